Context: an optimization exercise on an open-source flow, tuned for small area. The choices shown serve that exercise and are no tape-out recipe.
Where RTL was checked, it was by simulation tests only, not by an equivalence proof against the original.
Order is by start time. A run may have started before the one above it ended, and the first run may already hold edits.
The series may have gaps, and a smaller design here may also do less where the tests do not look.
Only the layout flow was run in run 4; the RTL was not checked for function there.
No activity file was given, so power comes from the tool's default toggle rates.

--- design.v ---
module Processing_Element #(
    parameter integer DATA_WIDTH=8,
    parameter integer ACCUMULATOR_DATA_WIDTH=32
) (
    input  wire                                     CLK,
    input  wire                                     ASYNC_RST,
    input  wire                                     SYNC_RST,
    input  wire                                     EN,
    input  wire                                     LOAD,
    input  wire signed [DATA_WIDTH-1:0]             Input,
    input  wire signed [ACCUMULATOR_DATA_WIDTH-1:0] PsumIn,
    output reg  signed [DATA_WIDTH-1:0]             ToRight,
    output reg  signed [ACCUMULATOR_DATA_WIDTH-1:0] PsumOut
);
    reg signed [DATA_WIDTH-1:0] registered_weight;
    reg signed [DATA_WIDTH-1:0] WeightToRight;
    reg signed [DATA_WIDTH-1:0] InputToRight;
    always @(*) begin
        if (LOAD) begin
            ToRight = WeightToRight;
        end
        else begin
            ToRight = InputToRight;
        end
    end
    always @(posedge CLK or negedge ASYNC_RST) begin
        if (~ASYNC_RST) begin
            registered_weight <= 'd0;
            WeightToRight     <= 'd0;
            InputToRight      <= 'd0;
            PsumOut           <= 'd0;
        end
        else if (EN) begin
            if (SYNC_RST) begin
                registered_weight <= 'd0;
                WeightToRight     <= 'd0;
                InputToRight      <= 'd0;
                PsumOut           <= 'd0;
            end
            else if (LOAD) begin
                registered_weight <= Input;
                WeightToRight     <= Input;
            end
            else begin
                PsumOut      <= (Input * registered_weight) + PsumIn;
                InputToRight <= Input;
            end
        end
    end
endmodule
module Matrix_Multiply_Unit #(
    parameter integer DATA_WIDTH=8,
    parameter integer ACCUMULATOR_DATA_WIDTH=19,
    parameter integer SA_LENGTH=6
) (
    input  wire                                               CLK,
    input  wire                                               ASYNC_RST,
    input  wire                                               SYNC_RST,
    input  wire                                               EN,
    input  wire                                               LOAD,
    input  wire [SA_LENGTH*DATA_WIDTH-1:0]                    Inputs,
    output wire [SA_LENGTH*ACCUMULATOR_DATA_WIDTH-1:0]        Result
);
    genvar row;
    genvar col;
    wire [SA_LENGTH*SA_LENGTH*DATA_WIDTH-1:0]             ToRight;
    wire [SA_LENGTH*SA_LENGTH*ACCUMULATOR_DATA_WIDTH-1:0] Psum;
    generate
        for (col = 0; col < SA_LENGTH; col = col + 1) begin : gen_result
            assign Result[col*ACCUMULATOR_DATA_WIDTH+:ACCUMULATOR_DATA_WIDTH] =
                Psum[((SA_LENGTH-1)*SA_LENGTH+col)*ACCUMULATOR_DATA_WIDTH+:ACCUMULATOR_DATA_WIDTH];
        end
    endgenerate
    generate
        for (row = 0; row < SA_LENGTH; row = row + 1) begin : gen_row
            for (col = 0; col < SA_LENGTH; col = col + 1) begin : gen_col
                wire signed [DATA_WIDTH-1:0]             pe_input;
                wire signed [ACCUMULATOR_DATA_WIDTH-1:0] pe_psum_in;
                if (col == 0) begin : gen_first_col
                    assign pe_input = Inputs[row*DATA_WIDTH+:DATA_WIDTH];
                end
                else begin : gen_other_col
                    assign pe_input = ToRight[(row*SA_LENGTH+col-1)*DATA_WIDTH+:DATA_WIDTH];
                end
                if (row == 0) begin : gen_first_row
                    assign pe_psum_in = {ACCUMULATOR_DATA_WIDTH{1'b0}};
                end
                else begin : gen_other_row
                    assign pe_psum_in = Psum[((row-1)*SA_LENGTH+col)*ACCUMULATOR_DATA_WIDTH+:ACCUMULATOR_DATA_WIDTH];
                end
                Processing_Element #(
                    .DATA_WIDTH(DATA_WIDTH),
                    .ACCUMULATOR_DATA_WIDTH(ACCUMULATOR_DATA_WIDTH)
                ) PE (
                    .CLK(CLK),
                    .ASYNC_RST(ASYNC_RST),
                    .SYNC_RST(SYNC_RST),
                    .EN(EN),
                    .LOAD(LOAD),
                    .Input(pe_input),
                    .PsumIn(pe_psum_in),
                    .ToRight(ToRight[(row*SA_LENGTH+col)*DATA_WIDTH+:DATA_WIDTH]),
                    .PsumOut(Psum[(row*SA_LENGTH+col)*ACCUMULATOR_DATA_WIDTH+:ACCUMULATOR_DATA_WIDTH])
                );
            end
        end
    endgenerate
endmodule
module Shift_Register #(
    parameter integer LENGTH=1,
    parameter integer DATA_WIDTH=32
) (
    input  wire                         CLK,
    input  wire                         ASYNC_RST,
    input  wire                         SYNC_RST,
    input  wire                         EN,
    input  wire signed [DATA_WIDTH-1:0] In,
    output wire signed [DATA_WIDTH-1:0] Out
);
    reg [LENGTH*DATA_WIDTH-1:0] regs;
    genvar i;
    always @(posedge CLK or negedge ASYNC_RST) begin
        if (~ASYNC_RST) begin
            regs[0+:DATA_WIDTH] <= 'd0;
        end
        else if (EN) begin
            if (SYNC_RST) begin
                regs[0+:DATA_WIDTH] <= 'd0;
            end
            else begin
                regs[0+:DATA_WIDTH] <= In;
            end
        end
    end
    generate
        for (i = 1; i < LENGTH; i = i + 1) begin : gen_reg
            always @(posedge CLK or negedge ASYNC_RST) begin
                if (~ASYNC_RST) begin
                    regs[i*DATA_WIDTH+:DATA_WIDTH] <= 'd0;
                end
                else if (EN) begin
                    if (SYNC_RST) begin
                        regs[i*DATA_WIDTH+:DATA_WIDTH] <= 'd0;
                    end
                    else begin
                        regs[i*DATA_WIDTH+:DATA_WIDTH] <= regs[(i-1)*DATA_WIDTH+:DATA_WIDTH];
                    end
                end
            end
        end
    endgenerate
    assign Out = regs[(LENGTH-1)*DATA_WIDTH+:DATA_WIDTH];
endmodule
module Systolic_Data_Setup #(
    parameter integer DATA_WIDTH=8,
    parameter integer SA_LENGTH=6,
    parameter integer REVERSE=0
) (
    input  wire                              CLK,
    input  wire                              ASYNC_RST,
    input  wire                              SYNC_RST,
    input  wire                              EN,
    input  wire [SA_LENGTH*DATA_WIDTH-1:0]   Inputs,
    output wire [SA_LENGTH*DATA_WIDTH-1:0]   Outputs
);
    genvar i;
    generate
        for (i = 0; i < SA_LENGTH; i = i + 1) begin : gen_shift_register
            localparam integer Lane = REVERSE ? SA_LENGTH - 1 - i : i;
            Shift_Register #(
                .LENGTH(i + 1),
                .DATA_WIDTH(DATA_WIDTH)
            ) shift_reg (
                .CLK(CLK),
                .SYNC_RST(SYNC_RST),
                .ASYNC_RST(ASYNC_RST),
                .EN(EN),
                .In(Inputs[Lane*DATA_WIDTH+:DATA_WIDTH]),
                .Out(Outputs[Lane*DATA_WIDTH+:DATA_WIDTH])
            );
        end
    endgenerate
endmodule
module Normalization #(
    parameter integer IN_WIDTH=19,
    parameter integer OUT_WIDTH=8,
    parameter integer SA_LENGTH=6
) (
    input  wire signed [7:0]                ShiftAmmount,
    input  wire signed [7:0]                Z,
    input  wire [SA_LENGTH*IN_WIDTH-1:0]    In,
    output reg  [SA_LENGTH*OUT_WIDTH-1:0]   Out
);
    localparam signed [IN_WIDTH-1:0] MAX_VALUE = (1 <<< (OUT_WIDTH-1)) - 1;
    localparam signed [IN_WIDTH-1:0] MIN_VALUE = -(1 <<< (OUT_WIDTH-1));
    integer i;
    reg signed [IN_WIDTH-1:0] in_value;
    reg signed [IN_WIDTH-1:0] shifted_value;
    always @(*) begin
        for (i = 0; i < SA_LENGTH; i = i + 1) begin
            in_value = In[i*IN_WIDTH+:IN_WIDTH];
            if (ShiftAmmount > 0) begin
                shifted_value = in_value <<< ShiftAmmount;
            end
            else begin
                shifted_value = in_value >>> (-ShiftAmmount);
            end
            shifted_value = shifted_value + Z;
            if (shifted_value > MAX_VALUE) begin
                Out[i*OUT_WIDTH+:OUT_WIDTH] = MAX_VALUE[OUT_WIDTH-1:0];
            end
            else if (shifted_value < MIN_VALUE) begin
                Out[i*OUT_WIDTH+:OUT_WIDTH] = MIN_VALUE[OUT_WIDTH-1:0];
            end
            else begin
                Out[i*OUT_WIDTH+:OUT_WIDTH] = shifted_value[OUT_WIDTH-1:0];
            end
        end
    end
endmodule
module Systolic_MMU_Top #(
    parameter  integer SA_LENGTH=6,
    parameter  integer DATA_WIDTH=8,
    localparam integer AccumulatorDataWidth=16+$clog2(SA_LENGTH)
) (
    input  wire                             CLK,
    input  wire                             ASYNC_RST,
    input  wire                             SYNC_RST,
    input  wire                             EN,
    input  wire                             LOAD,
    input  wire [SA_LENGTH*DATA_WIDTH-1:0]  Inputs,
    input  wire [7:0]                       ShiftAmmount,
    input  wire [7:0]                       Z,
    output wire [SA_LENGTH*DATA_WIDTH-1:0]  Out
);
    wire [SA_LENGTH*DATA_WIDTH-1:0]           data_setup_outputs;
    wire [SA_LENGTH*DATA_WIDTH-1:0]           mmu_inputs;
    wire [SA_LENGTH*AccumulatorDataWidth-1:0] mmu_outputs;
    wire [SA_LENGTH*AccumulatorDataWidth-1:0] deskew_outputs;
    assign mmu_inputs = LOAD ? Inputs : data_setup_outputs;
    Systolic_Data_Setup #(
        .DATA_WIDTH(DATA_WIDTH),
        .SA_LENGTH(SA_LENGTH),
        .REVERSE(0)
    ) data_setup (
        .CLK(CLK),
        .ASYNC_RST(ASYNC_RST),
        .SYNC_RST(SYNC_RST),
        .EN(EN),
        .Inputs(Inputs),
        .Outputs(data_setup_outputs)
    );
    Matrix_Multiply_Unit #(
        .DATA_WIDTH(DATA_WIDTH),
        .ACCUMULATOR_DATA_WIDTH(AccumulatorDataWidth),
        .SA_LENGTH(SA_LENGTH)
    ) mmu (
        .CLK(CLK),
        .ASYNC_RST(ASYNC_RST),
        .SYNC_RST(SYNC_RST),
        .EN(EN),
        .LOAD(LOAD),
        .Inputs(mmu_inputs),
        .Result(mmu_outputs)
    );
    Systolic_Data_Setup #(
        .DATA_WIDTH(AccumulatorDataWidth),
        .SA_LENGTH(SA_LENGTH),
        .REVERSE(1)
    ) data_deskew (
        .CLK(CLK),
        .ASYNC_RST(ASYNC_RST),
        .SYNC_RST(SYNC_RST),
        .EN(EN),
        .Inputs(mmu_outputs),
        .Outputs(deskew_outputs)
    );
    Normalization #(
        .IN_WIDTH(AccumulatorDataWidth),
        .OUT_WIDTH(DATA_WIDTH),
        .SA_LENGTH(SA_LENGTH)
    ) norm (
        .ShiftAmmount(ShiftAmmount),
        .Z(Z),
        .In(deskew_outputs),
        .Out(Out)
    );
endmodule
--- run.sh ---
#!/bin/bash
# synth_recipe.tcl (not shown) runs the flow's synth.tcl, then flattens the netlist and writes it again
# the make line also repeats each setting of config.mk as NAME=value (left out here)
make -C /OpenROAD-flow-scripts/flow DESIGN_CONFIG=/design/flow/config.mk WORK_HOME=/design/flow/orfs CLKGATE_MAP_FILE= SYNTH_SCRIPT=/design/flow/synth_recipe.tcl finish
--- config.mk ---
export PLATFORM = sky130hd
export DESIGN_NAME = Systolic_MMU_Top
export DESIGN_NICKNAME = Systolic_MMU_Top
export VERILOG_FILES = /design/flow/design.v
export SDC_FILE = /design/flow/constraint.sdc
export NUM_CORES = 4
export LEC_CHECK = 0
export CAP_MARGIN = 20
export CORE_MARGIN = 2
export CORE_UTILIZATION = 40
export SLEW_MARGIN = 20
--- constraint.sdc ---
create_clock -name core_clock -period 12.0 [get_ports {CLK}]
set_input_delay 2.4000 -clock core_clock [delete_from_list [all_inputs] [get_ports {CLK}]]
set_output_delay 2.4000 -clock core_clock [all_outputs]
set_load 0.01 [all_outputs]
==> flow_metrics.tcl, run 1 <==
set metrics [dict create \
    io_pins 117 \
    grt_pass1_vias 147400 \
    pwr-share-comb 0.222 \
    track_usage 0.2141 \
    synth_area_um2 200800 \
    synth_cells 21210 \
    placed_cell_area_um2 209600 \
    fmax_mhz 85.47 \
    dp_hpwl_um 426500 \
    cts_tree "built" \
    tns_ns 0 \
    place_congestion 0.9228 \
    period_needed_ns 11.70 \
    drtAntennaViolNets 0 \
    crit_fanout 22 \
    grt_pass1_wl_um 866500 \
    nets 25400 \
    num_rows 260 \
    max_stage_delay_ns 0.60 \
    hold-worst-slack_ns 0.4600 \
    setup_ws_ns 0.2997 \
    synth-compound-area-share 0.1198 \
    pwr-share-clk 0.406 \
    core_area_um2 500700 \
    final_hold_viol_count 0 \
    start_util 0.4010 \
    powerDensity_nw_per_um2 78.40 \
    nFillCells 48760 \
    synth-simple-area-share 0.1215 \
    stdcell_area_um2 217100 \
    synth_ff_type "dfrtp_1" \
    final_util 0.4337 \
    criticalPathCategory "primary input to output port" \
    seq_area_frac_synth 0.2195 \
    synth_fa_ha_area_frac 0.3815 \
    cpMaxStageDelayCell "clkdlybuf4s50_1" \
    antenna_found_initial 11 \
    cp_top_family "compound AO/OA/AOI/OAI gates" \
    intPower_mw 11.65 \
    cts_root_buf "clkbuf_16" \
    stdcell_count 27760 \
    initialDrtViolationCount 8421 \
    tightestPinTransition_ns 1.125 \
    async_reset_ff_frac 1.000 \
    cap_violations 0 \
    area_delta_synth_final_pct 8.135 \
    first_pass_iters 6 \
    worstPathArrival_ns 9.30 \
    vias 141800 \
    setup-violations-final 0 \
    rsz0062_at_grt "false" \
    max-vdd-ir-drop_mv 0.1255 \
    finalMaxSlewViolations 0 \
    die_w_um 712.5 \
    htreeDepth 4 \
    cpMostUsedCell "buf_4" \
    routed_via_density 5.109 \
    switchingPower_mw 5.369 \
    cts_sinks 1761 \
    seq_power_share 0.372 \
    drive_above_1_share 0.05954 \
    pre_cts_slack_ns 0.2121 \
    overflow 0 \
    end_kind "output port" \
    dpl.cell_count 27370 \
    p_leak_nw 103.8 \
    clock_path_buffers 4 \
    skew_ns 0.09946 \
    syn_area_per_cell_um2 9.468 \
    slew_headroom 0.2502 \
    min_period_over_period 0.9750 \
    path_clk_slew_ns 0.07 \
    drc 0 \
    numCtsBuffers 216 \
    critPathBufInv 8 \
    synth_edf_count 0 \
    die_y_um 712.5 \
    start_kind "primary input" \
    wl_per_cell_um 19.55 \
    status "finished clean" \
    p_total_mw 17.02 \
    cts_hold_buffers 0 \
    synth-xor-area-share 0.03157 \
    yosysWarnings 14 \
    die_area_um2 507600 \
    clk_latency_ns 0.97 \
    swShare 0.3154 \
    wirelength_um 542700 \
    io_buffers 116 \
    cp.required_ns 9.60 \
    grt_start_max_net_pins 263 \
    synth_top_family_by_area "adder cells" \
    ys_seq_elements 1761 \
    min_path_type "register to register" \
    synthesis.nets 25700 \
    synthDistinctLibCells 91 \
    synth_mux_area_frac 0.02723 \
]
## final cells by class
cell class                      count  area, µm²  area share
Clock inverter                     97       1289    0.005936
Antenna cell                        2      5.005  0.00002305
Multi-Input combinational cell  14190     137000      0.6311
Inverter                         4297      16130     0.07429
Clock buffer                      295       6136     0.02826
Timing Repair Buffer              442       4096     0.01887
Sequential cell                  1761      44070      0.2030
Tap cell                         6681       8359     0.03850
## placed cells by master (no fill, tap or decap), types with 499 or more instances in the layout
master and n:
ha_1 1590, a21oi_1 499, fa_1 2832, and2_1 747, dfrtp_1 1761, nand2_1 2114, inv_1 4293, nand3b_1 522
o21ai_0 1440, xnor2_1 499, a22o_1 662
## synth_stat cells, types with 50 or more instances
master       n  area (µm²)
xor2_1     218        1909
nor2b_1    334        2090
and2_1     750        4692
nor3_1     150       750.7
xnor2_1    502        4397
a21o_1     164        1231
nand2_1   2117        7946
o211ai_1    99       743.2
o31ai_1     62       465.5
a21boi_0    50       375.4
a31oi_1    129       807.0
o21ai_0   1440        7207
o21ai_1    142       710.7
a22o_1     662        5798
a21oi_1    500        2502
mux2_2     206        2320
dfrtp_1   1761       44070
a211oi_1    59       442.9
ha_1      1591       19910
or2_2      223        1395
mux4_2      66        1486
nand3b_1   522        3919
nand2b_1    94       588.1
nor2_1     410        1539
mux2i_1    166        1662
fa_1      2832       56690
clkbuf_1   836        3138
nand3_1    135       675.7
inv_1     4293       16110
buf_1       67       251.5
o21bai_1    50       375.4
o22ai_1     67       419.2
## worst register-to-register path, cell delays in order, from the launching register on
cell and delay [ns]:
dfrtp_1 0.32, inv_1 0.06, o21ai_1 0.64, nand2_1 0.64, inv_1 0.27, fa_1 0.46
fa_1 0.51, fa_1 0.56, fa_1 0.42, fa_1 0.44, ha_1 0.30, inv_1 0.09
o21ai_0 0.10, a21oi_1 0.27, o21ai_1 0.19, a211o_1 0.33, or4_1 0.43, a31oi_1 0.22
xor2_1 0.17, o21ai_1 0.07
## power groups by stage
stage	logic, mW	clock network (mW)	registers (mW)
after floorplan	2.67	0	6.33
after global placement	3.77	0	6.43
after detailed placement	3.81	0	6.44
after CTS	3.84	7.12	6.33
after global routing	4.31	7.35	6.35
final	3.78	6.92	6.33
## registers in the layout, summed over array words and instances, names as in the netlist
name                                           count
data_setup.gen_shift_register.shift_reg.regs     168
mmu.gen_row.gen_col.PE.InputToRight              240
mmu.gen_row.gen_col.PE.PsumOut                   666
mmu.gen_row.gen_col.PE.WeightToRight              24
data_deskew.gen_shift_register.shift_reg.regs    399
mmu.gen_row.gen_col.PE.registered_weight         264
## worst paths after layout
check                           startpoint                                            to  slack [ns]  cells past startpoint
setup / recovery           ShiftAmmount[5]                                       Out[12]        0.30                     26
hold / removal                    register                                      register        0.46                      2
setup reg to reg                  register      mmu.gen_row[3].gen_col[0].PE.PsumOut[17]        5.35                     19
hold reg to reg                   register                                      register        0.46                      2
max in group asynchronous        ASYNC_RST                                     async pin        8.22                      3
min in group asynchronous        ASYNC_RST  mmu.gen_row[1].gen_col[2].PE.InputToRight[2]        1.43                      1
## logic make-up after synthesis
family / count (synthesis)
buffers and inverters: 5259
AND/OR/NAND/NOR: 4858
adder cells (fa/ha/maj): 4423
AO/OA/AOI/OAI: 3745
flip-flops: 1761
XOR/XNOR: 722
multiplexers: 438
## per-layer routing
layer | wire (µm) | up-vias | global-route usage
met3 | 15770 | 599 | 0.01624
met5 | 16 | - | 0
met1 | 247300 | 72010 | 0.2935
li1 | - | 67030 | -
met4 | 14340 | 2 | 0.05170
met2 | 265200 | 2184 | 0.3688
## timing repair
action	CTS	global route
setup endpoints to repair	0	32
buffers inserted	0	0
gates resized for setup	0	8
==> run 2: too many edits to list; what changed since run 1 <==
design.v: 288 -> 1953 lines; modules unchanged: 0
  Processing_Element_R0: new, 132 lines
  Processing_Element_R1: new, 150 lines
  Processing_Element_R2: new, 151 lines, not shown
  Processing_Element_R3: new, 153 lines, not shown
  Processing_Element_R4: new, 154 lines, not shown
  Processing_Element_R5: new, 154 lines, not shown
  FA: new, 4 lines
  HA: new, 4 lines
  Gate_AND2: new, 3 lines
  Gate_NAND2: new, 3 lines
  Gate_INV: new, 3 lines
  Gate_XOR2: new, 3 lines
  Gate_XOR3: new, 3 lines
  Hold_Mux: new, 3 lines
  Normalization: edited, 37 -> 25 lines
  Shift_Decode: new, 10 lines
  Systolic_MMU_Top: edited, 68 -> 998 lines, shown in part
  removed: Processing_Element, Matrix_Multiply_Unit, Shift_Register, Systolic_Data_Setup
==> module Processing_Element_R0 as of run 2 <==
module Processing_Element_R0 (input wire [7:0] x, input wire [7:0] w, output wire [15:0] y);
    wire n2, n3, n4, n5, n6, n7, n8, n9, n10, n11, n12, n13, n14, n15, n16, n17, n18, n19, n20, n21, n22, n23, n24, n25, n26, n27, n28, n29, n30, n31, n32, n33, n34, n35, n36, n37, n38, n39, n40, n41, n42, n43, n44, n45, n46, n47, n48, n49, n50, n51, n52, n53, n54, n55, n56, n57, n58, n59, n60, n61, n62, n63, n64, n66, n67, n68, n70, n71, n72, n73, n74, n76, n77, n78, n79, n80, n81, n82, n84, n85, n86, n87, n88, n89, n90, n91, n92, n94, n95, n96, n97, n98, n99, n100, n101, n102, n103, n104, n106, n107, n108, n109, n110, n111, n112, n113, n114, n115, n116, n117, n118, n120, n121, n122, n123, n124, n125, n126, n127, n128, n129, n130, n131, n132, n133, n135, n136, n137, n138, n139, n140, n141, n142, n143, n144, n145, n146, n147, n149, n150, n151, n152, n153, n154, n155, n156, n157, n158, n159, n161, n162, n163, n164, n165, n166, n167, n168, n169, n171, n172, n173, n174, n175, n176, n177, n179, n180, n181, n182, n183, n185, n186, n187, n189, n190;
    Gate_AND2 gn1 (.a(x[0]), .b(w[0]), .y(y[0]));
    Gate_AND2 gn2 (.a(x[0]), .b(w[1]), .y(n2));
    Gate_AND2 gn3 (.a(x[0]), .b(w[2]), .y(n3));
    Gate_AND2 gn4 (.a(x[0]), .b(w[3]), .y(n4));
    Gate_AND2 gn5 (.a(x[0]), .b(w[4]), .y(n5));
    Gate_AND2 gn6 (.a(x[0]), .b(w[5]), .y(n6));
    Gate_AND2 gn7 (.a(x[0]), .b(w[6]), .y(n7));
    Gate_NAND2 gn8 (.a(x[0]), .b(w[7]), .y(n8));
    Gate_AND2 gn9 (.a(x[1]), .b(w[0]), .y(n9));
    Gate_AND2 gn10 (.a(x[1]), .b(w[1]), .y(n10));
    Gate_AND2 gn11 (.a(x[1]), .b(w[2]), .y(n11));
    Gate_AND2 gn12 (.a(x[1]), .b(w[3]), .y(n12));
    Gate_AND2 gn13 (.a(x[1]), .b(w[4]), .y(n13));
    Gate_AND2 gn14 (.a(x[1]), .b(w[5]), .y(n14));
    Gate_AND2 gn15 (.a(x[1]), .b(w[6]), .y(n15));
    Gate_NAND2 gn16 (.a(x[1]), .b(w[7]), .y(n16));
    Gate_AND2 gn17 (.a(x[2]), .b(w[0]), .y(n17));
    Gate_AND2 gn18 (.a(x[2]), .b(w[1]), .y(n18));
    Gate_AND2 gn19 (.a(x[2]), .b(w[2]), .y(n19));
    Gate_AND2 gn20 (.a(x[2]), .b(w[3]), .y(n20));
    Gate_AND2 gn21 (.a(x[2]), .b(w[4]), .y(n21));
    Gate_AND2 gn22 (.a(x[2]), .b(w[5]), .y(n22));
    Gate_AND2 gn23 (.a(x[2]), .b(w[6]), .y(n23));
    Gate_NAND2 gn24 (.a(x[2]), .b(w[7]), .y(n24));
    Gate_AND2 gn25 (.a(x[3]), .b(w[0]), .y(n25));
    Gate_AND2 gn26 (.a(x[3]), .b(w[1]), .y(n26));
    Gate_AND2 gn27 (.a(x[3]), .b(w[2]), .y(n27));
    Gate_AND2 gn28 (.a(x[3]), .b(w[3]), .y(n28));
    Gate_AND2 gn29 (.a(x[3]), .b(w[4]), .y(n29));
    Gate_AND2 gn30 (.a(x[3]), .b(w[5]), .y(n30));
    Gate_AND2 gn31 (.a(x[3]), .b(w[6]), .y(n31));
    Gate_NAND2 gn32 (.a(x[3]), .b(w[7]), .y(n32));
    Gate_AND2 gn33 (.a(x[4]), .b(w[0]), .y(n33));
    Gate_AND2 gn34 (.a(x[4]), .b(w[1]), .y(n34));
    Gate_AND2 gn35 (.a(x[4]), .b(w[2]), .y(n35));
    Gate_AND2 gn36 (.a(x[4]), .b(w[3]), .y(n36));
    Gate_AND2 gn37 (.a(x[4]), .b(w[4]), .y(n37));
    Gate_AND2 gn38 (.a(x[4]), .b(w[5]), .y(n38));
    Gate_AND2 gn39 (.a(x[4]), .b(w[6]), .y(n39));
    Gate_NAND2 gn40 (.a(x[4]), .b(w[7]), .y(n40));
    Gate_AND2 gn41 (.a(x[5]), .b(w[0]), .y(n41));
    Gate_AND2 gn42 (.a(x[5]), .b(w[1]), .y(n42));
    Gate_AND2 gn43 (.a(x[5]), .b(w[2]), .y(n43));
    Gate_AND2 gn44 (.a(x[5]), .b(w[3]), .y(n44));
    Gate_AND2 gn45 (.a(x[5]), .b(w[4]), .y(n45));
    Gate_AND2 gn46 (.a(x[5]), .b(w[5]), .y(n46));
    Gate_AND2 gn47 (.a(x[5]), .b(w[6]), .y(n47));
    Gate_NAND2 gn48 (.a(x[5]), .b(w[7]), .y(n48));
    Gate_AND2 gn49 (.a(x[6]), .b(w[0]), .y(n49));
    Gate_AND2 gn50 (.a(x[6]), .b(w[1]), .y(n50));
    Gate_AND2 gn51 (.a(x[6]), .b(w[2]), .y(n51));
    Gate_AND2 gn52 (.a(x[6]), .b(w[3]), .y(n52));
    Gate_AND2 gn53 (.a(x[6]), .b(w[4]), .y(n53));
    Gate_AND2 gn54 (.a(x[6]), .b(w[5]), .y(n54));
    Gate_AND2 gn55 (.a(x[6]), .b(w[6]), .y(n55));
    Gate_NAND2 gn56 (.a(x[6]), .b(w[7]), .y(n56));
    Gate_NAND2 gn57 (.a(x[7]), .b(w[0]), .y(n57));
    Gate_NAND2 gn58 (.a(x[7]), .b(w[1]), .y(n58));
    Gate_NAND2 gn59 (.a(x[7]), .b(w[2]), .y(n59));
    Gate_NAND2 gn60 (.a(x[7]), .b(w[3]), .y(n60));
    Gate_NAND2 gn61 (.a(x[7]), .b(w[4]), .y(n61));
    Gate_NAND2 gn62 (.a(x[7]), .b(w[5]), .y(n62));
    Gate_NAND2 gn63 (.a(x[7]), .b(w[6]), .y(n63));
    Gate_AND2 gn64 (.a(x[7]), .b(w[7]), .y(n64));
    HA gn65 (.a(n2), .b(n9), .s(y[1]), .co(n66));
    FA gn67 (.a(n3), .b(n10), .c(n17), .s(n67), .co(n68));
    HA gn69 (.a(n66), .b(n67), .s(y[2]), .co(n70));
    FA gn71 (.a(n4), .b(n11), .c(n18), .s(n71), .co(n72));
    FA gn73 (.a(n25), .b(n68), .c(n71), .s(n73), .co(n74));
    HA gn75 (.a(n70), .b(n73), .s(y[3]), .co(n76));
    FA gn77 (.a(n5), .b(n12), .c(n19), .s(n77), .co(n78));
    FA gn79 (.a(n26), .b(n33), .c(n72), .s(n79), .co(n80));
    FA gn81 (.a(n77), .b(n74), .c(n79), .s(n81), .co(n82));
    HA gn83 (.a(n76), .b(n81), .s(y[4]), .co(n84));
    FA gn85 (.a(n6), .b(n13), .c(n20), .s(n85), .co(n86));
    FA gn87 (.a(n27), .b(n34), .c(n41), .s(n87), .co(n88));
    FA gn89 (.a(n78), .b(n85), .c(n87), .s(n89), .co(n90));
    FA gn91 (.a(n80), .b(n89), .c(n82), .s(n91), .co(n92));
    HA gn93 (.a(n84), .b(n91), .s(y[5]), .co(n94));
    FA gn95 (.a(n7), .b(n14), .c(n21), .s(n95), .co(n96));
    FA gn97 (.a(n28), .b(n35), .c(n42), .s(n97), .co(n98));
    FA gn99 (.a(n49), .b(n86), .c(n88), .s(n99), .co(n100));
    FA gn101 (.a(n95), .b(n97), .c(n90), .s(n101), .co(n102));
    FA gn103 (.a(n99), .b(n101), .c(n92), .s(n103), .co(n104));
    HA gn105 (.a(n94), .b(n103), .s(y[6]), .co(n106));
    FA gn107 (.a(n8), .b(n15), .c(n22), .s(n107), .co(n108));
    FA gn109 (.a(n29), .b(n36), .c(n43), .s(n109), .co(n110));
    FA gn111 (.a(n50), .b(n57), .c(n96), .s(n111), .co(n112));
    FA gn113 (.a(n98), .b(n107), .c(n109), .s(n113), .co(n114));
    FA gn115 (.a(n100), .b(n111), .c(n113), .s(n115), .co(n116));
    FA gn117 (.a(n102), .b(n115), .c(n104), .s(n117), .co(n118));
    HA gn119 (.a(n106), .b(n117), .s(y[7]), .co(n120));
    Gate_INV gn121 (.a(n16), .y(n121));
    FA gn122 (.a(n23), .b(n30), .c(n37), .s(n122), .co(n123));
    FA gn124 (.a(n44), .b(n51), .c(n58), .s(n124), .co(n125));
    FA gn126 (.a(n121), .b(n108), .c(n110), .s(n126), .co(n127));
    FA gn128 (.a(n122), .b(n124), .c(n112), .s(n128), .co(n129));
    FA gn130 (.a(n114), .b(n126), .c(n128), .s(n130), .co(n131));
    FA gn132 (.a(n116), .b(n130), .c(n118), .s(n132), .co(n133));
    HA gn134 (.a(n120), .b(n132), .s(y[8]), .co(n135));
    FA gn136 (.a(n24), .b(n31), .c(n38), .s(n136), .co(n137));
    FA gn138 (.a(n45), .b(n52), .c(n59), .s(n138), .co(n139));
    FA gn140 (.a(n16), .b(n123), .c(n125), .s(n140), .co(n141));
    FA gn142 (.a(n136), .b(n138), .c(n127), .s(n142), .co(n143));
    FA gn144 (.a(n140), .b(n129), .c(n142), .s(n144), .co(n145));
    FA gn146 (.a(n131), .b(n144), .c(n133), .s(n146), .co(n147));
    HA gn148 (.a(n135), .b(n146), .s(y[9]), .co(n149));
    FA gn150 (.a(n32), .b(n39), .c(n46), .s(n150), .co(n151));
    FA gn152 (.a(n53), .b(n60), .c(n137), .s(n152), .co(n153));
    FA gn154 (.a(n139), .b(n150), .c(n141), .s(n154), .co(n155));
    FA gn156 (.a(n152), .b(n143), .c(n154), .s(n156), .co(n157));
    FA gn158 (.a(n145), .b(n156), .c(n147), .s(n158), .co(n159));
    HA gn160 (.a(n149), .b(n158), .s(y[10]), .co(n161));
    FA gn162 (.a(n40), .b(n47), .c(n54), .s(n162), .co(n163));
    FA gn164 (.a(n61), .b(n151), .c(n162), .s(n164), .co(n165));
    FA gn166 (.a(n153), .b(n164), .c(n155), .s(n166), .co(n167));
    FA gn168 (.a(n157), .b(n166), .c(n159), .s(n168), .co(n169));
    HA gn170 (.a(n161), .b(n168), .s(y[11]), .co(n171));
    FA gn172 (.a(n48), .b(n55), .c(n62), .s(n172), .co(n173));
    FA gn174 (.a(n163), .b(n172), .c(n165), .s(n174), .co(n175));
    FA gn176 (.a(n174), .b(n167), .c(n169), .s(n176), .co(n177));
    HA gn178 (.a(n171), .b(n176), .s(y[12]), .co(n179));
    FA gn180 (.a(n56), .b(n63), .c(n173), .s(n180), .co(n181));
    FA gn182 (.a(n180), .b(n175), .c(n177), .s(n182), .co(n183));
    HA gn184 (.a(n179), .b(n182), .s(y[13]), .co(n185));
    FA gn186 (.a(n64), .b(n181), .c(n183), .s(n186), .co(n187));
    HA gn188 (.a(n185), .b(n186), .s(y[14]), .co(n189));
    Gate_INV gn190 (.a(n187), .y(n190));
    Gate_XOR2 gn191 (.a(n190), .b(n189), .y(y[15]));
endmodule
==> module Processing_Element_R1 as of run 2 <==
module Processing_Element_R1 (input wire [7:0] x, input wire [7:0] w, input wire [15:0] pin, output wire [16:0] y);
    wire n1, n2, n3, n4, n5, n6, n7, n8, n9, n10, n11, n12, n13, n14, n15, n16, n17, n18, n19, n20, n21, n22, n23, n24, n25, n26, n27, n28, n29, n30, n31, n32, n33, n34, n35, n36, n37, n38, n39, n40, n41, n42, n43, n44, n45, n46, n47, n48, n49, n50, n51, n52, n53, n54, n55, n56, n57, n58, n59, n60, n61, n62, n63, n64, n65, n67, n68, n69, n71, n72, n73, n74, n75, n77, n78, n79, n80, n81, n82, n83, n85, n86, n87, n88, n89, n90, n91, n92, n93, n95, n96, n97, n98, n99, n100, n101, n102, n103, n104, n105, n107, n108, n109, n110, n111, n112, n113, n114, n115, n116, n117, n118, n119, n121, n122, n123, n124, n125, n126, n127, n128, n129, n130, n131, n132, n133, n134, n135, n137, n138, n139, n140, n141, n142, n143, n144, n145, n146, n147, n148, n149, n150, n151, n152, n154, n155, n156, n157, n158, n159, n160, n161, n162, n163, n164, n165, n166, n167, n168, n170, n171, n172, n173, n174, n175, n176, n177, n178, n179, n180, n181, n182, n184, n185, n186, n187, n188, n189, n190, n191, n192, n193, n194, n196, n197, n198, n199, n200, n201, n202, n203, n204, n206, n207, n208, n209, n210, n211, n212, n214, n215, n216, n217, n218, n220, n221, n222, n224, n225;
    Gate_AND2 gn1 (.a(x[0]), .b(w[0]), .y(n1));
    Gate_AND2 gn2 (.a(x[0]), .b(w[1]), .y(n2));
    Gate_AND2 gn3 (.a(x[0]), .b(w[2]), .y(n3));
    Gate_AND2 gn4 (.a(x[0]), .b(w[3]), .y(n4));
    Gate_AND2 gn5 (.a(x[0]), .b(w[4]), .y(n5));
    Gate_AND2 gn6 (.a(x[0]), .b(w[5]), .y(n6));
    Gate_AND2 gn7 (.a(x[0]), .b(w[6]), .y(n7));
    Gate_NAND2 gn8 (.a(x[0]), .b(w[7]), .y(n8));
    Gate_AND2 gn9 (.a(x[1]), .b(w[0]), .y(n9));
    Gate_AND2 gn10 (.a(x[1]), .b(w[1]), .y(n10));
    Gate_AND2 gn11 (.a(x[1]), .b(w[2]), .y(n11));
    Gate_AND2 gn12 (.a(x[1]), .b(w[3]), .y(n12));
    Gate_AND2 gn13 (.a(x[1]), .b(w[4]), .y(n13));
    Gate_AND2 gn14 (.a(x[1]), .b(w[5]), .y(n14));
    Gate_AND2 gn15 (.a(x[1]), .b(w[6]), .y(n15));
    Gate_NAND2 gn16 (.a(x[1]), .b(w[7]), .y(n16));
    Gate_AND2 gn17 (.a(x[2]), .b(w[0]), .y(n17));
    Gate_AND2 gn18 (.a(x[2]), .b(w[1]), .y(n18));
    Gate_AND2 gn19 (.a(x[2]), .b(w[2]), .y(n19));
    Gate_AND2 gn20 (.a(x[2]), .b(w[3]), .y(n20));
    Gate_AND2 gn21 (.a(x[2]), .b(w[4]), .y(n21));
    Gate_AND2 gn22 (.a(x[2]), .b(w[5]), .y(n22));
    Gate_AND2 gn23 (.a(x[2]), .b(w[6]), .y(n23));
    Gate_NAND2 gn24 (.a(x[2]), .b(w[7]), .y(n24));
    Gate_AND2 gn25 (.a(x[3]), .b(w[0]), .y(n25));
    Gate_AND2 gn26 (.a(x[3]), .b(w[1]), .y(n26));
    Gate_AND2 gn27 (.a(x[3]), .b(w[2]), .y(n27));
    Gate_AND2 gn28 (.a(x[3]), .b(w[3]), .y(n28));
    Gate_AND2 gn29 (.a(x[3]), .b(w[4]), .y(n29));
    Gate_AND2 gn30 (.a(x[3]), .b(w[5]), .y(n30));
    Gate_AND2 gn31 (.a(x[3]), .b(w[6]), .y(n31));
    Gate_NAND2 gn32 (.a(x[3]), .b(w[7]), .y(n32));
    Gate_AND2 gn33 (.a(x[4]), .b(w[0]), .y(n33));
    Gate_AND2 gn34 (.a(x[4]), .b(w[1]), .y(n34));
    Gate_AND2 gn35 (.a(x[4]), .b(w[2]), .y(n35));
    Gate_AND2 gn36 (.a(x[4]), .b(w[3]), .y(n36));
    Gate_AND2 gn37 (.a(x[4]), .b(w[4]), .y(n37));
    Gate_AND2 gn38 (.a(x[4]), .b(w[5]), .y(n38));
    Gate_AND2 gn39 (.a(x[4]), .b(w[6]), .y(n39));
    Gate_NAND2 gn40 (.a(x[4]), .b(w[7]), .y(n40));
    Gate_AND2 gn41 (.a(x[5]), .b(w[0]), .y(n41));
    Gate_AND2 gn42 (.a(x[5]), .b(w[1]), .y(n42));
    Gate_AND2 gn43 (.a(x[5]), .b(w[2]), .y(n43));
    Gate_AND2 gn44 (.a(x[5]), .b(w[3]), .y(n44));
    Gate_AND2 gn45 (.a(x[5]), .b(w[4]), .y(n45));
    Gate_AND2 gn46 (.a(x[5]), .b(w[5]), .y(n46));
    Gate_AND2 gn47 (.a(x[5]), .b(w[6]), .y(n47));
    Gate_NAND2 gn48 (.a(x[5]), .b(w[7]), .y(n48));
    Gate_AND2 gn49 (.a(x[6]), .b(w[0]), .y(n49));
    Gate_AND2 gn50 (.a(x[6]), .b(w[1]), .y(n50));
    Gate_AND2 gn51 (.a(x[6]), .b(w[2]), .y(n51));
    Gate_AND2 gn52 (.a(x[6]), .b(w[3]), .y(n52));
    Gate_AND2 gn53 (.a(x[6]), .b(w[4]), .y(n53));
    Gate_AND2 gn54 (.a(x[6]), .b(w[5]), .y(n54));
    Gate_AND2 gn55 (.a(x[6]), .b(w[6]), .y(n55));
    Gate_NAND2 gn56 (.a(x[6]), .b(w[7]), .y(n56));
    Gate_NAND2 gn57 (.a(x[7]), .b(w[0]), .y(n57));
    Gate_NAND2 gn58 (.a(x[7]), .b(w[1]), .y(n58));
    Gate_NAND2 gn59 (.a(x[7]), .b(w[2]), .y(n59));
    Gate_NAND2 gn60 (.a(x[7]), .b(w[3]), .y(n60));
    Gate_NAND2 gn61 (.a(x[7]), .b(w[4]), .y(n61));
    Gate_NAND2 gn62 (.a(x[7]), .b(w[5]), .y(n62));
    Gate_NAND2 gn63 (.a(x[7]), .b(w[6]), .y(n63));
    Gate_AND2 gn64 (.a(x[7]), .b(w[7]), .y(n64));
    Gate_INV gn65 (.a(pin[15]), .y(n65));
    HA gn66 (.a(pin[0]), .b(n1), .s(y[0]), .co(n67));
    FA gn68 (.a(pin[1]), .b(n2), .c(n9), .s(n68), .co(n69));
    HA gn70 (.a(n67), .b(n68), .s(y[1]), .co(n71));
    FA gn72 (.a(pin[2]), .b(n3), .c(n10), .s(n72), .co(n73));
    FA gn74 (.a(n17), .b(n69), .c(n72), .s(n74), .co(n75));
    HA gn76 (.a(n71), .b(n74), .s(y[2]), .co(n77));
    FA gn78 (.a(pin[3]), .b(n4), .c(n11), .s(n78), .co(n79));
    FA gn80 (.a(n18), .b(n25), .c(n73), .s(n80), .co(n81));
    FA gn82 (.a(n78), .b(n75), .c(n80), .s(n82), .co(n83));
    HA gn84 (.a(n77), .b(n82), .s(y[3]), .co(n85));
    FA gn86 (.a(pin[4]), .b(n5), .c(n12), .s(n86), .co(n87));
    FA gn88 (.a(n19), .b(n26), .c(n33), .s(n88), .co(n89));
    FA gn90 (.a(n79), .b(n86), .c(n88), .s(n90), .co(n91));
    FA gn92 (.a(n81), .b(n90), .c(n83), .s(n92), .co(n93));
    HA gn94 (.a(n85), .b(n92), .s(y[4]), .co(n95));
    FA gn96 (.a(pin[5]), .b(n6), .c(n13), .s(n96), .co(n97));
    FA gn98 (.a(n20), .b(n27), .c(n34), .s(n98), .co(n99));
    FA gn100 (.a(n41), .b(n87), .c(n89), .s(n100), .co(n101));
    FA gn102 (.a(n96), .b(n98), .c(n91), .s(n102), .co(n103));
    FA gn104 (.a(n100), .b(n102), .c(n93), .s(n104), .co(n105));
    HA gn106 (.a(n95), .b(n104), .s(y[5]), .co(n107));
    FA gn108 (.a(pin[6]), .b(n7), .c(n14), .s(n108), .co(n109));
    FA gn110 (.a(n21), .b(n28), .c(n35), .s(n110), .co(n111));
    FA gn112 (.a(n42), .b(n49), .c(n97), .s(n112), .co(n113));
    FA gn114 (.a(n99), .b(n108), .c(n110), .s(n114), .co(n115));
    FA gn116 (.a(n101), .b(n112), .c(n114), .s(n116), .co(n117));
    FA gn118 (.a(n103), .b(n116), .c(n105), .s(n118), .co(n119));
    HA gn120 (.a(n107), .b(n118), .s(y[6]), .co(n121));
    FA gn122 (.a(pin[7]), .b(n8), .c(n15), .s(n122), .co(n123));
    FA gn124 (.a(n22), .b(n29), .c(n36), .s(n124), .co(n125));
    FA gn126 (.a(n43), .b(n50), .c(n57), .s(n126), .co(n127));
    FA gn128 (.a(n109), .b(n111), .c(n122), .s(n128), .co(n129));
    FA gn130 (.a(n124), .b(n126), .c(n113), .s(n130), .co(n131));
    FA gn132 (.a(n115), .b(n128), .c(n130), .s(n132), .co(n133));
    FA gn134 (.a(n117), .b(n132), .c(n119), .s(n134), .co(n135));
    HA gn136 (.a(n121), .b(n134), .s(y[7]), .co(n137));
    Gate_INV gn138 (.a(pin[8]), .y(n138));
    FA gn139 (.a(n138), .b(n16), .c(n23), .s(n139), .co(n140));
    FA gn141 (.a(n30), .b(n37), .c(n44), .s(n141), .co(n142));
    FA gn143 (.a(n51), .b(n58), .c(n123), .s(n143), .co(n144));
    FA gn145 (.a(n125), .b(n127), .c(n139), .s(n145), .co(n146));
    FA gn147 (.a(n141), .b(n129), .c(n143), .s(n147), .co(n148));
    FA gn149 (.a(n145), .b(n131), .c(n147), .s(n149), .co(n150));
    FA gn151 (.a(n133), .b(n149), .c(n135), .s(n151), .co(n152));
    HA gn153 (.a(n137), .b(n151), .s(y[8]), .co(n154));
    FA gn155 (.a(pin[9]), .b(pin[8]), .c(n24), .s(n155), .co(n156));
    FA gn157 (.a(n31), .b(n38), .c(n45), .s(n157), .co(n158));
    FA gn159 (.a(n52), .b(n59), .c(n140), .s(n159), .co(n160));
    FA gn161 (.a(n142), .b(n155), .c(n157), .s(n161), .co(n162));
    FA gn163 (.a(n144), .b(n146), .c(n159), .s(n163), .co(n164));
    FA gn165 (.a(n161), .b(n148), .c(n163), .s(n165), .co(n166));
    FA gn167 (.a(n150), .b(n165), .c(n152), .s(n167), .co(n168));
    HA gn169 (.a(n154), .b(n167), .s(y[9]), .co(n170));
    FA gn171 (.a(pin[10]), .b(n32), .c(n39), .s(n171), .co(n172));
    FA gn173 (.a(n46), .b(n53), .c(n60), .s(n173), .co(n174));
    FA gn175 (.a(n156), .b(n158), .c(n171), .s(n175), .co(n176));
    FA gn177 (.a(n173), .b(n160), .c(n162), .s(n177), .co(n178));
    FA gn179 (.a(n175), .b(n164), .c(n177), .s(n179), .co(n180));
    FA gn181 (.a(n166), .b(n179), .c(n168), .s(n181), .co(n182));
    HA gn183 (.a(n170), .b(n181), .s(y[10]), .co(n184));
    FA gn185 (.a(pin[11]), .b(n40), .c(n47), .s(n185), .co(n186));
    FA gn187 (.a(n54), .b(n61), .c(n172), .s(n187), .co(n188));
    FA gn189 (.a(n174), .b(n185), .c(n176), .s(n189), .co(n190));
    FA gn191 (.a(n187), .b(n178), .c(n189), .s(n191), .co(n192));
    FA gn193 (.a(n180), .b(n191), .c(n182), .s(n193), .co(n194));
    HA gn195 (.a(n184), .b(n193), .s(y[11]), .co(n196));
    FA gn197 (.a(pin[12]), .b(n48), .c(n55), .s(n197), .co(n198));
    FA gn199 (.a(n62), .b(n186), .c(n197), .s(n199), .co(n200));
    FA gn201 (.a(n188), .b(n199), .c(n190), .s(n201), .co(n202));
    FA gn203 (.a(n192), .b(n201), .c(n194), .s(n203), .co(n204));
    HA gn205 (.a(n196), .b(n203), .s(y[12]), .co(n206));
    FA gn207 (.a(pin[13]), .b(n56), .c(n63), .s(n207), .co(n208));
    FA gn209 (.a(n198), .b(n207), .c(n200), .s(n209), .co(n210));
    FA gn211 (.a(n209), .b(n202), .c(n204), .s(n211), .co(n212));
    HA gn213 (.a(n206), .b(n211), .s(y[13]), .co(n214));
    FA gn215 (.a(pin[14]), .b(n64), .c(n208), .s(n215), .co(n216));
    FA gn217 (.a(n215), .b(n210), .c(n212), .s(n217), .co(n218));
    HA gn219 (.a(n214), .b(n217), .s(y[14]), .co(n220));
    FA gn221 (.a(n65), .b(n216), .c(n218), .s(n221), .co(n222));
    HA gn223 (.a(n220), .b(n221), .s(y[15]), .co(n224));
    Gate_INV gn225 (.a(n222), .y(n225));
    Gate_XOR2 gn226 (.a(n225), .b(n224), .y(y[16]));
endmodule
==> module FA as of run 2 <==
module FA (input wire a, input wire b, input wire c, output wire s, output wire co);
    assign s  = a ^ b ^ c;
    assign co = (a & b) | (a & c) | (b & c);
endmodule
==> module HA as of run 2 <==
module HA (input wire a, input wire b, output wire s, output wire co);
    assign s  = a ^ b;
    assign co = a & b;
endmodule
==> module Gate_AND2 as of run 2 <==
module Gate_AND2 (input wire a, input wire b, output wire y);
    assign y = a & b;
endmodule
==> module Gate_NAND2 as of run 2 <==
module Gate_NAND2 (input wire a, input wire b, output wire y);
    assign y = ~(a & b);
endmodule
==> module Gate_INV as of run 2 <==
module Gate_INV (input wire a, output wire y);
    assign y = ~a;
endmodule
==> module Gate_XOR2 as of run 2 <==
module Gate_XOR2 (input wire a, input wire b, output wire y);
    assign y = a ^ b;
endmodule
==> module Gate_XOR3 as of run 2 <==
module Gate_XOR3 (input wire a, input wire b, input wire c, output wire y);
    assign y = a ^ b ^ c;
endmodule
==> module Hold_Mux as of run 2 <==
module Hold_Mux (input wire q, input wire d, input wire h, input wire l, output wire y);
    assign y = (q & h) | (d & l);
endmodule
==> module Normalization as of run 2 <==
module Normalization (
    input  wire [17:0] In,       
    input  wire [5:0]  K,        
    input  wire [7:0]  Z,
    output wire [7:0]  Out
);
    wire [55:0] v = {{19{In[17]}}, In, 19'd0};
    wire [18:0] t = v >> K;
    wire z10 = ~|t[17:8];
    wire o10 = &t[17:8];
    wire t18 = t[18];
    wire t7  = t[7];
    wire [7:0] lo = {1'b0, t[6:0]} + {1'b0, Z[6:0]};
    wire c7  = lo[7];
    wire u7  = t7 ^ Z[7] ^ c7;
    wire d_zero = (Z[7] == c7);
    wire d_plus = c7 & ~Z[7];
    wire d_minus = Z[7] & ~c7;
    wire in_range = (d_zero  & ((z10 & ~t18 & ~t7) | (o10 & t18 & t7))) |
                    (d_plus  & o10 & t18) |
                    (d_minus & z10 & ~t18);
    wire wrap = (d_plus & ~t18 & o10 & t7) | (d_minus & t18 & z10 & ~t7);
    wire neg = t18 ^ wrap;
    assign Out = in_range ? {u7, lo[6:0]} : (neg ? 8'h80 : 8'h7f);
endmodule
==> module Shift_Decode as of run 2 <==
module Shift_Decode (
    input  wire [7:0] ShiftAmmount,
    output wire [5:0] K
);
    wire       left = ~ShiftAmmount[7] & (|ShiftAmmount[6:0]);
    wire [7:0] n    = -ShiftAmmount;                      
    wire [5:0] kl   = (ShiftAmmount[6:0] >= 7'd19) ? 6'd0 : 6'd19 - {1'b0, ShiftAmmount[4:0]};
    wire [5:0] kr   = (n >= 8'd18) ? 6'd37 : 6'd19 + {1'b0, n[4:0]};
    assign K = left ? kl : kr;
endmodule
==> module Systolic_MMU_Top, changes in run 2, first 49 of 1065 lines <==
@@ -1,68 +1,998 @@
-module Systolic_MMU_Top #(
-    parameter  integer SA_LENGTH=6,
-    parameter  integer DATA_WIDTH=8,
-    localparam integer AccumulatorDataWidth=16+$clog2(SA_LENGTH)
-) (
-    input  wire                             CLK,
-    input  wire                             ASYNC_RST,
-    input  wire                             SYNC_RST,
-    input  wire                             EN,
-    input  wire                             LOAD,
-    input  wire [SA_LENGTH*DATA_WIDTH-1:0]  Inputs,
-    input  wire [7:0]                       ShiftAmmount,
-    input  wire [7:0]                       Z,
-    output wire [SA_LENGTH*DATA_WIDTH-1:0]  Out
+module Systolic_MMU_Top (
+    input  wire        CLK,
+    input  wire        ASYNC_RST,
+    input  wire        SYNC_RST,
+    input  wire        EN,
+    input  wire        LOAD,
+    input  wire [47:0] Inputs,
+    input  wire [7:0]  ShiftAmmount,
+    input  wire [7:0]  Z,
+    output wire [47:0] Out
 );
-    wire [SA_LENGTH*DATA_WIDTH-1:0]           data_setup_outputs;
-    wire [SA_LENGTH*DATA_WIDTH-1:0]           mmu_inputs;
-    wire [SA_LENGTH*AccumulatorDataWidth-1:0] mmu_outputs;
-    wire [SA_LENGTH*AccumulatorDataWidth-1:0] deskew_outputs;
-    assign mmu_inputs = LOAD ? Inputs : data_setup_outputs;
-    Systolic_Data_Setup #(
-        .DATA_WIDTH(DATA_WIDTH),
-        .SA_LENGTH(SA_LENGTH),
-        .REVERSE(0)
-    ) data_setup (
-        .CLK(CLK),
-        .ASYNC_RST(ASYNC_RST),
-        .SYNC_RST(SYNC_RST),
-        .EN(EN),
-        .Inputs(Inputs),
-        .Outputs(data_setup_outputs)
-    );
-    Matrix_Multiply_Unit #(
-        .DATA_WIDTH(DATA_WIDTH),
-        .ACCUMULATOR_DATA_WIDTH(AccumulatorDataWidth),
-        .SA_LENGTH(SA_LENGTH)
-    ) mmu (
-        .CLK(CLK),
--- a/config.mk
+++ b/config.mk
@@ -9,3 +9,4 @@
 export CORE_MARGIN = 2
 export CORE_UTILIZATION = 40
 export SLEW_MARGIN = 20
+export SYNTH_HIERARCHICAL = 1
==> flow_metrics.tcl, run 2 <==
set metrics [dict create \
    status "finished clean" \
    die_y_um 591.1 \
    powerDensity_nw_per_um2 110.9 \
    critPathBufInv 6 \
    antenna_found_initial 1 \
    cp.required_ns 9.60 \
    synth_ff_type "dfrtp_1" \
    synthesis.nets 13560 \
    synth_area_leaders "fa_1, dfrtp_1, a22o_1, and2_1, ha_1" \
    setup_ws_ns 0.4823 \
    tns_ns 0 \
    grt_start_max_net_pins 185 \
    die_area_um2 349400 \
    cpMaxStageDelayCell "clkdlybuf4s50_1" \
    syn_area_per_cell_um2 12.95 \
    dp_hpwl_um 251000 \
    synth_edf_count 0 \
    synth_common_cells "fa_1, and2_1, a22o_1, dfrtp_1, nand2_1" \
    whs_path_depth 1 \
    num_rows 215 \
    place_congestion 0.8514 \
    initialDrtViolationCount 5531 \
    die_w_um 591.1 \
    min_to "sk_2_2[6]" \
    drc 0 \
    cpMostUsedCell "a21oi_1" \
    synth_top_cell_by_area "fa_1" \
    overflow 0 \
    ys_seq_elements 1698 \
    seq_area_frac_synth 0.3082 \
    period_needed_ns 11.52 \
    synth_cells 10650 \
    wirelength_um 342600 \
    p_leak_nw 72.22 \
    wl_per_cell_um 21.83 \
    yosysMostFrequentCell "fa_1" \
    synth_top_area_share 0.3197 \
    finalMaxSlewViolations 0 \
    min_path_type "register to register" \
    worstReg2RegStart "a_5_2[0]" \
    grt_pass1_wl_um 564100 \
    io_pins 117 \
    vias 88080 \
    cap_violations 0 \
    crit_fanout 24 \
    async_reset_ff_frac 1.000 \
    final_hold_viol_count 0 \
    area_delta_synth_final_pct 10.74 \
    setup-violations-final 0 \
    track_usage 0.1985 \
    io_buffers 116 \
    end_kind "output port" \
    r2r_cells 20 \
    yosysWarnings 7 \
    min_from "sk_2_1[6]" \
    criticalPathCategory "primary input to output port" \
    r2r_end "p_5_3[17]" \
    final_common_cell "fa_1" \
    cts_root_buf "clkbuf_16" \
    numCtsBuffers 194 \
    drtAntennaViolNets 0 \
    layout_common_cells "fa_1, and2_1, a22o_1, dfrtp_1, nand2_1" \
    max_stage_delay_ns 0.53 \
    worstPathArrival_ns 9.12 \
    start_util 0.4020 \
    grt_pass1_vias 97380 \
    htreeDepth 4 \
    start_kind "primary input" \
    synthDistinctLibCells 84 \
    slew_headroom 0.2913 \
    rsz0062_at_grt "false" \
    max-vdd-ir-drop_mv 0.1143 \
    clock_path_buffers 4 \
    path_clk_slew_ns 0.07 \
    pre_cts_slack_ns 0.2084 \
    cts_tree "built" \
    synth_area_um2 137900 \
    cts_hold_buffers 0 \
    first_pass_iters 8 \
    routed_via_density 5.612 \
    r2r_slack_ns 3.96 \
    cp_top_family "compound AO/OA/AOI/OAI gates" \
    skew_ns 0.06794 \
    fmax_mhz 86.82 \
    drive_above_1_share 0.06833 \
    min_period_over_period 0.9598 \
    nets 13900 \
    tightestPinTransition_ns 1.061 \
    cts_sinks 1698 \
    clk_latency_ns 0.89 \
    core_area_um2 343000 \
]
-- run 2: cell types whose count changed after synthesis, moves of 516 or more --
cell,delta
fa_1,-630
inv_1,-4121
a22o_1,+1036
o21ai_0,-1318
nand3b_1,-516
nand2_1,-1455
ha_1,-951
and2_1,+1068
clkbuf_1,-764
-- run 2: logic make-up (layout without fill, tap and decap cells) --
group	after synthesis	count (layout)	share of synthesized area
buffers and inverters	375	866	0.01231
adder cells (fa/ha/maj)	2842	2842	0.3778
other	0	1	0
multiplexers	260	260	0.02617
AND/OR/NAND/NOR	2908	2908	0.1191
AO/OA/AOI/OAI	2461	2461	0.1480
XOR/XNOR	102	102	0.008439
flip-flops	1698	1698	0.3082
-- run 2: through the flow --
step | instance area [µm²] | hold WS, ns | std cells | power (mW) | util
after floorplan | 137900 | 0.4671 | 10650 | 9.107 | -
after global placement | 146000 | 0.4783 | 15340 | 10.83 | 0.4256
after detailed placement | 146000 | 0.4787 | 15340 | 10.89 | 0.4256
after CTS | 152600 | 0.4579 | 15690 | 17.17 | 0.4449
after global routing | 152700 | 0.4796 | 15700 | 17.90 | 0.4452
final | 152700 | 0.4643 | 15700 | 16.93 | 0.4452
-- run 2: layer usage --
metal,GRT usage,routed length [µm],part of all wire,vias to the layer above
li1,-,-,-,38980
met3,0.01606,10920,0.032,387
met4,0.04210,6290,0.018,0
met1,0.2811,158700,0.46,47050
met2,0.3348,166700,0.49,1652
met5,0,0,0,-
-- run 2: worst register-to-register path, cell delays in order (launching register included) --
cell and delay (ns):
dfrtp_1 0.53, and2_1 0.26, fa_1 0.44, fa_1 0.44, fa_1 0.43, fa_1 0.39, fa_1 0.40, fa_1 0.41
fa_1 0.40, fa_1 0.39, fa_1 0.39, fa_1 0.39, fa_1 0.40, fa_1 0.39, fa_1 0.39, fa_1 0.40
fa_1 0.39, fa_1 0.51, ha_1 0.22, xor2_1 0.14, a22o_1 0.19
-- run 2: worst max path at each step --
stage	startpoint	endpoint	slack (ns)	cells after the start
3_3_place_gp	ShiftAmmount[1]	Out[12]	0.25	26
2_1_floorplan	LOAD	a_0_0[0]	-36.85	2
3_5_place_dp	ShiftAmmount[1]	Out[26]	0.21	27
4_1_cts	ShiftAmmount[1]	Out[26]	0.19	27
6_report	ShiftAmmount[0]	Out[26]	0.48	27
5_1_grt	ShiftAmmount[0]	Out[20]	0.04	28
-- run 2: layout make-up --
type	instances	area (µm²)
Fill cell	31080	190300
Multi-Input combinational cell	8573	93790
Sequential cell	1698	42490
Tap cell	4557	5702
Clock buffer	267	5451
Timing Repair Buffer	342	3381
Clock inverter	77	1167
Inverter	180	701.9
Antenna cell	1	2.502
-- run 2: per-module statistics from Yosys (local to each module, per instance), excerpt --
module            cells  flip-flops and latches  cell area (µm²)  times used
FA                    1                       0            20.02        2196
Gate_NAND2            1                       0            3.754         504
Gate_XOR2             1                       0            8.758          36
HA                    1                       0            12.51         582
Hold_Mux              1                       0            8.758        1698
Normalization       321                       0             2412           6
Systolic_MMU_Top   1705                    1698            42520           1
-- run 2: where the power goes --
| group | internal (mW) | switching [mW] | total (mW) |
|---|---|---|---|
| Sequential | 5.98 | 0.312 | 6.30 |
| Clock | 3.74 | 2.43 | 6.17 |
| Combinational | 2.05 | 2.42 | 4.47 |
-- run 2: what timing repair did --
action / CTS / global route
setup endpoints to repair: 0 / 48
buffers inserted: 0 / 6
gates resized for setup: 0 / 2
endpoints found under the hold margin: 0 / 0
==> inputs of run 3 (changes only) <==
--- a/design.v
+++ b/design.v
@@ -919,22 +919,27 @@
     assign y = (q & h) | (d & l);
 endmodule
 module Normalization (
-    input  wire [17:0] In,       
-    input  wire [5:0]  K,        
+    input  wire [17:0] In,        
+    input  wire [4:0]  J,         
+    input  wire        T_zero,    
+    input  wire [17:0] M,         
+    input  wire        M_full,    
+    input  wire [17:0] H,         
     input  wire [7:0]  Z,
     output wire [7:0]  Out
 );
-    wire [55:0] v = {{19{In[17]}}, In, 19'd0};
-    wire [18:0] t = v >> K;
-    wire z10 = ~|t[17:8];
-    wire o10 = &t[17:8];
-    wire t18 = t[18];
-    wire t7  = t[7];
-    wire [7:0] lo = {1'b0, t[6:0]} + {1'b0, Z[6:0]};
+    wire [32:0] u   = {{8{In[17]}}, In, 7'd0};
+    wire [32:0] us  = u >> J;
+    wire [7:0]  tl  = T_zero ? 8'd0 : us[7:0];
+    wire z10 = ~|(In & M);
+    wire o10 = M_full & (&(In | ~M));
+    wire t18 = |(In & H);
+    wire t7  = tl[7];
+    wire [7:0] lo = {1'b0, tl[6:0]} + {1'b0, Z[6:0]};
     wire c7  = lo[7];
     wire u7  = t7 ^ Z[7] ^ c7;
-    wire d_zero = (Z[7] == c7);
-    wire d_plus = c7 & ~Z[7];
+    wire d_zero  = (Z[7] == c7);
+    wire d_plus  = c7 & ~Z[7];
     wire d_minus = Z[7] & ~c7;
     wire in_range = (d_zero  & ((z10 & ~t18 & ~t7) | (o10 & t18 & t7))) |
                     (d_plus  & o10 & t18) |
@@ -944,14 +949,27 @@
     assign Out = in_range ? {u7, lo[6:0]} : (neg ? 8'h80 : 8'h7f);
 endmodule
 module Shift_Decode (
-    input  wire [7:0] ShiftAmmount,
-    output wire [5:0] K
+    input  wire [7:0]  ShiftAmmount,
+    output wire [4:0]  J,
+    output wire        T_zero,
+    output wire [17:0] M,
+    output wire        M_full,
+    output wire [17:0] H
 );
-    wire       left = ~ShiftAmmount[7] & (|ShiftAmmount[6:0]);
-    wire [7:0] n    = -ShiftAmmount;                      
-    wire [5:0] kl   = (ShiftAmmount[6:0] >= 7'd19) ? 6'd0 : 6'd19 - {1'b0, ShiftAmmount[4:0]};
-    wire [5:0] kr   = (n >= 8'd18) ? 6'd37 : 6'd19 + {1'b0, n[4:0]};
-    assign K = left ? kl : kr;
+    wire signed [7:0] s = ShiftAmmount;
+    wire [7:0] j7 = 8'd7 - ShiftAmmount;
+    assign T_zero = (s >= 8'sd8);
+    assign J      = (s <= -8'sd18) ? 5'd25 : j7[4:0];
+    assign M_full = (s <= 8'sd8);
+    genvar m;
+    generate
+        for (m = 0; m < 17; m = m + 1) begin : g_mask
+            assign M[m] = (s <= 17 - m) && (s >= 8 - m);
+            assign H[m] = (s == 18 - m);
+        end
+    endgenerate
+    assign M[17] = (s <= 8'sd0);
+    assign H[17] = (s <= 8'sd1);
 endmodule
 module Systolic_MMU_Top (
     input  wire        CLK,
@@ -970,8 +988,10 @@
     wire load_w = EN & ~SYNC_RST & LOAD;
     wire hold_c = ~(EN & (SYNC_RST | ~LOAD));        
     wire load_c = EN & ~SYNC_RST & ~LOAD;
-    wire [5:0] shift_k;
-    Shift_Decode shift_decode (.ShiftAmmount(ShiftAmmount), .K(shift_k));
+    wire [4:0]  nj;
+    wire        nt_zero, nm_full;
+    wire [17:0] nm, nh;
+    Shift_Decode shift_decode (.ShiftAmmount(ShiftAmmount), .J(nj), .T_zero(nt_zero), .M(nm), .M_full(nm_full), .H(nh));
     reg  [7:0] sk_0_0;
     wire [7:0] sk_0_0_d;
     Hold_Mux sk_0_0_m [7:0] (.q(sk_0_0), .d(Inputs[7:0]), .h(hold_s), .l(load_s), .y(sk_0_0_d));
@@ -1854,7 +1874,7 @@
     always @(posedge CLK or negedge ASYNC_RST)
         if (~ASYNC_RST) d_0_5 <= 18'd0;
         else d_0_5 <= d_0_5_d;
-    Normalization norm_0 (.In(d_0_5), .K(shift_k), .Z(Z), .Out(Out[7:0]));
+    Normalization norm_0 (.In(d_0_5), .J(nj), .T_zero(nt_zero), .M(nm), .M_full(nm_full), .H(nh), .Z(Z), .Out(Out[7:0]));
     reg  [17:0] d_1_0;
     wire [17:0] d_1_0_d;
     Hold_Mux d_1_0_m [17:0] (.q(d_1_0), .d(p_5_1), .h(hold_s), .l(load_s), .y(d_1_0_d));
@@ -1885,7 +1905,7 @@
     always @(posedge CLK or negedge ASYNC_RST)
         if (~ASYNC_RST) d_1_4 <= 18'd0;
         else d_1_4 <= d_1_4_d;
-    Normalization norm_1 (.In(d_1_4), .K(shift_k), .Z(Z), .Out(Out[15:8]));
+    Normalization norm_1 (.In(d_1_4), .J(nj), .T_zero(nt_zero), .M(nm), .M_full(nm_full), .H(nh), .Z(Z), .Out(Out[15:8]));
     reg  [17:0] d_2_0;
     wire [17:0] d_2_0_d;
     Hold_Mux d_2_0_m [17:0] (.q(d_2_0), .d(p_5_2), .h(hold_s), .l(load_s), .y(d_2_0_d));
@@ -1910,7 +1930,7 @@
     always @(posedge CLK or negedge ASYNC_RST)
         if (~ASYNC_RST) d_2_3 <= 18'd0;
         else d_2_3 <= d_2_3_d;
-    Normalization norm_2 (.In(d_2_3), .K(shift_k), .Z(Z), .Out(Out[23:16]));
+    Normalization norm_2 (.In(d_2_3), .J(nj), .T_zero(nt_zero), .M(nm), .M_full(nm_full), .H(nh), .Z(Z), .Out(Out[23:16]));
     reg  [17:0] d_3_0;
     wire [17:0] d_3_0_d;
     Hold_Mux d_3_0_m [17:0] (.q(d_3_0), .d(p_5_3), .h(hold_s), .l(load_s), .y(d_3_0_d));
@@ -1929,7 +1949,7 @@
     always @(posedge CLK or negedge ASYNC_RST)
         if (~ASYNC_RST) d_3_2 <= 18'd0;
         else d_3_2 <= d_3_2_d;
-    Normalization norm_3 (.In(d_3_2), .K(shift_k), .Z(Z), .Out(Out[31:24]));
+    Normalization norm_3 (.In(d_3_2), .J(nj), .T_zero(nt_zero), .M(nm), .M_full(nm_full), .H(nh), .Z(Z), .Out(Out[31:24]));
     reg  [17:0] d_4_0;
     wire [17:0] d_4_0_d;
     Hold_Mux d_4_0_m [17:0] (.q(d_4_0), .d(p_5_4), .h(hold_s), .l(load_s), .y(d_4_0_d));
@@ -1942,12 +1962,12 @@
     always @(posedge CLK or negedge ASYNC_RST)
         if (~ASYNC_RST) d_4_1 <= 18'd0;
         else d_4_1 <= d_4_1_d;
-    Normalization norm_4 (.In(d_4_1), .K(shift_k), .Z(Z), .Out(Out[39:32]));
+    Normalization norm_4 (.In(d_4_1), .J(nj), .T_zero(nt_zero), .M(nm), .M_full(nm_full), .H(nh), .Z(Z), .Out(Out[39:32]));
     reg  [17:0] d_5_0;
     wire [17:0] d_5_0_d;
     Hold_Mux d_5_0_m [17:0] (.q(d_5_0), .d(p_5_5), .h(hold_s), .l(load_s), .y(d_5_0_d));
     always @(posedge CLK or negedge ASYNC_RST)
         if (~ASYNC_RST) d_5_0 <= 18'd0;
         else d_5_0 <= d_5_0_d;
-    Normalization norm_5 (.In(d_5_0), .K(shift_k), .Z(Z), .Out(Out[47:40]));
+    Normalization norm_5 (.In(d_5_0), .J(nj), .T_zero(nt_zero), .M(nm), .M_full(nm_full), .H(nh), .Z(Z), .Out(Out[47:40]));
 endmodule
--- a/config.mk
+++ b/config.mk
@@ -7,6 +7,7 @@
 export LEC_CHECK = 0
 export CAP_MARGIN = 20
 export CORE_MARGIN = 2
-export CORE_UTILIZATION = 40
+export CORE_UTILIZATION = 55
+export CTS_BUF_LIST = sky130_fd_sc_hd__clkbuf_4
 export SLEW_MARGIN = 20
 export SYNTH_HIERARCHICAL = 1
==> flow_metrics.tcl, run 3 <==
set metrics [dict create \
    io_buffers 116 \
    ys_seq_elements 1698 \
    cpMaxStageDelayCell "clkdlybuf4s50_1" \
    synthDistinctLibCells 71 \
    synth_cells 10200 \
    fmax_mhz 86.91 \
    end_kind "output port" \
    synth_edf_count 0 \
    rsz0062_at_grt "false" \
    yosysMostFrequentCell "fa_1" \
    nets 13700 \
    powerDensity_nw_per_um2 105.6 \
    start_util 0.5523 \
    worstPathArrival_ns 9.11 \
    vias 86740 \
    cpMostUsedCell "ha_1" \
    worstPathCellList "clkdlybuf4s50_1 > inv_1 > ha_1 > nand4b_1 > a41o_1 > nand2_4 > buf_4 > mux2_2 > inv_1 > mux4_2 > nor2_1 > nor3_1 > a211oi_1 > ha_1 > a21oi_1 > o21bai_1 > a2111oi_0 > nor2_1 > ha_1 > nor3b_1 > o2111ai_2 > mux2i_4 > a21o_1 > clkdlybuf4s50_1" \
    grt_pass1_wl_um 555500 \
    synth_common_cells "fa_1, and2_1, a22o_1" \
    min_period_over_period 0.9588 \
    min_path_type "register to register" \
    antenna_found_initial 3 \
    cts_root_buf "clkbuf_4" \
    intPower_mw 10.48 \
    final_common_cell "fa_1" \
    die_w_um 497.8 \
    grt_start_max_net_pins 202 \
    status "finished clean" \
    synthesis.nets 13110 \
    wirelength_um 340200 \
    io_pins 117 \
    tightestPinTransition_ns 1.141 \
    clk_latency_ns 1.45 \
    area_delta_synth_final_pct 8.677 \
    criticalPathCategory "primary input to output port" \
    nFillCells 19560 \
    crit_fanout 32 \
    pwr-share-clk 0.328 \
    max_stage_delay_ns 0.54 \
    initialDrtViolationCount 5441 \
    synth_top_area_share 0.3287 \
    cts_tree "built" \
    ctsResizeCount 0 \
    cts_hold_buffers 0 \
    switchingPower_mw 4.914 \
    pwr-share-comb 0.262 \
    seq_power_share 0.410 \
    start_kind "primary input" \
    grt_pass1_vias 97040 \
    die_y_um 497.8 \
    seq_area_frac_synth 0.3169 \
    syn_area_per_cell_um2 13.15 \
    numCtsBuffers 469 \
    place_congestion 0.8817 \
    die_area_um2 247800 \
    hold-worst-slack_ns 0.4254 \
    core_area_um2 242800 \
    finalMaxSlewViolations 0 \
    synth_area_um2 134100 \
    post_cts_buffers 0 \
    drc 0 \
    routed_via_density 6.062 \
    period_needed_ns 11.51 \
    path_clk_slew_ns 0.06 \
    cp.required_ns 9.60 \
    stdcell_area_um2 145700 \
    setup-violations-final 0 \
    drtAntennaViolNets 0 \
    slew_headroom 0.2363 \
    synth_top_cell_by_area "fa_1" \
    cap_violations 0 \
    num_rows 181 \
    htreeDepth 5 \
    max-vdd-ir-drop_mv 0.1354 \
    tns_ns 0 \
    synth_ff_type "dfrtp_1" \
    placed_cell_area_um2 140100 \
    dp_hpwl_um 245100 \
    synth_area_leaders "fa_1, dfrtp_1, a22o_1, and2_1, ha_1" \
    yosysWarnings 7 \
    skew_ns 0.1317 \
    first_pass_iters 6 \
    p_leak_nw 70.96 \
    async_reset_ff_frac 1.000 \
    layout_common_cells "fa_1, and2_1, a22o_1" \
    final_hold_viol_count 0 \
    cts_sinks 1698 \
    drive_above_1_share 0.08580 \
    clock_path_buffers 4 \
    wl_per_cell_um 23.77 \
    swShare 0.3192 \
    track_usage 0.2816 \
    overflow 0 \
]
==> run 3: path summary, 6_finish.rpt <==
check / start / end / slack [ns] / depth (start not counted)
max reg2reg: sk_5_5[1] / p_5_0[17] / 3.88 / 20
min reg2reg: sk_5_2[1] / sk_5_3[1] / 0.43 / 1
max: ShiftAmmount[4] / Out[44] / 0.49 / 24
min in group asynchronous: ASYNC_RST / d_0_5[13] / 0.99 / 1
min: sk_5_2[1] / sk_5_3[1] / 0.43 / 1
max in group asynchronous: ASYNC_RST / p_0_1[10] / 8.50 / 3
==> run 3: power groups by stage <==
stage / combinational, mW / sequential, mW / clock (mW)
final: 4.04 / 6.31 / 5.04
after CTS: 4.12 / 6.31 / 5.23
after floorplan: 2.75 / 6.28 / 0
after global routing: 4.55 / 6.35 / 5.53
after global placement: 4.00 / 6.41 / 0
after detailed placement: 4.09 / 6.42 / 0
==> run 3: kinds of logic after synthesis <==
family,after synthesis,share of synthesized area
buffers and inverters,301,0.009051
AND/OR/NAND/NOR,2831,0.1191
AO/OA/AOI/OAI,2271,0.1414
XOR/XNOR,96,0.008286
flip-flops,1698,0.3169
adder cells (fa/ha/maj),2842,0.3885
multiplexers,162,0.01691
==> run 3: layout make-up <==
type	instances	area (µm²)	share of cell area
clock inverters	117	635.6	0.004362
repair buffers	222	2326	0.01596
clock buffers	658	4940	0.03390
well taps	3202	4006	0.02749
diodes	12	30.03	0.0002061
multi-input cells	8202	90530	0.6212
inverters	199	773.2	0.005306
flip-flops and latches	1698	42490	0.2916
==> run 3: per-stage QoR <==
| step | power (mW) | instances | utilization | setup slack (ns) |
|---|---|---|---|---|
| CTS | 15.66 | 14300 | 0.5999 | 0.5352 |
| finish | 15.39 | 14310 | 0.6003 | 0.4938 |
| global placement | 10.41 | 13520 | 0.5769 | 0.6319 |
| detailed placement | 10.51 | 13520 | 0.5769 | 0.5801 |
| floorplan | 9.033 | 10200 | - | -36.85 |
| global route | 16.43 | 14310 | 0.6003 | 0.02176 |
==> run 3: worst max-delay path: cells and delay by family <==
kind / cells / cell delay [ns]
compound gates: 7 / 1.83
fa+ha+maj: 3 / 1.03
mux: 3 / 0.97
buf+inv: 5 / 1.50
simple gates: 6 / 1.28
==> run 3: Yosys stat by module (local to each module, per instance), a selection <==
| module | times used | flops+latches | area (µm²) | cells |
|---|---|---|---|---|
| Gate_INV | 120 | 0 | 3.754 | 1 |
| Gate_XOR2 | 36 | 0 | 8.758 | 1 |
| Normalization | 6 | 0 | 1727 | 237 |
| Gate_XOR3 | 18 | 0 | 23.77 | 1 |
| Gate_AND2 | 1800 | 0 | 6.256 | 1 |
| FA | 2196 | 0 | 20.02 | 1 |
| Gate_NAND2 | 504 | 0 | 3.754 | 1 |
| Shift_Decode | 1 | 0 | 750.7 | 120 |
| Hold_Mux | 1698 | 0 | 8.758 | 1 |
| HA | 582 | 0 | 12.51 | 1 |
| Systolic_MMU_Top | 1 | 1698 | 42520 | 1705 |
==> run 3: layer usage <==
| metal | track usage | vias to the layer above | wire length (µm) |
|---|---|---|---|
| met5 | 0 | - | 0 |
| met4 | 0.08275 | 0 | 9078 |
| met3 | 0.03879 | 605 | 14930 |
| met2 | 0.4557 | 2125 | 164900 |
| met1 | 0.4005 | 46160 | 151200 |
| li1 | - | 37850 | - |
--- run 4: outline of the changes from run 3 ---
design.v: 1973 -> 1968 lines; modules unchanged: 10
  Processing_Element_R0: edited, 132 -> 131 lines
  Processing_Element_R1: edited, 150 -> 149 lines
  Processing_Element_R2: edited, 151 -> 149 lines, not shown
  Processing_Element_R3: edited, 153 -> 150 lines, not shown
  Processing_Element_R4: edited, 154 -> 151 lines, not shown
  Processing_Element_R5: edited, 154 -> 151 lines, not shown
  Hold_Mux_N: new, 3 lines
  Hold_Mux_I: new, 3 lines
  Systolic_MMU_Top: edited, 1000 -> 1002 lines, shown in part
==> module Processing_Element_R0 as of run 4 <==
module Processing_Element_R0 (input wire [7:0] x, input wire [7:0] w, output wire [14:0] y_n);
    wire n1, n2, n3, n4, n5, n6, n7, n8, n9, n10, n11, n12, n13, n14, n15, n16, n17, n18, n19, n20, n21, n22, n23, n24, n25, n26, n27, n28, n29, n30, n31, n32, n33, n34, n35, n36, n37, n38, n39, n40, n41, n42, n43, n44, n45, n46, n47, n48, n49, n50, n51, n52, n53, n54, n55, n56, n57, n58, n59, n60, n61, n62, n63, n64, n66, n68, n69, n70, n71, n73, n74, n75, n76, n77, n78, n80, n81, n82, n83, n84, n85, n86, n87, n89, n90, n91, n92, n93, n94, n95, n96, n97, n98, n100, n101, n102, n103, n104, n105, n106, n107, n108, n109, n110, n111, n113, n114, n115, n116, n117, n118, n119, n120, n121, n122, n123, n124, n125, n126, n128, n129, n130, n131, n132, n133, n134, n135, n136, n137, n138, n139, n140, n142, n143, n144, n145, n146, n147, n148, n149, n150, n151, n152, n154, n155, n156, n157, n158, n159, n160, n161, n162, n164, n165, n166, n167, n168, n169, n170, n172, n173, n174, n175, n176, n178, n179, n180, n182, n184;
    Gate_NAND2 gn1 (.a(x[0]), .b(w[0]), .y(n1));
    Gate_NAND2 gn2 (.a(x[0]), .b(w[1]), .y(n2));
    Gate_NAND2 gn3 (.a(x[0]), .b(w[2]), .y(n3));
    Gate_NAND2 gn4 (.a(x[0]), .b(w[3]), .y(n4));
    Gate_NAND2 gn5 (.a(x[0]), .b(w[4]), .y(n5));
    Gate_NAND2 gn6 (.a(x[0]), .b(w[5]), .y(n6));
    Gate_NAND2 gn7 (.a(x[0]), .b(w[6]), .y(n7));
    Gate_AND2 gn8 (.a(x[0]), .b(w[7]), .y(n8));
    Gate_NAND2 gn9 (.a(x[1]), .b(w[0]), .y(n9));
    Gate_NAND2 gn10 (.a(x[1]), .b(w[1]), .y(n10));
    Gate_NAND2 gn11 (.a(x[1]), .b(w[2]), .y(n11));
    Gate_NAND2 gn12 (.a(x[1]), .b(w[3]), .y(n12));
    Gate_NAND2 gn13 (.a(x[1]), .b(w[4]), .y(n13));
    Gate_NAND2 gn14 (.a(x[1]), .b(w[5]), .y(n14));
    Gate_NAND2 gn15 (.a(x[1]), .b(w[6]), .y(n15));
    Gate_AND2 gn16 (.a(x[1]), .b(w[7]), .y(n16));
    Gate_NAND2 gn17 (.a(x[2]), .b(w[0]), .y(n17));
    Gate_NAND2 gn18 (.a(x[2]), .b(w[1]), .y(n18));
    Gate_NAND2 gn19 (.a(x[2]), .b(w[2]), .y(n19));
    Gate_NAND2 gn20 (.a(x[2]), .b(w[3]), .y(n20));
    Gate_NAND2 gn21 (.a(x[2]), .b(w[4]), .y(n21));
    Gate_NAND2 gn22 (.a(x[2]), .b(w[5]), .y(n22));
    Gate_NAND2 gn23 (.a(x[2]), .b(w[6]), .y(n23));
    Gate_AND2 gn24 (.a(x[2]), .b(w[7]), .y(n24));
    Gate_NAND2 gn25 (.a(x[3]), .b(w[0]), .y(n25));
    Gate_NAND2 gn26 (.a(x[3]), .b(w[1]), .y(n26));
    Gate_NAND2 gn27 (.a(x[3]), .b(w[2]), .y(n27));
    Gate_NAND2 gn28 (.a(x[3]), .b(w[3]), .y(n28));
    Gate_NAND2 gn29 (.a(x[3]), .b(w[4]), .y(n29));
    Gate_NAND2 gn30 (.a(x[3]), .b(w[5]), .y(n30));
    Gate_NAND2 gn31 (.a(x[3]), .b(w[6]), .y(n31));
    Gate_AND2 gn32 (.a(x[3]), .b(w[7]), .y(n32));
    Gate_NAND2 gn33 (.a(x[4]), .b(w[0]), .y(n33));
    Gate_NAND2 gn34 (.a(x[4]), .b(w[1]), .y(n34));
    Gate_NAND2 gn35 (.a(x[4]), .b(w[2]), .y(n35));
    Gate_NAND2 gn36 (.a(x[4]), .b(w[3]), .y(n36));
    Gate_NAND2 gn37 (.a(x[4]), .b(w[4]), .y(n37));
    Gate_NAND2 gn38 (.a(x[4]), .b(w[5]), .y(n38));
    Gate_NAND2 gn39 (.a(x[4]), .b(w[6]), .y(n39));
    Gate_AND2 gn40 (.a(x[4]), .b(w[7]), .y(n40));
    Gate_NAND2 gn41 (.a(x[5]), .b(w[0]), .y(n41));
    Gate_NAND2 gn42 (.a(x[5]), .b(w[1]), .y(n42));
    Gate_NAND2 gn43 (.a(x[5]), .b(w[2]), .y(n43));
    Gate_NAND2 gn44 (.a(x[5]), .b(w[3]), .y(n44));
    Gate_NAND2 gn45 (.a(x[5]), .b(w[4]), .y(n45));
    Gate_NAND2 gn46 (.a(x[5]), .b(w[5]), .y(n46));
    Gate_NAND2 gn47 (.a(x[5]), .b(w[6]), .y(n47));
    Gate_AND2 gn48 (.a(x[5]), .b(w[7]), .y(n48));
    Gate_NAND2 gn49 (.a(x[6]), .b(w[0]), .y(n49));
    Gate_NAND2 gn50 (.a(x[6]), .b(w[1]), .y(n50));
    Gate_NAND2 gn51 (.a(x[6]), .b(w[2]), .y(n51));
    Gate_NAND2 gn52 (.a(x[6]), .b(w[3]), .y(n52));
    Gate_NAND2 gn53 (.a(x[6]), .b(w[4]), .y(n53));
    Gate_NAND2 gn54 (.a(x[6]), .b(w[5]), .y(n54));
    Gate_NAND2 gn55 (.a(x[6]), .b(w[6]), .y(n55));
    Gate_AND2 gn56 (.a(x[6]), .b(w[7]), .y(n56));
    Gate_AND2 gn57 (.a(x[7]), .b(w[0]), .y(n57));
    Gate_AND2 gn58 (.a(x[7]), .b(w[1]), .y(n58));
    Gate_AND2 gn59 (.a(x[7]), .b(w[2]), .y(n59));
    Gate_AND2 gn60 (.a(x[7]), .b(w[3]), .y(n60));
    Gate_AND2 gn61 (.a(x[7]), .b(w[4]), .y(n61));
    Gate_AND2 gn62 (.a(x[7]), .b(w[5]), .y(n62));
    Gate_AND2 gn63 (.a(x[7]), .b(w[6]), .y(n63));
    Gate_NAND2 gn64 (.a(x[7]), .b(w[7]), .y(n64));
    Gate_INV gn65 (.a(n1), .y(y_n[0]));
    Gate_INV gn66 (.a(n2), .y(n66));
    FA gn67 (.a(n9), .b(n1), .c(n66), .s(y_n[1]), .co(n68));
    Gate_INV gn69 (.a(n3), .y(n69));
    FA gn70 (.a(n10), .b(n17), .c(n2), .s(n70), .co(n71));
    FA gn72 (.a(n69), .b(n68), .c(n70), .s(y_n[2]), .co(n73));
    Gate_INV gn74 (.a(n4), .y(n74));
    FA gn75 (.a(n11), .b(n18), .c(n25), .s(n75), .co(n76));
    FA gn77 (.a(n3), .b(n74), .c(n71), .s(n77), .co(n78));
    FA gn79 (.a(n75), .b(n73), .c(n77), .s(y_n[3]), .co(n80));
    Gate_INV gn81 (.a(n5), .y(n81));
    FA gn82 (.a(n12), .b(n19), .c(n26), .s(n82), .co(n83));
    FA gn84 (.a(n33), .b(n4), .c(n81), .s(n84), .co(n85));
    FA gn86 (.a(n76), .b(n82), .c(n84), .s(n86), .co(n87));
    FA gn88 (.a(n78), .b(n86), .c(n80), .s(y_n[4]), .co(n89));
    Gate_INV gn90 (.a(n6), .y(n90));
    FA gn91 (.a(n13), .b(n20), .c(n27), .s(n91), .co(n92));
    FA gn93 (.a(n34), .b(n41), .c(n5), .s(n93), .co(n94));
    FA gn95 (.a(n90), .b(n83), .c(n85), .s(n95), .co(n96));
    FA gn97 (.a(n91), .b(n93), .c(n87), .s(n97), .co(n98));
    FA gn99 (.a(n95), .b(n97), .c(n89), .s(y_n[5]), .co(n100));
    Gate_INV gn101 (.a(n7), .y(n101));
    FA gn102 (.a(n14), .b(n21), .c(n28), .s(n102), .co(n103));
    FA gn104 (.a(n35), .b(n42), .c(n49), .s(n104), .co(n105));
    FA gn106 (.a(n6), .b(n101), .c(n92), .s(n106), .co(n107));
    FA gn108 (.a(n94), .b(n102), .c(n104), .s(n108), .co(n109));
    FA gn110 (.a(n96), .b(n106), .c(n108), .s(n110), .co(n111));
    FA gn112 (.a(n98), .b(n110), .c(n100), .s(y_n[6]), .co(n113));
    Gate_INV gn114 (.a(n8), .y(n114));
    FA gn115 (.a(n15), .b(n22), .c(n29), .s(n115), .co(n116));
    FA gn117 (.a(n36), .b(n43), .c(n50), .s(n117), .co(n118));
    FA gn119 (.a(n57), .b(n7), .c(n114), .s(n119), .co(n120));
    FA gn121 (.a(n103), .b(n105), .c(n115), .s(n121), .co(n122));
    FA gn123 (.a(n117), .b(n119), .c(n107), .s(n123), .co(n124));
    FA gn125 (.a(n109), .b(n121), .c(n123), .s(n125), .co(n126));
    FA gn127 (.a(n111), .b(n125), .c(n113), .s(y_n[7]), .co(n128));
    FA gn129 (.a(n16), .b(n23), .c(n30), .s(n129), .co(n130));
    FA gn131 (.a(n37), .b(n44), .c(n51), .s(n131), .co(n132));
    FA gn133 (.a(n58), .b(n8), .c(n116), .s(n133), .co(n134));
    FA gn135 (.a(n118), .b(n120), .c(n129), .s(n135), .co(n136));
    FA gn137 (.a(n131), .b(n122), .c(n133), .s(n137), .co(n138));
    FA gn139 (.a(n135), .b(n124), .c(n137), .s(n139), .co(n140));
    FA gn141 (.a(n126), .b(n139), .c(n128), .s(y_n[8]), .co(n142));
    FA gn143 (.a(n24), .b(n31), .c(n38), .s(n143), .co(n144));
    FA gn145 (.a(n45), .b(n52), .c(n59), .s(n145), .co(n146));
    FA gn147 (.a(n130), .b(n132), .c(n143), .s(n147), .co(n148));
    FA gn149 (.a(n145), .b(n134), .c(n136), .s(n149), .co(n150));
    FA gn151 (.a(n147), .b(n138), .c(n149), .s(n151), .co(n152));
    FA gn153 (.a(n140), .b(n151), .c(n142), .s(y_n[9]), .co(n154));
    FA gn155 (.a(n32), .b(n39), .c(n46), .s(n155), .co(n156));
    FA gn157 (.a(n53), .b(n60), .c(n144), .s(n157), .co(n158));
    FA gn159 (.a(n146), .b(n155), .c(n148), .s(n159), .co(n160));
    FA gn161 (.a(n157), .b(n150), .c(n159), .s(n161), .co(n162));
    FA gn163 (.a(n152), .b(n161), .c(n154), .s(y_n[10]), .co(n164));
    FA gn165 (.a(n40), .b(n47), .c(n54), .s(n165), .co(n166));
    FA gn167 (.a(n61), .b(n156), .c(n165), .s(n167), .co(n168));
    FA gn169 (.a(n158), .b(n167), .c(n160), .s(n169), .co(n170));
    FA gn171 (.a(n162), .b(n169), .c(n164), .s(y_n[11]), .co(n172));
    FA gn173 (.a(n48), .b(n55), .c(n62), .s(n173), .co(n174));
    FA gn175 (.a(n166), .b(n173), .c(n168), .s(n175), .co(n176));
    FA gn177 (.a(n175), .b(n170), .c(n172), .s(y_n[12]), .co(n178));
    FA gn179 (.a(n56), .b(n63), .c(n174), .s(n179), .co(n180));
    FA gn181 (.a(n179), .b(n176), .c(n178), .s(y_n[13]), .co(n182));
    FA gn183 (.a(n64), .b(n180), .c(n182), .s(y_n[14]), .co(n184));
endmodule
==> module Processing_Element_R1 as of run 4 <==
module Processing_Element_R1 (input wire [7:0] x, input wire [7:0] w, input wire [14:0] pin_n, output wire [15:0] y_n);
    wire n1, n2, n3, n4, n5, n6, n7, n8, n9, n10, n11, n12, n13, n14, n15, n16, n17, n18, n19, n20, n21, n22, n23, n24, n25, n26, n27, n28, n29, n30, n31, n32, n33, n34, n35, n36, n37, n38, n39, n40, n41, n42, n43, n44, n45, n46, n47, n48, n49, n50, n51, n52, n53, n54, n55, n56, n57, n58, n59, n60, n61, n62, n63, n64, n65, n66, n68, n69, n70, n71, n73, n74, n75, n76, n77, n78, n80, n81, n82, n83, n84, n85, n86, n87, n89, n90, n91, n92, n93, n94, n95, n96, n97, n98, n100, n101, n102, n103, n104, n105, n106, n107, n108, n109, n110, n111, n113, n114, n115, n116, n117, n118, n119, n120, n121, n122, n123, n124, n125, n126, n128, n129, n130, n131, n132, n133, n134, n135, n136, n137, n138, n139, n140, n141, n142, n143, n145, n146, n147, n148, n149, n150, n151, n152, n153, n154, n155, n156, n157, n158, n159, n161, n162, n163, n164, n165, n166, n167, n168, n169, n170, n171, n172, n173, n175, n176, n177, n178, n179, n180, n181, n182, n183, n184, n185, n187, n188, n189, n190, n191, n192, n193, n194, n195, n197, n198, n199, n200, n201, n202, n203, n205, n206, n207, n208, n209, n211, n212, n213, n214, n216, n218;
    Gate_NAND2 gn1 (.a(x[0]), .b(w[0]), .y(n1));
    Gate_NAND2 gn2 (.a(x[0]), .b(w[1]), .y(n2));
    Gate_NAND2 gn3 (.a(x[0]), .b(w[2]), .y(n3));
    Gate_NAND2 gn4 (.a(x[0]), .b(w[3]), .y(n4));
    Gate_NAND2 gn5 (.a(x[0]), .b(w[4]), .y(n5));
    Gate_NAND2 gn6 (.a(x[0]), .b(w[5]), .y(n6));
    Gate_NAND2 gn7 (.a(x[0]), .b(w[6]), .y(n7));
    Gate_AND2 gn8 (.a(x[0]), .b(w[7]), .y(n8));
    Gate_NAND2 gn9 (.a(x[1]), .b(w[0]), .y(n9));
    Gate_NAND2 gn10 (.a(x[1]), .b(w[1]), .y(n10));
    Gate_NAND2 gn11 (.a(x[1]), .b(w[2]), .y(n11));
    Gate_NAND2 gn12 (.a(x[1]), .b(w[3]), .y(n12));
    Gate_NAND2 gn13 (.a(x[1]), .b(w[4]), .y(n13));
    Gate_NAND2 gn14 (.a(x[1]), .b(w[5]), .y(n14));
    Gate_NAND2 gn15 (.a(x[1]), .b(w[6]), .y(n15));
    Gate_AND2 gn16 (.a(x[1]), .b(w[7]), .y(n16));
    Gate_NAND2 gn17 (.a(x[2]), .b(w[0]), .y(n17));
    Gate_NAND2 gn18 (.a(x[2]), .b(w[1]), .y(n18));
    Gate_NAND2 gn19 (.a(x[2]), .b(w[2]), .y(n19));
    Gate_NAND2 gn20 (.a(x[2]), .b(w[3]), .y(n20));
    Gate_NAND2 gn21 (.a(x[2]), .b(w[4]), .y(n21));
    Gate_NAND2 gn22 (.a(x[2]), .b(w[5]), .y(n22));
    Gate_NAND2 gn23 (.a(x[2]), .b(w[6]), .y(n23));
    Gate_AND2 gn24 (.a(x[2]), .b(w[7]), .y(n24));
    Gate_NAND2 gn25 (.a(x[3]), .b(w[0]), .y(n25));
    Gate_NAND2 gn26 (.a(x[3]), .b(w[1]), .y(n26));
    Gate_NAND2 gn27 (.a(x[3]), .b(w[2]), .y(n27));
    Gate_NAND2 gn28 (.a(x[3]), .b(w[3]), .y(n28));
    Gate_NAND2 gn29 (.a(x[3]), .b(w[4]), .y(n29));
    Gate_NAND2 gn30 (.a(x[3]), .b(w[5]), .y(n30));
    Gate_NAND2 gn31 (.a(x[3]), .b(w[6]), .y(n31));
    Gate_AND2 gn32 (.a(x[3]), .b(w[7]), .y(n32));
    Gate_NAND2 gn33 (.a(x[4]), .b(w[0]), .y(n33));
    Gate_NAND2 gn34 (.a(x[4]), .b(w[1]), .y(n34));
    Gate_NAND2 gn35 (.a(x[4]), .b(w[2]), .y(n35));
    Gate_NAND2 gn36 (.a(x[4]), .b(w[3]), .y(n36));
    Gate_NAND2 gn37 (.a(x[4]), .b(w[4]), .y(n37));
    Gate_NAND2 gn38 (.a(x[4]), .b(w[5]), .y(n38));
    Gate_NAND2 gn39 (.a(x[4]), .b(w[6]), .y(n39));
    Gate_AND2 gn40 (.a(x[4]), .b(w[7]), .y(n40));
    Gate_NAND2 gn41 (.a(x[5]), .b(w[0]), .y(n41));
    Gate_NAND2 gn42 (.a(x[5]), .b(w[1]), .y(n42));
    Gate_NAND2 gn43 (.a(x[5]), .b(w[2]), .y(n43));
    Gate_NAND2 gn44 (.a(x[5]), .b(w[3]), .y(n44));
    Gate_NAND2 gn45 (.a(x[5]), .b(w[4]), .y(n45));
    Gate_NAND2 gn46 (.a(x[5]), .b(w[5]), .y(n46));
    Gate_NAND2 gn47 (.a(x[5]), .b(w[6]), .y(n47));
    Gate_AND2 gn48 (.a(x[5]), .b(w[7]), .y(n48));
    Gate_NAND2 gn49 (.a(x[6]), .b(w[0]), .y(n49));
    Gate_NAND2 gn50 (.a(x[6]), .b(w[1]), .y(n50));
    Gate_NAND2 gn51 (.a(x[6]), .b(w[2]), .y(n51));
    Gate_NAND2 gn52 (.a(x[6]), .b(w[3]), .y(n52));
    Gate_NAND2 gn53 (.a(x[6]), .b(w[4]), .y(n53));
    Gate_NAND2 gn54 (.a(x[6]), .b(w[5]), .y(n54));
    Gate_NAND2 gn55 (.a(x[6]), .b(w[6]), .y(n55));
    Gate_AND2 gn56 (.a(x[6]), .b(w[7]), .y(n56));
    Gate_AND2 gn57 (.a(x[7]), .b(w[0]), .y(n57));
    Gate_AND2 gn58 (.a(x[7]), .b(w[1]), .y(n58));
    Gate_AND2 gn59 (.a(x[7]), .b(w[2]), .y(n59));
    Gate_AND2 gn60 (.a(x[7]), .b(w[3]), .y(n60));
    Gate_AND2 gn61 (.a(x[7]), .b(w[4]), .y(n61));
    Gate_AND2 gn62 (.a(x[7]), .b(w[5]), .y(n62));
    Gate_AND2 gn63 (.a(x[7]), .b(w[6]), .y(n63));
    Gate_NAND2 gn64 (.a(x[7]), .b(w[7]), .y(n64));
    Gate_INV gn65 (.a(pin_n[14]), .y(n65));
    Gate_INV gn66 (.a(pin_n[0]), .y(n66));
    HA gn67 (.a(n66), .b(n1), .s(y_n[0]), .co(n68));
    Gate_INV gn69 (.a(pin_n[1]), .y(n69));
    FA gn70 (.a(pin_n[0]), .b(n69), .c(n2), .s(n70), .co(n71));
    FA gn72 (.a(n9), .b(n68), .c(n70), .s(y_n[1]), .co(n73));
    Gate_INV gn74 (.a(pin_n[2]), .y(n74));
    FA gn75 (.a(pin_n[1]), .b(n74), .c(n3), .s(n75), .co(n76));
    FA gn77 (.a(n10), .b(n17), .c(n71), .s(n77), .co(n78));
    FA gn79 (.a(n75), .b(n73), .c(n77), .s(y_n[2]), .co(n80));
    Gate_INV gn81 (.a(pin_n[3]), .y(n81));
    FA gn82 (.a(pin_n[2]), .b(n81), .c(n4), .s(n82), .co(n83));
    FA gn84 (.a(n11), .b(n18), .c(n25), .s(n84), .co(n85));
    FA gn86 (.a(n76), .b(n82), .c(n84), .s(n86), .co(n87));
    FA gn88 (.a(n78), .b(n86), .c(n80), .s(y_n[3]), .co(n89));
    Gate_INV gn90 (.a(pin_n[4]), .y(n90));
    FA gn91 (.a(pin_n[3]), .b(n90), .c(n5), .s(n91), .co(n92));
    FA gn93 (.a(n12), .b(n19), .c(n26), .s(n93), .co(n94));
    FA gn95 (.a(n33), .b(n83), .c(n85), .s(n95), .co(n96));
    FA gn97 (.a(n91), .b(n93), .c(n87), .s(n97), .co(n98));
    FA gn99 (.a(n95), .b(n97), .c(n89), .s(y_n[4]), .co(n100));
    Gate_INV gn101 (.a(pin_n[5]), .y(n101));
    FA gn102 (.a(pin_n[4]), .b(n101), .c(n6), .s(n102), .co(n103));
    FA gn104 (.a(n13), .b(n20), .c(n27), .s(n104), .co(n105));
    FA gn106 (.a(n34), .b(n41), .c(n92), .s(n106), .co(n107));
    FA gn108 (.a(n94), .b(n102), .c(n104), .s(n108), .co(n109));
    FA gn110 (.a(n96), .b(n106), .c(n108), .s(n110), .co(n111));
    FA gn112 (.a(n98), .b(n110), .c(n100), .s(y_n[5]), .co(n113));
    Gate_INV gn114 (.a(pin_n[6]), .y(n114));
    FA gn115 (.a(pin_n[5]), .b(n114), .c(n7), .s(n115), .co(n116));
    FA gn117 (.a(n14), .b(n21), .c(n28), .s(n117), .co(n118));
    FA gn119 (.a(n35), .b(n42), .c(n49), .s(n119), .co(n120));
    FA gn121 (.a(n103), .b(n105), .c(n115), .s(n121), .co(n122));
    FA gn123 (.a(n117), .b(n119), .c(n107), .s(n123), .co(n124));
    FA gn125 (.a(n109), .b(n121), .c(n123), .s(n125), .co(n126));
    FA gn127 (.a(n111), .b(n125), .c(n113), .s(y_n[6]), .co(n128));
    Gate_INV gn129 (.a(pin_n[7]), .y(n129));
    FA gn130 (.a(pin_n[6]), .b(n129), .c(n8), .s(n130), .co(n131));
    FA gn132 (.a(n15), .b(n22), .c(n29), .s(n132), .co(n133));
    FA gn134 (.a(n36), .b(n43), .c(n50), .s(n134), .co(n135));
    FA gn136 (.a(n57), .b(n116), .c(n118), .s(n136), .co(n137));
    FA gn138 (.a(n120), .b(n130), .c(n132), .s(n138), .co(n139));
    FA gn140 (.a(n134), .b(n122), .c(n136), .s(n140), .co(n141));
    FA gn142 (.a(n138), .b(n124), .c(n140), .s(n142), .co(n143));
    FA gn144 (.a(n126), .b(n142), .c(n128), .s(y_n[7]), .co(n145));
    FA gn146 (.a(pin_n[8]), .b(pin_n[7]), .c(n16), .s(n146), .co(n147));
    FA gn148 (.a(n23), .b(n30), .c(n37), .s(n148), .co(n149));
    FA gn150 (.a(n44), .b(n51), .c(n58), .s(n150), .co(n151));
    FA gn152 (.a(n131), .b(n133), .c(n135), .s(n152), .co(n153));
    FA gn154 (.a(n146), .b(n148), .c(n150), .s(n154), .co(n155));
    FA gn156 (.a(n137), .b(n139), .c(n152), .s(n156), .co(n157));
    FA gn158 (.a(n154), .b(n141), .c(n156), .s(n158), .co(n159));
    FA gn160 (.a(n143), .b(n158), .c(n145), .s(y_n[8]), .co(n161));
    FA gn162 (.a(pin_n[9]), .b(n24), .c(n31), .s(n162), .co(n163));
    FA gn164 (.a(n38), .b(n45), .c(n52), .s(n164), .co(n165));
    FA gn166 (.a(n59), .b(n147), .c(n149), .s(n166), .co(n167));
    FA gn168 (.a(n151), .b(n162), .c(n164), .s(n168), .co(n169));
    FA gn170 (.a(n153), .b(n155), .c(n166), .s(n170), .co(n171));
    FA gn172 (.a(n168), .b(n157), .c(n170), .s(n172), .co(n173));
    FA gn174 (.a(n159), .b(n172), .c(n161), .s(y_n[9]), .co(n175));
    FA gn176 (.a(pin_n[10]), .b(n32), .c(n39), .s(n176), .co(n177));
    FA gn178 (.a(n46), .b(n53), .c(n60), .s(n178), .co(n179));
    FA gn180 (.a(n163), .b(n165), .c(n176), .s(n180), .co(n181));
    FA gn182 (.a(n178), .b(n167), .c(n169), .s(n182), .co(n183));
    FA gn184 (.a(n180), .b(n171), .c(n182), .s(n184), .co(n185));
    FA gn186 (.a(n173), .b(n184), .c(n175), .s(y_n[10]), .co(n187));
    FA gn188 (.a(pin_n[11]), .b(n40), .c(n47), .s(n188), .co(n189));
    FA gn190 (.a(n54), .b(n61), .c(n177), .s(n190), .co(n191));
    FA gn192 (.a(n179), .b(n188), .c(n181), .s(n192), .co(n193));
    FA gn194 (.a(n190), .b(n183), .c(n192), .s(n194), .co(n195));
    FA gn196 (.a(n185), .b(n194), .c(n187), .s(y_n[11]), .co(n197));
    FA gn198 (.a(pin_n[12]), .b(n48), .c(n55), .s(n198), .co(n199));
    FA gn200 (.a(n62), .b(n189), .c(n198), .s(n200), .co(n201));
    FA gn202 (.a(n191), .b(n200), .c(n193), .s(n202), .co(n203));
    FA gn204 (.a(n195), .b(n202), .c(n197), .s(y_n[12]), .co(n205));
    FA gn206 (.a(pin_n[13]), .b(n56), .c(n63), .s(n206), .co(n207));
    FA gn208 (.a(n199), .b(n206), .c(n201), .s(n208), .co(n209));
    FA gn210 (.a(n208), .b(n203), .c(n205), .s(y_n[13]), .co(n211));
    Gate_INV gn212 (.a(n65), .y(n212));
    FA gn213 (.a(n212), .b(n64), .c(n207), .s(n213), .co(n214));
    FA gn215 (.a(n213), .b(n209), .c(n211), .s(y_n[14]), .co(n216));
    FA gn217 (.a(n65), .b(n214), .c(n216), .s(y_n[15]), .co(n218));
endmodule
==> module Hold_Mux_N as of run 4 <==
module Hold_Mux_N (input wire q, input wire d, input wire h_n, input wire l_n, output wire y);
    assign y = (q | h_n) & (d | l_n);
endmodule
==> module Hold_Mux_I as of run 4 <==
module Hold_Mux_I (input wire q, input wire d_n, input wire h, input wire l, output wire y);
    assign y = (q & h) | (~d_n & l);
endmodule
==> module Systolic_MMU_Top, changes in run 4, first 43 of 640 lines <==
@@ -15,6 +15,8 @@
     wire load_w = EN & ~SYNC_RST & LOAD;
     wire hold_c = ~(EN & (SYNC_RST | ~LOAD));        
     wire load_c = EN & ~SYNC_RST & ~LOAD;
+    wire hold_c_n = ~hold_c;
+    wire load_c_n = ~load_c;
     wire [4:0]  nj;
     wire        nt_zero, nm_full;
     wire [17:0] nm, nh;
@@ -577,297 +579,297 @@
         if (~ASYNC_RST) a_5_4 <= 8'd0;
         else a_5_4 <= a_5_4_d;
     wire [7:0] x_5_5 = a_5_4;
-    wire [15:0] m_0_0;
-    Processing_Element_R0 mac_0_0 (.x(x_0_0), .w(w_0_0), .y(m_0_0));
-    reg  [15:0] p_0_0;
-    wire [15:0] p_0_0_d;
-    Hold_Mux p_0_0_m [15:0] (.q(p_0_0), .d(m_0_0), .h(hold_c), .l(load_c), .y(p_0_0_d));
-    always @(posedge CLK or negedge ASYNC_RST)
-        if (~ASYNC_RST) p_0_0 <= 16'd0;
-        else p_0_0 <= p_0_0_d;
-    wire [15:0] m_0_1;
-    Processing_Element_R0 mac_0_1 (.x(x_0_1), .w(w_0_1), .y(m_0_1));
-    reg  [15:0] p_0_1;
-    wire [15:0] p_0_1_d;
-    Hold_Mux p_0_1_m [15:0] (.q(p_0_1), .d(m_0_1), .h(hold_c), .l(load_c), .y(p_0_1_d));
-    always @(posedge CLK or negedge ASYNC_RST)
-        if (~ASYNC_RST) p_0_1 <= 16'd0;
-        else p_0_1 <= p_0_1_d;
-    wire [15:0] m_0_2;
-    Processing_Element_R0 mac_0_2 (.x(x_0_2), .w(w_0_2), .y(m_0_2));
-    reg  [15:0] p_0_2;
-    wire [15:0] p_0_2_d;
-    Hold_Mux p_0_2_m [15:0] (.q(p_0_2), .d(m_0_2), .h(hold_c), .l(load_c), .y(p_0_2_d));
-    always @(posedge CLK or negedge ASYNC_RST)
-        if (~ASYNC_RST) p_0_2 <= 16'd0;
-        else p_0_2 <= p_0_2_d;
-    wire [15:0] m_0_3;
-    Processing_Element_R0 mac_0_3 (.x(x_0_3), .w(w_0_3), .y(m_0_3));
-    reg  [15:0] p_0_3;
-    wire [15:0] p_0_3_d;
-    Hold_Mux p_0_3_m [15:0] (.q(p_0_3), .d(m_0_3), .h(hold_c), .l(load_c), .y(p_0_3_d));
-    always @(posedge CLK or negedge ASYNC_RST)
--- a/config.mk
+++ b/config.mk
@@ -8,6 +8,8 @@
 export CAP_MARGIN = 20
 export CORE_MARGIN = 2
 export CORE_UTILIZATION = 55
-export CTS_BUF_LIST = sky130_fd_sc_hd__clkbuf_4
+export CTS_BUF_LIST = sky130_fd_sc_hd__clkbuf_16
+export CTS_CLUSTER_DIAMETER = 100
+export CTS_CLUSTER_SIZE = 30
 export SLEW_MARGIN = 20
 export SYNTH_HIERARCHICAL = 1
==> flow_metrics.tcl, run 4 <==
set metrics [dict create \
    grt_start_max_net_pins 237 \
    worstPathCellList "clkdlybuf4s50_1 > inv_1 > ha_1 > nand4b_1 > a41o_1 > nand2_4 > buf_4 > mux2i_1 > o31ai_1 > a221oi_1 > a211oi_1 > ha_1 > a21o_1 > a21oi_1 > o21bai_1 > a2111oi_0 > nor2_1 > ha_1 > nor3b_1 > o2111ai_2 > mux2i_4 > a21o_1 > clkdlybuf4s50_1" \
    synthesis.nets 12960 \
    wirelength_um 312700 \
    synth_top_cell_by_area "fa_1" \
    cts_tree "built" \
    synth_common_cells "fa_1, nand2_1, dfrtp_1" \
    seq_area_frac_synth 0.3237 \
    cpMostUsedCell "ha_1" \
    synth_cells 10310 \
    min_path_type "register to register" \
    fmax_mhz 87.51 \
    io_buffers 116 \
    die_y_um 490.7 \
    overflow 0 \
    p_leak_nw 53.19 \
    max_stage_delay_ns 0.54 \
    clk_latency_ns 0.77 \
    synth_area_um2 130300 \
    synth_top_area_share 0.3826 \
    grt_pass1_vias 90210 \
    tightestPinTransition_ns 1.255 \
    use_met1 0.3749 \
    final_hold_viol_count 0 \
    htreeDepth 3 \
    worstPathArrival_ns 9.03 \
    area_delta_synth_final_pct 6.646 \
    wl_per_cell_um 22.83 \
    max-vdd-ir-drop_mv 0.1600 \
    io_pins 117 \
    drtAntennaViolNets 0 \
    cpMaxStageDelayCell "clkdlybuf4s50_1" \
    final_common_cell "fa_1" \
    period_needed_ns 11.43 \
    track_usage 0.2651 \
    async_reset_ff_frac 1.000 \
    clock_path_buffers 3 \
    rsz0062_at_grt "false" \
    layout_common_cells "fa_1, nand2_1, dfrtp_1" \
    routed_via_density 6.039 \
    cap_violations 0 \
    numCtsBuffers 81 \
    grtUsageMet2 0.4433 \
    grt_busiest_layer "met2" \
    place_congestion 0.8954 \
    cts_root_buf "clkbuf_16" \
    vias 82740 \
    synth_edf_count 0 \
    skew_ns 0.03624 \
    synth_ff_type "dfrtp_1" \
    met3_usage 0.02642 \
    finalMaxSlewViolations 0 \
    slew_headroom 0.1602 \
    dp_hpwl_um 232400 \
    setup-violations-final 0 \
    syn_area_per_cell_um2 12.64 \
    start_kind "primary input" \
    grt_pass1_wl_um 516000 \
    synthDistinctLibCells 73 \
    post_cts_buffers 0 \
    criticalPathCategory "primary input to output port" \
    tns_ns 0 \
    die_area_um2 240800 \
    die_w_um 490.7 \
    end_kind "output port" \
    pre_cts_slack_ns 0.5680 \
    start_util 0.5534 \
    initialDrtViolationCount 5507 \
    min_period_over_period 0.9522 \
    core_area_um2 235400 \
    crit_fanout 32 \
    num_rows 178 \
    yosysMostFrequentCell "fa_1" \
    nets 13150 \
    powerDensity_nw_per_um2 108.1 \
    p_total_mw 15.02 \
    synth_area_leaders "fa_1, dfrtp_1, a22o_1, nand2_1, and2_1" \
    drc 0 \
    ctsResizeCount 0 \
    cts_hold_buffers 0 \
    ys_seq_elements 1680 \
    setup_ws_ns 0.5731 \
    yosysWarnings 7 \
    first_pass_iters 8 \
    path_clk_slew_ns 0.10 \
    status "finished clean" \
    antenna_found_initial 1 \
    nFillCells 19010 \
    cp.required_ns 9.60 \
    cts_sinks 1680 \
    drive_above_1_share 0.05583 \
]
==> run 4: changes by cell type after synthesis, sizes merged, moves of 18 or more <==
cell / delta
a22o: -234
and2: -1296
dfrtp: -126
dfstp: +108
fa: +288
ha: -546
inv: +342
nand2: +1405
o21ai: +108
o22a: +108
xor2: -36
xor3: -18
==> run 4: metal layers <==
layer	wire length [µm]	part of all wire
met1	138100	0.44
met2	154400	0.49
met3	11690	0.037
met4	8530	0.027
met5	0	0
==> run 4: layout make-up <==
cell class / instances / area (µm²) / share of cell area
clock buffers: 84 / 2102 / 0.01513
inverters: 541 / 2034 / 0.01464
flip-flops and latches: 1680 / 42180 / 0.3036
multi-input cells: 7982 / 85770 / 0.6174
clock inverters: 56 / 700.7 / 0.005043
repair buffers: 206 / 2205 / 0.01587
well taps: 3150 / 3941 / 0.02837
diodes: 1 / 2.502 / 0.00001801
==> run 4: cell families after synthesis <==
kind of cell    Yosys count  share of synthesized area
compound gates         2254                     0.1443
simple gates           2940                     0.1009
xor+xnor                 42                   0.002824
flops                  1680                     0.3237
buf+inv                 643                    0.01917
mux                     162                    0.01740
fa+ha+maj              2584                     0.3917
==> run 4: worst max-delay path: cells and delay by family <==
family	cells	cell delay, ns
adders and majority gates	3	0.99
buffers and inverters	4	1.48
muxes	2	0.46
AOI/OAI and AO/OA	10	2.58
and+or+nand+nor	4	1.07
==> run 4: where the power goes <==
group | internal [mW] | switching (mW)
combinational | 2.38 | 2.73
sequential | 6.03 | 0.414
clock | 1.42 | 2.04
total | 9.84 | 5.18
==> run 4: worst paths after layout <==
path | start | end | slack [ns] | cells past startpoint
worst min-delay path | pn_5_1[1] | d_1_0[1] | 0.48 | 1
max in group asynchronous | ASYNC_RST | d_0_2[10] | 8.35 | 3
min in group asynchronous | ASYNC_RST | pn_0_5[11] | 1.56 | 1
worst max-delay path | ShiftAmmount[4] | Out[18] | 0.57 | 23
worst min register to register | pn_5_1[1] | d_1_0[1] | 0.48 | 1
worst max register to register | sk_5_5[0] | pn_5_0[17] | 3.50 | 20
==> run 4: metrics by stage <==
step           cells    util  cell area (µm²)  hold slack (ns)
2_1_floorplan  10310       -           130300           0.4559
3_3_place_gp   13560  0.5783           136100           0.4681
3_5_place_dp   13560  0.5783           136100           0.4698
4_1_cts        13700  0.5902           138900           0.4695
5_1_grt        13700  0.5902           138900           0.4778
6_report       13700  0.5902           138900           0.4810
==> run 4: modules after synthesis, one instance, submodules excluded, a selection <==
module / cell area (µm²) / cells inside
Systolic_MMU_Top: 42220 / 1689
Normalization: 1727 / 237
Hold_Mux_I: 16.27 / 3
HA: 12.51 / 1
Hold_Mux: 8.758 / 1
Gate_NAND2: 3.754 / 1
==> inputs of run 5 (changes only) <==
--- a/design.v
+++ b/design.v
@@ -130,7 +130,7 @@
     FA gn183 (.a(n64), .b(n180), .c(n182), .s(y_n[14]), .co(n184));
 endmodule
 module Processing_Element_R1 (input wire [7:0] x, input wire [7:0] w, input wire [14:0] pin_n, output wire [15:0] y_n);
-    wire n1, n2, n3, n4, n5, n6, n7, n8, n9, n10, n11, n12, n13, n14, n15, n16, n17, n18, n19, n20, n21, n22, n23, n24, n25, n26, n27, n28, n29, n30, n31, n32, n33, n34, n35, n36, n37, n38, n39, n40, n41, n42, n43, n44, n45, n46, n47, n48, n49, n50, n51, n52, n53, n54, n55, n56, n57, n58, n59, n60, n61, n62, n63, n64, n65, n66, n68, n69, n70, n71, n73, n74, n75, n76, n77, n78, n80, n81, n82, n83, n84, n85, n86, n87, n89, n90, n91, n92, n93, n94, n95, n96, n97, n98, n100, n101, n102, n103, n104, n105, n106, n107, n108, n109, n110, n111, n113, n114, n115, n116, n117, n118, n119, n120, n121, n122, n123, n124, n125, n126, n128, n129, n130, n131, n132, n133, n134, n135, n136, n137, n138, n139, n140, n141, n142, n143, n145, n146, n147, n148, n149, n150, n151, n152, n153, n154, n155, n156, n157, n158, n159, n161, n162, n163, n164, n165, n166, n167, n168, n169, n170, n171, n172, n173, n175, n176, n177, n178, n179, n180, n181, n182, n183, n184, n185, n187, n188, n189, n190, n191, n192, n193, n194, n195, n197, n198, n199, n200, n201, n202, n203, n205, n206, n207, n208, n209, n211, n212, n213, n214, n216, n218;
+    wire n1, n2, n3, n4, n5, n6, n7, n8, n9, n10, n11, n12, n13, n14, n15, n16, n17, n18, n19, n20, n21, n22, n23, n24, n25, n26, n27, n28, n29, n30, n31, n32, n33, n34, n35, n36, n37, n38, n39, n40, n41, n42, n43, n44, n45, n46, n47, n48, n49, n50, n51, n52, n53, n54, n55, n56, n57, n58, n59, n60, n61, n62, n63, n64, n65, n67, n68, n69, n71, n72, n73, n74, n75, n77, n78, n79, n80, n81, n82, n83, n85, n86, n87, n88, n89, n90, n91, n92, n93, n95, n96, n97, n98, n99, n100, n101, n102, n103, n104, n105, n107, n108, n109, n110, n111, n112, n113, n114, n115, n116, n117, n118, n119, n121, n122, n123, n124, n125, n126, n127, n128, n129, n130, n131, n132, n133, n134, n135, n137, n138, n139, n140, n141, n142, n143, n144, n145, n146, n147, n148, n149, n150, n151, n153, n154, n155, n156, n157, n158, n159, n160, n161, n162, n163, n164, n165, n167, n168, n169, n170, n171, n172, n173, n174, n175, n176, n177, n179, n180, n181, n182, n183, n184, n185, n186, n187, n189, n190, n191, n192, n193, n194, n195, n197, n198, n199, n200, n201, n203, n204, n205, n206, n208, n210;
     Gate_NAND2 gn1 (.a(x[0]), .b(w[0]), .y(n1));
     Gate_NAND2 gn2 (.a(x[0]), .b(w[1]), .y(n2));
     Gate_NAND2 gn3 (.a(x[0]), .b(w[2]), .y(n3));
@@ -196,90 +196,82 @@
     Gate_AND2 gn63 (.a(x[7]), .b(w[6]), .y(n63));
     Gate_NAND2 gn64 (.a(x[7]), .b(w[7]), .y(n64));
     Gate_INV gn65 (.a(pin_n[14]), .y(n65));
-    Gate_INV gn66 (.a(pin_n[0]), .y(n66));
-    HA gn67 (.a(n66), .b(n1), .s(y_n[0]), .co(n68));
-    Gate_INV gn69 (.a(pin_n[1]), .y(n69));
-    FA gn70 (.a(pin_n[0]), .b(n69), .c(n2), .s(n70), .co(n71));
-    FA gn72 (.a(n9), .b(n68), .c(n70), .s(y_n[1]), .co(n73));
-    Gate_INV gn74 (.a(pin_n[2]), .y(n74));
-    FA gn75 (.a(pin_n[1]), .b(n74), .c(n3), .s(n75), .co(n76));
-    FA gn77 (.a(n10), .b(n17), .c(n71), .s(n77), .co(n78));
-    FA gn79 (.a(n75), .b(n73), .c(n77), .s(y_n[2]), .co(n80));
-    Gate_INV gn81 (.a(pin_n[3]), .y(n81));
-    FA gn82 (.a(pin_n[2]), .b(n81), .c(n4), .s(n82), .co(n83));
-    FA gn84 (.a(n11), .b(n18), .c(n25), .s(n84), .co(n85));
-    FA gn86 (.a(n76), .b(n82), .c(n84), .s(n86), .co(n87));
-    FA gn88 (.a(n78), .b(n86), .c(n80), .s(y_n[3]), .co(n89));
-    Gate_INV gn90 (.a(pin_n[4]), .y(n90));
-    FA gn91 (.a(pin_n[3]), .b(n90), .c(n5), .s(n91), .co(n92));
-    FA gn93 (.a(n12), .b(n19), .c(n26), .s(n93), .co(n94));
-    FA gn95 (.a(n33), .b(n83), .c(n85), .s(n95), .co(n96));
-    FA gn97 (.a(n91), .b(n93), .c(n87), .s(n97), .co(n98));
-    FA gn99 (.a(n95), .b(n97), .c(n89), .s(y_n[4]), .co(n100));
-    Gate_INV gn101 (.a(pin_n[5]), .y(n101));
-    FA gn102 (.a(pin_n[4]), .b(n101), .c(n6), .s(n102), .co(n103));
-    FA gn104 (.a(n13), .b(n20), .c(n27), .s(n104), .co(n105));
-    FA gn106 (.a(n34), .b(n41), .c(n92), .s(n106), .co(n107));
-    FA gn108 (.a(n94), .b(n102), .c(n104), .s(n108), .co(n109));
-    FA gn110 (.a(n96), .b(n106), .c(n108), .s(n110), .co(n111));
-    FA gn112 (.a(n98), .b(n110), .c(n100), .s(y_n[5]), .co(n113));
-    Gate_INV gn114 (.a(pin_n[6]), .y(n114));
-    FA gn115 (.a(pin_n[5]), .b(n114), .c(n7), .s(n115), .co(n116));
-    FA gn117 (.a(n14), .b(n21), .c(n28), .s(n117), .co(n118));
-    FA gn119 (.a(n35), .b(n42), .c(n49), .s(n119), .co(n120));
-    FA gn121 (.a(n103), .b(n105), .c(n115), .s(n121), .co(n122));
-    FA gn123 (.a(n117), .b(n119), .c(n107), .s(n123), .co(n124));
-    FA gn125 (.a(n109), .b(n121), .c(n123), .s(n125), .co(n126));
-    FA gn127 (.a(n111), .b(n125), .c(n113), .s(y_n[6]), .co(n128));
-    Gate_INV gn129 (.a(pin_n[7]), .y(n129));
-    FA gn130 (.a(pin_n[6]), .b(n129), .c(n8), .s(n130), .co(n131));
-    FA gn132 (.a(n15), .b(n22), .c(n29), .s(n132), .co(n133));
-    FA gn134 (.a(n36), .b(n43), .c(n50), .s(n134), .co(n135));
-    FA gn136 (.a(n57), .b(n116), .c(n118), .s(n136), .co(n137));
-    FA gn138 (.a(n120), .b(n130), .c(n132), .s(n138), .co(n139));
-    FA gn140 (.a(n134), .b(n122), .c(n136), .s(n140), .co(n141));
-    FA gn142 (.a(n138), .b(n124), .c(n140), .s(n142), .co(n143));
-    FA gn144 (.a(n126), .b(n142), .c(n128), .s(y_n[7]), .co(n145));
-    FA gn146 (.a(pin_n[8]), .b(pin_n[7]), .c(n16), .s(n146), .co(n147));
-    FA gn148 (.a(n23), .b(n30), .c(n37), .s(n148), .co(n149));
-    FA gn150 (.a(n44), .b(n51), .c(n58), .s(n150), .co(n151));
-    FA gn152 (.a(n131), .b(n133), .c(n135), .s(n152), .co(n153));
-    FA gn154 (.a(n146), .b(n148), .c(n150), .s(n154), .co(n155));
-    FA gn156 (.a(n137), .b(n139), .c(n152), .s(n156), .co(n157));
-    FA gn158 (.a(n154), .b(n141), .c(n156), .s(n158), .co(n159));
-    FA gn160 (.a(n143), .b(n158), .c(n145), .s(y_n[8]), .co(n161));
-    FA gn162 (.a(pin_n[9]), .b(n24), .c(n31), .s(n162), .co(n163));
-    FA gn164 (.a(n38), .b(n45), .c(n52), .s(n164), .co(n165));
-    FA gn166 (.a(n59), .b(n147), .c(n149), .s(n166), .co(n167));
-    FA gn168 (.a(n151), .b(n162), .c(n164), .s(n168), .co(n169));
-    FA gn170 (.a(n153), .b(n155), .c(n166), .s(n170), .co(n171));
-    FA gn172 (.a(n168), .b(n157), .c(n170), .s(n172), .co(n173));
-    FA gn174 (.a(n159), .b(n172), .c(n161), .s(y_n[9]), .co(n175));
-    FA gn176 (.a(pin_n[10]), .b(n32), .c(n39), .s(n176), .co(n177));
-    FA gn178 (.a(n46), .b(n53), .c(n60), .s(n178), .co(n179));
-    FA gn180 (.a(n163), .b(n165), .c(n176), .s(n180), .co(n181));
-    FA gn182 (.a(n178), .b(n167), .c(n169), .s(n182), .co(n183));
-    FA gn184 (.a(n180), .b(n171), .c(n182), .s(n184), .co(n185));
-    FA gn186 (.a(n173), .b(n184), .c(n175), .s(y_n[10]), .co(n187));
-    FA gn188 (.a(pin_n[11]), .b(n40), .c(n47), .s(n188), .co(n189));
-    FA gn190 (.a(n54), .b(n61), .c(n177), .s(n190), .co(n191));
-    FA gn192 (.a(n179), .b(n188), .c(n181), .s(n192), .co(n193));
-    FA gn194 (.a(n190), .b(n183), .c(n192), .s(n194), .co(n195));
-    FA gn196 (.a(n185), .b(n194), .c(n187), .s(y_n[11]), .co(n197));
-    FA gn198 (.a(pin_n[12]), .b(n48), .c(n55), .s(n198), .co(n199));
-    FA gn200 (.a(n62), .b(n189), .c(n198), .s(n200), .co(n201));
-    FA gn202 (.a(n191), .b(n200), .c(n193), .s(n202), .co(n203));
-    FA gn204 (.a(n195), .b(n202), .c(n197), .s(y_n[12]), .co(n205));
-    FA gn206 (.a(pin_n[13]), .b(n56), .c(n63), .s(n206), .co(n207));
-    FA gn208 (.a(n199), .b(n206), .c(n201), .s(n208), .co(n209));
-    FA gn210 (.a(n208), .b(n203), .c(n205), .s(y_n[13]), .co(n211));
-    Gate_INV gn212 (.a(n65), .y(n212));
-    FA gn213 (.a(n212), .b(n64), .c(n207), .s(n213), .co(n214));
-    FA gn215 (.a(n213), .b(n209), .c(n211), .s(y_n[14]), .co(n216));
-    FA gn217 (.a(n65), .b(n214), .c(n216), .s(y_n[15]), .co(n218));
+    FA1 gn66 (.a(pin_n[0]), .b(n1), .s(y_n[0]), .co(n67));
+    FA1 gn68 (.a(pin_n[1]), .b(n2), .s(n68), .co(n69));
+    FA gn70 (.a(n9), .b(n67), .c(n68), .s(y_n[1]), .co(n71));
+    FA1 gn72 (.a(pin_n[2]), .b(n3), .s(n72), .co(n73));
+    FA gn74 (.a(n10), .b(n17), .c(n69), .s(n74), .co(n75));
+    FA gn76 (.a(n72), .b(n71), .c(n74), .s(y_n[2]), .co(n77));
+    FA1 gn78 (.a(pin_n[3]), .b(n4), .s(n78), .co(n79));
+    FA gn80 (.a(n11), .b(n18), .c(n25), .s(n80), .co(n81));
+    FA gn82 (.a(n73), .b(n78), .c(n80), .s(n82), .co(n83));
+    FA gn84 (.a(n75), .b(n82), .c(n77), .s(y_n[3]), .co(n85));
+    FA1 gn86 (.a(pin_n[4]), .b(n5), .s(n86), .co(n87));
+    FA gn88 (.a(n12), .b(n19), .c(n26), .s(n88), .co(n89));
+    FA gn90 (.a(n33), .b(n79), .c(n81), .s(n90), .co(n91));
+    FA gn92 (.a(n86), .b(n88), .c(n83), .s(n92), .co(n93));
+    FA gn94 (.a(n90), .b(n92), .c(n85), .s(y_n[4]), .co(n95));
+    FA1 gn96 (.a(pin_n[5]), .b(n6), .s(n96), .co(n97));
+    FA gn98 (.a(n13), .b(n20), .c(n27), .s(n98), .co(n99));
+    FA gn100 (.a(n34), .b(n41), .c(n87), .s(n100), .co(n101));
+    FA gn102 (.a(n89), .b(n96), .c(n98), .s(n102), .co(n103));
+    FA gn104 (.a(n91), .b(n100), .c(n102), .s(n104), .co(n105));
+    FA gn106 (.a(n93), .b(n104), .c(n95), .s(y_n[5]), .co(n107));
+    FA1 gn108 (.a(pin_n[6]), .b(n7), .s(n108), .co(n109));
+    FA gn110 (.a(n14), .b(n21), .c(n28), .s(n110), .co(n111));
+    FA gn112 (.a(n35), .b(n42), .c(n49), .s(n112), .co(n113));
+    FA gn114 (.a(n97), .b(n99), .c(n108), .s(n114), .co(n115));
+    FA gn116 (.a(n110), .b(n112), .c(n101), .s(n116), .co(n117));
+    FA gn118 (.a(n103), .b(n114), .c(n116), .s(n118), .co(n119));
+    FA gn120 (.a(n105), .b(n118), .c(n107), .s(y_n[6]), .co(n121));
+    FA1 gn122 (.a(pin_n[7]), .b(n8), .s(n122), .co(n123));
+    FA gn124 (.a(n15), .b(n22), .c(n29), .s(n124), .co(n125));
+    FA gn126 (.a(n36), .b(n43), .c(n50), .s(n126), .co(n127));
+    FA gn128 (.a(n57), .b(n109), .c(n111), .s(n128), .co(n129));
+    FA gn130 (.a(n113), .b(n122), .c(n124), .s(n130), .co(n131));
+    FA gn132 (.a(n126), .b(n115), .c(n128), .s(n132), .co(n133));
+    FA gn134 (.a(n130), .b(n117), .c(n132), .s(n134), .co(n135));
+    FA gn136 (.a(n119), .b(n134), .c(n121), .s(y_n[7]), .co(n137));
+    FA gn138 (.a(pin_n[8]), .b(n16), .c(n23), .s(n138), .co(n139));
+    FA gn140 (.a(n30), .b(n37), .c(n44), .s(n140), .co(n141));
+    FA gn142 (.a(n51), .b(n58), .c(n123), .s(n142), .co(n143));
+    FA gn144 (.a(n125), .b(n127), .c(n138), .s(n144), .co(n145));
+    FA gn146 (.a(n140), .b(n129), .c(n142), .s(n146), .co(n147));
+    FA gn148 (.a(n131), .b(n144), .c(n133), .s(n148), .co(n149));
+    FA gn150 (.a(n146), .b(n135), .c(n148), .s(n150), .co(n151));
+    HA gn152 (.a(n150), .b(n137), .s(y_n[8]), .co(n153));
+    FA gn154 (.a(pin_n[9]), .b(n24), .c(n31), .s(n154), .co(n155));
+    FA gn156 (.a(n38), .b(n45), .c(n52), .s(n156), .co(n157));
+    FA gn158 (.a(n59), .b(n139), .c(n141), .s(n158), .co(n159));
+    FA gn160 (.a(n154), .b(n156), .c(n143), .s(n160), .co(n161));
+    FA gn162 (.a(n145), .b(n158), .c(n147), .s(n162), .co(n163));
+    FA gn164 (.a(n160), .b(n149), .c(n162), .s(n164), .co(n165));
+    FA gn166 (.a(n151), .b(n164), .c(n153), .s(y_n[9]), .co(n167));
+    FA gn168 (.a(pin_n[10]), .b(n32), .c(n39), .s(n168), .co(n169));
+    FA gn170 (.a(n46), .b(n53), .c(n60), .s(n170), .co(n171));
+    FA gn172 (.a(n155), .b(n157), .c(n168), .s(n172), .co(n173));
+    FA gn174 (.a(n170), .b(n159), .c(n172), .s(n174), .co(n175));
+    FA gn176 (.a(n161), .b(n174), .c(n163), .s(n176), .co(n177));
+    FA gn178 (.a(n165), .b(n176), .c(n167), .s(y_n[10]), .co(n179));
+    FA gn180 (.a(pin_n[11]), .b(n40), .c(n47), .s(n180), .co(n181));
+    FA gn182 (.a(n54), .b(n61), .c(n169), .s(n182), .co(n183));
+    FA gn184 (.a(n171), .b(n180), .c(n173), .s(n184), .co(n185));
+    FA gn186 (.a(n182), .b(n175), .c(n184), .s(n186), .co(n187));
+    FA gn188 (.a(n186), .b(n177), .c(n179), .s(y_n[11]), .co(n189));
+    FA gn190 (.a(pin_n[12]), .b(n48), .c(n55), .s(n190), .co(n191));
+    FA gn192 (.a(n62), .b(n181), .c(n190), .s(n192), .co(n193));
+    FA gn194 (.a(n183), .b(n192), .c(n185), .s(n194), .co(n195));
+    FA gn196 (.a(n187), .b(n194), .c(n189), .s(y_n[12]), .co(n197));
+    FA gn198 (.a(pin_n[13]), .b(n56), .c(n63), .s(n198), .co(n199));
+    FA gn200 (.a(n191), .b(n198), .c(n193), .s(n200), .co(n201));
+    FA gn202 (.a(n200), .b(n195), .c(n197), .s(y_n[13]), .co(n203));
+    Gate_INV gn204 (.a(n65), .y(n204));
+    FA gn205 (.a(n204), .b(n64), .c(n199), .s(n205), .co(n206));
+    FA gn207 (.a(n205), .b(n201), .c(n203), .s(y_n[14]), .co(n208));
+    FA gn209 (.a(n65), .b(n206), .c(n208), .s(y_n[15]), .co(n210));
 endmodule
 module Processing_Element_R2 (input wire [7:0] x, input wire [7:0] w, input wire [15:0] pin_n, output wire [16:0] y_n);
-    wire n1, n2, n3, n4, n5, n6, n7, n8, n9, n10, n11, n12, n13, n14, n15, n16, n17, n18, n19, n20, n21, n22, n23, n24, n25, n26, n27, n28, n29, n30, n31, n32, n33, n34, n35, n36, n37, n38, n39, n40, n41, n42, n43, n44, n45, n46, n47, n48, n49, n50, n51, n52, n53, n54, n55, n56, n57, n58, n59, n60, n61, n62, n63, n64, n65, n66, n68, n69, n70, n71, n73, n74, n75, n76, n77, n78, n80, n81, n82, n83, n84, n85, n86, n87, n89, n90, n91, n92, n93, n94, n95, n96, n97, n98, n100, n101, n102, n103, n104, n105, n106, n107, n108, n109, n110, n111, n113, n114, n115, n116, n117, n118, n119, n120, n121, n122, n123, n124, n125, n126, n128, n129, n130, n131, n132, n133, n134, n135, n136, n137, n138, n139, n140, n141, n142, n143, n145, n146, n147, n148, n149, n150, n151, n152, n153, n154, n155, n156, n157, n158, n159, n161, n162, n163, n164, n165, n166, n167, n168, n169, n170, n171, n172, n173, n175, n176, n177, n178, n179, n180, n181, n182, n183, n184, n185, n187, n188, n189, n190, n191, n192, n193, n194, n195, n197, n198, n199, n200, n201, n202, n203, n205, n206, n207, n208, n209, n211, n212, n213, n215, n217;
+    wire n1, n2, n3, n4, n5, n6, n7, n8, n9, n10, n11, n12, n13, n14, n15, n16, n17, n18, n19, n20, n21, n22, n23, n24, n25, n26, n27, n28, n29, n30, n31, n32, n33, n34, n35, n36, n37, n38, n39, n40, n41, n42, n43, n44, n45, n46, n47, n48, n49, n50, n51, n52, n53, n54, n55, n56, n57, n58, n59, n60, n61, n62, n63, n64, n65, n67, n68, n69, n71, n72, n73, n74, n75, n77, n78, n79, n80, n81, n82, n83, n85, n86, n87, n88, n89, n90, n91, n92, n93, n95, n96, n97, n98, n99, n100, n101, n102, n103, n104, n105, n107, n108, n109, n110, n111, n112, n113, n114, n115, n116, n117, n118, n119, n121, n122, n123, n124, n125, n126, n127, n128, n129, n130, n131, n132, n133, n134, n135, n137, n138, n139, n140, n141, n142, n143, n144, n145, n146, n147, n148, n149, n150, n151, n153, n154, n155, n156, n157, n158, n159, n160, n161, n162, n163, n164, n165, n167, n168, n169, n170, n171, n172, n173, n174, n175, n176, n177, n179, n180, n181, n182, n183, n184, n185, n186, n187, n189, n190, n191, n192, n193, n194, n195, n197, n198, n199, n200, n201, n203, n204, n205, n207, n209;
     Gate_NAND2 gn1 (.a(x[0]), .b(w[0]), .y(n1));
     Gate_NAND2 gn2 (.a(x[0]), .b(w[1]), .y(n2));
     Gate_NAND2 gn3 (.a(x[0]), .b(w[2]), .y(n3));
@@ -345,90 +337,82 @@
     Gate_AND2 gn63 (.a(x[7]), .b(w[6]), .y(n63));
     Gate_NAND2 gn64 (.a(x[7]), .b(w[7]), .y(n64));
     Gate_INV gn65 (.a(pin_n[15]), .y(n65));
-    Gate_INV gn66 (.a(pin_n[0]), .y(n66));
-    HA gn67 (.a(n66), .b(n1), .s(y_n[0]), .co(n68));
-    Gate_INV gn69 (.a(pin_n[1]), .y(n69));
-    FA gn70 (.a(pin_n[0]), .b(n69), .c(n2), .s(n70), .co(n71));
-    FA gn72 (.a(n9), .b(n68), .c(n70), .s(y_n[1]), .co(n73));
-    Gate_INV gn74 (.a(pin_n[2]), .y(n74));
-    FA gn75 (.a(pin_n[1]), .b(n74), .c(n3), .s(n75), .co(n76));
-    FA gn77 (.a(n10), .b(n17), .c(n71), .s(n77), .co(n78));
-    FA gn79 (.a(n75), .b(n73), .c(n77), .s(y_n[2]), .co(n80));
-    Gate_INV gn81 (.a(pin_n[3]), .y(n81));
-    FA gn82 (.a(pin_n[2]), .b(n81), .c(n4), .s(n82), .co(n83));
-    FA gn84 (.a(n11), .b(n18), .c(n25), .s(n84), .co(n85));
-    FA gn86 (.a(n76), .b(n82), .c(n84), .s(n86), .co(n87));
-    FA gn88 (.a(n78), .b(n86), .c(n80), .s(y_n[3]), .co(n89));
-    Gate_INV gn90 (.a(pin_n[4]), .y(n90));
-    FA gn91 (.a(pin_n[3]), .b(n90), .c(n5), .s(n91), .co(n92));
-    FA gn93 (.a(n12), .b(n19), .c(n26), .s(n93), .co(n94));
-    FA gn95 (.a(n33), .b(n83), .c(n85), .s(n95), .co(n96));
-    FA gn97 (.a(n91), .b(n93), .c(n87), .s(n97), .co(n98));
-    FA gn99 (.a(n95), .b(n97), .c(n89), .s(y_n[4]), .co(n100));
-    Gate_INV gn101 (.a(pin_n[5]), .y(n101));
-    FA gn102 (.a(pin_n[4]), .b(n101), .c(n6), .s(n102), .co(n103));
-    FA gn104 (.a(n13), .b(n20), .c(n27), .s(n104), .co(n105));
-    FA gn106 (.a(n34), .b(n41), .c(n92), .s(n106), .co(n107));
-    FA gn108 (.a(n94), .b(n102), .c(n104), .s(n108), .co(n109));
-    FA gn110 (.a(n96), .b(n106), .c(n108), .s(n110), .co(n111));
-    FA gn112 (.a(n98), .b(n110), .c(n100), .s(y_n[5]), .co(n113));
-    Gate_INV gn114 (.a(pin_n[6]), .y(n114));
-    FA gn115 (.a(pin_n[5]), .b(n114), .c(n7), .s(n115), .co(n116));
-    FA gn117 (.a(n14), .b(n21), .c(n28), .s(n117), .co(n118));
-    FA gn119 (.a(n35), .b(n42), .c(n49), .s(n119), .co(n120));
-    FA gn121 (.a(n103), .b(n105), .c(n115), .s(n121), .co(n122));
-    FA gn123 (.a(n117), .b(n119), .c(n107), .s(n123), .co(n124));
-    FA gn125 (.a(n109), .b(n121), .c(n123), .s(n125), .co(n126));
-    FA gn127 (.a(n111), .b(n125), .c(n113), .s(y_n[6]), .co(n128));
-    Gate_INV gn129 (.a(pin_n[7]), .y(n129));
-    FA gn130 (.a(pin_n[6]), .b(n129), .c(n8), .s(n130), .co(n131));
-    FA gn132 (.a(n15), .b(n22), .c(n29), .s(n132), .co(n133));
-    FA gn134 (.a(n36), .b(n43), .c(n50), .s(n134), .co(n135));
-    FA gn136 (.a(n57), .b(n116), .c(n118), .s(n136), .co(n137));
-    FA gn138 (.a(n120), .b(n130), .c(n132), .s(n138), .co(n139));
-    FA gn140 (.a(n134), .b(n122), .c(n136), .s(n140), .co(n141));
-    FA gn142 (.a(n138), .b(n124), .c(n140), .s(n142), .co(n143));
-    FA gn144 (.a(n126), .b(n142), .c(n128), .s(y_n[7]), .co(n145));
-    FA gn146 (.a(pin_n[8]), .b(pin_n[7]), .c(n16), .s(n146), .co(n147));
-    FA gn148 (.a(n23), .b(n30), .c(n37), .s(n148), .co(n149));
-    FA gn150 (.a(n44), .b(n51), .c(n58), .s(n150), .co(n151));
-    FA gn152 (.a(n131), .b(n133), .c(n135), .s(n152), .co(n153));
-    FA gn154 (.a(n146), .b(n148), .c(n150), .s(n154), .co(n155));
-    FA gn156 (.a(n137), .b(n139), .c(n152), .s(n156), .co(n157));
-    FA gn158 (.a(n154), .b(n141), .c(n156), .s(n158), .co(n159));
-    FA gn160 (.a(n143), .b(n158), .c(n145), .s(y_n[8]), .co(n161));
-    FA gn162 (.a(pin_n[9]), .b(n24), .c(n31), .s(n162), .co(n163));
-    FA gn164 (.a(n38), .b(n45), .c(n52), .s(n164), .co(n165));
-    FA gn166 (.a(n59), .b(n147), .c(n149), .s(n166), .co(n167));
-    FA gn168 (.a(n151), .b(n162), .c(n164), .s(n168), .co(n169));
-    FA gn170 (.a(n153), .b(n155), .c(n166), .s(n170), .co(n171));
-    FA gn172 (.a(n168), .b(n157), .c(n170), .s(n172), .co(n173));
-    FA gn174 (.a(n159), .b(n172), .c(n161), .s(y_n[9]), .co(n175));
-    FA gn176 (.a(pin_n[10]), .b(n32), .c(n39), .s(n176), .co(n177));
-    FA gn178 (.a(n46), .b(n53), .c(n60), .s(n178), .co(n179));
-    FA gn180 (.a(n163), .b(n165), .c(n176), .s(n180), .co(n181));
-    FA gn182 (.a(n178), .b(n167), .c(n169), .s(n182), .co(n183));
-    FA gn184 (.a(n180), .b(n171), .c(n182), .s(n184), .co(n185));
-    FA gn186 (.a(n173), .b(n184), .c(n175), .s(y_n[10]), .co(n187));
-    FA gn188 (.a(pin_n[11]), .b(n40), .c(n47), .s(n188), .co(n189));
-    FA gn190 (.a(n54), .b(n61), .c(n177), .s(n190), .co(n191));
-    FA gn192 (.a(n179), .b(n188), .c(n181), .s(n192), .co(n193));
-    FA gn194 (.a(n190), .b(n183), .c(n192), .s(n194), .co(n195));
-    FA gn196 (.a(n185), .b(n194), .c(n187), .s(y_n[11]), .co(n197));
-    FA gn198 (.a(pin_n[12]), .b(n48), .c(n55), .s(n198), .co(n199));
-    FA gn200 (.a(n62), .b(n189), .c(n198), .s(n200), .co(n201));
-    FA gn202 (.a(n191), .b(n200), .c(n193), .s(n202), .co(n203));
-    FA gn204 (.a(n195), .b(n202), .c(n197), .s(y_n[12]), .co(n205));
-    FA gn206 (.a(pin_n[13]), .b(n56), .c(n63), .s(n206), .co(n207));
-    FA gn208 (.a(n199), .b(n206), .c(n201), .s(n208), .co(n209));
-    FA gn210 (.a(n208), .b(n203), .c(n205), .s(y_n[13]), .co(n211));
-    FA gn212 (.a(pin_n[14]), .b(n64), .c(n207), .s(n212), .co(n213));
-    FA gn214 (.a(n212), .b(n209), .c(n211), .s(y_n[14]), .co(n215));
-    FA gn216 (.a(n65), .b(n213), .c(n215), .s(y_n[15]), .co(n217));
-    Gate_INV gn218 (.a(n217), .y(y_n[16]));
+    FA1 gn66 (.a(pin_n[0]), .b(n1), .s(y_n[0]), .co(n67));
+    FA1 gn68 (.a(pin_n[1]), .b(n2), .s(n68), .co(n69));
+    FA gn70 (.a(n9), .b(n67), .c(n68), .s(y_n[1]), .co(n71));
+    FA1 gn72 (.a(pin_n[2]), .b(n3), .s(n72), .co(n73));
+    FA gn74 (.a(n10), .b(n17), .c(n69), .s(n74), .co(n75));
+    FA gn76 (.a(n72), .b(n71), .c(n74), .s(y_n[2]), .co(n77));
+    FA1 gn78 (.a(pin_n[3]), .b(n4), .s(n78), .co(n79));
+    FA gn80 (.a(n11), .b(n18), .c(n25), .s(n80), .co(n81));
+    FA gn82 (.a(n73), .b(n78), .c(n80), .s(n82), .co(n83));
+    FA gn84 (.a(n75), .b(n82), .c(n77), .s(y_n[3]), .co(n85));
+    FA1 gn86 (.a(pin_n[4]), .b(n5), .s(n86), .co(n87));
+    FA gn88 (.a(n12), .b(n19), .c(n26), .s(n88), .co(n89));
+    FA gn90 (.a(n33), .b(n79), .c(n81), .s(n90), .co(n91));
+    FA gn92 (.a(n86), .b(n88), .c(n83), .s(n92), .co(n93));
+    FA gn94 (.a(n90), .b(n92), .c(n85), .s(y_n[4]), .co(n95));
+    FA1 gn96 (.a(pin_n[5]), .b(n6), .s(n96), .co(n97));
+    FA gn98 (.a(n13), .b(n20), .c(n27), .s(n98), .co(n99));
+    FA gn100 (.a(n34), .b(n41), .c(n87), .s(n100), .co(n101));
+    FA gn102 (.a(n89), .b(n96), .c(n98), .s(n102), .co(n103));
+    FA gn104 (.a(n91), .b(n100), .c(n102), .s(n104), .co(n105));
+    FA gn106 (.a(n93), .b(n104), .c(n95), .s(y_n[5]), .co(n107));
+    FA1 gn108 (.a(pin_n[6]), .b(n7), .s(n108), .co(n109));
+    FA gn110 (.a(n14), .b(n21), .c(n28), .s(n110), .co(n111));
+    FA gn112 (.a(n35), .b(n42), .c(n49), .s(n112), .co(n113));
+    FA gn114 (.a(n97), .b(n99), .c(n108), .s(n114), .co(n115));
+    FA gn116 (.a(n110), .b(n112), .c(n101), .s(n116), .co(n117));
+    FA gn118 (.a(n103), .b(n114), .c(n116), .s(n118), .co(n119));
+    FA gn120 (.a(n105), .b(n118), .c(n107), .s(y_n[6]), .co(n121));
+    FA1 gn122 (.a(pin_n[7]), .b(n8), .s(n122), .co(n123));
+    FA gn124 (.a(n15), .b(n22), .c(n29), .s(n124), .co(n125));
+    FA gn126 (.a(n36), .b(n43), .c(n50), .s(n126), .co(n127));
+    FA gn128 (.a(n57), .b(n109), .c(n111), .s(n128), .co(n129));
+    FA gn130 (.a(n113), .b(n122), .c(n124), .s(n130), .co(n131));
+    FA gn132 (.a(n126), .b(n115), .c(n128), .s(n132), .co(n133));
+    FA gn134 (.a(n130), .b(n117), .c(n132), .s(n134), .co(n135));
+    FA gn136 (.a(n119), .b(n134), .c(n121), .s(y_n[7]), .co(n137));
+    FA gn138 (.a(pin_n[8]), .b(n16), .c(n23), .s(n138), .co(n139));
+    FA gn140 (.a(n30), .b(n37), .c(n44), .s(n140), .co(n141));
+    FA gn142 (.a(n51), .b(n58), .c(n123), .s(n142), .co(n143));
+    FA gn144 (.a(n125), .b(n127), .c(n138), .s(n144), .co(n145));
+    FA gn146 (.a(n140), .b(n129), .c(n142), .s(n146), .co(n147));
+    FA gn148 (.a(n131), .b(n144), .c(n133), .s(n148), .co(n149));
+    FA gn150 (.a(n146), .b(n135), .c(n148), .s(n150), .co(n151));
+    HA gn152 (.a(n150), .b(n137), .s(y_n[8]), .co(n153));
+    FA gn154 (.a(pin_n[9]), .b(n24), .c(n31), .s(n154), .co(n155));
+    FA gn156 (.a(n38), .b(n45), .c(n52), .s(n156), .co(n157));
+    FA gn158 (.a(n59), .b(n139), .c(n141), .s(n158), .co(n159));
+    FA gn160 (.a(n154), .b(n156), .c(n143), .s(n160), .co(n161));
+    FA gn162 (.a(n145), .b(n158), .c(n147), .s(n162), .co(n163));
+    FA gn164 (.a(n160), .b(n149), .c(n162), .s(n164), .co(n165));
+    FA gn166 (.a(n151), .b(n164), .c(n153), .s(y_n[9]), .co(n167));
+    FA gn168 (.a(pin_n[10]), .b(n32), .c(n39), .s(n168), .co(n169));
+    FA gn170 (.a(n46), .b(n53), .c(n60), .s(n170), .co(n171));
+    FA gn172 (.a(n155), .b(n157), .c(n168), .s(n172), .co(n173));
+    FA gn174 (.a(n170), .b(n159), .c(n172), .s(n174), .co(n175));
+    FA gn176 (.a(n161), .b(n174), .c(n163), .s(n176), .co(n177));
+    FA gn178 (.a(n165), .b(n176), .c(n167), .s(y_n[10]), .co(n179));
+    FA gn180 (.a(pin_n[11]), .b(n40), .c(n47), .s(n180), .co(n181));
+    FA gn182 (.a(n54), .b(n61), .c(n169), .s(n182), .co(n183));
+    FA gn184 (.a(n171), .b(n180), .c(n173), .s(n184), .co(n185));
+    FA gn186 (.a(n182), .b(n175), .c(n184), .s(n186), .co(n187));
+    FA gn188 (.a(n186), .b(n177), .c(n179), .s(y_n[11]), .co(n189));
+    FA gn190 (.a(pin_n[12]), .b(n48), .c(n55), .s(n190), .co(n191));
+    FA gn192 (.a(n62), .b(n181), .c(n190), .s(n192), .co(n193));
+    FA gn194 (.a(n183), .b(n192), .c(n185), .s(n194), .co(n195));
+    FA gn196 (.a(n187), .b(n194), .c(n189), .s(y_n[12]), .co(n197));
+    FA gn198 (.a(pin_n[13]), .b(n56), .c(n63), .s(n198), .co(n199));
+    FA gn200 (.a(n191), .b(n198), .c(n193), .s(n200), .co(n201));
+    FA gn202 (.a(n200), .b(n195), .c(n197), .s(y_n[13]), .co(n203));
+    FA gn204 (.a(pin_n[14]), .b(n64), .c(n199), .s(n204), .co(n205));
+    FA gn206 (.a(n204), .b(n201), .c(n203), .s(y_n[14]), .co(n207));
+    FA gn208 (.a(n65), .b(n205), .c(n207), .s(y_n[15]), .co(n209));
+    Gate_INV gn210 (.a(n209), .y(y_n[16]));
 endmodule
 module Processing_Element_R3 (input wire [7:0] x, input wire [7:0] w, input wire [16:0] pin_n, output wire [16:0] y_n);
-    wire n1, n2, n3, n4, n5, n6, n7, n8, n9, n10, n11, n12, n13, n14, n15, n16, n17, n18, n19, n20, n21, n22, n23, n24, n25, n26, n27, n28, n29, n30, n31, n32, n33, n34, n35, n36, n37, n38, n39, n40, n41, n42, n43, n44, n45, n46, n47, n48, n49, n50, n51, n52, n53, n54, n55, n56, n57, n58, n59, n60, n61, n62, n63, n64, n65, n67, n68, n69, n70, n72, n73, n74, n75, n76, n77, n79, n80, n81, n82, n83, n84, n85, n86, n88, n89, n90, n91, n92, n93, n94, n95, n96, n97, n99, n100, n101, n102, n103, n104, n105, n106, n107, n108, n109, n110, n112, n113, n114, n115, n116, n117, n118, n119, n120, n121, n122, n123, n124, n125, n127, n128, n129, n130, n131, n132, n133, n134, n135, n136, n137, n138, n139, n140, n141, n142, n144, n145, n146, n147, n148, n149, n150, n151, n152, n153, n154, n155, n156, n157, n158, n160, n161, n162, n163, n164, n165, n166, n167, n168, n169, n170, n171, n172, n174, n175, n176, n177, n178, n179, n180, n181, n182, n183, n184, n186, n187, n188, n189, n190, n191, n192, n193, n194, n196, n197, n198, n199, n200, n201, n202, n204, n205, n206, n207, n208, n210, n211, n212, n214, n215, n217, n218, n220;
+    wire n1, n2, n3, n4, n5, n6, n7, n8, n9, n10, n11, n12, n13, n14, n15, n16, n17, n18, n19, n20, n21, n22, n23, n24, n25, n26, n27, n28, n29, n30, n31, n32, n33, n34, n35, n36, n37, n38, n39, n40, n41, n42, n43, n44, n45, n46, n47, n48, n49, n50, n51, n52, n53, n54, n55, n56, n57, n58, n59, n60, n61, n62, n63, n64, n66, n67, n68, n70, n71, n72, n73, n74, n76, n77, n78, n79, n80, n81, n82, n84, n85, n86, n87, n88, n89, n90, n91, n92, n94, n95, n96, n97, n98, n99, n100, n101, n102, n103, n104, n106, n107, n108, n109, n110, n111, n112, n113, n114, n115, n116, n117, n118, n120, n121, n122, n123, n124, n125, n126, n127, n128, n129, n130, n131, n132, n133, n134, n136, n137, n138, n139, n140, n141, n142, n143, n144, n145, n146, n147, n148, n149, n150, n152, n153, n154, n155, n156, n157, n158, n159, n160, n161, n162, n163, n164, n166, n167, n168, n169, n170, n171, n172, n173, n174, n175, n176, n178, n179, n180, n181, n182, n183, n184, n185, n186, n188, n189, n190, n191, n192, n193, n194, n196, n197, n198, n199, n200, n202, n203, n204, n206, n207, n209, n210, n211;
     Gate_NAND2 gn1 (.a(x[0]), .b(w[0]), .y(n1));
     Gate_NAND2 gn2 (.a(x[0]), .b(w[1]), .y(n2));
     Gate_NAND2 gn3 (.a(x[0]), .b(w[2]), .y(n3));
@@ -493,92 +477,84 @@
     Gate_AND2 gn62 (.a(x[7]), .b(w[5]), .y(n62));
     Gate_AND2 gn63 (.a(x[7]), .b(w[6]), .y(n63));
     Gate_NAND2 gn64 (.a(x[7]), .b(w[7]), .y(n64));
-    Gate_INV gn65 (.a(pin_n[0]), .y(n65));
-    HA gn66 (.a(n65), .b(n1), .s(y_n[0]), .co(n67));
-    Gate_INV gn68 (.a(pin_n[1]), .y(n68));
-    FA gn69 (.a(pin_n[0]), .b(n68), .c(n2), .s(n69), .co(n70));
-    FA gn71 (.a(n9), .b(n67), .c(n69), .s(y_n[1]), .co(n72));
-    Gate_INV gn73 (.a(pin_n[2]), .y(n73));
-    FA gn74 (.a(pin_n[1]), .b(n73), .c(n3), .s(n74), .co(n75));
-    FA gn76 (.a(n10), .b(n17), .c(n70), .s(n76), .co(n77));
-    FA gn78 (.a(n74), .b(n72), .c(n76), .s(y_n[2]), .co(n79));
-    Gate_INV gn80 (.a(pin_n[3]), .y(n80));
-    FA gn81 (.a(pin_n[2]), .b(n80), .c(n4), .s(n81), .co(n82));
-    FA gn83 (.a(n11), .b(n18), .c(n25), .s(n83), .co(n84));
-    FA gn85 (.a(n75), .b(n81), .c(n83), .s(n85), .co(n86));
-    FA gn87 (.a(n77), .b(n85), .c(n79), .s(y_n[3]), .co(n88));
-    Gate_INV gn89 (.a(pin_n[4]), .y(n89));
-    FA gn90 (.a(pin_n[3]), .b(n89), .c(n5), .s(n90), .co(n91));
-    FA gn92 (.a(n12), .b(n19), .c(n26), .s(n92), .co(n93));
-    FA gn94 (.a(n33), .b(n82), .c(n84), .s(n94), .co(n95));
-    FA gn96 (.a(n90), .b(n92), .c(n86), .s(n96), .co(n97));
-    FA gn98 (.a(n94), .b(n96), .c(n88), .s(y_n[4]), .co(n99));
-    Gate_INV gn100 (.a(pin_n[5]), .y(n100));
-    FA gn101 (.a(pin_n[4]), .b(n100), .c(n6), .s(n101), .co(n102));
-    FA gn103 (.a(n13), .b(n20), .c(n27), .s(n103), .co(n104));
-    FA gn105 (.a(n34), .b(n41), .c(n91), .s(n105), .co(n106));
-    FA gn107 (.a(n93), .b(n101), .c(n103), .s(n107), .co(n108));
-    FA gn109 (.a(n95), .b(n105), .c(n107), .s(n109), .co(n110));
-    FA gn111 (.a(n97), .b(n109), .c(n99), .s(y_n[5]), .co(n112));
-    Gate_INV gn113 (.a(pin_n[6]), .y(n113));
-    FA gn114 (.a(pin_n[5]), .b(n113), .c(n7), .s(n114), .co(n115));
-    FA gn116 (.a(n14), .b(n21), .c(n28), .s(n116), .co(n117));
-    FA gn118 (.a(n35), .b(n42), .c(n49), .s(n118), .co(n119));
-    FA gn120 (.a(n102), .b(n104), .c(n114), .s(n120), .co(n121));
-    FA gn122 (.a(n116), .b(n118), .c(n106), .s(n122), .co(n123));
-    FA gn124 (.a(n108), .b(n120), .c(n122), .s(n124), .co(n125));
-    FA gn126 (.a(n110), .b(n124), .c(n112), .s(y_n[6]), .co(n127));
-    Gate_INV gn128 (.a(pin_n[7]), .y(n128));
-    FA gn129 (.a(pin_n[6]), .b(n128), .c(n8), .s(n129), .co(n130));
-    FA gn131 (.a(n15), .b(n22), .c(n29), .s(n131), .co(n132));
-    FA gn133 (.a(n36), .b(n43), .c(n50), .s(n133), .co(n134));
-    FA gn135 (.a(n57), .b(n115), .c(n117), .s(n135), .co(n136));
-    FA gn137 (.a(n119), .b(n129), .c(n131), .s(n137), .co(n138));
-    FA gn139 (.a(n133), .b(n121), .c(n135), .s(n139), .co(n140));
-    FA gn141 (.a(n137), .b(n123), .c(n139), .s(n141), .co(n142));
-    FA gn143 (.a(n125), .b(n141), .c(n127), .s(y_n[7]), .co(n144));
-    FA gn145 (.a(pin_n[8]), .b(pin_n[7]), .c(n16), .s(n145), .co(n146));
-    FA gn147 (.a(n23), .b(n30), .c(n37), .s(n147), .co(n148));
-    FA gn149 (.a(n44), .b(n51), .c(n58), .s(n149), .co(n150));
-    FA gn151 (.a(n130), .b(n132), .c(n134), .s(n151), .co(n152));
-    FA gn153 (.a(n145), .b(n147), .c(n149), .s(n153), .co(n154));
-    FA gn155 (.a(n136), .b(n138), .c(n151), .s(n155), .co(n156));
-    FA gn157 (.a(n153), .b(n140), .c(n155), .s(n157), .co(n158));
-    FA gn159 (.a(n142), .b(n157), .c(n144), .s(y_n[8]), .co(n160));
-    FA gn161 (.a(pin_n[9]), .b(n24), .c(n31), .s(n161), .co(n162));
-    FA gn163 (.a(n38), .b(n45), .c(n52), .s(n163), .co(n164));
-    FA gn165 (.a(n59), .b(n146), .c(n148), .s(n165), .co(n166));
-    FA gn167 (.a(n150), .b(n161), .c(n163), .s(n167), .co(n168));
-    FA gn169 (.a(n152), .b(n154), .c(n165), .s(n169), .co(n170));
-    FA gn171 (.a(n167), .b(n156), .c(n169), .s(n171), .co(n172));
-    FA gn173 (.a(n158), .b(n171), .c(n160), .s(y_n[9]), .co(n174));
-    FA gn175 (.a(pin_n[10]), .b(n32), .c(n39), .s(n175), .co(n176));
-    FA gn177 (.a(n46), .b(n53), .c(n60), .s(n177), .co(n178));
-    FA gn179 (.a(n162), .b(n164), .c(n175), .s(n179), .co(n180));
-    FA gn181 (.a(n177), .b(n166), .c(n168), .s(n181), .co(n182));
-    FA gn183 (.a(n179), .b(n170), .c(n181), .s(n183), .co(n184));
-    FA gn185 (.a(n172), .b(n183), .c(n174), .s(y_n[10]), .co(n186));
-    FA gn187 (.a(pin_n[11]), .b(n40), .c(n47), .s(n187), .co(n188));
-    FA gn189 (.a(n54), .b(n61), .c(n176), .s(n189), .co(n190));
-    FA gn191 (.a(n178), .b(n187), .c(n180), .s(n191), .co(n192));
-    FA gn193 (.a(n189), .b(n182), .c(n191), .s(n193), .co(n194));
-    FA gn195 (.a(n184), .b(n193), .c(n186), .s(y_n[11]), .co(n196));
-    FA gn197 (.a(pin_n[12]), .b(n48), .c(n55), .s(n197), .co(n198));
-    FA gn199 (.a(n62), .b(n188), .c(n197), .s(n199), .co(n200));
-    FA gn201 (.a(n190), .b(n199), .c(n192), .s(n201), .co(n202));
-    FA gn203 (.a(n194), .b(n201), .c(n196), .s(y_n[12]), .co(n204));
-    FA gn205 (.a(pin_n[13]), .b(n56), .c(n63), .s(n205), .co(n206));
-    FA gn207 (.a(n198), .b(n205), .c(n200), .s(n207), .co(n208));
-    FA gn209 (.a(n207), .b(n202), .c(n204), .s(y_n[13]), .co(n210));
-    FA gn211 (.a(pin_n[14]), .b(n64), .c(n206), .s(n211), .co(n212));
-    FA gn213 (.a(n211), .b(n208), .c(n210), .s(y_n[14]), .co(n214));
-    Gate_INV gn215 (.a(pin_n[15]), .y(n215));
-    FA gn216 (.a(n215), .b(n212), .c(n214), .s(y_n[15]), .co(n217));
-    Gate_INV gn218 (.a(pin_n[16]), .y(n218));
-    FA gn219 (.a(pin_n[15]), .b(n218), .c(n217), .s(y_n[16]), .co(n220));
+    FA1 gn65 (.a(pin_n[0]), .b(n1), .s(y_n[0]), .co(n66));
+    FA1 gn67 (.a(pin_n[1]), .b(n2), .s(n67), .co(n68));
+    FA gn69 (.a(n9), .b(n66), .c(n67), .s(y_n[1]), .co(n70));
+    FA1 gn71 (.a(pin_n[2]), .b(n3), .s(n71), .co(n72));
+    FA gn73 (.a(n10), .b(n17), .c(n68), .s(n73), .co(n74));
+    FA gn75 (.a(n71), .b(n70), .c(n73), .s(y_n[2]), .co(n76));
+    FA1 gn77 (.a(pin_n[3]), .b(n4), .s(n77), .co(n78));
+    FA gn79 (.a(n11), .b(n18), .c(n25), .s(n79), .co(n80));
+    FA gn81 (.a(n72), .b(n77), .c(n79), .s(n81), .co(n82));
+    FA gn83 (.a(n74), .b(n81), .c(n76), .s(y_n[3]), .co(n84));
+    FA1 gn85 (.a(pin_n[4]), .b(n5), .s(n85), .co(n86));
+    FA gn87 (.a(n12), .b(n19), .c(n26), .s(n87), .co(n88));
+    FA gn89 (.a(n33), .b(n78), .c(n80), .s(n89), .co(n90));
+    FA gn91 (.a(n85), .b(n87), .c(n82), .s(n91), .co(n92));
+    FA gn93 (.a(n89), .b(n91), .c(n84), .s(y_n[4]), .co(n94));
+    FA1 gn95 (.a(pin_n[5]), .b(n6), .s(n95), .co(n96));
+    FA gn97 (.a(n13), .b(n20), .c(n27), .s(n97), .co(n98));
+    FA gn99 (.a(n34), .b(n41), .c(n86), .s(n99), .co(n100));
+    FA gn101 (.a(n88), .b(n95), .c(n97), .s(n101), .co(n102));
+    FA gn103 (.a(n90), .b(n99), .c(n101), .s(n103), .co(n104));
+    FA gn105 (.a(n92), .b(n103), .c(n94), .s(y_n[5]), .co(n106));
+    FA1 gn107 (.a(pin_n[6]), .b(n7), .s(n107), .co(n108));
+    FA gn109 (.a(n14), .b(n21), .c(n28), .s(n109), .co(n110));
+    FA gn111 (.a(n35), .b(n42), .c(n49), .s(n111), .co(n112));
+    FA gn113 (.a(n96), .b(n98), .c(n107), .s(n113), .co(n114));
+    FA gn115 (.a(n109), .b(n111), .c(n100), .s(n115), .co(n116));
+    FA gn117 (.a(n102), .b(n113), .c(n115), .s(n117), .co(n118));
+    FA gn119 (.a(n104), .b(n117), .c(n106), .s(y_n[6]), .co(n120));
+    FA1 gn121 (.a(pin_n[7]), .b(n8), .s(n121), .co(n122));
+    FA gn123 (.a(n15), .b(n22), .c(n29), .s(n123), .co(n124));
+    FA gn125 (.a(n36), .b(n43), .c(n50), .s(n125), .co(n126));
+    FA gn127 (.a(n57), .b(n108), .c(n110), .s(n127), .co(n128));
+    FA gn129 (.a(n112), .b(n121), .c(n123), .s(n129), .co(n130));
+    FA gn131 (.a(n125), .b(n114), .c(n127), .s(n131), .co(n132));
+    FA gn133 (.a(n129), .b(n116), .c(n131), .s(n133), .co(n134));
+    FA gn135 (.a(n118), .b(n133), .c(n120), .s(y_n[7]), .co(n136));
+    FA gn137 (.a(pin_n[8]), .b(n16), .c(n23), .s(n137), .co(n138));
+    FA gn139 (.a(n30), .b(n37), .c(n44), .s(n139), .co(n140));
+    FA gn141 (.a(n51), .b(n58), .c(n122), .s(n141), .co(n142));
+    FA gn143 (.a(n124), .b(n126), .c(n137), .s(n143), .co(n144));
+    FA gn145 (.a(n139), .b(n128), .c(n141), .s(n145), .co(n146));
+    FA gn147 (.a(n130), .b(n143), .c(n132), .s(n147), .co(n148));
+    FA gn149 (.a(n145), .b(n134), .c(n147), .s(n149), .co(n150));
+    HA gn151 (.a(n149), .b(n136), .s(y_n[8]), .co(n152));
+    FA gn153 (.a(pin_n[9]), .b(n24), .c(n31), .s(n153), .co(n154));
+    FA gn155 (.a(n38), .b(n45), .c(n52), .s(n155), .co(n156));
+    FA gn157 (.a(n59), .b(n138), .c(n140), .s(n157), .co(n158));
+    FA gn159 (.a(n153), .b(n155), .c(n142), .s(n159), .co(n160));
+    FA gn161 (.a(n144), .b(n157), .c(n146), .s(n161), .co(n162));
+    FA gn163 (.a(n159), .b(n148), .c(n161), .s(n163), .co(n164));
+    FA gn165 (.a(n150), .b(n163), .c(n152), .s(y_n[9]), .co(n166));
+    FA gn167 (.a(pin_n[10]), .b(n32), .c(n39), .s(n167), .co(n168));
+    FA gn169 (.a(n46), .b(n53), .c(n60), .s(n169), .co(n170));
+    FA gn171 (.a(n154), .b(n156), .c(n167), .s(n171), .co(n172));
+    FA gn173 (.a(n169), .b(n158), .c(n171), .s(n173), .co(n174));
+    FA gn175 (.a(n160), .b(n173), .c(n162), .s(n175), .co(n176));
+    FA gn177 (.a(n164), .b(n175), .c(n166), .s(y_n[10]), .co(n178));
+    FA gn179 (.a(pin_n[11]), .b(n40), .c(n47), .s(n179), .co(n180));
+    FA gn181 (.a(n54), .b(n61), .c(n168), .s(n181), .co(n182));
+    FA gn183 (.a(n170), .b(n179), .c(n172), .s(n183), .co(n184));
+    FA gn185 (.a(n181), .b(n174), .c(n183), .s(n185), .co(n186));
+    FA gn187 (.a(n185), .b(n176), .c(n178), .s(y_n[11]), .co(n188));
+    FA gn189 (.a(pin_n[12]), .b(n48), .c(n55), .s(n189), .co(n190));
+    FA gn191 (.a(n62), .b(n180), .c(n189), .s(n191), .co(n192));
+    FA gn193 (.a(n182), .b(n191), .c(n184), .s(n193), .co(n194));
+    FA gn195 (.a(n186), .b(n193), .c(n188), .s(y_n[12]), .co(n196));
+    FA gn197 (.a(pin_n[13]), .b(n56), .c(n63), .s(n197), .co(n198));
+    FA gn199 (.a(n190), .b(n197), .c(n192), .s(n199), .co(n200));
+    FA gn201 (.a(n199), .b(n194), .c(n196), .s(y_n[13]), .co(n202));
+    FA gn203 (.a(pin_n[14]), .b(n64), .c(n198), .s(n203), .co(n204));
+    FA gn205 (.a(n203), .b(n200), .c(n202), .s(y_n[14]), .co(n206));
+    Gate_INV gn207 (.a(pin_n[15]), .y(n207));
+    FA gn208 (.a(n207), .b(n204), .c(n206), .s(y_n[15]), .co(n209));
+    FA1 gn210 (.a(pin_n[16]), .b(pin_n[15]), .s(n210), .co(n211));
+    Gate_XOR2 gn212 (.a(n210), .b(n209), .y(y_n[16]));
 endmodule
 module Processing_Element_R4 (input wire [7:0] x, input wire [7:0] w, input wire [16:0] pin_n, output wire [17:0] y_n);
-    wire n1, n2, n3, n4, n5, n6, n7, n8, n9, n10, n11, n12, n13, n14, n15, n16, n17, n18, n19, n20, n21, n22, n23, n24, n25, n26, n27, n28, n29, n30, n31, n32, n33, n34, n35, n36, n37, n38, n39, n40, n41, n42, n43, n44, n45, n46, n47, n48, n49, n50, n51, n52, n53, n54, n55, n56, n57, n58, n59, n60, n61, n62, n63, n64, n65, n66, n68, n69, n70, n71, n73, n74, n75, n76, n77, n78, n80, n81, n82, n83, n84, n85, n86, n87, n89, n90, n91, n92, n93, n94, n95, n96, n97, n98, n100, n101, n102, n103, n104, n105, n106, n107, n108, n109, n110, n111, n113, n114, n115, n116, n117, n118, n119, n120, n121, n122, n123, n124, n125, n126, n128, n129, n130, n131, n132, n133, n134, n135, n136, n137, n138, n139, n140, n141, n142, n143, n145, n146, n147, n148, n149, n150, n151, n152, n153, n154, n155, n156, n157, n158, n159, n161, n162, n163, n164, n165, n166, n167, n168, n169, n170, n171, n172, n173, n175, n176, n177, n178, n179, n180, n181, n182, n183, n184, n185, n187, n188, n189, n190, n191, n192, n193, n194, n195, n197, n198, n199, n200, n201, n202, n203, n205, n206, n207, n208, n209, n211, n212, n213, n215, n216, n218, n220;
+    wire n1, n2, n3, n4, n5, n6, n7, n8, n9, n10, n11, n12, n13, n14, n15, n16, n17, n18, n19, n20, n21, n22, n23, n24, n25, n26, n27, n28, n29, n30, n31, n32, n33, n34, n35, n36, n37, n38, n39, n40, n41, n42, n43, n44, n45, n46, n47, n48, n49, n50, n51, n52, n53, n54, n55, n56, n57, n58, n59, n60, n61, n62, n63, n64, n65, n67, n68, n69, n71, n72, n73, n74, n75, n77, n78, n79, n80, n81, n82, n83, n85, n86, n87, n88, n89, n90, n91, n92, n93, n95, n96, n97, n98, n99, n100, n101, n102, n103, n104, n105, n107, n108, n109, n110, n111, n112, n113, n114, n115, n116, n117, n118, n119, n121, n122, n123, n124, n125, n126, n127, n128, n129, n130, n131, n132, n133, n134, n135, n137, n138, n139, n140, n141, n142, n143, n144, n145, n146, n147, n148, n149, n150, n151, n153, n154, n155, n156, n157, n158, n159, n160, n161, n162, n163, n164, n165, n167, n168, n169, n170, n171, n172, n173, n174, n175, n176, n177, n179, n180, n181, n182, n183, n184, n185, n186, n187, n189, n190, n191, n192, n193, n194, n195, n197, n198, n199, n200, n201, n203, n204, n205, n207, n208, n210, n212;
     Gate_NAND2 gn1 (.a(x[0]), .b(w[0]), .y(n1));
     Gate_NAND2 gn2 (.a(x[0]), .b(w[1]), .y(n2));
     Gate_NAND2 gn3 (.a(x[0]), .b(w[2]), .y(n3));
@@ -644,92 +620,84 @@
     Gate_AND2 gn63 (.a(x[7]), .b(w[6]), .y(n63));
     Gate_NAND2 gn64 (.a(x[7]), .b(w[7]), .y(n64));
     Gate_INV gn65 (.a(pin_n[16]), .y(n65));
-    Gate_INV gn66 (.a(pin_n[0]), .y(n66));
-    HA gn67 (.a(n66), .b(n1), .s(y_n[0]), .co(n68));
-    Gate_INV gn69 (.a(pin_n[1]), .y(n69));
-    FA gn70 (.a(pin_n[0]), .b(n69), .c(n2), .s(n70), .co(n71));
-    FA gn72 (.a(n9), .b(n68), .c(n70), .s(y_n[1]), .co(n73));
-    Gate_INV gn74 (.a(pin_n[2]), .y(n74));
-    FA gn75 (.a(pin_n[1]), .b(n74), .c(n3), .s(n75), .co(n76));
-    FA gn77 (.a(n10), .b(n17), .c(n71), .s(n77), .co(n78));
-    FA gn79 (.a(n75), .b(n73), .c(n77), .s(y_n[2]), .co(n80));
-    Gate_INV gn81 (.a(pin_n[3]), .y(n81));
-    FA gn82 (.a(pin_n[2]), .b(n81), .c(n4), .s(n82), .co(n83));
-    FA gn84 (.a(n11), .b(n18), .c(n25), .s(n84), .co(n85));
-    FA gn86 (.a(n76), .b(n82), .c(n84), .s(n86), .co(n87));
-    FA gn88 (.a(n78), .b(n86), .c(n80), .s(y_n[3]), .co(n89));
-    Gate_INV gn90 (.a(pin_n[4]), .y(n90));
-    FA gn91 (.a(pin_n[3]), .b(n90), .c(n5), .s(n91), .co(n92));
-    FA gn93 (.a(n12), .b(n19), .c(n26), .s(n93), .co(n94));
-    FA gn95 (.a(n33), .b(n83), .c(n85), .s(n95), .co(n96));
-    FA gn97 (.a(n91), .b(n93), .c(n87), .s(n97), .co(n98));
-    FA gn99 (.a(n95), .b(n97), .c(n89), .s(y_n[4]), .co(n100));
-    Gate_INV gn101 (.a(pin_n[5]), .y(n101));
-    FA gn102 (.a(pin_n[4]), .b(n101), .c(n6), .s(n102), .co(n103));
-    FA gn104 (.a(n13), .b(n20), .c(n27), .s(n104), .co(n105));
-    FA gn106 (.a(n34), .b(n41), .c(n92), .s(n106), .co(n107));
-    FA gn108 (.a(n94), .b(n102), .c(n104), .s(n108), .co(n109));
-    FA gn110 (.a(n96), .b(n106), .c(n108), .s(n110), .co(n111));
-    FA gn112 (.a(n98), .b(n110), .c(n100), .s(y_n[5]), .co(n113));
-    Gate_INV gn114 (.a(pin_n[6]), .y(n114));
-    FA gn115 (.a(pin_n[5]), .b(n114), .c(n7), .s(n115), .co(n116));
-    FA gn117 (.a(n14), .b(n21), .c(n28), .s(n117), .co(n118));
-    FA gn119 (.a(n35), .b(n42), .c(n49), .s(n119), .co(n120));
-    FA gn121 (.a(n103), .b(n105), .c(n115), .s(n121), .co(n122));
-    FA gn123 (.a(n117), .b(n119), .c(n107), .s(n123), .co(n124));
-    FA gn125 (.a(n109), .b(n121), .c(n123), .s(n125), .co(n126));
-    FA gn127 (.a(n111), .b(n125), .c(n113), .s(y_n[6]), .co(n128));
-    Gate_INV gn129 (.a(pin_n[7]), .y(n129));
-    FA gn130 (.a(pin_n[6]), .b(n129), .c(n8), .s(n130), .co(n131));
-    FA gn132 (.a(n15), .b(n22), .c(n29), .s(n132), .co(n133));
-    FA gn134 (.a(n36), .b(n43), .c(n50), .s(n134), .co(n135));
-    FA gn136 (.a(n57), .b(n116), .c(n118), .s(n136), .co(n137));
-    FA gn138 (.a(n120), .b(n130), .c(n132), .s(n138), .co(n139));
-    FA gn140 (.a(n134), .b(n122), .c(n136), .s(n140), .co(n141));
-    FA gn142 (.a(n138), .b(n124), .c(n140), .s(n142), .co(n143));
-    FA gn144 (.a(n126), .b(n142), .c(n128), .s(y_n[7]), .co(n145));
-    FA gn146 (.a(pin_n[8]), .b(pin_n[7]), .c(n16), .s(n146), .co(n147));
-    FA gn148 (.a(n23), .b(n30), .c(n37), .s(n148), .co(n149));
-    FA gn150 (.a(n44), .b(n51), .c(n58), .s(n150), .co(n151));
-    FA gn152 (.a(n131), .b(n133), .c(n135), .s(n152), .co(n153));
-    FA gn154 (.a(n146), .b(n148), .c(n150), .s(n154), .co(n155));
-    FA gn156 (.a(n137), .b(n139), .c(n152), .s(n156), .co(n157));
-    FA gn158 (.a(n154), .b(n141), .c(n156), .s(n158), .co(n159));
-    FA gn160 (.a(n143), .b(n158), .c(n145), .s(y_n[8]), .co(n161));
-    FA gn162 (.a(pin_n[9]), .b(n24), .c(n31), .s(n162), .co(n163));
-    FA gn164 (.a(n38), .b(n45), .c(n52), .s(n164), .co(n165));
-    FA gn166 (.a(n59), .b(n147), .c(n149), .s(n166), .co(n167));
-    FA gn168 (.a(n151), .b(n162), .c(n164), .s(n168), .co(n169));
-    FA gn170 (.a(n153), .b(n155), .c(n166), .s(n170), .co(n171));
-    FA gn172 (.a(n168), .b(n157), .c(n170), .s(n172), .co(n173));
-    FA gn174 (.a(n159), .b(n172), .c(n161), .s(y_n[9]), .co(n175));
-    FA gn176 (.a(pin_n[10]), .b(n32), .c(n39), .s(n176), .co(n177));
-    FA gn178 (.a(n46), .b(n53), .c(n60), .s(n178), .co(n179));
-    FA gn180 (.a(n163), .b(n165), .c(n176), .s(n180), .co(n181));
-    FA gn182 (.a(n178), .b(n167), .c(n169), .s(n182), .co(n183));
-    FA gn184 (.a(n180), .b(n171), .c(n182), .s(n184), .co(n185));
-    FA gn186 (.a(n173), .b(n184), .c(n175), .s(y_n[10]), .co(n187));
-    FA gn188 (.a(pin_n[11]), .b(n40), .c(n47), .s(n188), .co(n189));
-    FA gn190 (.a(n54), .b(n61), .c(n177), .s(n190), .co(n191));
-    FA gn192 (.a(n179), .b(n188), .c(n181), .s(n192), .co(n193));
-    FA gn194 (.a(n190), .b(n183), .c(n192), .s(n194), .co(n195));
-    FA gn196 (.a(n185), .b(n194), .c(n187), .s(y_n[11]), .co(n197));
-    FA gn198 (.a(pin_n[12]), .b(n48), .c(n55), .s(n198), .co(n199));
-    FA gn200 (.a(n62), .b(n189), .c(n198), .s(n200), .co(n201));
-    FA gn202 (.a(n191), .b(n200), .c(n193), .s(n202), .co(n203));
-    FA gn204 (.a(n195), .b(n202), .c(n197), .s(y_n[12]), .co(n205));
-    FA gn206 (.a(pin_n[13]), .b(n56), .c(n63), .s(n206), .co(n207));
-    FA gn208 (.a(n199), .b(n206), .c(n201), .s(n208), .co(n209));
-    FA gn210 (.a(n208), .b(n203), .c(n205), .s(y_n[13]), .co(n211));
-    FA gn212 (.a(pin_n[14]), .b(n64), .c(n207), .s(n212), .co(n213));
-    FA gn214 (.a(n212), .b(n209), .c(n211), .s(y_n[14]), .co(n215));
-    Gate_INV gn216 (.a(pin_n[15]), .y(n216));
-    FA gn217 (.a(n216), .b(n213), .c(n215), .s(y_n[15]), .co(n218));
-    FA gn219 (.a(pin_n[15]), .b(n65), .c(n218), .s(y_n[16]), .co(n220));
-    Gate_INV gn221 (.a(n220), .y(y_n[17]));
+    FA1 gn66 (.a(pin_n[0]), .b(n1), .s(y_n[0]), .co(n67));
+    FA1 gn68 (.a(pin_n[1]), .b(n2), .s(n68), .co(n69));
+    FA gn70 (.a(n9), .b(n67), .c(n68), .s(y_n[1]), .co(n71));
+    FA1 gn72 (.a(pin_n[2]), .b(n3), .s(n72), .co(n73));
+    FA gn74 (.a(n10), .b(n17), .c(n69), .s(n74), .co(n75));
+    FA gn76 (.a(n72), .b(n71), .c(n74), .s(y_n[2]), .co(n77));
+    FA1 gn78 (.a(pin_n[3]), .b(n4), .s(n78), .co(n79));
+    FA gn80 (.a(n11), .b(n18), .c(n25), .s(n80), .co(n81));
+    FA gn82 (.a(n73), .b(n78), .c(n80), .s(n82), .co(n83));
+    FA gn84 (.a(n75), .b(n82), .c(n77), .s(y_n[3]), .co(n85));
+    FA1 gn86 (.a(pin_n[4]), .b(n5), .s(n86), .co(n87));
+    FA gn88 (.a(n12), .b(n19), .c(n26), .s(n88), .co(n89));
+    FA gn90 (.a(n33), .b(n79), .c(n81), .s(n90), .co(n91));
+    FA gn92 (.a(n86), .b(n88), .c(n83), .s(n92), .co(n93));
+    FA gn94 (.a(n90), .b(n92), .c(n85), .s(y_n[4]), .co(n95));
+    FA1 gn96 (.a(pin_n[5]), .b(n6), .s(n96), .co(n97));
+    FA gn98 (.a(n13), .b(n20), .c(n27), .s(n98), .co(n99));
+    FA gn100 (.a(n34), .b(n41), .c(n87), .s(n100), .co(n101));
+    FA gn102 (.a(n89), .b(n96), .c(n98), .s(n102), .co(n103));
+    FA gn104 (.a(n91), .b(n100), .c(n102), .s(n104), .co(n105));
+    FA gn106 (.a(n93), .b(n104), .c(n95), .s(y_n[5]), .co(n107));
+    FA1 gn108 (.a(pin_n[6]), .b(n7), .s(n108), .co(n109));
+    FA gn110 (.a(n14), .b(n21), .c(n28), .s(n110), .co(n111));
+    FA gn112 (.a(n35), .b(n42), .c(n49), .s(n112), .co(n113));
+    FA gn114 (.a(n97), .b(n99), .c(n108), .s(n114), .co(n115));
+    FA gn116 (.a(n110), .b(n112), .c(n101), .s(n116), .co(n117));
+    FA gn118 (.a(n103), .b(n114), .c(n116), .s(n118), .co(n119));
+    FA gn120 (.a(n105), .b(n118), .c(n107), .s(y_n[6]), .co(n121));
+    FA1 gn122 (.a(pin_n[7]), .b(n8), .s(n122), .co(n123));
+    FA gn124 (.a(n15), .b(n22), .c(n29), .s(n124), .co(n125));
+    FA gn126 (.a(n36), .b(n43), .c(n50), .s(n126), .co(n127));
+    FA gn128 (.a(n57), .b(n109), .c(n111), .s(n128), .co(n129));
+    FA gn130 (.a(n113), .b(n122), .c(n124), .s(n130), .co(n131));
+    FA gn132 (.a(n126), .b(n115), .c(n128), .s(n132), .co(n133));
+    FA gn134 (.a(n130), .b(n117), .c(n132), .s(n134), .co(n135));
+    FA gn136 (.a(n119), .b(n134), .c(n121), .s(y_n[7]), .co(n137));
+    FA gn138 (.a(pin_n[8]), .b(n16), .c(n23), .s(n138), .co(n139));
+    FA gn140 (.a(n30), .b(n37), .c(n44), .s(n140), .co(n141));
+    FA gn142 (.a(n51), .b(n58), .c(n123), .s(n142), .co(n143));
+    FA gn144 (.a(n125), .b(n127), .c(n138), .s(n144), .co(n145));
+    FA gn146 (.a(n140), .b(n129), .c(n142), .s(n146), .co(n147));
+    FA gn148 (.a(n131), .b(n144), .c(n133), .s(n148), .co(n149));
+    FA gn150 (.a(n146), .b(n135), .c(n148), .s(n150), .co(n151));
+    HA gn152 (.a(n150), .b(n137), .s(y_n[8]), .co(n153));
+    FA gn154 (.a(pin_n[9]), .b(n24), .c(n31), .s(n154), .co(n155));
+    FA gn156 (.a(n38), .b(n45), .c(n52), .s(n156), .co(n157));
+    FA gn158 (.a(n59), .b(n139), .c(n141), .s(n158), .co(n159));
+    FA gn160 (.a(n154), .b(n156), .c(n143), .s(n160), .co(n161));
+    FA gn162 (.a(n145), .b(n158), .c(n147), .s(n162), .co(n163));
+    FA gn164 (.a(n160), .b(n149), .c(n162), .s(n164), .co(n165));
+    FA gn166 (.a(n151), .b(n164), .c(n153), .s(y_n[9]), .co(n167));
+    FA gn168 (.a(pin_n[10]), .b(n32), .c(n39), .s(n168), .co(n169));
+    FA gn170 (.a(n46), .b(n53), .c(n60), .s(n170), .co(n171));
+    FA gn172 (.a(n155), .b(n157), .c(n168), .s(n172), .co(n173));
+    FA gn174 (.a(n170), .b(n159), .c(n172), .s(n174), .co(n175));
+    FA gn176 (.a(n161), .b(n174), .c(n163), .s(n176), .co(n177));
+    FA gn178 (.a(n165), .b(n176), .c(n167), .s(y_n[10]), .co(n179));
+    FA gn180 (.a(pin_n[11]), .b(n40), .c(n47), .s(n180), .co(n181));
+    FA gn182 (.a(n54), .b(n61), .c(n169), .s(n182), .co(n183));
+    FA gn184 (.a(n171), .b(n180), .c(n173), .s(n184), .co(n185));
+    FA gn186 (.a(n182), .b(n175), .c(n184), .s(n186), .co(n187));
+    FA gn188 (.a(n186), .b(n177), .c(n179), .s(y_n[11]), .co(n189));
+    FA gn190 (.a(pin_n[12]), .b(n48), .c(n55), .s(n190), .co(n191));
+    FA gn192 (.a(n62), .b(n181), .c(n190), .s(n192), .co(n193));
+    FA gn194 (.a(n183), .b(n192), .c(n185), .s(n194), .co(n195));
+    FA gn196 (.a(n187), .b(n194), .c(n189), .s(y_n[12]), .co(n197));
+    FA gn198 (.a(pin_n[13]), .b(n56), .c(n63), .s(n198), .co(n199));
+    FA gn200 (.a(n191), .b(n198), .c(n193), .s(n200), .co(n201));
+    FA gn202 (.a(n200), .b(n195), .c(n197), .s(y_n[13]), .co(n203));
+    FA gn204 (.a(pin_n[14]), .b(n64), .c(n199), .s(n204), .co(n205));
+    FA gn206 (.a(n204), .b(n201), .c(n203), .s(y_n[14]), .co(n207));
+    Gate_INV gn208 (.a(pin_n[15]), .y(n208));
+    FA gn209 (.a(n208), .b(n205), .c(n207), .s(y_n[15]), .co(n210));
+    FA gn211 (.a(pin_n[15]), .b(n65), .c(n210), .s(y_n[16]), .co(n212));
+    Gate_INV gn213 (.a(n212), .y(y_n[17]));
 endmodule
 module Processing_Element_R5 (input wire [7:0] x, input wire [7:0] w, input wire [17:0] pin_n, output wire [17:0] y_n);
-    wire n1, n2, n3, n4, n5, n6, n7, n8, n9, n10, n11, n12, n13, n14, n15, n16, n17, n18, n19, n20, n21, n22, n23, n24, n25, n26, n27, n28, n29, n30, n31, n32, n33, n34, n35, n36, n37, n38, n39, n40, n41, n42, n43, n44, n45, n46, n47, n48, n49, n50, n51, n52, n53, n54, n55, n56, n57, n58, n59, n60, n61, n62, n63, n64, n66, n67, n68, n69, n71, n72, n73, n74, n75, n76, n78, n79, n80, n81, n82, n83, n84, n85, n87, n88, n89, n90, n91, n92, n93, n94, n95, n96, n98, n99, n100, n101, n102, n103, n104, n105, n106, n107, n108, n109, n111, n112, n113, n114, n115, n116, n117, n118, n119, n120, n121, n122, n123, n124, n126, n127, n128, n129, n130, n131, n132, n133, n134, n135, n136, n137, n138, n139, n140, n141, n143, n144, n145, n146, n147, n148, n149, n150, n151, n152, n153, n154, n155, n156, n157, n159, n160, n161, n162, n163, n164, n165, n166, n167, n168, n169, n170, n171, n173, n174, n175, n176, n177, n178, n179, n180, n181, n182, n183, n185, n186, n187, n188, n189, n190, n191, n192, n193, n195, n196, n197, n198, n199, n200, n201, n203, n204, n205, n206, n207, n209, n210, n211, n213, n214, n216, n217, n219, n220, n222;
+    wire n1, n2, n3, n4, n5, n6, n7, n8, n9, n10, n11, n12, n13, n14, n15, n16, n17, n18, n19, n20, n21, n22, n23, n24, n25, n26, n27, n28, n29, n30, n31, n32, n33, n34, n35, n36, n37, n38, n39, n40, n41, n42, n43, n44, n45, n46, n47, n48, n49, n50, n51, n52, n53, n54, n55, n56, n57, n58, n59, n60, n61, n62, n63, n64, n66, n67, n68, n70, n71, n72, n73, n74, n76, n77, n78, n79, n80, n81, n82, n84, n85, n86, n87, n88, n89, n90, n91, n92, n94, n95, n96, n97, n98, n99, n100, n101, n102, n103, n104, n106, n107, n108, n109, n110, n111, n112, n113, n114, n115, n116, n117, n118, n120, n121, n122, n123, n124, n125, n126, n127, n128, n129, n130, n131, n132, n133, n134, n136, n137, n138, n139, n140, n141, n142, n143, n144, n145, n146, n147, n148, n149, n150, n152, n153, n154, n155, n156, n157, n158, n159, n160, n161, n162, n163, n164, n166, n167, n168, n169, n170, n171, n172, n173, n174, n175, n176, n178, n179, n180, n181, n182, n183, n184, n185, n186, n188, n189, n190, n191, n192, n193, n194, n196, n197, n198, n199, n200, n202, n203, n204, n206, n207, n209, n210, n212, n213, n214;
     Gate_NAND2 gn1 (.a(x[0]), .b(w[0]), .y(n1));
     Gate_NAND2 gn2 (.a(x[0]), .b(w[1]), .y(n2));
     Gate_NAND2 gn3 (.a(x[0]), .b(w[2]), .y(n3));
@@ -795,94 +763,103 @@
     Gate_AND2 gn63 (.a(x[7]), .b(w[6]), .y(n63));
     Gate_NAND2 gn64 (.a(x[7]), .b(w[7]), .y(n64));
     HA gn65 (.a(pin_n[0]), .b(n1), .s(y_n[0]), .co(n66));
-    Gate_INV gn67 (.a(pin_n[1]), .y(n67));
-    FA gn68 (.a(n67), .b(n2), .c(n9), .s(n68), .co(n69));
-    HA gn70 (.a(n66), .b(n68), .s(y_n[1]), .co(n71));
-    Gate_INV gn72 (.a(pin_n[2]), .y(n72));
-    FA gn73 (.a(pin_n[1]), .b(n72), .c(n3), .s(n73), .co(n74));
-    FA gn75 (.a(n10), .b(n17), .c(n69), .s(n75), .co(n76));
-    FA gn77 (.a(n73), .b(n71), .c(n75), .s(y_n[2]), .co(n78));
-    Gate_INV gn79 (.a(pin_n[3]), .y(n79));
-    FA gn80 (.a(pin_n[2]), .b(n79), .c(n4), .s(n80), .co(n81));
-    FA gn82 (.a(n11), .b(n18), .c(n25), .s(n82), .co(n83));
-    FA gn84 (.a(n74), .b(n80), .c(n82), .s(n84), .co(n85));
-    FA gn86 (.a(n76), .b(n84), .c(n78), .s(y_n[3]), .co(n87));
-    Gate_INV gn88 (.a(pin_n[4]), .y(n88));
-    FA gn89 (.a(pin_n[3]), .b(n88), .c(n5), .s(n89), .co(n90));
-    FA gn91 (.a(n12), .b(n19), .c(n26), .s(n91), .co(n92));
-    FA gn93 (.a(n33), .b(n81), .c(n83), .s(n93), .co(n94));
-    FA gn95 (.a(n89), .b(n91), .c(n85), .s(n95), .co(n96));
-    FA gn97 (.a(n93), .b(n95), .c(n87), .s(y_n[4]), .co(n98));
-    Gate_INV gn99 (.a(pin_n[5]), .y(n99));
-    FA gn100 (.a(pin_n[4]), .b(n99), .c(n6), .s(n100), .co(n101));
-    FA gn102 (.a(n13), .b(n20), .c(n27), .s(n102), .co(n103));
-    FA gn104 (.a(n34), .b(n41), .c(n90), .s(n104), .co(n105));
-    FA gn106 (.a(n92), .b(n100), .c(n102), .s(n106), .co(n107));
-    FA gn108 (.a(n94), .b(n104), .c(n106), .s(n108), .co(n109));
-    FA gn110 (.a(n96), .b(n108), .c(n98), .s(y_n[5]), .co(n111));
-    Gate_INV gn112 (.a(pin_n[6]), .y(n112));
-    FA gn113 (.a(pin_n[5]), .b(n112), .c(n7), .s(n113), .co(n114));
-    FA gn115 (.a(n14), .b(n21), .c(n28), .s(n115), .co(n116));
-    FA gn117 (.a(n35), .b(n42), .c(n49), .s(n117), .co(n118));
-    FA gn119 (.a(n101), .b(n103), .c(n113), .s(n119), .co(n120));
-    FA gn121 (.a(n115), .b(n117), .c(n105), .s(n121), .co(n122));
-    FA gn123 (.a(n107), .b(n119), .c(n121), .s(n123), .co(n124));
-    FA gn125 (.a(n109), .b(n123), .c(n111), .s(y_n[6]), .co(n126));
-    Gate_INV gn127 (.a(pin_n[7]), .y(n127));
-    FA gn128 (.a(pin_n[6]), .b(n127), .c(n8), .s(n128), .co(n129));
-    FA gn130 (.a(n15), .b(n22), .c(n29), .s(n130), .co(n131));
-    FA gn132 (.a(n36), .b(n43), .c(n50), .s(n132), .co(n133));
-    FA gn134 (.a(n57), .b(n114), .c(n116), .s(n134), .co(n135));
-    FA gn136 (.a(n118), .b(n128), .c(n130), .s(n136), .co(n137));
-    FA gn138 (.a(n132), .b(n120), .c(n134), .s(n138), .co(n139));
-    FA gn140 (.a(n136), .b(n122), .c(n138), .s(n140), .co(n141));
-    FA gn142 (.a(n124), .b(n140), .c(n126), .s(y_n[7]), .co(n143));
-    FA gn144 (.a(pin_n[8]), .b(pin_n[7]), .c(n16), .s(n144), .co(n145));
-    FA gn146 (.a(n23), .b(n30), .c(n37), .s(n146), .co(n147));
-    FA gn148 (.a(n44), .b(n51), .c(n58), .s(n148), .co(n149));
-    FA gn150 (.a(n129), .b(n131), .c(n133), .s(n150), .co(n151));
-    FA gn152 (.a(n144), .b(n146), .c(n148), .s(n152), .co(n153));
-    FA gn154 (.a(n135), .b(n137), .c(n150), .s(n154), .co(n155));
-    FA gn156 (.a(n152), .b(n139), .c(n154), .s(n156), .co(n157));
-    FA gn158 (.a(n141), .b(n156), .c(n143), .s(y_n[8]), .co(n159));
-    FA gn160 (.a(pin_n[9]), .b(n24), .c(n31), .s(n160), .co(n161));
-    FA gn162 (.a(n38), .b(n45), .c(n52), .s(n162), .co(n163));
-    FA gn164 (.a(n59), .b(n145), .c(n147), .s(n164), .co(n165));
-    FA gn166 (.a(n149), .b(n160), .c(n162), .s(n166), .co(n167));
-    FA gn168 (.a(n151), .b(n153), .c(n164), .s(n168), .co(n169));
-    FA gn170 (.a(n166), .b(n155), .c(n168), .s(n170), .co(n171));
-    FA gn172 (.a(n157), .b(n170), .c(n159), .s(y_n[9]), .co(n173));
-    FA gn174 (.a(pin_n[10]), .b(n32), .c(n39), .s(n174), .co(n175));
-    FA gn176 (.a(n46), .b(n53), .c(n60), .s(n176), .co(n177));
-    FA gn178 (.a(n161), .b(n163), .c(n174), .s(n178), .co(n179));
-    FA gn180 (.a(n176), .b(n165), .c(n167), .s(n180), .co(n181));
-    FA gn182 (.a(n178), .b(n169), .c(n180), .s(n182), .co(n183));
-    FA gn184 (.a(n171), .b(n182), .c(n173), .s(y_n[10]), .co(n185));
-    FA gn186 (.a(pin_n[11]), .b(n40), .c(n47), .s(n186), .co(n187));
-    FA gn188 (.a(n54), .b(n61), .c(n175), .s(n188), .co(n189));
-    FA gn190 (.a(n177), .b(n186), .c(n179), .s(n190), .co(n191));
-    FA gn192 (.a(n188), .b(n181), .c(n190), .s(n192), .co(n193));
-    FA gn194 (.a(n183), .b(n192), .c(n185), .s(y_n[11]), .co(n195));
-    FA gn196 (.a(pin_n[12]), .b(n48), .c(n55), .s(n196), .co(n197));
-    FA gn198 (.a(n62), .b(n187), .c(n196), .s(n198), .co(n199));
-    FA gn200 (.a(n189), .b(n198), .c(n191), .s(n200), .co(n201));
-    FA gn202 (.a(n193), .b(n200), .c(n195), .s(y_n[12]), .co(n203));
-    FA gn204 (.a(pin_n[13]), .b(n56), .c(n63), .s(n204), .co(n205));
-    FA gn206 (.a(n197), .b(n204), .c(n199), .s(n206), .co(n207));
-    FA gn208 (.a(n206), .b(n201), .c(n203), .s(y_n[13]), .co(n209));
-    FA gn210 (.a(pin_n[14]), .b(n64), .c(n205), .s(n210), .co(n211));
-    FA gn212 (.a(n210), .b(n207), .c(n209), .s(y_n[14]), .co(n213));
-    Gate_INV gn214 (.a(pin_n[15]), .y(n214));
-    FA gn215 (.a(n214), .b(n211), .c(n213), .s(y_n[15]), .co(n216));
-    Gate_INV gn217 (.a(pin_n[16]), .y(n217));
-    FA gn218 (.a(pin_n[15]), .b(n217), .c(n216), .s(y_n[16]), .co(n219));
-    Gate_INV gn220 (.a(pin_n[17]), .y(n220));
-    FA gn221 (.a(pin_n[16]), .b(n220), .c(n219), .s(y_n[17]), .co(n222));
+    FA1 gn67 (.a(pin_n[1]), .b(n2), .s(n67), .co(n68));
+    FA gn69 (.a(n9), .b(n66), .c(n67), .s(y_n[1]), .co(n70));
+    FA1 gn71 (.a(pin_n[2]), .b(n3), .s(n71), .co(n72));
+    FA gn73 (.a(n10), .b(n17), .c(n68), .s(n73), .co(n74));
+    FA gn75 (.a(n71), .b(n70), .c(n73), .s(y_n[2]), .co(n76));
+    FA1 gn77 (.a(pin_n[3]), .b(n4), .s(n77), .co(n78));
+    FA gn79 (.a(n11), .b(n18), .c(n25), .s(n79), .co(n80));
+    FA gn81 (.a(n72), .b(n77), .c(n79), .s(n81), .co(n82));
+    FA gn83 (.a(n74), .b(n81), .c(n76), .s(y_n[3]), .co(n84));
+    FA1 gn85 (.a(pin_n[4]), .b(n5), .s(n85), .co(n86));
+    FA gn87 (.a(n12), .b(n19), .c(n26), .s(n87), .co(n88));
+    FA gn89 (.a(n33), .b(n78), .c(n80), .s(n89), .co(n90));
+    FA gn91 (.a(n85), .b(n87), .c(n82), .s(n91), .co(n92));
+    FA gn93 (.a(n89), .b(n91), .c(n84), .s(y_n[4]), .co(n94));
+    FA1 gn95 (.a(pin_n[5]), .b(n6), .s(n95), .co(n96));
+    FA gn97 (.a(n13), .b(n20), .c(n27), .s(n97), .co(n98));
+    FA gn99 (.a(n34), .b(n41), .c(n86), .s(n99), .co(n100));
+    FA gn101 (.a(n88), .b(n95), .c(n97), .s(n101), .co(n102));
+    FA gn103 (.a(n90), .b(n99), .c(n101), .s(n103), .co(n104));
+    FA gn105 (.a(n92), .b(n103), .c(n94), .s(y_n[5]), .co(n106));
+    FA1 gn107 (.a(pin_n[6]), .b(n7), .s(n107), .co(n108));
+    FA gn109 (.a(n14), .b(n21), .c(n28), .s(n109), .co(n110));
+    FA gn111 (.a(n35), .b(n42), .c(n49), .s(n111), .co(n112));
+    FA gn113 (.a(n96), .b(n98), .c(n107), .s(n113), .co(n114));
+    FA gn115 (.a(n109), .b(n111), .c(n100), .s(n115), .co(n116));
+    FA gn117 (.a(n102), .b(n113), .c(n115), .s(n117), .co(n118));
+    FA gn119 (.a(n104), .b(n117), .c(n106), .s(y_n[6]), .co(n120));
+    FA1 gn121 (.a(pin_n[7]), .b(n8), .s(n121), .co(n122));
+    FA gn123 (.a(n15), .b(n22), .c(n29), .s(n123), .co(n124));
+    FA gn125 (.a(n36), .b(n43), .c(n50), .s(n125), .co(n126));
+    FA gn127 (.a(n57), .b(n108), .c(n110), .s(n127), .co(n128));
+    FA gn129 (.a(n112), .b(n121), .c(n123), .s(n129), .co(n130));
+    FA gn131 (.a(n125), .b(n114), .c(n127), .s(n131), .co(n132));
+    FA gn133 (.a(n129), .b(n116), .c(n131), .s(n133), .co(n134));
+    FA gn135 (.a(n118), .b(n133), .c(n120), .s(y_n[7]), .co(n136));
+    FA gn137 (.a(pin_n[8]), .b(n16), .c(n23), .s(n137), .co(n138));
+    FA gn139 (.a(n30), .b(n37), .c(n44), .s(n139), .co(n140));
+    FA gn141 (.a(n51), .b(n58), .c(n122), .s(n141), .co(n142));
+    FA gn143 (.a(n124), .b(n126), .c(n137), .s(n143), .co(n144));
+    FA gn145 (.a(n139), .b(n128), .c(n141), .s(n145), .co(n146));
+    FA gn147 (.a(n130), .b(n143), .c(n132), .s(n147), .co(n148));
+    FA gn149 (.a(n145), .b(n134), .c(n147), .s(n149), .co(n150));
+    HA gn151 (.a(n149), .b(n136), .s(y_n[8]), .co(n152));
+    FA gn153 (.a(pin_n[9]), .b(n24), .c(n31), .s(n153), .co(n154));
+    FA gn155 (.a(n38), .b(n45), .c(n52), .s(n155), .co(n156));
+    FA gn157 (.a(n59), .b(n138), .c(n140), .s(n157), .co(n158));
+    FA gn159 (.a(n153), .b(n155), .c(n142), .s(n159), .co(n160));
+    FA gn161 (.a(n144), .b(n157), .c(n146), .s(n161), .co(n162));
+    FA gn163 (.a(n159), .b(n148), .c(n161), .s(n163), .co(n164));
+    FA gn165 (.a(n150), .b(n163), .c(n152), .s(y_n[9]), .co(n166));
+    FA gn167 (.a(pin_n[10]), .b(n32), .c(n39), .s(n167), .co(n168));
+    FA gn169 (.a(n46), .b(n53), .c(n60), .s(n169), .co(n170));
+    FA gn171 (.a(n154), .b(n156), .c(n167), .s(n171), .co(n172));
+    FA gn173 (.a(n169), .b(n158), .c(n171), .s(n173), .co(n174));
+    FA gn175 (.a(n160), .b(n173), .c(n162), .s(n175), .co(n176));
+    FA gn177 (.a(n164), .b(n175), .c(n166), .s(y_n[10]), .co(n178));
+    FA gn179 (.a(pin_n[11]), .b(n40), .c(n47), .s(n179), .co(n180));
+    FA gn181 (.a(n54), .b(n61), .c(n168), .s(n181), .co(n182));
+    FA gn183 (.a(n170), .b(n179), .c(n172), .s(n183), .co(n184));
+    FA gn185 (.a(n181), .b(n174), .c(n183), .s(n185), .co(n186));
+    FA gn187 (.a(n185), .b(n176), .c(n178), .s(y_n[11]), .co(n188));
+    FA gn189 (.a(pin_n[12]), .b(n48), .c(n55), .s(n189), .co(n190));
+    FA gn191 (.a(n62), .b(n180), .c(n189), .s(n191), .co(n192));
+    FA gn193 (.a(n182), .b(n191), .c(n184), .s(n193), .co(n194));
+    FA gn195 (.a(n186), .b(n193), .c(n188), .s(y_n[12]), .co(n196));
+    FA gn197 (.a(pin_n[13]), .b(n56), .c(n63), .s(n197), .co(n198));
+    FA gn199 (.a(n190), .b(n197), .c(n192), .s(n199), .co(n200));
+    FA gn201 (.a(n199), .b(n194), .c(n196), .s(y_n[13]), .co(n202));
+    FA gn203 (.a(pin_n[14]), .b(n64), .c(n198), .s(n203), .co(n204));
+    FA gn205 (.a(n203), .b(n200), .c(n202), .s(y_n[14]), .co(n206));
+    Gate_INV gn207 (.a(pin_n[15]), .y(n207));
+    FA gn208 (.a(n207), .b(n204), .c(n206), .s(y_n[15]), .co(n209));
+    Gate_INV gn210 (.a(pin_n[16]), .y(n210));
+    FA gn211 (.a(pin_n[15]), .b(n210), .c(n209), .s(y_n[16]), .co(n212));
+    FA1 gn213 (.a(pin_n[17]), .b(pin_n[16]), .s(n213), .co(n214));
+    Gate_XOR2 gn215 (.a(n213), .b(n212), .y(y_n[17]));
 endmodule
 module FA (input wire a, input wire b, input wire c, output wire s, output wire co);
     assign s  = a ^ b ^ c;
     assign co = (a & b) | (a & c) | (b & c);
 endmodule
+module FA1 (input wire a, input wire b, output wire s, output wire co);
+    Gate_XNOR2 gs (.a(a), .b(b), .y(s));
+    Gate_OR2   gc (.a(a), .b(b), .y(co));
+endmodule
+module Gate_XNOR2 (input wire a, input wire b, output wire y);
+    assign y = ~(a ^ b);
+endmodule
+module Gate_OR2 (input wire a, input wire b, output wire y);
+    assign y = a | b;
+endmodule
+module Gate_NOR2 (input wire a, input wire b, output wire y);
+    assign y = ~(a | b);
+endmodule
+module Gate_A21O (input wire a1, input wire a2, input wire b, output wire y);
+    assign y = (a1 & a2) | b;
+endmodule
 module HA (input wire a, input wire b, output wire s, output wire co);
     assign s  = a ^ b;
     assign co = a & b;
@@ -908,8 +885,10 @@
 module Hold_Mux_N (input wire q, input wire d, input wire h_n, input wire l_n, output wire y);
     assign y = (q | h_n) & (d | l_n);
 endmodule
-module Hold_Mux_I (input wire q, input wire d_n, input wire h, input wire l, output wire y);
-    assign y = (q & h) | (~d_n & l);
+module Hold_Mux_I (input wire q, input wire d_n, input wire h, input wire l_n, output wire y);
+    wire t;
+    Gate_NOR2 gt (.a(d_n), .b(l_n), .y(t));
+    Gate_A21O gy (.a1(q), .a2(h), .b(t), .y(y));
 endmodule
 module Normalization (
     input  wire [17:0] In,        
@@ -921,9 +900,82 @@
     input  wire [7:0]  Z,
     output wire [7:0]  Out
 );
-    wire [32:0] u   = {{8{In[17]}}, In, 7'd0};
-    wire [32:0] us  = u >> J;
-    wire [7:0]  tl  = T_zero ? 8'd0 : us[7:0];
+    wire f4_0, f4_1, f4_2, f4_3, f4_4, f4_5, f4_6, f4_7, f4_8, f4_9, f4_10, f4_11, f4_12, f4_13, f4_14, f4_15, f4_16, f4_17, f4_18, f4_19, f4_20, f4_21, f4_22, f3_0, f3_1, f3_2, f3_3, f3_4, f3_5, f3_6, f3_7, f3_8, f3_9, f3_10, f3_11, f3_12, f3_13, f3_14, f2_0, f2_1, f2_2, f2_3, f2_4, f2_5, f2_6, f2_7, f2_8, f2_9, f2_10, f1_0, f1_1, f1_2, f1_3, f1_4, f1_5, f1_6, f1_7, f1_8, f0_0, f0_1, f0_2, f0_3, f0_4, f0_5, f0_6, f0_7, i_0, i_1, i_2, i_3, i_4, i_5, i_6, i_7;
+    Gate_NAND2 gf4_0 (.a(In[9]), .b(J[4]), .y(f4_0));
+    Gate_NAND2 gf4_1 (.a(In[10]), .b(J[4]), .y(f4_1));
+    Gate_NAND2 gf4_2 (.a(In[11]), .b(J[4]), .y(f4_2));
+    Gate_NAND2 gf4_3 (.a(In[12]), .b(J[4]), .y(f4_3));
+    Gate_NAND2 gf4_4 (.a(In[13]), .b(J[4]), .y(f4_4));
+    Gate_NAND2 gf4_5 (.a(In[14]), .b(J[4]), .y(f4_5));
+    Gate_NAND2 gf4_6 (.a(In[15]), .b(J[4]), .y(f4_6));
+    Gate_MUX2I gf4_7 (.a(In[0]), .b(In[16]), .s(J[4]), .y(f4_7));
+    Gate_MUX2I gf4_8 (.a(In[1]), .b(In[17]), .s(J[4]), .y(f4_8));
+    Gate_MUX2I gf4_9 (.a(In[2]), .b(In[17]), .s(J[4]), .y(f4_9));
+    Gate_MUX2I gf4_10 (.a(In[3]), .b(In[17]), .s(J[4]), .y(f4_10));
+    Gate_MUX2I gf4_11 (.a(In[4]), .b(In[17]), .s(J[4]), .y(f4_11));
+    Gate_MUX2I gf4_12 (.a(In[5]), .b(In[17]), .s(J[4]), .y(f4_12));
+    Gate_MUX2I gf4_13 (.a(In[6]), .b(In[17]), .s(J[4]), .y(f4_13));
+    Gate_MUX2I gf4_14 (.a(In[7]), .b(In[17]), .s(J[4]), .y(f4_14));
+    Gate_MUX2I gf4_15 (.a(In[8]), .b(In[17]), .s(J[4]), .y(f4_15));
+    Gate_MUX2I gf4_16 (.a(In[9]), .b(In[17]), .s(J[4]), .y(f4_16));
+    Gate_MUX2I gf4_17 (.a(In[10]), .b(In[17]), .s(J[4]), .y(f4_17));
+    Gate_MUX2I gf4_18 (.a(In[11]), .b(In[17]), .s(J[4]), .y(f4_18));
+    Gate_MUX2I gf4_19 (.a(In[12]), .b(In[17]), .s(J[4]), .y(f4_19));
+    Gate_MUX2I gf4_20 (.a(In[13]), .b(In[17]), .s(J[4]), .y(f4_20));
+    Gate_MUX2I gf4_21 (.a(In[14]), .b(In[17]), .s(J[4]), .y(f4_21));
+    Gate_MUX2I gf4_22 (.a(In[15]), .b(In[17]), .s(J[4]), .y(f4_22));
+    Gate_MUX2I gf3_0 (.a(f4_0), .b(f4_8), .s(J[3]), .y(f3_0));
+    Gate_MUX2I gf3_1 (.a(f4_1), .b(f4_9), .s(J[3]), .y(f3_1));
+    Gate_MUX2I gf3_2 (.a(f4_2), .b(f4_10), .s(J[3]), .y(f3_2));
+    Gate_MUX2I gf3_3 (.a(f4_3), .b(f4_11), .s(J[3]), .y(f3_3));
+    Gate_MUX2I gf3_4 (.a(f4_4), .b(f4_12), .s(J[3]), .y(f3_4));
+    Gate_MUX2I gf3_5 (.a(f4_5), .b(f4_13), .s(J[3]), .y(f3_5));
+    Gate_MUX2I gf3_6 (.a(f4_6), .b(f4_14), .s(J[3]), .y(f3_6));
+    Gate_MUX2I gf3_7 (.a(f4_7), .b(f4_15), .s(J[3]), .y(f3_7));
+    Gate_MUX2I gf3_8 (.a(f4_8), .b(f4_16), .s(J[3]), .y(f3_8));
+    Gate_MUX2I gf3_9 (.a(f4_9), .b(f4_17), .s(J[3]), .y(f3_9));
+    Gate_MUX2I gf3_10 (.a(f4_10), .b(f4_18), .s(J[3]), .y(f3_10));
+    Gate_MUX2I gf3_11 (.a(f4_11), .b(f4_19), .s(J[3]), .y(f3_11));
+    Gate_MUX2I gf3_12 (.a(f4_12), .b(f4_20), .s(J[3]), .y(f3_12));
+    Gate_MUX2I gf3_13 (.a(f4_13), .b(f4_21), .s(J[3]), .y(f3_13));
+    Gate_MUX2I gf3_14 (.a(f4_14), .b(f4_22), .s(J[3]), .y(f3_14));
+    Gate_MUX2I gf2_0 (.a(f3_0), .b(f3_4), .s(J[2]), .y(f2_0));
+    Gate_MUX2I gf2_1 (.a(f3_1), .b(f3_5), .s(J[2]), .y(f2_1));
+    Gate_MUX2I gf2_2 (.a(f3_2), .b(f3_6), .s(J[2]), .y(f2_2));
+    Gate_MUX2I gf2_3 (.a(f3_3), .b(f3_7), .s(J[2]), .y(f2_3));
+    Gate_MUX2I gf2_4 (.a(f3_4), .b(f3_8), .s(J[2]), .y(f2_4));
+    Gate_MUX2I gf2_5 (.a(f3_5), .b(f3_9), .s(J[2]), .y(f2_5));
+    Gate_MUX2I gf2_6 (.a(f3_6), .b(f3_10), .s(J[2]), .y(f2_6));
+    Gate_MUX2I gf2_7 (.a(f3_7), .b(f3_11), .s(J[2]), .y(f2_7));
+    Gate_MUX2I gf2_8 (.a(f3_8), .b(f3_12), .s(J[2]), .y(f2_8));
+    Gate_MUX2I gf2_9 (.a(f3_9), .b(f3_13), .s(J[2]), .y(f2_9));
+    Gate_MUX2I gf2_10 (.a(f3_10), .b(f3_14), .s(J[2]), .y(f2_10));
+    Gate_MUX2I gf1_0 (.a(f2_0), .b(f2_2), .s(J[1]), .y(f1_0));
+    Gate_MUX2I gf1_1 (.a(f2_1), .b(f2_3), .s(J[1]), .y(f1_1));
+    Gate_MUX2I gf1_2 (.a(f2_2), .b(f2_4), .s(J[1]), .y(f1_2));
+    Gate_MUX2I gf1_3 (.a(f2_3), .b(f2_5), .s(J[1]), .y(f1_3));
+    Gate_MUX2I gf1_4 (.a(f2_4), .b(f2_6), .s(J[1]), .y(f1_4));
+    Gate_MUX2I gf1_5 (.a(f2_5), .b(f2_7), .s(J[1]), .y(f1_5));
+    Gate_MUX2I gf1_6 (.a(f2_6), .b(f2_8), .s(J[1]), .y(f1_6));
+    Gate_MUX2I gf1_7 (.a(f2_7), .b(f2_9), .s(J[1]), .y(f1_7));
+    Gate_MUX2I gf1_8 (.a(f2_8), .b(f2_10), .s(J[1]), .y(f1_8));
+    Gate_MUX2I gf0_0 (.a(f1_0), .b(f1_1), .s(J[0]), .y(f0_0));
+    Gate_MUX2I gf0_1 (.a(f1_1), .b(f1_2), .s(J[0]), .y(f0_1));
+    Gate_MUX2I gf0_2 (.a(f1_2), .b(f1_3), .s(J[0]), .y(f0_2));
+    Gate_MUX2I gf0_3 (.a(f1_3), .b(f1_4), .s(J[0]), .y(f0_3));
+    Gate_MUX2I gf0_4 (.a(f1_4), .b(f1_5), .s(J[0]), .y(f0_4));
+    Gate_MUX2I gf0_5 (.a(f1_5), .b(f1_6), .s(J[0]), .y(f0_5));
+    Gate_MUX2I gf0_6 (.a(f1_6), .b(f1_7), .s(J[0]), .y(f0_6));
+    Gate_MUX2I gf0_7 (.a(f1_7), .b(f1_8), .s(J[0]), .y(f0_7));
+    Gate_INV gi_0 (.a(f0_0), .y(i_0));
+    Gate_INV gi_1 (.a(f0_1), .y(i_1));
+    Gate_INV gi_2 (.a(f0_2), .y(i_2));
+    Gate_INV gi_3 (.a(f0_3), .y(i_3));
+    Gate_INV gi_4 (.a(f0_4), .y(i_4));
+    Gate_INV gi_5 (.a(f0_5), .y(i_5));
+    Gate_INV gi_6 (.a(f0_6), .y(i_6));
+    Gate_INV gi_7 (.a(f0_7), .y(i_7));
+    wire [7:0]  tl  = T_zero ? 8'd0 : {i_7, i_6, i_5, i_4, i_3, i_2, i_1, i_0};
     wire z10 = ~|(In & M);
     wire o10 = M_full & (&(In | ~M));
     wire t18 = |(In & H);
@@ -964,6 +1016,15 @@
     assign M[17] = (s <= 8'sd0);
     assign H[17] = (s <= 8'sd1);
 endmodule
+module Gate_MUX2I (input wire a, input wire b, input wire s, output wire y);
+    assign y = ~(s ? b : a);
+endmodule
+module Gate_ANDN (input wire a, input wire b, output wire y);
+    assign y = a & ~b;
+endmodule
+module Gate_ORN (input wire a, input wire b, output wire y);
+    assign y = a | ~b;
+endmodule
 module Systolic_MMU_Top (
     input  wire        CLK,
     input  wire        ASYNC_RST,
@@ -977,6 +1038,7 @@
 );
     wire hold_s = ~EN;                               
     wire load_s = EN & ~SYNC_RST;
+    wire load_s_n = ~load_s;
     wire hold_w = ~(EN & (SYNC_RST | LOAD));         
     wire load_w = EN & ~SYNC_RST & LOAD;
     wire hold_c = ~(EN & (SYNC_RST | ~LOAD));        
@@ -1835,7 +1897,7 @@
         else pn_5_5 <= pn_5_5_d;
     reg  [17:0] d_0_0;
     wire [17:0] d_0_0_d;
-    Hold_Mux_I d_0_0_m [17:0] (.q(d_0_0), .d_n(pn_5_0), .h(hold_s), .l(load_s), .y(d_0_0_d));
+    Hold_Mux_I d_0_0_m [17:0] (.q(d_0_0), .d_n(pn_5_0), .h(hold_s), .l_n(load_s_n), .y(d_0_0_d));
     always @(posedge CLK or negedge ASYNC_RST)
         if (~ASYNC_RST) d_0_0 <= 18'd0;
         else d_0_0 <= d_0_0_d;
@@ -1872,7 +1934,7 @@
     Normalization norm_0 (.In(d_0_5), .J(nj), .T_zero(nt_zero), .M(nm), .M_full(nm_full), .H(nh), .Z(Z), .Out(Out[7:0]));
     reg  [17:0] d_1_0;
     wire [17:0] d_1_0_d;
-    Hold_Mux_I d_1_0_m [17:0] (.q(d_1_0), .d_n(pn_5_1), .h(hold_s), .l(load_s), .y(d_1_0_d));
+    Hold_Mux_I d_1_0_m [17:0] (.q(d_1_0), .d_n(pn_5_1), .h(hold_s), .l_n(load_s_n), .y(d_1_0_d));
     always @(posedge CLK or negedge ASYNC_RST)
         if (~ASYNC_RST) d_1_0 <= 18'd0;
         else d_1_0 <= d_1_0_d;
@@ -1903,7 +1965,7 @@
     Normalization norm_1 (.In(d_1_4), .J(nj), .T_zero(nt_zero), .M(nm), .M_full(nm_full), .H(nh), .Z(Z), .Out(Out[15:8]));
     reg  [17:0] d_2_0;
     wire [17:0] d_2_0_d;
-    Hold_Mux_I d_2_0_m [17:0] (.q(d_2_0), .d_n(pn_5_2), .h(hold_s), .l(load_s), .y(d_2_0_d));
+    Hold_Mux_I d_2_0_m [17:0] (.q(d_2_0), .d_n(pn_5_2), .h(hold_s), .l_n(load_s_n), .y(d_2_0_d));
     always @(posedge CLK or negedge ASYNC_RST)
         if (~ASYNC_RST) d_2_0 <= 18'd0;
         else d_2_0 <= d_2_0_d;
@@ -1928,7 +1990,7 @@
     Normalization norm_2 (.In(d_2_3), .J(nj), .T_zero(nt_zero), .M(nm), .M_full(nm_full), .H(nh), .Z(Z), .Out(Out[23:16]));
     reg  [17:0] d_3_0;
     wire [17:0] d_3_0_d;
-    Hold_Mux_I d_3_0_m [17:0] (.q(d_3_0), .d_n(pn_5_3), .h(hold_s), .l(load_s), .y(d_3_0_d));
+    Hold_Mux_I d_3_0_m [17:0] (.q(d_3_0), .d_n(pn_5_3), .h(hold_s), .l_n(load_s_n), .y(d_3_0_d));
     always @(posedge CLK or negedge ASYNC_RST)
         if (~ASYNC_RST) d_3_0 <= 18'd0;
         else d_3_0 <= d_3_0_d;
@@ -1947,7 +2009,7 @@
     Normalization norm_3 (.In(d_3_2), .J(nj), .T_zero(nt_zero), .M(nm), .M_full(nm_full), .H(nh), .Z(Z), .Out(Out[31:24]));
     reg  [17:0] d_4_0;
     wire [17:0] d_4_0_d;
-    Hold_Mux_I d_4_0_m [17:0] (.q(d_4_0), .d_n(pn_5_4), .h(hold_s), .l(load_s), .y(d_4_0_d));
+    Hold_Mux_I d_4_0_m [17:0] (.q(d_4_0), .d_n(pn_5_4), .h(hold_s), .l_n(load_s_n), .y(d_4_0_d));
     always @(posedge CLK or negedge ASYNC_RST)
         if (~ASYNC_RST) d_4_0 <= 18'd0;
         else d_4_0 <= d_4_0_d;
@@ -1960,7 +2022,7 @@
     Normalization norm_4 (.In(d_4_1), .J(nj), .T_zero(nt_zero), .M(nm), .M_full(nm_full), .H(nh), .Z(Z), .Out(Out[39:32]));
     reg  [17:0] d_5_0;
     wire [17:0] d_5_0_d;
-    Hold_Mux_I d_5_0_m [17:0] (.q(d_5_0), .d_n(pn_5_5), .h(hold_s), .l(load_s), .y(d_5_0_d));
+    Hold_Mux_I d_5_0_m [17:0] (.q(d_5_0), .d_n(pn_5_5), .h(hold_s), .l_n(load_s_n), .y(d_5_0_d));
     always @(posedge CLK or negedge ASYNC_RST)
         if (~ASYNC_RST) d_5_0 <= 18'd0;
         else d_5_0 <= d_5_0_d;
==> flow_metrics.tcl, run 5 <==
set metrics [dict create \
    first_pass_iters 8 \
    layout_common_cells "fa_1, nand2_1, dfrtp_1" \
    die_y_um 483.7 \
    status "finished clean" \
    htreeDepth 3 \
    setup_ws_ns 0.6998 \
    final_hold_viol_count 0 \
    post_cts_buffers 0 \
    grt_start_max_net_pins 213 \
    nets 12620 \
    grt_pass1_wl_um 498400 \
    place_congestion 0.8699 \
    crit_fanout 49 \
    routed_via_density 5.977 \
    slew_headroom 0.2302 \
    critPathBufInv 7 \
    num_rows 176 \
    pre_cts_slack_ns 0.7341 \
    intPower_mw 9.032 \
    cts_tree "built" \
    tns_ns 0 \
    end_kind "output port" \
    wirelength_um 299300 \
    min_path_type "register to register" \
    wl_per_cell_um 22.50 \
    pwr-share-clk 0.260 \
    dp_hpwl_um 221600 \
    setup-violations-final 0 \
    worstPathArrival_ns 8.90 \
    max-vdd-ir-drop_mv 0.1353 \
    cpMostUsedCell "mux2i_1" \
    drc 0 \
    switchingPower_mw 4.356 \
    period_needed_ns 11.30 \
    cp.required_ns 9.60 \
    antenna_found_initial 1 \
    max_stage_delay_ns 0.58 \
    nFillCells 18570 \
    io_pins 117 \
    criticalPathCategory "primary input to output port" \
    start_kind "primary input" \
    rsz0062_at_grt "false" \
    cts_hold_buffers 0 \
    r2r_slack_ns 4.14 \
    tightestPinTransition_ns 1.150 \
    p_total_mw 13.39 \
    overflow 0 \
    io_buffers 116 \
    cts_sinks 1680 \
    track_usage 0.2629 \
    cap_violations 0 \
    numCtsBuffers 82 \
    synthesis.nets 12340 \
    drive_above_1_share 0.04263 \
    finalMaxSlewViolations 0 \
    fmax_mhz 88.49 \
    seq_power_share 0.471 \
    final_common_cell "fa_1" \
    swShare 0.3254 \
    p_leak_nw 53.43 \
    start_util 0.5516 \
    pwr-share-comb 0.269 \
    synth_cells 9928 \
    r2r_end "pn_5_2[17]" \
    endpoint "Out[46]" \
    syn_area_per_cell_um2 12.75 \
    r2r_cells 20 \
    cp-startpoint "ShiftAmmount[4]" \
    die_w_um 483.7 \
    grt_pass1_vias 87180 \
    area_delta_synth_final_pct 7.068 \
    die_area_um2 234000 \
    clk_latency_ns 0.78 \
    vias 79500 \
    cp_top_family "buffers and inverters" \
    synth_area_um2 126600 \
    skew_ns 0.05536 \
    clock_path_buffers 3 \
    initialDrtViolationCount 4925 \
    cp.depth 26 \
    ctsResizeCount 0 \
    drtAntennaViolNets 0 \
    core_area_um2 229500 \
    yosysWarnings 7 \
    powerDensity_nw_per_um2 98.79 \
    cpMaxStageDelayCell "clkdlybuf4s50_1" \
    worstReg2RegStart "a_5_1[0]" \
    min_period_over_period 0.9417 \
    path_clk_slew_ns 0.11 \
    cts_root_buf "clkbuf_16" \
]
-- run 5: power groups by stage --
stage | Sequential, mW | Combinational, mW | Clock (mW)
floorplan | 6.28 | 2.37 | 0
global placement | 6.41 | 3.53 | 0
detailed placement | 6.42 | 3.62 | 0
CTS | 6.31 | 3.63 | 3.63
global route | 6.35 | 4.05 | 3.81
finish | 6.30 | 3.60 | 3.49
-- run 5: metrics by stage --
step / hold WS [ns] / instance area (µm²) / instances / util
5_1_grt: 0.4931 / 135500 / 13300 / 0.5906
3_5_place_dp: 0.4692 / 132700 / 13150 / 0.5782
4_1_cts: 0.4837 / 135500 / 13300 / 0.5906
2_1_floorplan: 0.4541 / 126600 / 9928 / -
6_report: 0.4764 / 135500 / 13300 / 0.5906
3_3_place_gp: 0.4638 / 132700 / 13150 / 0.5782
-- run 5: worst min-delay path by stage --
stage                     cells past startpoint  slack, ns         to       from
after floorplan                               1       0.45   d_0_0[0]   d_0_0[0]
after global placement                        1       0.46   d_0_0[0]   d_0_0[0]
after detailed placement                      1       0.47  d_4_0[11]  d_4_0[11]
after CTS                                     1       0.48   d_4_1[8]   d_4_0[8]
after global routing                          1       0.49   d_4_1[8]   d_4_0[8]
final                                         1       0.48   d_4_1[8]   d_4_0[8]
-- run 5: worst reg2reg max path, cell delays in order, from the launching register on --
cell and delay [ns]:
dfrtp_1 0.64, nand2_1 0.15, or2_1 0.27, fa_1 0.45, fa_1 0.39, fa_1 0.40, fa_1 0.40, fa_1 0.40
fa_1 0.40, fa_1 0.39, ha_1 0.21, fa_1 0.38, fa_1 0.39, fa_1 0.39, fa_1 0.40, fa_1 0.39
fa_1 0.39, fa_1 0.40, fa_1 0.40, xor2_1 0.35, o22a_1 0.18
-- run 5: cell type report --
type / count / area [µm²] / share of cell area
Multi-Input combinational cell: 7946 / 83420 / 0.6155
Sequential cell: 1680 / 42180 / 0.3112
Tap cell: 3026 / 3786 / 0.02794
Timing Repair Buffer: 210 / 2197 / 0.01621
Clock buffer: 84 / 2102 / 0.01551
Inverter: 290 / 1097 / 0.008097
Clock inverter: 64 / 739.5 / 0.005456
Antenna cell: 2 / 5.005 / 0.00003693
-- run 5: layer usage --
metal / global-route usage / up-vias / share of wire
met1: 0.3691 / 42440 / 0.44
met5: 0 / - / 0
li1: - / 34960 / -
met2: 0.4484 / 1725 / 0.50
met4: 0.06047 / 0 / 0.022
met3: 0.02435 / 378 / 0.035
==> inputs of run 6 (changes only) <==
--- a/config.mk
+++ b/config.mk
@@ -8,8 +8,8 @@
 export CAP_MARGIN = 20
 export CORE_MARGIN = 2
 export CORE_UTILIZATION = 55
-export CTS_BUF_LIST = sky130_fd_sc_hd__clkbuf_16
-export CTS_CLUSTER_DIAMETER = 100
-export CTS_CLUSTER_SIZE = 30
+export CTS_BUF_LIST = sky130_fd_sc_hd__clkbuf_8
+export CTS_CLUSTER_DIAMETER = 60
+export CTS_CLUSTER_SIZE = 14
 export SLEW_MARGIN = 20
 export SYNTH_HIERARCHICAL = 1
==> flow_metrics.tcl, run 6 <==
set metrics [dict create \
    status "finished clean" \
    p_leak_nw 54.12 \
    syn_area_per_cell_um2 12.75 \
    slew_headroom 0.2206 \
    area_delta_synth_final_pct 7.895 \
    setup_ws_ns 0.7151 \
    wirelength_um 301500 \
    clk_latency_ns 1.03 \
    post_cts_buffers 0 \
    rsz0062_at_grt "false" \
    min_period_over_period 0.9404 \
    cts_tree "built" \
    switchingPower_mw 4.569 \
    start_util 0.5516 \
    pwr-share-clk 0.292 \
    htreeDepth 4 \
    setup-violations-final 0 \
    ctsResizeCount 0 \
    stdcell_area_um2 136600 \
    hold-worst-slack_ns 0.4615 \
    vias 80340 \
    final_common_cell "fa_1" \
    placed_cell_area_um2 132700 \
    antenna_found_initial 1 \
    synthesis.nets 12340 \
    drive_above_1_share 0.05536 \
    nets 12710 \
    die_area_um2 234000 \
    nFillCells 18560 \
    path_clk_slew_ns 0.10 \
    period_needed_ns 11.28 \
    crit_fanout 49 \
    pre_cts_slack_ns 0.7341 \
    cts_root_buf "clkbuf_8" \
    final_hold_viol_count 0 \
    final_util 0.5952 \
    die_w_um 483.7 \
    dpl.cell_count 13150 \
    drc 0 \
    intPower_mw 9.421 \
    clock_path_buffers 3 \
    tns_ns 0 \
    criticalPathCategory "primary input to output port" \
    place_congestion 0.8699 \
    grt_pass1_vias 88160 \
    dp_hpwl_um 221600 \
    layout_common_cells "fa_1, nand2_1, dfrtp_1" \
    skew_ns 0.05518 \
    end_kind "output port" \
    drtAntennaViolNets 0 \
    max-vdd-ir-drop_mv 0.1406 \
    track_usage 0.2654 \
    cts_sinks 1680 \
    cp.required_ns 9.60 \
    stdcell_count 13470 \
    overflow 0 \
    wl_per_cell_um 22.39 \
    initialDrtViolationCount 4732 \
    synth_cells 9928 \
    finalMaxSlewViolations 0 \
    seq_power_share 0.450 \
    worstPathArrival_ns 8.88 \
    start_kind "primary input" \
    cts_hold_buffers 0 \
    numCtsBuffers 175 \
    tightestPinTransition_ns 1.165 \
    pwr-share-comb 0.258 \
    cap_violations 0 \
    routed_via_density 5.965 \
    fmax_mhz 88.61 \
    core_area_um2 229500 \
    min_path_type "register to register" \
    io_pins 117 \
    first_pass_iters 6 \
    swShare 0.3266 \
    yosysWarnings 7 \
    powerDensity_nw_per_um2 102.4 \
    p_total_mw 13.99 \
    num_rows 176 \
    die_y_um 483.7 \
    io_buffers 116 \
    grt_start_max_net_pins 213 \
    grt_pass1_wl_um 501700 \
    synth_area_um2 126600 \
]
-- run 6: changes by cell type in the layout (fill, tap and decap cells not counted), sizes merged --
cell	previous run	this run
clkinvlp	3	6
bufinv	1	12
clkbuf	84	185
clkinv	22	33
inv	328	368
-- run 6: layer usage --
layer,vias up,part of all wire,routed length (µm),global-route usage
li1,35190,-,-,-
met1,42860,0.44,133100,0.3696
met2,1823,0.50,149800,0.4488
met3,454,0.037,11220,0.02787
met4,0,0.024,7350,0.07110
met5,-,0,0,0
-- run 6: final cells by class --
class                   count  area (µm²)  share of cell area
multi-input cells        7946       83420              0.6108
flip-flops and latches   1680       42180              0.3088
well taps                3026        3786             0.02772
clock buffers             185        2546             0.01864
repair buffers            210        2197             0.01609
clock inverters           129        1343            0.009830
inverters                 290        1097            0.008035
diodes                      2       5.005          0.00003665
-- run 6: final timing paths --
kind                                  from          to  slack (ns)  depth (start not counted)
setup / recovery           ShiftAmmount[3]     Out[46]        0.72                         24
hold / removal                   d_0_0[16]   d_0_1[16]        0.46                          1
setup reg to reg                  w_5_2[1]  pn_5_2[17]        4.21                         20
hold reg to reg                  d_0_0[16]   d_0_1[16]        0.46                          1
max in group asynchronous        ASYNC_RST   sk_5_5[5]        8.21                          4
min in group asynchronous        ASYNC_RST  pn_0_5[14]        1.36                          1
-- run 6: worst max-delay path, stage by stage --
cell             delay, ns
clkdlybuf4s50_1       0.65
buf_4                 0.27
inv_1                 0.20
ha_1                  0.34
nand2b_4              0.39
buf_12                0.33
mux2i_1               0.29
mux2i_1               0.14
mux2i_1               0.22
mux2i_1               0.14
mux2i_1               0.14
inv_1                 0.05
nor2b_1               0.16
ha_1                  0.32
a21o_1                0.18
a21oi_1               0.29
nand2_1               0.09
a21oi_1               0.31
inv_1                 0.08
ha_1                  0.30
a21oi_1               0.09
o31ai_4               0.53
mux2i_1               0.33
clkdlybuf4s50_1       0.58
-- run 6: power groups by stage --
| stage | logic, mW | registers [mW] | clock network (mW) |
|---|---|---|---|
| floorplan | 2.37 | 6.28 | 0 |
| global placement | 3.53 | 6.41 | 0 |
| detailed placement | 3.62 | 6.42 | 0 |
| CTS | 3.63 | 6.31 | 4.23 |
| global route | 4.04 | 6.35 | 4.45 |
| finish | 3.60 | 6.30 | 4.09 |
==> inputs of run 7 (changes only) <==
==> config.mk (replaced) <==
export PLATFORM = sky130hd
export DESIGN_NAME = Systolic_MMU_Top
export DESIGN_NICKNAME = Systolic_MMU_Top
export VERILOG_FILES = /design/flow/design.v
export SDC_FILE = /design/flow/constraint.sdc
export NUM_CORES = 4
export LEC_CHECK = 0
export CAP_MARGIN = 5
export CORE_MARGIN = 2
export CORE_UTILIZATION = 55
export CTS_BUF_LIST = sky130_fd_sc_hd__clkbuf_16
export CTS_CLUSTER_DIAMETER = 100
export CTS_CLUSTER_SIZE = 30
export SLEW_MARGIN = 5
export SYNTH_HIERARCHICAL = 1
==> flow_metrics.tcl, run 7 <==
set metrics [dict create \
    status "finished clean" \
    dp_hpwl_um 221600 \
    cts_hold_buffers 0 \
    synth_area_um2 126600 \
    antenna_found_initial 1 \
    layout_common_cells "fa_1, nand2_1, dfrtp_1" \
    ctsResizeCount 0 \
    first_pass_iters 6 \
    grt_pass1_wl_um 498400 \
    criticalPathCategory "primary input to output port" \
    setup_ws_ns 0.7196 \
    die_y_um 483.7 \
    slew_headroom 0.1354 \
    p_leak_nw 53.43 \
    start_util 0.5516 \
    io_buffers 116 \
    final_hold_viol_count 0 \
    final_common_cell "fa_1" \
    initialDrtViolationCount 4858 \
    intPower_mw 9.032 \
    die_w_um 483.7 \
    start_kind "primary input" \
    grt_pass1_vias 87180 \
    switchingPower_mw 4.355 \
    rsz0062_at_grt "false" \
    area_delta_synth_final_pct 7.062 \
    worstPathArrival_ns 8.88 \
    fmax_mhz 88.65 \
    syn_area_per_cell_um2 12.75 \
    skew_ns 0.05602 \
    powerDensity_nw_per_um2 98.78 \
    post_cts_buffers 0 \
    routed_via_density 5.967 \
    max-vdd-ir-drop_mv 0.1342 \
    cp.required_ns 9.60 \
    period_needed_ns 11.28 \
    place_congestion 0.8699 \
    path_clk_slew_ns 0.11 \
    overflow 0 \
    clock_path_buffers 3 \
    setup-violations-final 0 \
    core_area_um2 229500 \
    pwr-share-comb 0.269 \
    nets 12620 \
    wl_per_cell_um 22.50 \
    grt_start_max_net_pins 213 \
    min_period_over_period 0.9400 \
    tightestPinTransition_ns 1.297 \
    track_usage 0.2629 \
    htreeDepth 3 \
    min_path_type "register to register" \
    pwr-share-clk 0.261 \
    tns_ns 0 \
    yosysWarnings 7 \
    swShare 0.3253 \
    finalMaxSlewViolations 0 \
    crit_fanout 49 \
    cap_violations 0 \
    clk_latency_ns 0.78 \
    numCtsBuffers 82 \
    seq_power_share 0.471 \
    io_pins 117 \
    drive_above_1_share 0.04263 \
    num_rows 176 \
    synthesis.nets 12340 \
    r2r_slack_ns 4.14 \
    die_area_um2 234000 \
    cts_sinks 1680 \
    wirelength_um 299200 \
    vias 79370 \
    pre_cts_slack_ns 0.7341 \
    end_kind "output port" \
    cts_tree "built" \
    drc 0 \
    drtAntennaViolNets 0 \
    synth_cells 9928 \
    cts_root_buf "clkbuf_16" \
]
[run 7: path summary, 6_finish.rpt]
| check | start | to | depth (start not counted) |
|---|---|---|---|
| hold / removal | d_4_0[8] | d_4_1[8] | 1 |
| max in group asynchronous | ASYNC_RST | sk_5_3[0] | 4 |
| setup reg to reg | w_5_2[1] | pn_5_2[17] | 20 |
| min in group asynchronous | ASYNC_RST | pn_0_5[14] | 1 |
| setup / recovery | ShiftAmmount[4] | Out[46] | 26 |
| hold reg to reg | d_4_0[8] | d_4_1[8] | 1 |
[run 7: worst max-delay path, cell delays in order]
cell	delay, ns
clkdlybuf4s50_1	0.41
buf_4	0.19
inv_1	0.12
ha_1	0.31
nand4b_1	0.16
a41o_1	0.31
nand2b_4	0.36
buf_12	0.33
mux2i_1	0.29
mux2i_1	0.14
mux2i_1	0.22
mux2i_1	0.14
mux2i_1	0.14
inv_1	0.05
nor2b_1	0.15
ha_1	0.32
a21o_1	0.18
a21oi_1	0.29
nand2_1	0.09
a21oi_1	0.32
inv_1	0.08
ha_1	0.30
a21oi_1	0.09
o31ai_4	0.52
mux2i_1	0.32
clkdlybuf4s50_1	0.58
[run 7: per-layer routing]
metal | GRT usage | part of all wire
met5 | 0 | 0
met1 | 0.3691 | 0.44
met3 | 0.02435 | 0.034
met4 | 0.06047 | 0.023
met2 | 0.4484 | 0.50
[run 7: per-stage QoR]
stage | utilization | power, mW | hold WS [ns] | instances | cell area, µm²
after floorplan | - | 8.653 | 0.4541 | 9928 | 126600
after global placement | 0.5782 | 9.935 | 0.4638 | 13150 | 132700
after detailed placement | 0.5782 | 10.04 | 0.4692 | 13150 | 132700
after CTS | 0.5906 | 13.56 | 0.4837 | 13300 | 135500
after global routing | 0.5906 | 14.20 | 0.4931 | 13300 | 135500
final | 0.5906 | 13.39 | 0.4762 | 13300 | 135500
[run 7: power groups by stage]
stage          Clock (mW)  Sequential (mW)  Combinational, mW
2_1_floorplan           0             6.28               2.37
3_3_place_gp            0             6.41               3.53
3_5_place_dp            0             6.42               3.62
4_1_cts              3.63             6.31               3.63
5_1_grt              3.81             6.35               4.05
6_report             3.49             6.30               3.60
[run 7: final cells by class]
type                       count  area, µm²
fill                       18570      93940
multi-input combinational   7946      83410
sequential                  1680      42180
tap                         3026       3786
timing repair buffer         210       2197
clock buffer                  84       2102
inverter                     290       1097
clock inverter                64      739.5
antenna                        2      5.005
==> inputs of run 8 (changes only) <==
--- a/design.v
+++ b/design.v
@@ -900,7 +900,7 @@
     input  wire [7:0]  Z,
     output wire [7:0]  Out
 );
-    wire f4_0, f4_1, f4_2, f4_3, f4_4, f4_5, f4_6, f4_7, f4_8, f4_9, f4_10, f4_11, f4_12, f4_13, f4_14, f4_15, f4_16, f4_17, f4_18, f4_19, f4_20, f4_21, f4_22, f3_0, f3_1, f3_2, f3_3, f3_4, f3_5, f3_6, f3_7, f3_8, f3_9, f3_10, f3_11, f3_12, f3_13, f3_14, f2_0, f2_1, f2_2, f2_3, f2_4, f2_5, f2_6, f2_7, f2_8, f2_9, f2_10, f1_0, f1_1, f1_2, f1_3, f1_4, f1_5, f1_6, f1_7, f1_8, f0_0, f0_1, f0_2, f0_3, f0_4, f0_5, f0_6, f0_7, i_0, i_1, i_2, i_3, i_4, i_5, i_6, i_7;
+    wire f4_0, f4_1, f4_2, f4_3, f4_4, f4_5, f4_6, f4_7, f4_8, f4_9, f4_10, f4_11, f4_12, f4_13, f4_14, f4_15, f4_16, f4_17, f4_18, f4_19, f4_20, f4_21, f4_22, f3_0, f3_1, f3_2, f3_3, f3_4, f3_5, f3_6, f3_7, f3_8, f3_9, f3_10, f3_11, f3_12, f3_13, f3_14, f2_0, f2_1, f2_2, f2_3, f2_4, f2_5, f2_6, f2_7, f2_8, f2_9, f2_10, f1_0, f1_1, f1_2, f1_3, f1_4, f1_5, f1_6, f1_7, f1_8, f0_0, f0_1, f0_2, f0_3, f0_4, f0_5, f0_6, f0_7;
     Gate_NAND2 gf4_0 (.a(In[9]), .b(J[4]), .y(f4_0));
     Gate_NAND2 gf4_1 (.a(In[10]), .b(J[4]), .y(f4_1));
     Gate_NAND2 gf4_2 (.a(In[11]), .b(J[4]), .y(f4_2));
@@ -967,31 +967,31 @@
     Gate_MUX2I gf0_5 (.a(f1_5), .b(f1_6), .s(J[0]), .y(f0_5));
     Gate_MUX2I gf0_6 (.a(f1_6), .b(f1_7), .s(J[0]), .y(f0_6));
     Gate_MUX2I gf0_7 (.a(f1_7), .b(f1_8), .s(J[0]), .y(f0_7));
-    Gate_INV gi_0 (.a(f0_0), .y(i_0));
-    Gate_INV gi_1 (.a(f0_1), .y(i_1));
-    Gate_INV gi_2 (.a(f0_2), .y(i_2));
-    Gate_INV gi_3 (.a(f0_3), .y(i_3));
-    Gate_INV gi_4 (.a(f0_4), .y(i_4));
-    Gate_INV gi_5 (.a(f0_5), .y(i_5));
-    Gate_INV gi_6 (.a(f0_6), .y(i_6));
-    Gate_INV gi_7 (.a(f0_7), .y(i_7));
-    wire [7:0]  tl  = T_zero ? 8'd0 : {i_7, i_6, i_5, i_4, i_3, i_2, i_1, i_0};
-    wire z10 = ~|(In & M);
-    wire o10 = M_full & (&(In | ~M));
-    wire t18 = |(In & H);
-    wire t7  = tl[7];
-    wire [7:0] lo = {1'b0, tl[6:0]} + {1'b0, Z[6:0]};
-    wire c7  = lo[7];
-    wire u7  = t7 ^ Z[7] ^ c7;
-    wire d_zero  = (Z[7] == c7);
-    wire d_plus  = c7 & ~Z[7];
-    wire d_minus = Z[7] & ~c7;
-    wire in_range = (d_zero  & ((z10 & ~t18 & ~t7) | (o10 & t18 & t7))) |
-                    (d_plus  & o10 & t18) |
-                    (d_minus & z10 & ~t18);
-    wire wrap = (d_plus & ~t18 & o10 & t7) | (d_minus & t18 & z10 & ~t7);
-    wire neg = t18 ^ wrap;
-    assign Out = in_range ? {u7, lo[6:0]} : (neg ? 8'h80 : 8'h7f);
+    wire [7:0] tl;    
+    Gate_NOR2 gtl0 (.a(f0_0), .b(T_zero), .y(tl[0]));
+    Gate_NOR2 gtl1 (.a(f0_1), .b(T_zero), .y(tl[1]));
+    Gate_NOR2 gtl2 (.a(f0_2), .b(T_zero), .y(tl[2]));
+    Gate_NOR2 gtl3 (.a(f0_3), .b(T_zero), .y(tl[3]));
+    Gate_NOR2 gtl4 (.a(f0_4), .b(T_zero), .y(tl[4]));
+    Gate_NOR2 gtl5 (.a(f0_5), .b(T_zero), .y(tl[5]));
+    Gate_NOR2 gtl6 (.a(f0_6), .b(T_zero), .y(tl[6]));
+    Gate_NOR2 gtl7 (.a(f0_7), .b(T_zero), .y(tl[7]));
+    wire z10, o10, t18;
+    Norm_Flags flags (.In(In), .M(M), .M_full(M_full), .H(H), .z10(z10), .o10(o10), .t18(t18));
+    wire [6:0] lo;
+    wire [7:0] cy;
+    HA ad0 (.a(tl[0]), .b(Z[0]), .s(lo[0]), .co(cy[1]));
+    FA ad [5:0] (.a(tl[6:1]), .b(Z[6:1]), .c(cy[6:1]), .s(lo[6:1]), .co(cy[7:2]));
+    wire c7 = cy[7];
+    wire t7 = tl[7];
+    wire u7x, u7;
+    Gate_XOR2 x7a (.a(t7), .b(Z[7]), .y(u7x));
+    Gate_XOR2 x7b (.a(u7x), .b(c7), .y(u7));
+    wire in_range, sat_lo, sat_hi;
+    Norm_Range range (.z10(z10), .o10(o10), .t18(t18), .t7(t7), .c7(c7), .z7(Z[7]),
+                      .in_range(in_range), .sat_lo(sat_lo), .sat_hi(sat_hi));
+    Gate_A21O go [6:0] (.a1(lo), .a2(in_range), .b(sat_lo), .y(Out[6:0]));
+    Gate_A21O go7 (.a1(u7), .a2(in_range), .b(sat_hi), .y(Out[7]));
 endmodule
 module Shift_Decode (
     input  wire [7:0]  ShiftAmmount,
@@ -1001,20 +1001,63 @@
     output wire        M_full,
     output wire [17:0] H
 );
-    wire signed [7:0] s = ShiftAmmount;
+    wire [27:0] le, gt;
+    Shift_Thermometer therm (.s(ShiftAmmount), .le(le));
+    Gate_INV ginv [27:0] (.a(le), .y(gt));
     wire [7:0] j7 = 8'd7 - ShiftAmmount;
-    assign T_zero = (s >= 8'sd8);
-    assign J      = (s <= -8'sd18) ? 5'd25 : j7[4:0];
-    assign M_full = (s <= 8'sd8);
+    wire signed [7:0] s = ShiftAmmount;
+    wire far_right = (s <= -8'sd18);
+    assign J      = far_right ? 5'd25 : j7[4:0];
+    assign T_zero = gt[16];                   
+    assign M_full = le[17];                   
     genvar m;
     generate
         for (m = 0; m < 17; m = m + 1) begin : g_mask
-            assign M[m] = (s <= 17 - m) && (s >= 8 - m);
-            assign H[m] = (s == 18 - m);
+            Gate_NOR2 gm (.a(gt[26 - m]), .b(le[16 - m]), .y(M[m]));
+            Gate_NOR2 gh (.a(gt[27 - m]), .b(le[26 - m]), .y(H[m]));
+        end
+    endgenerate
+    assign M[17] = le[9];                     
+    assign H[17] = le[10];                    
+endmodule
+module Shift_Thermometer (input wire signed [7:0] s, output wire [27:0] le);
+    genvar i;
+    generate
+        for (i = 0; i < 28; i = i + 1) begin : g_le
+            assign le[i] = (s <= i - 9);
         end
     endgenerate
-    assign M[17] = (s <= 8'sd0);
-    assign H[17] = (s <= 8'sd1);
+endmodule
+module Norm_Flags (
+    input  wire [17:0] In,
+    input  wire [17:0] M,
+    input  wire        M_full,
+    input  wire [17:0] H,
+    output wire        z10,
+    output wire        o10,
+    output wire        t18
+);
+    assign z10 = ~|(In & M);
+    assign o10 = M_full & (&(In | ~M));
+    assign t18 = |(In & H);
+endmodule
+module Norm_Range (
+    input  wire z10, input wire o10, input wire t18, input wire t7,
+    input  wire c7, input wire z7,
+    output wire in_range,
+    output wire sat_lo,      
+    output wire sat_hi       
+);
+    wire d_zero  = (z7 == c7);
+    wire d_plus  = c7 & ~z7;
+    wire d_minus = z7 & ~c7;
+    assign in_range = (d_zero  & ((z10 & ~t18 & ~t7) | (o10 & t18 & t7))) |
+                      (d_plus  & o10 & t18) |
+                      (d_minus & z10 & ~t18);
+    wire wrap = (d_plus & ~t18 & o10 & t7) | (d_minus & t18 & z10 & ~t7);
+    wire neg = t18 ^ wrap;
+    assign sat_lo = ~in_range & ~neg;
+    assign sat_hi = ~in_range & neg;
 endmodule
 module Gate_MUX2I (input wire a, input wire b, input wire s, output wire y);
     assign y = ~(s ? b : a);
--- a/config.mk
+++ b/config.mk
@@ -5,11 +5,11 @@
 export SDC_FILE = /design/flow/constraint.sdc
 export NUM_CORES = 4
 export LEC_CHECK = 0
-export CAP_MARGIN = 5
+export CAP_MARGIN = 20
 export CORE_MARGIN = 2
 export CORE_UTILIZATION = 55
 export CTS_BUF_LIST = sky130_fd_sc_hd__clkbuf_16
 export CTS_CLUSTER_DIAMETER = 100
 export CTS_CLUSTER_SIZE = 30
-export SLEW_MARGIN = 5
+export SLEW_MARGIN = 20
 export SYNTH_HIERARCHICAL = 1
==> flow_metrics.tcl, run 8 <==
set metrics [dict create \
    powerDensity_nw_per_um2 101.7 \
    multiInputGateArea_um2 81870 \
    nFillCells 18120 \
    p_leak_nw 52.31 \
    die_y_um 480.5 \
    place_congestion 0.8714 \
    max-vdd-ir-drop_mv 0.1440 \
    pwr-share-comb 0.275 \
    criticalPathCategory "primary input to output port" \
    finalMaxSlewViolations 0 \
    routed_via_density 6.003 \
    rsz0062_at_grt "true" \
    tightestPinTransition_ns 1.205 \
    slew_headroom 0.1965 \
    numCtsBuffers 84 \
    setup-violations-final 0 \
    num_rows 174 \
    period_needed_ns 11.69 \
    grt_start_max_net_pins 223 \
    final_hold_viol_count 0 \
    io_pins 117 \
    cts_tree "built" \
    cts_sinks 1680 \
    overflow 0 \
    worstPathArrival_ns 9.29 \
    synth_area_um2 124900 \
    die_w_um 480.5 \
    track_usage 0.2624 \
    vias 78630 \
    start_kind "primary input" \
    start_util 0.5543 \
    wl_per_cell_um 22.43 \
    drc 0 \
    crit_fanout 34 \
    antenna_found_initial 1 \
    min_period_over_period 0.9743 \
    switchingPower_mw 4.484 \
    clk_latency_ns 0.79 \
    initialDrtViolationCount 4645 \
    tns_ns 0 \
    intPower_mw 9.145 \
    drive_above_1_share 0.03898 \
    status "finished clean" \
    layout_common_cells "fa_1, nand2_1, dfrtp_1" \
    synthesis.nets 12150 \
    synth_cells 9750 \
    final_util 0.5948 \
    seq_power_share 0.462 \
    seq_area_um2 42180 \
    wirelength_um 293800 \
    drtAntennaViolNets 0 \
    core_area_um2 225300 \
    dp_hpwl_um 214200 \
    cp.required_ns 9.60 \
    skew_ns 0.04735 \
    cts_root_buf "clkbuf_16" \
    r2r_slack_ns 4.07 \
    io_buffers 116 \
    die_area_um2 230900 \
    clock_path_buffers 3 \
    first_pass_iters 6 \
    swShare 0.3290 \
    syn_area_per_cell_um2 12.81 \
    final_common_cell "fa_1" \
    yosysWarnings 7 \
    grt_pass1_vias 85750 \
    whs_path_depth 1 \
    area_delta_synth_final_pct 7.309 \
    r2r_cells 20 \
    pwr-share-clk 0.263 \
    htreeDepth 3 \
    end_kind "output port" \
    cap_violations 0 \
    fmax_mhz 85.53 \
    path_clk_slew_ns 0.11 \
    nets 12440 \
    grt_pass1_wl_um 488500 \
    min_path_type "register to register" \
]
[run 8: critical path, stage by stage]
cell,delay [ns]
clkdlybuf4s50_1,0.49
inv_1,0.06
ha_1,0.18
and4b_1,0.20
o21ai_2,0.21
nand3_4,0.17
buf_16,0.23
mux2i_2,0.24
mux2i_1,0.15
mux2i_1,0.21
mux2i_1,0.13
mux2i_1,0.17
nor2_1,0.06
ha_1,0.23
fa_1,0.38
fa_1,0.40
fa_1,0.39
fa_1,0.40
fa_1,0.39
fa_1,0.44
inv_1,0.10
ha_1,0.24
nor2b_1,0.14
o211a_1,0.24
or2_1,0.33
a21o_1,0.19
clkdlybuf4s50_1,0.47
[run 8: power by group through the flow]
stage	combinational, mW	sequential [mW]	clock [mW]
2_1_floorplan	2.38	6.28	0
3_3_place_gp	3.65	6.40	0
3_5_place_dp	3.77	6.41	0
4_1_cts	3.77	6.30	3.71
5_1_grt	4.19	6.35	3.90
6_report	3.75	6.30	3.58
[run 8: timing repair]
item / CTS / global route
endpoints found under the setup margin: 0 / 48
hold buffers: 0 / 0
buffers inserted: 0 / 6
gates resized for setup: 0 / 25
[run 8: layer usage]
metal  part of all wire  wire (µm)  vias to the layer above  track usage
li1                   -          -                    34320            -
met1               0.44     130400                    42290       0.3740
met2               0.50     146800                     1681       0.4437
met3              0.036      10520                      336      0.02333
met4              0.021       6091                        0      0.05702
met5                  0          0                        -            0
[run 8: area by class of cell]
type                       count  area share
sequential                  1680      0.3147
antenna                        1  0.00001867
timing repair buffer         210     0.01670
tap                         2992     0.02793
multi-input combinational   7800      0.6109
inverter                     265    0.007487
clock buffer                  88     0.01643
clock inverter                64    0.005807
[run 8: through the flow]
stage                     power (mW)  instance area (µm²)  hold WS, ns  cells  worst slack [ns]
after global placement         10.05               130800       0.4623  12940            0.3782
final                          13.63               134000       0.4828  13100            0.3088
after detailed placement       10.18               130800       0.4693  12940            0.2219
after global routing           14.43               134000       0.4902  13100          -0.02549
after CTS                      13.78               133800       0.4783  13090            0.2022
after floorplan                8.657               124900       0.4541   9750            -6.854
[run 8: final timing paths]
| path | from | to |
|---|---|---|
| max in group asynchronous | ASYNC_RST | d_0_5[2] |
| min reg2reg | sk_2_1[0] | sk_2_2[0] |
| min | sk_2_1[0] | sk_2_2[0] |
| max | ShiftAmmount[4] | Out[6] |
| min in group asynchronous | ASYNC_RST | d_4_0[17] |
| max reg2reg | a_5_2[0] | pn_5_3[17] |
--- run 9: outline of the changes from run 8 ---
design.v: 2073 -> 2537 lines; modules unchanged: 23
  Processing_Element_R0: edited, 131 -> 123 lines
  Processing_Element_R1: edited, 141 -> 141 lines
  Processing_Element_R2: edited, 141 -> 141 lines, not shown
  Processing_Element_R3: edited, 142 -> 142 lines, not shown
  Processing_Element_R4: edited, 143 -> 143 lines, not shown
  Processing_Element_R5: edited, 144 -> 144 lines
  Hold_Mux_S: new, 3 lines
  Systolic_MMU_Top: edited, 1003 -> 1472 lines, shown in part
==> module Processing_Element_R0 as of run 9 <==
module Processing_Element_R0 (input wire [7:0] x, input wire [7:0] w, output wire [14:0] y_n);
    wire n2, n3, n4, n5, n6, n7, n8, n9, n10, n11, n12, n13, n14, n15, n16, n17, n18, n19, n20, n21, n22, n23, n24, n25, n26, n27, n28, n29, n30, n31, n32, n33, n34, n35, n36, n37, n38, n39, n40, n41, n42, n43, n44, n45, n46, n47, n48, n49, n50, n51, n52, n53, n54, n55, n56, n57, n58, n59, n60, n61, n62, n63, n64, n66, n67, n68, n70, n71, n72, n73, n74, n76, n77, n78, n79, n80, n81, n82, n84, n85, n86, n87, n88, n89, n90, n91, n92, n94, n95, n96, n97, n98, n99, n100, n101, n102, n103, n104, n106, n107, n108, n109, n110, n111, n112, n113, n114, n115, n116, n117, n118, n120, n121, n122, n123, n124, n125, n126, n127, n128, n129, n130, n131, n132, n134, n135, n136, n137, n138, n139, n140, n141, n142, n143, n144, n146, n147, n148, n149, n150, n151, n152, n153, n154, n156, n157, n158, n159, n160, n161, n162, n164, n165, n166, n167, n168, n170, n171, n172, n174, n176;
    Gate_NAND2 gn1 (.a(x[0]), .b(w[0]), .y(y_n[0]));
    Gate_NAND2 gn2 (.a(x[0]), .b(w[1]), .y(n2));
    Gate_NAND2 gn3 (.a(x[0]), .b(w[2]), .y(n3));
    Gate_NAND2 gn4 (.a(x[0]), .b(w[3]), .y(n4));
    Gate_NAND2 gn5 (.a(x[0]), .b(w[4]), .y(n5));
    Gate_NAND2 gn6 (.a(x[0]), .b(w[5]), .y(n6));
    Gate_NAND2 gn7 (.a(x[0]), .b(w[6]), .y(n7));
    Gate_AND2 gn8 (.a(x[0]), .b(w[7]), .y(n8));
    Gate_NAND2 gn9 (.a(x[1]), .b(w[0]), .y(n9));
    Gate_NAND2 gn10 (.a(x[1]), .b(w[1]), .y(n10));
    Gate_NAND2 gn11 (.a(x[1]), .b(w[2]), .y(n11));
    Gate_NAND2 gn12 (.a(x[1]), .b(w[3]), .y(n12));
    Gate_NAND2 gn13 (.a(x[1]), .b(w[4]), .y(n13));
    Gate_NAND2 gn14 (.a(x[1]), .b(w[5]), .y(n14));
    Gate_NAND2 gn15 (.a(x[1]), .b(w[6]), .y(n15));
    Gate_AND2 gn16 (.a(x[1]), .b(w[7]), .y(n16));
    Gate_NAND2 gn17 (.a(x[2]), .b(w[0]), .y(n17));
    Gate_NAND2 gn18 (.a(x[2]), .b(w[1]), .y(n18));
    Gate_NAND2 gn19 (.a(x[2]), .b(w[2]), .y(n19));
    Gate_NAND2 gn20 (.a(x[2]), .b(w[3]), .y(n20));
    Gate_NAND2 gn21 (.a(x[2]), .b(w[4]), .y(n21));
    Gate_NAND2 gn22 (.a(x[2]), .b(w[5]), .y(n22));
    Gate_NAND2 gn23 (.a(x[2]), .b(w[6]), .y(n23));
    Gate_AND2 gn24 (.a(x[2]), .b(w[7]), .y(n24));
    Gate_NAND2 gn25 (.a(x[3]), .b(w[0]), .y(n25));
    Gate_NAND2 gn26 (.a(x[3]), .b(w[1]), .y(n26));
    Gate_NAND2 gn27 (.a(x[3]), .b(w[2]), .y(n27));
    Gate_NAND2 gn28 (.a(x[3]), .b(w[3]), .y(n28));
    Gate_NAND2 gn29 (.a(x[3]), .b(w[4]), .y(n29));
    Gate_NAND2 gn30 (.a(x[3]), .b(w[5]), .y(n30));
    Gate_NAND2 gn31 (.a(x[3]), .b(w[6]), .y(n31));
    Gate_AND2 gn32 (.a(x[3]), .b(w[7]), .y(n32));
    Gate_NAND2 gn33 (.a(x[4]), .b(w[0]), .y(n33));
    Gate_NAND2 gn34 (.a(x[4]), .b(w[1]), .y(n34));
    Gate_NAND2 gn35 (.a(x[4]), .b(w[2]), .y(n35));
    Gate_NAND2 gn36 (.a(x[4]), .b(w[3]), .y(n36));
    Gate_NAND2 gn37 (.a(x[4]), .b(w[4]), .y(n37));
    Gate_NAND2 gn38 (.a(x[4]), .b(w[5]), .y(n38));
    Gate_NAND2 gn39 (.a(x[4]), .b(w[6]), .y(n39));
    Gate_AND2 gn40 (.a(x[4]), .b(w[7]), .y(n40));
    Gate_NAND2 gn41 (.a(x[5]), .b(w[0]), .y(n41));
    Gate_NAND2 gn42 (.a(x[5]), .b(w[1]), .y(n42));
    Gate_NAND2 gn43 (.a(x[5]), .b(w[2]), .y(n43));
    Gate_NAND2 gn44 (.a(x[5]), .b(w[3]), .y(n44));
    Gate_NAND2 gn45 (.a(x[5]), .b(w[4]), .y(n45));
    Gate_NAND2 gn46 (.a(x[5]), .b(w[5]), .y(n46));
    Gate_NAND2 gn47 (.a(x[5]), .b(w[6]), .y(n47));
    Gate_AND2 gn48 (.a(x[5]), .b(w[7]), .y(n48));
    Gate_NAND2 gn49 (.a(x[6]), .b(w[0]), .y(n49));
    Gate_NAND2 gn50 (.a(x[6]), .b(w[1]), .y(n50));
    Gate_NAND2 gn51 (.a(x[6]), .b(w[2]), .y(n51));
    Gate_NAND2 gn52 (.a(x[6]), .b(w[3]), .y(n52));
    Gate_NAND2 gn53 (.a(x[6]), .b(w[4]), .y(n53));
    Gate_NAND2 gn54 (.a(x[6]), .b(w[5]), .y(n54));
    Gate_NAND2 gn55 (.a(x[6]), .b(w[6]), .y(n55));
    Gate_AND2 gn56 (.a(x[6]), .b(w[7]), .y(n56));
    Gate_AND2 gn57 (.a(x[7]), .b(w[0]), .y(n57));
    Gate_AND2 gn58 (.a(x[7]), .b(w[1]), .y(n58));
    Gate_AND2 gn59 (.a(x[7]), .b(w[2]), .y(n59));
    Gate_AND2 gn60 (.a(x[7]), .b(w[3]), .y(n60));
    Gate_AND2 gn61 (.a(x[7]), .b(w[4]), .y(n61));
    Gate_AND2 gn62 (.a(x[7]), .b(w[5]), .y(n62));
    Gate_AND2 gn63 (.a(x[7]), .b(w[6]), .y(n63));
    Gate_NAND2 gn64 (.a(x[7]), .b(w[7]), .y(n64));
    HA gn65 (.a(n2), .b(n9), .s(y_n[1]), .co(n66));
    FA gn67 (.a(n3), .b(n10), .c(n17), .s(n67), .co(n68));
    HA gn69 (.a(n66), .b(n67), .s(y_n[2]), .co(n70));
    FA gn71 (.a(n4), .b(n11), .c(n18), .s(n71), .co(n72));
    FA gn73 (.a(n25), .b(n68), .c(n71), .s(n73), .co(n74));
    HA gn75 (.a(n70), .b(n73), .s(y_n[3]), .co(n76));
    FA gn77 (.a(n5), .b(n12), .c(n19), .s(n77), .co(n78));
    FA gn79 (.a(n26), .b(n33), .c(n72), .s(n79), .co(n80));
    FA gn81 (.a(n77), .b(n74), .c(n79), .s(n81), .co(n82));
    HA gn83 (.a(n76), .b(n81), .s(y_n[4]), .co(n84));
    FA gn85 (.a(n6), .b(n13), .c(n20), .s(n85), .co(n86));
    FA gn87 (.a(n27), .b(n34), .c(n41), .s(n87), .co(n88));
    FA gn89 (.a(n78), .b(n85), .c(n87), .s(n89), .co(n90));
    FA gn91 (.a(n80), .b(n89), .c(n82), .s(n91), .co(n92));
    HA gn93 (.a(n84), .b(n91), .s(y_n[5]), .co(n94));
    FA gn95 (.a(n7), .b(n14), .c(n21), .s(n95), .co(n96));
    FA gn97 (.a(n28), .b(n35), .c(n42), .s(n97), .co(n98));
    FA gn99 (.a(n49), .b(n86), .c(n88), .s(n99), .co(n100));
    FA gn101 (.a(n95), .b(n97), .c(n90), .s(n101), .co(n102));
    FA gn103 (.a(n99), .b(n101), .c(n92), .s(n103), .co(n104));
    HA gn105 (.a(n94), .b(n103), .s(y_n[6]), .co(n106));
    FA gn107 (.a(n8), .b(n15), .c(n22), .s(n107), .co(n108));
    FA gn109 (.a(n29), .b(n36), .c(n43), .s(n109), .co(n110));
    FA gn111 (.a(n50), .b(n57), .c(n96), .s(n111), .co(n112));
    FA gn113 (.a(n98), .b(n107), .c(n109), .s(n113), .co(n114));
    FA gn115 (.a(n100), .b(n111), .c(n113), .s(n115), .co(n116));
    FA gn117 (.a(n102), .b(n115), .c(n104), .s(n117), .co(n118));
    HA gn119 (.a(n106), .b(n117), .s(y_n[7]), .co(n120));
    FA1 gn121 (.a(n16), .b(n23), .s(n121), .co(n122));
    FA gn123 (.a(n30), .b(n37), .c(n44), .s(n123), .co(n124));
    FA gn125 (.a(n51), .b(n58), .c(n108), .s(n125), .co(n126));
    FA gn127 (.a(n110), .b(n121), .c(n123), .s(n127), .co(n128));
    FA gn129 (.a(n112), .b(n114), .c(n125), .s(n129), .co(n130));
    FA gn131 (.a(n127), .b(n116), .c(n129), .s(n131), .co(n132));
    FA gn133 (.a(n131), .b(n118), .c(n120), .s(y_n[8]), .co(n134));
    FA gn135 (.a(n24), .b(n31), .c(n38), .s(n135), .co(n136));
    FA gn137 (.a(n45), .b(n52), .c(n59), .s(n137), .co(n138));
    FA gn139 (.a(n122), .b(n124), .c(n135), .s(n139), .co(n140));
    FA gn141 (.a(n137), .b(n126), .c(n128), .s(n141), .co(n142));
    FA gn143 (.a(n139), .b(n130), .c(n141), .s(n143), .co(n144));
    FA gn145 (.a(n132), .b(n143), .c(n134), .s(y_n[9]), .co(n146));
    FA gn147 (.a(n32), .b(n39), .c(n46), .s(n147), .co(n148));
    FA gn149 (.a(n53), .b(n60), .c(n136), .s(n149), .co(n150));
    FA gn151 (.a(n138), .b(n147), .c(n140), .s(n151), .co(n152));
    FA gn153 (.a(n149), .b(n142), .c(n151), .s(n153), .co(n154));
    FA gn155 (.a(n144), .b(n153), .c(n146), .s(y_n[10]), .co(n156));
    FA gn157 (.a(n40), .b(n47), .c(n54), .s(n157), .co(n158));
    FA gn159 (.a(n61), .b(n148), .c(n157), .s(n159), .co(n160));
    FA gn161 (.a(n150), .b(n159), .c(n152), .s(n161), .co(n162));
    FA gn163 (.a(n154), .b(n161), .c(n156), .s(y_n[11]), .co(n164));
    FA gn165 (.a(n48), .b(n55), .c(n62), .s(n165), .co(n166));
    FA gn167 (.a(n158), .b(n165), .c(n160), .s(n167), .co(n168));
    FA gn169 (.a(n167), .b(n162), .c(n164), .s(y_n[12]), .co(n170));
    FA gn171 (.a(n56), .b(n63), .c(n166), .s(n171), .co(n172));
    FA gn173 (.a(n171), .b(n168), .c(n170), .s(y_n[13]), .co(n174));
    FA gn175 (.a(n64), .b(n172), .c(n174), .s(y_n[14]), .co(n176));
endmodule
==> module Processing_Element_R1 as of run 9 <==
module Processing_Element_R1 (input wire [7:0] x, input wire [7:0] w, input wire [14:0] pin_n, output wire [15:0] y_n);
    wire n1, n2, n3, n4, n5, n6, n7, n8, n9, n10, n11, n12, n13, n14, n15, n16, n17, n18, n19, n20, n21, n22, n23, n24, n25, n26, n27, n28, n29, n30, n31, n32, n33, n34, n35, n36, n37, n38, n39, n40, n41, n42, n43, n44, n45, n46, n47, n48, n49, n50, n51, n52, n53, n54, n55, n56, n57, n58, n59, n60, n61, n62, n63, n64, n65, n67, n68, n69, n71, n72, n73, n74, n75, n77, n78, n79, n80, n81, n82, n83, n85, n86, n87, n88, n89, n90, n91, n92, n93, n95, n96, n97, n98, n99, n100, n101, n102, n103, n104, n105, n107, n108, n109, n110, n111, n112, n113, n114, n115, n116, n117, n118, n119, n121, n122, n123, n124, n125, n126, n127, n128, n129, n130, n131, n132, n133, n134, n135, n137, n138, n139, n140, n141, n142, n143, n144, n145, n146, n147, n148, n149, n150, n151, n153, n154, n155, n156, n157, n158, n159, n160, n161, n162, n163, n164, n165, n167, n168, n169, n170, n171, n172, n173, n174, n175, n176, n177, n179, n180, n181, n182, n183, n184, n185, n186, n187, n189, n190, n191, n192, n193, n194, n195, n197, n198, n199, n200, n201, n203, n204, n205, n206, n208, n210;
    Gate_NAND2 gn1 (.a(x[0]), .b(w[0]), .y(n1));
    Gate_NAND2 gn2 (.a(x[0]), .b(w[1]), .y(n2));
    Gate_NAND2 gn3 (.a(x[0]), .b(w[2]), .y(n3));
    Gate_NAND2 gn4 (.a(x[0]), .b(w[3]), .y(n4));
    Gate_NAND2 gn5 (.a(x[0]), .b(w[4]), .y(n5));
    Gate_NAND2 gn6 (.a(x[0]), .b(w[5]), .y(n6));
    Gate_NAND2 gn7 (.a(x[0]), .b(w[6]), .y(n7));
    Gate_AND2 gn8 (.a(x[0]), .b(w[7]), .y(n8));
    Gate_NAND2 gn9 (.a(x[1]), .b(w[0]), .y(n9));
    Gate_NAND2 gn10 (.a(x[1]), .b(w[1]), .y(n10));
    Gate_NAND2 gn11 (.a(x[1]), .b(w[2]), .y(n11));
    Gate_NAND2 gn12 (.a(x[1]), .b(w[3]), .y(n12));
    Gate_NAND2 gn13 (.a(x[1]), .b(w[4]), .y(n13));
    Gate_NAND2 gn14 (.a(x[1]), .b(w[5]), .y(n14));
    Gate_NAND2 gn15 (.a(x[1]), .b(w[6]), .y(n15));
    Gate_AND2 gn16 (.a(x[1]), .b(w[7]), .y(n16));
    Gate_NAND2 gn17 (.a(x[2]), .b(w[0]), .y(n17));
    Gate_NAND2 gn18 (.a(x[2]), .b(w[1]), .y(n18));
    Gate_NAND2 gn19 (.a(x[2]), .b(w[2]), .y(n19));
    Gate_NAND2 gn20 (.a(x[2]), .b(w[3]), .y(n20));
    Gate_NAND2 gn21 (.a(x[2]), .b(w[4]), .y(n21));
    Gate_NAND2 gn22 (.a(x[2]), .b(w[5]), .y(n22));
    Gate_NAND2 gn23 (.a(x[2]), .b(w[6]), .y(n23));
    Gate_AND2 gn24 (.a(x[2]), .b(w[7]), .y(n24));
    Gate_NAND2 gn25 (.a(x[3]), .b(w[0]), .y(n25));
    Gate_NAND2 gn26 (.a(x[3]), .b(w[1]), .y(n26));
    Gate_NAND2 gn27 (.a(x[3]), .b(w[2]), .y(n27));
    Gate_NAND2 gn28 (.a(x[3]), .b(w[3]), .y(n28));
    Gate_NAND2 gn29 (.a(x[3]), .b(w[4]), .y(n29));
    Gate_NAND2 gn30 (.a(x[3]), .b(w[5]), .y(n30));
    Gate_NAND2 gn31 (.a(x[3]), .b(w[6]), .y(n31));
    Gate_AND2 gn32 (.a(x[3]), .b(w[7]), .y(n32));
    Gate_NAND2 gn33 (.a(x[4]), .b(w[0]), .y(n33));
    Gate_NAND2 gn34 (.a(x[4]), .b(w[1]), .y(n34));
    Gate_NAND2 gn35 (.a(x[4]), .b(w[2]), .y(n35));
    Gate_NAND2 gn36 (.a(x[4]), .b(w[3]), .y(n36));
    Gate_NAND2 gn37 (.a(x[4]), .b(w[4]), .y(n37));
    Gate_NAND2 gn38 (.a(x[4]), .b(w[5]), .y(n38));
    Gate_NAND2 gn39 (.a(x[4]), .b(w[6]), .y(n39));
    Gate_AND2 gn40 (.a(x[4]), .b(w[7]), .y(n40));
    Gate_NAND2 gn41 (.a(x[5]), .b(w[0]), .y(n41));
    Gate_NAND2 gn42 (.a(x[5]), .b(w[1]), .y(n42));
    Gate_NAND2 gn43 (.a(x[5]), .b(w[2]), .y(n43));
    Gate_NAND2 gn44 (.a(x[5]), .b(w[3]), .y(n44));
    Gate_NAND2 gn45 (.a(x[5]), .b(w[4]), .y(n45));
    Gate_NAND2 gn46 (.a(x[5]), .b(w[5]), .y(n46));
    Gate_NAND2 gn47 (.a(x[5]), .b(w[6]), .y(n47));
    Gate_AND2 gn48 (.a(x[5]), .b(w[7]), .y(n48));
    Gate_NAND2 gn49 (.a(x[6]), .b(w[0]), .y(n49));
    Gate_NAND2 gn50 (.a(x[6]), .b(w[1]), .y(n50));
    Gate_NAND2 gn51 (.a(x[6]), .b(w[2]), .y(n51));
    Gate_NAND2 gn52 (.a(x[6]), .b(w[3]), .y(n52));
    Gate_NAND2 gn53 (.a(x[6]), .b(w[4]), .y(n53));
    Gate_NAND2 gn54 (.a(x[6]), .b(w[5]), .y(n54));
    Gate_NAND2 gn55 (.a(x[6]), .b(w[6]), .y(n55));
    Gate_AND2 gn56 (.a(x[6]), .b(w[7]), .y(n56));
    Gate_AND2 gn57 (.a(x[7]), .b(w[0]), .y(n57));
    Gate_AND2 gn58 (.a(x[7]), .b(w[1]), .y(n58));
    Gate_AND2 gn59 (.a(x[7]), .b(w[2]), .y(n59));
    Gate_AND2 gn60 (.a(x[7]), .b(w[3]), .y(n60));
    Gate_AND2 gn61 (.a(x[7]), .b(w[4]), .y(n61));
    Gate_AND2 gn62 (.a(x[7]), .b(w[5]), .y(n62));
    Gate_AND2 gn63 (.a(x[7]), .b(w[6]), .y(n63));
    Gate_NAND2 gn64 (.a(x[7]), .b(w[7]), .y(n64));
    Gate_INV gn65 (.a(pin_n[14]), .y(n65));
    HA gn66 (.a(pin_n[0]), .b(n1), .s(y_n[0]), .co(n67));
    FA gn68 (.a(pin_n[1]), .b(n2), .c(n9), .s(n68), .co(n69));
    HA gn70 (.a(n67), .b(n68), .s(y_n[1]), .co(n71));
    FA gn72 (.a(pin_n[2]), .b(n3), .c(n10), .s(n72), .co(n73));
    FA gn74 (.a(n17), .b(n69), .c(n72), .s(n74), .co(n75));
    HA gn76 (.a(n71), .b(n74), .s(y_n[2]), .co(n77));
    FA gn78 (.a(pin_n[3]), .b(n4), .c(n11), .s(n78), .co(n79));
    FA gn80 (.a(n18), .b(n25), .c(n73), .s(n80), .co(n81));
    FA gn82 (.a(n78), .b(n75), .c(n80), .s(n82), .co(n83));
    HA gn84 (.a(n77), .b(n82), .s(y_n[3]), .co(n85));
    FA gn86 (.a(pin_n[4]), .b(n5), .c(n12), .s(n86), .co(n87));
    FA gn88 (.a(n19), .b(n26), .c(n33), .s(n88), .co(n89));
    FA gn90 (.a(n79), .b(n86), .c(n88), .s(n90), .co(n91));
    FA gn92 (.a(n81), .b(n90), .c(n83), .s(n92), .co(n93));
    HA gn94 (.a(n85), .b(n92), .s(y_n[4]), .co(n95));
    FA gn96 (.a(pin_n[5]), .b(n6), .c(n13), .s(n96), .co(n97));
    FA gn98 (.a(n20), .b(n27), .c(n34), .s(n98), .co(n99));
    FA gn100 (.a(n41), .b(n87), .c(n89), .s(n100), .co(n101));
    FA gn102 (.a(n96), .b(n98), .c(n91), .s(n102), .co(n103));
    FA gn104 (.a(n100), .b(n102), .c(n93), .s(n104), .co(n105));
    HA gn106 (.a(n95), .b(n104), .s(y_n[5]), .co(n107));
    FA gn108 (.a(pin_n[6]), .b(n7), .c(n14), .s(n108), .co(n109));
    FA gn110 (.a(n21), .b(n28), .c(n35), .s(n110), .co(n111));
    FA gn112 (.a(n42), .b(n49), .c(n97), .s(n112), .co(n113));
    FA gn114 (.a(n99), .b(n108), .c(n110), .s(n114), .co(n115));
    FA gn116 (.a(n101), .b(n112), .c(n114), .s(n116), .co(n117));
    FA gn118 (.a(n103), .b(n116), .c(n105), .s(n118), .co(n119));
    HA gn120 (.a(n107), .b(n118), .s(y_n[6]), .co(n121));
    FA gn122 (.a(pin_n[7]), .b(n8), .c(n15), .s(n122), .co(n123));
    FA gn124 (.a(n22), .b(n29), .c(n36), .s(n124), .co(n125));
    FA gn126 (.a(n43), .b(n50), .c(n57), .s(n126), .co(n127));
    FA gn128 (.a(n109), .b(n111), .c(n122), .s(n128), .co(n129));
    FA gn130 (.a(n124), .b(n126), .c(n113), .s(n130), .co(n131));
    FA gn132 (.a(n115), .b(n128), .c(n130), .s(n132), .co(n133));
    FA gn134 (.a(n117), .b(n132), .c(n119), .s(n134), .co(n135));
    HA gn136 (.a(n121), .b(n134), .s(y_n[7]), .co(n137));
    FA1 gn138 (.a(pin_n[8]), .b(n16), .s(n138), .co(n139));
    FA gn140 (.a(n23), .b(n30), .c(n37), .s(n140), .co(n141));
    FA gn142 (.a(n44), .b(n51), .c(n58), .s(n142), .co(n143));
    FA gn144 (.a(n123), .b(n125), .c(n127), .s(n144), .co(n145));
    FA gn146 (.a(n138), .b(n140), .c(n142), .s(n146), .co(n147));
    FA gn148 (.a(n129), .b(n144), .c(n146), .s(n148), .co(n149));
    FA gn150 (.a(n131), .b(n148), .c(n133), .s(n150), .co(n151));
    FA gn152 (.a(n150), .b(n135), .c(n137), .s(y_n[8]), .co(n153));
    FA gn154 (.a(pin_n[9]), .b(n24), .c(n31), .s(n154), .co(n155));
    FA gn156 (.a(n38), .b(n45), .c(n52), .s(n156), .co(n157));
    FA gn158 (.a(n59), .b(n139), .c(n141), .s(n158), .co(n159));
    FA gn160 (.a(n143), .b(n154), .c(n156), .s(n160), .co(n161));
    FA gn162 (.a(n145), .b(n147), .c(n158), .s(n162), .co(n163));
    FA gn164 (.a(n160), .b(n149), .c(n162), .s(n164), .co(n165));
    FA gn166 (.a(n164), .b(n151), .c(n153), .s(y_n[9]), .co(n167));
    FA gn168 (.a(pin_n[10]), .b(n32), .c(n39), .s(n168), .co(n169));
    FA gn170 (.a(n46), .b(n53), .c(n60), .s(n170), .co(n171));
    FA gn172 (.a(n155), .b(n157), .c(n168), .s(n172), .co(n173));
    FA gn174 (.a(n170), .b(n159), .c(n161), .s(n174), .co(n175));
    FA gn176 (.a(n172), .b(n163), .c(n174), .s(n176), .co(n177));
    FA gn178 (.a(n165), .b(n176), .c(n167), .s(y_n[10]), .co(n179));
    FA gn180 (.a(pin_n[11]), .b(n40), .c(n47), .s(n180), .co(n181));
    FA gn182 (.a(n54), .b(n61), .c(n169), .s(n182), .co(n183));
    FA gn184 (.a(n171), .b(n180), .c(n173), .s(n184), .co(n185));
    FA gn186 (.a(n182), .b(n175), .c(n184), .s(n186), .co(n187));
    FA gn188 (.a(n177), .b(n186), .c(n179), .s(y_n[11]), .co(n189));
    FA gn190 (.a(pin_n[12]), .b(n48), .c(n55), .s(n190), .co(n191));
    FA gn192 (.a(n62), .b(n181), .c(n190), .s(n192), .co(n193));
    FA gn194 (.a(n183), .b(n192), .c(n185), .s(n194), .co(n195));
    FA gn196 (.a(n187), .b(n194), .c(n189), .s(y_n[12]), .co(n197));
    FA gn198 (.a(pin_n[13]), .b(n56), .c(n63), .s(n198), .co(n199));
    FA gn200 (.a(n191), .b(n198), .c(n193), .s(n200), .co(n201));
    FA gn202 (.a(n200), .b(n195), .c(n197), .s(y_n[13]), .co(n203));
    Gate_INV gn204 (.a(n65), .y(n204));
    FA gn205 (.a(n204), .b(n64), .c(n199), .s(n205), .co(n206));
    FA gn207 (.a(n205), .b(n201), .c(n203), .s(y_n[14]), .co(n208));
    FA gn209 (.a(n65), .b(n206), .c(n208), .s(y_n[15]), .co(n210));
endmodule
==> module Processing_Element_R5, changes in run 9 <==
@@ -1,5 +1,5 @@
 module Processing_Element_R5 (input wire [7:0] x, input wire [7:0] w, input wire [17:0] pin_n, output wire [17:0] y_n);
-    wire n1, n2, n3, n4, n5, n6, n7, n8, n9, n10, n11, n12, n13, n14, n15, n16, n17, n18, n19, n20, n21, n22, n23, n24, n25, n26, n27, n28, n29, n30, n31, n32, n33, n34, n35, n36, n37, n38, n39, n40, n41, n42, n43, n44, n45, n46, n47, n48, n49, n50, n51, n52, n53, n54, n55, n56, n57, n58, n59, n60, n61, n62, n63, n64, n66, n67, n68, n70, n71, n72, n73, n74, n76, n77, n78, n79, n80, n81, n82, n84, n85, n86, n87, n88, n89, n90, n91, n92, n94, n95, n96, n97, n98, n99, n100, n101, n102, n103, n104, n106, n107, n108, n109, n110, n111, n112, n113, n114, n115, n116, n117, n118, n120, n121, n122, n123, n124, n125, n126, n127, n128, n129, n130, n131, n132, n133, n134, n136, n137, n138, n139, n140, n141, n142, n143, n144, n145, n146, n147, n148, n149, n150, n152, n153, n154, n155, n156, n157, n158, n159, n160, n161, n162, n163, n164, n166, n167, n168, n169, n170, n171, n172, n173, n174, n175, n176, n178, n179, n180, n181, n182, n183, n184, n185, n186, n188, n189, n190, n191, n192, n193, n194, n196, n197, n198, n199, n200, n202, n203, n204, n206, n207, n209, n210, n212, n213, n214;
+    wire n1, n2, n3, n4, n5, n6, n7, n8, n9, n10, n11, n12, n13, n14, n15, n16, n17, n18, n19, n20, n21, n22, n23, n24, n25, n26, n27, n28, n29, n30, n31, n32, n33, n34, n35, n36, n37, n38, n39, n40, n41, n42, n43, n44, n45, n46, n47, n48, n49, n50, n51, n52, n53, n54, n55, n56, n57, n58, n59, n60, n61, n62, n63, n64, n66, n67, n68, n70, n71, n72, n73, n74, n76, n77, n78, n79, n80, n81, n82, n84, n85, n86, n87, n88, n89, n90, n91, n92, n94, n95, n96, n97, n98, n99, n100, n101, n102, n103, n104, n106, n107, n108, n109, n110, n111, n112, n113, n114, n115, n116, n117, n118, n120, n121, n122, n123, n124, n125, n126, n127, n128, n129, n130, n131, n132, n133, n134, n136, n137, n138, n139, n140, n141, n142, n143, n144, n145, n146, n147, n148, n149, n150, n152, n153, n154, n155, n156, n157, n158, n159, n160, n161, n162, n163, n164, n166, n167, n168, n169, n170, n171, n172, n173, n174, n175, n176, n178, n179, n180, n181, n182, n183, n184, n185, n186, n188, n189, n190, n191, n192, n193, n194, n196, n197, n198, n199, n200, n202, n203, n204, n206, n207, n209, n210, n212, n213, n215;
     Gate_NAND2 gn1 (.a(x[0]), .b(w[0]), .y(n1));
     Gate_NAND2 gn2 (.a(x[0]), .b(w[1]), .y(n2));
     Gate_NAND2 gn3 (.a(x[0]), .b(w[2]), .y(n3));
@@ -64,12 +64,12 @@
     Gate_AND2 gn62 (.a(x[7]), .b(w[5]), .y(n62));
     Gate_AND2 gn63 (.a(x[7]), .b(w[6]), .y(n63));
     Gate_NAND2 gn64 (.a(x[7]), .b(w[7]), .y(n64));
-    HA gn65 (.a(pin_n[0]), .b(n1), .s(y_n[0]), .co(n66));
-    FA1 gn67 (.a(pin_n[1]), .b(n2), .s(n67), .co(n68));
-    FA gn69 (.a(n9), .b(n66), .c(n67), .s(y_n[1]), .co(n70));
-    FA1 gn71 (.a(pin_n[2]), .b(n3), .s(n71), .co(n72));
-    FA gn73 (.a(n10), .b(n17), .c(n68), .s(n73), .co(n74));
-    FA gn75 (.a(n71), .b(n70), .c(n73), .s(y_n[2]), .co(n76));
+    FA1 gn65 (.a(pin_n[0]), .b(n1), .s(y_n[0]), .co(n66));
+    FA gn67 (.a(pin_n[1]), .b(n2), .c(n9), .s(n67), .co(n68));
+    HA gn69 (.a(n66), .b(n67), .s(y_n[1]), .co(n70));
+    FA gn71 (.a(pin_n[2]), .b(n3), .c(n10), .s(n71), .co(n72));
+    FA gn73 (.a(n17), .b(n68), .c(n71), .s(n73), .co(n74));
+    HA gn75 (.a(n70), .b(n73), .s(y_n[2]), .co(n76));
     FA1 gn77 (.a(pin_n[3]), .b(n4), .s(n77), .co(n78));
     FA gn79 (.a(n11), .b(n18), .c(n25), .s(n79), .co(n80));
     FA gn81 (.a(n72), .b(n77), .c(n79), .s(n81), .co(n82));
@@ -139,6 +139,6 @@
     FA gn208 (.a(n207), .b(n204), .c(n206), .s(y_n[15]), .co(n209));
     Gate_INV gn210 (.a(pin_n[16]), .y(n210));
     FA gn211 (.a(pin_n[15]), .b(n210), .c(n209), .s(y_n[16]), .co(n212));
-    FA1 gn213 (.a(pin_n[17]), .b(pin_n[16]), .s(n213), .co(n214));
-    Gate_XOR2 gn215 (.a(n213), .b(n212), .y(y_n[17]));
+    Gate_INV gn213 (.a(pin_n[17]), .y(n213));
+    FA gn214 (.a(pin_n[16]), .b(n213), .c(n212), .s(y_n[17]), .co(n215));
 endmodule
==> module Hold_Mux_S as of run 9 <==
module Hold_Mux_S (input wire q, input wire d, input wire h, input wire l, input wire c, output wire y);
    assign y = (q & h) | (d & l) | c;
endmodule
==> module Systolic_MMU_Top, changes in run 9, first 25 of 778 lines <==
@@ -12,6 +12,7 @@
     wire hold_s = ~EN;                               
     wire load_s = EN & ~SYNC_RST;
     wire load_s_n = ~load_s;
+    wire clr = EN & SYNC_RST;                        
     wire hold_w = ~(EN & (SYNC_RST | LOAD));         
     wire load_w = EN & ~SYNC_RST & LOAD;
     wire hold_c = ~(EN & (SYNC_RST | ~LOAD));        
@@ -584,241 +585,709 @@
     Processing_Element_R0 mac_0_0 (.x(x_0_0), .w(w_0_0), .y_n(mn_0_0));
     reg  [14:0] pn_0_0;
     wire [14:0] pn_0_0_d;
-    Hold_Mux pn_0_0_m [14:0] (.q(pn_0_0), .d(mn_0_0), .h(hold_c), .l(load_c), .y(pn_0_0_d));
+    Hold_Mux_S pn_0_0_m0 (.q(pn_0_0[0]), .d(mn_0_0[0]), .h(hold_c), .l(load_c), .c(clr), .y(pn_0_0_d[0]));
+    Hold_Mux pn_0_0_m1 (.q(pn_0_0[1]), .d(mn_0_0[1]), .h(hold_c), .l(load_c), .y(pn_0_0_d[1]));
+    Hold_Mux pn_0_0_m2 (.q(pn_0_0[2]), .d(mn_0_0[2]), .h(hold_c), .l(load_c), .y(pn_0_0_d[2]));
+    Hold_Mux pn_0_0_m3 (.q(pn_0_0[3]), .d(mn_0_0[3]), .h(hold_c), .l(load_c), .y(pn_0_0_d[3]));
+    Hold_Mux pn_0_0_m4 (.q(pn_0_0[4]), .d(mn_0_0[4]), .h(hold_c), .l(load_c), .y(pn_0_0_d[4]));
+    Hold_Mux pn_0_0_m5 (.q(pn_0_0[5]), .d(mn_0_0[5]), .h(hold_c), .l(load_c), .y(pn_0_0_d[5]));
+    Hold_Mux pn_0_0_m6 (.q(pn_0_0[6]), .d(mn_0_0[6]), .h(hold_c), .l(load_c), .y(pn_0_0_d[6]));
+    Hold_Mux pn_0_0_m7 (.q(pn_0_0[7]), .d(mn_0_0[7]), .h(hold_c), .l(load_c), .y(pn_0_0_d[7]));
+    Hold_Mux pn_0_0_m8 (.q(pn_0_0[8]), .d(mn_0_0[8]), .h(hold_c), .l(load_c), .y(pn_0_0_d[8]));
+    Hold_Mux pn_0_0_m9 (.q(pn_0_0[9]), .d(mn_0_0[9]), .h(hold_c), .l(load_c), .y(pn_0_0_d[9]));
+    Hold_Mux pn_0_0_m10 (.q(pn_0_0[10]), .d(mn_0_0[10]), .h(hold_c), .l(load_c), .y(pn_0_0_d[10]));
+    Hold_Mux pn_0_0_m11 (.q(pn_0_0[11]), .d(mn_0_0[11]), .h(hold_c), .l(load_c), .y(pn_0_0_d[11]));
==> flow_metrics.tcl, run 9 <==
set metrics [dict create \
    final_util 0.5926 \
    swShare 0.3297 \
    setup-violations-final 0 \
    max_stage_delay_ns 0.49 \
    tns_ns 0 \
    pwr-share-clk 0.254 \
    clk_latency_ns 0.80 \
    async_reset_ff_frac 1.000 \
    synthDistinctLibCells 52 \
    synth_edf_count 0 \
    synth_area_um2 124100 \
    start_util 0.5524 \
    end_kind "output port" \
    cts_tree "built" \
    drc 0 \
    first_pass_iters 7 \
    clock_path_buffers 3 \
    cts_hold_buffers 0 \
    met2WireLength_um 143600 \
    intPower_mw 9.292 \
    overflow 0 \
    critPathBufInv 5 \
    nFillCells 18000 \
    wirelength_um 290700 \
    yosysMostFrequentCell "fa_1" \
    skew_ns 0.06966 \
    pwr-share-comb 0.282 \
    die_area_um2 229500 \
    wl_met3_um 10400 \
    core_area_um2 224700 \
    io_buffers 116 \
    nets 12410 \
    cts_root_buf "clkbuf_16" \
    fmax_mhz 85.94 \
    worstPathArrival_ns 9.24 \
    p_total_mw 13.86 \
    syn_area_per_cell_um2 13.02 \
    synth_ff_type "dfrtp_1" \
    drtAntennaViolNets 0 \
    yosysWarnings 7 \
    start_kind "primary input" \
    finalMaxSlewViolations 0 \
    seq_area_um2 42230 \
    place_congestion 0.8720 \
    wl_per_cell_um 22.55 \
    pre_cts_slack_ns 0.2538 \
    cp_top_family "adder cells" \
    path_clk_slew_ns 0.11 \
    cts_sinks 1680 \
    grt_pass1_wl_um 482500 \
    setup_ws_ns 0.3639 \
    cpMaxStageDelayCell "clkdlybuf4s50_1" \
    seq_power_share 0.464 \
    grt_start_max_net_pins 193 \
    p_leak_nw 53.60 \
    io_pins 117 \
    multiInputGateArea_um2 81130 \
    track_usage 0.2601 \
    initialDrtViolationCount 4825 \
    slew_headroom 0.2416 \
    cpMostUsedCell "fa_1" \
    area_delta_synth_final_pct 7.271 \
    rsz0062_at_grt "true" \
    cp.required_ns 9.60 \
    synthesis.nets 12110 \
    switchingPower_mw 4.571 \
    synth_area_leaders "fa_1, dfrtp_1, a22o_1, nand2_1, dfstp_2" \
    cap_violations 0 \
    routed.top_layer "met4" \
    synth_common_cells "fa_1, nand2_1, dfrtp_1" \
    vias 77580 \
    die_y_um 479.0 \
    htreeDepth 3 \
    ys_seq_elements 1680 \
    drive_above_1_share 0.04314 \
    antenna_found_initial 1 \
    num_rows 174 \
    status "finished clean" \
    grt_pass1_vias 84390 \
    min_path_type "register to register" \
    final_common_cell "fa_1" \
    tightestPinTransition_ns 1.138 \
    dp_hpwl_um 210800 \
    min_period_over_period 0.9697 \
    routed_via_density 6.018 \
    crit_fanout 30 \
    layout_common_cells "fa_1, nand2_1, dfrtp_1" \
    die_w_um 479.0 \
    numCtsBuffers 81 \
    synth_top_cell_by_area "fa_1" \
    seq_area_frac_synth 0.3402 \
    criticalPathCategory "primary input to output port" \
    wl_met1_um 130400 \
    period_needed_ns 11.64 \
    synth_top_area_share 0.3610 \
    max-vdd-ir-drop_mv 0.1156 \
    final_hold_viol_count 0 \
    powerDensity_nw_per_um2 104.1 \
    synth_cells 9536 \
]
==> run 9: cell types whose count changed in the layout (fill, tap and decap cells not counted), moves of 8 or more <==
cell and delta:
a221o_1 +42, a22o_1 -42, fa_1 -34, or2_1 -168, xnor2_1 -180, xor2_1 -12
inv_8 -8, dfstp_2 +42, ha_1 +216, buf_4 +8, dfrtp_1 -42, inv_1 -33
==> run 9: cells by family (layout without fill, tap and decap cells) <==
family	Yosys count	after routing	share of synthesized area
simple gates	2744	2744	0.09642
fa+ha+maj	2509	2509	0.3883
compound gates	1936	1936	0.1338
flops	1680	1680	0.3402
mux	354	354	0.02855
buf+inv	235	598	0.007188
xor+xnor	78	78	0.005504
other cells	0	1	0
==> run 9: power groups by stage <==
stage | Sequential [mW] | Combinational, mW | Clock, mW
after floorplan | 6.38 | 2.58 | 0
after global placement | 6.53 | 3.83 | 0
after detailed placement | 6.54 | 3.94 | 0
after CTS | 6.43 | 3.95 | 3.66
after global routing | 6.48 | 4.40 | 3.85
final | 6.43 | 3.91 | 3.52
==> run 9: metrics by stage <==
stage	area, µm²	hold WS (ns)	instances
floorplan	124100	0.4541	9536
global placement	130100	0.4620	12730
detailed placement	130100	0.4692	12730
CTS	133000	0.4628	12880
global route	133100	0.4688	12890
finish	133100	0.4558	12890
==> run 9: per-layer routing <==
metal,vias up,track usage
met2,1663,0.4360
met3,355,0.02334
li1,33930,-
met1,41640,0.3721
met4,0,0.06202
met5,-,0
==> run 9: final timing paths <==
path                                  from    endpoint  slack (ns)  cells past startpoint
max                        ShiftAmmount[4]     Out[15]        0.36                     27
min                              d_1_0[13]   d_1_1[13]        0.46                      1
max reg2reg                       a_5_0[0]  pn_5_1[17]        3.99                     20
min reg2reg                      d_1_0[13]   d_1_1[13]        0.46                      1
max in group asynchronous        ASYNC_RST  pn_3_5[16]        8.27                      3
min in group asynchronous        ASYNC_RST    w_0_0[7]        1.47                      1
==> run 9: worst reg2reg max path, cell delays in order, from the launching register on <==
cell and delay, ns:
dfrtp_1 0.65, nand2_1 0.15, fa_1 0.54, fa_1 0.42, ha_1 0.20, fa_1 0.38
fa_1 0.39, fa_1 0.40, fa_1 0.40, fa_1 0.39, ha_1 0.21, fa_1 0.38
fa_1 0.41, fa_1 0.41, fa_1 0.40, fa_1 0.39, fa_1 0.39, fa_1 0.40
fa_1 0.39, fa_1 0.45, o22a_1 0.17
==> run 9: final cells by class <==
cell class / count / share of cell area
clock buffer: 82 / 0.01541
inverter: 230 / 0.006522
timing repair buffer: 219 / 0.01719
multi-input combinational: 7621 / 0.6094
clock inverter: 67 / 0.006221
antenna: 1 / 0.00001880
tap: 2992 / 0.02812
sequential: 1680 / 0.3172
==> run 9: modules after synthesis, one instance, submodules excluded, a selection <==
module / flops+latches / cells inside / copies in the design
Systolic_MMU_Top: 1680 / 1692 / 1
Hold_Mux_S: 0 / 1 / 42
Hold_Mux: 0 / 1 / 1422
Shift_Decode: 0 / 14 / 1
FA: 0 / 1 / 2238
Shift_Thermometer: 0 / 68 / 1
Gate_INV: 0 / 1 / 90
Gate_MUX2I: 0 / 1 / 354
Gate_A21O: 0 / 1 / 156
Norm_Flags: 0 / 53 / 6
==> run 9: repair_timing <==
item	4_1_cts	5_1_grt
endpoints found under the setup margin	0	48
setup buffers	0	7
gates resized for setup	0	12
==> inputs of run 10 (changes only) <==
--- a/config.mk
+++ b/config.mk
@@ -9,7 +9,7 @@
 export CORE_MARGIN = 2
 export CORE_UTILIZATION = 55
 export CTS_BUF_LIST = sky130_fd_sc_hd__clkbuf_16
-export CTS_CLUSTER_DIAMETER = 100
+export CTS_CLUSTER_DIAMETER = 60
 export CTS_CLUSTER_SIZE = 30
 export SLEW_MARGIN = 20
 export SYNTH_HIERARCHICAL = 1
==> flow_metrics.tcl, run 10 <==
set metrics [dict create \
    layout_common_cells "fa_1, nand2_1, dfrtp_1" \
    initialDrtViolationCount 4772 \
    numCtsBuffers 150 \
    die_area_um2 229500 \
    drive_above_1_share 0.05661 \
    powerDensity_nw_per_um2 115.6 \
    min_period_over_period 0.9699 \
    intPower_mw 10.62 \
    cpMaxStageDelayCell "clkdlybuf4s50_1" \
    skew_ns 0.05700 \
    pwr-share-clk 0.342 \
    end_kind "output port" \
    cts_root_buf "clkbuf_16" \
    grt_pass1_wl_um 484900 \
    wl_per_cell_um 22.39 \
    placed_cell_area_um2 130100 \
    io_pins 117 \
    rsz0062_at_grt "true" \
    max-vdd-ir-drop_mv 0.1292 \
    htreeDepth 4 \
    dp_hpwl_um 210800 \
    cap_violations 0 \
    track_usage 0.2616 \
    setup-violations-final 0 \
    routed_via_density 6.006 \
    drc 0 \
    synth_cells 9536 \
    nFillCells 17770 \
    syn_area_per_cell_um2 13.02 \
    switchingPower_mw 5.099 \
    pwr-share-comb 0.249 \
    swShare 0.3244 \
    final_util 0.6049 \
    antenna_found_initial 1 \
    period_needed_ns 11.64 \
    ys_seq_elements 1680 \
    nets 12480 \
    crit_fanout 30 \
    synth_common_cells "fa_1, nand2_1, dfrtp_1" \
    start_util 0.5524 \
    die_w_um 479.0 \
    wirelength_um 291600 \
    stdcell_area_um2 135900 \
    overflow 0 \
    critPathBufInv 5 \
    worstPathArrival_ns 9.24 \
    seq_power_share 0.409 \
    r2r_slack_ns 4.02 \
    synthDistinctLibCells 52 \
    die_y_um 479.0 \
    fmax_mhz 85.92 \
    seq_area_um2 42230 \
    final_hold_viol_count 0 \
    cp_top_family "adder cells" \
    clk_latency_ns 0.85 \
    grt_start_max_net_pins 193 \
    cp.required_ns 9.60 \
    synth_ff_type "dfrtp_1" \
    cts_tree "built" \
    synth_area_um2 124100 \
    p_leak_nw 54.88 \
    vias 78240 \
    tightestPinTransition_ns 1.156 \
    synthesis.nets 12110 \
    criticalPathCategory "primary input to output port" \
    seq_area_frac_synth 0.3402 \
    area_delta_synth_final_pct 9.505 \
    num_rows 174 \
    final_common_cell "fa_1" \
    synth_top_cell_by_area "fa_1" \
    io_buffers 116 \
    min_path_type "register to register" \
    core_area_um2 224700 \
    max_stage_delay_ns 0.49 \
    clock_path_buffers 3 \
    grt_pass1_vias 85260 \
    synth_edf_count 0 \
    cts_sinks 1680 \
    multiInputGateArea_um2 81130 \
    path_clk_slew_ns 0.08 \
    place_congestion 0.8720 \
    synth_area_leaders "fa_1, dfrtp_1, a22o_1, nand2_1, dfstp_2" \
    async_reset_ff_frac 1.000 \
    drtAntennaViolNets 0 \
    cpMostUsedCell "fa_1" \
    p_total_mw 15.72 \
    start_kind "primary input" \
    synth_top_area_share 0.3610 \
    first_pass_iters 6 \
    status "finished clean" \
    finalMaxSlewViolations 0 \
    yosysMostFrequentCell "fa_1" \
    slew_headroom 0.2296 \
    yosysWarnings 7 \
]
## run 10: cell counts after synthesis
No cell type changed its count.
## run 10: metal layers
layer	wire length [µm]	up-vias	GRT usage
met5	0	-	0
met4	6904	0	0.06513
met3	11530	423	0.03042
met2	143000	1772	0.4357
met1	130200	41860	0.3708
li1	-	34190	-
## run 10: logic make-up after synthesis
group | share of synthesized area
AND/OR/NAND/NOR | 0.09642
AO/OA/AOI/OAI | 0.1338
flip-flops | 0.3402
adder cells (fa/ha/maj) | 0.3883
buffers and inverters | 0.007188
multiplexers | 0.02855
XOR/XNOR | 0.005504
## run 10: layout make-up
class | instances | share of cell area
diodes | 3 | 0.00005524
clock buffers | 151 | 0.02780
clock inverters | 131 | 0.01372
inverters | 230 | 0.006389
multi-input cells | 7621 | 0.5969
flip-flops and latches | 1680 | 0.3107
well taps | 2992 | 0.02754
repair buffers | 220 | 0.01689
## run 10: final timing paths
kind                                 startpoint          to  cells after the start
worst max register to register        sk_5_5[0]  pn_5_0[17]                     20
max in group asynchronous             ASYNC_RST  pn_3_5[12]                      3
worst min-delay path                  sk_2_1[6]   sk_2_2[6]                      1
worst min register to register        sk_2_1[6]   sk_2_2[6]                      1
worst max-delay path            ShiftAmmount[4]     Out[15]                     27
min in group asynchronous             ASYNC_RST    w_0_0[7]                      1
## run 10: per-module statistics from Yosys, one instance, submodules excluded, a selection
module | cells inside | flops+latches | cell area [µm²]
Gate_MUX2I | 1 | 0 | 10.01
FA | 1 | 0 | 20.02
Systolic_MMU_Top | 1692 | 1680 | 42290
HA | 1 | 0 | 12.51
Gate_NAND2 | 1 | 0 | 3.754
Gate_NOR2 | 1 | 0 | 3.754
## run 10: per-stage QoR
step	cells	hold WS, ns	setup TNS (ns)	setup slack (ns)
3_3_place_gp	12730	0.4620	0	0.3148
3_5_place_dp	12730	0.4692	0	0.2538
5_1_grt	13030	0.4698	-0.01132	-0.007433
2_1_floorplan	9536	0.4541	-7151.76	-6.984
6_report	13030	0.4789	0	0.3609
4_1_cts	13020	0.4656	0	0.2286
## run 10: power groups by stage
stage	clock network [mW]	logic, mW	registers, mW
finish	5.37	3.92	6.43
global route	5.75	4.41	6.48
CTS	5.52	3.95	6.43
detailed placement	0	3.94	6.54
global placement	0	3.83	6.53
floorplan	0	2.58	6.38
## run 10: timing repair
action,in CTS,in global routing
hold buffers,0,0
gates resized for setup,0,11
setup endpoints to repair,0,48
buffers inserted,0,8
==> inputs of run 11 (changes only) <==
--- a/config.mk
+++ b/config.mk
@@ -9,7 +9,8 @@
 export CORE_MARGIN = 2
 export CORE_UTILIZATION = 55
 export CTS_BUF_LIST = sky130_fd_sc_hd__clkbuf_16
-export CTS_CLUSTER_DIAMETER = 60
+export CTS_CLUSTER_DIAMETER = 100
 export CTS_CLUSTER_SIZE = 30
+export PLACE_DENSITY = 0.75
 export SLEW_MARGIN = 20
 export SYNTH_HIERARCHICAL = 1
==> flow_metrics.tcl, run 11 <==
set metrics [dict create \
    status "finished clean" \
    cts_hold_buffers 0 \
    cpMaxStageDelayCell "clkdlybuf4s50_1" \
    end_kind "output port" \
    final_common_cell "fa_1" \
    endpoint "Out[32]" \
    seq_area_frac_synth 0.3402 \
    grt_pass1_wl_um 476500 \
    start_kind "primary input" \
    nFillCells 17730 \
    finalMaxSlewViolations 0 \
    pre_cts_slack_ns 0.2727 \
    synth_area_um2 124100 \
    r2r_slack_ns 4.00 \
    worstPathArrival_ns 9.36 \
    drtAntennaViolNets 0 \
    slew_headroom 0.1354 \
    layout_common_cells "fa_1, nand2_1, dfrtp_1" \
    io_buffers 116 \
    worstReg2RegStart "sk_5_5[0]" \
    synth_top_area_share 0.3610 \
    critPathBufInv 7 \
    cp-startpoint "ShiftAmmount[4]" \
    path_clk_slew_ns 0.11 \
    crit_fanout 17 \
    yosysWarnings 7 \
    stdcell_count 12880 \
    max_stage_delay_ns 0.48 \
    cts_sinks 1680 \
    place_congestion 0.8809 \
    cp.required_ns 9.60 \
    antenna_found_initial 3 \
    drc 0 \
    overflow 0 \
    min_path_type "register to register" \
    syn_area_per_cell_um2 13.02 \
    clock_path_buffers 3 \
    p_total_mw 13.71 \
    max-vdd-ir-drop_mv 0.1075 \
    core_area_um2 224700 \
    wirelength_um 287800 \
    first_pass_iters 5 \
    initialDrtViolationCount 6140 \
    synthesis.nets 12110 \
    cp.depth 29 \
    synth_area_leaders "fa_1, dfrtp_1, a22o_1, nand2_1, dfstp_2" \
    cp_top_family "adder cells" \
    die_w_um 479.0 \
    r2r_end "pn_5_0[17]" \
    seq_area_um2 42230 \
    clk_latency_ns 0.78 \
    grt_start_max_net_pins 239 \
    multiInputGateArea_um2 81190 \
    dp_hpwl_um 209500 \
    start_util 0.5524 \
    p_leak_nw 53.56 \
    grt_pass1_vias 86000 \
    wl_per_cell_um 22.34 \
    synth_cells 9536 \
    vias 79350 \
    num_rows 174 \
    ys_seq_elements 1680 \
    area_delta_synth_final_pct 7.266 \
    period_needed_ns 11.76 \
    die_y_um 479.0 \
    r2r_cells 20 \
    drive_above_1_share 0.04338 \
    synth_common_cells "fa_1, nand2_1, dfrtp_1" \
    synth_top_cell_by_area "fa_1" \
    tightestPinTransition_ns 1.292 \
    cts_tree "built" \
    track_usage 0.2547 \
    htreeDepth 3 \
    final_hold_viol_count 0 \
    min_period_over_period 0.9796 \
    synth_ff_type "dfrtp_1" \
    io_pins 117 \
    dpl.cell_count 12730 \
    setup_ws_ns 0.2444 \
    synthDistinctLibCells 52 \
    routed_via_density 6.159 \
    powerDensity_nw_per_um2 103.0 \
    fmax_mhz 85.07 \
    die_area_um2 229500 \
    cpMostUsedCell "fa_1" \
    setup-violations-final 0 \
    numCtsBuffers 76 \
    cts_root_buf "clkbuf_16" \
    cap_violations 0 \
    criticalPathCategory "primary input to output port" \
    yosysMostFrequentCell "fa_1" \
    hold-worst-slack_ns 0.4874 \
    nets 12410 \
    synth_edf_count 0 \
    skew_ns 0.04236 \
    async_reset_ff_frac 1.000 \
]
==> run 11: stage by stage <==
stage,TNS (ns),utilization,cell area (µm²)
2_1_floorplan,-7151.76,-,124100
3_3_place_gp,0,0.5788,130000
3_5_place_dp,0,0.5789,130100
4_1_cts,0,0.5907,132700
5_1_grt,-0.04689,0.5926,133100
6_report,0,0.5926,133100
==> run 11: worst reg2reg max path: cells and delay by family (launching register included) <==
kind / cells / cell delay [ns]
simple gates: 1 / 0.16
compound gates: 1 / 0.17
flops: 1 / 0.66
fa+ha+maj: 18 / 6.94
==> run 11: cells by family (layout without fill, tap and decap cells) <==
family	count (synthesis)	after routing	synth area share
buf+inv	235	589	0.007188
mux	354	354	0.02855
flops	1680	1680	0.3402
xor+xnor	78	78	0.005504
fa+ha+maj	2509	2509	0.3883
other cells	0	1	0
simple gates	2744	2744	0.09642
compound gates	1936	1936	0.1338
==> run 11: how the worst min path moves through the flow <==
stage	end	startpoint	depth (start not counted)	slack [ns]
3_3_place_gp	d_4_0[3]	d_4_0[3]	1	0.46
6_report	d_1_3[3]	d_1_2[3]	1	0.49
2_1_floorplan	d_0_0[0]	d_0_0[0]	1	0.45
3_5_place_dp	d_3_0[8]	d_3_0[8]	1	0.47
4_1_cts	sk_4_4[4]	sk_4_3[4]	1	0.49
5_1_grt	sk_4_4[4]	sk_4_3[4]	1	0.50
==> run 11: layer usage <==
metal  global-route usage  vias up  routed length [µm]
li1                     -    33910                   -
met4              0.05841        4                5606
met5                    0        -                  20
met1               0.3573    42590              123500
met2               0.4346     2425              145000
met3              0.02463      415               13650
==> run 11: cell type report <==
| class | count | share of cell area |
|---|---|---|
| multi-input combinational | 7621 | 0.6098 |
| antenna | 1 | 0.00001880 |
| tap | 2992 | 0.02812 |
| inverter | 230 | 0.006522 |
| timing repair buffer | 221 | 0.01845 |
| clock buffer | 77 | 0.01447 |
| sequential | 1680 | 0.3172 |
| clock inverter | 61 | 0.005404 |
==> run 11: power by group <==
part | total [mW] | switching [mW] | internal (mW)
Sequential | 6.43 | 0.396 | 6.03
Combinational | 3.95 | 2.09 | 1.86
Clock | 3.34 | 2.00 | 1.34
Total | 13.7 | 4.48 | 9.23
==> run 11: Yosys stat by module, one instance, submodules excluded, a selection <==
module            times used  flip-flops and latches  cell area, µm²
HA                       258                       0           12.51
Hold_Mux                1422                       0           8.758
Hold_Mux_S                42                       0           10.01
Gate_NAND2              1842                       0           3.754
Gate_A21O                156                       0           7.507
Gate_MUX2I               354                       0           10.01
Hold_Mux_N               108                       0           8.758
Shift_Decode               1                       0           85.08
Gate_OR2                  66                       0           6.256
Systolic_MMU_Top           1                    1680           42290
Gate_INV                  90                       0           3.754
==> run 11: repair_timing <==
action,in CTS,in global routing
setup buffers,0,11
endpoints found under the setup margin,0,48
gates resized for setup,0,25
==> inputs of run 12 (changes only) <==
--- a/design.v
+++ b/design.v
@@ -1,128 +1,5 @@
-module Processing_Element_R0 (input wire [7:0] x, input wire [7:0] w, output wire [14:0] y_n);
-    wire n2, n3, n4, n5, n6, n7, n8, n9, n10, n11, n12, n13, n14, n15, n16, n17, n18, n19, n20, n21, n22, n23, n24, n25, n26, n27, n28, n29, n30, n31, n32, n33, n34, n35, n36, n37, n38, n39, n40, n41, n42, n43, n44, n45, n46, n47, n48, n49, n50, n51, n52, n53, n54, n55, n56, n57, n58, n59, n60, n61, n62, n63, n64, n66, n67, n68, n70, n71, n72, n73, n74, n76, n77, n78, n79, n80, n81, n82, n84, n85, n86, n87, n88, n89, n90, n91, n92, n94, n95, n96, n97, n98, n99, n100, n101, n102, n103, n104, n106, n107, n108, n109, n110, n111, n112, n113, n114, n115, n116, n117, n118, n120, n121, n122, n123, n124, n125, n126, n127, n128, n129, n130, n131, n132, n134, n135, n136, n137, n138, n139, n140, n141, n142, n143, n144, n146, n147, n148, n149, n150, n151, n152, n153, n154, n156, n157, n158, n159, n160, n161, n162, n164, n165, n166, n167, n168, n170, n171, n172, n174, n176;
-    Gate_NAND2 gn1 (.a(x[0]), .b(w[0]), .y(y_n[0]));
-    Gate_NAND2 gn2 (.a(x[0]), .b(w[1]), .y(n2));
-    Gate_NAND2 gn3 (.a(x[0]), .b(w[2]), .y(n3));
-    Gate_NAND2 gn4 (.a(x[0]), .b(w[3]), .y(n4));
-    Gate_NAND2 gn5 (.a(x[0]), .b(w[4]), .y(n5));
-    Gate_NAND2 gn6 (.a(x[0]), .b(w[5]), .y(n6));
-    Gate_NAND2 gn7 (.a(x[0]), .b(w[6]), .y(n7));
-    Gate_AND2 gn8 (.a(x[0]), .b(w[7]), .y(n8));
-    Gate_NAND2 gn9 (.a(x[1]), .b(w[0]), .y(n9));
-    Gate_NAND2 gn10 (.a(x[1]), .b(w[1]), .y(n10));
-    Gate_NAND2 gn11 (.a(x[1]), .b(w[2]), .y(n11));
-    Gate_NAND2 gn12 (.a(x[1]), .b(w[3]), .y(n12));
-    Gate_NAND2 gn13 (.a(x[1]), .b(w[4]), .y(n13));
-    Gate_NAND2 gn14 (.a(x[1]), .b(w[5]), .y(n14));
-    Gate_NAND2 gn15 (.a(x[1]), .b(w[6]), .y(n15));
-    Gate_AND2 gn16 (.a(x[1]), .b(w[7]), .y(n16));
-    Gate_NAND2 gn17 (.a(x[2]), .b(w[0]), .y(n17));
-    Gate_NAND2 gn18 (.a(x[2]), .b(w[1]), .y(n18));
-    Gate_NAND2 gn19 (.a(x[2]), .b(w[2]), .y(n19));
-    Gate_NAND2 gn20 (.a(x[2]), .b(w[3]), .y(n20));
-    Gate_NAND2 gn21 (.a(x[2]), .b(w[4]), .y(n21));
-    Gate_NAND2 gn22 (.a(x[2]), .b(w[5]), .y(n22));
-    Gate_NAND2 gn23 (.a(x[2]), .b(w[6]), .y(n23));
-    Gate_AND2 gn24 (.a(x[2]), .b(w[7]), .y(n24));
-    Gate_NAND2 gn25 (.a(x[3]), .b(w[0]), .y(n25));
-    Gate_NAND2 gn26 (.a(x[3]), .b(w[1]), .y(n26));
-    Gate_NAND2 gn27 (.a(x[3]), .b(w[2]), .y(n27));
-    Gate_NAND2 gn28 (.a(x[3]), .b(w[3]), .y(n28));
-    Gate_NAND2 gn29 (.a(x[3]), .b(w[4]), .y(n29));
-    Gate_NAND2 gn30 (.a(x[3]), .b(w[5]), .y(n30));
-    Gate_NAND2 gn31 (.a(x[3]), .b(w[6]), .y(n31));
-    Gate_AND2 gn32 (.a(x[3]), .b(w[7]), .y(n32));
-    Gate_NAND2 gn33 (.a(x[4]), .b(w[0]), .y(n33));
-    Gate_NAND2 gn34 (.a(x[4]), .b(w[1]), .y(n34));
-    Gate_NAND2 gn35 (.a(x[4]), .b(w[2]), .y(n35));
-    Gate_NAND2 gn36 (.a(x[4]), .b(w[3]), .y(n36));
-    Gate_NAND2 gn37 (.a(x[4]), .b(w[4]), .y(n37));
-    Gate_NAND2 gn38 (.a(x[4]), .b(w[5]), .y(n38));
-    Gate_NAND2 gn39 (.a(x[4]), .b(w[6]), .y(n39));
-    Gate_AND2 gn40 (.a(x[4]), .b(w[7]), .y(n40));
-    Gate_NAND2 gn41 (.a(x[5]), .b(w[0]), .y(n41));
-    Gate_NAND2 gn42 (.a(x[5]), .b(w[1]), .y(n42));
-    Gate_NAND2 gn43 (.a(x[5]), .b(w[2]), .y(n43));
-    Gate_NAND2 gn44 (.a(x[5]), .b(w[3]), .y(n44));
-    Gate_NAND2 gn45 (.a(x[5]), .b(w[4]), .y(n45));
-    Gate_NAND2 gn46 (.a(x[5]), .b(w[5]), .y(n46));
-    Gate_NAND2 gn47 (.a(x[5]), .b(w[6]), .y(n47));
-    Gate_AND2 gn48 (.a(x[5]), .b(w[7]), .y(n48));
-    Gate_NAND2 gn49 (.a(x[6]), .b(w[0]), .y(n49));
-    Gate_NAND2 gn50 (.a(x[6]), .b(w[1]), .y(n50));
-    Gate_NAND2 gn51 (.a(x[6]), .b(w[2]), .y(n51));
-    Gate_NAND2 gn52 (.a(x[6]), .b(w[3]), .y(n52));
-    Gate_NAND2 gn53 (.a(x[6]), .b(w[4]), .y(n53));
-    Gate_NAND2 gn54 (.a(x[6]), .b(w[5]), .y(n54));
-    Gate_NAND2 gn55 (.a(x[6]), .b(w[6]), .y(n55));
-    Gate_AND2 gn56 (.a(x[6]), .b(w[7]), .y(n56));
-    Gate_AND2 gn57 (.a(x[7]), .b(w[0]), .y(n57));
-    Gate_AND2 gn58 (.a(x[7]), .b(w[1]), .y(n58));
-    Gate_AND2 gn59 (.a(x[7]), .b(w[2]), .y(n59));
-    Gate_AND2 gn60 (.a(x[7]), .b(w[3]), .y(n60));
-    Gate_AND2 gn61 (.a(x[7]), .b(w[4]), .y(n61));
-    Gate_AND2 gn62 (.a(x[7]), .b(w[5]), .y(n62));
-    Gate_AND2 gn63 (.a(x[7]), .b(w[6]), .y(n63));
-    Gate_NAND2 gn64 (.a(x[7]), .b(w[7]), .y(n64));
-    HA gn65 (.a(n2), .b(n9), .s(y_n[1]), .co(n66));
-    FA gn67 (.a(n3), .b(n10), .c(n17), .s(n67), .co(n68));
-    HA gn69 (.a(n66), .b(n67), .s(y_n[2]), .co(n70));
-    FA gn71 (.a(n4), .b(n11), .c(n18), .s(n71), .co(n72));
-    FA gn73 (.a(n25), .b(n68), .c(n71), .s(n73), .co(n74));
-    HA gn75 (.a(n70), .b(n73), .s(y_n[3]), .co(n76));
-    FA gn77 (.a(n5), .b(n12), .c(n19), .s(n77), .co(n78));
-    FA gn79 (.a(n26), .b(n33), .c(n72), .s(n79), .co(n80));
-    FA gn81 (.a(n77), .b(n74), .c(n79), .s(n81), .co(n82));
-    HA gn83 (.a(n76), .b(n81), .s(y_n[4]), .co(n84));
-    FA gn85 (.a(n6), .b(n13), .c(n20), .s(n85), .co(n86));
-    FA gn87 (.a(n27), .b(n34), .c(n41), .s(n87), .co(n88));
-    FA gn89 (.a(n78), .b(n85), .c(n87), .s(n89), .co(n90));
-    FA gn91 (.a(n80), .b(n89), .c(n82), .s(n91), .co(n92));
-    HA gn93 (.a(n84), .b(n91), .s(y_n[5]), .co(n94));
-    FA gn95 (.a(n7), .b(n14), .c(n21), .s(n95), .co(n96));
-    FA gn97 (.a(n28), .b(n35), .c(n42), .s(n97), .co(n98));
-    FA gn99 (.a(n49), .b(n86), .c(n88), .s(n99), .co(n100));
-    FA gn101 (.a(n95), .b(n97), .c(n90), .s(n101), .co(n102));
-    FA gn103 (.a(n99), .b(n101), .c(n92), .s(n103), .co(n104));
-    HA gn105 (.a(n94), .b(n103), .s(y_n[6]), .co(n106));
-    FA gn107 (.a(n8), .b(n15), .c(n22), .s(n107), .co(n108));
-    FA gn109 (.a(n29), .b(n36), .c(n43), .s(n109), .co(n110));
-    FA gn111 (.a(n50), .b(n57), .c(n96), .s(n111), .co(n112));
-    FA gn113 (.a(n98), .b(n107), .c(n109), .s(n113), .co(n114));
-    FA gn115 (.a(n100), .b(n111), .c(n113), .s(n115), .co(n116));
-    FA gn117 (.a(n102), .b(n115), .c(n104), .s(n117), .co(n118));
-    HA gn119 (.a(n106), .b(n117), .s(y_n[7]), .co(n120));
-    FA1 gn121 (.a(n16), .b(n23), .s(n121), .co(n122));
-    FA gn123 (.a(n30), .b(n37), .c(n44), .s(n123), .co(n124));
-    FA gn125 (.a(n51), .b(n58), .c(n108), .s(n125), .co(n126));
-    FA gn127 (.a(n110), .b(n121), .c(n123), .s(n127), .co(n128));
-    FA gn129 (.a(n112), .b(n114), .c(n125), .s(n129), .co(n130));
-    FA gn131 (.a(n127), .b(n116), .c(n129), .s(n131), .co(n132));
-    FA gn133 (.a(n131), .b(n118), .c(n120), .s(y_n[8]), .co(n134));
-    FA gn135 (.a(n24), .b(n31), .c(n38), .s(n135), .co(n136));
-    FA gn137 (.a(n45), .b(n52), .c(n59), .s(n137), .co(n138));
-    FA gn139 (.a(n122), .b(n124), .c(n135), .s(n139), .co(n140));
-    FA gn141 (.a(n137), .b(n126), .c(n128), .s(n141), .co(n142));
-    FA gn143 (.a(n139), .b(n130), .c(n141), .s(n143), .co(n144));
-    FA gn145 (.a(n132), .b(n143), .c(n134), .s(y_n[9]), .co(n146));
-    FA gn147 (.a(n32), .b(n39), .c(n46), .s(n147), .co(n148));
-    FA gn149 (.a(n53), .b(n60), .c(n136), .s(n149), .co(n150));
-    FA gn151 (.a(n138), .b(n147), .c(n140), .s(n151), .co(n152));
-    FA gn153 (.a(n149), .b(n142), .c(n151), .s(n153), .co(n154));
-    FA gn155 (.a(n144), .b(n153), .c(n146), .s(y_n[10]), .co(n156));
-    FA gn157 (.a(n40), .b(n47), .c(n54), .s(n157), .co(n158));
-    FA gn159 (.a(n61), .b(n148), .c(n157), .s(n159), .co(n160));
-    FA gn161 (.a(n150), .b(n159), .c(n152), .s(n161), .co(n162));
-    FA gn163 (.a(n154), .b(n161), .c(n156), .s(y_n[11]), .co(n164));
-    FA gn165 (.a(n48), .b(n55), .c(n62), .s(n165), .co(n166));
-    FA gn167 (.a(n158), .b(n165), .c(n160), .s(n167), .co(n168));
-    FA gn169 (.a(n167), .b(n162), .c(n164), .s(y_n[12]), .co(n170));
-    FA gn171 (.a(n56), .b(n63), .c(n166), .s(n171), .co(n172));
-    FA gn173 (.a(n171), .b(n168), .c(n170), .s(y_n[13]), .co(n174));
-    FA gn175 (.a(n64), .b(n172), .c(n174), .s(y_n[14]), .co(n176));
-endmodule
-module Processing_Element_R1 (input wire [7:0] x, input wire [7:0] w, input wire [14:0] pin_n, output wire [15:0] y_n);
-    wire n1, n2, n3, n4, n5, n6, n7, n8, n9, n10, n11, n12, n13, n14, n15, n16, n17, n18, n19, n20, n21, n22, n23, n24, n25, n26, n27, n28, n29, n30, n31, n32, n33, n34, n35, n36, n37, n38, n39, n40, n41, n42, n43, n44, n45, n46, n47, n48, n49, n50, n51, n52, n53, n54, n55, n56, n57, n58, n59, n60, n61, n62, n63, n64, n65, n67, n68, n69, n71, n72, n73, n74, n75, n77, n78, n79, n80, n81, n82, n83, n85, n86, n87, n88, n89, n90, n91, n92, n93, n95, n96, n97, n98, n99, n100, n101, n102, n103, n104, n105, n107, n108, n109, n110, n111, n112, n113, n114, n115, n116, n117, n118, n119, n121, n122, n123, n124, n125, n126, n127, n128, n129, n130, n131, n132, n133, n134, n135, n137, n138, n139, n140, n141, n142, n143, n144, n145, n146, n147, n148, n149, n150, n151, n153, n154, n155, n156, n157, n158, n159, n160, n161, n162, n163, n164, n165, n167, n168, n169, n170, n171, n172, n173, n174, n175, n176, n177, n179, n180, n181, n182, n183, n184, n185, n186, n187, n189, n190, n191, n192, n193, n194, n195, n197, n198, n199, n200, n201, n203, n204, n205, n206, n208, n210;
+module Processing_Element_R1 (input wire [7:0] x, input wire [7:0] w, input wire [7:0] x2, input wire [7:0] w2, output wire [15:0] y_n);
+    wire n1, n2, n3, n4, n5, n6, n7, n8, n9, n10, n11, n12, n13, n14, n15, n16, n17, n18, n19, n20, n21, n22, n23, n24, n25, n26, n27, n28, n29, n30, n31, n32, n33, n34, n35, n36, n37, n38, n39, n40, n41, n42, n43, n44, n45, n46, n47, n48, n49, n50, n51, n52, n53, n54, n55, n56, n57, n58, n59, n60, n61, n62, n63, n64, n65, n66, n67, n68, n69, n70, n71, n72, n73, n74, n75, n76, n77, n78, n79, n80, n81, n82, n83, n84, n85, n86, n87, n88, n89, n90, n91, n92, n93, n94, n95, n96, n97, n98, n99, n100, n101, n102, n103, n104, n105, n106, n107, n108, n109, n110, n111, n112, n113, n114, n115, n116, n117, n118, n119, n120, n121, n122, n123, n124, n125, n126, n127, n128, n130, n131, n132, n134, n135, n136, n137, n138, n139, n140, n142, n143, n144, n145, n146, n147, n148, n149, n150, n151, n152, n154, n155, n156, n157, n158, n159, n160, n161, n162, n163, n164, n165, n166, n167, n168, n170, n171, n172, n173, n174, n175, n176, n177, n178, n179, n180, n181, n182, n183, n184, n185, n186, n187, n188, n190, n191, n192, n193, n194, n195, n196, n197, n198, n199, n200, n201, n202, n203, n204, n205, n206, n207, n208, n209, n210, n211, n212, n214, n215, n216, n217, n218, n219, n220, n221, n222, n223, n224, n225, n226, n227, n228, n229, n230, n231, n232, n233, n234, n235, n236, n237, n238, n239, n240, n242, n243, n244, n245, n246, n247, n248, n249, n250, n251, n252, n253, n254, n255, n256, n257, n258, n259, n260, n261, n262, n263, n264, n265, n266, n267, n268, n270, n271, n272, n273, n274, n275, n276, n277, n278, n279, n280, n281, n282, n283, n284, n285, n286, n287, n288, n289, n290, n291, n292, n293, n294, n296, n297, n298, n299, n300, n301, n302, n303, n304, n305, n306, n307, n308, n309, n310, n311, n312, n313, n314, n315, n316, n318, n319, n320, n321, n322, n323, n324, n325, n326, n327, n328, n329, n330, n331, n332, n333, n334, n336, n337, n338, n339, n340, n341, n342, n343, n344, n345, n346, n347, n348, n350, n351, n352, n353, n354, n355, n356, n357, n358, n360, n361, n362, n363, n364, n366, n368;
     Gate_NAND2 gn1 (.a(x[0]), .b(w[0]), .y(n1));
     Gate_NAND2 gn2 (.a(x[0]), .b(w[1]), .y(n2));
     Gate_NAND2 gn3 (.a(x[0]), .b(w[2]), .y(n3));
@@ -187,80 +64,190 @@
     Gate_AND2 gn62 (.a(x[7]), .b(w[5]), .y(n62));
     Gate_AND2 gn63 (.a(x[7]), .b(w[6]), .y(n63));
     Gate_NAND2 gn64 (.a(x[7]), .b(w[7]), .y(n64));
-    Gate_INV gn65 (.a(pin_n[14]), .y(n65));
-    HA gn66 (.a(pin_n[0]), .b(n1), .s(y_n[0]), .co(n67));
-    FA gn68 (.a(pin_n[1]), .b(n2), .c(n9), .s(n68), .co(n69));
-    HA gn70 (.a(n67), .b(n68), .s(y_n[1]), .co(n71));
-    FA gn72 (.a(pin_n[2]), .b(n3), .c(n10), .s(n72), .co(n73));
-    FA gn74 (.a(n17), .b(n69), .c(n72), .s(n74), .co(n75));
-    HA gn76 (.a(n71), .b(n74), .s(y_n[2]), .co(n77));
-    FA gn78 (.a(pin_n[3]), .b(n4), .c(n11), .s(n78), .co(n79));
-    FA gn80 (.a(n18), .b(n25), .c(n73), .s(n80), .co(n81));
-    FA gn82 (.a(n78), .b(n75), .c(n80), .s(n82), .co(n83));
-    HA gn84 (.a(n77), .b(n82), .s(y_n[3]), .co(n85));
-    FA gn86 (.a(pin_n[4]), .b(n5), .c(n12), .s(n86), .co(n87));
-    FA gn88 (.a(n19), .b(n26), .c(n33), .s(n88), .co(n89));
-    FA gn90 (.a(n79), .b(n86), .c(n88), .s(n90), .co(n91));
-    FA gn92 (.a(n81), .b(n90), .c(n83), .s(n92), .co(n93));
-    HA gn94 (.a(n85), .b(n92), .s(y_n[4]), .co(n95));
-    FA gn96 (.a(pin_n[5]), .b(n6), .c(n13), .s(n96), .co(n97));
-    FA gn98 (.a(n20), .b(n27), .c(n34), .s(n98), .co(n99));
-    FA gn100 (.a(n41), .b(n87), .c(n89), .s(n100), .co(n101));
-    FA gn102 (.a(n96), .b(n98), .c(n91), .s(n102), .co(n103));
-    FA gn104 (.a(n100), .b(n102), .c(n93), .s(n104), .co(n105));
-    HA gn106 (.a(n95), .b(n104), .s(y_n[5]), .co(n107));
-    FA gn108 (.a(pin_n[6]), .b(n7), .c(n14), .s(n108), .co(n109));
-    FA gn110 (.a(n21), .b(n28), .c(n35), .s(n110), .co(n111));
-    FA gn112 (.a(n42), .b(n49), .c(n97), .s(n112), .co(n113));
-    FA gn114 (.a(n99), .b(n108), .c(n110), .s(n114), .co(n115));
-    FA gn116 (.a(n101), .b(n112), .c(n114), .s(n116), .co(n117));
-    FA gn118 (.a(n103), .b(n116), .c(n105), .s(n118), .co(n119));
-    HA gn120 (.a(n107), .b(n118), .s(y_n[6]), .co(n121));
-    FA gn122 (.a(pin_n[7]), .b(n8), .c(n15), .s(n122), .co(n123));
-    FA gn124 (.a(n22), .b(n29), .c(n36), .s(n124), .co(n125));
-    FA gn126 (.a(n43), .b(n50), .c(n57), .s(n126), .co(n127));
-    FA gn128 (.a(n109), .b(n111), .c(n122), .s(n128), .co(n129));
-    FA gn130 (.a(n124), .b(n126), .c(n113), .s(n130), .co(n131));
-    FA gn132 (.a(n115), .b(n128), .c(n130), .s(n132), .co(n133));
-    FA gn134 (.a(n117), .b(n132), .c(n119), .s(n134), .co(n135));
-    HA gn136 (.a(n121), .b(n134), .s(y_n[7]), .co(n137));
-    FA1 gn138 (.a(pin_n[8]), .b(n16), .s(n138), .co(n139));
-    FA gn140 (.a(n23), .b(n30), .c(n37), .s(n140), .co(n141));
-    FA gn142 (.a(n44), .b(n51), .c(n58), .s(n142), .co(n143));
-    FA gn144 (.a(n123), .b(n125), .c(n127), .s(n144), .co(n145));
-    FA gn146 (.a(n138), .b(n140), .c(n142), .s(n146), .co(n147));
-    FA gn148 (.a(n129), .b(n144), .c(n146), .s(n148), .co(n149));
-    FA gn150 (.a(n131), .b(n148), .c(n133), .s(n150), .co(n151));
-    FA gn152 (.a(n150), .b(n135), .c(n137), .s(y_n[8]), .co(n153));
-    FA gn154 (.a(pin_n[9]), .b(n24), .c(n31), .s(n154), .co(n155));
-    FA gn156 (.a(n38), .b(n45), .c(n52), .s(n156), .co(n157));
-    FA gn158 (.a(n59), .b(n139), .c(n141), .s(n158), .co(n159));
-    FA gn160 (.a(n143), .b(n154), .c(n156), .s(n160), .co(n161));
-    FA gn162 (.a(n145), .b(n147), .c(n158), .s(n162), .co(n163));
-    FA gn164 (.a(n160), .b(n149), .c(n162), .s(n164), .co(n165));
-    FA gn166 (.a(n164), .b(n151), .c(n153), .s(y_n[9]), .co(n167));
-    FA gn168 (.a(pin_n[10]), .b(n32), .c(n39), .s(n168), .co(n169));
-    FA gn170 (.a(n46), .b(n53), .c(n60), .s(n170), .co(n171));
-    FA gn172 (.a(n155), .b(n157), .c(n168), .s(n172), .co(n173));
-    FA gn174 (.a(n170), .b(n159), .c(n161), .s(n174), .co(n175));
-    FA gn176 (.a(n172), .b(n163), .c(n174), .s(n176), .co(n177));
-    FA gn178 (.a(n165), .b(n176), .c(n167), .s(y_n[10]), .co(n179));
-    FA gn180 (.a(pin_n[11]), .b(n40), .c(n47), .s(n180), .co(n181));
-    FA gn182 (.a(n54), .b(n61), .c(n169), .s(n182), .co(n183));
-    FA gn184 (.a(n171), .b(n180), .c(n173), .s(n184), .co(n185));
-    FA gn186 (.a(n182), .b(n175), .c(n184), .s(n186), .co(n187));
-    FA gn188 (.a(n177), .b(n186), .c(n179), .s(y_n[11]), .co(n189));
-    FA gn190 (.a(pin_n[12]), .b(n48), .c(n55), .s(n190), .co(n191));
-    FA gn192 (.a(n62), .b(n181), .c(n190), .s(n192), .co(n193));
-    FA gn194 (.a(n183), .b(n192), .c(n185), .s(n194), .co(n195));
-    FA gn196 (.a(n187), .b(n194), .c(n189), .s(y_n[12]), .co(n197));
-    FA gn198 (.a(pin_n[13]), .b(n56), .c(n63), .s(n198), .co(n199));
-    FA gn200 (.a(n191), .b(n198), .c(n193), .s(n200), .co(n201));
-    FA gn202 (.a(n200), .b(n195), .c(n197), .s(y_n[13]), .co(n203));
-    Gate_INV gn204 (.a(n65), .y(n204));
-    FA gn205 (.a(n204), .b(n64), .c(n199), .s(n205), .co(n206));
-    FA gn207 (.a(n205), .b(n201), .c(n203), .s(y_n[14]), .co(n208));
-    FA gn209 (.a(n65), .b(n206), .c(n208), .s(y_n[15]), .co(n210));
+    Gate_NAND2 gn65 (.a(x2[0]), .b(w2[0]), .y(n65));
+    Gate_NAND2 gn66 (.a(x2[0]), .b(w2[1]), .y(n66));
+    Gate_NAND2 gn67 (.a(x2[0]), .b(w2[2]), .y(n67));
+    Gate_NAND2 gn68 (.a(x2[0]), .b(w2[3]), .y(n68));
+    Gate_NAND2 gn69 (.a(x2[0]), .b(w2[4]), .y(n69));
+    Gate_NAND2 gn70 (.a(x2[0]), .b(w2[5]), .y(n70));
+    Gate_NAND2 gn71 (.a(x2[0]), .b(w2[6]), .y(n71));
+    Gate_AND2 gn72 (.a(x2[0]), .b(w2[7]), .y(n72));
+    Gate_NAND2 gn73 (.a(x2[1]), .b(w2[0]), .y(n73));
+    Gate_NAND2 gn74 (.a(x2[1]), .b(w2[1]), .y(n74));
+    Gate_NAND2 gn75 (.a(x2[1]), .b(w2[2]), .y(n75));
+    Gate_NAND2 gn76 (.a(x2[1]), .b(w2[3]), .y(n76));
+    Gate_NAND2 gn77 (.a(x2[1]), .b(w2[4]), .y(n77));
+    Gate_NAND2 gn78 (.a(x2[1]), .b(w2[5]), .y(n78));
+    Gate_NAND2 gn79 (.a(x2[1]), .b(w2[6]), .y(n79));
+    Gate_AND2 gn80 (.a(x2[1]), .b(w2[7]), .y(n80));
+    Gate_NAND2 gn81 (.a(x2[2]), .b(w2[0]), .y(n81));
+    Gate_NAND2 gn82 (.a(x2[2]), .b(w2[1]), .y(n82));
+    Gate_NAND2 gn83 (.a(x2[2]), .b(w2[2]), .y(n83));
+    Gate_NAND2 gn84 (.a(x2[2]), .b(w2[3]), .y(n84));
+    Gate_NAND2 gn85 (.a(x2[2]), .b(w2[4]), .y(n85));
+    Gate_NAND2 gn86 (.a(x2[2]), .b(w2[5]), .y(n86));
+    Gate_NAND2 gn87 (.a(x2[2]), .b(w2[6]), .y(n87));
+    Gate_AND2 gn88 (.a(x2[2]), .b(w2[7]), .y(n88));
+    Gate_NAND2 gn89 (.a(x2[3]), .b(w2[0]), .y(n89));
+    Gate_NAND2 gn90 (.a(x2[3]), .b(w2[1]), .y(n90));
+    Gate_NAND2 gn91 (.a(x2[3]), .b(w2[2]), .y(n91));
+    Gate_NAND2 gn92 (.a(x2[3]), .b(w2[3]), .y(n92));
+    Gate_NAND2 gn93 (.a(x2[3]), .b(w2[4]), .y(n93));
+    Gate_NAND2 gn94 (.a(x2[3]), .b(w2[5]), .y(n94));
+    Gate_NAND2 gn95 (.a(x2[3]), .b(w2[6]), .y(n95));
+    Gate_AND2 gn96 (.a(x2[3]), .b(w2[7]), .y(n96));
+    Gate_NAND2 gn97 (.a(x2[4]), .b(w2[0]), .y(n97));
+    Gate_NAND2 gn98 (.a(x2[4]), .b(w2[1]), .y(n98));
+    Gate_NAND2 gn99 (.a(x2[4]), .b(w2[2]), .y(n99));
+    Gate_NAND2 gn100 (.a(x2[4]), .b(w2[3]), .y(n100));
+    Gate_NAND2 gn101 (.a(x2[4]), .b(w2[4]), .y(n101));
+    Gate_NAND2 gn102 (.a(x2[4]), .b(w2[5]), .y(n102));
+    Gate_NAND2 gn103 (.a(x2[4]), .b(w2[6]), .y(n103));
+    Gate_AND2 gn104 (.a(x2[4]), .b(w2[7]), .y(n104));
+    Gate_NAND2 gn105 (.a(x2[5]), .b(w2[0]), .y(n105));
+    Gate_NAND2 gn106 (.a(x2[5]), .b(w2[1]), .y(n106));
+    Gate_NAND2 gn107 (.a(x2[5]), .b(w2[2]), .y(n107));
+    Gate_NAND2 gn108 (.a(x2[5]), .b(w2[3]), .y(n108));
+    Gate_NAND2 gn109 (.a(x2[5]), .b(w2[4]), .y(n109));
+    Gate_NAND2 gn110 (.a(x2[5]), .b(w2[5]), .y(n110));
+    Gate_NAND2 gn111 (.a(x2[5]), .b(w2[6]), .y(n111));
+    Gate_AND2 gn112 (.a(x2[5]), .b(w2[7]), .y(n112));
+    Gate_NAND2 gn113 (.a(x2[6]), .b(w2[0]), .y(n113));
+    Gate_NAND2 gn114 (.a(x2[6]), .b(w2[1]), .y(n114));
+    Gate_NAND2 gn115 (.a(x2[6]), .b(w2[2]), .y(n115));
+    Gate_NAND2 gn116 (.a(x2[6]), .b(w2[3]), .y(n116));
+    Gate_NAND2 gn117 (.a(x2[6]), .b(w2[4]), .y(n117));
+    Gate_NAND2 gn118 (.a(x2[6]), .b(w2[5]), .y(n118));
+    Gate_NAND2 gn119 (.a(x2[6]), .b(w2[6]), .y(n119));
+    Gate_AND2 gn120 (.a(x2[6]), .b(w2[7]), .y(n120));
+    Gate_AND2 gn121 (.a(x2[7]), .b(w2[0]), .y(n121));
+    Gate_AND2 gn122 (.a(x2[7]), .b(w2[1]), .y(n122));
+    Gate_AND2 gn123 (.a(x2[7]), .b(w2[2]), .y(n123));
+    Gate_AND2 gn124 (.a(x2[7]), .b(w2[3]), .y(n124));
+    Gate_AND2 gn125 (.a(x2[7]), .b(w2[4]), .y(n125));
+    Gate_AND2 gn126 (.a(x2[7]), .b(w2[5]), .y(n126));
+    Gate_AND2 gn127 (.a(x2[7]), .b(w2[6]), .y(n127));
+    Gate_NAND2 gn128 (.a(x2[7]), .b(w2[7]), .y(n128));
+    HA gn129 (.a(n1), .b(n65), .s(y_n[0]), .co(n130));
+    FA gn131 (.a(n2), .b(n9), .c(n66), .s(n131), .co(n132));
+    FA gn133 (.a(n73), .b(n130), .c(n131), .s(y_n[1]), .co(n134));
+    FA gn135 (.a(n3), .b(n10), .c(n17), .s(n135), .co(n136));
+    FA gn137 (.a(n67), .b(n74), .c(n81), .s(n137), .co(n138));
+    FA gn139 (.a(n132), .b(n135), .c(n137), .s(n139), .co(n140));
+    HA gn141 (.a(n134), .b(n139), .s(y_n[2]), .co(n142));
+    FA gn143 (.a(n4), .b(n11), .c(n18), .s(n143), .co(n144));
+    FA gn145 (.a(n25), .b(n68), .c(n75), .s(n145), .co(n146));
+    FA gn147 (.a(n82), .b(n89), .c(n136), .s(n147), .co(n148));
+    FA gn149 (.a(n138), .b(n143), .c(n145), .s(n149), .co(n150));
+    FA gn151 (.a(n140), .b(n147), .c(n149), .s(n151), .co(n152));
+    HA gn153 (.a(n142), .b(n151), .s(y_n[3]), .co(n154));
+    FA gn155 (.a(n5), .b(n12), .c(n19), .s(n155), .co(n156));
+    FA gn157 (.a(n26), .b(n33), .c(n69), .s(n157), .co(n158));
+    FA gn159 (.a(n76), .b(n83), .c(n90), .s(n159), .co(n160));
+    FA gn161 (.a(n97), .b(n144), .c(n146), .s(n161), .co(n162));
+    FA gn163 (.a(n155), .b(n157), .c(n159), .s(n163), .co(n164));
+    FA gn165 (.a(n148), .b(n150), .c(n161), .s(n165), .co(n166));
+    FA gn167 (.a(n163), .b(n152), .c(n165), .s(n167), .co(n168));
+    HA gn169 (.a(n154), .b(n167), .s(y_n[4]), .co(n170));
+    FA gn171 (.a(n6), .b(n13), .c(n20), .s(n171), .co(n172));
+    FA gn173 (.a(n27), .b(n34), .c(n41), .s(n173), .co(n174));
+    FA gn175 (.a(n70), .b(n77), .c(n84), .s(n175), .co(n176));
+    FA gn177 (.a(n91), .b(n98), .c(n105), .s(n177), .co(n178));
+    FA gn179 (.a(n156), .b(n158), .c(n160), .s(n179), .co(n180));
+    FA gn181 (.a(n171), .b(n173), .c(n175), .s(n181), .co(n182));
+    FA gn183 (.a(n177), .b(n162), .c(n164), .s(n183), .co(n184));
+    FA gn185 (.a(n179), .b(n181), .c(n166), .s(n185), .co(n186));
+    FA gn187 (.a(n183), .b(n168), .c(n185), .s(n187), .co(n188));
+    HA gn189 (.a(n170), .b(n187), .s(y_n[5]), .co(n190));
+    FA gn191 (.a(n7), .b(n14), .c(n21), .s(n191), .co(n192));
+    FA gn193 (.a(n28), .b(n35), .c(n42), .s(n193), .co(n194));
+    FA gn195 (.a(n49), .b(n71), .c(n78), .s(n195), .co(n196));
+    FA gn197 (.a(n85), .b(n92), .c(n99), .s(n197), .co(n198));
+    FA gn199 (.a(n106), .b(n113), .c(n172), .s(n199), .co(n200));
+    FA gn201 (.a(n174), .b(n176), .c(n178), .s(n201), .co(n202));
+    FA gn203 (.a(n191), .b(n193), .c(n195), .s(n203), .co(n204));
+    FA gn205 (.a(n197), .b(n180), .c(n182), .s(n205), .co(n206));
+    FA gn207 (.a(n199), .b(n201), .c(n203), .s(n207), .co(n208));
+    FA gn209 (.a(n184), .b(n205), .c(n207), .s(n209), .co(n210));
+    FA gn211 (.a(n186), .b(n209), .c(n188), .s(n211), .co(n212));
+    HA gn213 (.a(n190), .b(n211), .s(y_n[6]), .co(n214));
+    FA gn215 (.a(n8), .b(n15), .c(n22), .s(n215), .co(n216));
+    FA gn217 (.a(n29), .b(n36), .c(n43), .s(n217), .co(n218));
+    FA gn219 (.a(n50), .b(n57), .c(n72), .s(n219), .co(n220));
+    FA gn221 (.a(n79), .b(n86), .c(n93), .s(n221), .co(n222));
+    FA gn223 (.a(n100), .b(n107), .c(n114), .s(n223), .co(n224));
+    FA gn225 (.a(n121), .b(n192), .c(n194), .s(n225), .co(n226));
+    FA gn227 (.a(n196), .b(n198), .c(n215), .s(n227), .co(n228));
+    FA gn229 (.a(n217), .b(n219), .c(n221), .s(n229), .co(n230));
+    FA gn231 (.a(n223), .b(n200), .c(n202), .s(n231), .co(n232));
+    FA gn233 (.a(n204), .b(n225), .c(n227), .s(n233), .co(n234));
+    FA gn235 (.a(n229), .b(n206), .c(n231), .s(n235), .co(n236));
+    FA gn237 (.a(n208), .b(n233), .c(n235), .s(n237), .co(n238));
+    FA gn239 (.a(n210), .b(n237), .c(n212), .s(n239), .co(n240));
+    HA gn241 (.a(n214), .b(n239), .s(y_n[7]), .co(n242));
+    FA gn243 (.a(n16), .b(n23), .c(n30), .s(n243), .co(n244));
+    FA gn245 (.a(n37), .b(n44), .c(n51), .s(n245), .co(n246));
+    FA gn247 (.a(n58), .b(n80), .c(n87), .s(n247), .co(n248));
+    FA gn249 (.a(n94), .b(n101), .c(n108), .s(n249), .co(n250));
+    FA gn251 (.a(n115), .b(n122), .c(n216), .s(n251), .co(n252));
+    FA gn253 (.a(n218), .b(n220), .c(n222), .s(n253), .co(n254));
+    FA gn255 (.a(n224), .b(n243), .c(n245), .s(n255), .co(n256));
+    FA gn257 (.a(n247), .b(n249), .c(n226), .s(n257), .co(n258));
+    FA gn259 (.a(n228), .b(n230), .c(n251), .s(n259), .co(n260));
+    FA gn261 (.a(n253), .b(n255), .c(n232), .s(n261), .co(n262));
+    FA gn263 (.a(n257), .b(n234), .c(n259), .s(n263), .co(n264));
+    FA gn265 (.a(n236), .b(n261), .c(n263), .s(n265), .co(n266));
+    FA gn267 (.a(n238), .b(n265), .c(n240), .s(n267), .co(n268));
+    HA gn269 (.a(n242), .b(n267), .s(y_n[8]), .co(n270));
+    FA1 gn271 (.a(n24), .b(n31), .s(n271), .co(n272));
+    FA gn273 (.a(n38), .b(n45), .c(n52), .s(n273), .co(n274));
+    FA gn275 (.a(n59), .b(n88), .c(n95), .s(n275), .co(n276));
+    FA gn277 (.a(n102), .b(n109), .c(n116), .s(n277), .co(n278));
+    FA gn279 (.a(n123), .b(n244), .c(n246), .s(n279), .co(n280));
+    FA gn281 (.a(n248), .b(n250), .c(n271), .s(n281), .co(n282));
+    FA gn283 (.a(n273), .b(n275), .c(n277), .s(n283), .co(n284));
+    FA gn285 (.a(n252), .b(n254), .c(n256), .s(n285), .co(n286));
+    FA gn287 (.a(n279), .b(n281), .c(n283), .s(n287), .co(n288));
+    FA gn289 (.a(n258), .b(n260), .c(n285), .s(n289), .co(n290));
+    FA gn291 (.a(n262), .b(n287), .c(n264), .s(n291), .co(n292));
+    FA gn293 (.a(n289), .b(n266), .c(n291), .s(n293), .co(n294));
+    FA gn295 (.a(n293), .b(n268), .c(n270), .s(y_n[9]), .co(n296));
+    FA gn297 (.a(n32), .b(n39), .c(n46), .s(n297), .co(n298));
+    FA gn299 (.a(n53), .b(n60), .c(n96), .s(n299), .co(n300));
+    FA gn301 (.a(n103), .b(n110), .c(n117), .s(n301), .co(n302));
+    FA gn303 (.a(n124), .b(n272), .c(n274), .s(n303), .co(n304));
+    FA gn305 (.a(n276), .b(n278), .c(n297), .s(n305), .co(n306));
+    FA gn307 (.a(n299), .b(n301), .c(n280), .s(n307), .co(n308));
+    FA gn309 (.a(n282), .b(n284), .c(n303), .s(n309), .co(n310));
+    FA gn311 (.a(n305), .b(n286), .c(n307), .s(n311), .co(n312));
+    FA gn313 (.a(n288), .b(n309), .c(n290), .s(n313), .co(n314));
+    FA gn315 (.a(n311), .b(n292), .c(n313), .s(n315), .co(n316));
+    FA gn317 (.a(n294), .b(n315), .c(n296), .s(y_n[10]), .co(n318));
+    FA gn319 (.a(n40), .b(n47), .c(n54), .s(n319), .co(n320));
+    FA gn321 (.a(n61), .b(n104), .c(n111), .s(n321), .co(n322));
+    FA gn323 (.a(n118), .b(n125), .c(n298), .s(n323), .co(n324));
+    FA gn325 (.a(n300), .b(n302), .c(n319), .s(n325), .co(n326));
+    FA gn327 (.a(n321), .b(n304), .c(n306), .s(n327), .co(n328));
+    FA gn329 (.a(n323), .b(n325), .c(n308), .s(n329), .co(n330));
+    FA gn331 (.a(n310), .b(n327), .c(n312), .s(n331), .co(n332));
+    FA gn333 (.a(n329), .b(n314), .c(n331), .s(n333), .co(n334));
+    FA gn335 (.a(n316), .b(n333), .c(n318), .s(y_n[11]), .co(n336));
+    FA gn337 (.a(n48), .b(n55), .c(n62), .s(n337), .co(n338));
+    FA gn339 (.a(n112), .b(n119), .c(n126), .s(n339), .co(n340));
+    FA gn341 (.a(n320), .b(n322), .c(n337), .s(n341), .co(n342));
+    FA gn343 (.a(n339), .b(n324), .c(n326), .s(n343), .co(n344));
+    FA gn345 (.a(n341), .b(n328), .c(n343), .s(n345), .co(n346));
+    FA gn347 (.a(n330), .b(n345), .c(n332), .s(n347), .co(n348));
+    FA gn349 (.a(n334), .b(n347), .c(n336), .s(y_n[12]), .co(n350));
+    FA gn351 (.a(n56), .b(n63), .c(n120), .s(n351), .co(n352));
+    FA gn353 (.a(n127), .b(n338), .c(n340), .s(n353), .co(n354));
+    FA gn355 (.a(n351), .b(n342), .c(n353), .s(n355), .co(n356));
+    FA gn357 (.a(n344), .b(n355), .c(n346), .s(n357), .co(n358));
+    FA gn359 (.a(n357), .b(n348), .c(n350), .s(y_n[13]), .co(n360));
+    FA gn361 (.a(n64), .b(n128), .c(n352), .s(n361), .co(n362));
+    FA gn363 (.a(n354), .b(n361), .c(n356), .s(n363), .co(n364));
+    FA gn365 (.a(n363), .b(n358), .c(n360), .s(y_n[14]), .co(n366));
+    FA gn367 (.a(n362), .b(n364), .c(n366), .s(y_n[15]), .co(n368));
 endmodule
 module Processing_Element_R2 (input wire [7:0] x, input wire [7:0] w, input wire [15:0] pin_n, output wire [16:0] y_n);
     wire n1, n2, n3, n4, n5, n6, n7, n8, n9, n10, n11, n12, n13, n14, n15, n16, n17, n18, n19, n20, n21, n22, n23, n24, n25, n26, n27, n28, n29, n30, n31, n32, n33, n34, n35, n36, n37, n38, n39, n40, n41, n42, n43, n44, n45, n46, n47, n48, n49, n50, n51, n52, n53, n54, n55, n56, n57, n58, n59, n60, n61, n62, n63, n64, n65, n67, n68, n69, n71, n72, n73, n74, n75, n77, n78, n79, n80, n81, n82, n83, n85, n86, n87, n88, n89, n90, n91, n92, n93, n95, n96, n97, n98, n99, n100, n101, n102, n103, n104, n105, n107, n108, n109, n110, n111, n112, n113, n114, n115, n116, n117, n118, n119, n121, n122, n123, n124, n125, n126, n127, n128, n129, n130, n131, n132, n133, n134, n135, n137, n138, n139, n140, n141, n142, n143, n144, n145, n146, n147, n148, n149, n150, n151, n153, n154, n155, n156, n157, n158, n159, n160, n161, n162, n163, n164, n165, n167, n168, n169, n170, n171, n172, n173, n174, n175, n176, n177, n179, n180, n181, n182, n183, n184, n185, n186, n187, n189, n190, n191, n192, n193, n194, n195, n197, n198, n199, n200, n201, n203, n204, n205, n207, n209;
@@ -1466,6 +1453,12 @@
         if (~ASYNC_RST) a_0_4 <= 8'd0;
         else a_0_4 <= a_0_4_d;
     wire [7:0] x_0_5 = a_0_4;
+    reg  [7:0] a_0_5;
+    wire [7:0] a_0_5_d;
+    Hold_Mux a_0_5_m [7:0] (.q(a_0_5), .d(x_0_5), .h(hold_c), .l(load_c), .y(a_0_5_d));
+    always @(posedge CLK or negedge ASYNC_RST)
+        if (~ASYNC_RST) a_0_5 <= 8'd0;
+        else a_0_5 <= a_0_5_d;
     wire [7:0] x_1_0 = sk_1_1;
     reg  [7:0] a_1_0;
     wire [7:0] a_1_0_d;
@@ -1646,140 +1639,44 @@
         if (~ASYNC_RST) a_5_4 <= 8'd0;
         else a_5_4 <= a_5_4_d;
     wire [7:0] x_5_5 = a_5_4;
-    wire [14:0] mn_0_0;
-    Processing_Element_R0 mac_0_0 (.x(x_0_0), .w(w_0_0), .y_n(mn_0_0));
-    reg  [14:0] pn_0_0;
-    wire [14:0] pn_0_0_d;
-    Hold_Mux_S pn_0_0_m0 (.q(pn_0_0[0]), .d(mn_0_0[0]), .h(hold_c), .l(load_c), .c(clr), .y(pn_0_0_d[0]));
-    Hold_Mux pn_0_0_m1 (.q(pn_0_0[1]), .d(mn_0_0[1]), .h(hold_c), .l(load_c), .y(pn_0_0_d[1]));
-    Hold_Mux pn_0_0_m2 (.q(pn_0_0[2]), .d(mn_0_0[2]), .h(hold_c), .l(load_c), .y(pn_0_0_d[2]));
-    Hold_Mux pn_0_0_m3 (.q(pn_0_0[3]), .d(mn_0_0[3]), .h(hold_c), .l(load_c), .y(pn_0_0_d[3]));
-    Hold_Mux pn_0_0_m4 (.q(pn_0_0[4]), .d(mn_0_0[4]), .h(hold_c), .l(load_c), .y(pn_0_0_d[4]));
-    Hold_Mux pn_0_0_m5 (.q(pn_0_0[5]), .d(mn_0_0[5]), .h(hold_c), .l(load_c), .y(pn_0_0_d[5]));
-    Hold_Mux pn_0_0_m6 (.q(pn_0_0[6]), .d(mn_0_0[6]), .h(hold_c), .l(load_c), .y(pn_0_0_d[6]));
-    Hold_Mux pn_0_0_m7 (.q(pn_0_0[7]), .d(mn_0_0[7]), .h(hold_c), .l(load_c), .y(pn_0_0_d[7]));
-    Hold_Mux pn_0_0_m8 (.q(pn_0_0[8]), .d(mn_0_0[8]), .h(hold_c), .l(load_c), .y(pn_0_0_d[8]));
-    Hold_Mux pn_0_0_m9 (.q(pn_0_0[9]), .d(mn_0_0[9]), .h(hold_c), .l(load_c), .y(pn_0_0_d[9]));
-    Hold_Mux pn_0_0_m10 (.q(pn_0_0[10]), .d(mn_0_0[10]), .h(hold_c), .l(load_c), .y(pn_0_0_d[10]));
-    Hold_Mux pn_0_0_m11 (.q(pn_0_0[11]), .d(mn_0_0[11]), .h(hold_c), .l(load_c), .y(pn_0_0_d[11]));
-    Hold_Mux pn_0_0_m12 (.q(pn_0_0[12]), .d(mn_0_0[12]), .h(hold_c), .l(load_c), .y(pn_0_0_d[12]));
-    Hold_Mux pn_0_0_m13 (.q(pn_0_0[13]), .d(mn_0_0[13]), .h(hold_c), .l(load_c), .y(pn_0_0_d[13]));
-    Hold_Mux pn_0_0_m14 (.q(pn_0_0[14]), .d(mn_0_0[14]), .h(hold_c), .l(load_c), .y(pn_0_0_d[14]));
-    always @(posedge CLK or negedge ASYNC_RST)
-        if (~ASYNC_RST) pn_0_0 <= 15'd1;
-        else pn_0_0 <= pn_0_0_d;
-    wire [14:0] mn_0_1;
-    Processing_Element_R0 mac_0_1 (.x(x_0_1), .w(w_0_1), .y_n(mn_0_1));
-    reg  [14:0] pn_0_1;
-    wire [14:0] pn_0_1_d;
-    Hold_Mux_S pn_0_1_m0 (.q(pn_0_1[0]), .d(mn_0_1[0]), .h(hold_c), .l(load_c), .c(clr), .y(pn_0_1_d[0]));
-    Hold_Mux pn_0_1_m1 (.q(pn_0_1[1]), .d(mn_0_1[1]), .h(hold_c), .l(load_c), .y(pn_0_1_d[1]));
-    Hold_Mux pn_0_1_m2 (.q(pn_0_1[2]), .d(mn_0_1[2]), .h(hold_c), .l(load_c), .y(pn_0_1_d[2]));
-    Hold_Mux pn_0_1_m3 (.q(pn_0_1[3]), .d(mn_0_1[3]), .h(hold_c), .l(load_c), .y(pn_0_1_d[3]));
-    Hold_Mux pn_0_1_m4 (.q(pn_0_1[4]), .d(mn_0_1[4]), .h(hold_c), .l(load_c), .y(pn_0_1_d[4]));
-    Hold_Mux pn_0_1_m5 (.q(pn_0_1[5]), .d(mn_0_1[5]), .h(hold_c), .l(load_c), .y(pn_0_1_d[5]));
-    Hold_Mux pn_0_1_m6 (.q(pn_0_1[6]), .d(mn_0_1[6]), .h(hold_c), .l(load_c), .y(pn_0_1_d[6]));
-    Hold_Mux pn_0_1_m7 (.q(pn_0_1[7]), .d(mn_0_1[7]), .h(hold_c), .l(load_c), .y(pn_0_1_d[7]));
-    Hold_Mux pn_0_1_m8 (.q(pn_0_1[8]), .d(mn_0_1[8]), .h(hold_c), .l(load_c), .y(pn_0_1_d[8]));
-    Hold_Mux pn_0_1_m9 (.q(pn_0_1[9]), .d(mn_0_1[9]), .h(hold_c), .l(load_c), .y(pn_0_1_d[9]));
-    Hold_Mux pn_0_1_m10 (.q(pn_0_1[10]), .d(mn_0_1[10]), .h(hold_c), .l(load_c), .y(pn_0_1_d[10]));
-    Hold_Mux pn_0_1_m11 (.q(pn_0_1[11]), .d(mn_0_1[11]), .h(hold_c), .l(load_c), .y(pn_0_1_d[11]));
-    Hold_Mux pn_0_1_m12 (.q(pn_0_1[12]), .d(mn_0_1[12]), .h(hold_c), .l(load_c), .y(pn_0_1_d[12]));
-    Hold_Mux pn_0_1_m13 (.q(pn_0_1[13]), .d(mn_0_1[13]), .h(hold_c), .l(load_c), .y(pn_0_1_d[13]));
-    Hold_Mux pn_0_1_m14 (.q(pn_0_1[14]), .d(mn_0_1[14]), .h(hold_c), .l(load_c), .y(pn_0_1_d[14]));
-    always @(posedge CLK or negedge ASYNC_RST)
-        if (~ASYNC_RST) pn_0_1 <= 15'd1;
-        else pn_0_1 <= pn_0_1_d;
-    wire [14:0] mn_0_2;
-    Processing_Element_R0 mac_0_2 (.x(x_0_2), .w(w_0_2), .y_n(mn_0_2));
-    reg  [14:0] pn_0_2;
-    wire [14:0] pn_0_2_d;
-    Hold_Mux_S pn_0_2_m0 (.q(pn_0_2[0]), .d(mn_0_2[0]), .h(hold_c), .l(load_c), .c(clr), .y(pn_0_2_d[0]));
-    Hold_Mux pn_0_2_m1 (.q(pn_0_2[1]), .d(mn_0_2[1]), .h(hold_c), .l(load_c), .y(pn_0_2_d[1]));
-    Hold_Mux pn_0_2_m2 (.q(pn_0_2[2]), .d(mn_0_2[2]), .h(hold_c), .l(load_c), .y(pn_0_2_d[2]));
-    Hold_Mux pn_0_2_m3 (.q(pn_0_2[3]), .d(mn_0_2[3]), .h(hold_c), .l(load_c), .y(pn_0_2_d[3]));
-    Hold_Mux pn_0_2_m4 (.q(pn_0_2[4]), .d(mn_0_2[4]), .h(hold_c), .l(load_c), .y(pn_0_2_d[4]));
-    Hold_Mux pn_0_2_m5 (.q(pn_0_2[5]), .d(mn_0_2[5]), .h(hold_c), .l(load_c), .y(pn_0_2_d[5]));
-    Hold_Mux pn_0_2_m6 (.q(pn_0_2[6]), .d(mn_0_2[6]), .h(hold_c), .l(load_c), .y(pn_0_2_d[6]));
-    Hold_Mux pn_0_2_m7 (.q(pn_0_2[7]), .d(mn_0_2[7]), .h(hold_c), .l(load_c), .y(pn_0_2_d[7]));
-    Hold_Mux pn_0_2_m8 (.q(pn_0_2[8]), .d(mn_0_2[8]), .h(hold_c), .l(load_c), .y(pn_0_2_d[8]));
-    Hold_Mux pn_0_2_m9 (.q(pn_0_2[9]), .d(mn_0_2[9]), .h(hold_c), .l(load_c), .y(pn_0_2_d[9]));
-    Hold_Mux pn_0_2_m10 (.q(pn_0_2[10]), .d(mn_0_2[10]), .h(hold_c), .l(load_c), .y(pn_0_2_d[10]));
-    Hold_Mux pn_0_2_m11 (.q(pn_0_2[11]), .d(mn_0_2[11]), .h(hold_c), .l(load_c), .y(pn_0_2_d[11]));
-    Hold_Mux pn_0_2_m12 (.q(pn_0_2[12]), .d(mn_0_2[12]), .h(hold_c), .l(load_c), .y(pn_0_2_d[12]));
-    Hold_Mux pn_0_2_m13 (.q(pn_0_2[13]), .d(mn_0_2[13]), .h(hold_c), .l(load_c), .y(pn_0_2_d[13]));
-    Hold_Mux pn_0_2_m14 (.q(pn_0_2[14]), .d(mn_0_2[14]), .h(hold_c), .l(load_c), .y(pn_0_2_d[14]));
-    always @(posedge CLK or negedge ASYNC_RST)
-        if (~ASYNC_RST) pn_0_2 <= 15'd1;
-        else pn_0_2 <= pn_0_2_d;
-    wire [14:0] mn_0_3;
-    Processing_Element_R0 mac_0_3 (.x(x_0_3), .w(w_0_3), .y_n(mn_0_3));
-    reg  [14:0] pn_0_3;
-    wire [14:0] pn_0_3_d;
-    Hold_Mux_S pn_0_3_m0 (.q(pn_0_3[0]), .d(mn_0_3[0]), .h(hold_c), .l(load_c), .c(clr), .y(pn_0_3_d[0]));
-    Hold_Mux pn_0_3_m1 (.q(pn_0_3[1]), .d(mn_0_3[1]), .h(hold_c), .l(load_c), .y(pn_0_3_d[1]));
-    Hold_Mux pn_0_3_m2 (.q(pn_0_3[2]), .d(mn_0_3[2]), .h(hold_c), .l(load_c), .y(pn_0_3_d[2]));
-    Hold_Mux pn_0_3_m3 (.q(pn_0_3[3]), .d(mn_0_3[3]), .h(hold_c), .l(load_c), .y(pn_0_3_d[3]));
-    Hold_Mux pn_0_3_m4 (.q(pn_0_3[4]), .d(mn_0_3[4]), .h(hold_c), .l(load_c), .y(pn_0_3_d[4]));
-    Hold_Mux pn_0_3_m5 (.q(pn_0_3[5]), .d(mn_0_3[5]), .h(hold_c), .l(load_c), .y(pn_0_3_d[5]));
-    Hold_Mux pn_0_3_m6 (.q(pn_0_3[6]), .d(mn_0_3[6]), .h(hold_c), .l(load_c), .y(pn_0_3_d[6]));
-    Hold_Mux pn_0_3_m7 (.q(pn_0_3[7]), .d(mn_0_3[7]), .h(hold_c), .l(load_c), .y(pn_0_3_d[7]));
-    Hold_Mux pn_0_3_m8 (.q(pn_0_3[8]), .d(mn_0_3[8]), .h(hold_c), .l(load_c), .y(pn_0_3_d[8]));
-    Hold_Mux pn_0_3_m9 (.q(pn_0_3[9]), .d(mn_0_3[9]), .h(hold_c), .l(load_c), .y(pn_0_3_d[9]));
-    Hold_Mux pn_0_3_m10 (.q(pn_0_3[10]), .d(mn_0_3[10]), .h(hold_c), .l(load_c), .y(pn_0_3_d[10]));
-    Hold_Mux pn_0_3_m11 (.q(pn_0_3[11]), .d(mn_0_3[11]), .h(hold_c), .l(load_c), .y(pn_0_3_d[11]));
-    Hold_Mux pn_0_3_m12 (.q(pn_0_3[12]), .d(mn_0_3[12]), .h(hold_c), .l(load_c), .y(pn_0_3_d[12]));
-    Hold_Mux pn_0_3_m13 (.q(pn_0_3[13]), .d(mn_0_3[13]), .h(hold_c), .l(load_c), .y(pn_0_3_d[13]));
-    Hold_Mux pn_0_3_m14 (.q(pn_0_3[14]), .d(mn_0_3[14]), .h(hold_c), .l(load_c), .y(pn_0_3_d[14]));
-    always @(posedge CLK or negedge ASYNC_RST)
-        if (~ASYNC_RST) pn_0_3 <= 15'd1;
-        else pn_0_3 <= pn_0_3_d;
-    wire [14:0] mn_0_4;
-    Processing_Element_R0 mac_0_4 (.x(x_0_4), .w(w_0_4), .y_n(mn_0_4));
-    reg  [14:0] pn_0_4;
-    wire [14:0] pn_0_4_d;
-    Hold_Mux_S pn_0_4_m0 (.q(pn_0_4[0]), .d(mn_0_4[0]), .h(hold_c), .l(load_c), .c(clr), .y(pn_0_4_d[0]));
-    Hold_Mux pn_0_4_m1 (.q(pn_0_4[1]), .d(mn_0_4[1]), .h(hold_c), .l(load_c), .y(pn_0_4_d[1]));
-    Hold_Mux pn_0_4_m2 (.q(pn_0_4[2]), .d(mn_0_4[2]), .h(hold_c), .l(load_c), .y(pn_0_4_d[2]));
-    Hold_Mux pn_0_4_m3 (.q(pn_0_4[3]), .d(mn_0_4[3]), .h(hold_c), .l(load_c), .y(pn_0_4_d[3]));
-    Hold_Mux pn_0_4_m4 (.q(pn_0_4[4]), .d(mn_0_4[4]), .h(hold_c), .l(load_c), .y(pn_0_4_d[4]));
-    Hold_Mux pn_0_4_m5 (.q(pn_0_4[5]), .d(mn_0_4[5]), .h(hold_c), .l(load_c), .y(pn_0_4_d[5]));
-    Hold_Mux pn_0_4_m6 (.q(pn_0_4[6]), .d(mn_0_4[6]), .h(hold_c), .l(load_c), .y(pn_0_4_d[6]));
-    Hold_Mux pn_0_4_m7 (.q(pn_0_4[7]), .d(mn_0_4[7]), .h(hold_c), .l(load_c), .y(pn_0_4_d[7]));
-    Hold_Mux pn_0_4_m8 (.q(pn_0_4[8]), .d(mn_0_4[8]), .h(hold_c), .l(load_c), .y(pn_0_4_d[8]));
-    Hold_Mux pn_0_4_m9 (.q(pn_0_4[9]), .d(mn_0_4[9]), .h(hold_c), .l(load_c), .y(pn_0_4_d[9]));
-    Hold_Mux pn_0_4_m10 (.q(pn_0_4[10]), .d(mn_0_4[10]), .h(hold_c), .l(load_c), .y(pn_0_4_d[10]));
-    Hold_Mux pn_0_4_m11 (.q(pn_0_4[11]), .d(mn_0_4[11]), .h(hold_c), .l(load_c), .y(pn_0_4_d[11]));
-    Hold_Mux pn_0_4_m12 (.q(pn_0_4[12]), .d(mn_0_4[12]), .h(hold_c), .l(load_c), .y(pn_0_4_d[12]));
-    Hold_Mux pn_0_4_m13 (.q(pn_0_4[13]), .d(mn_0_4[13]), .h(hold_c), .l(load_c), .y(pn_0_4_d[13]));
-    Hold_Mux pn_0_4_m14 (.q(pn_0_4[14]), .d(mn_0_4[14]), .h(hold_c), .l(load_c), .y(pn_0_4_d[14]));
-    always @(posedge CLK or negedge ASYNC_RST)
-        if (~ASYNC_RST) pn_0_4 <= 15'd1;
-        else pn_0_4 <= pn_0_4_d;
-    wire [14:0] mn_0_5;
-    Processing_Element_R0 mac_0_5 (.x(x_0_5), .w(w_0_5), .y_n(mn_0_5));
-    reg  [14:0] pn_0_5;
-    wire [14:0] pn_0_5_d;
-    Hold_Mux_S pn_0_5_m0 (.q(pn_0_5[0]), .d(mn_0_5[0]), .h(hold_c), .l(load_c), .c(clr), .y(pn_0_5_d[0]));
-    Hold_Mux pn_0_5_m1 (.q(pn_0_5[1]), .d(mn_0_5[1]), .h(hold_c), .l(load_c), .y(pn_0_5_d[1]));
-    Hold_Mux pn_0_5_m2 (.q(pn_0_5[2]), .d(mn_0_5[2]), .h(hold_c), .l(load_c), .y(pn_0_5_d[2]));
-    Hold_Mux pn_0_5_m3 (.q(pn_0_5[3]), .d(mn_0_5[3]), .h(hold_c), .l(load_c), .y(pn_0_5_d[3]));
-    Hold_Mux pn_0_5_m4 (.q(pn_0_5[4]), .d(mn_0_5[4]), .h(hold_c), .l(load_c), .y(pn_0_5_d[4]));
-    Hold_Mux pn_0_5_m5 (.q(pn_0_5[5]), .d(mn_0_5[5]), .h(hold_c), .l(load_c), .y(pn_0_5_d[5]));
-    Hold_Mux pn_0_5_m6 (.q(pn_0_5[6]), .d(mn_0_5[6]), .h(hold_c), .l(load_c), .y(pn_0_5_d[6]));
-    Hold_Mux pn_0_5_m7 (.q(pn_0_5[7]), .d(mn_0_5[7]), .h(hold_c), .l(load_c), .y(pn_0_5_d[7]));
-    Hold_Mux pn_0_5_m8 (.q(pn_0_5[8]), .d(mn_0_5[8]), .h(hold_c), .l(load_c), .y(pn_0_5_d[8]));
-    Hold_Mux pn_0_5_m9 (.q(pn_0_5[9]), .d(mn_0_5[9]), .h(hold_c), .l(load_c), .y(pn_0_5_d[9]));
-    Hold_Mux pn_0_5_m10 (.q(pn_0_5[10]), .d(mn_0_5[10]), .h(hold_c), .l(load_c), .y(pn_0_5_d[10]));
-    Hold_Mux pn_0_5_m11 (.q(pn_0_5[11]), .d(mn_0_5[11]), .h(hold_c), .l(load_c), .y(pn_0_5_d[11]));
-    Hold_Mux pn_0_5_m12 (.q(pn_0_5[12]), .d(mn_0_5[12]), .h(hold_c), .l(load_c), .y(pn_0_5_d[12]));
-    Hold_Mux pn_0_5_m13 (.q(pn_0_5[13]), .d(mn_0_5[13]), .h(hold_c), .l(load_c), .y(pn_0_5_d[13]));
-    Hold_Mux pn_0_5_m14 (.q(pn_0_5[14]), .d(mn_0_5[14]), .h(hold_c), .l(load_c), .y(pn_0_5_d[14]));
+    reg  [7:0] wo_0;
+    wire [7:0] wo_0_d;
+    Hold_Mux wo_0_m [7:0] (.q(wo_0), .d(w_0_0), .h(hold_c), .l(load_c), .y(wo_0_d));
+    always @(posedge CLK or negedge ASYNC_RST)
+        if (~ASYNC_RST) wo_0 <= 8'd0;
+        else wo_0 <= wo_0_d;
+    reg  [7:0] wo_1;
+    wire [7:0] wo_1_d;
+    Hold_Mux wo_1_m [7:0] (.q(wo_1), .d(w_0_1), .h(hold_c), .l(load_c), .y(wo_1_d));
+    always @(posedge CLK or negedge ASYNC_RST)
+        if (~ASYNC_RST) wo_1 <= 8'd0;
+        else wo_1 <= wo_1_d;
+    reg  [7:0] wo_2;
+    wire [7:0] wo_2_d;
+    Hold_Mux wo_2_m [7:0] (.q(wo_2), .d(w_0_2), .h(hold_c), .l(load_c), .y(wo_2_d));
+    always @(posedge CLK or negedge ASYNC_RST)
+        if (~ASYNC_RST) wo_2 <= 8'd0;
+        else wo_2 <= wo_2_d;
+    reg  [7:0] wo_3;
+    wire [7:0] wo_3_d;
+    Hold_Mux wo_3_m [7:0] (.q(wo_3), .d(w_0_3), .h(hold_c), .l(load_c), .y(wo_3_d));
+    always @(posedge CLK or negedge ASYNC_RST)
+        if (~ASYNC_RST) wo_3 <= 8'd0;
+        else wo_3 <= wo_3_d;
+    reg  [7:0] wo_4;
+    wire [7:0] wo_4_d;
+    Hold_Mux wo_4_m [7:0] (.q(wo_4), .d(w_0_4), .h(hold_c), .l(load_c), .y(wo_4_d));
+    always @(posedge CLK or negedge ASYNC_RST)
+        if (~ASYNC_RST) wo_4 <= 8'd0;
+        else wo_4 <= wo_4_d;
+    reg  [7:0] wo_5;
+    wire [7:0] wo_5_d;
+    Hold_Mux wo_5_m [7:0] (.q(wo_5), .d(w_0_5), .h(hold_c), .l(load_c), .y(wo_5_d));
     always @(posedge CLK or negedge ASYNC_RST)
-        if (~ASYNC_RST) pn_0_5 <= 15'd1;
-        else pn_0_5 <= pn_0_5_d;
+        if (~ASYNC_RST) wo_5 <= 8'd0;
+        else wo_5 <= wo_5_d;
     wire [15:0] mn_1_0;
-    Processing_Element_R1 mac_1_0 (.x(x_1_0), .w(w_1_0), .pin_n(pn_0_0), .y_n(mn_1_0));
+    Processing_Element_R1 mac_1_0 (.x(x_1_0), .w(w_1_0), .x2(a_0_0), .w2(wo_0), .y_n(mn_1_0));
     reg  [15:0] pn_1_0;
     wire [15:0] pn_1_0_d;
     Hold_Mux pn_1_0_m0 (.q(pn_1_0[0]), .d(mn_1_0[0]), .h(hold_c), .l(load_c), .y(pn_1_0_d[0]));
@@ -1802,7 +1699,7 @@
         if (~ASYNC_RST) pn_1_0 <= 16'd2;
         else pn_1_0 <= pn_1_0_d;
     wire [15:0] mn_1_1;
-    Processing_Element_R1 mac_1_1 (.x(x_1_1), .w(w_1_1), .pin_n(pn_0_1), .y_n(mn_1_1));
+    Processing_Element_R1 mac_1_1 (.x(x_1_1), .w(w_1_1), .x2(a_0_1), .w2(wo_1), .y_n(mn_1_1));
     reg  [15:0] pn_1_1;
     wire [15:0] pn_1_1_d;
     Hold_Mux pn_1_1_m0 (.q(pn_1_1[0]), .d(mn_1_1[0]), .h(hold_c), .l(load_c), .y(pn_1_1_d[0]));
@@ -1825,7 +1722,7 @@
         if (~ASYNC_RST) pn_1_1 <= 16'd2;
         else pn_1_1 <= pn_1_1_d;
     wire [15:0] mn_1_2;
-    Processing_Element_R1 mac_1_2 (.x(x_1_2), .w(w_1_2), .pin_n(pn_0_2), .y_n(mn_1_2));
+    Processing_Element_R1 mac_1_2 (.x(x_1_2), .w(w_1_2), .x2(a_0_2), .w2(wo_2), .y_n(mn_1_2));
     reg  [15:0] pn_1_2;
     wire [15:0] pn_1_2_d;
     Hold_Mux pn_1_2_m0 (.q(pn_1_2[0]), .d(mn_1_2[0]), .h(hold_c), .l(load_c), .y(pn_1_2_d[0]));
@@ -1848,7 +1745,7 @@
         if (~ASYNC_RST) pn_1_2 <= 16'd2;
         else pn_1_2 <= pn_1_2_d;
     wire [15:0] mn_1_3;
-    Processing_Element_R1 mac_1_3 (.x(x_1_3), .w(w_1_3), .pin_n(pn_0_3), .y_n(mn_1_3));
+    Processing_Element_R1 mac_1_3 (.x(x_1_3), .w(w_1_3), .x2(a_0_3), .w2(wo_3), .y_n(mn_1_3));
     reg  [15:0] pn_1_3;
     wire [15:0] pn_1_3_d;
     Hold_Mux pn_1_3_m0 (.q(pn_1_3[0]), .d(mn_1_3[0]), .h(hold_c), .l(load_c), .y(pn_1_3_d[0]));
@@ -1871,7 +1768,7 @@
         if (~ASYNC_RST) pn_1_3 <= 16'd2;
         else pn_1_3 <= pn_1_3_d;
     wire [15:0] mn_1_4;
-    Processing_Element_R1 mac_1_4 (.x(x_1_4), .w(w_1_4), .pin_n(pn_0_4), .y_n(mn_1_4));
+    Processing_Element_R1 mac_1_4 (.x(x_1_4), .w(w_1_4), .x2(a_0_4), .w2(wo_4), .y_n(mn_1_4));
     reg  [15:0] pn_1_4;
     wire [15:0] pn_1_4_d;
     Hold_Mux pn_1_4_m0 (.q(pn_1_4[0]), .d(mn_1_4[0]), .h(hold_c), .l(load_c), .y(pn_1_4_d[0]));
@@ -1894,7 +1791,7 @@
         if (~ASYNC_RST) pn_1_4 <= 16'd2;
         else pn_1_4 <= pn_1_4_d;
     wire [15:0] mn_1_5;
-    Processing_Element_R1 mac_1_5 (.x(x_1_5), .w(w_1_5), .pin_n(pn_0_5), .y_n(mn_1_5));
+    Processing_Element_R1 mac_1_5 (.x(x_1_5), .w(w_1_5), .x2(a_0_5), .w2(wo_5), .y_n(mn_1_5));
     reg  [15:0] pn_1_5;
     wire [15:0] pn_1_5_d;
     Hold_Mux pn_1_5_m0 (.q(pn_1_5[0]), .d(mn_1_5[0]), .h(hold_c), .l(load_c), .y(pn_1_5_d[0]));
--- a/config.mk
+++ b/config.mk
@@ -11,6 +11,5 @@
 export CTS_BUF_LIST = sky130_fd_sc_hd__clkbuf_16
 export CTS_CLUSTER_DIAMETER = 100
 export CTS_CLUSTER_SIZE = 30
-export PLACE_DENSITY = 0.75
 export SLEW_MARGIN = 20
 export SYNTH_HIERARCHICAL = 1
==> flow_metrics.tcl, run 12 <==
set metrics [dict create \
    track_usage 0.2733 \
    yosysMostFrequentCell "fa_1" \
    tightestPinTransition_ns 1.098 \
    drc 0 \
    synth_area_um2 122300 \
    end_kind "output port" \
    io_pins 117 \
    clock_path_buffers 3 \
    synth_edf_count 0 \
    slew_headroom 0.2675 \
    synth_top_cell_by_area "fa_1" \
    fmax_mhz 85.74 \
    overflow 0 \
    period_needed_ns 11.66 \
    tns_ns 0 \
    cp.required_ns 9.60 \
    yosysWarnings 7 \
    drive_above_1_share 0.04302 \
    layout_common_cells "fa_1, nand2_1, dfrtp_1" \
    nets 12230 \
    place_congestion 0.8955 \
    vias 77430 \
    skew_ns 0.03962 \
    crit_fanout 22 \
    max_stage_delay_ns 0.49 \
    synth_top_area_share 0.3664 \
    powerDensity_nw_per_um2 98.91 \
    status "finished clean" \
    setup-violations-final 0 \
    dpl.cell_count 12580 \
    criticalPathCategory "primary input to output port" \
    grt_pass1_wl_um 490300 \
    max-vdd-ir-drop_mv 0.1238 \
    synth_common_cells "fa_1, nand2_1, dfrtp_1" \
    start_util 0.5517 \
    cts_root_buf "clkbuf_16" \
    die_w_um 475.5 \
    ys_seq_elements 1646 \
    cts_sinks 1646 \
    min_period_over_period 0.9720 \
    cts_tree "built" \
    synth_cells 9402 \
    p_leak_nw 51.60 \
    antenna_found_initial 1 \
    async_reset_ff_frac 1.000 \
    cpMaxStageDelayCell "clkdlybuf4s50_1" \
    wl_per_cell_um 23.58 \
    cp_top_family "adder cells" \
    first_pass_iters 6 \
    seq_area_frac_synth 0.3383 \
    area_delta_synth_final_pct 7.406 \
    syn_area_per_cell_um2 13.01 \
    cts_hold_buffers 0 \
    grt_start_max_net_pins 210 \
    final_hold_viol_count 0 \
    r2r_slack_ns 3.92 \
    die_y_um 475.5 \
    wirelength_um 300300 \
    final_common_cell "fa_1" \
    io_buffers 116 \
    core_area_um2 221700 \
    drtAntennaViolNets 0 \
    worstPathArrival_ns 9.26 \
    cpMostUsedCell "fa_1" \
    num_rows 173 \
    stdcell_count 12740 \
    numCtsBuffers 79 \
    min_path_type "register to register" \
    path_clk_slew_ns 0.10 \
    finalMaxSlewViolations 0 \
    cap_violations 0 \
    routed_via_density 6.078 \
    start_kind "primary input" \
    dp_hpwl_um 219100 \
    synth_ff_type "dfrtp_1" \
    die_area_um2 226100 \
    clk_latency_ns 0.78 \
    initialDrtViolationCount 5418 \
    synthDistinctLibCells 52 \
    critPathBufInv 6 \
    synth_area_leaders "fa_1, dfrtp_1, a22o_1, nand2_1, dfstp_2" \
    grt_pass1_vias 84530 \
    synthesis.nets 11940 \
    htreeDepth 3 \
    final_util 0.5926 \
]
[run 12: metal layers]
layer,vias to the layer above,track usage,share of wire
met5,-,0,0
met4,0,0.06989,0.025
met3,424,0.02511,0.037
met2,1872,0.4534,0.49
met1,41750,0.3927,0.45
li1,33380,-,-
[run 12: timing repair]
action                                  in CTS  in global routing
endpoints found under the setup margin       0                 48
setup buffers                                0                  4
gates resized for setup                      0                 12
[run 12: path summary, 6_finish.rpt]
path                                  from         end  cells past startpoint
setup / recovery           ShiftAmmount[4]     Out[47]                     28
min in group asynchronous        ASYNC_RST    a_0_5[6]                      1
setup reg to reg                 sk_5_5[1]  pn_5_0[17]                     20
hold reg to reg                  d_2_1[16]   d_2_2[16]                      1
hold / removal                   d_2_1[16]   d_2_2[16]                      1
max in group asynchronous        ASYNC_RST   sk_4_1[6]                      4
[run 12: cell type report]
| type | count | area, µm² |
|---|---|---|
| inverter | 218 | 823.3 |
| tap | 2975 | 3722 |
| sequential | 1646 | 41370 |
| clock buffer | 79 | 1977 |
| multi-input combinational | 7533 | 80220 |
| clock inverter | 69 | 902.1 |
| fill | 17810 | 90300 |
| antenna | 2 | 5.005 |
| timing repair buffer | 217 | 2325 |
[run 12: logic make-up (layout without fill, tap and decap cells)]
family / count (synthesis) / in the layout / synth area share
other: 0 / 2 / 0
XOR/XNOR: 72 / 72 / 0.005157
AO/OA/AOI/OAI: 1902 / 1902 / 0.1333
buffers and inverters: 223 / 583 / 0.006927
adder cells (fa/ha/maj): 2467 / 2467 / 0.3898
multiplexers: 354 / 354 / 0.02898
flip-flops: 1646 / 1646 / 0.3383
AND/OR/NAND/NOR: 2738 / 2738 / 0.09756
[run 12: through the flow]
step                total power [mW]  area, µm²  hold slack [ns]  worst slack (ns)
floorplan                      8.202     122300           0.4541            -6.594
global placement               9.506     128300           0.4624            0.3552
detailed placement             9.610     128300           0.4689            0.1800
CTS                            13.10     131200           0.4772            0.1697
global route                   13.69     131300           0.4992          -0.01683
finish                         12.99     131300           0.4819            0.3362
[run 12: power breakdown]
part / switching (mW) / total, mW / internal (mW) / leakage [nW]
Clock: 2.05 / 3.47 / 1.41 / 1.45
Combinational: 1.80 / 3.31 / 1.50 / 27.8
Sequential: 0.354 / 6.22 / 5.87 / 22.3
[run 12: modules after synthesis (local to each module, per instance), a selection]
module             cells  flip-flops and latches
Hold_Mux_S             1                       0
FA                     1                       0
Shift_Thermometer     68                       0
Hold_Mux               1                       0
Gate_XOR2              1                       0
HA                     1                       0
Gate_MUX2I             1                       0
Shift_Decode          14                       0
Gate_NAND2             1                       0
Gate_NOR2              1                       0
Gate_AND2              1                       0
Gate_A21O              1                       0
Norm_Range            16                       0
==> inputs of run 13 (changes only) <==
--- a/config.mk
+++ b/config.mk
@@ -11,5 +11,6 @@
 export CTS_BUF_LIST = sky130_fd_sc_hd__clkbuf_16
 export CTS_CLUSTER_DIAMETER = 100
 export CTS_CLUSTER_SIZE = 30
+export GPL_TIMING_DRIVEN = 0
 export SLEW_MARGIN = 20
 export SYNTH_HIERARCHICAL = 1
==> flow_metrics.tcl, run 13 <==
set metrics [dict create \
    status "finished clean" \
    crit_fanout 24 \
    area_delta_synth_final_pct 9.758 \
    slew_headroom 0.2394 \
    r2r_cells 20 \
    synth_cells 9402 \
    grt_pass1_wl_um 487600 \
    wl_met3_um 11650 \
    min_period_over_period 0.9775 \
    max-vdd-ir-drop_mv 0.1290 \
    min_to "d_1_4[9]" \
    tightestPinTransition_ns 1.137 \
    synthesis.nets 11940 \
    setup-violations-final 0 \
    place_congestion 0.8858 \
    io_pins 117 \
    start_util 0.5517 \
    final_common_cell "fa_1" \
    path_clk_slew_ns 0.11 \
    synth_area_um2 122300 \
    rsz0062_at_grt "false" \
    synth_edf_count 0 \
    hold-worst-slack_ns 0.4783 \
    numCtsBuffers 81 \
    final_util 0.6056 \
    routed_via_density 6.060 \
    cp-startpoint "ShiftAmmount[1]" \
    drive_above_1_share 0.05147 \
    yosysMostFrequentCell "fa_1" \
    drc 0 \
    cts_root_buf "clkbuf_16" \
    ys_seq_elements 1646 \
    finalMaxSlewViolations 0 \
    cp.required_ns 9.60 \
    criticalPathCategory "primary input to output port" \
    p_leak_nw 52.85 \
    synth_top_area_share 0.3664 \
    worstPathArrival_ns 9.33 \
    powerDensity_nw_per_um2 97.18 \
    async_reset_ff_frac 1.000 \
    cts_tree "built" \
    die_y_um 475.5 \
    seq_area_frac_synth 0.3383 \
    num_rows 173 \
    cts_sinks 1646 \
    first_pass_iters 6 \
    cpMostUsedCell "fa_1" \
    critPathBufInv 5 \
    grt_start_max_net_pins 152 \
    min_from "d_1_3[9]" \
    cap_violations 0 \
    nets 12300 \
    r2r_slack_ns 3.96 \
    dp_hpwl_um 226300 \
    r2r_end "pn_5_4[17]" \
    period_needed_ns 11.73 \
    overflow 0 \
    start_kind "primary input" \
    cpMaxStageDelayCell "clkdlybuf4s50_1" \
    track_usage 0.2725 \
    vias 77620 \
    synth_area_leaders "fa_1, dfrtp_1, a22o_1, nand2_1, dfstp_2" \
    met2WireLength_um 147400 \
    worstReg2RegStart "a_5_3[1]" \
    die_area_um2 226100 \
    synth_ff_type "dfrtp_1" \
    synthDistinctLibCells 52 \
    clock_path_buffers 3 \
    clk_latency_ns 0.79 \
    synth_common_cells "fa_1, nand2_1, dfrtp_1" \
    skew_ns 0.04773 \
    routed.top_layer "met4" \
    final_hold_viol_count 0 \
    synth_top_cell_by_area "fa_1" \
    die_w_um 475.5 \
    core_area_um2 221700 \
    io_buffers 116 \
    layout_common_cells "fa_1, nand2_1, dfrtp_1" \
    initialDrtViolationCount 5387 \
    fmax_mhz 85.26 \
    min_path_type "register to register" \
    wl_per_cell_um 23.42 \
    drtAntennaViolNets 0 \
    wl_met1_um 134000 \
    antenna_found_initial 1 \
    grt_pass1_vias 84200 \
    syn_area_per_cell_um2 13.01 \
    htreeDepth 3 \
    max_stage_delay_ns 0.57 \
    wirelength_um 300000 \
    p_total_mw 13.04 \
    yosysWarnings 7 \
    cp_top_family "adder cells" \
    cts_hold_buffers 0 \
    dpl.cell_count 12650 \
    stdcell_count 12810 \
    whs_path_depth 1 \
    end_kind "output port" \
]
run 13: how the worst max path moves through the flow:
stage | endpoint | depth (start not counted)
after floorplan | pn_1_0[1] | 4
after global placement | d_0_1[9] | 1
after detailed placement | Out[2] | 28
after CTS | Out[2] | 26
after global routing | Out[2] | 26
final | Out[2] | 26
run 13: final cells by class:
cell class,instances,area [µm²]
Fill cell,17750,87430
Multi-Input combinational cell,7533,80320
Sequential cell,1646,41370
Timing Repair Buffer,278,5047
Tap cell,2975,3722
Clock buffer,81,2027
Clock inverter,70,878.3
Inverter,218,827.0
Buffer,5,28.78
Antenna cell,2,5.005
run 13: report_power, final:
group | internal (mW) | leakage, nW | switching, mW | total [mW]
Sequential | 5.87 | 22.3 | 0.352 | 6.22
Combinational | 1.57 | 29.0 | 1.75 | 3.32
Clock | 1.42 | 1.49 | 2.09 | 3.51
Total | 8.85 | 52.9 | 4.19 | 13.0
run 13: routing by layer:
layer  up-vias  global-route usage
met4         0             0.06757
met2      1848              0.4522
li1      33600                   -
met3       394             0.02468
met5         -                   0
met1     41770              0.3924
run 13: what timing repair did:
item                       CTS  global route
setup endpoints to repair   48            48
resized for setup           12            15
cloned                       1             1
pin swaps                    1             2
buffers inserted             1             3
run 13: through the flow:
stage,area (µm²),setup WS [ns],setup TNS [ns]
final,134200,0.2706,0
after global routing,134200,0.001159,0
after CTS,134100,0.1368,0
after detailed placement,131100,-0.7007,-24.86
after global placement,127200,-64.86,-
after floorplan,122300,-6.594,-6648.22
run 13: modules after synthesis (local to each module, per instance), a selection:
module | cell area [µm²] | flops+latches | copies in the design
Hold_Mux | 8.758 | 0 | 1394
Hold_Mux_S | 10.01 | 0 | 36
Norm_Range | 100.1 | 0 | 6
HA | 12.51 | 0 | 216
Norm_Flags | 334.1 | 0 | 6
Gate_XNOR2 | 8.758 | 0 | 60
Gate_AND2 | 6.256 | 0 | 504
run 13: cell families after synthesis:
group / Yosys count / synth area share
and+or+nand+nor: 2738 / 0.09756
DFF: 1646 / 0.3383
adders and majority gates: 2467 / 0.3898
buffers and inverters: 223 / 0.006927
muxes: 354 / 0.02898
xor gates and xnor gates: 72 / 0.005157
AOI/OAI and AO/OA: 1902 / 0.1333

==> afterwards: timing with drivers on the ports <==
No port has a modelled driver above. Below, the same layouts with a new extraction and two added sets of constraints.
Step 1 (the two cells are an assumption about what drives the block):
set clk [get_ports {CLK}]
set_driving_cell -lib_cell sky130_fd_sc_hd__clkbuf_16 $clk
set_driving_cell -lib_cell sky130_fd_sc_hd__buf_2 [delete_from_list [all_inputs] $clk]
Step 2 also shifts input and output timing later by t, the mid clock arrival at the registers, as if the neighbouring blocks saw the same clock.
Slacks: ideal / step 1 / step 2; pairs: ideal / step 1.
| run | t, ns | setup slack, ns | worst setup path after step 2 | latest minus earliest clock arrival (ns) | worst data-port slew with drivers (ns) |
|---|---|---|---|---|---|
| run 1 | 1.026 | 0.300 / 0.272 / 0.272 | input to output | 0.112 / 0.113 | 0.19 |
| run 2 | 0.944 | 0.482 / 0.457 / 0.457 | input to output | 0.079 / 0.079 | 0.08 |
| run 3 | 1.451 | 0.494 / 0.464 / 0.464 | input to output | 0.162 / 0.162 | 0.15 |
| run 4 | 0.833 | 0.573 / 0.549 / 0.549 | input to output | 0.068 / 0.069 | 0.08 |
| run 5 | 0.836 | 0.700 / 0.672 / 0.672 | input to output | 0.073 / 0.073 | 0.08 |
| run 6 | 1.080 | 0.715 / 0.686 / 0.686 | input to output | 0.068 / 0.068 | 0.08 |
| run 7 | 0.837 | 0.720 / 0.692 / 0.692 | input to output | 0.073 / 0.072 | 0.08 |
| run 8 | 0.842 | 0.309 / 0.282 / 0.282 | input to output | 0.067 / 0.066 | 0.09 |
| run 9 | 0.852 | 0.364 / 0.334 / 0.334 | input to output | 0.075 / 0.076 | 0.08 |
| run 10 | 0.909 | 0.361 / 0.331 / 0.331 | input to output | 0.072 / 0.072 | 0.08 |
| run 11 | 0.843 | 0.244 / 0.215 / 0.215 | input to output | 0.061 / 0.061 | 0.16 |
| run 12 | 0.855 | 0.336 / 0.310 / 0.310 | input to output | 0.060 / 0.060 | 0.08 |
| run 13 | 0.852 | 0.271 / 0.243 / 0.243 | input to output | 0.054 / 0.054 | 0.08 |
After both steps every run listed still meets setup and hold.
